Context: an optimization exercise on an open-source flow, tuned for small area, a short achievable clock period and few clock cycles per item. The choices shown serve that exercise and are no tape-out recipe. In this exercise RTL edits were held to simulation tests only and were not proved equivalent to the original. Runs are listed by start time; runs that overlapped did not see each other's results, and the first one shown may already differ from the original design. Some runs may be left out. An edit can pass the tests and still lose a function that they never use.

--- design/flow/design.v ---
module PID(
    input clk,rst_n,
    input adc_complete,
    input [INPUT_BIT_WIDTH-1:0] sample,
	input wire signed[PARAMETER_BIT_WIDTH-1:0] target,
    input wire signed[PARAMETER_BIT_WIDTH-1:0] kp,
    input wire signed[PARAMETER_BIT_WIDTH-1:0] ki,
    input wire signed[PARAMETER_BIT_WIDTH-1:0] maximum_out,
    input wire signed[PARAMETER_BIT_WIDTH-1:0] minimum_out,
    input wire signed[PARAMETER_BIT_WIDTH-1:0] maximum_add,
    input wire signed[PARAMETER_BIT_WIDTH-1:0] minimum_add,
    output reg signed[PARAMETER_BIT_WIDTH-1:0] pi_out,
    output reg pi_valid
);
parameter PARAMETER_BIT_WIDTH = 26;
parameter INPUT_BIT_WIDTH = 12;
parameter PERIOD_BIT_WIDTH = 21;
wire signed [PARAMETER_BIT_WIDTH-1:0] sample_signed = sample;
reg signed[PARAMETER_BIT_WIDTH-1:0]pi_add;
reg signed[PARAMETER_BIT_WIDTH-1:0] pi_out_temp;
reg signed [PARAMETER_BIT_WIDTH-1:0]e0;
reg signed [PARAMETER_BIT_WIDTH-1:0]e1;
reg signed [PARAMETER_BIT_WIDTH-1:0]e2;
reg signed [PARAMETER_BIT_WIDTH-1:0] kp_comp;
reg signed [PARAMETER_BIT_WIDTH-1:0] ki_comp;
reg signed [PARAMETER_BIT_WIDTH-1:0] kp_comp_error;
reg[4:0] pi_state;
reg adc_complete_dly1;
reg adc_complete_dly2;
wire adc_read_flag = adc_complete_dly1&(~adc_complete_dly2);
always @(posedge clk or negedge rst_n) begin
    if(!rst_n)begin
        adc_complete_dly1 <= 0;
        adc_complete_dly2 <= 0;
    end
    else begin
        adc_complete_dly1 <= adc_complete;
        adc_complete_dly2 <= adc_complete_dly1;
    end
end
always @(posedge clk or negedge rst_n) begin
    if(~rst_n)begin
        pi_state <= 0;
        e0  <= 0;
        pi_add    <=  0;
        pi_out_temp <= 0;
        kp_comp_error <= 0;
        ki_comp <= 0;
        kp_comp <= 0;
		  e1  <=  0;
        e2  <=  0; 
    end
    else
    case(pi_state)
            0: pi_state <= (adc_read_flag)?1:0;
            1: begin
                e0  <=  target - sample_signed;
                pi_state <= 2;
            end
            2:begin
                kp_comp_error <= e0-e1;
                pi_state <= 3;
            end
            3:begin
                kp_comp <= kp*kp_comp_error;
					 e2  <=  e1;
					 e1  <=  e0;
                pi_state <= 4;
            end
            4:begin
                ki_comp <= ki*e0;
                pi_state <= 5;
            end
            5: begin
                pi_add <= kp_comp + ki_comp;
                pi_state <= 6;
            end
            6:begin
                if(pi_add>maximum_add)begin
                    pi_add <= maximum_add;
                end
                else if(pi_add<minimum_add)begin
                    pi_add <= minimum_add;
                end
                pi_state <= 7;
            end
            7:begin
                pi_out_temp <= pi_out_temp+pi_add;
                pi_state <= 8;
            end
            8:begin
                if(pi_out_temp>maximum_out)begin
                    pi_out_temp <= maximum_out;
                end
                else if(pi_out_temp<minimum_out)begin
                    pi_out_temp <= minimum_out;
                end
                pi_state <= 9;
            end
				9: begin
					pi_state <= 0;
				end
            default: pi_state <= 0;
    endcase
end
always @(posedge clk or negedge rst_n) begin
    if(~rst_n)begin
        pi_out<=0;
        pi_valid<=0;
    end
    else begin
        pi_valid <= (pi_state == 9);
		if(pi_state == 9) begin
        pi_out <= pi_out_temp;
		end
    end
end
endmodule
--- design/flow/constraint.sdc ---
create_clock -name core_clock -period 10.0 [get_ports {clk}]
set_input_delay 2.0000 -clock core_clock [delete_from_list [all_inputs] [get_ports {clk}]]
set_output_delay 2.0000 -clock core_clock [all_outputs]
set_load 0.01 [all_outputs]
--- design/flow/config.mk ---
export PLATFORM = sky130hd
export DESIGN_NAME = PID
export DESIGN_NICKNAME = PID
export VERILOG_FILES = /design/flow/design.v
export SDC_FILE = /design/flow/constraint.sdc
export NUM_CORES = 4
export LEC_CHECK = 0
export CAP_MARGIN = 20
export CORE_MARGIN = 2
export CORE_UTILIZATION = 40
export SLEW_MARGIN = 20
--- design/flow/run.sh ---
#!/bin/bash
# synth_recipe.tcl (not shown) runs the flow's synth.tcl, then flattens the netlist and writes it again
# the make line also repeats each setting of config.mk as NAME=value (left out here)
make -C /OpenROAD-flow-scripts/flow DESIGN_CONFIG=/design/flow/config.mk WORK_HOME=/design/flow/orfs CLKGATE_MAP_FILE= SYNTH_SCRIPT=/design/flow/synth_recipe.tcl finish
==> impl_metrics.csv, run 1 <==
group,metric,value,unit
status,outcome,"no timing/DRC/antenna violations",
routing,ant_nets,0,
routing,totalWireLength,98040,um
layout,drive_gt1_share,3.977,%
setup_path,critPathSlowestCell,"clkdlybuf4s50_1",
layout,final_common_cell,"inv_1",
global_routing,antenna_found_initial,1,
floorplanning,die_x,309.7,um
clocking,post_cts_resized,0,
clocking,clk_path_buf_depth,3,
clocking,cts-htree-levels,1,
timing,maxSlewViolCount,0,
setup_path,critical_path_class,"in -> reg",
timing,rsz0062_at_grt,"no",
timing,clock.fmax,0.1198,GHz
clocking,root_buffer,"clkbuf_16",
yosys,async_flop_share,100.0,%
layout,synthToLayoutAreaGrowth,12.08,%
timing,tns,0,ns
worst_hold_path,hold_class,"reg -> reg",
routing,drtPass1Iterations,5,
setup_path,cpLargestDelayFamily,"adder cells",
setup_path,reg2reg_from,"e0[2]",
global_routing,grt_max_degree,113,
setup_path,crit_arrival,8.76,ns
clocking,cts_made_buffers,27,
timing,maxSlewHeadroom,27.88,%
yosys,syn_area_per_cell,8.733,um2
yosys,syn_inst,4280,
setup_path,path_cells,"clkdlybuf4s50_1, nand2_1, fa_1, inv_1, fa_1, inv_1, fa_1, inv_1, ha_1, inv_1, fa_1, fa_1, fa_1, inv_1, ha_1, a21o_1, a21o_1, a21oi_1, a21oi_1, o31ai_1, o21ai_0, a21oi_1, xor2_1, o21ai_0",
setup_path,timing.critical_path.from,"kp[5]",
clocking,cts_tree,"built",
yosys,yosysWarnings,1,
timing,min_period_over_period,83.49,%
floorplanning,ios,224,
timing,min_period,8.349,ns
timing,worstMarginPinSlew,1.078,ns
layout,mostFrequentLayoutCells,"inv_1, nand2_1, fa_1",
clocking,clock_latency,0.57,ns
layout,stdcell_count,5681,
timing,setup_viol,0,
floorplanning,start_util,40.23,%
routing,routed_via_density,4.972,
setup_path,critPathRequiredTime,10.41,ns
floorplanning,row_count,112,
setup_path,endpoint_kind,"register",
global_routing,gr-total-overflow,0,
setup_path,crit_path_frequent_cell,"fa_1",
routing,post_drt_wl_per_cell,17.26,um
layout,multi_input_area,0.02824,mm2
global_routing,grt_pass1_wl,161500,um
placed_design,globalplace.congestion,0.8742,
placed_design,dp.cells,5631,
timing,hold_viol,0,
layout,fill_cells,9269,
setup_path,critPathMaxFanout,15,
yosys,ys.flop_type,"dfrtp_1",
floorplanning,die_y,309.7,um
routing,drtIter0Drc,1497,
clocking,holdBufCountCts,0,
timing,fin_skew,0.03734,ns
yosys,ys_types,71,
layout,layout.nets,5542,
yosys,synth_seq_cells,215,
routing,remaining_drc_errors,0,
placed_design,port_buffers,223,
worst_hold_path,hp-start,"adc_complete_dly1",
global_routing,grt_pass1_vias,29893,
setup_path,path_buf_inv,6,
yosys,synth_edf_count,0,
layout,seqCellArea,0.005380,mm2
routing,vias,28248,
clocking,path_clk_slew,0.06,ns
clocking,post_cts_buffers,0,
placed_design,dp_hpwl,79530,um
floorplanning,die_area,0.09590,mm2
setup_path,startpoint_type,"input pin",
yosys,synth_area,0.03738,mm2
global_routing,grtUsageTotal,21.14,%
flow_run,maxCapViolCount,0,
clocking,cts.sinks,215,
yosys,synth_seq_area_share,14.39,%
setup_path,cpPeakStageDelay,1.10,ns
yosys,synth_fp_nets,5416,
floorplanning,core_area,0.09291,mm2
[cells in the mapped netlist, types with 5 or more instances]
cell	number	share of area (%)
or4_1	9	0.18
o31ai_1	26	0.52
nand4_1	25	0.42
a211o_1	16	0.37
and3_1	8	0.13
a31oi_1	31	0.52
dfrtp_1	215	14
o21bai_1	16	0.32
inv_1	846	8.5
o21ai_0	189	2.5
or3_1	13	0.22
o31a_1	5	0.12
or2_2	9	0.15
a21o_1	65	1.3
nor4_1	7	0.12
a21oi_1	111	1.5
mux2_2	49	1.5
nor2b_1	25	0.42
ha_1	425	14
nor3_1	27	0.36
clkbuf_1	159	1.6
a211oi_1	26	0.52
fa_1	514	28
a31o_2	5	0.12
o211ai_1	12	0.24
nand2b_1	28	0.47
and2_1	388	6.5
a2111oi_0	5	0.12
nand3_1	23	0.31
o21a_1	18	0.36
xnor2_1	141	3.3
buf_1	10	0.10
a21boi_0	9	0.18
nor2_1	108	1.1
nand2_1	535	5.4
xor2_1	69	1.6
mux2i_1	46	1.2
[state kept, by name, indices dropped and copies added (netlist names)]
name	flops
pi_add	26
e1	26
adc_complete_dly2	1
ki_comp	26
pi_valid	1
kp_comp_error	26
adc_complete_dly1	1
pi_state	4
e0	26
kp_comp	26
pi_out_temp	26
pi_out	26
[logic make-up after synthesis]
family          Yosys count  share of synthesized area, %
simple gates           1223                         16.15
buf+inv                1019                         10.24
fa+ha+maj               939                         41.76
compound gates          579                         9.825
flops                   215                         14.39
xor+xnor                210                         4.921
mux                      95                         2.708
[path summary, 6_finish.rpt]
kind,to,cells past startpoint,slack (ns)
max,kp_comp[24],24,1.65
min,adc_complete_dly2,0,0.39
max reg2reg,ki_comp[25],23,3.16
min reg2reg,adc_complete_dly2,0,0.39
max in group asynchronous,e1[5],3,6.53
min in group asynchronous,pi_add[0],1,1.50
[stage by stage]
stage	hold WS, ns	setup WS [ns]	area (um2)	utilization (%)
global route	0.4092	1.288	41890	45.09
global placement	0.3819	1.163	40950	44.07
floorplan	0.3496	2.127	37380	-
finish	0.3879	1.651	41890	45.09
detailed placement	0.3863	1.058	40950	44.07
CTS	0.4035	1.683	41890	45.09
[final cells by class]
type | count | area share [%]
clock buffer | 32 | 1.705
inverter | 847 | 7.589
antenna | 1 | 0.005973
multi-input combinational | 3046 | 67.40
tap | 1254 | 3.745
sequential | 215 | 12.84
timing repair buffer | 269 | 6.165
clock inverter | 17 | 0.5436
[metal layers]
layer / routed length (um) / up-vias / global-route usage [%]
met2: 47490 / 586 / 36.86
met5: 0 / - / 0
met1: 44510 / 13886 / 28.75
met4: 1907 / 0 / 4.030
met3: 4133 / 103 / 1.810
li1: - / 13673 / -
Testbench counts, summed over its fixed seeds: cycles 17,600, items 1,600.
Power of run 1 is left out: the tool's default activity adds up to more than one toggle a clock period on the data nets, which glitch-free logic cannot reach.
==> run 2, diff against run 1 <==
==> design/flow/design.v (replaced) <==
module PID(
    input clk,rst_n,
    input adc_complete,
    input [INPUT_BIT_WIDTH-1:0] sample,
    input wire signed[PARAMETER_BIT_WIDTH-1:0] target,
    input wire signed[PARAMETER_BIT_WIDTH-1:0] kp,
    input wire signed[PARAMETER_BIT_WIDTH-1:0] ki,
    input wire signed[PARAMETER_BIT_WIDTH-1:0] maximum_out,
    input wire signed[PARAMETER_BIT_WIDTH-1:0] minimum_out,
    input wire signed[PARAMETER_BIT_WIDTH-1:0] maximum_add,
    input wire signed[PARAMETER_BIT_WIDTH-1:0] minimum_add,
    output reg signed[PARAMETER_BIT_WIDTH-1:0] pi_out,
    output reg pi_valid
);
parameter PARAMETER_BIT_WIDTH = 26;
parameter INPUT_BIT_WIDTH = 12;
reg adc_q;
reg s2, s3;                        
reg signed [25:0] e1;
reg [25:0] kpi_r;
reg [25:0] p1a_r, p1b_r;
reg signed [25:0] c_a, c_b;        
wire s1 = adc_complete & ~adc_q;   
wire [25:0] e0 = target - {14'd0, sample};
wire ns2 = ~s2;                    
wire [25:0] mx = s2 ? kpi_r : kp;
wire [25:0] p1a_g = p1a_r & {26{s2}};
wire [25:0] p1b_g = p1b_r & {26{s2}};
wire bd0one0 = e1[0] ^ 1'b0;
wire bd0two1 = (e1[1] & ~e1[0] & ~1'b0) | (~e1[1] & e1[0] & 1'b0);
wire bd0n2 = e1[1] ^ ns2;
wire bd0p3 = ((bd0one0 & mx[0])) ^ bd0n2;
wire bd0p4 = ((bd0one0 & mx[1]) | (bd0two1 & mx[0])) ^ bd0n2;
wire bd0p5 = ((bd0one0 & mx[2]) | (bd0two1 & mx[1])) ^ bd0n2;
wire bd0p6 = ((bd0one0 & mx[3]) | (bd0two1 & mx[2])) ^ bd0n2;
wire bd0p7 = ((bd0one0 & mx[4]) | (bd0two1 & mx[3])) ^ bd0n2;
wire bd0p8 = ((bd0one0 & mx[5]) | (bd0two1 & mx[4])) ^ bd0n2;
wire bd0p9 = ((bd0one0 & mx[6]) | (bd0two1 & mx[5])) ^ bd0n2;
wire bd0p10 = ((bd0one0 & mx[7]) | (bd0two1 & mx[6])) ^ bd0n2;
wire bd0p11 = ((bd0one0 & mx[8]) | (bd0two1 & mx[7])) ^ bd0n2;
wire bd0p12 = ((bd0one0 & mx[9]) | (bd0two1 & mx[8])) ^ bd0n2;
wire bd0p13 = ((bd0one0 & mx[10]) | (bd0two1 & mx[9])) ^ bd0n2;
wire bd0p14 = ((bd0one0 & mx[11]) | (bd0two1 & mx[10])) ^ bd0n2;
wire bd0p15 = ((bd0one0 & mx[12]) | (bd0two1 & mx[11])) ^ bd0n2;
wire bd0p16 = ((bd0one0 & mx[13]) | (bd0two1 & mx[12])) ^ bd0n2;
wire bd0p17 = ((bd0one0 & mx[14]) | (bd0two1 & mx[13])) ^ bd0n2;
wire bd0p18 = ((bd0one0 & mx[15]) | (bd0two1 & mx[14])) ^ bd0n2;
wire bd0p19 = ((bd0one0 & mx[16]) | (bd0two1 & mx[15])) ^ bd0n2;
wire bd0p20 = ((bd0one0 & mx[17]) | (bd0two1 & mx[16])) ^ bd0n2;
wire bd0p21 = ((bd0one0 & mx[18]) | (bd0two1 & mx[17])) ^ bd0n2;
wire bd0p22 = ((bd0one0 & mx[19]) | (bd0two1 & mx[18])) ^ bd0n2;
wire bd0p23 = ((bd0one0 & mx[20]) | (bd0two1 & mx[19])) ^ bd0n2;
wire bd0p24 = ((bd0one0 & mx[21]) | (bd0two1 & mx[20])) ^ bd0n2;
wire bd0p25 = ((bd0one0 & mx[22]) | (bd0two1 & mx[21])) ^ bd0n2;
wire bd0p26 = ((bd0one0 & mx[23]) | (bd0two1 & mx[22])) ^ bd0n2;
wire bd0p27 = ((bd0one0 & mx[24]) | (bd0two1 & mx[23])) ^ bd0n2;
wire bd0p28 = ((bd0one0 & mx[25]) | (bd0two1 & mx[24])) ^ bd0n2;
wire bd1one29 = e1[2] ^ e1[1];
wire bd1two30 = (e1[3] & ~e1[2] & ~e1[1]) | (~e1[3] & e1[2] & e1[1]);
wire bd1n31 = e1[3] ^ ns2;
wire bd1p32 = ((bd1one29 & mx[0])) ^ bd1n31;
wire bd1p33 = ((bd1one29 & mx[1]) | (bd1two30 & mx[0])) ^ bd1n31;
wire bd1p34 = ((bd1one29 & mx[2]) | (bd1two30 & mx[1])) ^ bd1n31;
wire bd1p35 = ((bd1one29 & mx[3]) | (bd1two30 & mx[2])) ^ bd1n31;
wire bd1p36 = ((bd1one29 & mx[4]) | (bd1two30 & mx[3])) ^ bd1n31;
wire bd1p37 = ((bd1one29 & mx[5]) | (bd1two30 & mx[4])) ^ bd1n31;
wire bd1p38 = ((bd1one29 & mx[6]) | (bd1two30 & mx[5])) ^ bd1n31;
wire bd1p39 = ((bd1one29 & mx[7]) | (bd1two30 & mx[6])) ^ bd1n31;
wire bd1p40 = ((bd1one29 & mx[8]) | (bd1two30 & mx[7])) ^ bd1n31;
wire bd1p41 = ((bd1one29 & mx[9]) | (bd1two30 & mx[8])) ^ bd1n31;
wire bd1p42 = ((bd1one29 & mx[10]) | (bd1two30 & mx[9])) ^ bd1n31;
wire bd1p43 = ((bd1one29 & mx[11]) | (bd1two30 & mx[10])) ^ bd1n31;
wire bd1p44 = ((bd1one29 & mx[12]) | (bd1two30 & mx[11])) ^ bd1n31;
wire bd1p45 = ((bd1one29 & mx[13]) | (bd1two30 & mx[12])) ^ bd1n31;
wire bd1p46 = ((bd1one29 & mx[14]) | (bd1two30 & mx[13])) ^ bd1n31;
wire bd1p47 = ((bd1one29 & mx[15]) | (bd1two30 & mx[14])) ^ bd1n31;
wire bd1p48 = ((bd1one29 & mx[16]) | (bd1two30 & mx[15])) ^ bd1n31;
wire bd1p49 = ((bd1one29 & mx[17]) | (bd1two30 & mx[16])) ^ bd1n31;
wire bd1p50 = ((bd1one29 & mx[18]) | (bd1two30 & mx[17])) ^ bd1n31;
wire bd1p51 = ((bd1one29 & mx[19]) | (bd1two30 & mx[18])) ^ bd1n31;
wire bd1p52 = ((bd1one29 & mx[20]) | (bd1two30 & mx[19])) ^ bd1n31;
wire bd1p53 = ((bd1one29 & mx[21]) | (bd1two30 & mx[20])) ^ bd1n31;
wire bd1p54 = ((bd1one29 & mx[22]) | (bd1two30 & mx[21])) ^ bd1n31;
wire bd1p55 = ((bd1one29 & mx[23]) | (bd1two30 & mx[22])) ^ bd1n31;
wire bd2one56 = e1[4] ^ e1[3];
wire bd2two57 = (e1[5] & ~e1[4] & ~e1[3]) | (~e1[5] & e1[4] & e1[3]);
wire bd2n58 = e1[5] ^ ns2;
wire bd2p59 = ((bd2one56 & mx[0])) ^ bd2n58;
wire bd2p60 = ((bd2one56 & mx[1]) | (bd2two57 & mx[0])) ^ bd2n58;
wire bd2p61 = ((bd2one56 & mx[2]) | (bd2two57 & mx[1])) ^ bd2n58;
wire bd2p62 = ((bd2one56 & mx[3]) | (bd2two57 & mx[2])) ^ bd2n58;
wire bd2p63 = ((bd2one56 & mx[4]) | (bd2two57 & mx[3])) ^ bd2n58;
wire bd2p64 = ((bd2one56 & mx[5]) | (bd2two57 & mx[4])) ^ bd2n58;
wire bd2p65 = ((bd2one56 & mx[6]) | (bd2two57 & mx[5])) ^ bd2n58;
wire bd2p66 = ((bd2one56 & mx[7]) | (bd2two57 & mx[6])) ^ bd2n58;
wire bd2p67 = ((bd2one56 & mx[8]) | (bd2two57 & mx[7])) ^ bd2n58;
wire bd2p68 = ((bd2one56 & mx[9]) | (bd2two57 & mx[8])) ^ bd2n58;
wire bd2p69 = ((bd2one56 & mx[10]) | (bd2two57 & mx[9])) ^ bd2n58;
wire bd2p70 = ((bd2one56 & mx[11]) | (bd2two57 & mx[10])) ^ bd2n58;
wire bd2p71 = ((bd2one56 & mx[12]) | (bd2two57 & mx[11])) ^ bd2n58;
wire bd2p72 = ((bd2one56 & mx[13]) | (bd2two57 & mx[12])) ^ bd2n58;
wire bd2p73 = ((bd2one56 & mx[14]) | (bd2two57 & mx[13])) ^ bd2n58;
wire bd2p74 = ((bd2one56 & mx[15]) | (bd2two57 & mx[14])) ^ bd2n58;
wire bd2p75 = ((bd2one56 & mx[16]) | (bd2two57 & mx[15])) ^ bd2n58;
wire bd2p76 = ((bd2one56 & mx[17]) | (bd2two57 & mx[16])) ^ bd2n58;
wire bd2p77 = ((bd2one56 & mx[18]) | (bd2two57 & mx[17])) ^ bd2n58;
wire bd2p78 = ((bd2one56 & mx[19]) | (bd2two57 & mx[18])) ^ bd2n58;
wire bd2p79 = ((bd2one56 & mx[20]) | (bd2two57 & mx[19])) ^ bd2n58;
wire bd2p80 = ((bd2one56 & mx[21]) | (bd2two57 & mx[20])) ^ bd2n58;
wire bd3one81 = e1[6] ^ e1[5];
wire bd3two82 = (e1[7] & ~e1[6] & ~e1[5]) | (~e1[7] & e1[6] & e1[5]);
wire bd3n83 = e1[7] ^ ns2;
wire bd3p84 = ((bd3one81 & mx[0])) ^ bd3n83;
wire bd3p85 = ((bd3one81 & mx[1]) | (bd3two82 & mx[0])) ^ bd3n83;
wire bd3p86 = ((bd3one81 & mx[2]) | (bd3two82 & mx[1])) ^ bd3n83;
wire bd3p87 = ((bd3one81 & mx[3]) | (bd3two82 & mx[2])) ^ bd3n83;
wire bd3p88 = ((bd3one81 & mx[4]) | (bd3two82 & mx[3])) ^ bd3n83;
wire bd3p89 = ((bd3one81 & mx[5]) | (bd3two82 & mx[4])) ^ bd3n83;
wire bd3p90 = ((bd3one81 & mx[6]) | (bd3two82 & mx[5])) ^ bd3n83;
wire bd3p91 = ((bd3one81 & mx[7]) | (bd3two82 & mx[6])) ^ bd3n83;
wire bd3p92 = ((bd3one81 & mx[8]) | (bd3two82 & mx[7])) ^ bd3n83;
wire bd3p93 = ((bd3one81 & mx[9]) | (bd3two82 & mx[8])) ^ bd3n83;
wire bd3p94 = ((bd3one81 & mx[10]) | (bd3two82 & mx[9])) ^ bd3n83;
wire bd3p95 = ((bd3one81 & mx[11]) | (bd3two82 & mx[10])) ^ bd3n83;
wire bd3p96 = ((bd3one81 & mx[12]) | (bd3two82 & mx[11])) ^ bd3n83;
wire bd3p97 = ((bd3one81 & mx[13]) | (bd3two82 & mx[12])) ^ bd3n83;
wire bd3p98 = ((bd3one81 & mx[14]) | (bd3two82 & mx[13])) ^ bd3n83;
wire bd3p99 = ((bd3one81 & mx[15]) | (bd3two82 & mx[14])) ^ bd3n83;
wire bd3p100 = ((bd3one81 & mx[16]) | (bd3two82 & mx[15])) ^ bd3n83;
wire bd3p101 = ((bd3one81 & mx[17]) | (bd3two82 & mx[16])) ^ bd3n83;
wire bd3p102 = ((bd3one81 & mx[18]) | (bd3two82 & mx[17])) ^ bd3n83;
wire bd3p103 = ((bd3one81 & mx[19]) | (bd3two82 & mx[18])) ^ bd3n83;
wire bd4one104 = e1[8] ^ e1[7];
wire bd4two105 = (e1[9] & ~e1[8] & ~e1[7]) | (~e1[9] & e1[8] & e1[7]);
wire bd4n106 = e1[9] ^ ns2;
wire bd4p107 = ((bd4one104 & mx[0])) ^ bd4n106;
wire bd4p108 = ((bd4one104 & mx[1]) | (bd4two105 & mx[0])) ^ bd4n106;
wire bd4p109 = ((bd4one104 & mx[2]) | (bd4two105 & mx[1])) ^ bd4n106;
wire bd4p110 = ((bd4one104 & mx[3]) | (bd4two105 & mx[2])) ^ bd4n106;
wire bd4p111 = ((bd4one104 & mx[4]) | (bd4two105 & mx[3])) ^ bd4n106;
wire bd4p112 = ((bd4one104 & mx[5]) | (bd4two105 & mx[4])) ^ bd4n106;
wire bd4p113 = ((bd4one104 & mx[6]) | (bd4two105 & mx[5])) ^ bd4n106;
wire bd4p114 = ((bd4one104 & mx[7]) | (bd4two105 & mx[6])) ^ bd4n106;
wire bd4p115 = ((bd4one104 & mx[8]) | (bd4two105 & mx[7])) ^ bd4n106;
wire bd4p116 = ((bd4one104 & mx[9]) | (bd4two105 & mx[8])) ^ bd4n106;
wire bd4p117 = ((bd4one104 & mx[10]) | (bd4two105 & mx[9])) ^ bd4n106;
wire bd4p118 = ((bd4one104 & mx[11]) | (bd4two105 & mx[10])) ^ bd4n106;
wire bd4p119 = ((bd4one104 & mx[12]) | (bd4two105 & mx[11])) ^ bd4n106;
wire bd4p120 = ((bd4one104 & mx[13]) | (bd4two105 & mx[12])) ^ bd4n106;
wire bd4p121 = ((bd4one104 & mx[14]) | (bd4two105 & mx[13])) ^ bd4n106;
wire bd4p122 = ((bd4one104 & mx[15]) | (bd4two105 & mx[14])) ^ bd4n106;
wire bd4p123 = ((bd4one104 & mx[16]) | (bd4two105 & mx[15])) ^ bd4n106;
wire bd4p124 = ((bd4one104 & mx[17]) | (bd4two105 & mx[16])) ^ bd4n106;
wire bd5one125 = e1[10] ^ e1[9];
wire bd5two126 = (e1[11] & ~e1[10] & ~e1[9]) | (~e1[11] & e1[10] & e1[9]);
wire bd5n127 = e1[11] ^ ns2;
wire bd5p128 = ((bd5one125 & mx[0])) ^ bd5n127;
wire bd5p129 = ((bd5one125 & mx[1]) | (bd5two126 & mx[0])) ^ bd5n127;
wire bd5p130 = ((bd5one125 & mx[2]) | (bd5two126 & mx[1])) ^ bd5n127;
wire bd5p131 = ((bd5one125 & mx[3]) | (bd5two126 & mx[2])) ^ bd5n127;
wire bd5p132 = ((bd5one125 & mx[4]) | (bd5two126 & mx[3])) ^ bd5n127;
wire bd5p133 = ((bd5one125 & mx[5]) | (bd5two126 & mx[4])) ^ bd5n127;
wire bd5p134 = ((bd5one125 & mx[6]) | (bd5two126 & mx[5])) ^ bd5n127;
wire bd5p135 = ((bd5one125 & mx[7]) | (bd5two126 & mx[6])) ^ bd5n127;
wire bd5p136 = ((bd5one125 & mx[8]) | (bd5two126 & mx[7])) ^ bd5n127;
wire bd5p137 = ((bd5one125 & mx[9]) | (bd5two126 & mx[8])) ^ bd5n127;
wire bd5p138 = ((bd5one125 & mx[10]) | (bd5two126 & mx[9])) ^ bd5n127;
wire bd5p139 = ((bd5one125 & mx[11]) | (bd5two126 & mx[10])) ^ bd5n127;
wire bd5p140 = ((bd5one125 & mx[12]) | (bd5two126 & mx[11])) ^ bd5n127;
wire bd5p141 = ((bd5one125 & mx[13]) | (bd5two126 & mx[12])) ^ bd5n127;
wire bd5p142 = ((bd5one125 & mx[14]) | (bd5two126 & mx[13])) ^ bd5n127;
wire bd5p143 = ((bd5one125 & mx[15]) | (bd5two126 & mx[14])) ^ bd5n127;
wire bd6one144 = e1[12] ^ e1[11];
wire bd6two145 = (e1[13] & ~e1[12] & ~e1[11]) | (~e1[13] & e1[12] & e1[11]);
wire bd6n146 = e1[13] ^ ns2;
wire bd6p147 = ((bd6one144 & mx[0])) ^ bd6n146;
wire bd6p148 = ((bd6one144 & mx[1]) | (bd6two145 & mx[0])) ^ bd6n146;
wire bd6p149 = ((bd6one144 & mx[2]) | (bd6two145 & mx[1])) ^ bd6n146;
wire bd6p150 = ((bd6one144 & mx[3]) | (bd6two145 & mx[2])) ^ bd6n146;
wire bd6p151 = ((bd6one144 & mx[4]) | (bd6two145 & mx[3])) ^ bd6n146;
wire bd6p152 = ((bd6one144 & mx[5]) | (bd6two145 & mx[4])) ^ bd6n146;
wire bd6p153 = ((bd6one144 & mx[6]) | (bd6two145 & mx[5])) ^ bd6n146;
wire bd6p154 = ((bd6one144 & mx[7]) | (bd6two145 & mx[6])) ^ bd6n146;
wire bd6p155 = ((bd6one144 & mx[8]) | (bd6two145 & mx[7])) ^ bd6n146;
wire bd6p156 = ((bd6one144 & mx[9]) | (bd6two145 & mx[8])) ^ bd6n146;
wire bd6p157 = ((bd6one144 & mx[10]) | (bd6two145 & mx[9])) ^ bd6n146;
wire bd6p158 = ((bd6one144 & mx[11]) | (bd6two145 & mx[10])) ^ bd6n146;
wire bd6p159 = ((bd6one144 & mx[12]) | (bd6two145 & mx[11])) ^ bd6n146;
wire bd6p160 = ((bd6one144 & mx[13]) | (bd6two145 & mx[12])) ^ bd6n146;
wire bd7one161 = e1[14] ^ e1[13];
wire bd7two162 = (e1[15] & ~e1[14] & ~e1[13]) | (~e1[15] & e1[14] & e1[13]);
wire bd7n163 = e1[15] ^ ns2;
wire bd7p164 = ((bd7one161 & mx[0])) ^ bd7n163;
wire bd7p165 = ((bd7one161 & mx[1]) | (bd7two162 & mx[0])) ^ bd7n163;
wire bd7p166 = ((bd7one161 & mx[2]) | (bd7two162 & mx[1])) ^ bd7n163;
wire bd7p167 = ((bd7one161 & mx[3]) | (bd7two162 & mx[2])) ^ bd7n163;
wire bd7p168 = ((bd7one161 & mx[4]) | (bd7two162 & mx[3])) ^ bd7n163;
wire bd7p169 = ((bd7one161 & mx[5]) | (bd7two162 & mx[4])) ^ bd7n163;
wire bd7p170 = ((bd7one161 & mx[6]) | (bd7two162 & mx[5])) ^ bd7n163;
wire bd7p171 = ((bd7one161 & mx[7]) | (bd7two162 & mx[6])) ^ bd7n163;
wire bd7p172 = ((bd7one161 & mx[8]) | (bd7two162 & mx[7])) ^ bd7n163;
wire bd7p173 = ((bd7one161 & mx[9]) | (bd7two162 & mx[8])) ^ bd7n163;
wire bd7p174 = ((bd7one161 & mx[10]) | (bd7two162 & mx[9])) ^ bd7n163;
wire bd7p175 = ((bd7one161 & mx[11]) | (bd7two162 & mx[10])) ^ bd7n163;
wire bd8one176 = e1[16] ^ e1[15];
wire bd8two177 = (e1[17] & ~e1[16] & ~e1[15]) | (~e1[17] & e1[16] & e1[15]);
wire bd8n178 = e1[17] ^ ns2;
wire bd8p179 = ((bd8one176 & mx[0])) ^ bd8n178;
wire bd8p180 = ((bd8one176 & mx[1]) | (bd8two177 & mx[0])) ^ bd8n178;
wire bd8p181 = ((bd8one176 & mx[2]) | (bd8two177 & mx[1])) ^ bd8n178;
wire bd8p182 = ((bd8one176 & mx[3]) | (bd8two177 & mx[2])) ^ bd8n178;
wire bd8p183 = ((bd8one176 & mx[4]) | (bd8two177 & mx[3])) ^ bd8n178;
wire bd8p184 = ((bd8one176 & mx[5]) | (bd8two177 & mx[4])) ^ bd8n178;
wire bd8p185 = ((bd8one176 & mx[6]) | (bd8two177 & mx[5])) ^ bd8n178;
wire bd8p186 = ((bd8one176 & mx[7]) | (bd8two177 & mx[6])) ^ bd8n178;
wire bd8p187 = ((bd8one176 & mx[8]) | (bd8two177 & mx[7])) ^ bd8n178;
wire bd8p188 = ((bd8one176 & mx[9]) | (bd8two177 & mx[8])) ^ bd8n178;
wire bd9one189 = e1[18] ^ e1[17];
wire bd9two190 = (e1[19] & ~e1[18] & ~e1[17]) | (~e1[19] & e1[18] & e1[17]);
wire bd9n191 = e1[19] ^ ns2;
wire bd9p192 = ((bd9one189 & mx[0])) ^ bd9n191;
wire bd9p193 = ((bd9one189 & mx[1]) | (bd9two190 & mx[0])) ^ bd9n191;
wire bd9p194 = ((bd9one189 & mx[2]) | (bd9two190 & mx[1])) ^ bd9n191;
wire bd9p195 = ((bd9one189 & mx[3]) | (bd9two190 & mx[2])) ^ bd9n191;
wire bd9p196 = ((bd9one189 & mx[4]) | (bd9two190 & mx[3])) ^ bd9n191;
wire bd9p197 = ((bd9one189 & mx[5]) | (bd9two190 & mx[4])) ^ bd9n191;
wire bd9p198 = ((bd9one189 & mx[6]) | (bd9two190 & mx[5])) ^ bd9n191;
wire bd9p199 = ((bd9one189 & mx[7]) | (bd9two190 & mx[6])) ^ bd9n191;
wire bd10one200 = e1[20] ^ e1[19];
wire bd10two201 = (e1[21] & ~e1[20] & ~e1[19]) | (~e1[21] & e1[20] & e1[19]);
wire bd10n202 = e1[21] ^ ns2;
wire bd10p203 = ((bd10one200 & mx[0])) ^ bd10n202;
wire bd10p204 = ((bd10one200 & mx[1]) | (bd10two201 & mx[0])) ^ bd10n202;
wire bd10p205 = ((bd10one200 & mx[2]) | (bd10two201 & mx[1])) ^ bd10n202;
wire bd10p206 = ((bd10one200 & mx[3]) | (bd10two201 & mx[2])) ^ bd10n202;
wire bd10p207 = ((bd10one200 & mx[4]) | (bd10two201 & mx[3])) ^ bd10n202;
wire bd10p208 = ((bd10one200 & mx[5]) | (bd10two201 & mx[4])) ^ bd10n202;
wire bd11one209 = e1[22] ^ e1[21];
wire bd11two210 = (e1[23] & ~e1[22] & ~e1[21]) | (~e1[23] & e1[22] & e1[21]);
wire bd11n211 = e1[23] ^ ns2;
wire bd11p212 = ((bd11one209 & mx[0])) ^ bd11n211;
wire bd11p213 = ((bd11one209 & mx[1]) | (bd11two210 & mx[0])) ^ bd11n211;
wire bd11p214 = ((bd11one209 & mx[2]) | (bd11two210 & mx[1])) ^ bd11n211;
wire bd11p215 = ((bd11one209 & mx[3]) | (bd11two210 & mx[2])) ^ bd11n211;
wire bd12one216 = e1[24] ^ e1[23];
wire bd12two217 = (e1[25] & ~e1[24] & ~e1[23]) | (~e1[25] & e1[24] & e1[23]);
wire bd12n218 = e1[25] ^ ns2;
wire bd12p219 = ((bd12one216 & mx[0])) ^ bd12n218;
wire bd12p220 = ((bd12one216 & mx[1]) | (bd12two217 & mx[0])) ^ bd12n218;
wire fs221 = p1a_g[0] ^ p1b_g[0] ^ bd0n2;
wire fc222 = (p1a_g[0] & p1b_g[0]) | (bd0n2 & (p1a_g[0] ^ p1b_g[0]));
wire fs223 = p1a_g[1] ^ p1b_g[1] ^ fc222;
wire fc224 = (p1a_g[1] & p1b_g[1]) | (fc222 & (p1a_g[1] ^ p1b_g[1]));
wire fs225 = p1a_g[2] ^ p1b_g[2] ^ bd1n31;
wire fc226 = (p1a_g[2] & p1b_g[2]) | (bd1n31 & (p1a_g[2] ^ p1b_g[2]));
wire fs227 = fs225 ^ fc224 ^ bd0p5;
wire fc228 = (fs225 & fc224) | (bd0p5 & (fs225 ^ fc224));
wire fs229 = p1a_g[3] ^ p1b_g[3] ^ fc226;
wire fc230 = (p1a_g[3] & p1b_g[3]) | (fc226 & (p1a_g[3] ^ p1b_g[3]));
wire fs231 = fs229 ^ bd0p6 ^ bd1p33;
wire fc232 = (fs229 & bd0p6) | (bd1p33 & (fs229 ^ bd0p6));
wire fs233 = p1a_g[4] ^ p1b_g[4] ^ bd2n58;
wire fc234 = (p1a_g[4] & p1b_g[4]) | (bd2n58 & (p1a_g[4] ^ p1b_g[4]));
wire fs235 = fs233 ^ fc230 ^ bd0p7;
wire fc236 = (fs233 & fc230) | (bd0p7 & (fs233 ^ fc230));
wire fs237 = bd1p34 ^ bd2p59 ^ fc232;
wire fc238 = (bd1p34 & bd2p59) | (fc232 & (bd1p34 ^ bd2p59));
wire fs239 = p1a_g[5] ^ p1b_g[5] ^ fc234;
wire fc240 = (p1a_g[5] & p1b_g[5]) | (fc234 & (p1a_g[5] ^ p1b_g[5]));
wire fs241 = fs239 ^ bd0p8 ^ bd1p35;
wire fc242 = (fs239 & bd0p8) | (bd1p35 & (fs239 ^ bd0p8));
wire fs243 = bd2p60 ^ fc236 ^ fs241;
wire fc244 = (bd2p60 & fc236) | (fs241 & (bd2p60 ^ fc236));
wire fs245 = p1a_g[6] ^ p1b_g[6] ^ bd3n83;
wire fc246 = (p1a_g[6] & p1b_g[6]) | (bd3n83 & (p1a_g[6] ^ p1b_g[6]));
wire fs247 = fs245 ^ fc240 ^ bd0p9;
wire fc248 = (fs245 & fc240) | (bd0p9 & (fs245 ^ fc240));
wire fs249 = bd1p36 ^ bd2p61 ^ bd3p84;
wire fc250 = (bd1p36 & bd2p61) | (bd3p84 & (bd1p36 ^ bd2p61));
wire fs251 = fc242 ^ fs247 ^ fs249;
wire fc252 = (fc242 & fs247) | (fs249 & (fc242 ^ fs247));
wire fs253 = p1a_g[7] ^ p1b_g[7] ^ fc246;
wire fc254 = (p1a_g[7] & p1b_g[7]) | (fc246 & (p1a_g[7] ^ p1b_g[7]));
wire fs255 = fs253 ^ bd0p10 ^ bd1p37;
wire fc256 = (fs253 & bd0p10) | (bd1p37 & (fs253 ^ bd0p10));
wire fs257 = bd2p62 ^ bd3p85 ^ fc248;
wire fc258 = (bd2p62 & bd3p85) | (fc248 & (bd2p62 ^ bd3p85));
wire fs259 = fc250 ^ fs255 ^ fc252;
wire fc260 = (fc250 & fs255) | (fc252 & (fc250 ^ fs255));
wire fs261 = p1a_g[8] ^ p1b_g[8] ^ bd4n106;
wire fc262 = (p1a_g[8] & p1b_g[8]) | (bd4n106 & (p1a_g[8] ^ p1b_g[8]));
wire fs263 = fs261 ^ fc254 ^ bd0p11;
wire fc264 = (fs261 & fc254) | (bd0p11 & (fs261 ^ fc254));
wire fs265 = bd1p38 ^ bd2p63 ^ bd3p86;
wire fc266 = (bd1p38 & bd2p63) | (bd3p86 & (bd1p38 ^ bd2p63));
wire fs267 = bd4p107 ^ fc256 ^ fs263;
wire fc268 = (bd4p107 & fc256) | (fs263 & (bd4p107 ^ fc256));
wire fs269 = fs265 ^ fc258 ^ fs267;
wire fc270 = (fs265 & fc258) | (fs267 & (fs265 ^ fc258));
wire fs271 = p1a_g[9] ^ p1b_g[9] ^ fc262;
wire fc272 = (p1a_g[9] & p1b_g[9]) | (fc262 & (p1a_g[9] ^ p1b_g[9]));
wire fs273 = fs271 ^ bd0p12 ^ bd1p39;
wire fc274 = (fs271 & bd0p12) | (bd1p39 & (fs271 ^ bd0p12));
wire fs275 = bd2p64 ^ bd3p87 ^ bd4p108;
wire fc276 = (bd2p64 & bd3p87) | (bd4p108 & (bd2p64 ^ bd3p87));
wire fs277 = fc264 ^ fc266 ^ fs273;
wire fc278 = (fc264 & fc266) | (fs273 & (fc264 ^ fc266));
wire fs279 = fs275 ^ fc268 ^ fs277;
wire fc280 = (fs275 & fc268) | (fs277 & (fs275 ^ fc268));
wire fs281 = p1a_g[10] ^ p1b_g[10] ^ bd5n127;
wire fc282 = (p1a_g[10] & p1b_g[10]) | (bd5n127 & (p1a_g[10] ^ p1b_g[10]));
wire fs283 = fs281 ^ fc272 ^ bd0p13;
wire fc284 = (fs281 & fc272) | (bd0p13 & (fs281 ^ fc272));
wire fs285 = bd1p40 ^ bd2p65 ^ bd3p88;
wire fc286 = (bd1p40 & bd2p65) | (bd3p88 & (bd1p40 ^ bd2p65));
wire fs287 = bd4p109 ^ bd5p128 ^ fc274;
wire fc288 = (bd4p109 & bd5p128) | (fc274 & (bd4p109 ^ bd5p128));
wire fs289 = fc276 ^ fs283 ^ fs285;
wire fc290 = (fc276 & fs283) | (fs285 & (fc276 ^ fs283));
wire fs291 = fc278 ^ fs287 ^ fs289;
wire fc292 = (fc278 & fs287) | (fs289 & (fc278 ^ fs287));
wire fs293 = p1a_g[11] ^ p1b_g[11] ^ fc282;
wire fc294 = (p1a_g[11] & p1b_g[11]) | (fc282 & (p1a_g[11] ^ p1b_g[11]));
wire fs295 = fs293 ^ bd0p14 ^ bd1p41;
wire fc296 = (fs293 & bd0p14) | (bd1p41 & (fs293 ^ bd0p14));
wire fs297 = bd2p66 ^ bd3p89 ^ bd4p110;
wire fc298 = (bd2p66 & bd3p89) | (bd4p110 & (bd2p66 ^ bd3p89));
wire fs299 = bd5p129 ^ fc284 ^ fc286;
wire fc300 = (bd5p129 & fc284) | (fc286 & (bd5p129 ^ fc284));
wire fs301 = fs295 ^ fs297 ^ fc288;
wire fc302 = (fs295 & fs297) | (fc288 & (fs295 ^ fs297));
wire fs303 = fc290 ^ fs299 ^ fs301;
wire fc304 = (fc290 & fs299) | (fs301 & (fc290 ^ fs299));
wire fs305 = p1a_g[12] ^ p1b_g[12] ^ bd6n146;
wire fc306 = (p1a_g[12] & p1b_g[12]) | (bd6n146 & (p1a_g[12] ^ p1b_g[12]));
wire fs307 = fs305 ^ fc294 ^ bd0p15;
wire fc308 = (fs305 & fc294) | (bd0p15 & (fs305 ^ fc294));
wire fs309 = bd1p42 ^ bd2p67 ^ bd3p90;
wire fc310 = (bd1p42 & bd2p67) | (bd3p90 & (bd1p42 ^ bd2p67));
wire fs311 = bd4p111 ^ bd5p130 ^ bd6p147;
wire fc312 = (bd4p111 & bd5p130) | (bd6p147 & (bd4p111 ^ bd5p130));
wire fs313 = fc296 ^ fc298 ^ fs307;
wire fc314 = (fc296 & fc298) | (fs307 & (fc296 ^ fc298));
wire fs315 = fs309 ^ fs311 ^ fc300;
wire fc316 = (fs309 & fs311) | (fc300 & (fs309 ^ fs311));
wire fs317 = fs313 ^ fc302 ^ fs315;
wire fc318 = (fs313 & fc302) | (fs315 & (fs313 ^ fc302));
wire fs319 = p1a_g[13] ^ p1b_g[13] ^ fc306;
wire fc320 = (p1a_g[13] & p1b_g[13]) | (fc306 & (p1a_g[13] ^ p1b_g[13]));
wire fs321 = fs319 ^ bd0p16 ^ bd1p43;
wire fc322 = (fs319 & bd0p16) | (bd1p43 & (fs319 ^ bd0p16));
wire fs323 = bd2p68 ^ bd3p91 ^ bd4p112;
wire fc324 = (bd2p68 & bd3p91) | (bd4p112 & (bd2p68 ^ bd3p91));
wire fs325 = bd5p131 ^ bd6p148 ^ fc308;
wire fc326 = (bd5p131 & bd6p148) | (fc308 & (bd5p131 ^ bd6p148));
wire fs327 = fc310 ^ fc312 ^ fs321;
wire fc328 = (fc310 & fc312) | (fs321 & (fc310 ^ fc312));
wire fs329 = fs323 ^ fc314 ^ fs325;
wire fc330 = (fs323 & fc314) | (fs325 & (fs323 ^ fc314));
wire fs331 = fs327 ^ fc316 ^ fs329;
wire fc332 = (fs327 & fc316) | (fs329 & (fs327 ^ fc316));
wire fs333 = p1a_g[14] ^ p1b_g[14] ^ bd7n163;
wire fc334 = (p1a_g[14] & p1b_g[14]) | (bd7n163 & (p1a_g[14] ^ p1b_g[14]));
wire fs335 = fs333 ^ fc320 ^ bd0p17;
wire fc336 = (fs333 & fc320) | (bd0p17 & (fs333 ^ fc320));
wire fs337 = bd1p44 ^ bd2p69 ^ bd3p92;
wire fc338 = (bd1p44 & bd2p69) | (bd3p92 & (bd1p44 ^ bd2p69));
wire fs339 = bd4p113 ^ bd5p132 ^ bd6p149;
wire fc340 = (bd4p113 & bd5p132) | (bd6p149 & (bd4p113 ^ bd5p132));
wire fs341 = bd7p164 ^ fc322 ^ fc324;
wire fc342 = (bd7p164 & fc322) | (fc324 & (bd7p164 ^ fc322));
wire fs343 = fs335 ^ fs337 ^ fs339;
wire fc344 = (fs335 & fs337) | (fs339 & (fs335 ^ fs337));
wire fs345 = fc326 ^ fc328 ^ fs341;
wire fc346 = (fc326 & fc328) | (fs341 & (fc326 ^ fc328));
wire fs347 = fs343 ^ fc330 ^ fs345;
wire fc348 = (fs343 & fc330) | (fs345 & (fs343 ^ fc330));
wire fs349 = p1a_g[15] ^ p1b_g[15] ^ fc334;
wire fc350 = (p1a_g[15] & p1b_g[15]) | (fc334 & (p1a_g[15] ^ p1b_g[15]));
wire fs351 = fs349 ^ bd0p18 ^ bd1p45;
wire fc352 = (fs349 & bd0p18) | (bd1p45 & (fs349 ^ bd0p18));
wire fs353 = bd2p70 ^ bd3p93 ^ bd4p114;
wire fc354 = (bd2p70 & bd3p93) | (bd4p114 & (bd2p70 ^ bd3p93));
wire fs355 = bd5p133 ^ bd6p150 ^ bd7p165;
wire fc356 = (bd5p133 & bd6p150) | (bd7p165 & (bd5p133 ^ bd6p150));
wire fs357 = fc336 ^ fc338 ^ fc340;
wire fc358 = (fc336 & fc338) | (fc340 & (fc336 ^ fc338));
wire fs359 = fs351 ^ fs353 ^ fs355;
wire fc360 = (fs351 & fs353) | (fs355 & (fs351 ^ fs353));
wire fs361 = fc342 ^ fc344 ^ fs357;
wire fc362 = (fc342 & fc344) | (fs357 & (fc342 ^ fc344));
wire fs363 = fs359 ^ fc346 ^ fs361;
wire fc364 = (fs359 & fc346) | (fs361 & (fs359 ^ fc346));
wire fs365 = p1a_g[16] ^ p1b_g[16] ^ bd8n178;
wire fc366 = (p1a_g[16] & p1b_g[16]) | (bd8n178 & (p1a_g[16] ^ p1b_g[16]));
wire fs367 = fs365 ^ fc350 ^ bd0p19;
wire fc368 = (fs365 & fc350) | (bd0p19 & (fs365 ^ fc350));
wire fs369 = bd1p46 ^ bd2p71 ^ bd3p94;
wire fc370 = (bd1p46 & bd2p71) | (bd3p94 & (bd1p46 ^ bd2p71));
wire fs371 = bd4p115 ^ bd5p134 ^ bd6p151;
wire fc372 = (bd4p115 & bd5p134) | (bd6p151 & (bd4p115 ^ bd5p134));
wire fs373 = bd7p166 ^ bd8p179 ^ fc352;
wire fc374 = (bd7p166 & bd8p179) | (fc352 & (bd7p166 ^ bd8p179));
wire fs375 = fc354 ^ fc356 ^ fs367;
wire fc376 = (fc354 & fc356) | (fs367 & (fc354 ^ fc356));
wire fs377 = fs369 ^ fs371 ^ fc358;
wire fc378 = (fs369 & fs371) | (fc358 & (fs369 ^ fs371));
wire fs379 = fc360 ^ fs373 ^ fs375;
wire fc380 = (fc360 & fs373) | (fs375 & (fc360 ^ fs373));
wire fs381 = fc362 ^ fs377 ^ fs379;
wire fc382 = (fc362 & fs377) | (fs379 & (fc362 ^ fs377));
wire fs383 = p1a_g[17] ^ p1b_g[17] ^ fc366;
wire fc384 = (p1a_g[17] & p1b_g[17]) | (fc366 & (p1a_g[17] ^ p1b_g[17]));
wire fs385 = fs383 ^ bd0p20 ^ bd1p47;
wire fc386 = (fs383 & bd0p20) | (bd1p47 & (fs383 ^ bd0p20));
wire fs387 = bd2p72 ^ bd3p95 ^ bd4p116;
wire fc388 = (bd2p72 & bd3p95) | (bd4p116 & (bd2p72 ^ bd3p95));
wire fs389 = bd5p135 ^ bd6p152 ^ bd7p167;
wire fc390 = (bd5p135 & bd6p152) | (bd7p167 & (bd5p135 ^ bd6p152));
wire fs391 = bd8p180 ^ fc368 ^ fc370;
wire fc392 = (bd8p180 & fc368) | (fc370 & (bd8p180 ^ fc368));
wire fs393 = fc372 ^ fs385 ^ fs387;
wire fc394 = (fc372 & fs385) | (fs387 & (fc372 ^ fs385));
wire fs395 = fs389 ^ fc374 ^ fc376;
wire fc396 = (fs389 & fc374) | (fc376 & (fs389 ^ fc374));
wire fs397 = fs391 ^ fs393 ^ fc378;
wire fc398 = (fs391 & fs393) | (fc378 & (fs391 ^ fs393));
wire fs399 = fc380 ^ fs395 ^ fs397;
wire fc400 = (fc380 & fs395) | (fs397 & (fc380 ^ fs395));
wire fs401 = p1a_g[18] ^ p1b_g[18] ^ bd9n191;
wire fc402 = (p1a_g[18] & p1b_g[18]) | (bd9n191 & (p1a_g[18] ^ p1b_g[18]));
wire fs403 = fs401 ^ fc384 ^ bd0p21;
wire fc404 = (fs401 & fc384) | (bd0p21 & (fs401 ^ fc384));
wire fs405 = bd1p48 ^ bd2p73 ^ bd3p96;
wire fc406 = (bd1p48 & bd2p73) | (bd3p96 & (bd1p48 ^ bd2p73));
wire fs407 = bd4p117 ^ bd5p136 ^ bd6p153;
wire fc408 = (bd4p117 & bd5p136) | (bd6p153 & (bd4p117 ^ bd5p136));
wire fs409 = bd7p168 ^ bd8p181 ^ bd9p192;
wire fc410 = (bd7p168 & bd8p181) | (bd9p192 & (bd7p168 ^ bd8p181));
wire fs411 = fc386 ^ fc388 ^ fc390;
wire fc412 = (fc386 & fc388) | (fc390 & (fc386 ^ fc388));
wire fs413 = fs403 ^ fs405 ^ fs407;
wire fc414 = (fs403 & fs405) | (fs407 & (fs403 ^ fs405));
wire fs415 = fs409 ^ fc392 ^ fc394;
wire fc416 = (fs409 & fc392) | (fc394 & (fs409 ^ fc392));
wire fs417 = fs411 ^ fs413 ^ fc396;
wire fc418 = (fs411 & fs413) | (fc396 & (fs411 ^ fs413));
wire fs419 = fs415 ^ fc398 ^ fs417;
wire fc420 = (fs415 & fc398) | (fs417 & (fs415 ^ fc398));
wire fs421 = p1a_g[19] ^ p1b_g[19] ^ fc402;
wire fc422 = (p1a_g[19] & p1b_g[19]) | (fc402 & (p1a_g[19] ^ p1b_g[19]));
wire fs423 = fs421 ^ bd0p22 ^ bd1p49;
wire fc424 = (fs421 & bd0p22) | (bd1p49 & (fs421 ^ bd0p22));
wire fs425 = bd2p74 ^ bd3p97 ^ bd4p118;
wire fc426 = (bd2p74 & bd3p97) | (bd4p118 & (bd2p74 ^ bd3p97));
wire fs427 = bd5p137 ^ bd6p154 ^ bd7p169;
wire fc428 = (bd5p137 & bd6p154) | (bd7p169 & (bd5p137 ^ bd6p154));
wire fs429 = bd8p182 ^ bd9p193 ^ fc404;
wire fc430 = (bd8p182 & bd9p193) | (fc404 & (bd8p182 ^ bd9p193));
wire fs431 = fc406 ^ fc408 ^ fc410;
wire fc432 = (fc406 & fc408) | (fc410 & (fc406 ^ fc408));
wire fs433 = fs423 ^ fs425 ^ fs427;
wire fc434 = (fs423 & fs425) | (fs427 & (fs423 ^ fs425));
wire fs435 = fc412 ^ fc414 ^ fs429;
wire fc436 = (fc412 & fc414) | (fs429 & (fc412 ^ fc414));
wire fs437 = fs431 ^ fs433 ^ fc416;
wire fc438 = (fs431 & fs433) | (fc416 & (fs431 ^ fs433));
wire fs439 = fs435 ^ fc418 ^ fs437;
wire fc440 = (fs435 & fc418) | (fs437 & (fs435 ^ fc418));
wire fs441 = p1a_g[20] ^ p1b_g[20] ^ bd10n202;
wire fc442 = (p1a_g[20] & p1b_g[20]) | (bd10n202 & (p1a_g[20] ^ p1b_g[20]));
wire fs443 = fs441 ^ fc422 ^ bd0p23;
wire fc444 = (fs441 & fc422) | (bd0p23 & (fs441 ^ fc422));
wire fs445 = bd10p203 ^ bd1p50 ^ bd2p75;
wire fc446 = (bd10p203 & bd1p50) | (bd2p75 & (bd10p203 ^ bd1p50));
wire fs447 = bd3p98 ^ bd4p119 ^ bd5p138;
wire fc448 = (bd3p98 & bd4p119) | (bd5p138 & (bd3p98 ^ bd4p119));
wire fs449 = bd6p155 ^ bd7p170 ^ bd8p183;
wire fc450 = (bd6p155 & bd7p170) | (bd8p183 & (bd6p155 ^ bd7p170));
wire fs451 = bd9p194 ^ fc424 ^ fc426;
wire fc452 = (bd9p194 & fc424) | (fc426 & (bd9p194 ^ fc424));
wire fs453 = fc428 ^ fs443 ^ fs445;
wire fc454 = (fc428 & fs443) | (fs445 & (fc428 ^ fs443));
wire fs455 = fs447 ^ fs449 ^ fc430;
wire fc456 = (fs447 & fs449) | (fc430 & (fs447 ^ fs449));
wire fs457 = fc432 ^ fc434 ^ fs451;
wire fc458 = (fc432 & fc434) | (fs451 & (fc432 ^ fc434));
wire fs459 = fs453 ^ fc436 ^ fs455;
wire fc460 = (fs453 & fc436) | (fs455 & (fs453 ^ fc436));
wire fs461 = fs457 ^ fc438 ^ fs459;
wire fc462 = (fs457 & fc438) | (fs459 & (fs457 ^ fc438));
wire fs463 = p1a_g[21] ^ p1b_g[21] ^ fc442;
wire fc464 = (p1a_g[21] & p1b_g[21]) | (fc442 & (p1a_g[21] ^ p1b_g[21]));
wire fs465 = fs463 ^ bd0p24 ^ bd10p204;
wire fc466 = (fs463 & bd0p24) | (bd10p204 & (fs463 ^ bd0p24));
wire fs467 = bd1p51 ^ bd2p76 ^ bd3p99;
wire fc468 = (bd1p51 & bd2p76) | (bd3p99 & (bd1p51 ^ bd2p76));
wire fs469 = bd4p120 ^ bd5p139 ^ bd6p156;
wire fc470 = (bd4p120 & bd5p139) | (bd6p156 & (bd4p120 ^ bd5p139));
wire fs471 = bd7p171 ^ bd8p184 ^ bd9p195;
wire fc472 = (bd7p171 & bd8p184) | (bd9p195 & (bd7p171 ^ bd8p184));
wire fs473 = fc444 ^ fc446 ^ fc448;
wire fc474 = (fc444 & fc446) | (fc448 & (fc444 ^ fc446));
wire fs475 = fc450 ^ fs465 ^ fs467;
wire fc476 = (fc450 & fs465) | (fs467 & (fc450 ^ fs465));
wire fs477 = fs469 ^ fs471 ^ fc452;
wire fc478 = (fs469 & fs471) | (fc452 & (fs469 ^ fs471));
wire fs479 = fc454 ^ fs473 ^ fs475;
wire fc480 = (fc454 & fs473) | (fs475 & (fc454 ^ fs473));
wire fs481 = fc456 ^ fc458 ^ fs477;
wire fc482 = (fc456 & fc458) | (fs477 & (fc456 ^ fc458));
wire fs483 = fs479 ^ fc460 ^ fs481;
wire fc484 = (fs479 & fc460) | (fs481 & (fs479 ^ fc460));
wire fs485 = p1a_g[22] ^ p1b_g[22] ^ bd11n211;
wire fc486 = (p1a_g[22] & p1b_g[22]) | (bd11n211 & (p1a_g[22] ^ p1b_g[22]));
wire fs487 = fs485 ^ fc464 ^ bd0p25;
wire fc488 = (fs485 & fc464) | (bd0p25 & (fs485 ^ fc464));
wire fs489 = bd10p205 ^ bd11p212 ^ bd1p52;
wire fc490 = (bd10p205 & bd11p212) | (bd1p52 & (bd10p205 ^ bd11p212));
wire fs491 = bd2p77 ^ bd3p100 ^ bd4p121;
wire fc492 = (bd2p77 & bd3p100) | (bd4p121 & (bd2p77 ^ bd3p100));
wire fs493 = bd5p140 ^ bd6p157 ^ bd7p172;
wire fc494 = (bd5p140 & bd6p157) | (bd7p172 & (bd5p140 ^ bd6p157));
wire fs495 = bd8p185 ^ bd9p196 ^ fc466;
wire fc496 = (bd8p185 & bd9p196) | (fc466 & (bd8p185 ^ bd9p196));
wire fs497 = fc468 ^ fc470 ^ fc472;
wire fc498 = (fc468 & fc470) | (fc472 & (fc468 ^ fc470));
wire fs499 = fs487 ^ fs489 ^ fs491;
wire fc500 = (fs487 & fs489) | (fs491 & (fs487 ^ fs489));
wire fs501 = fs493 ^ fc474 ^ fc476;
wire fc502 = (fs493 & fc474) | (fc476 & (fs493 ^ fc474));
wire fs503 = fs495 ^ fs497 ^ fs499;
wire fc504 = (fs495 & fs497) | (fs499 & (fs495 ^ fs497));
wire fs505 = fc478 ^ fc480 ^ fs501;
wire fc506 = (fc478 & fc480) | (fs501 & (fc478 ^ fc480));
wire fs507 = fs503 ^ fc482 ^ fs505;
wire fc508 = (fs503 & fc482) | (fs505 & (fs503 ^ fc482));
wire fs509 = p1a_g[23] ^ p1b_g[23] ^ fc486;
wire fc510 = (p1a_g[23] & p1b_g[23]) | (fc486 & (p1a_g[23] ^ p1b_g[23]));
wire fs511 = fs509 ^ bd0p26 ^ bd10p206;
wire fc512 = (fs509 & bd0p26) | (bd10p206 & (fs509 ^ bd0p26));
wire fs513 = bd11p213 ^ bd1p53 ^ bd2p78;
wire fc514 = (bd11p213 & bd1p53) | (bd2p78 & (bd11p213 ^ bd1p53));
wire fs515 = bd3p101 ^ bd4p122 ^ bd5p141;
wire fc516 = (bd3p101 & bd4p122) | (bd5p141 & (bd3p101 ^ bd4p122));
wire fs517 = bd6p158 ^ bd7p173 ^ bd8p186;
wire fc518 = (bd6p158 & bd7p173) | (bd8p186 & (bd6p158 ^ bd7p173));
wire fs519 = bd9p197 ^ fc488 ^ fc490;
wire fc520 = (bd9p197 & fc488) | (fc490 & (bd9p197 ^ fc488));
wire fs521 = fc492 ^ fc494 ^ fs511;
wire fc522 = (fc492 & fc494) | (fs511 & (fc492 ^ fc494));
wire fs523 = fs513 ^ fs515 ^ fs517;
wire fc524 = (fs513 & fs515) | (fs517 & (fs513 ^ fs515));
wire fs525 = fc496 ^ fc498 ^ fc500;
wire fc526 = (fc496 & fc498) | (fc500 & (fc496 ^ fc498));
wire fs527 = fs519 ^ fs521 ^ fs523;
wire fc528 = (fs519 & fs521) | (fs523 & (fs519 ^ fs521));
wire fs529 = fc502 ^ fc504 ^ fs525;
wire fc530 = (fc502 & fc504) | (fs525 & (fc502 ^ fc504));
wire fs531 = fs527 ^ fc506 ^ fs529;
wire fc532 = (fs527 & fc506) | (fs529 & (fs527 ^ fc506));
wire fs533 = p1a_g[24] ^ p1b_g[24] ^ bd12n218;
wire fc534 = (p1a_g[24] & p1b_g[24]) | (bd12n218 & (p1a_g[24] ^ p1b_g[24]));
wire fs535 = fs533 ^ fc510 ^ bd0p27;
wire fc536 = (fs533 & fc510) | (bd0p27 & (fs533 ^ fc510));
wire fs537 = bd10p207 ^ bd11p214 ^ bd12p219;
wire fc538 = (bd10p207 & bd11p214) | (bd12p219 & (bd10p207 ^ bd11p214));
wire fs539 = bd1p54 ^ bd2p79 ^ bd3p102;
wire fc540 = (bd1p54 & bd2p79) | (bd3p102 & (bd1p54 ^ bd2p79));
wire fs541 = bd4p123 ^ bd5p142 ^ bd6p159;
wire fc542 = (bd4p123 & bd5p142) | (bd6p159 & (bd4p123 ^ bd5p142));
wire fs543 = bd7p174 ^ bd8p187 ^ bd9p198;
wire fc544 = (bd7p174 & bd8p187) | (bd9p198 & (bd7p174 ^ bd8p187));
wire fs545 = fc512 ^ fc514 ^ fc516;
wire fc546 = (fc512 & fc514) | (fc516 & (fc512 ^ fc514));
wire fs547 = fc518 ^ fs535 ^ fs537;
wire fc548 = (fc518 & fs535) | (fs537 & (fc518 ^ fs535));
wire fs549 = fs539 ^ fs541 ^ fs543;
wire fc550 = (fs539 & fs541) | (fs543 & (fs539 ^ fs541));
wire fs551 = fc520 ^ fc522 ^ fc524;
wire fc552 = (fc520 & fc522) | (fc524 & (fc520 ^ fc522));
wire fs553 = fs545 ^ fs547 ^ fs549;
wire fc554 = (fs545 & fs547) | (fs549 & (fs545 ^ fs547));
wire fs555 = fc526 ^ fc528 ^ fs551;
wire fc556 = (fc526 & fc528) | (fs551 & (fc526 ^ fc528));
wire fs557 = fs553 ^ fc530 ^ fs555;
wire fc558 = (fs553 & fc530) | (fs555 & (fs553 ^ fc530));
wire fs559 = p1a_g[25] ^ p1b_g[25] ^ fc534;
wire fs560 = fs559 ^ bd0p28 ^ bd10p208;
wire fs561 = bd11p215 ^ bd12p220 ^ bd1p55;
wire fs562 = bd2p80 ^ bd3p103 ^ bd4p124;
wire fs563 = bd5p143 ^ bd6p160 ^ bd7p175;
wire fs564 = bd8p188 ^ bd9p199 ^ fc536;
wire fs565 = fc538 ^ fc540 ^ fc542;
wire fs566 = fc544 ^ fs560 ^ fs561;
wire fs567 = fs562 ^ fs563 ^ fc546;
wire fs568 = fc548 ^ fc550 ^ fs564;
wire fs569 = fs565 ^ fs566 ^ fc552;
wire fs570 = fs567 ^ fc554 ^ fs568;
wire fs571 = fc556 ^ fs569 ^ fs570;
wire us572 = pi_out[0] ^ ua[0] ^ ub[0];
wire uc573 = (pi_out[0] & ua[0]) | (ub[0] & (pi_out[0] ^ ua[0]));
wire us574 = pi_out[1] ^ ua[1] ^ ub[1];
wire uc575 = (pi_out[1] & ua[1]) | (ub[1] & (pi_out[1] ^ ua[1]));
wire us576 = pi_out[2] ^ ua[2] ^ ub[2];
wire uc577 = (pi_out[2] & ua[2]) | (ub[2] & (pi_out[2] ^ ua[2]));
wire us578 = pi_out[3] ^ ua[3] ^ ub[3];
wire uc579 = (pi_out[3] & ua[3]) | (ub[3] & (pi_out[3] ^ ua[3]));
wire us580 = pi_out[4] ^ ua[4] ^ ub[4];
wire uc581 = (pi_out[4] & ua[4]) | (ub[4] & (pi_out[4] ^ ua[4]));
wire us582 = pi_out[5] ^ ua[5] ^ ub[5];
wire uc583 = (pi_out[5] & ua[5]) | (ub[5] & (pi_out[5] ^ ua[5]));
wire us584 = pi_out[6] ^ ua[6] ^ ub[6];
wire uc585 = (pi_out[6] & ua[6]) | (ub[6] & (pi_out[6] ^ ua[6]));
wire us586 = pi_out[7] ^ ua[7] ^ ub[7];
wire uc587 = (pi_out[7] & ua[7]) | (ub[7] & (pi_out[7] ^ ua[7]));
wire us588 = pi_out[8] ^ ua[8] ^ ub[8];
wire uc589 = (pi_out[8] & ua[8]) | (ub[8] & (pi_out[8] ^ ua[8]));
wire us590 = pi_out[9] ^ ua[9] ^ ub[9];
wire uc591 = (pi_out[9] & ua[9]) | (ub[9] & (pi_out[9] ^ ua[9]));
wire us592 = pi_out[10] ^ ua[10] ^ ub[10];
wire uc593 = (pi_out[10] & ua[10]) | (ub[10] & (pi_out[10] ^ ua[10]));
wire us594 = pi_out[11] ^ ua[11] ^ ub[11];
wire uc595 = (pi_out[11] & ua[11]) | (ub[11] & (pi_out[11] ^ ua[11]));
wire us596 = pi_out[12] ^ ua[12] ^ ub[12];
wire uc597 = (pi_out[12] & ua[12]) | (ub[12] & (pi_out[12] ^ ua[12]));
wire us598 = pi_out[13] ^ ua[13] ^ ub[13];
wire uc599 = (pi_out[13] & ua[13]) | (ub[13] & (pi_out[13] ^ ua[13]));
wire us600 = pi_out[14] ^ ua[14] ^ ub[14];
wire uc601 = (pi_out[14] & ua[14]) | (ub[14] & (pi_out[14] ^ ua[14]));
wire us602 = pi_out[15] ^ ua[15] ^ ub[15];
wire uc603 = (pi_out[15] & ua[15]) | (ub[15] & (pi_out[15] ^ ua[15]));
wire us604 = pi_out[16] ^ ua[16] ^ ub[16];
wire uc605 = (pi_out[16] & ua[16]) | (ub[16] & (pi_out[16] ^ ua[16]));
wire us606 = pi_out[17] ^ ua[17] ^ ub[17];
wire uc607 = (pi_out[17] & ua[17]) | (ub[17] & (pi_out[17] ^ ua[17]));
wire us608 = pi_out[18] ^ ua[18] ^ ub[18];
wire uc609 = (pi_out[18] & ua[18]) | (ub[18] & (pi_out[18] ^ ua[18]));
wire us610 = pi_out[19] ^ ua[19] ^ ub[19];
wire uc611 = (pi_out[19] & ua[19]) | (ub[19] & (pi_out[19] ^ ua[19]));
wire us612 = pi_out[20] ^ ua[20] ^ ub[20];
wire uc613 = (pi_out[20] & ua[20]) | (ub[20] & (pi_out[20] ^ ua[20]));
wire us614 = pi_out[21] ^ ua[21] ^ ub[21];
wire uc615 = (pi_out[21] & ua[21]) | (ub[21] & (pi_out[21] ^ ua[21]));
wire us616 = pi_out[22] ^ ua[22] ^ ub[22];
wire uc617 = (pi_out[22] & ua[22]) | (ub[22] & (pi_out[22] ^ ua[22]));
wire us618 = pi_out[23] ^ ua[23] ^ ub[23];
wire uc619 = (pi_out[23] & ua[23]) | (ub[23] & (pi_out[23] ^ ua[23]));
wire us620 = pi_out[24] ^ ua[24] ^ ub[24];
wire uc621 = (pi_out[24] & ua[24]) | (ub[24] & (pi_out[24] ^ ua[24]));
wire us622 = pi_out[25] ^ ua[25] ^ ub[25];
wire uc623 = (pi_out[25] & ua[25]) | (ub[25] & (pi_out[25] ^ ua[25]));
wire [25:0] ta = {fc558, fc532, fc508, fc484, fc462, fc440, fc420, fc400, fc382, fc364, fc348, fc332, fc318, fc304, fc292, fc280, fc270, fc260, fs257, fc244, fc238, fs235, fc228, bd1p32, fs223, fs221};
wire [25:0] tb = {fs571, fs557, fs531, fs507, fs483, fs461, fs439, fs419, fs399, fs381, fs363, fs347, fs331, fs317, fs303, fs291, fs279, fs269, fs259, fs251, fs243, fs237, fs231, fs227, bd0p4, bd0p3};
wire signed [25:0] s_r = p1a_r + p1b_r;
wire [25:0] ua = s3 ? p1a_r : (s2 ? minimum_add : maximum_add);
wire [25:0] ub = p1b_r & {26{s3}};
wire signed [25:0] ut = {us622, us620, us618, us616, us614, us612, us610, us608, us606, us604, us602, us600, us598, us596, us594, us592, us590, us588, us586, us584, us582, us580, us578, us576, us574, us572} + {uc621, uc619, uc617, uc615, uc613, uc611, uc609, uc607, uc605, uc603, uc601, uc599, uc597, uc595, uc593, uc591, uc589, uc587, uc585, uc583, uc581, uc579, uc577, uc575, uc573, 1'b0};
wire signed [25:0] u = (ut > maximum_out) ? maximum_out :
                       (ut < minimum_out) ? minimum_out : ut;
wire a_hi = s_r > maximum_add;
wire a_lo = s_r < minimum_add;
wire signed [25:0] t_new = a_hi ? c_b : (a_lo ? c_a : u);
always @(posedge clk or negedge rst_n) begin
    if (!rst_n) begin
        adc_q <= 1'b0;
        s2 <= 1'b0;
        s3 <= 1'b0;
        pi_valid <= 1'b0;
        pi_out <= 26'd0;
        e1 <= 26'd0;
    end else begin
        adc_q <= adc_complete;
        s2 <= s1;
        s3 <= s2;
        pi_valid <= s3;
        if (s1)
            e1 <= e0;
        if (s3)
            pi_out <= t_new;
    end
end
always @(posedge clk) begin
    kpi_r <= kp + ki;
    p1a_r <= ta;
    p1b_r <= tb;
    c_a <= u;         
    c_b <= c_a;       
end
endmodule
==> impl_metrics.csv, run 2 <==
group,metric,value,unit
status,outcome,"no timing/DRC/antenna violations",
layout,stdcell_area,0.02853,mm2
clocking,path_clk_slew,0.09,ns
layout,layout.nets,3706,
setup_path,critical_path_class,"in -> reg",
setup_path,endpoint_kind,"register",
yosys,syn_area_per_cell,8.208,um2
floorplanning,ios,224,
routing,vias,22927,
global_routing,gr-total-overflow,0,
global_routing,antenna_found_initial,0,
timing,tns,0,ns
yosys,syn_inst,3038,
clocking,holdBufCountCts,0,
setup_path,r2r_slack,2.33,ns
clocking,clock_latency,0.52,ns
global_routing,grt_pass1_vias,23179,
yosys,synth_area_leader_cell,"fa_1",
placed_design,globalplace.congestion,1.006,
routing,ant_nets,0,
yosys,synth.area.top_cells,"fa_1, dfxtp_1, ha_1",
routing,routed_via_density,5.771,
setup_path,worst-r2r-cell-count,23,
yosys,ys_types,73,
placed_design,place_area,0.02790,mm2
clocking,root_buffer,"clkbuf_16",
clocking,cts-htree-levels,4,
routing,drtPass1Iterations,6,
layout,diodes,0,
flow_run,maxCapViolCount,0,
clocking,cts_made_buffers,17,
clocking,cts_tree,"built",
worst_hold_path,worstHoldPathCells,0,
floorplanning,core_area,0.06171,mm2
yosys,synth_seq_area_share,16.06,%
setup_path,startpoint_type,"input pin",
timing,clock.fmax,0.1159,GHz
timing,maxSlewViolCount,0,
yosys,synth_area,0.02494,mm2
floorplanning,start_util,40.41,%
routing,totalWireLength,87310,um
layout,mostFrequentLayoutCells,"nand2_1, a21oi_1, inv_1",
layout,drive_gt1_share,4.847,%
yosys,netlist_top_cells_count,"nand2_1, a21oi_1, inv_1",
placed_design,dp.cells,3940,
timing,worstMarginPinSlew,1.007,ns
global_routing,grtUsageTotal,27.22,%
yosys,async_flop_share,30.11,%
setup_path,reg2reg_from,"s3",
routing,remaining_drc_errors,0,
layout,synthToLayoutAreaGrowth,14.42,%
yosys,synth_most_common_cell,"nand2_1",
timing,min_period_over_period,86.25,%
placed_design,port_buffers,223,
clocking,post_cts_buffers,0,
floorplanning,die_area,0.06435,mm2
clocking,post_cts_resized,0,
clocking,cts.sinks,186,
timing,fin_skew,0.02508,ns
yosys,ys.flop_type,"dfxtp_1",
timing,min_period,8.625,ns
worst_hold_path,hp-start,"c_a[24]",
routing,post_drt_wl_per_cell,21.98,um
yosys,yosysWarnings,1,
routing,drtIter0Drc,2071,
floorplanning,die_y,253.7,um
placed_design,dp_hpwl,66970,um
worst_hold_path,min_to,"c_b[24]",
setup_path,crit_arrival,8.99,ns
timing,hold_viol,0,
timing,setup_viol,0,
clocking,clk_path_buf_depth,2,
layout,final_core_util,46.23,%
setup_path,r2r-end,"pi_out[6]",
layout,stdcell_count,3973,
yosys,synth_edf_count,0,
global_routing,grt_max_degree,90,
floorplanning,die_x,253.7,um
setup_path,critPathMaxFanout,33,
setup_path,critPathRequiredTime,10.36,ns
layout,final_common_cell,"nand2_1",
floorplanning,row_count,91,
yosys,synth_fp_nets,3621,
yosys,synth_seq_cells,186,
timing,rsz0062_at_grt,"no",
yosys,yosys.area.top_type_share,15.90,%
global_routing,grt_pass1_wl,133600,um
timing,maxSlewHeadroom,32.85,%
worst_hold_path,hold_class,"reg -> reg",
## run 2: cell types whose count changed after synthesis, moves of 118 or more
cell,change
dfxtp_1,+130
ha_1,-237
xnor2_1,+118
dfrtp_1,-159
and2_1,-344
inv_1,-580
fa_1,-316
nand2_1,-212
a21oi_1,+157
## run 2: layout make-up
type / count / area (um2)
Fill cell: 6128 / 33180
Multi-Input combinational cell: 2375 / 19210
Sequential cell: 186 / 4011
Timing Repair Buffer: 275 / 2630
Tap cell: 837 / 1047
Inverter: 268 / 1008
Clock buffer: 18 / 429.2
Clock inverter: 14 / 200.2
## run 2: routing by layer
layer  GRT usage, %  wire length [um]  up-vias
met4          14.86              4961        0
li1               -                 -    10768
met1          33.62             35680    10993
met2          46.14             41060      950
met3          3.411              5605      216
met5              0                 0        -
## run 2: cell families (layout without fill, tap and decap cells)
kind of cell | count (synthesis) | count (layout) | share of synthesized area (%)
DFF | 186 | 186 | 16.06
adders and majority gates | 410 | 410 | 26.29
buffers and inverters | 477 | 575 | 7.285
and+or+nand+nor | 666 | 666 | 12.50
muxes | 112 | 112 | 4.656
xor gates and xnor gates | 316 | 316 | 11.10
AOI/OAI and AO/OA | 871 | 871 | 22.11
## run 2: worst max path at each step
| stage | slack, ns | startpoint | cells after the start | end |
|---|---|---|---|---|
| final | 1.37 | minimum_add[1] | 26 | pi_out[6] |
| after global routing | 0.81 | minimum_add[1] | 26 | pi_out[6] |
| after CTS | 1.43 | minimum_add[1] | 26 | pi_out[6] |
| after detailed placement | 0.88 | minimum_add[1] | 26 | pi_out[6] |
| after global placement | 1.08 | minimum_add[1] | 26 | pi_out[15] |
| after floorplan | 2.73 | minimum_add[1] | 25 | pi_out[14] |
## run 2: metrics by stage
stage                     setup WS [ns]  hold slack [ns]
final                             1.375           0.3530
after global routing             0.8079           0.3554
after CTS                         1.433           0.3471
after detailed placement         0.8837           0.3351
after global placement            1.078           0.3242
after floorplan                   2.734           0.3224
## run 2: worst max-delay path, cell delays in order
cell             delay, ns
clkdlybuf4s50_1       0.44
mux2i_1               0.15
o21ai_0               0.13
fa_1                  0.54
ha_1                  0.20
inv_1                 0.08
fa_1                  0.45
nor2b_1               0.15
o31a_1                0.25
o2111ai_1             0.23
a21oi_1               0.43
o21ai_0               0.19
o21ai_0               0.18
a21oi_1               0.10
xnor2_1               0.26
inv_1                 0.13
ha_1                  0.40
nand4_1               0.18
nor4_1                0.47
o311ai_0              0.23
nand4_1               0.21
mux2i_4               0.59
buf_4                 0.45
o21ai_0               0.21
mux2i_1               0.20
o221ai_1              0.12
Testbench counts for the RTL of run 2, summed over its fixed seeds: cycles 4,800, items 1,600.
Power of run 2 is not shown: the default activity estimate is doubtful for this run.
==> run 3, diff against run 2 <==
--- a/design/flow/design.v
+++ b/design/flow/design.v
@@ -26,4 +26,2 @@
 wire [25:0] mx = s2 ? kpi_r : kp;
-wire [25:0] p1a_g = p1a_r & {26{s2}};
-wire [25:0] p1b_g = p1b_r & {26{s2}};
 wire bd0one0 = e1[0] ^ 1'b0;
@@ -249,16 +247,16 @@
 wire bd12p220 = ((bd12one216 & mx[1]) | (bd12two217 & mx[0])) ^ bd12n218;
-wire fs221 = p1a_g[0] ^ p1b_g[0] ^ bd0n2;
-wire fc222 = (p1a_g[0] & p1b_g[0]) | (bd0n2 & (p1a_g[0] ^ p1b_g[0]));
-wire fs223 = p1a_g[1] ^ p1b_g[1] ^ fc222;
-wire fc224 = (p1a_g[1] & p1b_g[1]) | (fc222 & (p1a_g[1] ^ p1b_g[1]));
-wire fs225 = p1a_g[2] ^ p1b_g[2] ^ bd1n31;
-wire fc226 = (p1a_g[2] & p1b_g[2]) | (bd1n31 & (p1a_g[2] ^ p1b_g[2]));
+wire fs221 = p1a_r[0] ^ p1b_r[0] ^ bd0n2;
+wire fc222 = (p1a_r[0] & p1b_r[0]) | (bd0n2 & (p1a_r[0] ^ p1b_r[0]));
+wire fs223 = p1a_r[1] ^ p1b_r[1] ^ fc222;
+wire fc224 = (p1a_r[1] & p1b_r[1]) | (fc222 & (p1a_r[1] ^ p1b_r[1]));
+wire fs225 = p1a_r[2] ^ p1b_r[2] ^ bd1n31;
+wire fc226 = (p1a_r[2] & p1b_r[2]) | (bd1n31 & (p1a_r[2] ^ p1b_r[2]));
 wire fs227 = fs225 ^ fc224 ^ bd0p5;
 wire fc228 = (fs225 & fc224) | (bd0p5 & (fs225 ^ fc224));
-wire fs229 = p1a_g[3] ^ p1b_g[3] ^ fc226;
-wire fc230 = (p1a_g[3] & p1b_g[3]) | (fc226 & (p1a_g[3] ^ p1b_g[3]));
+wire fs229 = p1a_r[3] ^ p1b_r[3] ^ fc226;
+wire fc230 = (p1a_r[3] & p1b_r[3]) | (fc226 & (p1a_r[3] ^ p1b_r[3]));
 wire fs231 = fs229 ^ bd0p6 ^ bd1p33;
 wire fc232 = (fs229 & bd0p6) | (bd1p33 & (fs229 ^ bd0p6));
-wire fs233 = p1a_g[4] ^ p1b_g[4] ^ bd2n58;
-wire fc234 = (p1a_g[4] & p1b_g[4]) | (bd2n58 & (p1a_g[4] ^ p1b_g[4]));
+wire fs233 = p1a_r[4] ^ p1b_r[4] ^ bd2n58;
+wire fc234 = (p1a_r[4] & p1b_r[4]) | (bd2n58 & (p1a_r[4] ^ p1b_r[4]));
 wire fs235 = fs233 ^ fc230 ^ bd0p7;
@@ -267,4 +265,4 @@
 wire fc238 = (bd1p34 & bd2p59) | (fc232 & (bd1p34 ^ bd2p59));
-wire fs239 = p1a_g[5] ^ p1b_g[5] ^ fc234;
-wire fc240 = (p1a_g[5] & p1b_g[5]) | (fc234 & (p1a_g[5] ^ p1b_g[5]));
+wire fs239 = p1a_r[5] ^ p1b_r[5] ^ fc234;
+wire fc240 = (p1a_r[5] & p1b_r[5]) | (fc234 & (p1a_r[5] ^ p1b_r[5]));
 wire fs241 = fs239 ^ bd0p8 ^ bd1p35;
@@ -273,4 +271,4 @@
 wire fc244 = (bd2p60 & fc236) | (fs241 & (bd2p60 ^ fc236));
-wire fs245 = p1a_g[6] ^ p1b_g[6] ^ bd3n83;
-wire fc246 = (p1a_g[6] & p1b_g[6]) | (bd3n83 & (p1a_g[6] ^ p1b_g[6]));
+wire fs245 = p1a_r[6] ^ p1b_r[6] ^ bd3n83;
+wire fc246 = (p1a_r[6] & p1b_r[6]) | (bd3n83 & (p1a_r[6] ^ p1b_r[6]));
 wire fs247 = fs245 ^ fc240 ^ bd0p9;
@@ -281,4 +279,4 @@
 wire fc252 = (fc242 & fs247) | (fs249 & (fc242 ^ fs247));
-wire fs253 = p1a_g[7] ^ p1b_g[7] ^ fc246;
-wire fc254 = (p1a_g[7] & p1b_g[7]) | (fc246 & (p1a_g[7] ^ p1b_g[7]));
+wire fs253 = p1a_r[7] ^ p1b_r[7] ^ fc246;
+wire fc254 = (p1a_r[7] & p1b_r[7]) | (fc246 & (p1a_r[7] ^ p1b_r[7]));
 wire fs255 = fs253 ^ bd0p10 ^ bd1p37;
@@ -289,4 +287,4 @@
 wire fc260 = (fc250 & fs255) | (fc252 & (fc250 ^ fs255));
-wire fs261 = p1a_g[8] ^ p1b_g[8] ^ bd4n106;
-wire fc262 = (p1a_g[8] & p1b_g[8]) | (bd4n106 & (p1a_g[8] ^ p1b_g[8]));
+wire fs261 = p1a_r[8] ^ p1b_r[8] ^ bd4n106;
+wire fc262 = (p1a_r[8] & p1b_r[8]) | (bd4n106 & (p1a_r[8] ^ p1b_r[8]));
 wire fs263 = fs261 ^ fc254 ^ bd0p11;
@@ -299,4 +297,4 @@
 wire fc270 = (fs265 & fc258) | (fs267 & (fs265 ^ fc258));
-wire fs271 = p1a_g[9] ^ p1b_g[9] ^ fc262;
-wire fc272 = (p1a_g[9] & p1b_g[9]) | (fc262 & (p1a_g[9] ^ p1b_g[9]));
+wire fs271 = p1a_r[9] ^ p1b_r[9] ^ fc262;
+wire fc272 = (p1a_r[9] & p1b_r[9]) | (fc262 & (p1a_r[9] ^ p1b_r[9]));
 wire fs273 = fs271 ^ bd0p12 ^ bd1p39;
@@ -309,4 +307,4 @@
 wire fc280 = (fs275 & fc268) | (fs277 & (fs275 ^ fc268));
-wire fs281 = p1a_g[10] ^ p1b_g[10] ^ bd5n127;
-wire fc282 = (p1a_g[10] & p1b_g[10]) | (bd5n127 & (p1a_g[10] ^ p1b_g[10]));
+wire fs281 = p1a_r[10] ^ p1b_r[10] ^ bd5n127;
+wire fc282 = (p1a_r[10] & p1b_r[10]) | (bd5n127 & (p1a_r[10] ^ p1b_r[10]));
 wire fs283 = fs281 ^ fc272 ^ bd0p13;
@@ -321,4 +319,4 @@
 wire fc292 = (fc278 & fs287) | (fs289 & (fc278 ^ fs287));
-wire fs293 = p1a_g[11] ^ p1b_g[11] ^ fc282;
-wire fc294 = (p1a_g[11] & p1b_g[11]) | (fc282 & (p1a_g[11] ^ p1b_g[11]));
+wire fs293 = p1a_r[11] ^ p1b_r[11] ^ fc282;
+wire fc294 = (p1a_r[11] & p1b_r[11]) | (fc282 & (p1a_r[11] ^ p1b_r[11]));
 wire fs295 = fs293 ^ bd0p14 ^ bd1p41;
@@ -333,4 +331,4 @@
 wire fc304 = (fc290 & fs299) | (fs301 & (fc290 ^ fs299));
-wire fs305 = p1a_g[12] ^ p1b_g[12] ^ bd6n146;
-wire fc306 = (p1a_g[12] & p1b_g[12]) | (bd6n146 & (p1a_g[12] ^ p1b_g[12]));
+wire fs305 = p1a_r[12] ^ p1b_r[12] ^ bd6n146;
+wire fc306 = (p1a_r[12] & p1b_r[12]) | (bd6n146 & (p1a_r[12] ^ p1b_r[12]));
 wire fs307 = fs305 ^ fc294 ^ bd0p15;
@@ -347,4 +345,4 @@
 wire fc318 = (fs313 & fc302) | (fs315 & (fs313 ^ fc302));
-wire fs319 = p1a_g[13] ^ p1b_g[13] ^ fc306;
-wire fc320 = (p1a_g[13] & p1b_g[13]) | (fc306 & (p1a_g[13] ^ p1b_g[13]));
+wire fs319 = p1a_r[13] ^ p1b_r[13] ^ fc306;
+wire fc320 = (p1a_r[13] & p1b_r[13]) | (fc306 & (p1a_r[13] ^ p1b_r[13]));
 wire fs321 = fs319 ^ bd0p16 ^ bd1p43;
@@ -361,4 +359,4 @@
 wire fc332 = (fs327 & fc316) | (fs329 & (fs327 ^ fc316));
-wire fs333 = p1a_g[14] ^ p1b_g[14] ^ bd7n163;
-wire fc334 = (p1a_g[14] & p1b_g[14]) | (bd7n163 & (p1a_g[14] ^ p1b_g[14]));
+wire fs333 = p1a_r[14] ^ p1b_r[14] ^ bd7n163;
+wire fc334 = (p1a_r[14] & p1b_r[14]) | (bd7n163 & (p1a_r[14] ^ p1b_r[14]));
 wire fs335 = fs333 ^ fc320 ^ bd0p17;
@@ -377,4 +375,4 @@
 wire fc348 = (fs343 & fc330) | (fs345 & (fs343 ^ fc330));
-wire fs349 = p1a_g[15] ^ p1b_g[15] ^ fc334;
-wire fc350 = (p1a_g[15] & p1b_g[15]) | (fc334 & (p1a_g[15] ^ p1b_g[15]));
+wire fs349 = p1a_r[15] ^ p1b_r[15] ^ fc334;
+wire fc350 = (p1a_r[15] & p1b_r[15]) | (fc334 & (p1a_r[15] ^ p1b_r[15]));
 wire fs351 = fs349 ^ bd0p18 ^ bd1p45;
@@ -393,4 +391,4 @@
 wire fc364 = (fs359 & fc346) | (fs361 & (fs359 ^ fc346));
-wire fs365 = p1a_g[16] ^ p1b_g[16] ^ bd8n178;
-wire fc366 = (p1a_g[16] & p1b_g[16]) | (bd8n178 & (p1a_g[16] ^ p1b_g[16]));
+wire fs365 = p1a_r[16] ^ p1b_r[16] ^ bd8n178;
+wire fc366 = (p1a_r[16] & p1b_r[16]) | (bd8n178 & (p1a_r[16] ^ p1b_r[16]));
 wire fs367 = fs365 ^ fc350 ^ bd0p19;
@@ -411,4 +409,4 @@
 wire fc382 = (fc362 & fs377) | (fs379 & (fc362 ^ fs377));
-wire fs383 = p1a_g[17] ^ p1b_g[17] ^ fc366;
-wire fc384 = (p1a_g[17] & p1b_g[17]) | (fc366 & (p1a_g[17] ^ p1b_g[17]));
+wire fs383 = p1a_r[17] ^ p1b_r[17] ^ fc366;
+wire fc384 = (p1a_r[17] & p1b_r[17]) | (fc366 & (p1a_r[17] ^ p1b_r[17]));
 wire fs385 = fs383 ^ bd0p20 ^ bd1p47;
@@ -429,4 +427,4 @@
 wire fc400 = (fc380 & fs395) | (fs397 & (fc380 ^ fs395));
-wire fs401 = p1a_g[18] ^ p1b_g[18] ^ bd9n191;
-wire fc402 = (p1a_g[18] & p1b_g[18]) | (bd9n191 & (p1a_g[18] ^ p1b_g[18]));
+wire fs401 = p1a_r[18] ^ p1b_r[18] ^ bd9n191;
+wire fc402 = (p1a_r[18] & p1b_r[18]) | (bd9n191 & (p1a_r[18] ^ p1b_r[18]));
 wire fs403 = fs401 ^ fc384 ^ bd0p21;
@@ -449,4 +447,4 @@
 wire fc420 = (fs415 & fc398) | (fs417 & (fs415 ^ fc398));
-wire fs421 = p1a_g[19] ^ p1b_g[19] ^ fc402;
-wire fc422 = (p1a_g[19] & p1b_g[19]) | (fc402 & (p1a_g[19] ^ p1b_g[19]));
+wire fs421 = p1a_r[19] ^ p1b_r[19] ^ fc402;
+wire fc422 = (p1a_r[19] & p1b_r[19]) | (fc402 & (p1a_r[19] ^ p1b_r[19]));
 wire fs423 = fs421 ^ bd0p22 ^ bd1p49;
@@ -469,4 +467,4 @@
 wire fc440 = (fs435 & fc418) | (fs437 & (fs435 ^ fc418));
-wire fs441 = p1a_g[20] ^ p1b_g[20] ^ bd10n202;
-wire fc442 = (p1a_g[20] & p1b_g[20]) | (bd10n202 & (p1a_g[20] ^ p1b_g[20]));
+wire fs441 = p1a_r[20] ^ p1b_r[20] ^ bd10n202;
+wire fc442 = (p1a_r[20] & p1b_r[20]) | (bd10n202 & (p1a_r[20] ^ p1b_r[20]));
 wire fs443 = fs441 ^ fc422 ^ bd0p23;
@@ -491,4 +489,4 @@
 wire fc462 = (fs457 & fc438) | (fs459 & (fs457 ^ fc438));
-wire fs463 = p1a_g[21] ^ p1b_g[21] ^ fc442;
-wire fc464 = (p1a_g[21] & p1b_g[21]) | (fc442 & (p1a_g[21] ^ p1b_g[21]));
+wire fs463 = p1a_r[21] ^ p1b_r[21] ^ fc442;
+wire fc464 = (p1a_r[21] & p1b_r[21]) | (fc442 & (p1a_r[21] ^ p1b_r[21]));
 wire fs465 = fs463 ^ bd0p24 ^ bd10p204;
@@ -513,4 +511,4 @@
 wire fc484 = (fs479 & fc460) | (fs481 & (fs479 ^ fc460));
-wire fs485 = p1a_g[22] ^ p1b_g[22] ^ bd11n211;
-wire fc486 = (p1a_g[22] & p1b_g[22]) | (bd11n211 & (p1a_g[22] ^ p1b_g[22]));
+wire fs485 = p1a_r[22] ^ p1b_r[22] ^ bd11n211;
+wire fc486 = (p1a_r[22] & p1b_r[22]) | (bd11n211 & (p1a_r[22] ^ p1b_r[22]));
 wire fs487 = fs485 ^ fc464 ^ bd0p25;
@@ -537,4 +535,4 @@
 wire fc508 = (fs503 & fc482) | (fs505 & (fs503 ^ fc482));
-wire fs509 = p1a_g[23] ^ p1b_g[23] ^ fc486;
-wire fc510 = (p1a_g[23] & p1b_g[23]) | (fc486 & (p1a_g[23] ^ p1b_g[23]));
+wire fs509 = p1a_r[23] ^ p1b_r[23] ^ fc486;
+wire fc510 = (p1a_r[23] & p1b_r[23]) | (fc486 & (p1a_r[23] ^ p1b_r[23]));
 wire fs511 = fs509 ^ bd0p26 ^ bd10p206;
@@ -561,4 +559,4 @@
 wire fc532 = (fs527 & fc506) | (fs529 & (fs527 ^ fc506));
-wire fs533 = p1a_g[24] ^ p1b_g[24] ^ bd12n218;
-wire fc534 = (p1a_g[24] & p1b_g[24]) | (bd12n218 & (p1a_g[24] ^ p1b_g[24]));
+wire fs533 = p1a_r[24] ^ p1b_r[24] ^ bd12n218;
+wire fc534 = (p1a_r[24] & p1b_r[24]) | (bd12n218 & (p1a_r[24] ^ p1b_r[24]));
 wire fs535 = fs533 ^ fc510 ^ bd0p27;
@@ -587,3 +585,3 @@
 wire fc558 = (fs553 & fc530) | (fs555 & (fs553 ^ fc530));
-wire fs559 = p1a_g[25] ^ p1b_g[25] ^ fc534;
+wire fs559 = p1a_r[25] ^ p1b_r[25] ^ fc534;
 wire fs560 = fs559 ^ bd0p28 ^ bd10p208;
@@ -652,12 +650,241 @@
 wire uc623 = (pi_out[25] & ua[25]) | (ub[25] & (pi_out[25] ^ ua[25]));
+wire us624 = 1'b0 ^ 1'b0 ^ 1'b0;
+wire uc625 = (1'b0 & 1'b0) | (1'b0 & (1'b0 ^ 1'b0));
+wire us626 = 1'b0 ^ 1'b0 ^ 1'b0;
+wire qs627 = us572 ^ 1'b0 ^ ~maximum_out[0];
+wire qc628 = (us572 & 1'b0) | (~maximum_out[0] & (us572 ^ 1'b0));
+wire qs629 = us574 ^ uc573 ^ ~maximum_out[1];
+wire qc630 = (us574 & uc573) | (~maximum_out[1] & (us574 ^ uc573));
+wire qs631 = us576 ^ uc575 ^ ~maximum_out[2];
+wire qc632 = (us576 & uc575) | (~maximum_out[2] & (us576 ^ uc575));
+wire qs633 = us578 ^ uc577 ^ ~maximum_out[3];
+wire qc634 = (us578 & uc577) | (~maximum_out[3] & (us578 ^ uc577));
+wire qs635 = us580 ^ uc579 ^ ~maximum_out[4];
+wire qc636 = (us580 & uc579) | (~maximum_out[4] & (us580 ^ uc579));
+wire qs637 = us582 ^ uc581 ^ ~maximum_out[5];
+wire qc638 = (us582 & uc581) | (~maximum_out[5] & (us582 ^ uc581));
+wire qs639 = us584 ^ uc583 ^ ~maximum_out[6];
+wire qc640 = (us584 & uc583) | (~maximum_out[6] & (us584 ^ uc583));
+wire qs641 = us586 ^ uc585 ^ ~maximum_out[7];
+wire qc642 = (us586 & uc585) | (~maximum_out[7] & (us586 ^ uc585));
+wire qs643 = us588 ^ uc587 ^ ~maximum_out[8];
+wire qc644 = (us588 & uc587) | (~maximum_out[8] & (us588 ^ uc587));
+wire qs645 = us590 ^ uc589 ^ ~maximum_out[9];
+wire qc646 = (us590 & uc589) | (~maximum_out[9] & (us590 ^ uc589));
+wire qs647 = us592 ^ uc591 ^ ~maximum_out[10];
+wire qc648 = (us592 & uc591) | (~maximum_out[10] & (us592 ^ uc591));
+wire qs649 = us594 ^ uc593 ^ ~maximum_out[11];
+wire qc650 = (us594 & uc593) | (~maximum_out[11] & (us594 ^ uc593));
+wire qs651 = us596 ^ uc595 ^ ~maximum_out[12];
+wire qc652 = (us596 & uc595) | (~maximum_out[12] & (us596 ^ uc595));
+wire qs653 = us598 ^ uc597 ^ ~maximum_out[13];
+wire qc654 = (us598 & uc597) | (~maximum_out[13] & (us598 ^ uc597));
+wire qs655 = us600 ^ uc599 ^ ~maximum_out[14];
+wire qc656 = (us600 & uc599) | (~maximum_out[14] & (us600 ^ uc599));
+wire qs657 = us602 ^ uc601 ^ ~maximum_out[15];
+wire qc658 = (us602 & uc601) | (~maximum_out[15] & (us602 ^ uc601));
+wire qs659 = us604 ^ uc603 ^ ~maximum_out[16];
+wire qc660 = (us604 & uc603) | (~maximum_out[16] & (us604 ^ uc603));
+wire qs661 = us606 ^ uc605 ^ ~maximum_out[17];
+wire qc662 = (us606 & uc605) | (~maximum_out[17] & (us606 ^ uc605));
+wire qs663 = us608 ^ uc607 ^ ~maximum_out[18];
+wire qc664 = (us608 & uc607) | (~maximum_out[18] & (us608 ^ uc607));
+wire qs665 = us610 ^ uc609 ^ ~maximum_out[19];
+wire qc666 = (us610 & uc609) | (~maximum_out[19] & (us610 ^ uc609));
+wire qs667 = us612 ^ uc611 ^ ~maximum_out[20];
+wire qc668 = (us612 & uc611) | (~maximum_out[20] & (us612 ^ uc611));
+wire qs669 = us614 ^ uc613 ^ ~maximum_out[21];
+wire qc670 = (us614 & uc613) | (~maximum_out[21] & (us614 ^ uc613));
+wire qs671 = us616 ^ uc615 ^ ~maximum_out[22];
+wire qc672 = (us616 & uc615) | (~maximum_out[22] & (us616 ^ uc615));
+wire qs673 = us618 ^ uc617 ^ ~maximum_out[23];
+wire qc674 = (us618 & uc617) | (~maximum_out[23] & (us618 ^ uc617));
+wire qs675 = us620 ^ uc619 ^ ~maximum_out[24];
+wire qc676 = (us620 & uc619) | (~maximum_out[24] & (us620 ^ uc619));
+wire qs677 = us622 ^ uc621 ^ ~maximum_out[25];
+wire qc678 = (us622 & uc621) | (~maximum_out[25] & (us622 ^ uc621));
+wire qs679 = us624 ^ uc623 ^ 1'b0;
+wire qc680 = (us624 & uc623) | (1'b0 & (us624 ^ uc623));
+wire qs681 = us626 ^ uc625 ^ 1'b0;
+wire rs682 = us572 ^ 1'b0 ^ ~minimum_out[0];
+wire rc683 = (us572 & 1'b0) | (~minimum_out[0] & (us572 ^ 1'b0));
+wire rs684 = us574 ^ uc573 ^ ~minimum_out[1];
+wire rc685 = (us574 & uc573) | (~minimum_out[1] & (us574 ^ uc573));
+wire rs686 = us576 ^ uc575 ^ ~minimum_out[2];
+wire rc687 = (us576 & uc575) | (~minimum_out[2] & (us576 ^ uc575));
+wire rs688 = us578 ^ uc577 ^ ~minimum_out[3];
+wire rc689 = (us578 & uc577) | (~minimum_out[3] & (us578 ^ uc577));
+wire rs690 = us580 ^ uc579 ^ ~minimum_out[4];
+wire rc691 = (us580 & uc579) | (~minimum_out[4] & (us580 ^ uc579));
+wire rs692 = us582 ^ uc581 ^ ~minimum_out[5];
+wire rc693 = (us582 & uc581) | (~minimum_out[5] & (us582 ^ uc581));
+wire rs694 = us584 ^ uc583 ^ ~minimum_out[6];
+wire rc695 = (us584 & uc583) | (~minimum_out[6] & (us584 ^ uc583));
+wire rs696 = us586 ^ uc585 ^ ~minimum_out[7];
+wire rc697 = (us586 & uc585) | (~minimum_out[7] & (us586 ^ uc585));
+wire rs698 = us588 ^ uc587 ^ ~minimum_out[8];
+wire rc699 = (us588 & uc587) | (~minimum_out[8] & (us588 ^ uc587));
+wire rs700 = us590 ^ uc589 ^ ~minimum_out[9];
+wire rc701 = (us590 & uc589) | (~minimum_out[9] & (us590 ^ uc589));
+wire rs702 = us592 ^ uc591 ^ ~minimum_out[10];
+wire rc703 = (us592 & uc591) | (~minimum_out[10] & (us592 ^ uc591));
+wire rs704 = us594 ^ uc593 ^ ~minimum_out[11];
+wire rc705 = (us594 & uc593) | (~minimum_out[11] & (us594 ^ uc593));
+wire rs706 = us596 ^ uc595 ^ ~minimum_out[12];
+wire rc707 = (us596 & uc595) | (~minimum_out[12] & (us596 ^ uc595));
+wire rs708 = us598 ^ uc597 ^ ~minimum_out[13];
+wire rc709 = (us598 & uc597) | (~minimum_out[13] & (us598 ^ uc597));
+wire rs710 = us600 ^ uc599 ^ ~minimum_out[14];
+wire rc711 = (us600 & uc599) | (~minimum_out[14] & (us600 ^ uc599));
+wire rs712 = us602 ^ uc601 ^ ~minimum_out[15];
+wire rc713 = (us602 & uc601) | (~minimum_out[15] & (us602 ^ uc601));
+wire rs714 = us604 ^ uc603 ^ ~minimum_out[16];
+wire rc715 = (us604 & uc603) | (~minimum_out[16] & (us604 ^ uc603));
+wire rs716 = us606 ^ uc605 ^ ~minimum_out[17];
+wire rc717 = (us606 & uc605) | (~minimum_out[17] & (us606 ^ uc605));
+wire rs718 = us608 ^ uc607 ^ ~minimum_out[18];
+wire rc719 = (us608 & uc607) | (~minimum_out[18] & (us608 ^ uc607));
+wire rs720 = us610 ^ uc609 ^ ~minimum_out[19];
+wire rc721 = (us610 & uc609) | (~minimum_out[19] & (us610 ^ uc609));
+wire rs722 = us612 ^ uc611 ^ ~minimum_out[20];
+wire rc723 = (us612 & uc611) | (~minimum_out[20] & (us612 ^ uc611));
+wire rs724 = us614 ^ uc613 ^ ~minimum_out[21];
+wire rc725 = (us614 & uc613) | (~minimum_out[21] & (us614 ^ uc613));
+wire rs726 = us616 ^ uc615 ^ ~minimum_out[22];
+wire rc727 = (us616 & uc615) | (~minimum_out[22] & (us616 ^ uc615));
+wire rs728 = us618 ^ uc617 ^ ~minimum_out[23];
+wire rc729 = (us618 & uc617) | (~minimum_out[23] & (us618 ^ uc617));
+wire rs730 = us620 ^ uc619 ^ ~minimum_out[24];
+wire rc731 = (us620 & uc619) | (~minimum_out[24] & (us620 ^ uc619));
+wire rs732 = us622 ^ uc621 ^ ~minimum_out[25];
+wire rc733 = (us622 & uc621) | (~minimum_out[25] & (us622 ^ uc621));
+wire rs734 = us624 ^ uc623 ^ 1'b0;
+wire rc735 = (us624 & uc623) | (1'b0 & (us624 ^ uc623));
+wire rs736 = us626 ^ uc625 ^ 1'b0;
+wire gs737 = p1a_r[0] ^ p1b_r[0] ^ ~maximum_add[0];
+wire gc738 = (p1a_r[0] & p1b_r[0]) | (~maximum_add[0] & (p1a_r[0] ^ p1b_r[0]));
+wire gs739 = p1a_r[1] ^ p1b_r[1] ^ ~maximum_add[1];
+wire gc740 = (p1a_r[1] & p1b_r[1]) | (~maximum_add[1] & (p1a_r[1] ^ p1b_r[1]));
+wire gs741 = p1a_r[2] ^ p1b_r[2] ^ ~maximum_add[2];
+wire gc742 = (p1a_r[2] & p1b_r[2]) | (~maximum_add[2] & (p1a_r[2] ^ p1b_r[2]));
+wire gs743 = p1a_r[3] ^ p1b_r[3] ^ ~maximum_add[3];
+wire gc744 = (p1a_r[3] & p1b_r[3]) | (~maximum_add[3] & (p1a_r[3] ^ p1b_r[3]));
+wire gs745 = p1a_r[4] ^ p1b_r[4] ^ ~maximum_add[4];
+wire gc746 = (p1a_r[4] & p1b_r[4]) | (~maximum_add[4] & (p1a_r[4] ^ p1b_r[4]));
+wire gs747 = p1a_r[5] ^ p1b_r[5] ^ ~maximum_add[5];
+wire gc748 = (p1a_r[5] & p1b_r[5]) | (~maximum_add[5] & (p1a_r[5] ^ p1b_r[5]));
+wire gs749 = p1a_r[6] ^ p1b_r[6] ^ ~maximum_add[6];
+wire gc750 = (p1a_r[6] & p1b_r[6]) | (~maximum_add[6] & (p1a_r[6] ^ p1b_r[6]));
+wire gs751 = p1a_r[7] ^ p1b_r[7] ^ ~maximum_add[7];
+wire gc752 = (p1a_r[7] & p1b_r[7]) | (~maximum_add[7] & (p1a_r[7] ^ p1b_r[7]));
+wire gs753 = p1a_r[8] ^ p1b_r[8] ^ ~maximum_add[8];
+wire gc754 = (p1a_r[8] & p1b_r[8]) | (~maximum_add[8] & (p1a_r[8] ^ p1b_r[8]));
+wire gs755 = p1a_r[9] ^ p1b_r[9] ^ ~maximum_add[9];
+wire gc756 = (p1a_r[9] & p1b_r[9]) | (~maximum_add[9] & (p1a_r[9] ^ p1b_r[9]));
+wire gs757 = p1a_r[10] ^ p1b_r[10] ^ ~maximum_add[10];
+wire gc758 = (p1a_r[10] & p1b_r[10]) | (~maximum_add[10] & (p1a_r[10] ^ p1b_r[10]));
+wire gs759 = p1a_r[11] ^ p1b_r[11] ^ ~maximum_add[11];
+wire gc760 = (p1a_r[11] & p1b_r[11]) | (~maximum_add[11] & (p1a_r[11] ^ p1b_r[11]));
+wire gs761 = p1a_r[12] ^ p1b_r[12] ^ ~maximum_add[12];
+wire gc762 = (p1a_r[12] & p1b_r[12]) | (~maximum_add[12] & (p1a_r[12] ^ p1b_r[12]));
+wire gs763 = p1a_r[13] ^ p1b_r[13] ^ ~maximum_add[13];
+wire gc764 = (p1a_r[13] & p1b_r[13]) | (~maximum_add[13] & (p1a_r[13] ^ p1b_r[13]));
+wire gs765 = p1a_r[14] ^ p1b_r[14] ^ ~maximum_add[14];
+wire gc766 = (p1a_r[14] & p1b_r[14]) | (~maximum_add[14] & (p1a_r[14] ^ p1b_r[14]));
+wire gs767 = p1a_r[15] ^ p1b_r[15] ^ ~maximum_add[15];
+wire gc768 = (p1a_r[15] & p1b_r[15]) | (~maximum_add[15] & (p1a_r[15] ^ p1b_r[15]));
+wire gs769 = p1a_r[16] ^ p1b_r[16] ^ ~maximum_add[16];
+wire gc770 = (p1a_r[16] & p1b_r[16]) | (~maximum_add[16] & (p1a_r[16] ^ p1b_r[16]));
+wire gs771 = p1a_r[17] ^ p1b_r[17] ^ ~maximum_add[17];
+wire gc772 = (p1a_r[17] & p1b_r[17]) | (~maximum_add[17] & (p1a_r[17] ^ p1b_r[17]));
+wire gs773 = p1a_r[18] ^ p1b_r[18] ^ ~maximum_add[18];
+wire gc774 = (p1a_r[18] & p1b_r[18]) | (~maximum_add[18] & (p1a_r[18] ^ p1b_r[18]));
+wire gs775 = p1a_r[19] ^ p1b_r[19] ^ ~maximum_add[19];
+wire gc776 = (p1a_r[19] & p1b_r[19]) | (~maximum_add[19] & (p1a_r[19] ^ p1b_r[19]));
+wire gs777 = p1a_r[20] ^ p1b_r[20] ^ ~maximum_add[20];
+wire gc778 = (p1a_r[20] & p1b_r[20]) | (~maximum_add[20] & (p1a_r[20] ^ p1b_r[20]));
+wire gs779 = p1a_r[21] ^ p1b_r[21] ^ ~maximum_add[21];
+wire gc780 = (p1a_r[21] & p1b_r[21]) | (~maximum_add[21] & (p1a_r[21] ^ p1b_r[21]));
+wire gs781 = p1a_r[22] ^ p1b_r[22] ^ ~maximum_add[22];
+wire gc782 = (p1a_r[22] & p1b_r[22]) | (~maximum_add[22] & (p1a_r[22] ^ p1b_r[22]));
+wire gs783 = p1a_r[23] ^ p1b_r[23] ^ ~maximum_add[23];
+wire gc784 = (p1a_r[23] & p1b_r[23]) | (~maximum_add[23] & (p1a_r[23] ^ p1b_r[23]));
+wire gs785 = p1a_r[24] ^ p1b_r[24] ^ ~maximum_add[24];
+wire gc786 = (p1a_r[24] & p1b_r[24]) | (~maximum_add[24] & (p1a_r[24] ^ p1b_r[24]));
+wire gs787 = p1a_r[25] ^ p1b_r[25] ^ ~maximum_add[25];
+wire gc788 = (p1a_r[25] & p1b_r[25]) | (~maximum_add[25] & (p1a_r[25] ^ p1b_r[25]));
+wire gs789 = 1'b0 ^ 1'b0 ^ 1'b0;
+wire gc790 = (1'b0 & 1'b0) | (1'b0 & (1'b0 ^ 1'b0));
+wire gs791 = 1'b0 ^ 1'b0 ^ 1'b0;
+wire hs792 = p1a_r[0] ^ p1b_r[0] ^ ~minimum_add[0];
+wire hc793 = (p1a_r[0] & p1b_r[0]) | (~minimum_add[0] & (p1a_r[0] ^ p1b_r[0]));
+wire hs794 = p1a_r[1] ^ p1b_r[1] ^ ~minimum_add[1];
+wire hc795 = (p1a_r[1] & p1b_r[1]) | (~minimum_add[1] & (p1a_r[1] ^ p1b_r[1]));
+wire hs796 = p1a_r[2] ^ p1b_r[2] ^ ~minimum_add[2];
+wire hc797 = (p1a_r[2] & p1b_r[2]) | (~minimum_add[2] & (p1a_r[2] ^ p1b_r[2]));
+wire hs798 = p1a_r[3] ^ p1b_r[3] ^ ~minimum_add[3];
+wire hc799 = (p1a_r[3] & p1b_r[3]) | (~minimum_add[3] & (p1a_r[3] ^ p1b_r[3]));
+wire hs800 = p1a_r[4] ^ p1b_r[4] ^ ~minimum_add[4];
+wire hc801 = (p1a_r[4] & p1b_r[4]) | (~minimum_add[4] & (p1a_r[4] ^ p1b_r[4]));
+wire hs802 = p1a_r[5] ^ p1b_r[5] ^ ~minimum_add[5];
+wire hc803 = (p1a_r[5] & p1b_r[5]) | (~minimum_add[5] & (p1a_r[5] ^ p1b_r[5]));
+wire hs804 = p1a_r[6] ^ p1b_r[6] ^ ~minimum_add[6];
+wire hc805 = (p1a_r[6] & p1b_r[6]) | (~minimum_add[6] & (p1a_r[6] ^ p1b_r[6]));
+wire hs806 = p1a_r[7] ^ p1b_r[7] ^ ~minimum_add[7];
+wire hc807 = (p1a_r[7] & p1b_r[7]) | (~minimum_add[7] & (p1a_r[7] ^ p1b_r[7]));
+wire hs808 = p1a_r[8] ^ p1b_r[8] ^ ~minimum_add[8];
+wire hc809 = (p1a_r[8] & p1b_r[8]) | (~minimum_add[8] & (p1a_r[8] ^ p1b_r[8]));
+wire hs810 = p1a_r[9] ^ p1b_r[9] ^ ~minimum_add[9];
+wire hc811 = (p1a_r[9] & p1b_r[9]) | (~minimum_add[9] & (p1a_r[9] ^ p1b_r[9]));
+wire hs812 = p1a_r[10] ^ p1b_r[10] ^ ~minimum_add[10];
+wire hc813 = (p1a_r[10] & p1b_r[10]) | (~minimum_add[10] & (p1a_r[10] ^ p1b_r[10]));
+wire hs814 = p1a_r[11] ^ p1b_r[11] ^ ~minimum_add[11];
+wire hc815 = (p1a_r[11] & p1b_r[11]) | (~minimum_add[11] & (p1a_r[11] ^ p1b_r[11]));
+wire hs816 = p1a_r[12] ^ p1b_r[12] ^ ~minimum_add[12];
+wire hc817 = (p1a_r[12] & p1b_r[12]) | (~minimum_add[12] & (p1a_r[12] ^ p1b_r[12]));
+wire hs818 = p1a_r[13] ^ p1b_r[13] ^ ~minimum_add[13];
+wire hc819 = (p1a_r[13] & p1b_r[13]) | (~minimum_add[13] & (p1a_r[13] ^ p1b_r[13]));
+wire hs820 = p1a_r[14] ^ p1b_r[14] ^ ~minimum_add[14];
+wire hc821 = (p1a_r[14] & p1b_r[14]) | (~minimum_add[14] & (p1a_r[14] ^ p1b_r[14]));
+wire hs822 = p1a_r[15] ^ p1b_r[15] ^ ~minimum_add[15];
+wire hc823 = (p1a_r[15] & p1b_r[15]) | (~minimum_add[15] & (p1a_r[15] ^ p1b_r[15]));
+wire hs824 = p1a_r[16] ^ p1b_r[16] ^ ~minimum_add[16];
+wire hc825 = (p1a_r[16] & p1b_r[16]) | (~minimum_add[16] & (p1a_r[16] ^ p1b_r[16]));
+wire hs826 = p1a_r[17] ^ p1b_r[17] ^ ~minimum_add[17];
+wire hc827 = (p1a_r[17] & p1b_r[17]) | (~minimum_add[17] & (p1a_r[17] ^ p1b_r[17]));
+wire hs828 = p1a_r[18] ^ p1b_r[18] ^ ~minimum_add[18];
+wire hc829 = (p1a_r[18] & p1b_r[18]) | (~minimum_add[18] & (p1a_r[18] ^ p1b_r[18]));
+wire hs830 = p1a_r[19] ^ p1b_r[19] ^ ~minimum_add[19];
+wire hc831 = (p1a_r[19] & p1b_r[19]) | (~minimum_add[19] & (p1a_r[19] ^ p1b_r[19]));
+wire hs832 = p1a_r[20] ^ p1b_r[20] ^ ~minimum_add[20];
+wire hc833 = (p1a_r[20] & p1b_r[20]) | (~minimum_add[20] & (p1a_r[20] ^ p1b_r[20]));
+wire hs834 = p1a_r[21] ^ p1b_r[21] ^ ~minimum_add[21];
+wire hc835 = (p1a_r[21] & p1b_r[21]) | (~minimum_add[21] & (p1a_r[21] ^ p1b_r[21]));
+wire hs836 = p1a_r[22] ^ p1b_r[22] ^ ~minimum_add[22];
+wire hc837 = (p1a_r[22] & p1b_r[22]) | (~minimum_add[22] & (p1a_r[22] ^ p1b_r[22]));
+wire hs838 = p1a_r[23] ^ p1b_r[23] ^ ~minimum_add[23];
+wire hc839 = (p1a_r[23] & p1b_r[23]) | (~minimum_add[23] & (p1a_r[23] ^ p1b_r[23]));
+wire hs840 = p1a_r[24] ^ p1b_r[24] ^ ~minimum_add[24];
+wire hc841 = (p1a_r[24] & p1b_r[24]) | (~minimum_add[24] & (p1a_r[24] ^ p1b_r[24]));
+wire hs842 = p1a_r[25] ^ p1b_r[25] ^ ~minimum_add[25];
+wire hc843 = (p1a_r[25] & p1b_r[25]) | (~minimum_add[25] & (p1a_r[25] ^ p1b_r[25]));
+wire hs844 = 1'b0 ^ 1'b0 ^ 1'b0;
+wire hc845 = (1'b0 & 1'b0) | (1'b0 & (1'b0 ^ 1'b0));
+wire hs846 = 1'b0 ^ 1'b0 ^ 1'b0;
 wire [25:0] ta = {fc558, fc532, fc508, fc484, fc462, fc440, fc420, fc400, fc382, fc364, fc348, fc332, fc318, fc304, fc292, fc280, fc270, fc260, fs257, fc244, fc238, fs235, fc228, bd1p32, fs223, fs221};
 wire [25:0] tb = {fs571, fs557, fs531, fs507, fs483, fs461, fs439, fs419, fs399, fs381, fs363, fs347, fs331, fs317, fs303, fs291, fs279, fs269, fs259, fs251, fs243, fs237, fs231, fs227, bd0p4, bd0p3};
-wire signed [25:0] s_r = p1a_r + p1b_r;
 wire [25:0] ua = s3 ? p1a_r : (s2 ? minimum_add : maximum_add);
 wire [25:0] ub = p1b_r & {26{s3}};
-wire signed [25:0] ut = {us622, us620, us618, us616, us614, us612, us610, us608, us606, us604, us602, us600, us598, us596, us594, us592, us590, us588, us586, us584, us582, us580, us578, us576, us574, us572} + {uc621, uc619, uc617, uc615, uc613, uc611, uc609, uc607, uc605, uc603, uc601, uc599, uc597, uc595, uc593, uc591, uc589, uc587, uc585, uc583, uc581, uc579, uc577, uc575, uc573, 1'b0};
-wire signed [25:0] u = (ut > maximum_out) ? maximum_out :
-                       (ut < minimum_out) ? minimum_out : ut;
-wire a_hi = s_r > maximum_add;
-wire a_lo = s_r < minimum_add;
+wire [27:0] up = {us626, us624, us622, us620, us618, us616, us614, us612, us610, us608, us606, us604, us602, us600, us598, us596, us594, us592, us590, us588, us586, us584, us582, us580, us578, us576, us574, us572} + {uc625, uc623, uc621, uc619, uc617, uc615, uc613, uc611, uc609, uc607, uc605, uc603, uc601, uc599, uc597, uc595, uc593, uc591, uc589, uc587, uc585, uc583, uc581, uc579, uc577, uc575, uc573, 1'b0};                 
+wire [27:0] uq = {qs681, qs679, qs677, qs675, qs673, qs671, qs669, qs667, qs665, qs663, qs661, qs659, qs657, qs655, qs653, qs651, qs649, qs647, qs645, qs643, qs641, qs639, qs637, qs635, qs633, qs631, qs629, qs627} + {qc680, qc678, qc676, qc674, qc672, qc670, qc668, qc666, qc664, qc662, qc660, qc658, qc656, qc654, qc652, qc650, qc648, qc646, qc644, qc642, qc640, qc638, qc636, qc634, qc632, qc630, qc628, 1'b0};                 
+wire [27:0] ur = {rs736, rs734, rs732, rs730, rs728, rs726, rs724, rs722, rs720, rs718, rs716, rs714, rs712, rs710, rs708, rs706, rs704, rs702, rs700, rs698, rs696, rs694, rs692, rs690, rs688, rs686, rs684, rs682} + {rc735, rc733, rc731, rc729, rc727, rc725, rc723, rc721, rc719, rc717, rc715, rc713, rc711, rc709, rc707, rc705, rc703, rc701, rc699, rc697, rc695, rc693, rc691, rc689, rc687, rc685, rc683, 1'b1};                 
+wire [25:0] ut = up[25:0];
+wire u_hi = ut[25] ^ maximum_out[25] ^ uq[26] ^ up[26];
+wire u_lo = ut[25] ^ ~minimum_out[25] ^ ur[26] ^ up[26];
+wire signed [25:0] u = u_hi ? maximum_out : (u_lo ? minimum_out : ut);
+wire [27:0] fp = {2'b0, p1a_r} + {2'b0, p1b_r};    
+wire [27:0] fg = {gs791, gs789, gs787, gs785, gs783, gs781, gs779, gs777, gs775, gs773, gs771, gs769, gs767, gs765, gs763, gs761, gs759, gs757, gs755, gs753, gs751, gs749, gs747, gs745, gs743, gs741, gs739, gs737} + {gc790, gc788, gc786, gc784, gc782, gc780, gc778, gc776, gc774, gc772, gc770, gc768, gc766, gc764, gc762, gc760, gc758, gc756, gc754, gc752, gc750, gc748, gc746, gc744, gc742, gc740, gc738, 1'b0};                 
+wire [27:0] fh = {hs846, hs844, hs842, hs840, hs838, hs836, hs834, hs832, hs830, hs828, hs826, hs824, hs822, hs820, hs818, hs816, hs814, hs812, hs810, hs808, hs806, hs804, hs802, hs800, hs798, hs796, hs794, hs792} + {hc845, hc843, hc841, hc839, hc837, hc835, hc833, hc831, hc829, hc827, hc825, hc823, hc821, hc819, hc817, hc815, hc813, hc811, hc809, hc807, hc805, hc803, hc801, hc799, hc797, hc795, hc793, 1'b1};                 
+wire a_hi = fp[25] ^ maximum_add[25] ^ fg[26] ^ fp[26];
+wire a_lo = fp[25] ^ ~minimum_add[25] ^ fh[26] ^ fp[26];
 wire signed [25:0] t_new = a_hi ? c_b : (a_lo ? c_a : u);
@@ -671,2 +898,4 @@
         e1 <= 26'd0;
+        p1a_r <= 26'd0;
+        p1b_r <= 26'd0;
     end else begin
@@ -680,2 +909,4 @@
             pi_out <= t_new;
+        p1a_r <= (s1 | s2) ? ta : 26'd0;
+        p1b_r <= (s1 | s2) ? tb : 26'd0;
     end
@@ -684,4 +915,2 @@
     kpi_r <= kp + ki;
-    p1a_r <= ta;
-    p1b_r <= tb;
     c_a <= u;         
==> impl_metrics.csv, run 3 <==
group,metric,value,unit
setup_path,crit_arrival,7.85,ns
routing,top_layer_used,"met4",
layout,fill_cells,6714,
clocking,cts-htree-levels,4,
yosys,yosys.area.top_type_share,21.79,%
layout,synthToLayoutAreaGrowth,13.23,%
layout,layout.nets,3984,
yosys,synth.area.top_cells,"fa_1, dfrtp_1, ha_1",
timing,tns,0,ns
setup_path,reg2reg_from,"s2",
flow_run,maxCapViolCount,0,
layout,final_common_cell,"inv_1",
floorplanning,start_util,40.19,%
yosys,syn_inst,3215,
floorplanning,die_area,0.07079,mm2
placed_design,globalplace.congestion,0.9236,
global_routing,grtUsageTotal,25.88,%
setup_path,worst-r2r-cell-count,18,
routing,totalWireLength,89390,um
status,outcome,"no timing/DRC/antenna violations",
setup_path,timing.critical_path.from,"minimum_add[25]",
timing,clock.fmax,0.1344,GHz
layout,seqCellArea,0.004270,mm2
routing,drtPass1Iterations,6,
setup_path,crit_path_end,"pi_out[2]",
global_routing,antenna_found_initial,0,
clocking,clock_latency,0.51,ns
routing,drtIter0Drc,2037,
timing,maxSlewViolCount,0,
yosys,synth_area,0.02747,mm2
yosys,synth_edf_count,0,
clocking,path_clk_slew,0.09,ns
yosys,yosysWarnings,1,
setup_path,critPathRequiredTime,10.41,ns
clocking,root_buffer,"clkbuf_16",
clocking,post_cts_buffers,0,
global_routing,grt_pass1_vias,23925,
timing,maxSlewHeadroom,30.44,%
timing,min_period,7.439,ns
layout,diodes,0,
yosys,synth_seq_area_share,15.52,%
setup_path,r2r_slack,3.05,ns
clocking,holdBufCountCts,0,
floorplanning,row_count,96,
yosys,ys_types,79,
layout,mostFrequentLayoutCells,"inv_1, fa_1, o21ai_0",
timing,worstMarginPinSlew,1.040,ns
timing,rsz0062_at_grt,"no",
yosys,async_flop_share,58.06,%
timing,setup_viol,0,
setup_path,r2r-end,"pi_out[2]",
timing,hold_viol,0,
setup_path,startpoint_type,"input pin",
yosys,synth_seq_cells,186,
routing,vias,23676,
yosys,syn_area_per_cell,8.545,um2
clocking,post_cts_resized,0,
routing,dr_wl_met3,6029,um
clocking,cts_tree,"built",
yosys,netlist_top_cells_count,"inv_1, fa_1, o21ai_0",
yosys,synth_area_leader_cell,"fa_1",
setup_path,critPathMaxFanout,19,
clocking,cts.sinks,186,
routing,routed_via_density,5.643,
timing,min_period_over_period,74.39,%
layout,drive_gt1_share,5.733,%
yosys,ys.flop_type,"dfrtp_1",
placed_design,port_buffers,223,
floorplanning,die_y,266.1,um
routing,wl_met2,40830,um
setup_path,endpoint_kind,"register",
yosys,synth_fp_nets,3898,
timing,fin_skew,0.02227,ns
routing,ant_nets,0,
routing,remaining_drc_errors,0,
global_routing,gr-total-overflow,0,
floorplanning,die_x,266.1,um
worst_hold_path,hold_class,"reg -> reg",
placed_design,dp_hpwl,69860,um
clocking,cts_made_buffers,17,
layout,multi_input_area,0.02089,mm2
routing,post_drt_wl_per_cell,21.30,um
floorplanning,core_area,0.06835,mm2
routing,drt-met1-wl,38160,um
yosys,synth_most_common_cell,"inv_1",
global_routing,grt_max_degree,60,
worst_hold_path,hp-start,"c_a[13]",
global_routing,grt_pass1_wl,140400,um
setup_path,critical_path_class,"in -> reg",
clocking,clk_path_buf_depth,2,
floorplanning,ios,224,
## run 3: area by class of cell
class / count / area share, %
Clock buffer: 17 / 1.368
Sequential cell: 186 / 13.73
Multi-Input combinational cell: 2398 / 67.15
Tap cell: 882 / 3.548
Timing Repair Buffer: 283 / 8.656
Clock inverter: 15 / 0.5430
Inverter: 415 / 5.008
## run 3: through the flow
stage	hold slack (ns)	cell area [um2]	setup slack, ns	util (%)	instances
3_3_place_gp	0.3360	30500	1.982	44.63	4163
3_5_place_dp	0.3378	30500	1.951	44.63	4163
6_report	0.3537	31110	2.561	45.51	4196
4_1_cts	0.3550	31100	2.493	45.50	4195
5_1_grt	0.3570	31110	2.358	45.51	4196
2_1_floorplan	0.3317	27470	3.336	-	3215
## run 3: how the worst min path moves through the flow
stage                    to  slack, ns  cells past startpoint
detailed placement  c_b[14]       0.34                      0
floorplan            c_b[0]       0.33                      0
finish              c_b[13]       0.35                      0
global placement    c_b[25]       0.34                      0
global route        c_b[14]       0.36                      0
CTS                 c_b[12]       0.35                      0
## run 3: logic make-up (layout without fill, tap and decap cells)
family                     after synthesis  after routing  share of synthesized area, %
AOI/OAI and AO/OA                      882            882                         21.36
buffers and inverters                  631            730                         8.781
and+or+nand+nor                        612            612                         10.08
adders and majority gates              522            522                         31.62
xor gates and xnor gates               311            311                         9.965
DFF                                    186            186                         15.52
muxes                                   71             71                         2.674
## run 3: layer usage
metal / global-route usage, % / vias up
met1: 34.62 / 11327
met5: 0 / -
met3: 3.882 / 201
li1: - / 11184
met2: 41.56 / 964
met4: 11.45 / 0
## run 3: critical path: stages
cell and delay, ns:
clkdlybuf4s50_1 0.47, mux2i_1 0.15, o21ai_0 0.18, fa_1 0.59, inv_1 0.09, fa_1 0.52, inv_1 0.05, ha_1 0.28
nand4_1 0.22, nor4_1 0.56, o211ai_1 0.26, o211ai_1 0.31, xnor2_1 0.28, nor4b_2 0.88, or2_1 0.20, buf_4 0.38
a221oi_2 0.15, o221a_2 0.24
Testbench counts for the RTL of run 3, summed over its fixed seeds: cycles 4,800, items 1,600.
Power of run 3 is not shown: the default activity estimate is doubtful for this run.
==> run 4, diff against run 3 <==
--- a/design/flow/config.mk
+++ b/design/flow/config.mk
@@ -10,2 +10,3 @@
 export CORE_UTILIZATION = 40
+export SETUP_SLACK_MARGIN = 2
 export SLEW_MARGIN = 20
==> impl_metrics.csv, run 4 <==
group,metric,value,unit
global_routing,grt_max_degree,60,
clocking,cts-htree-levels,4,
yosys,synth_area_leader_cell,"fa_1",
timing,tns,0,ns
worst_hold_path,hold_class,"reg -> reg",
flow_run,maxCapViolCount,0,
setup_path,path_cells,"clkdlybuf4s50_1, mux2i_1, o21ai_0, fa_1, inv_1, fa_1, inv_1, ha_1, nand4_1, nor4_1, o211ai_1, o211ai_1, xnor2_1, nor4b_2, or2_1, buf_4, a221oi_2, o221a_2",
setup_path,critical_path_class,"in -> reg",
setup_path,r2r-end,"pi_out[2]",
setup_path,endpoint_kind,"register",
setup_path,critPathRequiredTime,10.41,ns
timing,clock.fmax,0.1344,GHz
global_routing,grt_pass1_wl,140400,um
clocking,cts.sinks,186,
yosys,netlist_top_cells_count,"inv_1, fa_1, o21ai_0",
setup_path,cpPeakStageDelay,0.88,ns
routing,ant_nets,0,
layout,diodes,0,
placed_design,port_buffers,223,
floorplanning,ios,224,
yosys,synth_seq_area_share,15.52,%
yosys,yosysWarnings,1,
global_routing,grtUsageTotal,25.88,%
layout,seqCellArea,0.004270,mm2
yosys,async_flop_share,58.06,%
yosys,synth_seq_cells,186,
routing,totalWireLength,89390,um
yosys,syn_area_per_cell,8.545,um2
yosys,ys.flop_type,"dfrtp_1",
timing,min_period,7.439,ns
setup_path,critPathSlowestCell,"nor4b_2",
setup_path,cpLargestDelayFamily,"simple AND/OR/NAND/NOR gates",
clocking,cts_made_buffers,17,
clocking,post_cts_resized,0,
routing,drtIter0Drc,2037,
timing,maxSlewViolCount,0,
setup_path,cp.depth,18,
routing,drtPass1Iterations,6,
routing,vias,23676,
setup_path,r2r_slack,3.05,ns
timing,fin_skew,0.02227,ns
worst_hold_path,min_to,"c_b[13]",
floorplanning,core_area,0.06835,mm2
clocking,clock_latency,0.51,ns
timing,min_period_over_period,74.39,%
setup_path,path_buf_inv,4,
worst_hold_path,worstHoldPathCells,0,
timing,rsz0062_at_grt,"no",
clocking,path_clk_slew,0.09,ns
global_routing,gr-total-overflow,0,
layout,layout.nets,3984,
yosys,yosys.area.top_type_share,21.79,%
yosys,synth_area,0.02747,mm2
placed_design,globalplace.congestion,0.9236,
setup_path,critPathMaxFanout,19,
clocking,root_buffer,"clkbuf_16",
worst_hold_path,hp-start,"c_a[13]",
clocking,holdBufCountCts,0,
global_routing,grt_pass1_vias,23925,
clocking,clk_path_buf_depth,2,
timing,setup_viol,0,
yosys,ys_types,79,
timing,worstMarginPinSlew,1.040,ns
floorplanning,row_count,96,
floorplanning,die_x,266.1,um
setup_path,startpoint_type,"input pin",
layout,final_common_cell,"inv_1",
setup_path,reg2reg_from,"s2",
floorplanning,start_util,40.19,%
setup_path,worst-r2r-cell-count,18,
floorplanning,die_area,0.07079,mm2
layout,drive_gt1_share,5.733,%
layout,mostFrequentLayoutCells,"inv_1, fa_1, o21ai_0",
yosys,syn_inst,3215,
timing,hold_viol,0,
global_routing,antenna_found_initial,0,
setup_path,crit_arrival,7.85,ns
layout,fill_cells,6714,
layout,multi_input_area,0.02089,mm2
clocking,post_cts_buffers,0,
yosys,synth_most_common_cell,"inv_1",
yosys,synth_fp_nets,3898,
status,outcome,"no timing/DRC/antenna violations",
yosys,synth.area.top_cells,"fa_1, dfrtp_1, ha_1",
layout,synthToLayoutAreaGrowth,13.23,%
routing,remaining_drc_errors,0,
routing,post_drt_wl_per_cell,21.30,um
clocking,cts_tree,"built",
routing,routed_via_density,5.643,
floorplanning,die_y,266.1,um
placed_design,dp_hpwl,69860,um
yosys,synth_edf_count,0,
timing,maxSlewHeadroom,30.44,%
==> run 4: cell counts after synthesis <==
No cell type changed its count.
==> run 4: kinds of logic (layout without fill, tap and decap cells) <==
group                    count (synthesis)  in the layout  share of synthesized area, %
AO/OA/AOI/OAI                          882            882                         21.36
XOR/XNOR                               311            311                         9.965
adder cells (fa/ha/maj)                522            522                         31.62
buffers and inverters                  631            730                         8.781
flip-flops                             186            186                         15.52
multiplexers                            71             71                         2.674
AND/OR/NAND/NOR                        612            612                         10.08
==> run 4: worst max path at each step <==
stage / start / to / slack [ns]
6_report: minimum_add[25] / pi_out[2] / 2.56
3_5_place_dp: minimum_add[25] / pi_out[1] / 1.95
5_1_grt: minimum_add[25] / pi_out[0] / 2.36
3_3_place_gp: minimum_add[25] / pi_out[1] / 1.98
2_1_floorplan: s2 / pi_out[10] / 3.34
4_1_cts: minimum_add[25] / pi_out[1] / 2.49
==> run 4: cell type report <==
type,count,share of cell area (%)
clock buffer,17,1.368
tap,882,3.548
multi-input combinational,2398,67.15
sequential,186,13.73
clock inverter,15,0.5430
timing repair buffer,283,8.656
inverter,415,5.008
==> run 4: through the flow <==
| step | area, um2 | hold WS [ns] | instances | util [%] | worst slack, ns |
|---|---|---|---|---|---|
| 5_1_grt | 31110 | 0.3570 | 4196 | 45.51 | 2.358 |
| 3_3_place_gp | 30500 | 0.3360 | 4163 | 44.63 | 1.982 |
| 2_1_floorplan | 27470 | 0.3317 | 3215 | - | 3.336 |
| 6_report | 31110 | 0.3537 | 4196 | 45.51 | 2.561 |
| 4_1_cts | 31100 | 0.3550 | 4195 | 45.50 | 2.493 |
| 3_5_place_dp | 30500 | 0.3378 | 4163 | 44.63 | 1.951 |
==> run 4: metal layers <==
layer | track usage, % | vias up | share of wire (%) | wire [um]
met5 | 0 | - | 0 | 0
met4 | 11.45 | 0 | 4.9 | 4365
met3 | 3.882 | 201 | 6.7 | 6029
met2 | 41.56 | 964 | 46 | 40830
met1 | 34.62 | 11327 | 43 | 38160
li1 | - | 11184 | - | -
Power of run 4 is not shown: the default activity estimate is doubtful for this run.
==> run 5, diff against run 4 <==
--- a/design/flow/config.mk
+++ b/design/flow/config.mk
@@ -10,3 +10,3 @@
 export CORE_UTILIZATION = 40
-export SETUP_SLACK_MARGIN = 2
+export SETUP_SLACK_MARGIN = 3
 export SLEW_MARGIN = 20
==> impl_metrics.csv, run 5 <==
group,metric,value,unit
status,outcome,"no timing/DRC/antenna violations",
yosys,synth_area_leader_cell,"fa_1",
clocking,cts.sinks,186,
routing,totalWireLength,89290,um
worst_hold_path,hold_class,"reg -> reg",
worst_hold_path,min_to,"c_b[13]",
layout,seqCellArea,0.004270,mm2
timing,tns,0,ns
yosys,syn_inst,3215,
yosys,synth_area,0.02747,mm2
timing,min_period,6.789,ns
yosys,ys_types,79,
placed_design,dp_hpwl,69860,um
clocking,cts_made_buffers,17,
timing,hold_viol,0,
timing,maxSlewHeadroom,32.59,%
routing,routed_via_density,5.641,
global_routing,grt_pass1_wl,140400,um
setup_path,critPathRequiredTime,10.40,ns
setup_path,crit_arrival,7.18,ns
yosys,yosys.area.top_type_share,21.79,%
global_routing,grt_max_degree,60,
routing,post_drt_wl_per_cell,21.27,um
setup_path,worst-r2r-cell-count,19,
layout,diodes,0,
setup_path,r2r-end,"pi_out[7]",
yosys,synth.area.top_cells,"fa_1, dfrtp_1, ha_1",
yosys,ys.flop_type,"dfrtp_1",
timing,clock.fmax,0.1473,GHz
setup_path,critPathMaxFanout,19,
layout,final_common_cell,"inv_1",
floorplanning,die_y,266.1,um
layout,mostFrequentLayoutCells,"inv_1, fa_1, o21ai_0",
clocking,cts_tree,"built",
routing,drtPass1Iterations,6,
timing,fin_skew,0.02158,ns
yosys,synth_fp_nets,3898,
timing,min_period_over_period,67.89,%
setup_path,r2r_slack,3.70,ns
clocking,root_buffer,"clkbuf_16",
floorplanning,die_x,266.1,um
layout,stdcell_area,0.03116,mm2
routing,ant_nets,0,
global_routing,grtUsageTotal,25.89,%
routing,drtIter0Drc,2059,
setup_path,critical_path_class,"in -> reg",
yosys,synth_seq_cells,186,
timing,maxSlewViolCount,0,
floorplanning,ios,224,
yosys,syn_area_per_cell,8.545,um2
clocking,clk_path_buf_depth,2,
layout,multi_input_area,0.02092,mm2
placed_design,port_buffers,223,
global_routing,grt_pass1_vias,23910,
flow_run,maxCapViolCount,0,
clocking,cts-htree-levels,4,
worst_hold_path,worstHoldPathCells,0,
floorplanning,core_area,0.06835,mm2
clocking,clock_latency,0.51,ns
yosys,synth_most_common_cell,"inv_1",
setup_path,startpoint_type,"input pin",
routing,remaining_drc_errors,0,
worst_hold_path,hp-start,"c_a[13]",
yosys,yosysWarnings,1,
floorplanning,row_count,96,
layout,fill_cells,6709,
layout,layout.nets,3986,
placed_design,place_area,0.03050,mm2
yosys,synth_seq_area_share,15.52,%
timing,setup_viol,0,
floorplanning,die_area,0.07079,mm2
floorplanning,start_util,40.19,%
global_routing,antenna_found_initial,0,
yosys,synth_edf_count,0,
routing,vias,23681,
yosys,async_flop_share,58.06,%
setup_path,reg2reg_from,"s2",
setup_path,endpoint_kind,"register",
clocking,path_clk_slew,0.08,ns
layout,synthToLayoutAreaGrowth,13.42,%
timing,worstMarginPinSlew,1.007,ns
placed_design,globalplace.congestion,0.9236,
timing,rsz0062_at_grt,"no",
yosys,netlist_top_cells_count,"inv_1, fa_1, o21ai_0",
layout,drive_gt1_share,5.881,%
global_routing,gr-total-overflow,0,
[run 5: cell counts after synthesis]
Identical to the previous run, type by type.
[run 5: worst max path at each step]
stage	startpoint	endpoint	cells after the start
final	minimum_add[25]	pi_out[7]	19
after detailed placement	minimum_add[25]	pi_out[1]	18
after floorplan	s2	pi_out[10]	25
after global routing	minimum_add[25]	pi_out[7]	19
after CTS	minimum_add[25]	pi_out[3]	19
after global placement	minimum_add[25]	pi_out[1]	18
[run 5: critical path, stage by stage]
cell,delay (ns)
clkdlybuf4s50_1,0.47
mux2i_1,0.15
o21ai_0,0.18
fa_1,0.59
inv_1,0.09
fa_1,0.52
inv_1,0.05
ha_1,0.28
nand4_1,0.24
nor4_2,0.45
o211ai_1,0.23
o211ai_1,0.33
xnor2_2,0.20
or2_2,0.35
nor3_1,0.25
a21o_1,0.14
buf_6,0.27
a221oi_2,0.12
o221a_2,0.24
[run 5: cell families after synthesis]
kind of cell | after synthesis | share of synthesized area [%]
fa+ha+maj | 522 | 31.62
mux | 71 | 2.674
flops | 186 | 15.52
simple gates | 612 | 10.08
compound gates | 882 | 21.36
buf+inv | 631 | 8.781
xor+xnor | 311 | 9.965
[run 5: timing repair]
| action | 4_1_cts | 5_1_grt |
|---|---|---|
| resized for setup | 5 | 4 |
| setup buffers | 1 | 1 |
| hold buffers | 0 | 0 |
| pin swaps | 1 | 1 |
| setup endpoints to repair | 50 | 30 |
[run 5: layout make-up]
cell class	instances	share of cell area, %
multi-input combinational	2398	67.13
sequential	186	13.71
timing repair buffer	285	8.714
inverter	415	4.999
tap	882	3.542
clock buffer	17	1.365
clock inverter	15	0.5421
[run 5: per-stage QoR]
stage	setup WS (ns)	utilization, %	hold WS, ns	std cells
after floorplan	3.336	-	0.3317	3215
after global placement	1.982	44.63	0.3360	4163
after detailed placement	1.951	44.63	0.3378	4163
after CTS	3.032	45.55	0.3550	4196
after global routing	3.008	45.59	0.3570	4198
final	3.211	45.59	0.3538	4198
[run 5: layer usage]
layer	track usage, %	wire length [um]	share of wire, %
met1	34.63	38120	43
met2	41.64	40730	46
met3	3.882	6124	6.9
met5	0	0	0
met4	11.30	4315	4.8
Power of run 5 is not shown: the default activity estimate is doubtful for this run.
==> run 6, diff against run 5 <==
--- a/design/flow/design.v
+++ b/design/flow/design.v
@@ -763,112 +763,2 @@
 wire rs736 = us626 ^ uc625 ^ 1'b0;
-wire gs737 = p1a_r[0] ^ p1b_r[0] ^ ~maximum_add[0];
-wire gc738 = (p1a_r[0] & p1b_r[0]) | (~maximum_add[0] & (p1a_r[0] ^ p1b_r[0]));
-wire gs739 = p1a_r[1] ^ p1b_r[1] ^ ~maximum_add[1];
-wire gc740 = (p1a_r[1] & p1b_r[1]) | (~maximum_add[1] & (p1a_r[1] ^ p1b_r[1]));
-wire gs741 = p1a_r[2] ^ p1b_r[2] ^ ~maximum_add[2];
-wire gc742 = (p1a_r[2] & p1b_r[2]) | (~maximum_add[2] & (p1a_r[2] ^ p1b_r[2]));
-wire gs743 = p1a_r[3] ^ p1b_r[3] ^ ~maximum_add[3];
-wire gc744 = (p1a_r[3] & p1b_r[3]) | (~maximum_add[3] & (p1a_r[3] ^ p1b_r[3]));
-wire gs745 = p1a_r[4] ^ p1b_r[4] ^ ~maximum_add[4];
-wire gc746 = (p1a_r[4] & p1b_r[4]) | (~maximum_add[4] & (p1a_r[4] ^ p1b_r[4]));
-wire gs747 = p1a_r[5] ^ p1b_r[5] ^ ~maximum_add[5];
-wire gc748 = (p1a_r[5] & p1b_r[5]) | (~maximum_add[5] & (p1a_r[5] ^ p1b_r[5]));
-wire gs749 = p1a_r[6] ^ p1b_r[6] ^ ~maximum_add[6];
-wire gc750 = (p1a_r[6] & p1b_r[6]) | (~maximum_add[6] & (p1a_r[6] ^ p1b_r[6]));
-wire gs751 = p1a_r[7] ^ p1b_r[7] ^ ~maximum_add[7];
-wire gc752 = (p1a_r[7] & p1b_r[7]) | (~maximum_add[7] & (p1a_r[7] ^ p1b_r[7]));
-wire gs753 = p1a_r[8] ^ p1b_r[8] ^ ~maximum_add[8];
-wire gc754 = (p1a_r[8] & p1b_r[8]) | (~maximum_add[8] & (p1a_r[8] ^ p1b_r[8]));
-wire gs755 = p1a_r[9] ^ p1b_r[9] ^ ~maximum_add[9];
-wire gc756 = (p1a_r[9] & p1b_r[9]) | (~maximum_add[9] & (p1a_r[9] ^ p1b_r[9]));
-wire gs757 = p1a_r[10] ^ p1b_r[10] ^ ~maximum_add[10];
-wire gc758 = (p1a_r[10] & p1b_r[10]) | (~maximum_add[10] & (p1a_r[10] ^ p1b_r[10]));
-wire gs759 = p1a_r[11] ^ p1b_r[11] ^ ~maximum_add[11];
-wire gc760 = (p1a_r[11] & p1b_r[11]) | (~maximum_add[11] & (p1a_r[11] ^ p1b_r[11]));
-wire gs761 = p1a_r[12] ^ p1b_r[12] ^ ~maximum_add[12];
-wire gc762 = (p1a_r[12] & p1b_r[12]) | (~maximum_add[12] & (p1a_r[12] ^ p1b_r[12]));
-wire gs763 = p1a_r[13] ^ p1b_r[13] ^ ~maximum_add[13];
-wire gc764 = (p1a_r[13] & p1b_r[13]) | (~maximum_add[13] & (p1a_r[13] ^ p1b_r[13]));
-wire gs765 = p1a_r[14] ^ p1b_r[14] ^ ~maximum_add[14];
-wire gc766 = (p1a_r[14] & p1b_r[14]) | (~maximum_add[14] & (p1a_r[14] ^ p1b_r[14]));
-wire gs767 = p1a_r[15] ^ p1b_r[15] ^ ~maximum_add[15];
-wire gc768 = (p1a_r[15] & p1b_r[15]) | (~maximum_add[15] & (p1a_r[15] ^ p1b_r[15]));
-wire gs769 = p1a_r[16] ^ p1b_r[16] ^ ~maximum_add[16];
-wire gc770 = (p1a_r[16] & p1b_r[16]) | (~maximum_add[16] & (p1a_r[16] ^ p1b_r[16]));
-wire gs771 = p1a_r[17] ^ p1b_r[17] ^ ~maximum_add[17];
-wire gc772 = (p1a_r[17] & p1b_r[17]) | (~maximum_add[17] & (p1a_r[17] ^ p1b_r[17]));
-wire gs773 = p1a_r[18] ^ p1b_r[18] ^ ~maximum_add[18];
-wire gc774 = (p1a_r[18] & p1b_r[18]) | (~maximum_add[18] & (p1a_r[18] ^ p1b_r[18]));
-wire gs775 = p1a_r[19] ^ p1b_r[19] ^ ~maximum_add[19];
-wire gc776 = (p1a_r[19] & p1b_r[19]) | (~maximum_add[19] & (p1a_r[19] ^ p1b_r[19]));
-wire gs777 = p1a_r[20] ^ p1b_r[20] ^ ~maximum_add[20];
-wire gc778 = (p1a_r[20] & p1b_r[20]) | (~maximum_add[20] & (p1a_r[20] ^ p1b_r[20]));
-wire gs779 = p1a_r[21] ^ p1b_r[21] ^ ~maximum_add[21];
-wire gc780 = (p1a_r[21] & p1b_r[21]) | (~maximum_add[21] & (p1a_r[21] ^ p1b_r[21]));
-wire gs781 = p1a_r[22] ^ p1b_r[22] ^ ~maximum_add[22];
-wire gc782 = (p1a_r[22] & p1b_r[22]) | (~maximum_add[22] & (p1a_r[22] ^ p1b_r[22]));
-wire gs783 = p1a_r[23] ^ p1b_r[23] ^ ~maximum_add[23];
-wire gc784 = (p1a_r[23] & p1b_r[23]) | (~maximum_add[23] & (p1a_r[23] ^ p1b_r[23]));
-wire gs785 = p1a_r[24] ^ p1b_r[24] ^ ~maximum_add[24];
-wire gc786 = (p1a_r[24] & p1b_r[24]) | (~maximum_add[24] & (p1a_r[24] ^ p1b_r[24]));
-wire gs787 = p1a_r[25] ^ p1b_r[25] ^ ~maximum_add[25];
-wire gc788 = (p1a_r[25] & p1b_r[25]) | (~maximum_add[25] & (p1a_r[25] ^ p1b_r[25]));
-wire gs789 = 1'b0 ^ 1'b0 ^ 1'b0;
-wire gc790 = (1'b0 & 1'b0) | (1'b0 & (1'b0 ^ 1'b0));
-wire gs791 = 1'b0 ^ 1'b0 ^ 1'b0;
-wire hs792 = p1a_r[0] ^ p1b_r[0] ^ ~minimum_add[0];
-wire hc793 = (p1a_r[0] & p1b_r[0]) | (~minimum_add[0] & (p1a_r[0] ^ p1b_r[0]));
-wire hs794 = p1a_r[1] ^ p1b_r[1] ^ ~minimum_add[1];
-wire hc795 = (p1a_r[1] & p1b_r[1]) | (~minimum_add[1] & (p1a_r[1] ^ p1b_r[1]));
-wire hs796 = p1a_r[2] ^ p1b_r[2] ^ ~minimum_add[2];
-wire hc797 = (p1a_r[2] & p1b_r[2]) | (~minimum_add[2] & (p1a_r[2] ^ p1b_r[2]));
-wire hs798 = p1a_r[3] ^ p1b_r[3] ^ ~minimum_add[3];
-wire hc799 = (p1a_r[3] & p1b_r[3]) | (~minimum_add[3] & (p1a_r[3] ^ p1b_r[3]));
-wire hs800 = p1a_r[4] ^ p1b_r[4] ^ ~minimum_add[4];
-wire hc801 = (p1a_r[4] & p1b_r[4]) | (~minimum_add[4] & (p1a_r[4] ^ p1b_r[4]));
-wire hs802 = p1a_r[5] ^ p1b_r[5] ^ ~minimum_add[5];
-wire hc803 = (p1a_r[5] & p1b_r[5]) | (~minimum_add[5] & (p1a_r[5] ^ p1b_r[5]));
-wire hs804 = p1a_r[6] ^ p1b_r[6] ^ ~minimum_add[6];
-wire hc805 = (p1a_r[6] & p1b_r[6]) | (~minimum_add[6] & (p1a_r[6] ^ p1b_r[6]));
-wire hs806 = p1a_r[7] ^ p1b_r[7] ^ ~minimum_add[7];
-wire hc807 = (p1a_r[7] & p1b_r[7]) | (~minimum_add[7] & (p1a_r[7] ^ p1b_r[7]));
-wire hs808 = p1a_r[8] ^ p1b_r[8] ^ ~minimum_add[8];
-wire hc809 = (p1a_r[8] & p1b_r[8]) | (~minimum_add[8] & (p1a_r[8] ^ p1b_r[8]));
-wire hs810 = p1a_r[9] ^ p1b_r[9] ^ ~minimum_add[9];
-wire hc811 = (p1a_r[9] & p1b_r[9]) | (~minimum_add[9] & (p1a_r[9] ^ p1b_r[9]));
-wire hs812 = p1a_r[10] ^ p1b_r[10] ^ ~minimum_add[10];
-wire hc813 = (p1a_r[10] & p1b_r[10]) | (~minimum_add[10] & (p1a_r[10] ^ p1b_r[10]));
-wire hs814 = p1a_r[11] ^ p1b_r[11] ^ ~minimum_add[11];
-wire hc815 = (p1a_r[11] & p1b_r[11]) | (~minimum_add[11] & (p1a_r[11] ^ p1b_r[11]));
-wire hs816 = p1a_r[12] ^ p1b_r[12] ^ ~minimum_add[12];
-wire hc817 = (p1a_r[12] & p1b_r[12]) | (~minimum_add[12] & (p1a_r[12] ^ p1b_r[12]));
-wire hs818 = p1a_r[13] ^ p1b_r[13] ^ ~minimum_add[13];
-wire hc819 = (p1a_r[13] & p1b_r[13]) | (~minimum_add[13] & (p1a_r[13] ^ p1b_r[13]));
-wire hs820 = p1a_r[14] ^ p1b_r[14] ^ ~minimum_add[14];
-wire hc821 = (p1a_r[14] & p1b_r[14]) | (~minimum_add[14] & (p1a_r[14] ^ p1b_r[14]));
-wire hs822 = p1a_r[15] ^ p1b_r[15] ^ ~minimum_add[15];
-wire hc823 = (p1a_r[15] & p1b_r[15]) | (~minimum_add[15] & (p1a_r[15] ^ p1b_r[15]));
-wire hs824 = p1a_r[16] ^ p1b_r[16] ^ ~minimum_add[16];
-wire hc825 = (p1a_r[16] & p1b_r[16]) | (~minimum_add[16] & (p1a_r[16] ^ p1b_r[16]));
-wire hs826 = p1a_r[17] ^ p1b_r[17] ^ ~minimum_add[17];
-wire hc827 = (p1a_r[17] & p1b_r[17]) | (~minimum_add[17] & (p1a_r[17] ^ p1b_r[17]));
-wire hs828 = p1a_r[18] ^ p1b_r[18] ^ ~minimum_add[18];
-wire hc829 = (p1a_r[18] & p1b_r[18]) | (~minimum_add[18] & (p1a_r[18] ^ p1b_r[18]));
-wire hs830 = p1a_r[19] ^ p1b_r[19] ^ ~minimum_add[19];
-wire hc831 = (p1a_r[19] & p1b_r[19]) | (~minimum_add[19] & (p1a_r[19] ^ p1b_r[19]));
-wire hs832 = p1a_r[20] ^ p1b_r[20] ^ ~minimum_add[20];
-wire hc833 = (p1a_r[20] & p1b_r[20]) | (~minimum_add[20] & (p1a_r[20] ^ p1b_r[20]));
-wire hs834 = p1a_r[21] ^ p1b_r[21] ^ ~minimum_add[21];
-wire hc835 = (p1a_r[21] & p1b_r[21]) | (~minimum_add[21] & (p1a_r[21] ^ p1b_r[21]));
-wire hs836 = p1a_r[22] ^ p1b_r[22] ^ ~minimum_add[22];
-wire hc837 = (p1a_r[22] & p1b_r[22]) | (~minimum_add[22] & (p1a_r[22] ^ p1b_r[22]));
-wire hs838 = p1a_r[23] ^ p1b_r[23] ^ ~minimum_add[23];
-wire hc839 = (p1a_r[23] & p1b_r[23]) | (~minimum_add[23] & (p1a_r[23] ^ p1b_r[23]));
-wire hs840 = p1a_r[24] ^ p1b_r[24] ^ ~minimum_add[24];
-wire hc841 = (p1a_r[24] & p1b_r[24]) | (~minimum_add[24] & (p1a_r[24] ^ p1b_r[24]));
-wire hs842 = p1a_r[25] ^ p1b_r[25] ^ ~minimum_add[25];
-wire hc843 = (p1a_r[25] & p1b_r[25]) | (~minimum_add[25] & (p1a_r[25] ^ p1b_r[25]));
-wire hs844 = 1'b0 ^ 1'b0 ^ 1'b0;
-wire hc845 = (1'b0 & 1'b0) | (1'b0 & (1'b0 ^ 1'b0));
-wire hs846 = 1'b0 ^ 1'b0 ^ 1'b0;
 wire [25:0] ta = {fc558, fc532, fc508, fc484, fc462, fc440, fc420, fc400, fc382, fc364, fc348, fc332, fc318, fc304, fc292, fc280, fc270, fc260, fs257, fc244, fc238, fs235, fc228, bd1p32, fs223, fs221};
@@ -884,7 +774,5 @@
 wire signed [25:0] u = u_hi ? maximum_out : (u_lo ? minimum_out : ut);
-wire [27:0] fp = {2'b0, p1a_r} + {2'b0, p1b_r};    
-wire [27:0] fg = {gs791, gs789, gs787, gs785, gs783, gs781, gs779, gs777, gs775, gs773, gs771, gs769, gs767, gs765, gs763, gs761, gs759, gs757, gs755, gs753, gs751, gs749, gs747, gs745, gs743, gs741, gs739, gs737} + {gc790, gc788, gc786, gc784, gc782, gc780, gc778, gc776, gc774, gc772, gc770, gc768, gc766, gc764, gc762, gc760, gc758, gc756, gc754, gc752, gc750, gc748, gc746, gc744, gc742, gc740, gc738, 1'b0};                 
-wire [27:0] fh = {hs846, hs844, hs842, hs840, hs838, hs836, hs834, hs832, hs830, hs828, hs826, hs824, hs822, hs820, hs818, hs816, hs814, hs812, hs810, hs808, hs806, hs804, hs802, hs800, hs798, hs796, hs794, hs792} + {hc845, hc843, hc841, hc839, hc837, hc835, hc833, hc831, hc829, hc827, hc825, hc823, hc821, hc819, hc817, hc815, hc813, hc811, hc809, hc807, hc805, hc803, hc801, hc799, hc797, hc795, hc793, 1'b1};                 
-wire a_hi = fp[25] ^ maximum_add[25] ^ fg[26] ^ fp[26];
-wire a_lo = fp[25] ^ ~minimum_add[25] ^ fh[26] ^ fp[26];
+wire signed [25:0] s_r = p1a_r + p1b_r;
+wire a_hi = s_r > maximum_add;
+wire a_lo = s_r < minimum_add;
 wire signed [25:0] t_new = a_hi ? c_b : (a_lo ? c_a : u);
--- a/design/flow/config.mk
+++ b/design/flow/config.mk
@@ -10,3 +10,3 @@
 export CORE_UTILIZATION = 40
-export SETUP_SLACK_MARGIN = 3
+export SETUP_SLACK_MARGIN = 4
 export SLEW_MARGIN = 20
==> impl_metrics.csv, run 6 <==
group,metric,value,unit
status,outcome,"no timing/DRC/antenna violations",
routing,vias,24715,
floorplanning,start_util,40.55,%
clocking,cts_made_buffers,17,
routing,ant_nets,0,
setup_path,worst-r2r-cell-count,18,
clocking,cts-htree-levels,4,
yosys,synth_seq_cells,186,
placed_design,port_buffers,223,
layout,drive_gt1_share,14.84,%
yosys,synth_most_common_cell,"inv_1",
timing,fin_skew,0.01479,ns
routing,remaining_drc_errors,0,
routing,drtIter0Drc,2501,
clocking,path_clk_slew,0.09,ns
yosys,synth_area,0.02680,mm2
layout,final_core_util,49.91,%
timing,setup_viol,0,
layout,diodes,0,
yosys,syn_inst,3195,
setup_path,endpoint_kind,"register",
yosys,synth_fp_nets,3829,
global_routing,antenna_found_initial,0,
floorplanning,die_area,0.06909,mm2
yosys,yosysWarnings,1,
setup_path,r2r_slack,4.02,ns
layout,fill_cells,6303,
setup_path,crit_arrival,6.54,ns
timing,maxSlewViolCount,0,
timing,clock.fmax,0.1631,GHz
setup_path,critical_path_class,"in -> reg",
timing,whs,0.3535,ns
floorplanning,die_x,262.9,um
yosys,yosys.area.top_type_share,18.60,%
setup_path,critPathRequiredTime,10.41,ns
timing,min_period,6.132,ns
routing,totalWireLength,93660,um
floorplanning,die_y,262.9,um
clocking,clock_latency,0.52,ns
setup_path,startpoint_type,"input pin",
floorplanning,ios,224,
yosys,synth_seq_area_share,15.91,%
timing,min_period_over_period,61.32,%
yosys,ys_types,76,
global_routing,grt_max_degree,105,
timing,hold_viol,0,
clocking,root_buffer,"clkbuf_16",
routing,routed_via_density,5.765,
layout,synthToLayoutAreaGrowth,23.08,%
clocking,cts_tree,"built",
placed_design,globalplace.congestion,0.9501,
worst_hold_path,hold_class,"reg -> reg",
yosys,synth.area.top_cells,"fa_1, dfrtp_1, ha_1",
floorplanning,row_count,94,
yosys,netlist_top_cells_count,"inv_1, a21oi_1, fa_1",
routing,drtPass1Iterations,7,
timing,tns,0,ns
yosys,async_flop_share,58.06,%
yosys,synth_area_leader_cell,"fa_1",
routing,post_drt_wl_per_cell,21.85,um
yosys,syn_area_per_cell,8.389,um2
clocking,clk_path_buf_depth,2,
timing,rsz0062_at_grt,"yes",
layout,stdcell_area,0.03299,mm2
global_routing,grt_pass1_vias,24417,
layout,mostFrequentLayoutCells,"inv_1, a21oi_1, fa_1",
layout,final_common_cell,"inv_1",
timing,maxSlewHeadroom,29.05,%
worst_hold_path,worstHoldPathCells,0,
yosys,ys.flop_type,"dfrtp_1",
clocking,holdBufCountCts,0,
global_routing,grt_pass1_wl,144000,um
timing,worstMarginPinSlew,1.062,ns
flow_run,maxCapViolCount,0,
global_routing,grtUsageTotal,27.00,%
placed_design,dp_hpwl,67560,um
layout,layout.nets,4044,
global_routing,gr-total-overflow,0,
floorplanning,core_area,0.06610,mm2
yosys,synth_edf_count,0,
placed_design,place_area,0.02979,mm2
clocking,cts.sinks,186,
setup_path,critPathMaxFanout,5,
## run 6: cell count changes in the layout (fill, tap and decap cells not counted), sizes merged, moves of 37 or more
cell	before	now
clkdlybuf4s50	222	157
nor2	194	157
xnor2	160	204
a21oi	201	256
buf	62	181
fa	299	249
## run 6: cell families (layout without fill, tap and decap cells)
| kind of cell | after synthesis | in the layout | synth area share [%] |
|---|---|---|---|
| mux | 78 | 81 | 3.039 |
| xor+xnor | 342 | 342 | 11.40 |
| buf+inv | 620 | 841 | 8.786 |
| simple gates | 584 | 588 | 9.972 |
| flops | 186 | 186 | 15.91 |
| compound gates | 918 | 918 | 22.39 |
| fa+ha+maj | 467 | 467 | 28.50 |
## run 6: timing repair
item                       4_1_cts  5_1_grt
setup endpoints to repair       70       62
setup buffers                   93       31
cloned                          13        2
gates resized for setup        271      179
pin swaps                      110      118
## run 6: layer usage
layer	global-route usage [%]	part of all wire (%)	vias up
li1	-	-	11486
met1	34.60	41	11877
met2	43.98	46	1112
met3	3.739	7.0	240
met4	14.92	5.9	0
met5	0	0	-
## run 6: critical path, cell delays in order
cell             delay, ns
clkdlybuf4s15_1       0.19
mux2i_1               0.23
o21ai_1               0.14
fa_2                  0.51
buf_6                 0.14
fa_1                  0.51
ha_1                  0.32
nand4_1               0.16
a211oi_2              0.25
nand2_1               0.12
o2111ai_4             0.27
nand2_4               0.11
xnor2_4               0.17
nor2b_4               0.15
mux2_4                0.26
a222oi_1              0.47
mux2i_1               0.20
o31a_1                0.33
## run 6: path summary, 6_finish.rpt
path,from,to
min in group asynchronous,rst_n,pi_out[0]
min,c_a[11],c_b[11]
max reg2reg,s3,pi_out[25]
max,maximum_add[13],pi_out[25]
max in group asynchronous,rst_n,s2
min reg2reg,c_a[11],c_b[11]
## run 6: cell type report
class,instances,area [um2],share of cell area [%]
Multi-Input combinational cell,2396,21610,65.51
Timing Repair Buffer,403,3897,11.82
Sequential cell,186,4273,12.95
Inverter,406,1524,4.620
Tap cell,864,1081,3.277
Clock inverter,14,172.7,0.5234
Clock buffer,18,429.2,1.301
## run 6: metrics by stage
step	setup slack [ns]	instances
finish	3.868	4287
CTS	4.001	4254
floorplan	3.981	3195
global placement	1.832	4116
global route	3.726	4287
detailed placement	2.030	4116
Testbench counts for the RTL of run 6, summed over its fixed seeds: cycles 4,800, items 1,600.
Power of run 6 is not shown: the default activity estimate is doubtful for this run.
==> run 7, diff against run 6 <==
--- a/design/flow/config.mk
+++ b/design/flow/config.mk
@@ -10,3 +10,3 @@
 export CORE_UTILIZATION = 40
-export SETUP_SLACK_MARGIN = 4
+export SETUP_SLACK_MARGIN = 5
 export SLEW_MARGIN = 20
==> impl_metrics.csv, run 7 <==
group,metric,value,unit
layout,stdcell_area,0.03493,mm2
timing,maxSlewHeadroom,33.43,%
global_routing,grt_pass1_wl,151500,um
clocking,holdBufCountCts,0,
timing,worstMarginPinSlew,0.9949,ns
timing,maxSlewViolCount,0,
clocking,root_buffer,"clkbuf_16",
clocking,clock_latency,0.51,ns
layout,layout.nets,4132,
yosys,synth_most_common_cell,"inv_1",
yosys,ys.flop_type,"dfrtp_1",
placed_design,dp_hpwl,67270,um
routing,routed_via_density,5.840,
floorplanning,die_area,0.06909,mm2
routing,drtIter0Drc,2712,
placed_design,globalplace.congestion,0.9543,
global_routing,grt_max_degree,56,
placed_design,pre_cts_slack,1.933,ns
timing,clock.fmax,0.1652,GHz
timing,timing.final.ws_setup,3.947,ns
setup_path,critPathRequiredTime,10.39,ns
timing,rsz0062_at_grt,"yes",
routing,totalWireLength,99930,um
layout,drive_gt1_share,22.56,%
yosys,synth_area_leader_cell,"fa_1",
setup_path,cpPeakStageDelay,0.54,ns
yosys,netlist_top_cells_count,"inv_1, a21oi_1, fa_1",
routing,drtPass1Iterations,8,
setup_path,critical_path_class,"in -> reg",
yosys,synth_area,0.02680,mm2
timing,min_period_over_period,60.53,%
global_routing,gr-total-overflow,0,
setup_path,cpLargestDelayFamily,"adder cells",
layout,final_common_cell,"inv_1",
global_routing,grtUsageTotal,28.57,%
timing,fin_skew,0.01581,ns
yosys,syn_inst,3195,
yosys,async_flop_share,58.06,%
yosys,synth_fp_nets,3829,
timing,setup_viol,0,
floorplanning,ios,224,
clocking,cts-htree-levels,4,
global_routing,grt_use_met3,5.519,%
global_routing,grt_util_met2,46.33,%
setup_path,path_cells,"clkdlybuf4s15_1, mux2i_1, o21ai_1, fa_1, inv_2, fa_1, inv_2, ha_4, nand2_4, nor2_4, o221ai_4, nor4_4, a21oi_2, xnor2_2, buf_4, buf_6, nor2_2, mux2_4, nand2_8, o221a_2",
floorplanning,die_x,262.9,um
routing,post_drt_wl_per_cell,22.83,um
timing,hold_viol,0,
worst_hold_path,hold_class,"reg -> reg",
clocking,clk_path_buf_depth,2,
clocking,cts.sinks,186,
routing,ant_nets,0,
timing,min_period,6.053,ns
layout,synthToLayoutAreaGrowth,30.33,%
global_routing,antenna_found_initial,2,
placed_design,port_buffers,223,
timing,tns,0,ns
global_routing,global_route.usage.met1,35.14,%
flow_run,maxCapViolCount,0,
yosys,synth_edf_count,0,
clocking,cts_made_buffers,17,
placed_design,place_area,0.02993,mm2
yosys,synth_seq_area_share,15.91,%
floorplanning,core_area,0.06610,mm2
routing,remaining_drc_errors,0,
routing,vias,25563,
layout,final_core_util,52.85,%
setup_path,endpoint_kind,"register",
floorplanning,die_y,262.9,um
setup_path,crit_arrival,6.44,ns
yosys,syn_area_per_cell,8.389,um2
yosys,synth_seq_cells,186,
clocking,path_clk_slew,0.08,ns
setup_path,startpoint_type,"input pin",
setup_path,critPathSlowestCell,"fa_1",
floorplanning,row_count,94,
setup_path,worst-r2r-cell-count,25,
yosys,ys_types,76,
clocking,cts_tree,"built",
setup_path,critPathMaxFanout,19,
layout,fill_cells,6061,
floorplanning,start_util,40.55,%
yosys,yosys.area.top_type_share,18.60,%
setup_path,path_buf_inv,5,
worst_hold_path,worstHoldPathCells,0,
yosys,yosysWarnings,1,
status,outcome,"no timing/DRC/antenna violations",
global_routing,grt_pass1_vias,25581,
layout,mostFrequentLayoutCells,"inv_1, a21oi_1, nand2_1",
yosys,synth.area.top_cells,"fa_1, dfrtp_1, ha_1",
setup_path,cp.depth,20,
global_routing,gr-max-usage-layer,"met2",
-- run 7: what timing repair did --
item | CTS | global route
setup buffers | 174 | 29
cloned | 25 | 2
pin swaps | 227 | 124
gates resized for setup | 645 | 135
endpoints found under the setup margin | 93 | 95
-- run 7: cell families after synthesis --
group	after synthesis	share of synthesized area (%)
flops	186	15.91
fa+ha+maj	467	28.50
simple gates	584	9.972
compound gates	918	22.39
xor+xnor	342	11.40
mux	78	3.039
buf+inv	620	8.786
-- run 7: worst paths after layout --
check / startpoint / endpoint / slack (ns)
worst min-delay path: c_a[19] / c_b[19] / 0.35
max in group asynchronous: rst_n / s2 / 6.93
worst max register to register: p1b_r[0] / pi_out[12] / 4.28
worst max-delay path: minimum_add[22] / pi_out[12] / 3.95
worst min register to register: c_a[19] / c_b[19] / 0.35
min in group asynchronous: rst_n / pi_out[0] / 1.41
-- run 7: per-layer routing --
metal  up-vias  wire [um]
met4         2       7499
met3       382       8845
li1      11682          -
met2      1371      45240
met5         -         10
met1     12126      38330
-- run 7: per-stage QoR --
stage | hold WS [ns] | std cells
2_1_floorplan | 0.3308 | 3195
3_3_place_gp | 0.3323 | 4113
3_5_place_dp | 0.3367 | 4113
4_1_cts | 0.3506 | 4344
5_1_grt | 0.3525 | 4375
6_report | 0.3513 | 4377
-- run 7: final cells by class --
cell class	instances	area (um2)	area share, %
sequential	186	4273	12.23
tap	864	1081	3.095
timing repair buffer	486	4862	13.92
multi-input combinational	2401	22550	64.57
clock inverter	14	202.7	0.5803
clock buffer	18	429.2	1.229
inverter	406	1524	4.363
antenna	2	5.005	0.01433
Power of run 7 is not shown: the default activity estimate is doubtful for this run.
==> run 8, diff against run 7 <==
--- a/design/flow/config.mk
+++ b/design/flow/config.mk
@@ -7,2 +7,3 @@
 export LEC_CHECK = 0
+export ABC_AREA = 1
 export CAP_MARGIN = 20
@@ -10,3 +11,3 @@
 export CORE_UTILIZATION = 40
-export SETUP_SLACK_MARGIN = 5
+export SETUP_SLACK_MARGIN = 4
 export SLEW_MARGIN = 20
==> impl_metrics.csv, run 8 <==
group,metric,value,unit
status,outcome,"no timing/DRC/antenna violations",
setup_path,critical_path_class,"in -> reg",
timing,setup_viol,0,
setup_path,critPathSlowestCell,"fa_1",
timing,min_period_over_period,58.45,%
setup_path,cpPeakStageDelay,0.55,ns
setup_path,crit_path_frequent_cell,"fa_1",
placed_design,dp_hpwl,63170,um
routing,drtIter0Drc,1504,
timing,maxSlewViolCount,0,
setup_path,cpLargestDelayFamily,"adder cells",
setup_path,path_cells,"clkdlybuf4s50_1, o21a_4, clkinvlp_4, o21ai_0, xor2_1, fa_1, fa_1, fa_1, inv_1, fa_1, inv_1, fa_1, nor2_1",
clocking,root_buffer,"clkbuf_16",
routing,remaining_drc_errors,0,
placed_design,place_area,0.02765,mm2
timing,hold_viol,0,
setup_path,crit_arrival,6.21,ns
clocking,holdBufCountCts,0,
yosys,async_flop_share,58.06,%
yosys,netlist_top_cells_count,"nand2_1, inv_1, fa_1",
clocking,path_clk_slew,0.08,ns
placed_design,globalplace.congestion,0.9489,
yosys,ys_types,47,
layout,fill_cells,6112,
yosys,synth_area_leader_cell,"fa_1",
clocking,cts_made_buffers,17,
layout,drive_gt1_share,6.255,%
yosys,synth.area.top_cells,"fa_1, dfrtp_1, ha_1",
yosys,syn_area_per_cell,7.625,um2
yosys,yosys.area.top_type_share,20.30,%
routing,post_drt_wl_per_cell,18.86,um
timing,fin_skew,0.01566,ns
clocking,clk_path_buf_depth,2,
floorplanning,ios,224,
layout,stdcell_area,0.02887,mm2
yosys,syn_inst,3221,
yosys,ys.flop_type,"dfrtp_1",
clocking,cts_tree,"built",
yosys,synth_most_common_cell,"nand2_1",
yosys,synth_edf_count,0,
yosys,synth_seq_area_share,17.36,%
clocking,cts.sinks,186,
worst_hold_path,hold_class,"reg -> reg",
floorplanning,die_x,251.8,um
global_routing,grt_pass1_wl,122400,um
placed_design,port_buffers,223,
layout,diodes,0,
yosys,synth_area,0.02456,mm2
yosys,synth_seq_cells,186,
floorplanning,row_count,90,
global_routing,antenna_found_initial,0,
floorplanning,start_util,40.54,%
layout,mostFrequentLayoutCells,"nand2_1, inv_1, fa_1",
setup_path,startpoint_type,"input pin",
setup_path,critPathRequiredTime,10.36,ns
routing,routed_via_density,5.165,
setup_path,r2r_slack,4.26,ns
layout,final_common_cell,"nand2_1",
flow_run,maxCapViolCount,0,
routing,ant_nets,0,
clocking,cts-htree-levels,4,
floorplanning,die_area,0.06340,mm2
yosys,yosysWarnings,1,
layout,layout.nets,4058,
global_routing,grt_max_degree,61,
routing,vias,21792,
layout,synthToLayoutAreaGrowth,17.56,%
global_routing,grt_pass1_vias,21959,
yosys,synth_fp_nets,3855,
clocking,clock_latency,0.51,ns
setup_path,endpoint_kind,"register",
setup_path,critPathMaxFanout,5,
global_routing,grtUsageTotal,25.10,%
timing,min_period,5.845,ns
timing,tns,0,ns
floorplanning,core_area,0.06058,mm2
setup_path,path_buf_inv,4,
routing,drtPass1Iterations,7,
routing,totalWireLength,79550,um
timing,worstMarginPinSlew,1.004,ns
timing,maxSlewHeadroom,33.04,%
timing,clock.fmax,0.1711,GHz
global_routing,gr-total-overflow,0,
timing,rsz0062_at_grt,"yes",
floorplanning,die_y,251.8,um
==> run 8: cell count changes after synthesis, sizes merged, moves of 94 or more <==
cell   change
nand2    +366
o21ai     -94
xnor2    -136
xor2     +101
nand3    +122
inv      +161
==> run 8: cell families after synthesis <==
| family | Yosys count | share of synthesized area (%) |
|---|---|---|
| and+or+nand+nor | 1063 | 18.20 |
| AOI/OAI and AO/OA | 531 | 12.18 |
| muxes | 12 | 0.5044 |
| xor gates and xnor gates | 306 | 11.22 |
| DFF | 186 | 17.36 |
| adders and majority gates | 437 | 29.87 |
| buffers and inverters | 686 | 10.66 |
==> run 8: layout make-up <==
class / count / area [um2] / share of cell area [%]
Multi-Input combinational cell: 2350 / 18010 / 62.37
Sequential cell: 186 / 4272 / 14.80
Timing Repair Buffer: 297 / 2834 / 9.816
Inverter: 569 / 2152 / 7.454
Tap cell: 782 / 978.4 / 3.389
Clock buffer: 17 / 425.4 / 1.473
Clock inverter: 15 / 186.4 / 0.6457
Timing Repair inverter: 3 / 15.01 / 0.05200
==> run 8: final timing paths <==
path / start / endpoint / cells after the start
max: kp[1] / p1b_r[22] / 13
min: c_a[15] / c_b[15] / 0
max reg2reg: s2 / p1b_r[25] / 18
min reg2reg: c_a[15] / c_b[15] / 0
max in group asynchronous: rst_n / pi_out[9] / 2
min in group asynchronous: rst_n / e1[14] / 1
==> run 8: routing by layer <==
layer	wire (um)	up-vias	global-route usage, %
li1	-	10646	-
met1	35190	10274	33.25
met2	37760	721	42.23
met3	3822	151	2.796
met4	2781	0	9.400
met5	0	-	0
==> run 8: what timing repair did <==
item / in CTS / in global routing
resized for setup: 18 / 63
pin swaps: 0 / 19
setup endpoints to repair: 60 / 47
cloned: 2 / 4
endpoints found under the hold margin: 0 / 0
buffers inserted: 4 / 26
==> run 8: metrics by stage <==
step	utilization, %	hold WS (ns)	std cells	worst slack [ns]
after detailed placement	45.63	0.3298	4151	2.978
after CTS	46.83	0.3497	4189	4.015
after global placement	45.63	0.3276	4151	3.093
final	47.66	0.3484	4219	4.155
after global routing	47.66	0.3536	4219	3.937
after floorplan	-	0.3237	3221	4.100
Power of run 8 is left out: the tool's default activity adds up to more than one toggle a clock period on the data nets, which glitch-free logic cannot reach.
==> run 9, diff against run 8 <==
--- a/design/flow/config.mk
+++ b/design/flow/config.mk
@@ -11,3 +11,3 @@
 export CORE_UTILIZATION = 40
-export SETUP_SLACK_MARGIN = 4
+export SETUP_SLACK_MARGIN = 5
 export SLEW_MARGIN = 20
==> impl_metrics.csv, run 9 <==
group,metric,value,unit
timing,worstMarginPinSlew,1.085,ns
timing,clock.fmax,0.1851,GHz
global_routing,gr-total-overflow,0,
setup_path,reg2reg_from,"s3",
clocking,holdBufCountCts,0,
floorplanning,row_count,90,
setup_path,critPathMaxFanout,7,
yosys,yosys.area_share.simple,18.20,%
timing,setup_viol,0,
clocking,clk_path_buf_depth,2,
clocking,cts.sinks,186,
layout,synthToLayoutAreaGrowth,31.48,%
yosys,yosys.area_share.xor_xnor,11.22,%
yosys,synth_seq_area_share,17.36,%
timing,hold_viol,0,
worst_hold_path,min_to,"c_b[7]",
global_routing,grtUsageTotal,27.37,%
timing,tns,0,ns
yosys,yosys.area.top_type_share,20.30,%
placed_design,pre_cts_slack,3.354,ns
yosys,synth_fp_nets,3855,
clocking,clock_latency,0.51,ns
setup_path,path_buf_inv,4,
setup_path,critPathSlowestCell,"fa_1",
yosys,syn_inst,3221,
setup_path,endpoint_kind,"register",
setup_path,critPathRequiredTime,10.43,ns
yosys,netlist_top_cells_count,"nand2_1, inv_1, fa_1",
status,outcome,"no timing/DRC/antenna violations",
timing,fin_skew,0.01906,ns
clocking,root_buffer,"clkbuf_16",
clocking,cts_made_buffers,17,
yosys,synth_edf_count,0,
setup_path,r2r-end,"pi_out[14]",
yosys,synth_seq_cells,186,
floorplanning,die_y,251.8,um
yosys,synth_area,0.02456,mm2
placed_design,dp_hpwl,63580,um
timing,timing.final.ws_setup,4.598,ns
timing,min_period_over_period,54.02,%
routing,vias,23319,
routing,drtIter0Drc,1782,
yosys,synth_top_family_by_area,"adder cells",
floorplanning,start_util,40.54,%
yosys,ys.flop_type,"dfrtp_1",
yosys,yosysWarnings,1,
floorplanning,ios,224,
floorplanning,die_area,0.06340,mm2
yosys,synth_fa_ha_area_share,29.87,%
placed_design,port_buffers,223,
setup_path,cpPeakStageDelay,0.54,ns
clocking,cts-htree-levels,4,
flow_run,maxCapViolCount,0,
routing,routed_via_density,5.308,
placed_design,globalplace.congestion,0.9413,
setup_path,crit_arrival,5.83,ns
worst_hold_path,worstHoldPathCells,0,
layout,layout.nets,4231,
setup_path,path_cells,"clkdlybuf4s15_2, a21oi_2, a21oi_2, fa_1, inv_2, fa_1, inv_2, ha_4, nand2_2, nor2_4, nand4_1, nor2_1, nand2_2, nand4_1, nand3_4, nand2_8, nand2_8, buf_8, nand3b_1, nand3_2, nand3_2, nand2_2, a21oi_2",
yosys,synth_area_leader_cell,"fa_1",
layout,mostFrequentLayoutCells,"nand2_1, inv_1, xor2_1",
global_routing,grt_pass1_vias,23318,
layout,final_common_cell,"nand2_1",
routing,ant_nets,0,
routing,post_drt_wl_per_cell,19.89,um
placed_design,dp.cells,4144,
worst_hold_path,hp-start,"c_a[7]",
worst_hold_path,hold_class,"reg -> reg",
layout,stdcell_count,4393,
clocking,path_clk_slew,0.10,ns
yosys,synth-compound-area-share,12.18,%
timing,maxSlewViolCount,0,
global_routing,grt_max_degree,71,
global_routing,grt_pass1_wl,132500,um
setup_path,cpLargestDelayFamily,"simple AND/OR/NAND/NOR gates",
floorplanning,core_area,0.06058,mm2
timing,maxSlewHeadroom,27.60,%
yosys,syn_area_per_cell,7.625,um2
floorplanning,die_x,251.8,um
setup_path,r2r_slack,4.91,ns
timing,min_period,5.402,ns
timing,rsz0062_at_grt,"yes",
yosys,async_flop_share,58.06,%
setup_path,startpoint_type,"input pin",
yosys,ys_types,47,
setup_path,worst-r2r-cell-count,23,
clocking,cts_tree,"built",
yosys,synth_most_common_cell,"nand2_1",
layout,drive_gt1_share,22.85,%
routing,remaining_drc_errors,0,
yosys,synth.area.top_cells,"fa_1, dfrtp_1, ha_1",
setup_path,critical_path_class,"in -> reg",
routing,totalWireLength,87360,um
yosys,synthMuxAreaShare,0.5044,%
routing,drtPass1Iterations,5,
global_routing,antenna_found_initial,1,
-- run 9: cell counts after synthesis --
No cell type changed its count.
-- run 9: area by class of cell --
cell class / instances / area, um2
Tap cell: 782 / 978.4
Sequential cell: 186 / 4272
Multi-Input combinational cell: 2359 / 19890
Inverter: 569 / 2183
Fill cell: 5651 / 28290
Timing Repair inverter: 2 / 13.76
Clock inverter: 15 / 190.2
Clock buffer: 17 / 425.4
Timing Repair Buffer: 462 / 4337
Antenna cell: 1 / 2.502
-- run 9: metal layers --
metal | share of wire (%) | routed length, um | vias up | GRT usage (%)
li1 | - | - | 11009 | -
met1 | 41 | 35810 | 11006 | 34.74
met2 | 47 | 41060 | 1020 | 45.91
met3 | 6.6 | 5805 | 284 | 4.333
met4 | 5.4 | 4675 | 0 | 12.46
met5 | 0 | 0 | - | 0
-- run 9: logic make-up (layout without fill, tap and decap cells) --
kind of cell	Yosys count	in the layout
AND/OR/NAND/NOR	1063	1072
XOR/XNOR	306	306
buffers and inverters	686	1065
multiplexers	12	12
AO/OA/AOI/OAI	531	532
adder cells (fa/ha/maj)	437	437
other	0	1
flip-flops	186	186
-- run 9: worst reg2reg max path, cell delays in order, from the launching register on --
cell	delay, ns
dfrtp_4	0.64
clkinv_1	0.14
buf_4	0.47
nor2_1	0.28
a21oi_2	0.24
fa_2	0.52
fa_1	0.59
ha_4	0.21
a21o_1	0.17
nor2_2	0.15
nand3_4	0.10
nand2_2	0.08
nand4_1	0.23
nand2_4	0.19
nand2_8	0.10
nand3_4	0.13
buf_12	0.16
nand2_8	0.11
nand2_2	0.09
nand3_2	0.07
nand3_1	0.11
nand2_1	0.07
nand2_1	0.08
nand2_1	0.05
-- run 9: stage by stage --
step	util [%]	instance area [um2]	hold WS [ns]
after floorplan	-	25200	0.3237
after detailed placement	46.33	28070	0.3293
after CTS	51.50	31200	0.3409
final	53.30	32290	0.3348
after global placement	46.33	28070	0.3264
after global routing	53.30	32290	0.3422
-- run 9: timing repair --
action / 4_1_cts / 5_1_grt
gates resized for setup: 522 / 211
cloned: 15 / 2
pin swaps: 250 / 169
buffers inserted: 143 / 55
endpoints found under the setup margin: 80 / 67
endpoints found under the hold margin: 0 / 0
-- run 9: worst max path at each step --
stage / depth (start not counted) / to / slack (ns) / from
global route: 23 / pi_out[23] / 4.54 / minimum_add[25]
global placement: 27 / pi_out[24] / 3.41 / minimum_add[1]
CTS: 22 / pi_out[14] / 4.82 / minimum_add[15]
floorplan: 18 / p1b_r[25] / 4.71 / kp[6]
detailed placement: 27 / pi_out[0] / 3.35 / minimum_add[1]
finish: 23 / pi_out[6] / 4.60 / minimum_add[25]
Power of run 9 is left out for the same reason.
==> run 10, diff against run 9 <==
==> design/flow/flow/run.sh (new file) <==
#!/bin/bash
set -euo pipefail
echo 'export BUFFER_PORTS_ARGS = -buffer_cell sky130_fd_sc_hd__buf_2' >> config.mk
bash standard.sh finish > standard_flow.log 2>&1
==> design/flow/standard.sh (new file) <==
#!/bin/bash
# synth_recipe.tcl (not shown) runs the flow's synth.tcl, then flattens the netlist and writes it again
# the make line also repeats each setting of config.mk as NAME=value (left out here)
make -C /OpenROAD-flow-scripts/flow DESIGN_CONFIG=/design/flow/config.mk WORK_HOME=/design/flow/orfs CLKGATE_MAP_FILE= SYNTH_SCRIPT=/design/flow/synth_recipe.tcl "${@:-finish}"
--- a/design/flow/config.mk
+++ b/design/flow/config.mk
@@ -11,3 +11,4 @@
 export CORE_UTILIZATION = 40
-export SETUP_SLACK_MARGIN = 5
+export SETUP_SLACK_MARGIN = 4
 export SLEW_MARGIN = 20
+export BUFFER_PORTS_ARGS = -buffer_cell sky130_fd_sc_hd__buf_2
removed: design/flow/run.sh
==> impl_metrics.csv, run 10 <==
group,metric,value,unit
yosys,synth_most_common_cell,"nand2_1",
timing,fin_skew,0.02427,ns
setup_path,endpoint_kind,"register",
timing,setup_viol,0,
timing,rsz0062_at_grt,"no",
setup_path,crit_arrival,6.15,ns
yosys,synth_fp_nets,3855,
routing,top_layer_used,"met4",
clocking,clk_path_buf_depth,2,
global_routing,gr-total-overflow,0,
yosys,syn_inst,3221,
global_routing,grt_pass1_wl,122700,um
floorplanning,die_y,251.8,um
yosys,syn_area_per_cell,7.625,um2
yosys,async_flop_share,58.06,%
global_routing,antenna_found_initial,0,
yosys,yosys.area.top_type_share,20.30,%
yosys,synth_area_leader_cell,"fa_1",
floorplanning,die_x,251.8,um
timing,maxSlewViolCount,0,
layout,mostFrequentLayoutCells,"nand2_1, inv_1, fa_1",
clocking,cts_made_buffers,17,
yosys,netlist_top_cells_count,"nand2_1, inv_1, fa_1",
routing,remaining_drc_errors,0,
timing,hold_viol,0,
floorplanning,ios,224,
routing,drt-met1-wl,34610,um
routing,ant_nets,0,
yosys,yosysWarnings,1,
placed_design,dp_hpwl,63130,um
global_routing,grt_pass1_vias,21475,
yosys,ys_types,47,
clocking,cts.sinks,186,
yosys,synth.area.top_cells,"fa_1, dfrtp_1, ha_1",
timing,min_period,5.745,ns
placed_design,pre_cts_slack,3.488,ns
setup_path,startpoint_type,"input pin",
layout,synthToLayoutAreaGrowth,10.99,%
yosys,synth_seq_cells,186,
routing,wl_met2,36490,um
layout,final_core_util,44.99,%
global_routing,grt_max_degree,62,
setup_path,critPathRequiredTime,10.41,ns
worst_hold_path,hold_class,"reg -> reg",
clocking,path_clk_slew,0.09,ns
routing,vias,21850,
placed_design,place_area,0.02658,mm2
layout,diodes,0,
placed_design,globalplace.congestion,0.9444,
status,outcome,"no timing/DRC/antenna violations",
timing,timing.final.ws_setup,4.255,ns
floorplanning,die_area,0.06340,mm2
routing,drtIter0Drc,1731,
timing,worstMarginPinSlew,0.9528,ns
routing,totalWireLength,78520,um
yosys,ys.flop_type,"dfrtp_1",
clocking,cts-htree-levels,4,
floorplanning,row_count,90,
routing,routed_via_density,5.215,
timing,tns,0,ns
global_routing,grtUsageTotal,25.21,%
layout,final_common_cell,"nand2_1",
timing,min_period_over_period,57.45,%
yosys,synth_seq_area_share,17.36,%
placed_design,port_buffers,223,
routing,drtPass1Iterations,6,
yosys,synth_area,0.02456,mm2
timing,maxSlewHeadroom,36.41,%
clocking,cts_tree,"built",
timing,clock.fmax,0.1741,GHz
flow_run,maxCapViolCount,0,
clocking,clock_latency,0.52,ns
routing,post_drt_wl_per_cell,18.74,um
floorplanning,core_area,0.06058,mm2
layout,layout.nets,4029,
floorplanning,start_util,40.54,%
setup_path,critical_path_class,"in -> reg",
routing,dr_wl_met3,4856,um
clocking,root_buffer,"clkbuf_16",
layout,drive_gt1_share,11.00,%
setup_path,critPathMaxFanout,22,
yosys,synth_edf_count,0,
layout,stdcell_area,0.02726,mm2
run 10: cell counts after synthesis:
No cell type changed its count.
run 10: cell type report:
cell class,instances,area [um2]
flip-flops and latches,186,4272
inverters,569,2148
fillers,6236,33320
clock inverters,15,183.9
clock buffers,17,425.4
repair buffers,272,1500
multi-input cells,2349,17750
well taps,782,978.4
run 10: worst max-delay path: stages:
cell and delay (ns):
buf_2 0.10, nand2_1 0.06, nand2_1 0.18, clkinvlp_4 0.45, o21ai_0 0.44, xor2_1 0.13, fa_1 0.41, fa_1 0.45
fa_1 0.49, fa_1 0.47, xnor2_1 0.21, xor2_1 0.18, xor2_1 0.20, inv_1 0.06, nand3_1 0.08, nand2_1 0.07
a21oi_1 0.12, nor2_1 0.06
run 10: cells by family (layout without fill, tap and decap cells):
family                   after synthesis  in the layout  synth area share, %
flip-flops                           186            186                17.36
buffers and inverters                686            873                10.66
multiplexers                          12             12               0.5044
adder cells (fa/ha/maj)              437            437                29.87
AO/OA/AOI/OAI                        531            531                12.18
XOR/XNOR                             306            306                11.22
AND/OR/NAND/NOR                     1063           1063                18.20
run 10: metrics by stage:
| step | hold WS, ns | cells |
|---|---|---|
| final | 0.3492 | 4190 |
| after global routing | 0.3564 | 4190 |
| after CTS | 0.3493 | 4190 |
| after detailed placement | 0.3303 | 4158 |
| after global placement | 0.3277 | 4158 |
| after floorplan | 0.3237 | 3221 |
run 10: path summary, 6_finish.rpt:
path | from | endpoint | slack (ns) | depth (start not counted)
max | kp[2] | p1b_r[25] | 4.25 | 18
min | c_a[25] | c_b[25] | 0.35 | 0
max reg2reg | s2 | p1b_r[25] | 4.27 | 18
min reg2reg | c_a[25] | c_b[25] | 0.35 | 0
max in group asynchronous | rst_n | p1b_r[21] | 6.92 | 3
min in group asynchronous | rst_n | p1b_r[25] | 1.38 | 1
run 10: repair_timing:
| action | CTS | global route |
|---|---|---|
| cloned | 0 | 0 |
| resized for setup | 1 | 21 |
| hold buffers | 0 | 0 |
| setup endpoints to repair | 11 | 52 |
| buffers inserted | 0 | 0 |
run 10: per-layer routing:
layer	vias to the layer above	GRT usage, %
met5	-	0
met4	0	9.349
met3	144	3.136
met2	826	41.33
met1	10287	34.14
li1	10593	-
Power of run 10 is left out for the same reason.
==> run 11, diff against run 10 <==
==> design/flow/flow/run.sh (replaced) <==
#!/bin/bash
set -euo pipefail
echo 'export BUFFER_PORTS_ARGS = -buffer_cell sky130_fd_sc_hd__buf_2' >> config.mk
echo 'export SYNTH_ARGS = -noabc' >> config.mk
bash standard.sh finish > standard_flow.log 2>&1
--- a/design/flow/config.mk
+++ b/design/flow/config.mk
@@ -14 +14,2 @@
 export BUFFER_PORTS_ARGS = -buffer_cell sky130_fd_sc_hd__buf_2
+export SYNTH_ARGS = -noabc
==> impl_metrics.csv, run 11 <==
group,metric,value,unit
floorplanning,ios,224,
setup_path,crit_path_frequent_cell,"nand2_1",
timing,setup_viol,0,
timing,min_period,5.587,ns
routing,totalWireLength,73900,um
yosys,yosys.area.top_type_share,20.82,%
clocking,cts-htree-levels,4,
timing,worstMarginPinSlew,1.101,ns
worst_hold_path,hold_class,"reg -> reg",
layout,drive_gt1_share,10.82,%
setup_path,critPathSlowestCell,"fa_1",
setup_path,critPathRequiredTime,10.40,ns
timing,min_period_over_period,55.87,%
yosys,synth_edf_count,0,
placed_design,port_buffers,223,
floorplanning,die_x,248.7,um
clocking,root_buffer,"clkbuf_16",
global_routing,gr-total-overflow,0,
clocking,post_cts_buffers,0,
clocking,cts.sinks,186,
global_routing,grtUsageTotal,24.35,%
floorplanning,core_area,0.05913,mm2
floorplanning,die_area,0.06184,mm2
routing,vias,21042,
timing,whs,0.3476,ns
global_routing,grt_pass1_wl,118100,um
setup_path,cpPeakStageDelay,0.64,ns
placed_design,globalplace.congestion,0.9213,
clocking,path_clk_slew,0.08,ns
setup_path,startpoint_type,"input pin",
yosys,syn_area_per_cell,7.895,um2
timing,clock.fmax,0.1790,GHz
yosys,yosysWarnings,1,
routing,post_drt_wl_per_cell,18.61,um
setup_path,crit_arrival,5.99,ns
yosys,synth_area_leader_cell,"fa_1",
clocking,cts_made_buffers,17,
global_routing,antenna_found_initial,0,
clocking,clock_latency,0.51,ns
global_routing,grt_pass1_vias,21267,
routing,drtIter0Drc,1399,
timing,rsz0062_at_grt,"no",
yosys,synth_seq_area_share,17.81,%
setup_path,critPathMaxFanout,27,
yosys,netlist_top_cells_count,"nand2_1, inv_1, nor2_1",
clocking,holdBufCountCts,0,
yosys,synth_most_common_cell,"nand2_1",
yosys,async_flop_share,58.06,%
yosys,synth.area.top_cells,"fa_1, dfrtp_1, ha_1",
layout,final_common_cell,"nand2_1",
routing,routed_via_density,5.300,
timing,fin_skew,0.01838,ns
layout,stdcell_area,0.02647,mm2
floorplanning,die_y,248.7,um
clocking,post_cts_resized,0,
routing,drtPass1Iterations,24,
yosys,synth_area,0.02395,mm2
routing,ant_nets,0,
timing,hold_viol,0,
yosys,syn_inst,3033,
global_routing,grt_max_degree,78,
flow_run,maxCapViolCount,0,
status,outcome,"no timing/DRC/antenna violations",
setup_path,endpoint_kind,"register",
yosys,ys.flop_type,"dfrtp_1",
timing,maxSlewHeadroom,25.14,%
yosys,synth_fp_nets,3670,
clocking,clk_path_buf_depth,2,
floorplanning,row_count,89,
floorplanning,start_util,40.50,%
yosys,ys_types,54,
timing,timing.final.ws_setup,4.413,ns
placed_design,place_area,0.02579,mm2
layout,synthToLayoutAreaGrowth,10.55,%
timing,tns,0,ns
yosys,synth_seq_cells,186,
timing,maxSlewViolCount,0,
placed_design,pre_cts_slack,3.672,ns
placed_design,dp_hpwl,58790,um
layout,layout.nets,3821,
clocking,cts_tree,"built",
layout,diodes,0,
layout,mostFrequentLayoutCells,"nand2_1, inv_1, nor2_1",
routing,remaining_drc_errors,0,
setup_path,critical_path_class,"in -> reg",
-- run 11: cell count changes in the layout (fill, tap and decap cells not counted), moves of 20 or more --
| cell | previous run | this run |
|---|---|---|
| xnor2_1 | 65 | 40 |
| nand3_1 | 147 | 203 |
| nor2_1 | 211 | 262 |
| a21oi_1 | 208 | 228 |
| o21ai_0 | 104 | 81 |
| nand2_1 | 579 | 504 |
| inv_1 | 558 | 384 |
-- run 11: cells by family (layout without fill, tap and decap cells) --
| kind of cell | count (synthesis) | in the layout | share of synthesized area (%) |
|---|---|---|---|
| AOI/OAI and AO/OA | 536 | 536 | 12.78 |
| xor gates and xnor gates | 292 | 292 | 11.10 |
| adders and majority gates | 440 | 440 | 30.80 |
| buffers and inverters | 508 | 672 | 8.349 |
| DFF | 186 | 186 | 17.81 |
| muxes | 11 | 11 | 0.5068 |
| and+or+nand+nor | 1060 | 1060 | 18.66 |
-- run 11: cell type report --
cell class / count / area (um2)
clock buffer: 17 / 425.4
clock inverter: 15 / 202.7
fill: 6006 / 32660
inverter: 387 / 1455
multi-input combinational: 2339 / 17810
sequential: 186 / 4269
tap: 773 / 967.2
timing repair buffer: 253 / 1344
-- run 11: layer usage --
metal | vias up | share of wire, % | global-route usage, %
li1 | 10234 | - | -
met1 | 9992 | 43 | 31.65
met2 | 678 | 48 | 41.49
met3 | 138 | 5.0 | 3.130
met4 | 0 | 3.2 | 8.952
met5 | - | 0 | 0
-- run 11: critical path: cells and delay by family --
kind | cells | cell delay, ns
AOI/OAI and AO/OA | 3 | 0.28
and+or+nand+nor | 15 | 1.91
buffers and inverters | 4 | 0.35
adders and majority gates | 3 | 1.41
-- run 11: final timing paths --
kind	start	to	slack [ns]	depth (start not counted)
setup / recovery	minimum_add[25]	pi_out[19]	4.41	25
hold / removal	c_a[17]	c_b[17]	0.35	0
setup reg to reg	s2	p1b_r[23]	4.44	11
hold reg to reg	c_a[17]	c_b[17]	0.35	0
max in group asynchronous	rst_n	s3	7.53	2
min in group asynchronous	rst_n	p1b_r[24]	1.44	1
-- run 11: through the flow --
step	utilization [%]	cells
final	44.77	3970
after global routing	44.77	3970
after CTS	44.68	3970
after detailed placement	43.62	3938
after global placement	43.62	3938
after floorplan	-	3033
Power of run 11 is left out for the same reason.
==> run 12, diff against run 11 <==
==> design/flow/flow/run.sh (replaced) <==
#!/bin/bash
set -euo pipefail
echo 'export BUFFER_PORTS_ARGS = -buffer_cell sky130_fd_sc_hd__buf_2' >> config.mk
bash standard.sh finish > standard_flow.log 2>&1
--- a/design/flow/config.mk
+++ b/design/flow/config.mk
@@ -10,3 +10,3 @@
 export CORE_MARGIN = 2
-export CORE_UTILIZATION = 40
+export CORE_UTILIZATION = 60
 export SETUP_SLACK_MARGIN = 4
@@ -14,2 +14 @@
 export BUFFER_PORTS_ARGS = -buffer_cell sky130_fd_sc_hd__buf_2
-export SYNTH_ARGS = -noabc
==> impl_metrics.csv, run 12 <==
group,metric,value,unit
setup_path,cpLargestDelayFamily,"adder cells",
global_routing,gr-total-overflow,0,
clocking,root_buffer,"clkbuf_16",
layout,multi_input_area,0.01774,mm2
floorplanning,die_x,206.3,um
clocking,holdBufCountCts,0,
clocking,cts_made_buffers,17,
floorplanning,die_y,206.3,um
clocking,path_clk_slew,0.08,ns
routing,remaining_drc_errors,0,
floorplanning,core_area,0.04065,mm2
layout,diodes,0,
flow_run,maxCapViolCount,0,
clocking,cts_tree,"built",
floorplanning,start_util,60.42,%
routing,drtPass1Iterations,6,
layout,drive_gt1_share,10.88,%
yosys,synth_area_leader_cell,"fa_1",
timing,clock.fmax,0.1760,GHz
yosys,synth_seq_cells,186,
layout,layout.nets,4031,
layout,fill_cells,3524,
routing,totalWireLength,77770,um
clocking,cts.sinks,186,
timing,tns,0,ns
yosys,yosys.area.top_type_share,20.30,%
routing,post_drt_wl_per_cell,19.73,um
layout,synthToLayoutAreaGrowth,9.619,%
timing,setup_viol,0,
placed_design,port_buffers,223,
setup_path,critPathSlowestCell,"dfrtp_4",
yosys,synth_edf_count,0,
setup_path,critical_path_class,"reg -> reg",
setup_path,critPathRequiredTime,10.40,ns
routing,ant_nets,0,
clocking,cts-htree-levels,4,
timing,worstMarginPinSlew,0.9935,ns
clocking,clk_path_buf_depth,2,
floorplanning,row_count,74,
layout,final_common_cell,"nand2_1",
yosys,synth_area,0.02456,mm2
setup_path,startpoint_type,"register",
yosys,ys_types,47,
routing,vias,22450,
routing,drtIter0Drc,1845,
worst_hold_path,hold_class,"reg -> reg",
setup_path,crit_path_frequent_cell,"fa_1",
placed_design,dp_hpwl,63180,um
placed_design,globalplace.congestion,0.9567,
timing,maxSlewHeadroom,33.69,%
global_routing,grt_pass1_wl,121000,um
setup_path,endpoint_kind,"register",
global_routing,grt_pass1_vias,22804,
setup_path,crit_arrival,6.08,ns
floorplanning,ios,224,
timing,min_period_over_period,56.82,%
layout,seqCellArea,0.004269,mm2
timing,rsz0062_at_grt,"no",
yosys,ys.flop_type,"dfrtp_1",
setup_path,path_buf_inv,4,
yosys,synth_seq_area_share,17.36,%
timing,fin_skew,0.01030,ns
setup_path,path_cells,"buf_6, xor2_1, fa_1, fa_1, inv_1, fa_1, inv_1, fa_1, fa_1, fa_1, xnor2_1, xor2_1, xor2_1, inv_1, nand3_1, nand2_1, a21oi_1, nor2_1",
yosys,syn_inst,3221,
status,outcome,"no timing/DRC/antenna violations",
timing,min_period,5.682,ns
floorplanning,die_area,0.04257,mm2
clocking,clock_latency,0.50,ns
timing,maxSlewViolCount,0,
yosys,async_flop_share,58.06,%
layout,mostFrequentLayoutCells,"nand2_1, inv_1, fa_1",
global_routing,grtUsageTotal,37.43,%
yosys,netlist_top_cells_count,"nand2_1, inv_1, fa_1",
yosys,synth.area.top_cells,"fa_1, dfrtp_1, ha_1",
yosys,syn_area_per_cell,7.625,um2
yosys,yosysWarnings,1,
routing,routed_via_density,5.695,
yosys,synth_fp_nets,3855,
setup_path,critPathMaxFanout,41,
setup_path,cpPeakStageDelay,0.65,ns
timing,hold_viol,0,
yosys,synth_most_common_cell,"nand2_1",
global_routing,antenna_found_initial,0,
global_routing,grt_max_degree,91,
==> run 12: cell types whose count changed in the layout (fill, tap and decap cells not counted), sizes merged, moves of 10 or more <==
cell    delta
a21oi     -20
and2      +10
buf       +20
inv      +179
nand2     +74
nand3     -59
nand3b    +15
nor2      -53
o21ai     +25
or2       +19
xnor2     +14
==> run 12: logic make-up (layout without fill, tap and decap cells) <==
logic type	Yosys count	after routing	synth area share, %
and+or+nand+nor	1063	1063	18.20
buffers and inverters	686	875	10.66
AOI/OAI and AO/OA	531	531	12.18
adders and majority gates	437	437	29.87
xor gates and xnor gates	306	306	11.22
DFF	186	186	17.36
muxes	12	12	0.5044
==> run 12: layer usage <==
layer	track usage (%)	part of all wire, %	vias to the layer above
li1	-	-	10588
met1	45.16	39	10664
met2	64.41	49	961
met3	6.418	7.2	237
met4	18.85	5.1	0
met5	0	0	-
==> run 12: layout make-up <==
type,instances,share of cell area [%]
sequential,186,15.86
timing repair inverter,1,0.01859
clock buffer,19,1.645
multi-input combinational,2349,65.91
inverter,569,7.966
tap,532,2.472
timing repair buffer,273,5.637
clock inverter,13,0.4926
==> run 12: per-stage QoR <==
step           worst slack, ns  util, %  hold slack (ns)  instance area [um2]  instances
2_1_floorplan            4.100        -           0.3237                24560       3221
3_3_place_gp             3.591    64.58           0.3247                26250       3906
3_5_place_dp             3.456    64.65           0.3307                26280       3907
4_1_cts                  4.107    66.07           0.3470                26860       3939
5_1_grt                  4.017    66.23           0.3526                26920       3942
6_report                 4.318    66.23           0.3439                26920       3942
==> run 12: final timing paths <==
kind | slack, ns | to | cells past startpoint | startpoint
max in group asynchronous | 7.26 | s3 | 2 | rst_n
min reg2reg | 0.34 | c_b[18] | 0 | c_a[18]
min in group asynchronous | 1.61 | e1[7] | 1 | rst_n
min | 0.34 | c_b[18] | 0 | c_a[18]
max reg2reg | 4.32 | p1b_r[25] | 18 | s2
max | 4.32 | p1b_r[25] | 18 | s2
==> run 12: timing repair <==
action                                  CTS  global route
endpoints found under the setup margin   10            38
pin swaps                                 0             0
setup buffers                             0             2
gates resized for setup                   2            13
cloned                                    0             1
==> run 12: worst register-to-register path, delay by kind of cell, from the launching register on <==
family	cells	cell delay, ns
AOI/OAI and AO/OA	1	0.12
xor gates and xnor gates	4	1.03
adders and majority gates	6	2.86
buffers and inverters	4	0.70
DFF	1	0.65
and+or+nand+nor	3	0.22
Power of run 12 is left out for the same reason.
==> run 13, diff against run 12 <==
--- a/design/flow/config.mk
+++ b/design/flow/config.mk
@@ -11,3 +11,3 @@
 export CORE_UTILIZATION = 60
-export SETUP_SLACK_MARGIN = 4
+export SETUP_SLACK_MARGIN = 4.5
 export SLEW_MARGIN = 20
==> impl_metrics.csv, run 13 <==
group,metric,value,unit
status,outcome,"no timing/DRC/antenna violations",
clocking,clock_latency,0.50,ns
routing,totalWireLength,79430,um
yosys,async_flop_share,58.06,%
routing,vias,23058,
timing,clock.fmax,0.1818,GHz
yosys,synth.area.top_cells,"fa_1, dfrtp_1, ha_1",
setup_path,critical_path_class,"in -> reg",
clocking,clk_path_buf_depth,2,
flow_run,maxCapViolCount,0,
setup_path,cpPeakStageDelay,0.55,ns
floorplanning,die_area,0.04257,mm2
clocking,cts_made_buffers,17,
yosys,synth_seq_area_share,17.36,%
yosys,synth_edf_count,0,
global_routing,grt_pass1_vias,22937,
setup_path,cpLargestDelayFamily,"simple AND/OR/NAND/NOR gates",
routing,ant_nets,0,
setup_path,critPathRequiredTime,10.44,ns
layout,final_core_util,68.94,%
yosys,synth_area_leader_cell,"fa_1",
floorplanning,core_area,0.04065,mm2
yosys,syn_area_per_cell,7.625,um2
routing,drtIter0Drc,2125,
clocking,cts-htree-levels,4,
yosys,synth_most_common_cell,"nand2_1",
floorplanning,ios,224,
yosys,yosys.area.top_type_share,20.30,%
placed_design,dp_hpwl,61950,um
yosys,netlist_top_cells_count,"nand2_1, inv_1, fa_1",
routing,routed_via_density,5.789,
placed_design,globalplace.congestion,0.9950,
floorplanning,die_y,206.3,um
layout,layout.nets,4072,
placed_design,port_buffers,223,
yosys,synth_fp_nets,3855,
setup_path,critPathMaxFanout,5,
layout,mostFrequentLayoutCells,"nand2_1, inv_1, fa_1",
clocking,path_clk_slew,0.07,ns
setup_path,crit_arrival,5.94,ns
setup_path,startpoint_type,"input pin",
clocking,cts.sinks,186,
setup_path,path_buf_inv,5,
timing,fin_skew,0.01365,ns
timing,maxSlewViolCount,0,
timing,min_period_over_period,55.02,%
worst_hold_path,hold_class,"reg -> reg",
yosys,synth_seq_cells,186,
setup_path,endpoint_kind,"register",
timing,worstMarginPinSlew,0.9653,ns
timing,setup_viol,0,
yosys,ys_types,47,
yosys,yosysWarnings,1,
clocking,cts_tree,"built",
setup_path,crit_path_frequent_cell,"nand2_1",
floorplanning,die_x,206.3,um
timing,maxSlewHeadroom,35.18,%
floorplanning,start_util,60.42,%
layout,drive_gt1_share,15.10,%
setup_path,critPathSlowestCell,"fa_1",
timing,tns,0,ns
placed_design,pre_cts_slack,3.195,ns
layout,final_common_cell,"nand2_1",
timing,timing.final.ws_setup,4.498,ns
global_routing,grt_max_degree,60,
global_routing,gr-total-overflow,0,
yosys,syn_inst,3221,
yosys,synth_area,0.02456,mm2
clocking,root_buffer,"clkbuf_16",
yosys,ys.flop_type,"dfrtp_1",
routing,drtPass1Iterations,5,
global_routing,grtUsageTotal,37.14,%
global_routing,antenna_found_initial,1,
floorplanning,row_count,74,
clocking,holdBufCountCts,0,
timing,min_period,5.502,ns
timing,hold_viol,0,
timing,rsz0062_at_grt,"yes",
routing,remaining_drc_errors,0,
layout,synthToLayoutAreaGrowth,14.10,%
layout,diodes,0,
timing,whs,0.3486,ns
global_routing,grt_pass1_wl,120600,um
routing,post_drt_wl_per_cell,19.94,um
layout,fill_cells,3417,
## run 13: final timing paths
path,from,end,slack (ns),cells past startpoint
setup / recovery,minimum_add[16],pi_out[21],4.50,27
hold / removal,c_a[2],c_b[2],0.35,0
setup reg to reg,s3,pi_out[21],4.65,25
hold reg to reg,c_a[2],c_b[2],0.35,0
max in group asynchronous,rst_n,p1a_r[25],7.23,2
min in group asynchronous,rst_n,e1[6],1.61,1
## run 13: timing repair
| action | 4_1_cts | 5_1_grt |
|---|---|---|
| endpoints found under the setup margin | 60 | 62 |
| gates resized for setup | 35 | 131 |
| buffers inserted | 19 | 25 |
| pin swaps | 1 | 39 |
| cloned | 3 | 8 |
## run 13: worst register-to-register path, cell delays in order (launching register included)
cell        delay, ns
dfrtp_4          0.71
clkinvlp_4       0.43
buf_4            0.37
o21ai_1          0.14
a21oi_1          0.08
a21oi_2          0.21
fa_2             0.52
fa_1             0.51
ha_1             0.32
a21oi_1          0.14
nand2_1          0.08
nand2_1          0.07
nand3_2          0.15
nand2_2          0.13
nand4_1          0.23
nand2_2          0.16
nand2_4          0.11
nand3_4          0.15
buf_12           0.15
nand2_4          0.11
nand2_1          0.10
nand3_1          0.11
nand3_1          0.09
nand2_1          0.06
nand2_1          0.05
nand2_1          0.04
## run 13: layout make-up
cell class | count | area (um2) | area share [%]
clock buffer | 18 | 429.2 | 1.531
sequential | 186 | 4272 | 15.24
tap | 532 | 665.6 | 2.375
clock inverter | 14 | 160.2 | 0.5715
timing repair inverter | 3 | 15.01 | 0.05358
inverter | 569 | 2162 | 7.715
multi-input combinational | 2354 | 18440 | 65.79
timing repair buffer | 307 | 1883 | 6.720
## run 13: metal layers
metal  GRT usage, %  vias up  share of wire (%)
met2          62.38     1111                 47
met3          5.377      315                7.7
met4          21.45        2                6.7
met5              0        -              0.016
li1               -    10691                  -
met1          45.66    10939                 38
## run 13: through the flow
step / cell area, um2 / std cells
2_1_floorplan: 24680 / 3221
3_3_place_gp: 26240 / 3896
3_5_place_dp: 26240 / 3896
4_1_cts: 27160 / 3950
5_1_grt: 28020 / 3983
6_report: 28020 / 3983
## run 13: cells by family (layout without fill, tap and decap cells)
family / after synthesis / after routing / share of synthesized area [%]
xor gates and xnor gates: 306 / 306 / 11.22
buffers and inverters: 686 / 911 / 10.66
DFF: 186 / 186 / 17.36
muxes: 12 / 12 / 0.5044
adders and majority gates: 437 / 437 / 29.87
and+or+nand+nor: 1063 / 1068 / 18.20
AOI/OAI and AO/OA: 531 / 531 / 12.18
Power of run 13 is left out for the same reason.
==> run 14, diff against run 13 <==
--- a/design/flow/config.mk
+++ b/design/flow/config.mk
@@ -11,3 +11,3 @@
 export CORE_UTILIZATION = 60
-export SETUP_SLACK_MARGIN = 4.5
+export SETUP_SLACK_MARGIN = 3.5
 export SLEW_MARGIN = 20
==> impl_metrics.csv, run 14 <==
group,metric,value,unit
status,outcome,"no timing/DRC/antenna violations",
clocking,clock_latency,0.51,ns
yosys,async_flop_share,58.06,%
routing,totalWireLength,77630,um
yosys,synth_edf_count,0,
floorplanning,ios,224,
yosys,synth_area,0.02456,mm2
setup_path,r2r_slack,4.07,ns
yosys,ys_types,47,
global_routing,grt_max_degree,91,
placed_design,dp_hpwl,63180,um
clocking,cts-htree-levels,4,
timing,setup_viol,0,
setup_path,critPathSlowestCell,"fa_1",
timing,clock.fmax,0.1638,GHz
setup_path,r2r-end,"p1b_r[25]",
setup_path,crit_path_frequent_cell,"nand2_1",
global_routing,gr-total-overflow,0,
routing,post_drt_wl_per_cell,19.71,um
timing,hold_viol,0,
clocking,cts_tree,"built",
floorplanning,core_area,0.04065,mm2
yosys,synth_most_common_cell,"nand2_1",
routing,ant_nets,0,
yosys,synth_seq_cells,186,
timing,maxSlewHeadroom,33.99,%
setup_path,cp.depth,26,
timing,min_period_over_period,61.06,%
yosys,synth_fp_nets,3855,
clocking,post_cts_resized,0,
setup_path,critical_path_class,"in -> reg",
layout,final_common_cell,"nand2_1",
global_routing,grt_pass1_vias,22801,
setup_path,startpoint_type,"input pin",
setup_path,critPathMaxFanout,16,
setup_path,critPathRequiredTime,10.45,ns
timing,rsz0062_at_grt,"no",
global_routing,grtUsageTotal,37.45,%
yosys,syn_inst,3221,
setup_path,endpoint_kind,"register",
yosys,netlist_top_cells_count,"nand2_1, inv_1, fa_1",
routing,remaining_drc_errors,0,
worst_hold_path,hp-start,"c_a[18]",
worst_hold_path,hold_class,"reg -> reg",
floorplanning,row_count,74,
setup_path,path_buf_inv,4,
layout,layout.nets,4028,
timing,fin_skew,0.01196,ns
global_routing,grt_pass1_wl,121000,um
layout,mostFrequentLayoutCells,"nand2_1, inv_1, fa_1",
clocking,path_clk_slew,0.07,ns
worst_hold_path,min_to,"c_b[18]",
placed_design,port_buffers,223,
setup_path,cpPeakStageDelay,0.62,ns
timing,worstMarginPinSlew,0.9890,ns
clocking,post_cts_buffers,0,
clocking,cts.sinks,186,
routing,vias,22555,
routing,drtPass1Iterations,8,
floorplanning,die_y,206.3,um
worst_hold_path,worstHoldPathCells,0,
layout,synthToLayoutAreaGrowth,9.333,%
routing,drtIter0Drc,1922,
setup_path,reg2reg_from,"s2",
yosys,synth_seq_area_share,17.36,%
floorplanning,start_util,60.42,%
flow_run,maxCapViolCount,0,
floorplanning,die_area,0.04257,mm2
routing,routed_via_density,5.726,
setup_path,cpLargestDelayFamily,"simple AND/OR/NAND/NOR gates",
layout,diodes,0,
placed_design,globalplace.congestion,0.9567,
layout,drive_gt1_share,10.57,%
yosys,syn_area_per_cell,7.625,um2
setup_path,crit_arrival,6.55,ns
yosys,yosysWarnings,1,
timing,tns,0,ns
timing,min_period,6.106,ns
clocking,cts_made_buffers,17,
timing,maxSlewViolCount,0,
floorplanning,die_x,206.3,um
clocking,clk_path_buf_depth,2,
yosys,yosys.area.top_type_share,20.30,%
yosys,ys.flop_type,"dfrtp_1",
yosys,synth_area_leader_cell,"fa_1",
yosys,synth.area.top_cells,"fa_1, dfrtp_1, ha_1",
global_routing,antenna_found_initial,0,
setup_path,worst-r2r-cell-count,18,
clocking,root_buffer,"clkbuf_16",
clocking,holdBufCountCts,0,
==> run 14: cell counts after synthesis <==
Identical to the previous run, type by type.
==> run 14: cell type report <==
cell class              instances  area [um2]
clock buffers                  19       442.9
clock inverters                13       132.6
fillers                      3535       13790
inverters                     569        2136
multi-input cells            2349       17710
flip-flops and latches        186        4269
well taps                     532       665.6
repair buffers                271        1499
==> run 14: kinds of logic (layout without fill, tap and decap cells) <==
group,after synthesis,after routing,share of synthesized area (%)
adders and majority gates,437,437,29.87
AOI/OAI and AO/OA,531,531,12.18
buffers and inverters,686,872,10.66
xor gates and xnor gates,306,306,11.22
DFF,186,186,17.36
muxes,12,12,0.5044
and+or+nand+nor,1063,1063,18.20
==> run 14: worst max path at each step <==
stage	startpoint	slack, ns	to
floorplan	kp[6]	4.10	p1b_r[25]
global placement	minimum_add[16]	3.59	pi_out[5]
detailed placement	minimum_add[16]	3.46	pi_out[2]
CTS	minimum_add[16]	3.96	pi_out[5]
global route	minimum_add[16]	3.50	pi_out[11]
finish	minimum_add[16]	3.89	pi_out[20]
==> run 14: metal layers <==
metal	wire (um)	GRT usage [%]	up-vias
met4	3913	18.70	0
met3	5536	6.418	242
li1	-	-	10582
met5	0	0	-
met1	30560	45.19	10753
met2	37620	64.50	978
==> run 14: worst register-to-register path, stage by stage, from the launching register on <==
cell	delay [ns]
dfrtp_4	0.64
buf_4	0.68
xor2_1	0.50
fa_1	0.51
fa_1	0.49
inv_1	0.08
fa_1	0.49
inv_1	0.05
fa_1	0.44
fa_1	0.50
fa_1	0.45
xnor2_1	0.19
xor2_1	0.19
xor2_1	0.22
inv_1	0.06
nand3_1	0.08
nand2_1	0.08
a21oi_1	0.12
nor2_1	0.06
==> run 14: through the flow <==
stage | utilization, % | cells | worst slack, ns | hold slack (ns) | cell area, um2
4_1_cts | 66.06 | 3939 | 3.963 | 0.3470 | 26850
6_report | 66.06 | 3939 | 3.894 | 0.3449 | 26850
2_1_floorplan | - | 3221 | 4.100 | 0.3237 | 24560
3_5_place_dp | 64.65 | 3907 | 3.456 | 0.3307 | 26280
5_1_grt | 66.06 | 3939 | 3.505 | 0.3526 | 26850
3_3_place_gp | 64.58 | 3906 | 3.591 | 0.3247 | 26250
Power of run 14 is left out for the same reason.
==> run 15, diff against run 14 <==
==> design/flow/flow/run.sh (replaced) <==
#!/bin/bash
set -euo pipefail
echo 'export BUFFER_PORTS_ARGS = -buffer_cell sky130_fd_sc_hd__buf_2' >> config.mk
echo 'export SYNTH_ARGS = -noabc' >> config.mk
bash standard.sh finish > standard_flow.log 2>&1
--- a/design/flow/config.mk
+++ b/design/flow/config.mk
@@ -11,4 +11,5 @@
 export CORE_UTILIZATION = 60
-export SETUP_SLACK_MARGIN = 3.5
+export SETUP_SLACK_MARGIN = 4
 export SLEW_MARGIN = 20
 export BUFFER_PORTS_ARGS = -buffer_cell sky130_fd_sc_hd__buf_2
+export SYNTH_ARGS = -noabc
==> impl_metrics.csv, run 15 <==
group,metric,value,unit
floorplanning,die_x,203.8,um
layout,layout.nets,3817,
layout,final_common_cell,"nand2_1",
yosys,yosysWarnings,1,
timing,maxSlewViolCount,0,
yosys,syn_inst,3033,
floorplanning,die_area,0.04152,mm2
floorplanning,core_area,0.03955,mm2
clocking,path_clk_slew,0.07,ns
timing,min_period_over_period,56.39,%
timing,min_period,5.639,ns
placed_design,pre_cts_slack,3.744,ns
placed_design,port_buffers,223,
yosys,async_flop_share,58.06,%
yosys,synth_seq_cells,186,
timing,maxSlewHeadroom,20.73,%
routing,top_layer_used,"met4",
placed_design,globalplace.congestion,0.9655,
layout,synthToLayoutAreaGrowth,9.295,%
yosys,netlist_top_cells_count,"nand2_1, inv_1, nor2_1",
yosys,synth_area,0.02395,mm2
flow_run,maxCapViolCount,0,
floorplanning,start_util,60.55,%
routing,ant_nets,0,
routing,routed_via_density,5.891,
yosys,synth.area.top_cells,"fa_1, dfrtp_1, ha_1",
timing,clock.fmax,0.1773,GHz
placed_design,dp_hpwl,57550,um
routing,totalWireLength,73220,um
timing,rsz0062_at_grt,"no",
status,outcome,"no timing/DRC/antenna violations",
floorplanning,die_y,203.8,um
routing,vias,21904,
yosys,synth_seq_area_share,17.81,%
timing,tns,0,ns
worst_hold_path,hold_class,"reg -> reg",
clocking,root_buffer,"clkbuf_16",
setup_path,endpoint_kind,"register",
routing,dr_wl_met3,5177,um
timing,worstMarginPinSlew,1.189,ns
setup_path,crit_arrival,6.05,ns
clocking,holdBufCountCts,0,
clocking,clock_latency,0.51,ns
routing,drtIter0Drc,1630,
global_routing,grtUsageTotal,36.28,%
global_routing,grt_pass1_wl,116800,um
routing,post_drt_wl_per_cell,19.69,um
global_routing,antenna_found_initial,0,
timing,setup_viol,0,
global_routing,grt_max_degree,69,
routing,wl_met2,35280,um
yosys,synth_most_common_cell,"nand2_1",
timing,hold_viol,0,
routing,drt-met1-wl,28690,um
setup_path,critical_path_class,"in -> reg",
timing,fin_skew,0.01481,ns
layout,diodes,0,
yosys,synth_edf_count,0,
yosys,syn_area_per_cell,7.895,um2
yosys,synth_area_leader_cell,"fa_1",
clocking,cts.sinks,186,
yosys,synth_fp_nets,3670,
setup_path,critPathMaxFanout,25,
setup_path,startpoint_type,"input pin",
clocking,cts_made_buffers,17,
yosys,yosys.area.top_type_share,20.82,%
layout,mostFrequentLayoutCells,"nand2_1, inv_1, nor2_1",
routing,remaining_drc_errors,0,
clocking,cts_tree,"built",
global_routing,grt_pass1_vias,22526,
setup_path,critPathRequiredTime,10.41,ns
yosys,ys_types,54,
routing,drtPass1Iterations,5,
clocking,clk_path_buf_depth,2,
floorplanning,ios,224,
global_routing,gr-total-overflow,0,
yosys,ys.flop_type,"dfrtp_1",
clocking,cts-htree-levels,4,
floorplanning,row_count,73,
layout,drive_gt1_share,10.71,%
layout,fill_cells,3472,
timing,timing.final.ws_setup,4.361,ns
## run 15: cell count changes in the layout (fill, tap and decap cells not counted), sizes merged, moves of 10 or more
cell | previous run | this run
inv | 574 | 392
nand2 | 586 | 512
nand3 | 149 | 208
nor2 | 212 | 265
o21ai | 115 | 90
buf | 271 | 249
a21oi | 208 | 228
or2 | 38 | 19
nand3b | 16 | 1
xnor2 | 68 | 54
and2 | 13 | 3
## run 15: layer usage
layer / vias up / track usage [%]
li1: 10233 / -
met1: 10396 / 44.32
met2: 1013 / 62.27
met3: 262 / 5.161
met4: 0 / 19.06
met5: - / 0
## run 15: path summary, 6_finish.rpt
path	start	end	slack (ns)	cells past startpoint
worst max-delay path	minimum_add[25]	pi_out[2]	4.36	26
worst max register to register	s3	pi_out[2]	4.54	26
worst min-delay path	c_a[16]	c_b[16]	0.35	0
min in group asynchronous	rst_n	e1[7]	1.47	1
worst min register to register	c_a[16]	c_b[16]	0.35	0
max in group asynchronous	rst_n	s3	7.35	3
## run 15: per-stage QoR
step / util [%] / std cells / area [um2] / hold slack [ns]
floorplan: - / 3033 / 23950 / 0.3311
global placement: 64.36 / 3683 / 25450 / 0.3329
detailed placement: 64.43 / 3684 / 25480 / 0.3356
CTS: 65.94 / 3716 / 26080 / 0.3489
global route: 66.18 / 3718 / 26170 / 0.3507
finish: 66.18 / 3718 / 26170 / 0.3502
## run 15: logic make-up after synthesis
kind of cell | after synthesis | synth area share [%]
AND/OR/NAND/NOR | 1060 | 18.66
AO/OA/AOI/OAI | 536 | 12.78
buffers and inverters | 508 | 8.349
adder cells (fa/ha/maj) | 440 | 30.80
XOR/XNOR | 292 | 11.10
flip-flops | 186 | 17.81
multiplexers | 11 | 0.5068
## run 15: layout make-up
class | instances | area (um2) | share of cell area, %
Multi-Input combinational cell | 2339 | 17830 | 68.11
Timing Repair Buffer | 249 | 1366 | 5.220
Clock inverter | 10 | 102.6 | 0.3920
Clock buffer | 22 | 496.7 | 1.898
Tap cell | 525 | 656.9 | 2.510
Inverter | 387 | 1455 | 5.560
Sequential cell | 186 | 4269 | 16.31
## run 15: critical path, cell delays in order
cell     delay [ns]
buf_2          0.10
inv_1          0.07
o21ai_0        0.07
a21oi_1        0.15
a21oi_1        0.07
fa_1           0.61
inv_1          0.07
fa_1           0.47
inv_1          0.04
ha_1           0.29
nand2_1        0.07
nor2_1         0.18
nand4_1        0.14
nor2_1         0.14
nand2_1        0.09
nand3_1        0.08
nand2_1        0.10
nand2_1        0.10
nand2_1        0.16
nand2_1        0.22
nand2_4        0.22
nand3_1        0.13
nand3_1        0.12
nand3_1        0.10
nand2_1        0.06
a21oi_1        0.17
## run 15: repair_timing
item	in CTS	in global routing
buffers inserted	0	1
gates resized for setup	0	6
setup endpoints to repair	0	53
Power of run 15 is left out for the same reason.
==> run 16, diff against run 15 <==
==> design/flow/flow/run.sh (replaced) <==
#!/bin/bash
set -euo pipefail
echo 'export BUFFER_PORTS_ARGS = -buffer_cell sky130_fd_sc_hd__buf_1' >> config.mk
echo 'export SYNTH_ARGS = -noabc' >> config.mk
bash standard.sh finish > standard_flow.log 2>&1
--- a/design/flow/config.mk
+++ b/design/flow/config.mk
@@ -13,3 +13,3 @@
 export SLEW_MARGIN = 20
-export BUFFER_PORTS_ARGS = -buffer_cell sky130_fd_sc_hd__buf_2
+export BUFFER_PORTS_ARGS = -buffer_cell sky130_fd_sc_hd__buf_1
 export SYNTH_ARGS = -noabc
==> impl_metrics.csv, run 16 <==
group,metric,value,unit
timing,tns,0,ns
setup_path,critical_path_class,"reg -> reg",
layout,drive_gt1_share,3.851,%
layout,final_common_cell,"nand2_1",
floorplanning,ios,224,
timing,worstMarginPinSlew,1.074,ns
setup_path,endpoint_kind,"register",
clocking,cts_tree,"built",
setup_path,critPathMaxFanout,36,
clocking,cts.sinks,186,
setup_path,critPathSlowestCell,"dfrtp_4",
clocking,holdBufCountCts,0,
yosys,ys_types,54,
flow_run,maxCapViolCount,0,
global_routing,grt_pass1_vias,22454,
placed_design,dp_hpwl,57610,um
layout,stdcell_count,3719,
floorplanning,start_util,60.55,%
layout,diodes,0,
timing,setup_viol,0,
floorplanning,die_y,203.8,um
layout,final_core_util,65.48,%
yosys,synth_edf_count,0,
yosys,async_flop_share,58.06,%
yosys,synth_most_common_cell,"nand2_1",
yosys,yosys.area.top_type_share,20.82,%
timing,maxSlewViolCount,0,
setup_path,cpPeakStageDelay,0.82,ns
layout,mostFrequentLayoutCells,"nand2_1, inv_1, nor2_1",
global_routing,grtUsageTotal,36.19,%
routing,vias,21897,
yosys,yosysWarnings,1,
setup_path,startpoint_type,"register",
layout,layout.nets,3818,
global_routing,gr-total-overflow,0,
setup_path,crit_arrival,6.12,ns
yosys,synth.area.top_cells,"fa_1, dfrtp_1, ha_1",
setup_path,crit_path_frequent_cell,"fa_1",
setup_path,critPathRequiredTime,10.41,ns
clocking,path_clk_slew,0.08,ns
layout,fill_cells,3480,
placed_design,globalplace.congestion,0.9658,
routing,routed_via_density,5.888,
clocking,cts-htree-levels,4,
floorplanning,core_area,0.03955,mm2
clocking,root_buffer,"clkbuf_16",
setup_path,path_buf_inv,2,
clocking,clk_path_buf_depth,2,
yosys,synth_area_leader_cell,"fa_1",
global_routing,grt_pass1_wl,116300,um
timing,maxSlewHeadroom,28.40,%
timing,rsz0062_at_grt,"no",
floorplanning,die_x,203.8,um
floorplanning,row_count,73,
routing,totalWireLength,72600,um
clocking,clock_latency,0.51,ns
yosys,synth_seq_area_share,17.81,%
yosys,synth_area,0.02395,mm2
routing,remaining_drc_errors,0,
status,outcome,"no timing/DRC/antenna violations",
yosys,netlist_top_cells_count,"nand2_1, inv_1, nor2_1",
worst_hold_path,hold_class,"reg -> reg",
yosys,ys.flop_type,"dfrtp_1",
routing,drtPass1Iterations,7,
timing,fin_skew,0.01343,ns
routing,drtIter0Drc,1740,
global_routing,antenna_found_initial,0,
routing,ant_nets,0,
placed_design,port_buffers,223,
floorplanning,die_area,0.04152,mm2
global_routing,grt_max_degree,77,
timing,clock.fmax,0.1752,GHz
placed_design,dp.cells,3685,
timing,min_period_over_period,57.09,%
setup_path,path_cells,"buf_4, xnor2_2, fa_1, fa_1, fa_1, fa_1, fa_1, xnor2_1, xnor2_1, xor2_1, xor2_1, nand3_1, nand2_1, inv_1, nand2_1, nand2_1, nor2_1",
yosys,synth_seq_cells,186,
timing,min_period,5.709,ns
timing,hold_viol,0,
yosys,synth_fp_nets,3670,
layout,synthToLayoutAreaGrowth,8.151,%
setup_path,cpLargestDelayFamily,"adder cells",
yosys,syn_inst,3033,
clocking,cts_made_buffers,17,
yosys,syn_area_per_cell,7.895,um2
routing,post_drt_wl_per_cell,19.52,um
## run 16: cell counts after synthesis
Identical to the previous run, type by type.
## run 16: per-layer routing
| metal | global-route usage (%) | vias up | wire length [um] |
|---|---|---|---|
| met1 | 45.17 | 10518 | 28710 |
| met4 | 16.92 | 0 | 3106 |
| met3 | 5.673 | 210 | 5237 |
| met5 | 0 | - | 0 |
| li1 | - | 10224 | - |
| met2 | 61.58 | 945 | 35550 |
## run 16: timing repair
| item | 4_1_cts | 5_1_grt |
|---|---|---|
| pin swaps | 0 | 0 |
| resized for setup | 1 | 10 |
| endpoints found under the setup margin | 14 | 28 |
| buffers inserted | 1 | 0 |
## run 16: path summary, 6_finish.rpt
path                          from         to  slack (ns)  depth (start not counted)
setup / recovery                s2  p1b_r[25]        4.29                         17
hold / removal             c_a[25]    c_b[25]        0.35                          0
setup reg to reg                s2  p1b_r[25]        4.29                         17
hold reg to reg            c_a[25]    c_b[25]        0.35                          0
max in group asynchronous    rst_n  p1a_r[25]        7.42                          2
min in group asynchronous    rst_n      e1[1]        1.47                          1
## run 16: worst register-to-register path: stages, from the launching register on
cell and delay, ns:
dfrtp_4 0.82, buf_4 0.73, xnor2_2 0.39, fa_1 0.48, fa_1 0.58, fa_1 0.45, fa_1 0.40, fa_1 0.42
xnor2_1 0.24, xnor2_1 0.16, xor2_1 0.20, xor2_1 0.26, nand3_1 0.11, nand2_1 0.07, inv_1 0.04, nand2_1 0.05
nand2_1 0.05, nor2_1 0.17
## run 16: cell families (layout without fill, tap and decap cells)
kind of cell / count (synthesis) / in the layout / share of synthesized area, %
buffers and inverters: 508 / 669 / 8.349
AO/OA/AOI/OAI: 536 / 536 / 12.78
multiplexers: 11 / 11 / 0.5068
XOR/XNOR: 292 / 292 / 11.10
AND/OR/NAND/NOR: 1060 / 1060 / 18.66
flip-flops: 186 / 186 / 17.81
adder cells (fa/ha/maj): 440 / 440 / 30.80
## run 16: final cells by class
class / count / area [um2] / area share [%]
Inverter: 387 / 1456 / 5.623
Timing Repair Buffer: 250 / 1072 / 4.140
Sequential cell: 186 / 4269 / 16.48
Multi-Input combinational cell: 2339 / 17870 / 68.98
Tap cell: 525 / 656.9 / 2.536
Clock inverter: 14 / 148.9 / 0.5749
Clock buffer: 18 / 429.2 / 1.657
## run 16: metrics by stage
stage          worst slack (ns)  area, um2  hold WS, ns
6_report                  4.291      25900       0.3512
5_1_grt                   4.010      25900       0.3646
4_1_cts                   4.113      25790       0.3518
3_5_place_dp              3.659      25200       0.3371
3_3_place_gp              3.710      25180       0.3338
2_1_floorplan             4.335      23950       0.3311
Power of run 16 is left out for the same reason.
==> run 17, diff against run 16 <==
==> design/flow/flow/run.sh (replaced) <==
#!/bin/bash
set -euo pipefail
echo 'export BUFFER_PORTS_ARGS = -buffer_cell sky130_fd_sc_hd__buf_2' >> config.mk
echo 'export SYNTH_ARGS = -noabc' >> config.mk
bash standard.sh finish > standard_flow.log 2>&1
--- a/design/flow/config.mk
+++ b/design/flow/config.mk
@@ -10,6 +10,6 @@
 export CORE_MARGIN = 2
-export CORE_UTILIZATION = 60
+export CORE_UTILIZATION = 70
 export SETUP_SLACK_MARGIN = 4
 export SLEW_MARGIN = 20
-export BUFFER_PORTS_ARGS = -buffer_cell sky130_fd_sc_hd__buf_1
+export BUFFER_PORTS_ARGS = -buffer_cell sky130_fd_sc_hd__buf_2
 export SYNTH_ARGS = -noabc
==> impl_metrics.csv, run 17 <==
group,metric,value,unit
status,outcome,"no timing/DRC/antenna violations",
worst_hold_path,hold_class,"reg -> reg",
setup_path,cp.depth,20,
layout,layout.nets,3818,
yosys,netlist_top_cells_count,"nand2_1, inv_1, nor2_1",
worst_hold_path,worstHoldPathCells,0,
clocking,holdBufCountCts,0,
timing,hold_viol,0,
clocking,clock_latency,0.48,ns
yosys,syn_inst,3033,
yosys,synth_edf_count,0,
global_routing,antenna_found_initial,0,
timing,maxSlewHeadroom,24.03,%
routing,remaining_drc_errors,0,
floorplanning,row_count,67,
timing,worstMarginPinSlew,1.132,ns
clocking,cts-htree-levels,4,
routing,totalWireLength,71410,um
setup_path,r2r-end,"pi_out[11]",
setup_path,path_cells,"buf_2, nand2_1, a21oi_1, fa_1, ha_1, nand2_1, nor2_1, nand3_1, nand3_1, nand2_1, nand3b_1, nand2_1, nand2_2, nand3_2, buf_4, nand2_4, nand3_1, nand3_1, nand2_1, a21oi_1",
yosys,yosysWarnings,1,
yosys,ys.flop_type,"dfrtp_1",
setup_path,worst-r2r-cell-count,19,
yosys,synth_area_leader_cell,"fa_1",
clocking,post_cts_buffers,0,
setup_path,path_buf_inv,2,
floorplanning,start_util,71.24,%
timing,min_period_over_period,56.94,%
clocking,cts_made_buffers,17,
floorplanning,core_area,0.03362,mm2
setup_path,r2r_slack,4.48,ns
setup_path,crit_path_frequent_cell,"nand2_1",
layout,mostFrequentLayoutCells,"nand2_1, inv_1, nor2_1",
floorplanning,ios,224,
worst_hold_path,min_to,"c_b[19]",
layout,synthToLayoutAreaGrowth,8.684,%
flow_run,maxCapViolCount,0,
setup_path,cpPeakStageDelay,0.55,ns
setup_path,cpLargestDelayFamily,"simple AND/OR/NAND/NOR gates",
timing,clock.fmax,0.1756,GHz
timing,tns,0,ns
yosys,yosys.area.top_type_share,20.82,%
setup_path,critPathSlowestCell,"fa_1",
floorplanning,die_area,0.03571,mm2
yosys,synth_fp_nets,3670,
placed_design,dp_hpwl,55930,um
routing,vias,22321,
clocking,path_clk_slew,0.07,ns
yosys,synth_seq_cells,186,
yosys,async_flop_share,58.06,%
global_routing,gr-total-overflow,0,
routing,drtPass1Iterations,6,
layout,fill_cells,2487,
layout,diodes,0,
clocking,root_buffer,"clkbuf_16",
global_routing,grt_pass1_vias,22818,
yosys,synth.area.top_cells,"fa_1, dfrtp_1, ha_1",
yosys,ys_types,54,
timing,fin_skew,0.01601,ns
floorplanning,die_y,189.0,um
routing,routed_via_density,6.129,
routing,post_drt_wl_per_cell,19.61,um
setup_path,critPathRequiredTime,10.38,ns
timing,maxSlewViolCount,0,
clocking,clk_path_buf_depth,2,
floorplanning,die_x,189.0,um
setup_path,crit_arrival,6.07,ns
yosys,synth_seq_area_share,17.81,%
setup_path,critPathMaxFanout,27,
global_routing,grt_max_degree,68,
layout,drive_gt1_share,10.77,%
clocking,cts.sinks,186,
setup_path,endpoint_kind,"register",
placed_design,port_buffers,223,
setup_path,startpoint_type,"input pin",
setup_path,reg2reg_from,"s2",
yosys,syn_area_per_cell,7.895,um2
timing,min_period,5.694,ns
routing,ant_nets,0,
global_routing,grt_pass1_wl,114400,um
routing,drtIter0Drc,1942,
setup_path,critical_path_class,"in -> reg",
yosys,synth_area,0.02395,mm2
yosys,synth_most_common_cell,"nand2_1",
layout,final_common_cell,"nand2_1",
clocking,cts_tree,"built",
timing,setup_viol,0,
worst_hold_path,hp-start,"c_a[19]",
global_routing,grtUsageTotal,40.94,%
placed_design,globalplace.congestion,0.9905,
timing,rsz0062_at_grt,"no",
## run 17: cell counts after synthesis
No cell type changed its count.
## run 17: per-layer routing
| metal | share of wire, % | GRT usage [%] | wire (um) | up-vias |
|---|---|---|---|---|
| li1 | - | - | - | 10222 |
| met1 | 37 | 49.45 | 26530 | 10595 |
| met2 | 48 | 69.30 | 34380 | 1216 |
| met3 | 8.7 | 7.970 | 6243 | 288 |
| met4 | 6.0 | 22.00 | 4251 | 0 |
| met5 | 0 | 0 | 0 | - |
## run 17: cells by family after synthesis
family,count (synthesis),synth area share (%)
and+or+nand+nor,1060,18.66
DFF,186,17.81
AOI/OAI and AO/OA,536,12.78
buffers and inverters,508,8.349
xor gates and xnor gates,292,11.10
adders and majority gates,440,30.80
muxes,11,0.5068
## run 17: final cells by class
cell class	instances	area (um2)	area share [%]
multi-input cells	2339	17820	68.48
flip-flops and latches	186	4269	16.40
inverters	387	1453	5.581
repair buffers	250	1354	5.202
well taps	448	560.5	2.154
clock buffers	18	439.2	1.687
clock inverters	14	127.6	0.4904
## run 17: worst max path at each step
stage	from	endpoint	slack (ns)
after global routing	minimum_add[25]	pi_out[11]	4.00
after CTS	minimum_add[25]	pi_out[25]	4.21
after floorplan	kp[6]	p1b_r[20]	4.33
final	maximum_add[9]	pi_out[11]	4.31
after global placement	minimum_add[25]	pi_out[19]	3.91
after detailed placement	minimum_add[25]	pi_out[25]	3.76
## run 17: worst register-to-register path, delay by kind of cell, from the launching register on
family | cells | cell delay, ns
AO/OA/AOI/OAI | 6 | 1.10
adder cells (fa/ha/maj) | 3 | 1.38
buffers and inverters | 2 | 0.84
flip-flops | 1 | 0.76
AND/OR/NAND/NOR | 8 | 1.34
## run 17: per-stage QoR
step / setup WS, ns / cells / cell area (um2) / util [%] / hold slack [ns]
final: 4.306 / 3642 / 26030 / 77.42 / 0.3513
after global routing: 4.002 / 3642 / 26030 / 77.42 / 0.3586
after CTS: 4.211 / 3641 / 25950 / 77.19 / 0.3524
after detailed placement: 3.765 / 3609 / 25380 / 75.50 / 0.3377
after global placement: 3.906 / 3608 / 25350 / 75.42 / 0.3334
after floorplan: 4.335 / 3033 / 23950 / - / 0.3311
## run 17: repair_timing
action / CTS / global route
endpoints found under the hold margin: 0 / 0
endpoints found under the setup margin: 0 / 26
gates resized for setup: 0 / 8
Power of run 17 is left out for the same reason.
==> run 18, diff against run 17 <==
--- a/design/flow/config.mk
+++ b/design/flow/config.mk
@@ -10,4 +10,4 @@
 export CORE_MARGIN = 2
-export CORE_UTILIZATION = 70
-export SETUP_SLACK_MARGIN = 4
+export CORE_UTILIZATION = 60
+export SETUP_SLACK_MARGIN = 4.25
 export SLEW_MARGIN = 20
==> impl_metrics.csv, run 18 <==
group,metric,value,unit
timing,worstMarginPinSlew,1.200,ns
yosys,synth_seq_area_share,17.81,%
yosys,synth.area.top_cells,"fa_1, dfrtp_1, ha_1",
layout,final_core_util,66.51,%
timing,rsz0062_at_grt,"no",
timing,min_period,5.585,ns
clocking,clk_path_buf_depth,2,
yosys,synth_fp_nets,3670,
yosys,yosysWarnings,1,
setup_path,cpLargestDelayFamily,"adder cells",
worst_hold_path,hp-start,"c_a[16]",
floorplanning,ios,224,
yosys,synth_most_common_cell,"nand2_1",
setup_path,critPathSlowestCell,"mux2i_2",
setup_path,crit_path_frequent_cell,"fa_1",
timing,fin_skew,0.01412,ns
setup_path,critPathRequiredTime,10.43,ns
clocking,cts_made_buffers,17,
worst_hold_path,hold_class,"reg -> reg",
setup_path,cpPeakStageDelay,0.85,ns
clocking,root_buffer,"clkbuf_16",
yosys,syn_area_per_cell,7.895,um2
setup_path,r2r-end,"p1b_r[18]",
global_routing,gr-total-overflow,0,
clocking,holdBufCountCts,0,
routing,vias,22004,
global_routing,grt_pass1_wl,116800,um
routing,remaining_drc_errors,0,
clocking,cts_tree,"built",
floorplanning,die_x,203.8,um
timing,clock.fmax,0.1790,GHz
layout,final_common_cell,"nand2_1",
status,outcome,"no timing/DRC/antenna violations",
layout,mostFrequentLayoutCells,"nand2_1, inv_1, nor2_1",
setup_path,critPathMaxFanout,13,
yosys,syn_inst,3033,
routing,ant_nets,0,
timing,min_period_over_period,55.85,%
clocking,clock_latency,0.51,ns
clocking,path_clk_slew,0.07,ns
worst_hold_path,min_to,"c_b[16]",
clocking,cts-htree-levels,4,
global_routing,antenna_found_initial,0,
yosys,yosys.area.top_type_share,20.82,%
layout,diodes,0,
placed_design,dp_hpwl,57550,um
timing,tns,0,ns
yosys,synth_edf_count,0,
timing,maxSlewHeadroom,20.02,%
global_routing,grt_pass1_vias,22526,
setup_path,path_cells,"buf_2, mux2i_2, o22ai_1, xor2_1, fa_1, fa_1, fa_1, fa_1, fa_1, inv_1, nor2_1",
floorplanning,die_area,0.04152,mm2
yosys,synth_area,0.02395,mm2
yosys,synth_seq_cells,186,
routing,drtPass1Iterations,5,
yosys,ys_types,54,
flow_run,maxCapViolCount,0,
layout,synthToLayoutAreaGrowth,9.838,%
layout,layout.nets,3823,
routing,routed_via_density,5.909,
timing,maxSlewViolCount,0,
setup_path,path_buf_inv,2,
setup_path,endpoint_kind,"register",
routing,drtIter0Drc,1787,
yosys,synth_area_leader_cell,"fa_1",
global_routing,grtUsageTotal,36.28,%
placed_design,pre_cts_slack,3.744,ns
routing,totalWireLength,74070,um
placed_design,port_buffers,223,
global_routing,grt_max_degree,69,
layout,drive_gt1_share,11.13,%
routing,post_drt_wl_per_cell,19.89,um
yosys,async_flop_share,58.06,%
floorplanning,die_y,203.8,um
floorplanning,start_util,60.55,%
timing,whs,0.3502,ns
setup_path,worst-r2r-cell-count,14,
floorplanning,row_count,73,
timing,timing.final.ws_setup,4.415,ns
setup_path,r2r_slack,4.58,ns
yosys,netlist_top_cells_count,"nand2_1, inv_1, nor2_1",
timing,setup_viol,0,
setup_path,reg2reg_from,"s2",
floorplanning,core_area,0.03955,mm2
timing,hold_viol,0,
setup_path,startpoint_type,"input pin",
clocking,cts.sinks,186,
placed_design,globalplace.congestion,0.9655,
worst_hold_path,worstHoldPathCells,0,
yosys,ys.flop_type,"dfrtp_1",
setup_path,critical_path_class,"in -> reg",
setup_path,crit_arrival,6.01,ns
-- run 18: metal layers --
layer / global-route usage (%) / up-vias / wire length, um
met5: 0 / - / 0
li1: - / 10248 / -
met3: 5.161 / 264 / 5244
met4: 19.06 / 0 / 4180
met2: 62.28 / 1026 / 35650
met1: 44.31 / 10466 / 29000
-- run 18: worst max path at each step --
stage	start	endpoint	cells past startpoint
after global routing	minimum_add[25]	pi_out[17]	24
after floorplan	kp[6]	p1b_r[20]	13
after CTS	minimum_add[25]	pi_out[8]	23
after global placement	minimum_add[25]	pi_out[19]	25
final	kp[13]	p1b_r[18]	11
after detailed placement	minimum_add[25]	pi_out[23]	25
-- run 18: stage by stage --
step,cell area (um2),cells
6_report,26300,3724
3_3_place_gp,25450,3683
3_5_place_dp,25480,3684
5_1_grt,26300,3724
4_1_cts,26080,3716
2_1_floorplan,23950,3033
-- run 18: cell type report --
cell class | count | area [um2]
clock buffers | 22 | 496.7
inverters | 387 | 1466
fillers | 3461 | 13250
multi-input cells | 2341 | 17920
flip-flops and latches | 186 | 4269
repair buffers | 251 | 1381
well taps | 525 | 656.9
repair inverters | 2 | 10.01
clock inverters | 10 | 102.6
-- run 18: kinds of logic after synthesis --
| logic type | share of synthesized area [%] |
|---|---|
| adders and majority gates | 30.80 |
| xor gates and xnor gates | 11.10 |
| buffers and inverters | 8.349 |
| and+or+nand+nor | 18.66 |
| AOI/OAI and AO/OA | 12.78 |
| muxes | 0.5068 |
| DFF | 17.81 |
-- run 18: timing repair --
action                     4_1_cts  5_1_grt
setup endpoints to repair       27       69
gates cloned                     0        4
hold endpoints to repair         0        0
resized for setup                1       21
pin swaps                        0        3
setup buffers                    0        3
Power of run 18 is left out for the same reason.
==> run 19, diff against run 18 <==
--- a/design/flow/config.mk
+++ b/design/flow/config.mk
@@ -11,2 +11,3 @@
 export CORE_UTILIZATION = 60
+export CTS_BUF_LIST = sky130_fd_sc_hd__clkbuf_4 sky130_fd_sc_hd__clkbuf_8
 export SETUP_SLACK_MARGIN = 4.25
==> impl_metrics.csv, run 19 <==
group,metric,value,unit
setup_path,cpPeakStageDelay,0.86,ns
routing,vias,21805,
setup_path,startpoint_type,"input pin",
yosys,synth_seq_cells,186,
yosys,ys_types,54,
routing,post_drt_wl_per_cell,19.69,um
floorplanning,core_area,0.03955,mm2
yosys,yosys.area.top_type_share,20.82,%
floorplanning,die_y,203.8,um
global_routing,grt_pass1_vias,22466,
timing,rsz0062_at_grt,"no",
floorplanning,ios,224,
timing,clock.fmax,0.1819,GHz
yosys,async_flop_share,58.06,%
global_routing,grt_pass1_wl,116300,um
setup_path,crit_path_frequent_cell,"fa_1",
routing,drtIter0Drc,1722,
yosys,ys.flop_type,"dfrtp_1",
layout,stdcell_area,0.02602,mm2
layout,final_common_cell,"nand2_1",
layout,fill_cells,3508,
layout,stdcell_count,3718,
timing,worstMarginPinSlew,1.141,ns
yosys,syn_inst,3033,
global_routing,grtUsageTotal,36.19,%
clocking,path_clk_slew,0.10,ns
layout,drive_gt1_share,10.84,%
yosys,synth_fa_ha_area_share,30.80,%
yosys,synth_area,0.02395,mm2
setup_path,path_cells,"buf_2, mux2i_2, o22ai_1, xor2_1, fa_1, fa_1, fa_1, fa_1, fa_1, inv_1, nor2_1",
setup_path,endpoint_kind,"register",
layout,layout.nets,3817,
yosys,synth_area_leader_cell,"fa_1",
worst_hold_path,hold_class,"reg -> reg",
yosys,syn_area_per_cell,7.895,um2
clocking,cts_tree,"built",
floorplanning,die_x,203.8,um
global_routing,antenna_found_initial,0,
floorplanning,die_area,0.04152,mm2
yosys,synth_fp_nets,3670,
yosys,synth_top_family_by_area,"adder cells",
yosys,yosys.area_share.xor_xnor,11.10,%
timing,min_period,5.498,ns
clocking,cts-htree-levels,4,
setup_path,critPathRequiredTime,10.52,ns
yosys,synth_most_common_cell,"nand2_1",
timing,maxSlewHeadroom,22.46,%
placed_design,globalplace.congestion,0.9655,
timing,min_period_over_period,54.98,%
layout,mostFrequentLayoutCells,"nand2_1, inv_1, nor2_1",
placed_design,dp_hpwl,57550,um
routing,drtPass1Iterations,5,
status,outcome,"no timing/DRC/antenna violations",
floorplanning,row_count,73,
clocking,cts_made_buffers,17,
timing,hold_viol,0,
setup_path,critical_path_class,"in -> reg",
timing,setup_viol,0,
routing,remaining_drc_errors,0,
yosys,synth.area.top_cells,"fa_1, dfrtp_1, ha_1",
routing,ant_nets,0,
placed_design,place_area,0.02548,mm2
routing,routed_via_density,5.865,
clocking,holdBufCountCts,0,
layout,synthToLayoutAreaGrowth,8.673,%
clocking,clock_latency,0.59,ns
setup_path,crit_arrival,6.02,ns
yosys,synth_edf_count,0,
setup_path,cpLargestDelayFamily,"adder cells",
yosys,netlist_top_cells_count,"nand2_1, inv_1, nor2_1",
placed_design,port_buffers,223,
flow_run,maxCapViolCount,0,
yosys,synth-compound-area-share,12.77,%
global_routing,gr-total-overflow,0,
global_routing,grt_max_degree,69,
routing,totalWireLength,73210,um
yosys,synthMuxAreaShare,0.5068,%
timing,fin_skew,0.01810,ns
placed_design,dp.cells,3684,
yosys,yosys.area_share.simple,18.66,%
setup_path,reg2reg_from,"s2",
layout,diodes,0,
yosys,synth_seq_area_share,17.81,%
setup_path,critPathMaxFanout,13,
clocking,cts.sinks,186,
timing,tns,0,ns
clocking,clk_path_buf_depth,2,
clocking,root_buffer,"clkbuf_8",
timing,maxSlewViolCount,0,
yosys,yosysWarnings,1,
setup_path,timing.critical_path.from,"kp[13]",
setup_path,critPathSlowestCell,"mux2i_2",
floorplanning,start_util,60.55,%
layout,final_core_util,65.80,%
worst_hold_path,hp-start,"c_a[20]",
setup_path,path_buf_inv,2,
[run 19: cell counts after synthesis]
Identical to the previous run, type by type.
[run 19: metrics by stage]
stage               worst slack (ns)  hold WS (ns)
global route                   4.242        0.3508
finish                         4.502        0.3535
CTS                            4.342        0.3519
floorplan                      4.335        0.3311
global placement               3.821        0.3329
detailed placement             3.744        0.3356
[run 19: logic make-up after synthesis]
kind of cell | count (synthesis)
XOR/XNOR | 292
AND/OR/NAND/NOR | 1060
multiplexers | 11
adder cells (fa/ha/maj) | 440
AO/OA/AOI/OAI | 536
buffers and inverters | 508
flip-flops | 186
[run 19: per-layer routing]
metal	global-route usage, %	wire length [um]	up-vias
li1	-	-	10239
met1	44.21	28920	10369
met2	62.17	35380	959
met3	5.257	5009	238
met4	18.72	3897	0
met5	0	0	-
[run 19: worst paths after layout]
kind                        endpoint  slack [ns]  cells past startpoint
hold reg to reg              c_b[20]        0.35                      0
hold / removal               c_b[20]        0.35                      0
max in group asynchronous         s3        7.14                      2
min in group asynchronous      e1[7]        1.39                      1
setup / recovery           p1b_r[18]        4.50                     11
setup reg to reg           p1b_r[18]        4.59                     14
[run 19: cell type report]
type / instances / area, um2 / area share (%)
Multi-Input combinational cell: 2340 / 17870 / 68.67
Sequential cell: 186 / 4269 / 16.40
Inverter: 387 / 1455 / 5.592
Timing Repair Buffer: 248 / 1346 / 5.173
Tap cell: 525 / 656.9 / 2.524
Clock buffer: 20 / 262.8 / 1.010
Clock inverter: 12 / 162.7 / 0.6250
[run 19: what timing repair did]
action,CTS,global route
setup endpoints to repair,28,69
buffers inserted,0,1
resized for setup,1,11
cloned,0,1
pin swaps,0,2
Power of run 19 is left out for the same reason.
==> run 20, diff against run 19 <==
--- a/design/flow/config.mk
+++ b/design/flow/config.mk
@@ -12,3 +12,3 @@
 export CTS_BUF_LIST = sky130_fd_sc_hd__clkbuf_4 sky130_fd_sc_hd__clkbuf_8
-export SETUP_SLACK_MARGIN = 4.25
+export SETUP_SLACK_MARGIN = 4.5
 export SLEW_MARGIN = 20
==> impl_metrics.csv, run 20 <==
group,metric,value,unit
yosys,synth_seq_area_share,17.81,%
placed_design,dp_hpwl,57600,um
clocking,clk_path_buf_depth,2,
routing,drtIter0Drc,1905,
setup_path,critPathMaxFanout,8,
floorplanning,die_x,203.8,um
setup_path,critPathRequiredTime,10.47,ns
routing,routed_via_density,5.998,
setup_path,startpoint_type,"input pin",
placed_design,globalplace.congestion,0.9821,
layout,drive_gt1_share,12.52,%
yosys,async_flop_share,58.06,%
setup_path,endpoint_kind,"register",
timing,fin_skew,0.02538,ns
placed_design,place_area,0.02548,mm2
yosys,synth_fp_nets,3670,
floorplanning,row_count,73,
layout,mostFrequentLayoutCells,"nand2_1, inv_1, nor2_1",
yosys,yosysWarnings,1,
floorplanning,core_area,0.03955,mm2
yosys,synth_seq_cells,186,
yosys,yosys.area.top_type_share,20.82,%
clocking,cts_tree,"built",
timing,setup_viol,0,
flow_run,maxCapViolCount,0,
clocking,path_clk_slew,0.12,ns
clocking,cts.sinks,186,
global_routing,gr-total-overflow,0,
routing,remaining_drc_errors,0,
clocking,cts_made_buffers,17,
yosys,ys_types,54,
floorplanning,start_util,60.55,%
timing,maxSlewHeadroom,22.38,%
yosys,synth_most_common_cell,"nand2_1",
routing,drtPass1Iterations,6,
layout,stdcell_area,0.02652,mm2
global_routing,grt_pass1_wl,116100,um
yosys,synth_area_leader_cell,"fa_1",
floorplanning,die_y,203.8,um
routing,post_drt_wl_per_cell,20.45,um
timing,maxSlewViolCount,0,
timing,min_period_over_period,55.30,%
yosys,synth_area,0.02395,mm2
timing,hold_viol,0,
yosys,ys.flop_type,"dfrtp_1",
timing,tns,0,ns
timing,min_period,5.530,ns
floorplanning,die_area,0.04152,mm2
global_routing,grt_pass1_vias,22397,
global_routing,grt_max_degree,55,
clocking,clock_latency,0.60,ns
placed_design,port_buffers,223,
layout,diodes,0,
routing,ant_nets,0,
routing,totalWireLength,76580,um
worst_hold_path,hold_class,"reg -> reg",
yosys,synth.area.top_cells,"fa_1, dfrtp_1, ha_1",
layout,final_common_cell,"nand2_1",
setup_path,critical_path_class,"in -> reg",
timing,rsz0062_at_grt,"yes",
layout,synthToLayoutAreaGrowth,10.74,%
routing,vias,22455,
yosys,netlist_top_cells_count,"nand2_1, inv_1, nor2_1",
setup_path,crit_arrival,6.00,ns
status,outcome,"no timing/DRC/antenna violations",
yosys,syn_area_per_cell,7.895,um2
layout,layout.nets,3844,
clocking,holdBufCountCts,0,
clocking,root_buffer,"clkbuf_8",
global_routing,grtUsageTotal,36.00,%
global_routing,antenna_found_initial,0,
yosys,synth_edf_count,0,
timing,clock.fmax,0.1808,GHz
yosys,syn_inst,3033,
floorplanning,ios,224,
clocking,cts-htree-levels,4,
timing,worstMarginPinSlew,1.164,ns
-- run 20: worst paths after layout --
path | slack, ns | endpoint | cells past startpoint | start
worst max-delay path | 4.47 | pi_out[14] | 21 | maximum_add[14]
worst min-delay path | 0.34 | c_b[9] | 0 | c_a[9]
worst max register to register | 4.50 | pi_out[14] | 21 | s3
worst min register to register | 0.34 | c_b[9] | 0 | c_a[9]
max in group asynchronous | 7.18 | s3 | 3 | rst_n
min in group asynchronous | 1.30 | e1[5] | 1 | rst_n
-- run 20: kinds of logic (layout without fill, tap and decap cells) --
kind of cell             Yosys count  after routing  share of synthesized area, %
AND/OR/NAND/NOR                 1060           1073                         18.66
AO/OA/AOI/OAI                    536            536                         12.78
buffers and inverters            508            681                         8.349
adder cells (fa/ha/maj)          440            440                         30.80
XOR/XNOR                         292            292                         11.10
flip-flops                       186            186                         17.81
multiplexers                      11             11                        0.5068
-- run 20: final cells by class --
| class | count | area (um2) |
|---|---|---|
| multi-input combinational | 2352 | 18270 |
| fill | 3359 | 13030 |
| sequential | 186 | 4269 |
| timing repair buffer | 260 | 1468 |
| inverter | 387 | 1466 |
| tap | 525 | 656.9 |
| clock buffer | 17 | 234.0 |
| clock inverter | 14 | 137.6 |
| timing repair inverter | 3 | 15.01 |
-- run 20: timing repair --
action	CTS	global route
gates cloned	0	16
gates resized for setup	9	61
endpoints found under the setup margin	67	59
setup buffers	0	11
pin swaps	0	15
-- run 20: worst max-delay path, cell delays in order --
cell and delay [ns]:
buf_2 0.12, nand2_1 0.07, a21oi_1 0.35, fa_1 0.58, fa_1 0.52, ha_1 0.30
nand2_1 0.07, nor2_1 0.19, nand4_1 0.20, nor2_1 0.13, nand2_1 0.09, nand4_1 0.20
nand2_4 0.10, nand2_8 0.17, nand2_8 0.20, nand2_8 0.19, nand3_1 0.12, nand3_1 0.13
nand3_1 0.08, nand2_1 0.10, a21oi_2 0.05
-- run 20: layer usage --
metal | vias up | routed length (um) | GRT usage, %
met5 | - | 0 | 0
met1 | 10635 | 28990 | 45.15
li1 | 10314 | - | -
met2 | 1214 | 36580 | 60.45
met3 | 292 | 6396 | 5.689
met4 | 0 | 4618 | 18.01
-- run 20: stage by stage --
stage / instances / utilization (%) / hold slack (ns) / setup slack, ns
floorplan: 3033 / - / 0.3311 / 4.521
global placement: 3685 / 64.37 / 0.3332 / 3.751
detailed placement: 3686 / 64.44 / 0.3380 / 3.728
CTS: 3717 / 65.50 / 0.3363 / 4.538
global route: 3744 / 67.05 / 0.3452 / 4.289
finish: 3744 / 67.05 / 0.3414 / 4.470
Power of run 20 is left out for the same reason.
==> run 21, diff against run 20 <==
--- a/design/flow/design.v
+++ b/design/flow/design.v
@@ -598,174 +598,119 @@
 wire fs571 = fc556 ^ fs569 ^ fs570;
-wire us572 = pi_out[0] ^ ua[0] ^ ub[0];
-wire uc573 = (pi_out[0] & ua[0]) | (ub[0] & (pi_out[0] ^ ua[0]));
-wire us574 = pi_out[1] ^ ua[1] ^ ub[1];
-wire uc575 = (pi_out[1] & ua[1]) | (ub[1] & (pi_out[1] ^ ua[1]));
-wire us576 = pi_out[2] ^ ua[2] ^ ub[2];
-wire uc577 = (pi_out[2] & ua[2]) | (ub[2] & (pi_out[2] ^ ua[2]));
-wire us578 = pi_out[3] ^ ua[3] ^ ub[3];
-wire uc579 = (pi_out[3] & ua[3]) | (ub[3] & (pi_out[3] ^ ua[3]));
-wire us580 = pi_out[4] ^ ua[4] ^ ub[4];
-wire uc581 = (pi_out[4] & ua[4]) | (ub[4] & (pi_out[4] ^ ua[4]));
-wire us582 = pi_out[5] ^ ua[5] ^ ub[5];
-wire uc583 = (pi_out[5] & ua[5]) | (ub[5] & (pi_out[5] ^ ua[5]));
-wire us584 = pi_out[6] ^ ua[6] ^ ub[6];
-wire uc585 = (pi_out[6] & ua[6]) | (ub[6] & (pi_out[6] ^ ua[6]));
-wire us586 = pi_out[7] ^ ua[7] ^ ub[7];
-wire uc587 = (pi_out[7] & ua[7]) | (ub[7] & (pi_out[7] ^ ua[7]));
-wire us588 = pi_out[8] ^ ua[8] ^ ub[8];
-wire uc589 = (pi_out[8] & ua[8]) | (ub[8] & (pi_out[8] ^ ua[8]));
-wire us590 = pi_out[9] ^ ua[9] ^ ub[9];
-wire uc591 = (pi_out[9] & ua[9]) | (ub[9] & (pi_out[9] ^ ua[9]));
-wire us592 = pi_out[10] ^ ua[10] ^ ub[10];
-wire uc593 = (pi_out[10] & ua[10]) | (ub[10] & (pi_out[10] ^ ua[10]));
-wire us594 = pi_out[11] ^ ua[11] ^ ub[11];
-wire uc595 = (pi_out[11] & ua[11]) | (ub[11] & (pi_out[11] ^ ua[11]));
-wire us596 = pi_out[12] ^ ua[12] ^ ub[12];
-wire uc597 = (pi_out[12] & ua[12]) | (ub[12] & (pi_out[12] ^ ua[12]));
-wire us598 = pi_out[13] ^ ua[13] ^ ub[13];
-wire uc599 = (pi_out[13] & ua[13]) | (ub[13] & (pi_out[13] ^ ua[13]));
-wire us600 = pi_out[14] ^ ua[14] ^ ub[14];
-wire uc601 = (pi_out[14] & ua[14]) | (ub[14] & (pi_out[14] ^ ua[14]));
-wire us602 = pi_out[15] ^ ua[15] ^ ub[15];
-wire uc603 = (pi_out[15] & ua[15]) | (ub[15] & (pi_out[15] ^ ua[15]));
-wire us604 = pi_out[16] ^ ua[16] ^ ub[16];
-wire uc605 = (pi_out[16] & ua[16]) | (ub[16] & (pi_out[16] ^ ua[16]));
-wire us606 = pi_out[17] ^ ua[17] ^ ub[17];
-wire uc607 = (pi_out[17] & ua[17]) | (ub[17] & (pi_out[17] ^ ua[17]));
-wire us608 = pi_out[18] ^ ua[18] ^ ub[18];
-wire uc609 = (pi_out[18] & ua[18]) | (ub[18] & (pi_out[18] ^ ua[18]));
-wire us610 = pi_out[19] ^ ua[19] ^ ub[19];
-wire uc611 = (pi_out[19] & ua[19]) | (ub[19] & (pi_out[19] ^ ua[19]));
-wire us612 = pi_out[20] ^ ua[20] ^ ub[20];
-wire uc613 = (pi_out[20] & ua[20]) | (ub[20] & (pi_out[20] ^ ua[20]));
-wire us614 = pi_out[21] ^ ua[21] ^ ub[21];
-wire uc615 = (pi_out[21] & ua[21]) | (ub[21] & (pi_out[21] ^ ua[21]));
-wire us616 = pi_out[22] ^ ua[22] ^ ub[22];
-wire uc617 = (pi_out[22] & ua[22]) | (ub[22] & (pi_out[22] ^ ua[22]));
-wire us618 = pi_out[23] ^ ua[23] ^ ub[23];
-wire uc619 = (pi_out[23] & ua[23]) | (ub[23] & (pi_out[23] ^ ua[23]));
-wire us620 = pi_out[24] ^ ua[24] ^ ub[24];
-wire uc621 = (pi_out[24] & ua[24]) | (ub[24] & (pi_out[24] ^ ua[24]));
-wire us622 = pi_out[25] ^ ua[25] ^ ub[25];
-wire uc623 = (pi_out[25] & ua[25]) | (ub[25] & (pi_out[25] ^ ua[25]));
-wire us624 = 1'b0 ^ 1'b0 ^ 1'b0;
-wire uc625 = (1'b0 & 1'b0) | (1'b0 & (1'b0 ^ 1'b0));
-wire us626 = 1'b0 ^ 1'b0 ^ 1'b0;
-wire qs627 = us572 ^ 1'b0 ^ ~maximum_out[0];
-wire qc628 = (us572 & 1'b0) | (~maximum_out[0] & (us572 ^ 1'b0));
-wire qs629 = us574 ^ uc573 ^ ~maximum_out[1];
-wire qc630 = (us574 & uc573) | (~maximum_out[1] & (us574 ^ uc573));
-wire qs631 = us576 ^ uc575 ^ ~maximum_out[2];
-wire qc632 = (us576 & uc575) | (~maximum_out[2] & (us576 ^ uc575));
-wire qs633 = us578 ^ uc577 ^ ~maximum_out[3];
-wire qc634 = (us578 & uc577) | (~maximum_out[3] & (us578 ^ uc577));
-wire qs635 = us580 ^ uc579 ^ ~maximum_out[4];
-wire qc636 = (us580 & uc579) | (~maximum_out[4] & (us580 ^ uc579));
-wire qs637 = us582 ^ uc581 ^ ~maximum_out[5];
-wire qc638 = (us582 & uc581) | (~maximum_out[5] & (us582 ^ uc581));
-wire qs639 = us584 ^ uc583 ^ ~maximum_out[6];
-wire qc640 = (us584 & uc583) | (~maximum_out[6] & (us584 ^ uc583));
-wire qs641 = us586 ^ uc585 ^ ~maximum_out[7];
-wire qc642 = (us586 & uc585) | (~maximum_out[7] & (us586 ^ uc585));
-wire qs643 = us588 ^ uc587 ^ ~maximum_out[8];
-wire qc644 = (us588 & uc587) | (~maximum_out[8] & (us588 ^ uc587));
-wire qs645 = us590 ^ uc589 ^ ~maximum_out[9];
-wire qc646 = (us590 & uc589) | (~maximum_out[9] & (us590 ^ uc589));
-wire qs647 = us592 ^ uc591 ^ ~maximum_out[10];
-wire qc648 = (us592 & uc591) | (~maximum_out[10] & (us592 ^ uc591));
-wire qs649 = us594 ^ uc593 ^ ~maximum_out[11];
-wire qc650 = (us594 & uc593) | (~maximum_out[11] & (us594 ^ uc593));
-wire qs651 = us596 ^ uc595 ^ ~maximum_out[12];
-wire qc652 = (us596 & uc595) | (~maximum_out[12] & (us596 ^ uc595));
-wire qs653 = us598 ^ uc597 ^ ~maximum_out[13];
-wire qc654 = (us598 & uc597) | (~maximum_out[13] & (us598 ^ uc597));
-wire qs655 = us600 ^ uc599 ^ ~maximum_out[14];
-wire qc656 = (us600 & uc599) | (~maximum_out[14] & (us600 ^ uc599));
-wire qs657 = us602 ^ uc601 ^ ~maximum_out[15];
-wire qc658 = (us602 & uc601) | (~maximum_out[15] & (us602 ^ uc601));
-wire qs659 = us604 ^ uc603 ^ ~maximum_out[16];
-wire qc660 = (us604 & uc603) | (~maximum_out[16] & (us604 ^ uc603));
-wire qs661 = us606 ^ uc605 ^ ~maximum_out[17];
-wire qc662 = (us606 & uc605) | (~maximum_out[17] & (us606 ^ uc605));
-wire qs663 = us608 ^ uc607 ^ ~maximum_out[18];
-wire qc664 = (us608 & uc607) | (~maximum_out[18] & (us608 ^ uc607));
-wire qs665 = us610 ^ uc609 ^ ~maximum_out[19];
-wire qc666 = (us610 & uc609) | (~maximum_out[19] & (us610 ^ uc609));
-wire qs667 = us612 ^ uc611 ^ ~maximum_out[20];
-wire qc668 = (us612 & uc611) | (~maximum_out[20] & (us612 ^ uc611));
-wire qs669 = us614 ^ uc613 ^ ~maximum_out[21];
-wire qc670 = (us614 & uc613) | (~maximum_out[21] & (us614 ^ uc613));
-wire qs671 = us616 ^ uc615 ^ ~maximum_out[22];
-wire qc672 = (us616 & uc615) | (~maximum_out[22] & (us616 ^ uc615));
-wire qs673 = us618 ^ uc617 ^ ~maximum_out[23];
-wire qc674 = (us618 & uc617) | (~maximum_out[23] & (us618 ^ uc617));
-wire qs675 = us620 ^ uc619 ^ ~maximum_out[24];
-wire qc676 = (us620 & uc619) | (~maximum_out[24] & (us620 ^ uc619));
-wire qs677 = us622 ^ uc621 ^ ~maximum_out[25];
-wire qc678 = (us622 & uc621) | (~maximum_out[25] & (us622 ^ uc621));
-wire qs679 = us624 ^ uc623 ^ 1'b0;
-wire qc680 = (us624 & uc623) | (1'b0 & (us624 ^ uc623));
-wire qs681 = us626 ^ uc625 ^ 1'b0;
-wire rs682 = us572 ^ 1'b0 ^ ~minimum_out[0];
-wire rc683 = (us572 & 1'b0) | (~minimum_out[0] & (us572 ^ 1'b0));
-wire rs684 = us574 ^ uc573 ^ ~minimum_out[1];
-wire rc685 = (us574 & uc573) | (~minimum_out[1] & (us574 ^ uc573));
-wire rs686 = us576 ^ uc575 ^ ~minimum_out[2];
-wire rc687 = (us576 & uc575) | (~minimum_out[2] & (us576 ^ uc575));
-wire rs688 = us578 ^ uc577 ^ ~minimum_out[3];
-wire rc689 = (us578 & uc577) | (~minimum_out[3] & (us578 ^ uc577));
-wire rs690 = us580 ^ uc579 ^ ~minimum_out[4];
-wire rc691 = (us580 & uc579) | (~minimum_out[4] & (us580 ^ uc579));
-wire rs692 = us582 ^ uc581 ^ ~minimum_out[5];
-wire rc693 = (us582 & uc581) | (~minimum_out[5] & (us582 ^ uc581));
-wire rs694 = us584 ^ uc583 ^ ~minimum_out[6];
-wire rc695 = (us584 & uc583) | (~minimum_out[6] & (us584 ^ uc583));
-wire rs696 = us586 ^ uc585 ^ ~minimum_out[7];
-wire rc697 = (us586 & uc585) | (~minimum_out[7] & (us586 ^ uc585));
-wire rs698 = us588 ^ uc587 ^ ~minimum_out[8];
-wire rc699 = (us588 & uc587) | (~minimum_out[8] & (us588 ^ uc587));
-wire rs700 = us590 ^ uc589 ^ ~minimum_out[9];
-wire rc701 = (us590 & uc589) | (~minimum_out[9] & (us590 ^ uc589));
-wire rs702 = us592 ^ uc591 ^ ~minimum_out[10];
-wire rc703 = (us592 & uc591) | (~minimum_out[10] & (us592 ^ uc591));
-wire rs704 = us594 ^ uc593 ^ ~minimum_out[11];
-wire rc705 = (us594 & uc593) | (~minimum_out[11] & (us594 ^ uc593));
-wire rs706 = us596 ^ uc595 ^ ~minimum_out[12];
-wire rc707 = (us596 & uc595) | (~minimum_out[12] & (us596 ^ uc595));
-wire rs708 = us598 ^ uc597 ^ ~minimum_out[13];
-wire rc709 = (us598 & uc597) | (~minimum_out[13] & (us598 ^ uc597));
-wire rs710 = us600 ^ uc599 ^ ~minimum_out[14];
-wire rc711 = (us600 & uc599) | (~minimum_out[14] & (us600 ^ uc599));
-wire rs712 = us602 ^ uc601 ^ ~minimum_out[15];
-wire rc713 = (us602 & uc601) | (~minimum_out[15] & (us602 ^ uc601));
-wire rs714 = us604 ^ uc603 ^ ~minimum_out[16];
-wire rc715 = (us604 & uc603) | (~minimum_out[16] & (us604 ^ uc603));
-wire rs716 = us606 ^ uc605 ^ ~minimum_out[17];
-wire rc717 = (us606 & uc605) | (~minimum_out[17] & (us606 ^ uc605));
-wire rs718 = us608 ^ uc607 ^ ~minimum_out[18];
-wire rc719 = (us608 & uc607) | (~minimum_out[18] & (us608 ^ uc607));
-wire rs720 = us610 ^ uc609 ^ ~minimum_out[19];
-wire rc721 = (us610 & uc609) | (~minimum_out[19] & (us610 ^ uc609));
-wire rs722 = us612 ^ uc611 ^ ~minimum_out[20];
-wire rc723 = (us612 & uc611) | (~minimum_out[20] & (us612 ^ uc611));
-wire rs724 = us614 ^ uc613 ^ ~minimum_out[21];
-wire rc725 = (us614 & uc613) | (~minimum_out[21] & (us614 ^ uc613));
-wire rs726 = us616 ^ uc615 ^ ~minimum_out[22];
-wire rc727 = (us616 & uc615) | (~minimum_out[22] & (us616 ^ uc615));
-wire rs728 = us618 ^ uc617 ^ ~minimum_out[23];
-wire rc729 = (us618 & uc617) | (~minimum_out[23] & (us618 ^ uc617));
-wire rs730 = us620 ^ uc619 ^ ~minimum_out[24];
-wire rc731 = (us620 & uc619) | (~minimum_out[24] & (us620 ^ uc619));
-wire rs732 = us622 ^ uc621 ^ ~minimum_out[25];
-wire rc733 = (us622 & uc621) | (~minimum_out[25] & (us622 ^ uc621));
-wire rs734 = us624 ^ uc623 ^ 1'b0;
-wire rc735 = (us624 & uc623) | (1'b0 & (us624 ^ uc623));
-wire rs736 = us626 ^ uc625 ^ 1'b0;
+wire qs572 = pi_out[0] ^ ua[0] ^ ~maximum_out[0];
+wire qc573 = (pi_out[0] & ua[0]) | (~maximum_out[0] & (pi_out[0] ^ ua[0]));
+wire qs574 = pi_out[1] ^ ua[1] ^ ~maximum_out[1];
+wire qc575 = (pi_out[1] & ua[1]) | (~maximum_out[1] & (pi_out[1] ^ ua[1]));
+wire qs576 = pi_out[2] ^ ua[2] ^ ~maximum_out[2];
+wire qc577 = (pi_out[2] & ua[2]) | (~maximum_out[2] & (pi_out[2] ^ ua[2]));
+wire qs578 = pi_out[3] ^ ua[3] ^ ~maximum_out[3];
+wire qc579 = (pi_out[3] & ua[3]) | (~maximum_out[3] & (pi_out[3] ^ ua[3]));
+wire qs580 = pi_out[4] ^ ua[4] ^ ~maximum_out[4];
+wire qc581 = (pi_out[4] & ua[4]) | (~maximum_out[4] & (pi_out[4] ^ ua[4]));
+wire qs582 = pi_out[5] ^ ua[5] ^ ~maximum_out[5];
+wire qc583 = (pi_out[5] & ua[5]) | (~maximum_out[5] & (pi_out[5] ^ ua[5]));
+wire qs584 = pi_out[6] ^ ua[6] ^ ~maximum_out[6];
+wire qc585 = (pi_out[6] & ua[6]) | (~maximum_out[6] & (pi_out[6] ^ ua[6]));
+wire qs586 = pi_out[7] ^ ua[7] ^ ~maximum_out[7];
+wire qc587 = (pi_out[7] & ua[7]) | (~maximum_out[7] & (pi_out[7] ^ ua[7]));
+wire qs588 = pi_out[8] ^ ua[8] ^ ~maximum_out[8];
+wire qc589 = (pi_out[8] & ua[8]) | (~maximum_out[8] & (pi_out[8] ^ ua[8]));
+wire qs590 = pi_out[9] ^ ua[9] ^ ~maximum_out[9];
+wire qc591 = (pi_out[9] & ua[9]) | (~maximum_out[9] & (pi_out[9] ^ ua[9]));
+wire qs592 = pi_out[10] ^ ua[10] ^ ~maximum_out[10];
+wire qc593 = (pi_out[10] & ua[10]) | (~maximum_out[10] & (pi_out[10] ^ ua[10]));
+wire qs594 = pi_out[11] ^ ua[11] ^ ~maximum_out[11];
+wire qc595 = (pi_out[11] & ua[11]) | (~maximum_out[11] & (pi_out[11] ^ ua[11]));
+wire qs596 = pi_out[12] ^ ua[12] ^ ~maximum_out[12];
+wire qc597 = (pi_out[12] & ua[12]) | (~maximum_out[12] & (pi_out[12] ^ ua[12]));
+wire qs598 = pi_out[13] ^ ua[13] ^ ~maximum_out[13];
+wire qc599 = (pi_out[13] & ua[13]) | (~maximum_out[13] & (pi_out[13] ^ ua[13]));
+wire qs600 = pi_out[14] ^ ua[14] ^ ~maximum_out[14];
+wire qc601 = (pi_out[14] & ua[14]) | (~maximum_out[14] & (pi_out[14] ^ ua[14]));
+wire qs602 = pi_out[15] ^ ua[15] ^ ~maximum_out[15];
+wire qc603 = (pi_out[15] & ua[15]) | (~maximum_out[15] & (pi_out[15] ^ ua[15]));
+wire qs604 = pi_out[16] ^ ua[16] ^ ~maximum_out[16];
+wire qc605 = (pi_out[16] & ua[16]) | (~maximum_out[16] & (pi_out[16] ^ ua[16]));
+wire qs606 = pi_out[17] ^ ua[17] ^ ~maximum_out[17];
+wire qc607 = (pi_out[17] & ua[17]) | (~maximum_out[17] & (pi_out[17] ^ ua[17]));
+wire qs608 = pi_out[18] ^ ua[18] ^ ~maximum_out[18];
+wire qc609 = (pi_out[18] & ua[18]) | (~maximum_out[18] & (pi_out[18] ^ ua[18]));
+wire qs610 = pi_out[19] ^ ua[19] ^ ~maximum_out[19];
+wire qc611 = (pi_out[19] & ua[19]) | (~maximum_out[19] & (pi_out[19] ^ ua[19]));
+wire qs612 = pi_out[20] ^ ua[20] ^ ~maximum_out[20];
+wire qc613 = (pi_out[20] & ua[20]) | (~maximum_out[20] & (pi_out[20] ^ ua[20]));
+wire qs614 = pi_out[21] ^ ua[21] ^ ~maximum_out[21];
+wire qc615 = (pi_out[21] & ua[21]) | (~maximum_out[21] & (pi_out[21] ^ ua[21]));
+wire qs616 = pi_out[22] ^ ua[22] ^ ~maximum_out[22];
+wire qc617 = (pi_out[22] & ua[22]) | (~maximum_out[22] & (pi_out[22] ^ ua[22]));
+wire qs618 = pi_out[23] ^ ua[23] ^ ~maximum_out[23];
+wire qc619 = (pi_out[23] & ua[23]) | (~maximum_out[23] & (pi_out[23] ^ ua[23]));
+wire qs620 = pi_out[24] ^ ua[24] ^ ~maximum_out[24];
+wire qc621 = (pi_out[24] & ua[24]) | (~maximum_out[24] & (pi_out[24] ^ ua[24]));
+wire qs622 = pi_out[25] ^ ua[25] ^ ~maximum_out[25];
+wire qc623 = (pi_out[25] & ua[25]) | (~maximum_out[25] & (pi_out[25] ^ ua[25]));
+wire qs624 = 1'b0 ^ 1'b0 ^ 1'b0;
+wire qc625 = (1'b0 & 1'b0) | (1'b0 & (1'b0 ^ 1'b0));
+wire qs626 = 1'b0 ^ 1'b0 ^ 1'b0;
+wire rs627 = pi_out[0] ^ ua[0] ^ ~minimum_out[0];
+wire rc628 = (pi_out[0] & ua[0]) | (~minimum_out[0] & (pi_out[0] ^ ua[0]));
+wire rs629 = pi_out[1] ^ ua[1] ^ ~minimum_out[1];
+wire rc630 = (pi_out[1] & ua[1]) | (~minimum_out[1] & (pi_out[1] ^ ua[1]));
+wire rs631 = pi_out[2] ^ ua[2] ^ ~minimum_out[2];
+wire rc632 = (pi_out[2] & ua[2]) | (~minimum_out[2] & (pi_out[2] ^ ua[2]));
+wire rs633 = pi_out[3] ^ ua[3] ^ ~minimum_out[3];
+wire rc634 = (pi_out[3] & ua[3]) | (~minimum_out[3] & (pi_out[3] ^ ua[3]));
+wire rs635 = pi_out[4] ^ ua[4] ^ ~minimum_out[4];
+wire rc636 = (pi_out[4] & ua[4]) | (~minimum_out[4] & (pi_out[4] ^ ua[4]));
+wire rs637 = pi_out[5] ^ ua[5] ^ ~minimum_out[5];
+wire rc638 = (pi_out[5] & ua[5]) | (~minimum_out[5] & (pi_out[5] ^ ua[5]));
+wire rs639 = pi_out[6] ^ ua[6] ^ ~minimum_out[6];
+wire rc640 = (pi_out[6] & ua[6]) | (~minimum_out[6] & (pi_out[6] ^ ua[6]));
+wire rs641 = pi_out[7] ^ ua[7] ^ ~minimum_out[7];
+wire rc642 = (pi_out[7] & ua[7]) | (~minimum_out[7] & (pi_out[7] ^ ua[7]));
+wire rs643 = pi_out[8] ^ ua[8] ^ ~minimum_out[8];
+wire rc644 = (pi_out[8] & ua[8]) | (~minimum_out[8] & (pi_out[8] ^ ua[8]));
+wire rs645 = pi_out[9] ^ ua[9] ^ ~minimum_out[9];
+wire rc646 = (pi_out[9] & ua[9]) | (~minimum_out[9] & (pi_out[9] ^ ua[9]));
+wire rs647 = pi_out[10] ^ ua[10] ^ ~minimum_out[10];
+wire rc648 = (pi_out[10] & ua[10]) | (~minimum_out[10] & (pi_out[10] ^ ua[10]));
+wire rs649 = pi_out[11] ^ ua[11] ^ ~minimum_out[11];
+wire rc650 = (pi_out[11] & ua[11]) | (~minimum_out[11] & (pi_out[11] ^ ua[11]));
+wire rs651 = pi_out[12] ^ ua[12] ^ ~minimum_out[12];
+wire rc652 = (pi_out[12] & ua[12]) | (~minimum_out[12] & (pi_out[12] ^ ua[12]));
+wire rs653 = pi_out[13] ^ ua[13] ^ ~minimum_out[13];
+wire rc654 = (pi_out[13] & ua[13]) | (~minimum_out[13] & (pi_out[13] ^ ua[13]));
+wire rs655 = pi_out[14] ^ ua[14] ^ ~minimum_out[14];
+wire rc656 = (pi_out[14] & ua[14]) | (~minimum_out[14] & (pi_out[14] ^ ua[14]));
+wire rs657 = pi_out[15] ^ ua[15] ^ ~minimum_out[15];
+wire rc658 = (pi_out[15] & ua[15]) | (~minimum_out[15] & (pi_out[15] ^ ua[15]));
+wire rs659 = pi_out[16] ^ ua[16] ^ ~minimum_out[16];
+wire rc660 = (pi_out[16] & ua[16]) | (~minimum_out[16] & (pi_out[16] ^ ua[16]));
+wire rs661 = pi_out[17] ^ ua[17] ^ ~minimum_out[17];
+wire rc662 = (pi_out[17] & ua[17]) | (~minimum_out[17] & (pi_out[17] ^ ua[17]));
+wire rs663 = pi_out[18] ^ ua[18] ^ ~minimum_out[18];
+wire rc664 = (pi_out[18] & ua[18]) | (~minimum_out[18] & (pi_out[18] ^ ua[18]));
+wire rs665 = pi_out[19] ^ ua[19] ^ ~minimum_out[19];
+wire rc666 = (pi_out[19] & ua[19]) | (~minimum_out[19] & (pi_out[19] ^ ua[19]));
+wire rs667 = pi_out[20] ^ ua[20] ^ ~minimum_out[20];
+wire rc668 = (pi_out[20] & ua[20]) | (~minimum_out[20] & (pi_out[20] ^ ua[20]));
+wire rs669 = pi_out[21] ^ ua[21] ^ ~minimum_out[21];
+wire rc670 = (pi_out[21] & ua[21]) | (~minimum_out[21] & (pi_out[21] ^ ua[21]));
+wire rs671 = pi_out[22] ^ ua[22] ^ ~minimum_out[22];
+wire rc672 = (pi_out[22] & ua[22]) | (~minimum_out[22] & (pi_out[22] ^ ua[22]));
+wire rs673 = pi_out[23] ^ ua[23] ^ ~minimum_out[23];
+wire rc674 = (pi_out[23] & ua[23]) | (~minimum_out[23] & (pi_out[23] ^ ua[23]));
+wire rs675 = pi_out[24] ^ ua[24] ^ ~minimum_out[24];
+wire rc676 = (pi_out[24] & ua[24]) | (~minimum_out[24] & (pi_out[24] ^ ua[24]));
+wire rs677 = pi_out[25] ^ ua[25] ^ ~minimum_out[25];
+wire rc678 = (pi_out[25] & ua[25]) | (~minimum_out[25] & (pi_out[25] ^ ua[25]));
+wire rs679 = 1'b0 ^ 1'b0 ^ 1'b0;
+wire rc680 = (1'b0 & 1'b0) | (1'b0 & (1'b0 ^ 1'b0));
+wire rs681 = 1'b0 ^ 1'b0 ^ 1'b0;
 wire [25:0] ta = {fc558, fc532, fc508, fc484, fc462, fc440, fc420, fc400, fc382, fc364, fc348, fc332, fc318, fc304, fc292, fc280, fc270, fc260, fs257, fc244, fc238, fs235, fc228, bd1p32, fs223, fs221};
 wire [25:0] tb = {fs571, fs557, fs531, fs507, fs483, fs461, fs439, fs419, fs399, fs381, fs363, fs347, fs331, fs317, fs303, fs291, fs279, fs269, fs259, fs251, fs243, fs237, fs231, fs227, bd0p4, bd0p3};
-wire [25:0] ua = s3 ? p1a_r : (s2 ? minimum_add : maximum_add);
-wire [25:0] ub = p1b_r & {26{s3}};
-wire [27:0] up = {us626, us624, us622, us620, us618, us616, us614, us612, us610, us608, us606, us604, us602, us600, us598, us596, us594, us592, us590, us588, us586, us584, us582, us580, us578, us576, us574, us572} + {uc625, uc623, uc621, uc619, uc617, uc615, uc613, uc611, uc609, uc607, uc605, uc603, uc601, uc599, uc597, uc595, uc593, uc591, uc589, uc587, uc585, uc583, uc581, uc579, uc577, uc575, uc573, 1'b0};                 
-wire [27:0] uq = {qs681, qs679, qs677, qs675, qs673, qs671, qs669, qs667, qs665, qs663, qs661, qs659, qs657, qs655, qs653, qs651, qs649, qs647, qs645, qs643, qs641, qs639, qs637, qs635, qs633, qs631, qs629, qs627} + {qc680, qc678, qc676, qc674, qc672, qc670, qc668, qc666, qc664, qc662, qc660, qc658, qc656, qc654, qc652, qc650, qc648, qc646, qc644, qc642, qc640, qc638, qc636, qc634, qc632, qc630, qc628, 1'b0};                 
-wire [27:0] ur = {rs736, rs734, rs732, rs730, rs728, rs726, rs724, rs722, rs720, rs718, rs716, rs714, rs712, rs710, rs708, rs706, rs704, rs702, rs700, rs698, rs696, rs694, rs692, rs690, rs688, rs686, rs684, rs682} + {rc735, rc733, rc731, rc729, rc727, rc725, rc723, rc721, rc719, rc717, rc715, rc713, rc711, rc709, rc707, rc705, rc703, rc701, rc699, rc697, rc695, rc693, rc691, rc689, rc687, rc685, rc683, 1'b1};                 
+wire signed [25:0] s_r = p1a_r + p1b_r;
+wire [25:0] ua = s3 ? s_r : (s2 ? minimum_add : maximum_add);
+wire [27:0] up = {2'b0, pi_out} + {2'b0, ua};    
+wire [27:0] uq = {qs626, qs624, qs622, qs620, qs618, qs616, qs614, qs612, qs610, qs608, qs606, qs604, qs602, qs600, qs598, qs596, qs594, qs592, qs590, qs588, qs586, qs584, qs582, qs580, qs578, qs576, qs574, qs572} + {qc625, qc623, qc621, qc619, qc617, qc615, qc613, qc611, qc609, qc607, qc605, qc603, qc601, qc599, qc597, qc595, qc593, qc591, qc589, qc587, qc585, qc583, qc581, qc579, qc577, qc575, qc573, 1'b0};                 
+wire [27:0] ur = {rs681, rs679, rs677, rs675, rs673, rs671, rs669, rs667, rs665, rs663, rs661, rs659, rs657, rs655, rs653, rs651, rs649, rs647, rs645, rs643, rs641, rs639, rs637, rs635, rs633, rs631, rs629, rs627} + {rc680, rc678, rc676, rc674, rc672, rc670, rc668, rc666, rc664, rc662, rc660, rc658, rc656, rc654, rc652, rc650, rc648, rc646, rc644, rc642, rc640, rc638, rc636, rc634, rc632, rc630, rc628, 1'b1};                 
 wire [25:0] ut = up[25:0];
@@ -774,3 +719,2 @@
 wire signed [25:0] u = u_hi ? maximum_out : (u_lo ? minimum_out : ut);
-wire signed [25:0] s_r = p1a_r + p1b_r;
 wire a_hi = s_r > maximum_add;
--- a/design/flow/config.mk
+++ b/design/flow/config.mk
@@ -12,3 +12,3 @@
 export CTS_BUF_LIST = sky130_fd_sc_hd__clkbuf_4 sky130_fd_sc_hd__clkbuf_8
-export SETUP_SLACK_MARGIN = 4.5
+export SETUP_SLACK_MARGIN = 4.25
 export SLEW_MARGIN = 20
==> impl_metrics.csv, run 21 <==
group,metric,value,unit
yosys,synth_fa_ha_area_share,29.42,%
setup_path,endpoint_kind,"register",
setup_path,critPathRequiredTime,10.47,ns
clocking,clock_latency,0.57,ns
clocking,path_clk_slew,0.12,ns
placed_design,pre_cts_slack,3.582,ns
clocking,cts.sinks,186,
timing,tns,0,ns
routing,drtIter0Drc,1722,
global_routing,grt_pass1_wl,112300,um
yosys,yosys.area_share.simple,18.47,%
clocking,holdBufCountCts,0,
layout,mostFrequentLayoutCells,"nand2_1, inv_1, xor2_1",
setup_path,critical_path_class,"in -> reg",
flow_run,maxCapViolCount,0,
yosys,synth_area_leader_cell,"fa_1",
floorplanning,core_area,0.03856,mm2
clocking,cts_tree,"built",
placed_design,port_buffers,223,
yosys,synth_most_common_cell,"nand2_1",
clocking,cts_made_buffers,17,
layout,final_core_util,67.18,%
floorplanning,start_util,60.60,%
routing,drtPass1Iterations,6,
layout,final_common_cell,"nand2_1",
layout,fill_cells,3378,
global_routing,grt_pass1_vias,21994,
layout,diodes,0,
yosys,ys.flop_type,"dfrtp_1",
clocking,root_buffer,"clkbuf_8",
clocking,clk_path_buf_depth,2,
floorplanning,ios,224,
floorplanning,row_count,72,
yosys,synth-compound-area-share,13.69,%
yosys,yosys.area.top_type_share,19.19,%
timing,timing.final.ws_setup,4.505,ns
timing,hold_viol,0,
timing,clock.fmax,0.1820,GHz
yosys,synth_seq_area_share,18.25,%
yosys,syn_inst,2953,
timing,rsz0062_at_grt,"no",
layout,layout.nets,3760,
yosys,synth_fp_nets,3565,
layout,synthToLayoutAreaGrowth,10.85,%
yosys,async_flop_share,58.06,%
yosys,yosys.area_share.xor_xnor,11.62,%
timing,maxSlewViolCount,0,
yosys,synth_top_family_by_area,"adder cells",
timing,min_period,5.495,ns
routing,vias,21316,
global_routing,grtUsageTotal,35.19,%
global_routing,gr-total-overflow,0,
timing,min_period_over_period,54.95,%
yosys,syn_area_per_cell,7.913,um2
global_routing,antenna_found_initial,0,
setup_path,critPathMaxFanout,6,
yosys,synth_seq_cells,186,
clocking,cts-htree-levels,4,
timing,worstMarginPinSlew,1.039,ns
timing,maxSlewHeadroom,30.74,%
routing,post_drt_wl_per_cell,19.38,um
worst_hold_path,hold_class,"reg -> reg",
status,outcome,"no timing/DRC/antenna violations",
routing,routed_via_density,5.794,
floorplanning,die_y,201.3,um
timing,whs,0.3402,ns
global_routing,grt_max_degree,53,
yosys,synth_area,0.02337,mm2
yosys,synth.area.top_cells,"fa_1, dfrtp_1, ha_1",
timing,setup_viol,0,
yosys,ys_types,57,
routing,ant_nets,0,
routing,remaining_drc_errors,0,
routing,totalWireLength,71300,um
placed_design,dp_hpwl,54330,um
floorplanning,die_x,201.3,um
placed_design,globalplace.congestion,0.9792,
layout,drive_gt1_share,13.51,%
yosys,netlist_top_cells_count,"nand2_1, inv_1, xor2_1",
timing,fin_skew,0.02870,ns
setup_path,crit_arrival,5.97,ns
yosys,synth_edf_count,0,
yosys,yosysWarnings,1,
setup_path,startpoint_type,"input pin",
yosys,synthMuxAreaShare,0.3159,%
floorplanning,die_area,0.04054,mm2
-- run 21: worst max-delay path, cell delays in order --
cell,delay [ns]
buf_2,0.11
or2_2,0.28
o21ai_1,0.14
buf_6,0.17
o22ai_1,0.10
xor2_1,0.21
fa_1,0.50
fa_1,0.45
fa_1,0.46
fa_1,0.45
xnor2_1,0.17
xnor2_1,0.16
xnor2_1,0.15
xor2_1,0.20
inv_1,0.06
nand2_1,0.06
nand2_1,0.07
nor2_1,0.14
nor2_1,0.07
-- run 21: area by class of cell --
cell class	count	area, um2	share of cell area [%]
multi-input combinational	2284	17460	67.40
sequential	186	4269	16.48
timing repair buffer	288	1692	6.531
inverter	369	1405	5.425
tap	518	648.1	2.502
clock buffer	17	234.0	0.9033
clock inverter	15	185.2	0.7149
timing repair inverter	2	10.01	0.03864
-- run 21: cells by family after synthesis --
group	after synthesis
flip-flops	186
AND/OR/NAND/NOR	1007
multiplexers	7
adder cells (fa/ha/maj)	415
XOR/XNOR	295
AO/OA/AOI/OAI	556
buffers and inverters	487
-- run 21: path summary, 6_finish.rpt --
| kind | from | end | slack (ns) | cells after the start |
|---|---|---|---|---|
| worst max-delay path | kp[12] | p1b_r[25] | 4.51 | 19 |
| worst max register to register | p1b_r[0] | pi_out[21] | 4.57 | 31 |
| max in group asynchronous | rst_n | e1[9] | 7.57 | 2 |
| worst min register to register | c_a[15] | c_b[15] | 0.34 | 0 |
| worst min-delay path | c_a[15] | c_b[15] | 0.34 | 0 |
| min in group asynchronous | rst_n | p1b_r[3] | 1.42 | 1 |
-- run 21: per-layer routing --
layer  global-route usage, %  up-vias  wire length [um]
met5                       0        -                 0
met4                   22.24        0              4685
met3                   5.053      272              4820
met2                   61.76      960             35170
met1                   40.39    10041             26630
li1                        -    10043                 -
-- run 21: timing repair --
action	4_1_cts	5_1_grt
cloned	3	3
pin swaps	1	7
buffers inserted	1	31
gates resized for setup	10	44
setup endpoints to repair	57	53
-- run 21: through the flow --
stage / area (um2) / instances
after floorplan: 23380 / 2953
after global placement: 24900 / 3609
after detailed placement: 24910 / 3609
after CTS: 25430 / 3645
after global routing: 25900 / 3679
final: 25900 / 3679
Testbench counts for the RTL of run 21, summed over its fixed seeds: cycles 4,800, items 1,600.
Power of run 21 is left out for the same reason.
==> run 22, diff against run 21 <==
--- a/design/flow/config.mk
+++ b/design/flow/config.mk
@@ -11,3 +11,3 @@
 export CORE_UTILIZATION = 60
-export CTS_BUF_LIST = sky130_fd_sc_hd__clkbuf_4 sky130_fd_sc_hd__clkbuf_8
+export CTS_BUF_LIST = sky130_fd_sc_hd__clkbuf_8
 export SETUP_SLACK_MARGIN = 4.25
==> impl_metrics.csv, run 22 <==
group,metric,value,unit
floorplanning,core_area,0.03856,mm2
clocking,cts-htree-levels,4,
timing,fin_skew,0.02870,ns
global_routing,global_route.usage.met1,40.39,%
timing,maxSlewViolCount,0,
yosys,yosys.area_share.simple,18.47,%
clocking,clock_latency,0.57,ns
layout,drive_gt1_share,13.51,%
global_routing,grt_max_degree,53,
clocking,path_clk_slew,0.12,ns
yosys,synth_fp_nets,3565,
worst_hold_path,worstHoldPathCells,0,
timing,min_period,5.495,ns
layout,final_common_cell,"nand2_1",
setup_path,critical_path_class,"in -> reg",
routing,post_drt_wl_per_cell,19.38,um
layout,synthToLayoutAreaGrowth,10.85,%
timing,timing.final.ws_setup,4.505,ns
setup_path,path_buf_inv,3,
timing,setup_viol,0,
setup_path,startpoint_type,"input pin",
yosys,async_flop_share,58.06,%
routing,drtIter0Drc,1722,
yosys,synth-compound-area-share,13.69,%
placed_design,globalplace.congestion,0.9792,
yosys,yosysWarnings,1,
yosys,ys_types,57,
yosys,synth_top_family_by_area,"adder cells",
placed_design,pre_cts_slack,3.582,ns
floorplanning,row_count,72,
layout,mostFrequentLayoutCells,"nand2_1, inv_1, xor2_1",
clocking,clk_path_buf_depth,2,
floorplanning,die_x,201.3,um
placed_design,dp_hpwl,54330,um
global_routing,grt_pass1_vias,21994,
status,outcome,"no timing/DRC/antenna violations",
layout,multi_input_area,0.01746,mm2
routing,vias,21316,
setup_path,cpPeakStageDelay,0.50,ns
global_routing,grt_util_met2,61.76,%
routing,ant_nets,0,
global_routing,grt_use_met3,5.053,%
placed_design,place_area,0.02491,mm2
layout,fill_cells,3378,
global_routing,grt_pass1_wl,112300,um
yosys,synth_seq_cells,186,
yosys,synth_most_common_cell,"nand2_1",
clocking,cts.sinks,186,
floorplanning,ios,224,
setup_path,critPathRequiredTime,10.47,ns
yosys,yosys.area.top_type_share,19.19,%
setup_path,crit_arrival,5.97,ns
timing,maxSlewHeadroom,30.74,%
setup_path,crit_path_frequent_cell,"fa_1",
setup_path,critPathSlowestCell,"fa_1",
yosys,ys.flop_type,"dfrtp_1",
clocking,cts_made_buffers,17,
floorplanning,die_y,201.3,um
setup_path,worst-r2r-cell-count,31,
clocking,root_buffer,"clkbuf_8",
setup_path,critPathMaxFanout,6,
yosys,syn_area_per_cell,7.913,um2
timing,hold_viol,0,
floorplanning,start_util,60.60,%
layout,seqCellArea,0.004269,mm2
timing,rsz0062_at_grt,"no",
yosys,synth.area.top_cells,"fa_1, dfrtp_1, ha_1",
yosys,syn_inst,2953,
routing,totalWireLength,71300,um
yosys,synth_fa_ha_area_share,29.42,%
global_routing,gr-max-usage-layer,"met2",
worst_hold_path,hold_class,"reg -> reg",
yosys,synthMuxAreaShare,0.3159,%
routing,routed_via_density,5.794,
yosys,synth_edf_count,0,
yosys,synth_area,0.02337,mm2
layout,stdcell_area,0.02590,mm2
floorplanning,die_area,0.04054,mm2
flow_run,maxCapViolCount,0,
timing,clock.fmax,0.1820,GHz
setup_path,cp.depth,19,
yosys,netlist_top_cells_count,"nand2_1, inv_1, xor2_1",
routing,remaining_drc_errors,0,
yosys,synth_area_leader_cell,"fa_1",
global_routing,antenna_found_initial,0,
clocking,holdBufCountCts,0,
setup_path,endpoint_kind,"register",
layout,diodes,0,
setup_path,path_cells,"buf_2, or2_2, o21ai_1, buf_6, o22ai_1, xor2_1, fa_1, fa_1, fa_1, fa_1, xnor2_1, xnor2_1, xnor2_1, xor2_1, inv_1, nand2_1, nand2_1, nor2_1, nor2_1",
yosys,yosys.area_share.xor_xnor,11.62,%
global_routing,gr-total-overflow,0,
timing,whs,0.3402,ns
layout,layout.nets,3760,
clocking,cts_tree,"built",
global_routing,grtUsageTotal,35.19,%
timing,min_period_over_period,54.95,%
setup_path,cpLargestDelayFamily,"adder cells",
placed_design,port_buffers,223,
routing,drtPass1Iterations,6,
timing,tns,0,ns
timing,worstMarginPinSlew,1.039,ns
yosys,synth_seq_area_share,18.25,%
## run 22: cell counts after synthesis
Identical to the previous run, type by type.
## run 22: through the flow
stage / utilization, % / instances
2_1_floorplan: - / 2953
3_3_place_gp: 64.59 / 3609
3_5_place_dp: 64.60 / 3609
4_1_cts: 65.95 / 3645
5_1_grt: 67.18 / 3679
6_report: 67.18 / 3679
## run 22: final timing paths
path | startpoint | endpoint | slack [ns]
worst max register to register | p1b_r[0] | pi_out[21] | 4.57
worst min-delay path | c_a[15] | c_b[15] | 0.34
min in group asynchronous | rst_n | p1b_r[3] | 1.42
worst min register to register | c_a[15] | c_b[15] | 0.34
worst max-delay path | kp[12] | p1b_r[25] | 4.51
max in group asynchronous | rst_n | e1[9] | 7.57
## run 22: repair_timing
item / in CTS / in global routing
gates cloned: 3 / 3
pin swaps: 1 / 7
resized for setup: 10 / 44
buffers inserted: 1 / 31
endpoints found under the setup margin: 57 / 53
## run 22: worst reg2reg max path: cells and delay by family (launching register included)
kind,cells,cell delay [ns]
AO/OA/AOI/OAI,6,0.96
adder cells (fa/ha/maj),3,1.03
buffers and inverters,3,0.32
flip-flops,1,0.44
AND/OR/NAND/NOR,19,2.55
## run 22: logic make-up after synthesis
logic type | after synthesis
compound gates | 556
xor+xnor | 295
fa+ha+maj | 415
buf+inv | 487
flops | 186
mux | 7
simple gates | 1007
## run 22: routing by layer
metal  vias up  part of all wire [%]
met5         -                     0
met4         0                   6.6
met3       272                   6.8
met2       960                    49
li1      10043                     -
met1     10041                    37
## run 22: area by class of cell
type	count	share of cell area [%]
inverter	369	5.425
clock buffer	17	0.9033
tap	518	2.502
timing repair buffer	288	6.531
clock inverter	15	0.7149
timing repair inverter	2	0.03864
sequential	186	16.48
multi-input combinational	2284	67.40
Power of run 22 is left out for the same reason.
==> run 23, diff against run 22 <==
--- a/design/flow/config.mk
+++ b/design/flow/config.mk
@@ -11,3 +11,2 @@
 export CORE_UTILIZATION = 60
-export CTS_BUF_LIST = sky130_fd_sc_hd__clkbuf_8
 export SETUP_SLACK_MARGIN = 4.25
==> impl_metrics.csv, run 23 <==
group,metric,value,unit
status,outcome,"no timing/DRC/antenna violations",
global_routing,gr-total-overflow,0,
floorplanning,ios,224,
placed_design,place_area,0.02491,mm2
routing,ant_nets,0,
global_routing,grt_pass1_wl,113000,um
layout,final_core_util,67.53,%
clocking,cts_tree,"built",
yosys,ys_types,57,
clocking,holdBufCountCts,0,
yosys,syn_inst,2953,
timing,rsz0062_at_grt,"no",
setup_path,startpoint_type,"input pin",
floorplanning,die_x,201.3,um
global_routing,antenna_found_initial,0,
yosys,synth_fp_nets,3565,
clocking,cts-htree-levels,4,
yosys,synth_seq_area_share,18.25,%
yosys,ys.flop_type,"dfrtp_1",
yosys,synth_area,0.02337,mm2
timing,timing.final.ws_setup,4.385,ns
layout,mostFrequentLayoutCells,"nand2_1, inv_1, xor2_1",
clocking,clk_path_buf_depth,2,
timing,maxSlewHeadroom,28.62,%
setup_path,endpoint_kind,"register",
floorplanning,core_area,0.03856,mm2
yosys,yosysWarnings,1,
layout,drive_gt1_share,13.39,%
yosys,netlist_top_cells_count,"nand2_1, inv_1, xor2_1",
yosys,synth_most_common_cell,"nand2_1",
timing,worstMarginPinSlew,1.071,ns
setup_path,critPathRequiredTime,10.38,ns
global_routing,grtUsageTotal,35.44,%
routing,remaining_drc_errors,0,
clocking,cts.sinks,186,
layout,synthToLayoutAreaGrowth,11.43,%
setup_path,critPathMaxFanout,9,
yosys,synth_area_leader_cell,"fa_1",
routing,drtIter0Drc,1666,
clocking,root_buffer,"clkbuf_16",
routing,routed_via_density,5.840,
floorplanning,die_area,0.04054,mm2
timing,hold_viol,0,
setup_path,crit_arrival,6.00,ns
yosys,syn_area_per_cell,7.913,um2
clocking,path_clk_slew,0.09,ns
timing,maxSlewViolCount,0,
placed_design,port_buffers,223,
layout,stdcell_area,0.02604,mm2
timing,setup_viol,0,
setup_path,critical_path_class,"in -> reg",
routing,totalWireLength,71540,um
placed_design,dp_hpwl,54330,um
yosys,async_flop_share,58.06,%
placed_design,globalplace.congestion,0.9792,
floorplanning,row_count,72,
yosys,yosys.area.top_type_share,19.19,%
global_routing,grt_pass1_vias,22080,
worst_hold_path,hold_class,"reg -> reg",
routing,drtPass1Iterations,7,
timing,tns,0,ns
layout,layout.nets,3751,
layout,final_common_cell,"nand2_1",
clocking,clock_latency,0.49,ns
global_routing,grt_max_degree,53,
routing,vias,21434,
clocking,cts_made_buffers,17,
floorplanning,die_y,201.3,um
routing,post_drt_wl_per_cell,19.49,um
floorplanning,start_util,60.60,%
timing,fin_skew,0.01930,ns
yosys,synth.area.top_cells,"fa_1, dfrtp_1, ha_1",
timing,clock.fmax,0.1781,GHz
timing,min_period,5.615,ns
timing,min_period_over_period,56.15,%
layout,diodes,0,
flow_run,maxCapViolCount,0,
yosys,synth_seq_cells,186,
yosys,synth_edf_count,0,
placed_design,pre_cts_slack,3.582,ns
run 23: worst paths after layout:
check	start	endpoint	slack (ns)	cells after the start
max	kp[17]	p1b_r[25]	4.39	17
min	c_a[15]	c_b[15]	0.34	0
max reg2reg	s2	p1b_r[25]	4.51	17
min reg2reg	c_a[15]	c_b[15]	0.34	0
max in group asynchronous	rst_n	e1[8]	7.49	2
min in group asynchronous	rst_n	e1[2]	1.51	1
run 23: cells by family after synthesis:
kind of cell	share of synthesized area, %
buf+inv	8.240
flops	18.25
xor+xnor	11.62
mux	0.3159
fa+ha+maj	29.42
compound gates	13.69
simple gates	18.47
run 23: metrics by stage:
stage          hold WS (ns)  std cells
2_1_floorplan        0.3311       2953
3_3_place_gp         0.3329       3609
3_5_place_dp         0.3371       3609
4_1_cts              0.3471       3647
5_1_grt              0.3497       3670
6_report             0.3438       3670
run 23: metal layers:
layer  wire (um)  part of all wire [%]  vias up  GRT usage [%]
li1            -                     -    10022              -
met3        4795                   6.7      319          4.665
met1       26490                    37    10109          40.87
met2       35050                    49      984          61.92
met4        5200                   7.3        0          23.14
met5           0                     0        -              0
run 23: layout make-up:
type                    count  area [um2]
multi-input cells        2285       17500
fillers                  3341       12520
flip-flops and latches    186        4269
repair buffers            278        1598
inverters                 369        1405
well taps                 518       648.1
clock buffers              17       425.4
clock inverters            15       185.2
repair inverters            2       10.01
run 23: critical path, stage by stage:
cell and delay [ns]:
buf_2 0.12, o21ai_2 0.46, o22ai_1 0.21, xor2_1 0.22, fa_1 0.48, fa_1 0.48
fa_1 0.46, fa_2 0.42, xnor2_2 0.22, xnor2_2 0.15, xnor2_1 0.15, xor2_1 0.20
inv_1 0.06, nand2_1 0.06, nand2_1 0.07, nor2_1 0.15, nor2_1 0.07
run 23: what timing repair did:
item / CTS / global route
setup buffers: 3 / 18
endpoints found under the setup margin: 57 / 53
cloned: 3 / 5
pin swaps: 1 / 6
resized for setup: 12 / 48
Power of run 23 is left out for the same reason.

## what the ideal ports hide
Ports are ideal in the flow. The routed layouts listed here were re-timed in OpenROAD. Step 1 assumes that a clkbuf_16 drives the clock port and a buf_2 every other input. Step 2, shift: input delay + t, output delay - t, t = (earliest + latest rising clock arrival at the registers) / 2. This alone moves slack from input paths to output paths. Three values: ideal ports, drivers, drivers and shift; two values: the first two.
run	t, ns	setup WS [ns]	worst setup path after step 2
run 1	0.621	1.651 / 1.693 / 1.073	input to register
run 2	0.569	1.375 / 1.408 / 0.839	input to register
run 3	0.554	2.561 / 2.590 / 2.036	input to register
run 4	0.554	2.561 / 2.590 / 2.036	input to register
run 5	0.554	3.211 / 3.240 / 2.686	input to register
run 6	0.570	3.868 / 3.906 / 3.337	input to register
run 7	0.566	3.947 / 3.983 / 3.417	input to register
run 8	0.567	4.155 / 4.194 / 3.627	input to register
run 9	0.565	4.598 / 4.635 / 4.070	input to register
run 10	0.570	4.255 / 4.251 / 3.681	input to register
run 11	0.563	4.413 / 4.437 / 3.889	input to register
run 12	0.558	4.318 / 4.318 / 3.804	input to register
run 13	0.550	4.498 / 4.536 / 3.986	input to register
run 14	0.561	3.894 / 3.932 / 3.371	input to register
run 15	0.564	4.361 / 4.403 / 3.839	input to register
run 16	0.562	4.291 / 4.291 / 3.779	input to register
run 17	0.525	4.306 / 4.339 / 3.814	input to register
run 18	0.560	4.415 / 4.449 / 3.889	input to register
run 19	0.639	4.502 / 4.529 / 3.891	input to register
run 20	0.639	4.470 / 4.497 / 3.864	input to register
run 21	0.611	4.505 / 4.541 / 3.931	input to register
run 22	0.611	4.505 / 4.541 / 3.931	input to register
run 23	0.538	4.385 / 4.424 / 3.885	input to register
After both steps every run listed still meets setup and hold. For run 19, which loses most, drivers alone change the setup slack by +0.027 ns; drivers and shift together by -0.611 ns.
